This design comes from an exercise in tuning for small area on the open sky130 flow, not from production work. In this exercise RTL edits were held to simulation tests only and were not proved equivalent to the original. Order is by start time. A run may have started before the one above it ended, and the first run may already hold edits. Not every run is shown, and edits may drop behaviour that the tests do not exercise. Power is estimated from default activity; no workload was simulated.

==> design/flow/run.sh <==
#!/bin/bash
# synth_recipe.tcl (not shown) runs the flow's synth.tcl, then flattens the netlist and writes it again
# the make line also repeats each setting of config.mk as NAME=value (left out here)
make -C /OpenROAD-flow-scripts/flow DESIGN_CONFIG=/design/flow/config.mk WORK_HOME=/design/flow/orfs CLKGATE_MAP_FILE= SYNTH_SCRIPT=/design/flow/synth_recipe.tcl finish
==> design/flow/config.mk <==
export PLATFORM = sky130hd
export DESIGN_NAME = ticket_booking_system
export DESIGN_NICKNAME = ticket_booking_system
export VERILOG_FILES = /design/flow/design.v
export SDC_FILE = /design/flow/constraint.sdc
export NUM_CORES = 4
export LEC_CHECK = 0
export CAP_MARGIN = 20
export CORE_MARGIN = 2
export CORE_UTILIZATION = 40
export PLACE_DENSITY = 0.6
export SLEW_MARGIN = 20
==> design/flow/constraint.sdc <==
create_clock -name core_clock -period 8.0 [get_ports {clk}]
set_input_delay 1.6000 -clock core_clock [delete_from_list [all_inputs] [get_ports {clk}]]
set_output_delay 1.6000 -clock core_clock [all_outputs]
set_load 0.01 [all_outputs]
==> design/flow/design.v <==
`timescale 1ns/1ps
module ticket_booking_system (
    input clk,
    input rst,
    input book,
    input cancel,
    input check,
    input [3:0] seat_type,
    input [4:0] travel_date,
    output reg [7:0] price,
    output reg [7:0] seats_left,
    output reg booking_success,
    output reg cancel_success,
    output reg availability_status
);
    parameter IDLE = 2'b00,
              BOOKING = 2'b01,
              CANCELLING = 2'b10,
              CHECKING = 2'b11;
    reg [1:0] state, next_state;
    reg [7:0] seat_matrix [0:2][0:31];   
    reg [1:0] pulse_count;
    integer i, j;
    wire type_ok = (seat_type < 4'd3);
    wire [7:0] seats_cur = type_ok ? seat_matrix[seat_type[1:0]][travel_date] : 8'd0;
    always @(*) begin
        case (state)
            IDLE: begin
                if (book)
                    next_state = BOOKING;
                else if (cancel)
                    next_state = CANCELLING;
                else if (check)
                    next_state = CHECKING;
                else
                    next_state = IDLE;
            end
            default: next_state = IDLE;
        endcase
    end
    always @(posedge clk or posedge rst) begin
        if (rst) begin
            state <= IDLE;
            price <= 8'd0;
            booking_success <= 0;
            cancel_success <= 0;
            availability_status <= 0;
            seats_left <= 0;
            pulse_count <= 0;
            for (i = 0; i < 3; i = i + 1)
                for (j = 0; j < 32; j = j + 1)
                    seat_matrix[i][j] <= 8'd10;
        end else begin
            state <= next_state;
            if (pulse_count > 0)
                pulse_count <= pulse_count - 1;
            else begin
                booking_success <= 0;
                cancel_success <= 0;
                availability_status <= 0;
            end
            case (next_state)
                BOOKING: begin
                    if (seats_cur > 0) begin
                        seat_matrix[seat_type[1:0]][travel_date] <= seats_cur - 1;
                        booking_success <= 1;
                        pulse_count <= 2;
                        case (seat_type)
                            0: price <= 8'd100;
                            1: price <= 8'd150;
                            2: price <= 8'd200;
                            default: price <= 8'd0;
                        endcase
                    end
                end
                CANCELLING: begin
                    if (type_ok && seats_cur < 8'd10) begin
                        seat_matrix[seat_type[1:0]][travel_date] <= seats_cur + 1;
                        cancel_success <= 1;
                        price <= 8'd0;
                        pulse_count <= 2;
                    end
                end
                CHECKING: begin
                    seats_left <= seats_cur;
                    availability_status <= 1;
                    pulse_count <= 2;
                end
            endcase
        end
    end
endmodule
==> flow_summary.yaml, run 1 <==
drt:
  drtPass1Iterations: 16
  drc: 0
  drt-vias-per-instance: 6.87
  vias: 31425
  drt_iter0_drc: 4950
  ant_nets: 0
  wire_per_inst_um: 41.7
  wirelength_mm: 191
worst_setup_path:
  critPathMaxStageDelay_ns: 0.81
  timing.critical_path.mode_cell: "buf_4"
  r2r_end: "seat_matrix[29][7]$_DFFE_PP0P_"
  path_cells: "buf_4 > buf_4 > nor2b_1 > buf_4 > a22oi_1 > nor3_1 > a2111oi_0 > buf_4 > o2111ai_1 > o41ai_2 > o2111a_2 > nand3_2 > and2_4 > buf_12 > buf_4 > nor3_4 > mux2_2"
  startpoint_type: "input pin"
  path_class: "input pin to flop"
  crit_arrival_ns: 7.81
  crit_slowest_cell: "a2111oi_0"
  worstPathRequired_ns: 8.57
  endpoint: "seat_matrix[29][7]$_DFFE_PP0P_"
  timing.rr.start: "seat_matrix[5][6]$_DFFE_PP0P_"
  cp_max_fo: 45
  cp-startpoint: "travel_date[3]"
  rrSetupSlack_ns: 2.77
  end_kind: "flop"
  reg2reg_depth: 14
die:
  die_width_um: 317
  initial_core_util_pct: 40.5
  pin_count: 33
  dieHeight_um: 317
  dieArea_um2: 101000
  num_rows: 114
  coreArea_um2: 96900
logic_synthesis:
  yosys-top-cells-area: "dfrtp_1, mux2_2, dfstp_2"
  async_flop_share_pct: 100
  syn_area_um2: 39200
  ys_seq_elements: 789
  ys_seq_area_share_pct: 51.0
  yosysTopAreaCell: "dfrtp_1"
  netlist_instances: 3010
  synthTopCellsByCount: "mux2_2, dfrtp_1, dfstp_2"
  synth_cell_type_count: 93
  synth_edf_count: 0
  synth_area_per_cell_um2: 13.0
  yosys_warnings: 2
  synth_top_area_share_pct: 38.1
  synth_most_common_cell: "mux2_2"
  synth_ff_type: "dfrtp_1"
power_and_ir_drop:
  pwr-share-seq_pct: 44.5
  swShare_pct: 27.5
  p_int_mw: 6.92
  ir_drop_v: 0.000162
  combPwrFrac_pct: 11.3
  netSwitchingPower_mw: 2.62
  clock_power_share_pct: 44.2
  p_leak_nw: 21.8
  p_per_area_nw_per_um2: 203
sta:
  worst_pin_slew_ns: 1.26
  fmax_ghz: 0.138
  rsz0062_at_grt: "no"
  relSlewSlack_pct: 15.8
  slew_violations: 0
  period_needed_ns: 7.24
  hold_violations: 0
  setup_viol: 0
  finalClockSkew_ns: 0.0253
  fin_crit_sh_pct: 90.5
  finalHoldWorstSlack_ns: 0.479
final_layout:
  layout-drive-gt1-share_pct: 50.1
  fin_area_um2: 47000
  fin_nets: 3239
  syn2layout_area_growth_pct: 19.8
cts:
  cts_resized: 0
  htree_levels: 3
  postCtsHoldBufs: 0
  cts_tree: "yes"
  cts-buffers-inserted: 90
  root_buffer: "clkbuf_16"
  clkSinkCount: 789
  cts_setup_buffers: 0
  cts_buffer_depth: 3
  insertion_delay_ns: 0.69
  clk_pin_slew_ns: 0.06
placed_design:
  dpl_cell_area_um2: 44000
  io_buffers: 31
  dp_hpwl_mm: 134
  globalplace.congestion: 1.09
run:
  max_cap_viol_count: 0
grt:
  overflow: 0
  grt_max_degree: 180
  grt_pass1_wl_mm: 262
  grt_usage_pct: 37.9
  grt_pass1_vias: 30513
  antenna_found_initial: 16
outcome:
  status: "finished clean"
min_path:
  hp-class: "flop to flop"
==> critical path, delay by kind of cell <==
kind / cells / cell delay [ns]
buf+inv: 6 / 1.87
simple gates: 5 / 1.27
compound gates: 5 / 2.53
mux: 1 / 0.42
==> layer usage <==
metal | vias to the layer above | track usage, % | routed length (um)
li1 | 11776 | - | -
met1 | 16393 | 49.0 | 72100
met2 | 2516 | 53.0 | 77800
met3 | 724 | 13.1 | 24000
met4 | 16 | 26.8 | 16600
met5 | - | 0 | 110
==> cell type report <==
cell class,instances,area [um2]
Inverter,15,60.1
Clock buffer,141,2690
Fill cell,8377,49900
Timing Repair Buffer,395,4300
Multi-Input combinational cell,1927,18000
Clock inverter,27,265
Sequential cell,789,20000
Antenna cell,5,12.5
Tap cell,1276,1600
==> cell families after synthesis <==
kind of cell	synth area share, %
other	0.00957
AND/OR/NAND/NOR	11.5
AO/OA/AOI/OAI	8.61
XOR/XNOR	0.156
flip-flops	51.0
multiplexers	24.9
buffers and inverters	3.59
adder cells (fa/ha/maj)	0.243
==> through the flow <==
step,util [%],worst slack (ns),instances,setup TNS [ns],total power [mW]
floorplan,-,-4.27,3010,-2786.13,4.79
global placement,45.4,0.219,4402,0,5.33
detailed placement,45.4,0.510,4402,0,5.34
CTS,48.5,1.19,4570,0,9.53
global route,48.5,0.914,4570,0,9.74
finish,48.5,0.756,4575,0,9.54
==> flip-flops by register name, summed over array words and instances, names as in the netlist <==
signal / count
availability_status: 1
booking_success: 1
cancel_success: 1
price: 6
pulse_count: 2
seat_matrix: 768
seats_left: 8
state: 2
==> cell usage in the layout (no fill, tap or decap), drive strengths merged, types with 20 or more instances in the layout <==
cell type,synthesis,final
a21oi,36,36
a22o,22,22
a22oi,119,119
a32oi,31,31
and3b,20,20
buf,132,371
clkbuf,147,141
clkdlybuf4s50,0,24
dfrtp,597,597
dfstp,192,192
mux2,813,813
mux2i,35,35
nand2,78,78
nand3,145,145
nand3b,26,26
nand4,38,38
nor2,42,42
nor3,103,103
o21ai,49,49
o22ai,20,20
==> worst min-delay path by stage <==
stage,from,endpoint,slack (ns),cells past startpoint
floorplan,seat_matrix[46][7]$_DFFE_PP0P_,seat_matrix[46][7]$_DFFE_PP0P_,0.45,1
global placement,price[5]$_DFFE_PP0P_,price[5]$_DFFE_PP0P_,0.46,2
detailed placement,seat_matrix[55][7]$_DFFE_PP0P_,seat_matrix[55][7]$_DFFE_PP0P_,0.47,1
CTS,seat_matrix[69][7]$_DFFE_PP0P_,seat_matrix[69][7]$_DFFE_PP0P_,0.49,1
global route,seat_matrix[55][7]$_DFFE_PP0P_,seat_matrix[55][7]$_DFFE_PP0P_,0.50,1
finish,seats_left[6]$_DFFE_PP0P_,seats_left[6]$_DFFE_PP0P_,0.48,2
==> power by group through the flow <==
stage,clock network (mW),registers [mW],logic (mW)
floorplan,0,4.27,0.512
global placement,0,4.30,1.03
detailed placement,0,4.30,1.04
CTS,4.25,4.24,1.05
global route,4.40,4.25,1.09
finish,4.22,4.24,1.08
==> run 2, diff against run 1 <==
==> design/flow/design.v (replaced) <==
`timescale 1ns/1ps
module ticket_booking_system (
    input clk,
    input rst,
    input book,
    input cancel,
    input check,
    input [3:0] seat_type,
    input [4:0] travel_date,
    output reg [7:0] price,
    output reg [7:0] seats_left,
    output reg booking_success,
    output reg cancel_success,
    output reg availability_status
);
    localparam [6:0] FULL = 7'd120;   
    reg        busy;
    reg [1:0]  pulse_count;
    reg [6:0]  mem [0:47];
    reg [47:0] valid;
    wire       type_ok = ~seat_type[3] & ~seat_type[2] & ~(seat_type[1] & seat_type[0]);
    wire [5:0] waddr   = {seat_type[1:0], travel_date[4:1]};
    wire       hi_sel  = travel_date[0];
    wire [6:0] raw = mem[waddr];
    wire [6:0] v   = valid[waddr] ? raw : FULL;
    reg [6:0] r;
    reg [3:0] q;
    always @(*) begin
        r = v;
        q[3] = (r >= 7'd88); if (q[3]) r = r - 7'd88;
        q[2] = (r >= 7'd44); if (q[2]) r = r - 7'd44;
        q[1] = (r >= 7'd22); if (q[1]) r = r - 7'd22;
        q[0] = (r >= 7'd11); if (q[0]) r = r - 7'd11;
    end
    wire [3:0] cur = hi_sel ? q : r[3:0];
    wire accept = ~busy & (book | cancel | check);
    wire do_book   = accept & book;
    wire do_cancel = accept & ~book & cancel;
    wire do_check  = accept & ~book & ~cancel & check;
    wire book_ok   = do_book & type_ok & (cur != 4'd0);
    wire cancel_ok = do_cancel & type_ok & (cur != 4'd10);
    wire wr = book_ok | cancel_ok;
    wire [6:0] step = hi_sel ? 7'd11 : 7'd1;
    wire [6:0] nv   = book ? v - step : v + step;
    integer i;
    always @(posedge clk) begin
        for (i = 0; i < 48; i = i + 1)
            if (wr && waddr == i) mem[i] <= nv;
    end
    always @(posedge clk or posedge rst) begin
        if (rst) begin
            busy <= 1'b0;
            valid <= 48'd0;
            price <= 8'd0;
            seats_left <= 8'd0;
            booking_success <= 1'b0;
            cancel_success <= 1'b0;
            availability_status <= 1'b0;
            pulse_count <= 2'd0;
        end else begin
            busy <= accept;
            if (wr) valid[waddr] <= 1'b1;
            if (pulse_count != 2'd0)
                pulse_count <= pulse_count - 2'd1;
            else begin
                booking_success <= 1'b0;
                cancel_success <= 1'b0;
                availability_status <= 1'b0;
            end
            if (book_ok) begin
                booking_success <= 1'b1;
                pulse_count <= 2'd2;
                case (seat_type[1:0])
                    2'd0: price <= 8'd100;
                    2'd1: price <= 8'd150;
                    default: price <= 8'd200;
                endcase
            end
            if (cancel_ok) begin
                cancel_success <= 1'b1;
                price <= 8'd0;
                pulse_count <= 2'd2;
            end
            if (do_check) begin
                seats_left <= type_ok ? {4'd0, cur} : 8'd0;
                availability_status <= 1'b1;
                pulse_count <= 2'd2;
            end
        end
    end
endmodule
==> run 2 against run 1 <==
  * Non-clock buffer count down 1
  * Still clean on timing, DRC and antenna
  * Critical path type unchanged
  * Sequential cell count down 389
  * Power down 48%
  * Critical path depth up 11
  * Sequential power down 45%
  * Via count down 55%
  * Final area down 49%
==> flow_summary.yaml, run 2 <==
logic_synthesis:
  synth_top_area_share_pct: 56.2
  yosys_warnings: 2
  synth_area_per_cell_um2: 13.6
  synthTopCellsByCount: "edfxtp_1, nand3_1, dfrtp_1"
  synth_edf_count: 336
  synth_compound_area_share_pct: 13.2
  synth-adder-area-share_pct: 1.16
  yosysTopAreaCell: "edfxtp_1"
  synth_most_common_cell: "edfxtp_1"
  ys_seq_area_share_pct: 65.1
  synthXorXnorAreaFrac_pct: 0.732
  synth_cell_type_count: 100
  ys_seq_elements: 400
  async_flop_share_pct: 16.0
  synth_ff_type: "edfxtp_1"
  netlist_instances: 1318
  synth_mux_area_share_pct: 2.91
  synthSimpleGateAreaFrac_pct: 13.4
  syn_area_um2: 18000
  synth_top_family_by_area: "simple AND/OR/NAND/NOR gates"
  yosys-top-cells-area: "edfxtp_1, dfrtp_1, nand3_1"
power_and_ir_drop:
  p_per_area_nw_per_um2: 205
  ir_drop_v: 0.000173
  p_total_mw: 4.93
  p_leak_nw: 9.34
drt:
  drtPass1Iterations: 5
  vias: 14171
  wire_per_inst_um: 29.5
  drt-vias-per-instance: 6.22
  ant_nets: 0
  wirelength_mm: 67.2
  drt_iter0_drc: 2290
  drc: 0
final_layout:
  fin_cells: 2279
  largest_register_ffs: 336
  layout-drive-gt1-share_pct: 36.0
  reg_top3: "mem (336), valid (48), price (6)"
  fin_area_um2: 24000
  mostFrequentLayoutCell: "edfxtp_1"
  antenna_cells: 0
  final_cell_mix: "edfxtp_1, buf_4, nand3_1"
  syn2layout_area_growth_pct: 33.9
  fin_nets: 1688
  top_register: "mem"
cts:
  clkSinkCount: 400
  cts_tree: "yes"
  postCtsHoldBufs: 0
  htree_levels: 2
  root_buffer: "clkbuf_16"
  cts-buffers-inserted: 42
  insertion_delay_ns: 0.58
  cts_buffer_depth: 3
  clk_pin_slew_ns: 0.06
grt:
  grt_pass1_wl_mm: 96.6
  antenna_found_initial: 2
  grt_usage_pct: 28.8
  grt_pass1_vias: 13732
  grt_max_degree: 65
  overflow: 0
die:
  initial_core_util_pct: 40.6
  die_width_um: 216
  num_rows: 77
  dieHeight_um: 216
  pin_count: 33
  dieArea_um2: 46600
  coreArea_um2: 44200
min_path:
  hold_path_startpoint: "valid[46]$_DFFE_PP0N_"
  hp-class: "flop to flop"
worst_setup_path:
  timing.rr.start: "mem[23][5]$_DFFE_PP_"
  startpoint_type: "input pin"
  end_kind: "flop"
  path_class: "input pin to flop"
  rrSetupSlack_ns: 1.42
  crit_arrival_ns: 8.01
  cp-startpoint: "travel_date[3]"
  worstPathRequired_ns: 8.30
  cp_max_fo: 13
placed_design:
  io_buffers: 27
  dp_hpwl_mm: 48.4
  globalplace.congestion: 0.998
  dpl_cell_area_um2: 21800
  dp_cells: 2169
sta:
  period_needed_ns: 7.71
  worst_pin_slew_ns: 1.12
  finalClockSkew_ns: 0.0257
  setup_viol: 0
  relSlewSlack_pct: 24.5
  slew_violations: 0
  fmax_ghz: 0.130
  hold_violations: 0
  rsz0062_at_grt: "yes"
  fin_crit_sh_pct: 96.4
outcome:
  status: "finished clean"
run:
  max_cap_viol_count: 0
==> run 2: area by class of cell <==
type	count	area, um2
clock inverter	14	87.6
multi-input combinational	793	6640
inverter	27	111
tap	592	741
fill	3619	20200
sequential	400	11700
clock buffer	59	1140
timing repair buffer	394	3620
==> run 2: final timing paths <==
check	to	cells after the start
max reg2reg	mem[32][4]$_DFFE_PP_	24
min reg2reg	valid[46]$_DFFE_PP0N_	1
max in group asynchronous	valid[24]$_DFFE_PP0N_	3
max	mem[32][4]$_DFFE_PP_	28
min in group asynchronous	valid[44]$_DFFE_PP0N_	3
min	valid[46]$_DFFE_PP0N_	1
==> run 2: timing repair <==
| action | CTS | global route |
|---|---|---|
| pin swaps | 32 | 35 |
| setup endpoints to repair | 392 | 391 |
| buffers inserted | 22 | 15 |
| gates cloned | 2 | 0 |
| resized for setup | 61 | 63 |
==> run 2: per-stage QoR <==
stage	setup slack (ns)	util [%]	hold WS (ns)	setup TNS [ns]
detailed placement	-1.24	49.4	0.450	-413.50
floorplan	-0.0417	-	0.431	-0.655
CTS	0.0414	53.6	0.463	0
global placement	-1.23	49.4	0.442	-413.28
global route	-0.0211	54.3	0.474	-0.505
finish	0.286	54.3	0.461	0
==> run 2: logic make-up after synthesis <==
group                    count (synthesis)
AO/OA/AOI/OAI                          291
AND/OR/NAND/NOR                        431
flip-flops                             400
XOR/XNOR                                15
buffers and inverters                  129
other                                    1
adder cells (fa/ha/maj)                 16
multiplexers                            35
==> run 2: metal layers <==
layer | share of wire, % | routed length [um] | GRT usage (%)
met2 | 44 | 29800 | 43.6
met3 | 12 | 7890 | 7.91
met1 | 40 | 26700 | 39.4
met4 | 4.3 | 2880 | 11.4
met5 | 0.021 | 14 | 0
==> run 2: worst max-delay path, stage by stage <==
cell and delay [ns]:
clkbuf_4 0.29, buf_4 0.27, mux2_2 0.40, and3_1 0.19
a31oi_1 0.17, nand4_1 0.12, or4_4 0.59, and4bb_2 0.36
inv_4 0.05, ha_4 0.24, buf_4 0.13, and2_1 0.14
a221o_1 0.39, or2_4 0.30, o31ai_1 0.40, nor2_1 0.16
buf_4 0.16, o32a_4 0.32, o211ai_1 0.14, a21oi_2 0.11
buf_4 0.16, buf_4 0.15, a211oi_4 0.28, o21ai_4 0.15
buf_12 0.22, buf_12 0.14, nor3_4 0.20, buf_12 0.15
==> run 2: power breakdown <==
group / total, mW / switching [mW] / internal, mW / leakage, nW
combinational: 0.767 / 0.444 / 0.322 / 4.76
clock: 1.81 / 0.817 / 0.993 / 0.591
sequential: 2.35 / 0.0241 / 2.33 / 4.00
--- run 3: outline of the changes from run 2 ---
design/flow/design.v: 91 -> 2139 lines; modules unchanged: 0
  ticket_booking_system: edited, 90 -> 702 lines, shown in part
  tbk_glue: new, 1364 lines
  tbk_a211o_1: new, 3 lines
  tbk_a222oi_1: new, 3 lines
  tbk_a22o_1: new, 3 lines
  tbk_a31oi_1: new, 3 lines
  tbk_a32o_1: new, 3 lines
  tbk_a32oi_1: new, 3 lines
  tbk_and2_0: new, 3 lines
  tbk_and3_1: new, 3 lines
  tbk_clkinv_1: new, 3 lines
  tbk_nand2_1: new, 3 lines
  tbk_nand2b_1: new, 3 lines
  tbk_nand3_1: new, 3 lines
  tbk_nand4_1: new, 3 lines
  tbk_nor2_1: new, 3 lines
  tbk_o21ai_0: new, 3 lines
  tbk_o21ba_1: new, 3 lines
  tbk_o21bai_1: new, 3 lines
  tbk_o22a_1: new, 3 lines
  tbk_o22ai_1: new, 3 lines
  tbk_o31a_1: new, 3 lines
  tbk_or2_0: new, 3 lines
  tbk_or4_1: new, 3 lines
  tbk_xnor2_1: new, 3 lines
  tbk_xor2_1: new, 3 lines
==> module ticket_booking_system, changes in run 3, first 49 of 751 lines <==
@@ -13,42 +13,674 @@
     output reg availability_status
 );
-    localparam [6:0] FULL = 7'd120;   
-    reg        busy;
-    reg [1:0]  pulse_count;
-    reg [6:0]  mem [0:47];
-    reg [47:0] valid;
-    wire       type_ok = ~seat_type[3] & ~seat_type[2] & ~(seat_type[1] & seat_type[0]);
-    wire [5:0] waddr   = {seat_type[1:0], travel_date[4:1]};
-    wire       hi_sel  = travel_date[0];
-    wire [6:0] raw = mem[waddr];
-    wire [6:0] v   = valid[waddr] ? raw : FULL;
-    reg [6:0] r;
-    reg [3:0] q;
-    always @(*) begin
-        r = v;
-        q[3] = (r >= 7'd88); if (q[3]) r = r - 7'd88;
-        q[2] = (r >= 7'd44); if (q[2]) r = r - 7'd44;
-        q[1] = (r >= 7'd22); if (q[1]) r = r - 7'd22;
-        q[0] = (r >= 7'd11); if (q[0]) r = r - 7'd11;
-    end
-    wire [3:0] cur = hi_sel ? q : r[3:0];
-    wire accept = ~busy & (book | cancel | check);
-    wire do_book   = accept & book;
-    wire do_cancel = accept & ~book & cancel;
-    wire do_check  = accept & ~book & ~cancel & check;
-    wire book_ok   = do_book & type_ok & (cur != 4'd0);
-    wire cancel_ok = do_cancel & type_ok & (cur != 4'd10);
-    wire wr = book_ok | cancel_ok;
-    wire [6:0] step = hi_sel ? 7'd11 : 7'd1;
-    wire [6:0] nv   = book ? v - step : v + step;
-    integer i;
-    always @(posedge clk) begin
-        for (i = 0; i < 48; i = i + 1)
-            if (wr && waddr == i) mem[i] <= nv;
-    end
+    reg         busy;
+    reg [1:0]   pulse_count;
+    reg [7:0]   valid;
+    reg [335:0] mem;                
+    wire busy_d, bs_d, cs_d, av_d;
+    wire [1:0] pc_d;
+    wire [7:1] price_d;
+    wire [3:0] sl_d;
+    wire [7:0] valid_d, blkv_n, inv, wrb, wrb_n;
+    wire [5:0] pos_oh, pos_n;
+    wire [6:0] nv, raw;
+    tbk_glue g (
==> module tbk_glue as of run 3 <==
module tbk_glue(book, cancel, check, seat_type, travel_date, busy, pc, bs, cs, av, price, sl, valid, raw, busy_d, pc_d, bs_d, cs_d, av_d, price_d, sl_d
, valid_d, blkv_n, pos_oh, pos_n, inv, wrb, wrb_n, nv);
  input book;
  wire book;
  input cancel;
  wire cancel;
  input check;
  wire check;
  input [3:0] seat_type;
  wire [3:0] seat_type;
  input [4:0] travel_date;
  wire [4:0] travel_date;
  input busy;
  wire busy;
  input [1:0] pc;
  wire [1:0] pc;
  input bs;
  wire bs;
  input cs;
  wire cs;
  input av;
  wire av;
  input [7:1] price;
  wire [7:1] price;
  input [3:0] sl;
  wire [3:0] sl;
  input [7:0] valid;
  wire [7:0] valid;
  input [6:0] raw;
  wire [6:0] raw;
  output busy_d;
  wire busy_d;
  output [1:0] pc_d;
  wire [1:0] pc_d;
  output bs_d;
  wire bs_d;
  output cs_d;
  wire cs_d;
  output av_d;
  wire av_d;
  output [7:1] price_d;
  wire [7:1] price_d;
  output [3:0] sl_d;
  wire [3:0] sl_d;
  output [7:0] valid_d;
  wire [7:0] valid_d;
  output [7:0] blkv_n;
  wire [7:0] blkv_n;
  output [5:0] pos_oh;
  wire [5:0] pos_oh;
  output [5:0] pos_n;
  wire [5:0] pos_n;
  output [7:0] inv;
  wire [7:0] inv;
  output [7:0] wrb;
  wire [7:0] wrb;
  output [7:0] wrb_n;
  wire [7:0] wrb_n;
  output [6:0] nv;
  wire [6:0] nv;
  wire _000_;
  wire _001_;
  wire _002_;
  wire _003_;
  wire _004_;
  wire _005_;
  wire _006_;
  wire _007_;
  wire _008_;
  wire _009_;
  wire _010_;
  wire _011_;
  wire _012_;
  wire _013_;
  wire _014_;
  wire _015_;
  wire _016_;
  wire _017_;
  wire _018_;
  wire _019_;
  wire _020_;
  wire _021_;
  wire _022_;
  wire _023_;
  wire _024_;
  wire _025_;
  wire _026_;
  wire _027_;
  wire _028_;
  wire _029_;
  wire _030_;
  wire _031_;
  wire _032_;
  wire _033_;
  wire _034_;
  wire _035_;
  wire _036_;
  wire _037_;
  wire _038_;
  wire _039_;
  wire _040_;
  wire _041_;
  wire _042_;
  wire _043_;
  wire _044_;
  wire _045_;
  wire _046_;
  wire _047_;
  wire _048_;
  wire _049_;
  wire _050_;
  wire _051_;
  wire _052_;
  wire _053_;
  wire _054_;
  wire _055_;
  wire _056_;
  wire _057_;
  wire _058_;
  wire _059_;
  wire _060_;
  wire _061_;
  wire _062_;
  wire _063_;
  wire _064_;
  wire _065_;
  wire _066_;
  wire _067_;
  wire _068_;
  wire _069_;
  wire _070_;
  wire _071_;
  wire _072_;
  wire _073_;
  wire _074_;
  wire _075_;
  wire _076_;
  wire _077_;
  wire _078_;
  wire _079_;
  wire _080_;
  wire _081_;
  wire _082_;
  wire _083_;
  wire _084_;
  wire _085_;
  wire _086_;
  wire _087_;
  wire _088_;
  wire _089_;
  wire _090_;
  wire _091_;
  wire _092_;
  wire _093_;
  wire _094_;
  wire _095_;
  wire _096_;
  wire _097_;
  wire _098_;
  wire _099_;
  wire _100_;
  wire _101_;
  wire _102_;
  wire _103_;
  wire _104_;
  wire _105_;
  wire _106_;
  wire _107_;
  wire _108_;
  wire _109_;
  wire _110_;
  wire _111_;
  wire _112_;
  wire _113_;
  wire _114_;
  wire _115_;
  wire _116_;
  wire _117_;
  wire _118_;
  wire _119_;
  wire _120_;
  wire _121_;
  wire _122_;
  wire _123_;
  wire _124_;
  wire _125_;
  wire _126_;
  wire _127_;
  wire _128_;
  wire _129_;
  wire _130_;
  wire _131_;
  wire _132_;
  wire _133_;
  wire _134_;
  wire _135_;
  wire _136_;
  wire _137_;
  wire _138_;
  wire _139_;
  wire _140_;
  wire _141_;
  wire _142_;
  wire _143_;
  wire _144_;
  wire _145_;
  wire _146_;
  wire _147_;
  wire accept;
  wire [2:0] blk;
  wire hi_sel;
  wire [7:0] pb;
  wire [2:0] pos;
  wire [3:0] step;
  tbk_xnor2_1 _148_ (
    .A(book),
    .B(raw[4]),
    .Y(_000_)
  );
  tbk_clkinv_1 _149_ (
    .A(book),
    .Y(_001_)
  );
  tbk_clkinv_1 _150_ (
    .A(travel_date[0]),
    .Y(_002_)
  );
  tbk_nand2_1 _151_ (
    .A(_001_),
    .B(_002_),
    .Y(_003_)
  );
  tbk_nand2_1 _152_ (
    .A(book),
    .B(travel_date[0]),
    .Y(_004_)
  );
  tbk_nand2_1 _153_ (
    .A(_003_),
    .B(_004_),
    .Y(_005_)
  );
  tbk_nand2_1 _154_ (
    .A(_005_),
    .B(raw[3]),
    .Y(_006_)
  );
  tbk_clkinv_1 _155_ (
    .A(raw[3]),
    .Y(_007_)
  );
  tbk_nand3_1 _156_ (
    .A(_003_),
    .B(_007_),
    .C(_004_),
    .Y(_008_)
  );
  tbk_nand2_1 _157_ (
    .A(_006_),
    .B(_008_),
    .Y(_009_)
  );
  tbk_nor2_1 _158_ (
    .A(raw[2]),
    .B(_001_),
    .Y(_010_)
  );
  tbk_clkinv_1 _159_ (
    .A(raw[1]),
    .Y(_011_)
  );
  tbk_clkinv_1 _160_ (
    .A(raw[0]),
    .Y(nv[0])
  );
  tbk_nand2_1 _161_ (
    .A(_011_),
    .B(nv[0]),
    .Y(_012_)
  );
  tbk_nand2_1 _162_ (
    .A(raw[1]),
    .B(raw[0]),
    .Y(_013_)
  );
  tbk_nand2_1 _163_ (
    .A(_012_),
    .B(_013_),
    .Y(_014_)
  );
  tbk_o21ai_0 _164_ (
    .A1(_005_),
    .A2(_014_),
    .B1(_012_),
    .Y(_015_)
  );
  tbk_clkinv_1 _165_ (
    .A(raw[2]),
    .Y(_016_)
  );
  tbk_nor2_1 _166_ (
    .A(book),
    .B(_016_),
    .Y(_017_)
  );
  tbk_o21ba_1 _167_ (
    .A1(_010_),
    .A2(_015_),
    .B1_N(_017_),
    .X(_018_)
  );
  tbk_o21ai_0 _168_ (
    .A1(_009_),
    .A2(_018_),
    .B1(_006_),
    .Y(_019_)
  );
  tbk_xor2_1 _169_ (
    .A(_000_),
    .B(_019_),
    .X(nv[4])
  );
  tbk_clkinv_1 _170_ (
    .A(busy),
    .Y(_020_)
  );
  tbk_o31a_1 _171_ (
    .A1(book),
    .A2(check),
    .A3(cancel),
    .B1(_020_),
    .X(busy_d)
  );
  tbk_clkinv_1 _172_ (
    .A(raw[6]),
    .Y(_021_)
  );
  tbk_clkinv_1 _173_ (
    .A(raw[4]),
    .Y(_022_)
  );
  tbk_nor2_1 _174_ (
    .A(_007_),
    .B(_022_),
    .Y(_023_)
  );
  tbk_nor2_1 _175_ (
    .A(_021_),
    .B(_023_),
    .Y(_024_)
  );
  tbk_clkinv_1 _176_ (
    .A(_024_),
    .Y(_025_)
  );
  tbk_nor2_1 _177_ (
    .A(raw[5]),
    .B(_025_),
    .Y(_026_)
  );
  tbk_nor2_1 _178_ (
    .A(_021_),
    .B(_026_),
    .Y(_027_)
  );
  tbk_clkinv_1 _179_ (
    .A(_027_),
    .Y(_028_)
  );
  tbk_nor2_1 _180_ (
    .A(_007_),
    .B(_028_),
    .Y(_029_)
  );
  tbk_nor2_1 _181_ (
    .A(raw[4]),
    .B(_029_),
    .Y(_030_)
  );
  tbk_a31oi_1 _182_ (
    .A1(raw[3]),
    .A2(raw[4]),
    .A3(raw[6]),
    .B1(_030_),
    .Y(_031_)
  );
  tbk_nor2_1 _183_ (
    .A(raw[3]),
    .B(_027_),
    .Y(_032_)
  );
  tbk_nor2_1 _184_ (
    .A(_032_),
    .B(_029_),
    .Y(_033_)
  );
  tbk_clkinv_1 _185_ (
    .A(_033_),
    .Y(_034_)
  );
  tbk_nor2_1 _186_ (
    .A(_016_),
    .B(_034_),
    .Y(_035_)
  );
  tbk_nor2_1 _187_ (
    .A(_031_),
    .B(_035_),
    .Y(_036_)
  );
  tbk_clkinv_1 _188_ (
    .A(raw[5]),
    .Y(_037_)
  );
  tbk_nor2_1 _189_ (
    .A(_037_),
    .B(_024_),
    .Y(_038_)
  );
  tbk_clkinv_1 _190_ (
    .A(_038_),
    .Y(_039_)
  );
  tbk_nand2_1 _191_ (
    .A(_036_),
    .B(_039_),
    .Y(_040_)
  );
  tbk_o21ai_0 _192_ (
    .A1(_026_),
    .A2(_036_),
    .B1(_040_),
    .Y(_041_)
  );
  tbk_o21bai_1 _193_ (
    .A1(_039_),
    .A2(_036_),
    .B1_N(_026_),
    .Y(_042_)
  );
  tbk_nand2_1 _194_ (
    .A(_042_),
    .B(raw[2]),
    .Y(_043_)
  );
  tbk_xor2_1 _195_ (
    .A(_033_),
    .B(_043_),
    .X(_044_)
  );
  tbk_xor2_1 _196_ (
    .A(raw[2]),
    .B(_042_),
    .X(_045_)
  );
  tbk_nand2_1 _197_ (
    .A(_045_),
    .B(raw[1]),
    .Y(_046_)
  );
  tbk_nand2_1 _198_ (
    .A(_044_),
    .B(_046_),
    .Y(_047_)
  );
  tbk_nand2b_1 _199_ (
    .A_N(_041_),
    .B(_047_),
    .Y(_048_)
  );
  tbk_o21ai_0 _200_ (
    .A1(_016_),
    .A2(_034_),
    .B1(_042_),
    .Y(_049_)
  );
  tbk_a32oi_1 _201_ (
    .A1(_037_),
    .A2(_024_),
    .A3(_036_),
    .B1(_049_),
    .B2(_031_),
    .Y(_050_)
  );
  tbk_nand2_1 _202_ (
    .A(_048_),
    .B(_050_),
    .Y(_051_)
  );
  tbk_nand2b_1 _203_ (
    .A_N(_050_),
    .B(_047_),
    .Y(_052_)
  );
  tbk_and2_0 _204_ (
    .A(_051_),
    .B(_052_),
    .X(_053_)
  );
  tbk_nand2_1 _205_ (
    .A(_052_),
    .B(_041_),
    .Y(_054_)
  );
  tbk_nand2_1 _206_ (
    .A(_054_),
    .B(raw[1]),
    .Y(_055_)
  );
  tbk_nand3_1 _207_ (
    .A(_052_),
    .B(_011_),
    .C(_041_),
    .Y(_056_)
  );
  tbk_and2_0 _208_ (
    .A(_055_),
    .B(_056_),
    .X(_057_)
  );
  tbk_clkinv_1 _209_ (
    .A(_057_),
    .Y(_058_)
  );
  tbk_xor2_1 _210_ (
    .A(_045_),
    .B(_055_),
    .X(_059_)
  );
  tbk_o21ai_0 _211_ (
    .A1(nv[0]),
    .A2(_058_),
    .B1(_059_),
    .Y(_060_)
  );
  tbk_and2_0 _212_ (
    .A(_054_),
    .B(_046_),
    .X(_061_)
  );
  tbk_o22ai_1 _213_ (
    .A1(_047_),
    .A2(_041_),
    .B1(_044_),
    .B2(_061_),
    .Y(_062_)
  );
  tbk_nand2_1 _214_ (
    .A(_060_),
    .B(_062_),
    .Y(_063_)
  );
  tbk_nand2b_1 _215_ (
    .A_N(_053_),
    .B(_063_),
    .Y(_064_)
  );
  tbk_clkinv_1 _216_ (
    .A(_064_),
    .Y(_065_)
  );
  tbk_o21ai_0 _217_ (
    .A1(travel_date[0]),
    .A2(nv[0]),
    .B1(_065_),
    .Y(_066_)
  );
  tbk_nand3_1 _218_ (
    .A(_064_),
    .B(_002_),
    .C(raw[0]),
    .Y(_067_)
  );
  tbk_and2_0 _219_ (
    .A(_066_),
    .B(_067_),
    .X(_068_)
  );
  tbk_clkinv_1 _220_ (
    .A(_068_),
    .Y(_069_)
  );
  tbk_o21ai_0 _221_ (
    .A1(_002_),
    .A2(_011_),
    .B1(_067_),
    .Y(_070_)
  );
  tbk_nand2b_1 _222_ (
    .A_N(_070_),
    .B(_058_),
    .Y(_071_)
  );
  tbk_nand2_1 _223_ (
    .A(_070_),
    .B(_057_),
    .Y(_072_)
  );
  tbk_nand2_1 _224_ (
    .A(_071_),
    .B(_072_),
    .Y(_073_)
  );
  tbk_nor2_1 _225_ (
    .A(_069_),
    .B(_073_),
    .Y(_074_)
  );
  tbk_a31oi_1 _226_ (
    .A1(raw[0]),
    .A2(_055_),
    .A3(_056_),
    .B1(_065_),
    .Y(_075_)
  );
  tbk_nor2_1 _227_ (
    .A(_059_),
    .B(_075_),
    .Y(_076_)
  );
  tbk_nand2_1 _228_ (
    .A(_075_),
    .B(_059_),
    .Y(_077_)
  );
  tbk_nand2_1 _229_ (
    .A(_077_),
    .B(_002_),
    .Y(_078_)
  );
  tbk_o22a_1 _230_ (
    .A1(_002_),
    .A2(_042_),
    .B1(_076_),
    .B2(_078_),
    .X(_079_)
  );
  tbk_or2_0 _231_ (
    .A(_074_),
    .B(_079_),
    .X(_080_)
  );
  tbk_nand2_1 _232_ (
    .A(_079_),
    .B(_074_),
    .Y(_081_)
  );
  tbk_nand2_1 _233_ (
    .A(seat_type[1]),
    .B(seat_type[0]),
    .Y(_082_)
  );
  tbk_clkinv_1 _234_ (
    .A(seat_type[3]),
    .Y(_083_)
  );
  tbk_clkinv_1 _235_ (
    .A(seat_type[2]),
    .Y(_084_)
  );
  tbk_nand3_1 _236_ (
    .A(_082_),
    .B(_083_),
    .C(_084_),
    .Y(_085_)
  );
  tbk_nor2_1 _237_ (
    .A(book),
    .B(cancel),
    .Y(_086_)
  );
  tbk_nand2_1 _238_ (
    .A(busy_d),
    .B(_086_),
    .Y(_087_)
  );
  tbk_nor2_1 _239_ (
    .A(_085_),
    .B(_087_),
    .Y(_088_)
  );
  tbk_a32o_1 _240_ (
    .A1(_080_),
    .A2(_081_),
    .A3(_088_),
    .B1(sl[2]),
    .B2(_087_),
    .X(sl_d[2])
  );
  tbk_clkinv_1 _241_ (
    .A(_073_),
    .Y(_089_)
  );
  tbk_nor2_1 _242_ (
    .A(_068_),
    .B(_089_),
    .Y(_090_)
  );
  tbk_o21ai_0 _243_ (
    .A1(_074_),
    .A2(_090_),
    .B1(_088_),
    .Y(_091_)
  );
  tbk_nand2_1 _244_ (
    .A(_087_),
    .B(sl[1]),
    .Y(_092_)
  );
  tbk_nand2_1 _245_ (
    .A(_091_),
    .B(_092_),
    .Y(sl_d[1])
  );
  tbk_clkinv_1 _246_ (
    .A(_088_),
    .Y(_093_)
  );
  tbk_nand2_1 _247_ (
    .A(_087_),
    .B(sl[0]),
    .Y(_094_)
  );
  tbk_o21ai_0 _248_ (
    .A1(_093_),
    .A2(_069_),
    .B1(_094_),
    .Y(sl_d[0])
  );
  tbk_a31oi_1 _249_ (
    .A1(_060_),
    .A2(_052_),
    .A3(_051_),
    .B1(_062_),
    .Y(_095_)
  );
  tbk_nand2_1 _250_ (
    .A(_063_),
    .B(_002_),
    .Y(_096_)
  );
  tbk_o22ai_1 _251_ (
    .A1(_002_),
    .A2(_028_),
    .B1(_095_),
    .B2(_096_),
    .Y(_097_)
  );
  tbk_nand3_1 _252_ (
    .A(_089_),
    .B(_069_),
    .C(_097_),
    .Y(_098_)
  );
  tbk_clkinv_1 _253_ (
    .A(_085_),
    .Y(_099_)
  );
  tbk_and3_1 _254_ (
    .A(_099_),
    .B(book),
    .C(_020_),
    .X(_100_)
  );
  tbk_nand2_1 _255_ (
    .A(_098_),
    .B(_100_),
    .Y(_101_)
  );
  tbk_clkinv_1 _256_ (
    .A(seat_type[0]),
    .Y(_102_)
  );
  tbk_nor2_1 _257_ (
    .A(seat_type[1]),
    .B(_102_),
    .Y(_103_)
  );
  tbk_nor2_1 _258_ (
    .A(_097_),
    .B(_080_),
    .Y(_104_)
  );
  tbk_nand3_1 _259_ (
    .A(_099_),
    .B(busy_d),
    .C(cancel),
    .Y(_105_)
  );
  tbk_a211o_1 _260_ (
    .A1(_104_),
    .A2(_090_),
    .B1(book),
    .C1(_105_),
    .X(_106_)
  );
  tbk_nand2_1 _261_ (
    .A(_106_),
    .B(_101_),
    .Y(_107_)
  );
  tbk_clkinv_1 _262_ (
    .A(_107_),
    .Y(_108_)
  );
  tbk_nand2_1 _263_ (
    .A(_108_),
    .B(price[6]),
    .Y(_109_)
  );
  tbk_o21ai_0 _264_ (
    .A1(_101_),
    .A2(_103_),
    .B1(_109_),
    .Y(price_d[6])
  );
  tbk_nor2_1 _265_ (
    .A(seat_type[1]),
    .B(_101_),
    .Y(_110_)
  );
  tbk_clkinv_1 _266_ (
    .A(_110_),
    .Y(_111_)
  );
  tbk_nand2_1 _267_ (
    .A(_108_),
    .B(price[5]),
    .Y(_112_)
  );
  tbk_o21ai_0 _268_ (
    .A1(seat_type[0]),
    .A2(_111_),
    .B1(_112_),
    .Y(price_d[5])
  );
  tbk_nand2_1 _269_ (
    .A(_108_),
    .B(price[4]),
    .Y(_113_)
  );
  tbk_nand2_1 _270_ (
    .A(_110_),
    .B(seat_type[0]),
    .Y(_114_)
  );
  tbk_nand2_1 _271_ (
    .A(_113_),
    .B(_114_),
    .Y(price_d[4])
  );
  tbk_a32o_1 _272_ (
    .A1(seat_type[1]),
    .A2(_098_),
    .A3(_100_),
    .B1(_108_),
    .B2(price[3]),
    .X(price_d[3])
  );
  tbk_nand2_1 _273_ (
    .A(_108_),
    .B(price[2]),
    .Y(_115_)
  );
  tbk_nand2_1 _274_ (
    .A(_115_),
    .B(_111_),
    .Y(price_d[2])
  );
  tbk_nand2_1 _275_ (
    .A(_108_),
    .B(price[1]),
    .Y(_116_)
  );
  tbk_nand2_1 _276_ (
    .A(_116_),
    .B(_114_),
    .Y(price_d[1])
  );
  tbk_clkinv_1 _277_ (
    .A(pc[1]),
    .Y(_117_)
  );
  tbk_nand2_1 _278_ (
    .A(pc[1]),
    .B(pc[0]),
    .Y(_118_)
  );
  tbk_nand3_1 _279_ (
    .A(_108_),
    .B(_087_),
    .C(_118_),
    .Y(pc_d[1])
  );
  tbk_nor2_1 _280_ (
    .A(_117_),
    .B(pc_d[1]),
    .Y(pc_d[0])
  );
  tbk_clkinv_1 _281_ (
    .A(travel_date[2]),
    .Y(_119_)
  );
  tbk_nand3_1 _282_ (
    .A(_119_),
    .B(travel_date[4]),
    .C(travel_date[3]),
    .Y(_120_)
  );
  tbk_nor2_1 _283_ (
    .A(_120_),
    .B(_108_),
    .Y(wrb[6])
  );
  tbk_clkinv_1 _284_ (
    .A(wrb[6]),
    .Y(wrb_n[6])
  );
  tbk_clkinv_1 _285_ (
    .A(valid[6]),
    .Y(inv[6])
  );
  tbk_nand2_1 _286_ (
    .A(wrb_n[6]),
    .B(inv[6]),
    .Y(valid_d[6])
  );
  tbk_clkinv_1 _287_ (
    .A(travel_date[3]),
    .Y(_121_)
  );
  tbk_nand3_1 _288_ (
    .A(_121_),
    .B(travel_date[4]),
    .C(travel_date[2]),
    .Y(_122_)
  );
  tbk_nor2_1 _289_ (
    .A(_122_),
    .B(_108_),
    .Y(wrb[5])
  );
  tbk_clkinv_1 _290_ (
    .A(wrb[5]),
    .Y(wrb_n[5])
  );
  tbk_clkinv_1 _291_ (
    .A(valid[5]),
    .Y(inv[5])
  );
  tbk_nand2_1 _292_ (
    .A(wrb_n[5]),
    .B(inv[5]),
    .Y(valid_d[5])
  );
  tbk_nand3_1 _293_ (
    .A(_119_),
    .B(_121_),
    .C(travel_date[4]),
    .Y(_123_)
  );
  tbk_nor2_1 _294_ (
    .A(_123_),
    .B(_108_),
    .Y(wrb[4])
  );
  tbk_clkinv_1 _295_ (
    .A(wrb[4]),
    .Y(wrb_n[4])
  );
  tbk_clkinv_1 _296_ (
    .A(valid[4]),
    .Y(inv[4])
  );
  tbk_nand2_1 _297_ (
    .A(wrb_n[4]),
    .B(inv[4]),
    .Y(valid_d[4])
  );
  tbk_clkinv_1 _298_ (
    .A(travel_date[4]),
    .Y(_124_)
  );
  tbk_nand3_1 _299_ (
    .A(_124_),
    .B(travel_date[2]),
    .C(travel_date[3]),
    .Y(_125_)
  );
  tbk_nor2_1 _300_ (
    .A(_125_),
    .B(_108_),
    .Y(wrb[3])
  );
  tbk_clkinv_1 _301_ (
    .A(wrb[3]),
    .Y(wrb_n[3])
  );
  tbk_clkinv_1 _302_ (
    .A(valid[3]),
    .Y(inv[3])
  );
  tbk_nand2_1 _303_ (
    .A(wrb_n[3]),
    .B(inv[3]),
    .Y(valid_d[3])
  );
  tbk_nand3_1 _304_ (
    .A(_124_),
    .B(_119_),
    .C(travel_date[3]),
    .Y(_126_)
  );
  tbk_nor2_1 _305_ (
    .A(_126_),
    .B(_108_),
    .Y(wrb[2])
  );
  tbk_clkinv_1 _306_ (
    .A(wrb[2]),
    .Y(wrb_n[2])
  );
  tbk_clkinv_1 _307_ (
    .A(valid[2]),
    .Y(inv[2])
  );
  tbk_nand2_1 _308_ (
    .A(wrb_n[2]),
    .B(inv[2]),
    .Y(valid_d[2])
  );
  tbk_nand3_1 _309_ (
    .A(_124_),
    .B(_121_),
    .C(travel_date[2]),
    .Y(_127_)
  );
  tbk_nor2_1 _310_ (
    .A(_127_),
    .B(_108_),
    .Y(wrb[1])
  );
  tbk_clkinv_1 _311_ (
    .A(wrb[1]),
    .Y(wrb_n[1])
  );
  tbk_clkinv_1 _312_ (
    .A(valid[1]),
    .Y(inv[1])
  );
  tbk_nand2_1 _313_ (
    .A(wrb_n[1]),
    .B(inv[1]),
    .Y(valid_d[1])
  );
  tbk_nand3_1 _314_ (
    .A(_124_),
    .B(_119_),
    .C(_121_),
    .Y(_128_)
  );
  tbk_nor2_1 _315_ (
    .A(_128_),
    .B(_108_),
    .Y(wrb[0])
  );
  tbk_clkinv_1 _316_ (
    .A(wrb[0]),
    .Y(wrb_n[0])
  );
  tbk_clkinv_1 _317_ (
    .A(valid[0]),
    .Y(inv[0])
  );
  tbk_nand2_1 _318_ (
    .A(wrb_n[0]),
    .B(inv[0]),
    .Y(valid_d[0])
  );
  tbk_nand4_1 _319_ (
    .A(_119_),
    .B(travel_date[4]),
    .C(travel_date[3]),
    .D(valid[6]),
    .Y(blkv_n[6])
  );
  tbk_nand4_1 _320_ (
    .A(_121_),
    .B(travel_date[4]),
    .C(travel_date[2]),
    .D(valid[5]),
    .Y(blkv_n[5])
  );
  tbk_nand4_1 _321_ (
    .A(_119_),
    .B(_121_),
    .C(travel_date[4]),
    .D(valid[4]),
    .Y(blkv_n[4])
  );
  tbk_nand4_1 _322_ (
    .A(_124_),
    .B(travel_date[2]),
    .C(travel_date[3]),
    .D(valid[3]),
    .Y(blkv_n[3])
  );
  tbk_nand4_1 _323_ (
    .A(_124_),
    .B(_119_),
    .C(travel_date[3]),
    .D(valid[2]),
    .Y(blkv_n[2])
  );
  tbk_nand4_1 _324_ (
    .A(_124_),
    .B(_121_),
    .C(travel_date[2]),
    .D(valid[1]),
    .Y(blkv_n[1])
  );
  tbk_nand4_1 _325_ (
    .A(_124_),
    .B(_119_),
    .C(valid[0]),
    .D(_121_),
    .Y(blkv_n[0])
  );
  tbk_nand2_1 _326_ (
    .A(_102_),
    .B(seat_type[1]),
    .Y(_129_)
  );
  tbk_nor2_1 _327_ (
    .A(travel_date[1]),
    .B(_129_),
    .Y(pos_oh[4])
  );
  tbk_clkinv_1 _328_ (
    .A(pos_oh[4]),
    .Y(pos_n[4])
  );
  tbk_clkinv_1 _329_ (
    .A(travel_date[1]),
    .Y(_130_)
  );
  tbk_clkinv_1 _330_ (
    .A(_103_),
    .Y(_131_)
  );
  tbk_nor2_1 _331_ (
    .A(_130_),
    .B(_131_),
    .Y(pos_oh[3])
  );
  tbk_clkinv_1 _332_ (
    .A(pos_oh[3]),
    .Y(pos_n[3])
  );
  tbk_nor2_1 _333_ (
    .A(travel_date[1]),
    .B(_131_),
    .Y(pos_oh[2])
  );
  tbk_clkinv_1 _334_ (
    .A(pos_oh[2]),
    .Y(pos_n[2])
  );
  tbk_nor2_1 _335_ (
    .A(seat_type[1]),
    .B(seat_type[0]),
    .Y(_132_)
  );
  tbk_clkinv_1 _336_ (
    .A(_132_),
    .Y(_133_)
  );
  tbk_nor2_1 _337_ (
    .A(_130_),
    .B(_133_),
    .Y(pos_oh[1])
  );
  tbk_clkinv_1 _338_ (
    .A(pos_oh[1]),
    .Y(pos_n[1])
  );
  tbk_nor2_1 _339_ (
    .A(travel_date[1]),
    .B(_133_),
    .Y(pos_oh[0])
  );
  tbk_clkinv_1 _340_ (
    .A(pos_oh[0]),
    .Y(pos_n[0])
  );
  tbk_nor2_1 _341_ (
    .A(_130_),
    .B(_129_),
    .Y(pos_oh[5])
  );
  tbk_nor2_1 _342_ (
    .A(_017_),
    .B(_010_),
    .Y(_134_)
  );
  tbk_xnor2_1 _343_ (
    .A(_134_),
    .B(_015_),
    .Y(nv[2])
  );
  tbk_xnor2_1 _344_ (
    .A(book),
    .B(raw[6]),
    .Y(_135_)
  );
  tbk_nand2_1 _345_ (
    .A(_019_),
    .B(_000_),
    .Y(_136_)
  );
  tbk_o21ai_0 _346_ (
    .A1(book),
    .A2(_022_),
    .B1(_136_),
    .Y(_137_)
  );
  tbk_xnor2_1 _347_ (
    .A(book),
    .B(raw[5]),
    .Y(_138_)
  );
  tbk_nand2_1 _348_ (
    .A(_137_),
    .B(_138_),
    .Y(_139_)
  );
  tbk_o21ai_0 _349_ (
    .A1(book),
    .A2(_037_),
    .B1(_139_),
    .Y(_140_)
  );
  tbk_xor2_1 _350_ (
    .A(_135_),
    .B(_140_),
    .X(nv[6])
  );
  tbk_xnor2_1 _351_ (
    .A(_005_),
    .B(_014_),
    .Y(nv[1])
  );
  tbk_xor2_1 _352_ (
    .A(_138_),
    .B(_137_),
    .X(nv[5])
  );
  tbk_xor2_1 _353_ (
    .A(_009_),
    .B(_018_),
    .X(nv[3])
  );
  tbk_xor2_1 _354_ (
    .A(_097_),
    .B(_080_),
    .X(_141_)
  );
  tbk_nand2_1 _355_ (
    .A(_087_),
    .B(sl[3]),
    .Y(_142_)
  );
  tbk_o21ai_0 _356_ (
    .A1(_093_),
    .A2(_141_),
    .B1(_142_),
    .Y(sl_d[3])
  );
  tbk_nand2_1 _357_ (
    .A(_108_),
    .B(price[7]),
    .Y(_143_)
  );
  tbk_o21ai_0 _358_ (
    .A1(_101_),
    .A2(_132_),
    .B1(_143_),
    .Y(price_d[7])
  );
  tbk_o21ai_0 _359_ (
    .A1(pc[1]),
    .A2(pc[0]),
    .B1(av),
    .Y(_144_)
  );
  tbk_nand2_1 _360_ (
    .A(_087_),
    .B(_144_),
    .Y(av_d)
  );
  tbk_o21ai_0 _361_ (
    .A1(pc[1]),
    .A2(pc[0]),
    .B1(cs),
    .Y(_145_)
  );
  tbk_nand2_1 _362_ (
    .A(_106_),
    .B(_145_),
    .Y(cs_d)
  );
  tbk_o21ai_0 _363_ (
    .A1(pc[1]),
    .A2(pc[0]),
    .B1(bs),
    .Y(_146_)
  );
  tbk_nand2_1 _364_ (
    .A(_101_),
    .B(_146_),
    .Y(bs_d)
  );
  tbk_nand3_1 _365_ (
    .A(travel_date[4]),
    .B(travel_date[2]),
    .C(travel_date[3]),
    .Y(_147_)
  );
  tbk_nor2_1 _366_ (
    .A(_147_),
    .B(_108_),
    .Y(wrb[7])
  );
  tbk_clkinv_1 _367_ (
    .A(wrb[7]),
    .Y(wrb_n[7])
  );
  tbk_clkinv_1 _368_ (
    .A(valid[7]),
    .Y(inv[7])
  );
  tbk_nand2_1 _369_ (
    .A(wrb_n[7]),
    .B(inv[7]),
    .Y(valid_d[7])
  );
  tbk_nand4_1 _370_ (
    .A(travel_date[4]),
    .B(travel_date[2]),
    .C(travel_date[3]),
    .D(valid[7]),
    .Y(blkv_n[7])
  );
  tbk_clkinv_1 _371_ (
    .A(pos_oh[5]),
    .Y(pos_n[5])
  );
  assign { pb[4], pb[0] } = { pb[1], 1'h0 };
  assign accept = busy_d;
  assign step = { travel_date[0], 1'h0, travel_date[0], 1'h1 };
  assign hi_sel = travel_date[0];
  assign pos = { seat_type[1:0], travel_date[1] };
  assign blk = travel_date[4:2];
endmodule
==> module tbk_a211o_1 as of run 3 <==
module tbk_a211o_1 (input A1, A2, B1, C1, output X);
    assign X = (A1&A2) | (B1) | (C1);
endmodule
==> module tbk_a222oi_1 as of run 3 <==
module tbk_a222oi_1 (input A1, A2, B1, B2, C1, C2, output Y);
    assign Y = (~A1&~B1&~C1) | (~A1&~B1&~C2) | (~A1&~B2&~C1) | (~A2&~B1&~C1) | (~A1&~B2&~C2) | (~A2&~B1&~C2) | (~A2&~B2&~C1) | (~A2&~B2&~C2);
endmodule
==> module tbk_a22o_1 as of run 3 <==
module tbk_a22o_1 (input A1, A2, B1, B2, output X);
    assign X = (B1&B2) | (A1&A2);
endmodule
==> module tbk_a31oi_1 as of run 3 <==
module tbk_a31oi_1 (input A1, A2, A3, B1, output Y);
    assign Y = (~A1&~B1) | (~A2&~B1) | (~A3&~B1);
endmodule
==> module tbk_a32o_1 as of run 3 <==
module tbk_a32o_1 (input A1, A2, A3, B1, B2, output X);
    assign X = (A1&A2&A3) | (B1&B2);
endmodule
==> module tbk_a32oi_1 as of run 3 <==
module tbk_a32oi_1 (input A1, A2, A3, B1, B2, output Y);
    assign Y = (~A1&~B1) | (~A1&~B2) | (~A2&~B1) | (~A3&~B1) | (~A2&~B2) | (~A3&~B2);
endmodule
==> module tbk_and2_0 as of run 3 <==
module tbk_and2_0 (input A, B, output X);
    assign X = (A&B);
endmodule
==> module tbk_and3_1 as of run 3 <==
module tbk_and3_1 (input A, B, C, output X);
    assign X = (A&B&C);
endmodule
==> module tbk_clkinv_1 as of run 3 <==
module tbk_clkinv_1 (input A, output Y);
    assign Y = (~A);
endmodule
==> module tbk_nand2_1 as of run 3 <==
module tbk_nand2_1 (input A, B, output Y);
    assign Y = (~A) | (~B);
endmodule
==> module tbk_nand2b_1 as of run 3 <==
module tbk_nand2b_1 (input A_N, B, output Y);
    assign Y = (A_N) | (~B);
endmodule
==> module tbk_nand3_1 as of run 3 <==
module tbk_nand3_1 (input A, B, C, output Y);
    assign Y = (~A) | (~B) | (~C);
endmodule
==> module tbk_nand4_1 as of run 3 <==
module tbk_nand4_1 (input A, B, C, D, output Y);
    assign Y = (~A) | (~B) | (~C) | (~D);
endmodule
==> module tbk_nor2_1 as of run 3 <==
module tbk_nor2_1 (input A, B, output Y);
    assign Y = (~A&~B);
endmodule
==> module tbk_o21ai_0 as of run 3 <==
module tbk_o21ai_0 (input A1, A2, B1, output Y);
    assign Y = (~A1&~A2) | (~B1);
endmodule
==> module tbk_o21ba_1 as of run 3 <==
module tbk_o21ba_1 (input A1, A2, B1_N, output X);
    assign X = (A1&~B1_N) | (A2&~B1_N);
endmodule
==> module tbk_o21bai_1 as of run 3 <==
module tbk_o21bai_1 (input A1, A2, B1_N, output Y);
    assign Y = (~A1&~A2) | (B1_N);
endmodule
==> module tbk_o22a_1 as of run 3 <==
module tbk_o22a_1 (input A1, A2, B1, B2, output X);
    assign X = (A1&B1) | (A2&B1) | (A1&B2) | (A2&B2);
endmodule
==> module tbk_o22ai_1 as of run 3 <==
module tbk_o22ai_1 (input A1, A2, B1, B2, output Y);
    assign Y = (~B1&~B2) | (~A1&~A2);
endmodule
==> module tbk_o31a_1 as of run 3 <==
module tbk_o31a_1 (input A1, A2, A3, B1, output X);
    assign X = (A1&B1) | (A2&B1) | (A3&B1);
endmodule
==> module tbk_or2_0 as of run 3 <==
module tbk_or2_0 (input A, B, output X);
    assign X = (A) | (B);
endmodule
==> module tbk_or4_1 as of run 3 <==
module tbk_or4_1 (input A, B, C, D, output X);
    assign X = (A) | (B) | (C) | (D);
endmodule
==> module tbk_xnor2_1 as of run 3 <==
module tbk_xnor2_1 (input A, B, output Y);
    assign Y = (~A&~B) | (A&B);
endmodule
==> module tbk_xor2_1 as of run 3 <==
module tbk_xor2_1 (input A, B, output X);
    assign X = (A&~B) | (~A&B);
endmodule
--- a/design/flow/config.mk
+++ b/design/flow/config.mk
@@ -11,2 +11,4 @@
 export PLACE_DENSITY = 0.6
 export SLEW_MARGIN = 20
+export SYNTH_HIERARCHICAL = 1
+export SYNTH_MINIMUM_KEEP_SIZE = 0
==> run 3 against run 2 <==
  * Still clean on timing, DRC and antenna
  * Non-clock buffer count fell by 126
  * First-iteration DRC count fell by 30%
  * Die area fell by 25%
  * Clock power barely moved
  * Critical path depth rose by 21
  * Power fell by 16%
  * Count of clock-buffer cells in the layout fell by 5
  * Synthesized area fell by 26%
==> flow_summary.yaml, run 3 <==
sta:
  worst_pin_slew_ns: 0.683
  setup_viol: 0
  finalClockSkew_ns: 0.0171
  period_needed_ns: 7.80
  fin_crit_sh_pct: 97.5
  relSlewSlack_pct: 54.5
  slew_violations: 0
  fmax_ghz: 0.128
  hold_violations: 0
placed_design:
  globalplace.congestion: 0.917
  dp_cells: 1891
  dp_hpwl_mm: 29.8
  io_buffers: 27
min_path:
  hp-class: "flop to flop"
  hold_path_startpoint: "seats_left[1]$_DFF_PP0_"
  hold_end: "seats_left[1]$_DFF_PP0_"
  whs_path_depth: 2
die:
  dieArea_um2: 34800
  pin_count: 33
  dieHeight_um: 187
  num_rows: 66
  initial_core_util_pct: 40.8
  coreArea_um2: 32700
  die_width_um: 187
logic_synthesis:
  async_flop_share_pct: 6.93
  synth_edf_count: 0
  yosysTopAreaCell: "dfxtp_1"
  synth_top_area_share_pct: 50.4
  ys_seq_elements: 361
  synth_area_per_cell_um2: 10.9
  syn_area_um2: 13300
  yosys-top-cells-area: "dfxtp_1, a22o_1, a222oi_1"
  yosys_warnings: 7
  ys_seq_area_share_pct: 55.1
  synth_cell_type_count: 28
  synth_ff_type: "dfxtp_1"
  netlist_instances: 1219
  synthTopCellsByCount: "a22o_1, dfxtp_1, nor2_1"
worst_setup_path:
  crit_arrival_ns: 8.25
  worst-path-buf-inv: 15
  end_kind: "flop"
  path_class: "input pin to flop"
  rrSetupSlack_ns: 1.22
  path_delay_family: "simple AND/OR/NAND/NOR gates"
  cp_max_fo: 7
  startpoint_type: "input pin"
  timing.rr.start: "valid[3]$_DFF_PP0_"
  r2r_end: "mem[177]$_DFF_P_"
  worstPathRequired_ns: 8.45
  reg2reg_depth: 43
  critPathMaxStageDelay_ns: 0.58
  timing.critical_path.mode_cell: "nor2_4"
  crit_slowest_cell: "or4_4"
cts:
  root_buffer: "clkbuf_16"
  cts_buffer_depth: 3
  clk_pin_slew_ns: 0.06
  htree_levels: 2
  clkSinkCount: 361
  cts_tree: "yes"
  insertion_delay_ns: 0.52
  cts-buffers-inserted: 40
grt:
  grt_max_degree: 46
  antenna_found_initial: 1
  grt_usage_pct: 24.5
  overflow: 0
  grt_pass1_vias: 11648
  grt_pass1_wl_mm: 68.0
drt:
  drtPass1Iterations: 9
  drt-vias-per-instance: 6.16
  drt_iter0_drc: 1602
  ant_nets: 0
  drc: 0
  vias: 12321
  wirelength_mm: 44.9
  wire_per_inst_um: 22.4
final_layout:
  antenna_cells: 0
  final_cell_mix: "a22o_1, dfxtp_1, buf_4"
  top_register: "mem"
  fin_nets: 1543
  fin_cells: 1999
  layout-drive-gt1-share_pct: 29.0
  largest_register_ffs: 336
  syn2layout_area_growth_pct: 36.1
  utilization_pct: 55.5
  reg_top3: "mem (336), valid (8), price (7)"
power_and_ir_drop:
  pwr-share-seq_pct: 46.7
  ir_drop_v: 0.000122
  netSwitchingPower_mw: 0.980
  p_leak_nw: 7.15
  p_total_mw: 4.12
  swShare_pct: 23.8
  clock_power_share_pct: 44.6
  combPwrFrac_pct: 8.7
  p_int_mw: 3.14
  p_per_area_nw_per_um2: 227
run:
  max_cap_viol_count: 0
outcome:
  status: "finished clean"
[run 3: cell types whose count changed after synthesis, moves of 39 or more]
cell      previous run  this run
dfxtp_1              0       336
edfxtp_1           336         0
a22o_1              13       336
a222oi_1             2       112
nor2_1              58       134
o21ai_1              4        66
nand3_1             75        15
nor3_1              54         0
clkbuf_1            48         0
and3_1              47         1
dfrtp_1             64        25
[run 3: final cells by class]
cell class | instances | area (um2)
Fill cell | 2843 | 14600
Inverter | 55 | 235
Multi-Input combinational cell | 802 | 6440
Timing Repair Buffer | 268 | 2240
Sequential cell | 361 | 7350
Tap cell | 442 | 553
Clock buffer | 54 | 1120
Timing Repair inverter | 1 | 7.51
Clock inverter | 16 | 190
[run 3: what timing repair did]
item | in CTS | in global routing
hold buffers | 0 | 0
gates resized for setup | 111 | 125
pin swaps | 17 | 55
endpoints found under the setup margin | 346 | 354
cloned | 1 | 1
setup buffers | 12 | 29
[run 3: worst reg2reg max path, delay by kind of cell, from the launching register on]
family          cells  cell delay, ns
compound gates     10            2.18
buf+inv            10            1.06
flops               1            0.40
simple gates       23            3.09
[run 3: power groups by stage]
stage / Clock [mW] / Sequential, mW / Combinational, mW
floorplan: 0 / 1.95 / 0.151
global placement: 0 / 1.96 / 0.314
detailed placement: 0 / 1.96 / 0.319
CTS: 1.86 / 1.92 / 0.331
global route: 1.95 / 1.93 / 0.378
finish: 1.84 / 1.92 / 0.357
[run 3: worst max-delay path by stage]
stage / end / cells after the start / start
finish: mem[177]$_DFF_P_ / 49 / seat_type[0]
global route: mem[20]$_DFF_P_ / 49 / seat_type[0]
CTS: mem[253]$_DFF_P_ / 49 / seat_type[0]
detailed placement: mem[66]$_DFF_P_ / 45 / travel_date[3]
global placement: mem[68]$_DFF_P_ / 49 / seat_type[1]
floorplan: mem[106]$_DFF_P_ / 47 / seat_type[0]
[run 3: cell families (layout without fill, tap and decap cells)]
family / Yosys count / count (layout) / synth area share [%]
flip-flops: 361 / 361 / 55.1
XOR/XNOR: 13 / 13 / 0.854
AO/OA/AOI/OAI: 527 / 527 / 33.7
other: 1 / 5 / 0.0281
buffers and inverters: 60 / 394 / 1.83
AND/OR/NAND/NOR: 257 / 257 / 8.43
[run 3: metal layers]
metal | global-route usage [%] | up-vias | part of all wire [%]
met5 | 0 | - | 0.036
met4 | 9.89 | 2 | 3.7
met3 | 4.48 | 111 | 8.4
met2 | 36.7 | 611 | 44
met1 | 34.7 | 5975 | 44
li1 | - | 5622 | -
[run 3: Yosys stat by module (local to each module, per instance), excerpt]
module / area (um2) / cells inside / flops+latches / times used
tbk_o21ba_1: 10.0 / 1 / 0 / 1
tbk_o21ai_0: 5.00 / 1 / 0 / 66
tbk_and2_0: 6.26 / 1 / 0 / 4
tbk_o21bai_1: 7.51 / 1 / 0 / 1
tbk_nand2_1: 3.75 / 1 / 0 / 55
tbk_o31a_1: 8.76 / 1 / 0 / 1
tbk_or4_1: 7.51 / 1 / 0 / 7
tbk_o22a_1: 8.76 / 1 / 0 / 1
tbk_a31oi_1: 6.26 / 1 / 0 / 3
tbk_xnor2_1: 8.76 / 1 / 0 / 5
tbk_a222oi_1: 10.0 / 1 / 0 / 112
tbk_xor2_1: 8.76 / 1 / 0 / 8
tbk_nand2b_1: 6.26 / 1 / 0 / 4
tbk_nand4_1: 6.26 / 1 / 0 / 36
tbk_and3_1: 6.26 / 1 / 0 / 1
tbk_nor2_1: 3.75 / 1 / 0 / 134
[run 3: per-stage QoR]
stage                     setup TNS [ns]  hold slack, ns  area [um2]  worst slack (ns)
after global routing              -41.49           0.482       18100            -0.186
after global placement           -290.72           0.453       15800            -0.928
after detailed placement         -359.87           0.454       15800             -1.12
after CTS                              0           0.468       17600           0.00207
final                                  0           0.464       18100             0.200
after floorplan                        0           0.441       13400           0.00133
==> run 4, diff against run 3 <==
--- a/design/flow/config.mk
+++ b/design/flow/config.mk
@@ -8,6 +8,8 @@
 export CAP_MARGIN = 20
 export CORE_MARGIN = 2
-export CORE_UTILIZATION = 40
-export PLACE_DENSITY = 0.6
+export CORE_UTILIZATION = 60
+export CTS_BUF_LIST = sky130_fd_sc_hd__clkbuf_8
+export GPL_TIMING_DRIVEN = 0
+export PLACE_DENSITY = 0.75
 export SLEW_MARGIN = 20
 export SYNTH_HIERARCHICAL = 1
==> run 4 against run 3 <==
  * Now fails the layout checks on negative setup slack
  * Combinational power grew 17%
  * Non-clock buffer count shrank 93
  * Fmax shrank 11%
  * Die area shrank 33%
  * Cell count shrank 11%
  * Clock skew grew 0.018 ns
  * Final area shrank 1.9%
  * Critical path type unchanged
  * Highest routed layer unchanged
==> flow_summary.yaml, run 4 <==
placed_design:
  dp_hpwl_mm: 26.2
  io_buffers: 27
  pre_cts_slack_ns: -2.88
  dpl_cell_area_um2: 14300
  globalplace.congestion: 0.987
final_layout:
  fin_area_um2: 17800
  top_register: "mem"
  final_cell_mix: "a22o_1, dfxtp_1, a222oi_1"
  layout-drive-gt1-share_pct: 28.4
  reg_top3: "mem (336), valid (8), price (7)"
  fillers: 1169
  syn2layout_area_growth_pct: 33.4
  fin_nets: 1464
  largest_register_ffs: 336
worst_setup_path:
  path_delay_family: "simple AND/OR/NAND/NOR gates"
  worstPathRequired_ns: 8.52
  path_class: "input pin to flop"
  timing.rr.start: "valid[4]$_DFF_PP0_"
  cp_max_fo: 9
  end_kind: "flop"
  startpoint_type: "input pin"
  crit_slowest_cell: "or4_4"
  worst-path-buf-inv: 14
  r2r_end: "mem[68]$_DFF_P_"
  cp-startpoint: "travel_date[2]"
  reg2reg_depth: 46
  timing.critical_path.mode_cell: "nor2_4"
  critPathMaxStageDelay_ns: 0.62
  crit_arrival_ns: 9.32
  rrSetupSlack_ns: 0.17
die:
  num_rows: 54
  dieArea_um2: 23400
  dieHeight_um: 153
  die_width_um: 153
  coreArea_um2: 21800
  initial_core_util_pct: 61.1
  pin_count: 33
cts:
  root_buffer: "clkbuf_8"
  htree_levels: 2
  cts_tree: "yes"
  clk_pin_slew_ns: 0.07
  postCtsHoldBufs: 0
  cts-buffers-inserted: 55
  cts_buffer_depth: 3
  clkSinkCount: 361
  insertion_delay_ns: 0.62
min_path:
  hp-class: "flop to flop"
  hold_path_startpoint: "mem[178]$_DFF_P_"
  hold_end: "mem[178]$_DFF_P_"
  whs_path_depth: 1
power_and_ir_drop:
  p_int_mw: 2.96
  swShare_pct: 26.1
  combPwrFrac_pct: 10.4
  clock_power_share_pct: 41.5
  p_leak_nw: 6.86
  p_total_mw: 4.01
  ir_drop_v: 0.000172
  pwr-share-seq_pct: 48.1
  p_per_area_nw_per_um2: 225
  netSwitchingPower_mw: 1.05
logic_synthesis:
  syn_area_um2: 13300
  synth_edf_count: 0
  synthTopCellsByCount: "a22o_1, dfxtp_1, nor2_1"
  synth_cell_type_count: 28
  async_flop_share_pct: 6.93
  yosysTopAreaCell: "dfxtp_1"
  yosys_warnings: 7
  synth_area_per_cell_um2: 10.9
  netlist_instances: 1219
  synth_top_area_share_pct: 50.4
  synth_ff_type: "dfxtp_1"
  yosys-top-cells-area: "dfxtp_1, a22o_1, a222oi_1"
  ys_seq_elements: 361
  ys_seq_area_share_pct: 55.1
sta:
  finalClockSkew_ns: 0.0349
  finalHoldWorstSlack_ns: 0.475
  setup_viol: 352
  period_needed_ns: 8.80
  setup_ws_ns: -0.799
  relSlewSlack_pct: 31.2
  worst_pin_slew_ns: 1.03
  rsz0062_at_grt: "yes"
  fmax_ghz: 0.114
  fin_crit_sh_pct: 110
  hold_violations: 0
  slew_violations: 0
outcome:
  violatedChecks: "negative setup slack"
  status: "failed layout checks"
drt:
  wirelength_mm: 49.8
  drc: 0
  drt_iter0_drc: 2450
  vias: 13069
  drt-vias-per-instance: 7.35
  drtPass1Iterations: 10
  wire_per_inst_um: 28.0
  ant_nets: 0
grt:
  grt_pass1_vias: 11566
  grt_pass1_wl_mm: 66.0
  overflow: 0
  grt_usage_pct: 35.2
  antenna_found_initial: 2
  grt_max_degree: 28
run:
  max_cap_viol_count: 0
## run 4: cell counts after synthesis
Identical to the previous run, type by type.
## run 4: worst reg2reg max path: cells and delay by family (launching register included)
family | cells | cell delay, ns
buffers and inverters | 11 | 1.36
AOI/OAI and AO/OA | 7 | 1.84
DFF | 1 | 0.38
xor gates and xnor gates | 2 | 0.48
and+or+nand+nor | 26 | 3.69
## run 4: area by class of cell
cell class	instances	area (um2)	area share (%)
plain buffers	5	37.5	0.211
clock buffers	83	1140	6.42
repair buffers	170	1800	10.1
inverters	55	297	1.67
clock inverters	19	91.3	0.513
multi-input cells	802	6720	37.7
flip-flops and latches	361	7350	41.3
diodes	2	5.00	0.0281
well taps	280	350	1.97
## run 4: worst max-delay path by stage
stage                  endpoint  slack, ns  cells past startpoint
6_report        mem[68]$_DFF_P_      -0.80                     49
3_3_place_gp    mem[19]$_DFF_P_      -3.61                     19
5_1_grt         mem[91]$_DFF_P_      -0.96                     46
4_1_cts        mem[214]$_DFF_P_      0.006                     49
2_1_floorplan  mem[106]$_DFF_P_      0.001                     47
3_5_place_dp   mem[122]$_DFF_P_      -2.88                     47
## run 4: repair_timing
action | in CTS | in global routing
buffers inserted | 61 | 66
endpoints found under the setup margin | 359 | 353
cloned | 0 | 1
pin swaps | 50 | 210
endpoints found under the hold margin | 0 | 0
gates resized for setup | 209 | 144
## run 4: cells by family (layout without fill, tap and decap cells)
family | Yosys count | count (layout) | share of synthesized area [%]
xor gates and xnor gates | 13 | 13 | 0.854
AOI/OAI and AO/OA | 527 | 527 | 33.7
other | 1 | 7 | 0.0281
buffers and inverters | 60 | 332 | 1.83
DFF | 361 | 361 | 55.1
and+or+nand+nor | 257 | 257 | 8.43
## run 4: metal layers
metal | global-route usage, % | share of wire [%]
met1 | 48.2 | 37
met4 | 18.0 | 7.0
met5 | 0 | 0.034
met2 | 50.7 | 43
met3 | 10.5 | 14
## run 4: power by group through the flow
| stage | Sequential (mW) | Combinational (mW) | Clock [mW] |
|---|---|---|---|
| after floorplan | 1.95 | 0.151 | 0 |
| after global placement | 1.96 | 0.258 | 0 |
| after detailed placement | 1.96 | 0.305 | 0 |
| after CTS | 1.92 | 0.340 | 1.65 |
| after global routing | 1.93 | 0.429 | 1.74 |
| final | 1.93 | 0.418 | 1.66 |
## run 4: Yosys stat by module, one instance, submodules excluded, a selection
| module | cells | flip-flops and latches | times used | cell area [um2] |
|---|---|---|---|---|
| tbk_a211o_1 | 1 | 0 | 1 | 8.76 |
| tbk_o21ba_1 | 1 | 0 | 1 | 10.0 |
| tbk_nand2b_1 | 1 | 0 | 4 | 6.26 |
| tbk_and2_0 | 1 | 0 | 4 | 6.26 |
| tbk_o31a_1 | 1 | 0 | 1 | 8.76 |
| tbk_nand2_1 | 1 | 0 | 55 | 3.75 |
| tbk_a222oi_1 | 1 | 0 | 112 | 10.0 |
| tbk_nor2_1 | 1 | 0 | 134 | 3.75 |
| tbk_or4_1 | 1 | 0 | 7 | 7.51 |
| tbk_o22ai_1 | 1 | 0 | 2 | 6.26 |
| tbk_nand3_1 | 1 | 0 | 15 | 5.00 |
| tbk_xnor2_1 | 1 | 0 | 5 | 8.76 |
| tbk_a32oi_1 | 1 | 0 | 1 | 8.76 |
| tbk_xor2_1 | 1 | 0 | 8 | 8.76 |
| ticket_booking_system | 368 | 361 | 1 | 7400 |
## run 4: through the flow
step                      instances  utilization [%]  TNS (ns)
after global routing           1775             81.5   -288.66
after floorplan                1223                -         0
after detailed placement       1545             65.7   -985.46
final                          1777             81.6   -226.43
after global placement         1530             64.0  -1155.31
after CTS                      1708             76.7         0
## Run 5: large edit since run 4, in outline
design/flow/design.v: 2139 -> 1863 lines; modules unchanged: 15
  ticket_booking_system: edited, 702 -> 729 lines, shown in part
  tbk_glue: edited, 1364 -> 1070 lines
  tbk_a2111o_1: new, 3 lines
  tbk_a21o_1: new, 3 lines
  tbk_a311oi_1: new, 3 lines
  tbk_o21a_1: new, 3 lines
  tbk_o221a_1: new, 3 lines
  tbk_or3_1: new, 3 lines
  removed: tbk_a211o_1, tbk_a31oi_1, tbk_and3_1, tbk_nand2b_1, tbk_o21ba_1, tbk_o31a_1, tbk_or4_1, tbk_xnor2_1, tbk_xor2_1
==> module ticket_booking_system, changes in run 5, first 43 of 1005 lines <==
@@ -15,5 +15,5 @@
     reg         busy;
     reg [1:0]   pulse_count;
-    reg [7:0]   valid;
+    reg         valid;              
     reg [335:0] mem;                
     wire busy_d, bs_d, cs_d, av_d;
@@ -21,7 +21,12 @@
     wire [7:1] price_d;
     wire [3:0] sl_d;
-    wire [7:0] valid_d, blkv_n, inv, wrb, wrb_n;
-    wire [5:0] pos_oh, pos_n;
+    wire valid_d, wpinv;
+    wire [7:0] blkv_n, wrb_n;
+    wire [5:0] pos_n, wpos_n;
     wire [6:0] nv, raw;
+    wire wr;
+    reg        wp;                  
+    reg [2:0]  wblk, wpos;
+    reg [6:0]  nvr;
     tbk_glue g (
         .book(book), .cancel(cancel), .check(check),
@@ -32,6 +37,7 @@
         .busy_d(busy_d), .pc_d(pc_d), .bs_d(bs_d), .cs_d(cs_d), .av_d(av_d),
         .price_d(price_d), .sl_d(sl_d), .valid_d(valid_d),
-        .blkv_n(blkv_n), .pos_oh(pos_oh), .pos_n(pos_n), .inv(inv),
-        .wrb(wrb), .wrb_n(wrb_n), .nv(nv));
+        .blkv_n(blkv_n), .pos_n(pos_n), .wr(wr), .nv(nv),
+        .wp(wp), .wblk(wblk), .wpos(wpos), .wpos_n(wpos_n),
+        .wpinv(wpinv), .wrb_n(wrb_n));
     wire [47:0] sel;
     tbk_nor2_1 s0 (.A(blkv_n[0]), .B(pos_n[0]), .Y(sel[0]));
@@ -84,5 +90,5 @@
     tbk_nor2_1 s47 (.A(blkv_n[7]), .B(pos_n[5]), .Y(sel[47]));
     wire [15:0] g0;
-    wire [3:0] h0;
+    wire [5:0] h0;
     tbk_a222oi_1 r0_0 (.A1(mem[0]), .A2(sel[0]), .B1(mem[7]), .B2(sel[1]), .C1(mem[14]), .C2(sel[2]), .Y(g0[0]));
     tbk_a222oi_1 r0_1 (.A1(mem[21]), .A2(sel[3]), .B1(mem[28]), .B2(sel[4]), .C1(mem[35]), .C2(sel[5]), .Y(g0[1]));
@@ -105,7 +111,9 @@
     tbk_nand4_1 n0_2 (.A(g0[8]), .B(g0[9]), .C(g0[10]), .D(g0[11]), .Y(h0[2]));
     tbk_nand4_1 n0_3 (.A(g0[12]), .B(g0[13]), .C(g0[14]), .D(g0[15]), .Y(h0[3]));
-    tbk_or4_1 o0 (.A(h0[0]), .B(h0[1]), .C(h0[2]), .D(h0[3]), .X(raw[0]));
==> module tbk_glue as of run 5 <==
module tbk_glue(book, cancel, check, seat_type, travel_date, busy, pc, bs, cs, av, price, sl, valid, raw, busy_d, pc_d, bs_d, cs_d, av_d, price_d, sl_d
, valid_d, blkv_n, pos_n, wr, nv, wp, wblk, wpos, wpos_n, wpinv, wrb_n);
  input book;
  wire book;
  input cancel;
  wire cancel;
  input check;
  wire check;
  input [3:0] seat_type;
  wire [3:0] seat_type;
  input [4:0] travel_date;
  wire [4:0] travel_date;
  input busy;
  wire busy;
  input [1:0] pc;
  wire [1:0] pc;
  input bs;
  wire bs;
  input cs;
  wire cs;
  input av;
  wire av;
  input [7:1] price;
  wire [7:1] price;
  input [3:0] sl;
  wire [3:0] sl;
  input valid;
  wire valid;
  input [6:0] raw;
  wire [6:0] raw;
  output busy_d;
  wire busy_d;
  output [1:0] pc_d;
  wire [1:0] pc_d;
  output bs_d;
  wire bs_d;
  output cs_d;
  wire cs_d;
  output av_d;
  wire av_d;
  output [7:1] price_d;
  wire [7:1] price_d;
  output [3:0] sl_d;
  wire [3:0] sl_d;
  output valid_d;
  wire valid_d;
  output [7:0] blkv_n;
  wire [7:0] blkv_n;
  output [5:0] pos_n;
  wire [5:0] pos_n;
  output wr;
  wire wr;
  output [6:0] nv;
  wire [6:0] nv;
  input wp;
  wire wp;
  input [2:0] wblk;
  wire [2:0] wblk;
  input [2:0] wpos;
  wire [2:0] wpos;
  output [5:0] wpos_n;
  wire [5:0] wpos_n;
  output wpinv;
  wire wpinv;
  output [7:0] wrb_n;
  wire [7:0] wrb_n;
  wire _000_;
  wire _001_;
  wire _002_;
  wire _003_;
  wire _004_;
  wire _005_;
  wire _006_;
  wire _007_;
  wire _008_;
  wire _009_;
  wire _010_;
  wire _011_;
  wire _012_;
  wire _013_;
  wire _014_;
  wire _015_;
  wire _016_;
  wire _017_;
  wire _018_;
  wire _019_;
  wire _020_;
  wire _021_;
  wire _022_;
  wire _023_;
  wire _024_;
  wire _025_;
  wire _026_;
  wire _027_;
  wire _028_;
  wire _029_;
  wire _030_;
  wire _031_;
  wire _032_;
  wire _033_;
  wire _034_;
  wire _035_;
  wire _036_;
  wire _037_;
  wire _038_;
  wire _039_;
  wire _040_;
  wire _041_;
  wire _042_;
  wire _043_;
  wire _044_;
  wire _045_;
  wire _046_;
  wire _047_;
  wire _048_;
  wire _049_;
  wire _050_;
  wire _051_;
  wire _052_;
  wire _053_;
  wire _054_;
  wire _055_;
  wire _056_;
  wire _057_;
  wire _058_;
  wire _059_;
  wire _060_;
  wire _061_;
  wire _062_;
  wire _063_;
  wire _064_;
  wire _065_;
  wire _066_;
  wire _067_;
  wire _068_;
  wire _069_;
  wire _070_;
  wire _071_;
  wire _072_;
  wire _073_;
  wire _074_;
  wire _075_;
  wire _076_;
  wire _077_;
  wire _078_;
  wire _079_;
  wire _080_;
  wire _081_;
  wire _082_;
  wire _083_;
  wire _084_;
  wire _085_;
  wire _086_;
  wire _087_;
  wire _088_;
  wire _089_;
  wire _090_;
  wire _091_;
  wire _092_;
  wire _093_;
  wire _094_;
  wire _095_;
  wire _096_;
  wire _097_;
  wire _098_;
  wire _099_;
  wire _100_;
  wire _101_;
  wire _102_;
  wire _103_;
  wire _104_;
  wire _105_;
  wire _106_;
  wire _107_;
  wire [3:0] A;
  wire [2:0] B;
  wire accept;
  wire [2:0] blk;
  wire [6:0] enc;
  wire hi_sel;
  wire [7:0] pb;
  wire [2:0] pos;
  tbk_or2_0 _108_ (
    .A(cancel),
    .B(book),
    .X(_000_)
  );
  tbk_nor2_1 _109_ (
    .A(check),
    .B(_000_),
    .Y(_001_)
  );
  tbk_nor2_1 _110_ (
    .A(busy),
    .B(_001_),
    .Y(busy_d)
  );
  tbk_nand3_1 _111_ (
    .A(raw[3]),
    .B(raw[4]),
    .C(raw[6]),
    .Y(_002_)
  );
  tbk_clkinv_1 _112_ (
    .A(_002_),
    .Y(_003_)
  );
  tbk_nand2_1 _113_ (
    .A(raw[5]),
    .B(raw[6]),
    .Y(_004_)
  );
  tbk_clkinv_1 _114_ (
    .A(_004_),
    .Y(_005_)
  );
  tbk_nor2_1 _115_ (
    .A(_003_),
    .B(_005_),
    .Y(_006_)
  );
  tbk_o22ai_1 _116_ (
    .A1(raw[0]),
    .A2(_006_),
    .B1(raw[3]),
    .B2(_005_),
    .Y(_007_)
  );
  tbk_clkinv_1 _117_ (
    .A(_007_),
    .Y(_008_)
  );
  tbk_clkinv_1 _118_ (
    .A(raw[6]),
    .Y(_009_)
  );
  tbk_o21ai_0 _119_ (
    .A1(raw[2]),
    .A2(_009_),
    .B1(raw[5]),
    .Y(_010_)
  );
  tbk_or2_0 _120_ (
    .A(raw[3]),
    .B(_004_),
    .X(_011_)
  );
  tbk_o21ai_0 _121_ (
    .A1(raw[0]),
    .A2(_005_),
    .B1(_011_),
    .Y(_012_)
  );
  tbk_a21o_1 _122_ (
    .A1(_003_),
    .A2(_010_),
    .B1(_012_),
    .X(_013_)
  );
  tbk_nand2_1 _123_ (
    .A(travel_date[0]),
    .B(_013_),
    .Y(_014_)
  );
  tbk_o21ai_0 _124_ (
    .A1(travel_date[0]),
    .A2(_008_),
    .B1(_014_),
    .Y(_015_)
  );
  tbk_clkinv_1 _125_ (
    .A(travel_date[0]),
    .Y(_016_)
  );
  tbk_clkinv_1 _126_ (
    .A(raw[4]),
    .Y(_017_)
  );
  tbk_o21ai_0 _127_ (
    .A1(raw[1]),
    .A2(_003_),
    .B1(_004_),
    .Y(_018_)
  );
  tbk_o21ai_0 _128_ (
    .A1(_017_),
    .A2(_011_),
    .B1(_018_),
    .Y(_019_)
  );
  tbk_o22a_1 _129_ (
    .A1(raw[1]),
    .A2(_006_),
    .B1(raw[4]),
    .B2(_005_),
    .X(_020_)
  );
  tbk_o22ai_1 _130_ (
    .A1(_016_),
    .A2(_019_),
    .B1(travel_date[0]),
    .B2(_020_),
    .Y(_021_)
  );
  tbk_nor2_1 _131_ (
    .A(_015_),
    .B(_021_),
    .Y(_022_)
  );
  tbk_clkinv_1 _132_ (
    .A(_022_),
    .Y(_023_)
  );
  tbk_nand2_1 _133_ (
    .A(raw[2]),
    .B(_004_),
    .Y(_024_)
  );
  tbk_clkinv_1 _134_ (
    .A(_024_),
    .Y(_025_)
  );
  tbk_nor2_1 _135_ (
    .A(_003_),
    .B(_010_),
    .Y(_026_)
  );
  tbk_a32oi_1 _136_ (
    .A1(travel_date[0]),
    .A2(_002_),
    .A3(_025_),
    .B1(_016_),
    .B2(_026_),
    .Y(_027_)
  );
  tbk_nand2_1 _137_ (
    .A(_023_),
    .B(_027_),
    .Y(_028_)
  );
  tbk_o21a_1 _138_ (
    .A1(_023_),
    .A2(_027_),
    .B1(_028_),
    .X(_029_)
  );
  tbk_clkinv_1 _139_ (
    .A(busy_d),
    .Y(_030_)
  );
  tbk_a2111o_1 _140_ (
    .A1(seat_type[0]),
    .A2(seat_type[1]),
    .B1(seat_type[3]),
    .C1(seat_type[2]),
    .D1(_030_),
    .X(_031_)
  );
  tbk_nor2_1 _141_ (
    .A(_000_),
    .B(_031_),
    .Y(_032_)
  );
  tbk_or3_1 _142_ (
    .A(cancel),
    .B(book),
    .C(_030_),
    .X(_033_)
  );
  tbk_a22o_1 _143_ (
    .A1(_029_),
    .A2(_032_),
    .B1(sl[2]),
    .B2(_033_),
    .X(sl_d[2])
  );
  tbk_clkinv_1 _144_ (
    .A(_032_),
    .Y(_034_)
  );
  tbk_and2_0 _145_ (
    .A(_015_),
    .B(_021_),
    .X(_035_)
  );
  tbk_nor2_1 _146_ (
    .A(_022_),
    .B(_035_),
    .Y(_036_)
  );
  tbk_nand2_1 _147_ (
    .A(sl[1]),
    .B(_033_),
    .Y(_037_)
  );
  tbk_o21ai_0 _148_ (
    .A1(_034_),
    .A2(_036_),
    .B1(_037_),
    .Y(sl_d[1])
  );
  tbk_nand2_1 _149_ (
    .A(sl[0]),
    .B(_033_),
    .Y(_038_)
  );
  tbk_o21ai_0 _150_ (
    .A1(_015_),
    .A2(_034_),
    .B1(_038_),
    .Y(sl_d[0])
  );
  tbk_nor2_1 _151_ (
    .A(_016_),
    .B(_003_),
    .Y(_039_)
  );
  tbk_nor2_1 _152_ (
    .A(raw[5]),
    .B(_009_),
    .Y(_040_)
  );
  tbk_nor2_1 _153_ (
    .A(_003_),
    .B(_040_),
    .Y(_041_)
  );
  tbk_o22ai_1 _154_ (
    .A1(_016_),
    .A2(_004_),
    .B1(_039_),
    .B2(_041_),
    .Y(_042_)
  );
  tbk_nand2_1 _155_ (
    .A(_023_),
    .B(_042_),
    .Y(_043_)
  );
  tbk_o21ai_0 _156_ (
    .A1(_021_),
    .A2(_043_),
    .B1(book),
    .Y(_044_)
  );
  tbk_nor2_1 _157_ (
    .A(_031_),
    .B(_044_),
    .Y(_045_)
  );
  tbk_clkinv_1 _158_ (
    .A(_045_),
    .Y(_046_)
  );
  tbk_clkinv_1 _159_ (
    .A(_042_),
    .Y(_047_)
  );
  tbk_clkinv_1 _160_ (
    .A(book),
    .Y(_048_)
  );
  tbk_nand2_1 _161_ (
    .A(cancel),
    .B(_048_),
    .Y(_049_)
  );
  tbk_a311oi_1 _162_ (
    .A1(_027_),
    .A2(_047_),
    .A3(_035_),
    .B1(_031_),
    .C1(_049_),
    .Y(_050_)
  );
  tbk_nor2_1 _163_ (
    .A(_045_),
    .B(_050_),
    .Y(_051_)
  );
  tbk_nand2_1 _164_ (
    .A(price[6]),
    .B(_051_),
    .Y(_052_)
  );
  tbk_o21ai_0 _165_ (
    .A1(seat_type[0]),
    .A2(_046_),
    .B1(_052_),
    .Y(price_d[6])
  );
  tbk_nor2_1 _166_ (
    .A(seat_type[0]),
    .B(seat_type[1]),
    .Y(_053_)
  );
  tbk_a22o_1 _167_ (
    .A1(price[5]),
    .A2(_051_),
    .B1(_045_),
    .B2(_053_),
    .X(price_d[5])
  );
  tbk_clkinv_1 _168_ (
    .A(price[4]),
    .Y(_054_)
  );
  tbk_clkinv_1 _169_ (
    .A(_051_),
    .Y(wr)
  );
  tbk_nand2_1 _170_ (
    .A(seat_type[0]),
    .B(_045_),
    .Y(_055_)
  );
  tbk_o21ai_0 _171_ (
    .A1(_054_),
    .A2(wr),
    .B1(_055_),
    .Y(price_d[4])
  );
  tbk_clkinv_1 _172_ (
    .A(seat_type[1]),
    .Y(_056_)
  );
  tbk_nand2_1 _173_ (
    .A(price[3]),
    .B(_051_),
    .Y(_057_)
  );
  tbk_o21ai_0 _174_ (
    .A1(_056_),
    .A2(_046_),
    .B1(_057_),
    .Y(price_d[3])
  );
  tbk_nand2_1 _175_ (
    .A(price[2]),
    .B(_051_),
    .Y(_058_)
  );
  tbk_o21ai_0 _176_ (
    .A1(seat_type[1]),
    .A2(_046_),
    .B1(_058_),
    .Y(price_d[2])
  );
  tbk_clkinv_1 _177_ (
    .A(price[1]),
    .Y(_059_)
  );
  tbk_o21ai_0 _178_ (
    .A1(_059_),
    .A2(wr),
    .B1(_055_),
    .Y(price_d[1])
  );
  tbk_clkinv_1 _179_ (
    .A(pc[1]),
    .Y(_060_)
  );
  tbk_nand2_1 _180_ (
    .A(pc[1]),
    .B(pc[0]),
    .Y(_061_)
  );
  tbk_nand3_1 _181_ (
    .A(_051_),
    .B(_061_),
    .C(_033_),
    .Y(pc_d[1])
  );
  tbk_nor2_1 _182_ (
    .A(_060_),
    .B(pc_d[1]),
    .Y(pc_d[0])
  );
  tbk_clkinv_1 _183_ (
    .A(wblk[0]),
    .Y(_062_)
  );
  tbk_and2_0 _184_ (
    .A(wp),
    .B(wblk[2]),
    .X(_063_)
  );
  tbk_nand3_1 _185_ (
    .A(_062_),
    .B(wblk[1]),
    .C(_063_),
    .Y(wrb_n[6])
  );
  tbk_clkinv_1 _186_ (
    .A(wblk[1]),
    .Y(_064_)
  );
  tbk_nand3_1 _187_ (
    .A(wblk[0]),
    .B(_064_),
    .C(_063_),
    .Y(wrb_n[5])
  );
  tbk_nand3_1 _188_ (
    .A(_062_),
    .B(_064_),
    .C(_063_),
    .Y(wrb_n[4])
  );
  tbk_clkinv_1 _189_ (
    .A(wp),
    .Y(_065_)
  );
  tbk_nor2_1 _190_ (
    .A(_065_),
    .B(wblk[2]),
    .Y(_066_)
  );
  tbk_nand3_1 _191_ (
    .A(wblk[0]),
    .B(wblk[1]),
    .C(_066_),
    .Y(wrb_n[3])
  );
  tbk_nand3_1 _192_ (
    .A(_062_),
    .B(wblk[1]),
    .C(_066_),
    .Y(wrb_n[2])
  );
  tbk_nand3_1 _193_ (
    .A(wblk[0]),
    .B(_064_),
    .C(_066_),
    .Y(wrb_n[1])
  );
  tbk_nand3_1 _194_ (
    .A(_062_),
    .B(_064_),
    .C(_066_),
    .Y(wrb_n[0])
  );
  tbk_clkinv_1 _195_ (
    .A(valid),
    .Y(_067_)
  );
  tbk_nor2_1 _196_ (
    .A(_067_),
    .B(travel_date[2]),
    .Y(_068_)
  );
  tbk_nand3_1 _197_ (
    .A(travel_date[4]),
    .B(travel_date[3]),
    .C(_068_),
    .Y(blkv_n[6])
  );
  tbk_clkinv_1 _198_ (
    .A(travel_date[3]),
    .Y(_069_)
  );
  tbk_and2_0 _199_ (
    .A(valid),
    .B(travel_date[2]),
    .X(_070_)
  );
  tbk_nand3_1 _200_ (
    .A(travel_date[4]),
    .B(_069_),
    .C(_070_),
    .Y(blkv_n[5])
  );
  tbk_nand3_1 _201_ (
    .A(travel_date[4]),
    .B(_069_),
    .C(_068_),
    .Y(blkv_n[4])
  );
  tbk_clkinv_1 _202_ (
    .A(travel_date[4]),
    .Y(_071_)
  );
  tbk_nand3_1 _203_ (
    .A(_071_),
    .B(travel_date[3]),
    .C(_070_),
    .Y(blkv_n[3])
  );
  tbk_nand3_1 _204_ (
    .A(_071_),
    .B(travel_date[3]),
    .C(_068_),
    .Y(blkv_n[2])
  );
  tbk_nand3_1 _205_ (
    .A(_071_),
    .B(_069_),
    .C(_070_),
    .Y(blkv_n[1])
  );
  tbk_nand3_1 _206_ (
    .A(_071_),
    .B(_069_),
    .C(_068_),
    .Y(blkv_n[0])
  );
  tbk_clkinv_1 _207_ (
    .A(wpos[1]),
    .Y(_072_)
  );
  tbk_clkinv_1 _208_ (
    .A(wpos[0]),
    .Y(_073_)
  );
  tbk_nand3_1 _209_ (
    .A(wpos[2]),
    .B(_072_),
    .C(_073_),
    .Y(wpos_n[4])
  );
  tbk_clkinv_1 _210_ (
    .A(wpos[2]),
    .Y(_074_)
  );
  tbk_nand3_1 _211_ (
    .A(_074_),
    .B(wpos[0]),
    .C(wpos[1]),
    .Y(wpos_n[3])
  );
  tbk_nand3_1 _212_ (
    .A(_074_),
    .B(_073_),
    .C(wpos[1]),
    .Y(wpos_n[2])
  );
  tbk_nand3_1 _213_ (
    .A(_074_),
    .B(wpos[0]),
    .C(_072_),
    .Y(wpos_n[1])
  );
  tbk_nand3_1 _214_ (
    .A(_074_),
    .B(_073_),
    .C(_072_),
    .Y(wpos_n[0])
  );
  tbk_clkinv_1 _215_ (
    .A(seat_type[0]),
    .Y(_075_)
  );
  tbk_clkinv_1 _216_ (
    .A(travel_date[1]),
    .Y(_076_)
  );
  tbk_nand3_1 _217_ (
    .A(_075_),
    .B(seat_type[1]),
    .C(_076_),
    .Y(pos_n[4])
  );
  tbk_nand3_1 _218_ (
    .A(seat_type[0]),
    .B(_056_),
    .C(travel_date[1]),
    .Y(pos_n[3])
  );
  tbk_nand3_1 _219_ (
    .A(seat_type[0]),
    .B(_056_),
    .C(_076_),
    .Y(pos_n[2])
  );
  tbk_nand2_1 _220_ (
    .A(travel_date[1]),
    .B(_053_),
    .Y(pos_n[1])
  );
  tbk_nand2_1 _221_ (
    .A(_076_),
    .B(_053_),
    .Y(pos_n[0])
  );
  tbk_o22ai_1 _222_ (
    .A1(travel_date[0]),
    .A2(_008_),
    .B1(_016_),
    .B2(_007_),
    .Y(_077_)
  );
  tbk_o22ai_1 _223_ (
    .A1(book),
    .A2(_035_),
    .B1(_048_),
    .B2(_022_),
    .Y(_078_)
  );
  tbk_nor2_1 _224_ (
    .A(_016_),
    .B(_078_),
    .Y(_079_)
  );
  tbk_clkinv_1 _225_ (
    .A(_079_),
    .Y(_080_)
  );
  tbk_nor2_1 _226_ (
    .A(_029_),
    .B(_080_),
    .Y(_081_)
  );
  tbk_nand2_1 _227_ (
    .A(_006_),
    .B(_081_),
    .Y(_082_)
  );
  tbk_o21ai_0 _228_ (
    .A1(_006_),
    .A2(_081_),
    .B1(_082_),
    .Y(_083_)
  );
  tbk_o21ai_0 _229_ (
    .A1(travel_date[0]),
    .A2(_013_),
    .B1(_014_),
    .Y(_084_)
  );
  tbk_clkinv_1 _230_ (
    .A(_083_),
    .Y(_085_)
  );
  tbk_or2_0 _231_ (
    .A(travel_date[0]),
    .B(_078_),
    .X(_086_)
  );
  tbk_nor2_1 _232_ (
    .A(_029_),
    .B(_086_),
    .Y(_087_)
  );
  tbk_nand2_1 _233_ (
    .A(_041_),
    .B(_087_),
    .Y(_088_)
  );
  tbk_o21ai_0 _234_ (
    .A1(_041_),
    .A2(_087_),
    .B1(_088_),
    .Y(_089_)
  );
  tbk_or2_0 _235_ (
    .A(_085_),
    .B(_089_),
    .X(_090_)
  );
  tbk_o22a_1 _236_ (
    .A1(_077_),
    .A2(_083_),
    .B1(_084_),
    .B2(_090_),
    .X(nv[3])
  );
  tbk_nand2_1 _237_ (
    .A(_026_),
    .B(_086_),
    .Y(_091_)
  );
  tbk_o21ai_0 _238_ (
    .A1(_026_),
    .A2(_086_),
    .B1(_091_),
    .Y(_092_)
  );
  tbk_o22ai_1 _239_ (
    .A1(_024_),
    .A2(_079_),
    .B1(_025_),
    .B2(_080_),
    .Y(_093_)
  );
  tbk_nor2_1 _240_ (
    .A(_085_),
    .B(_084_),
    .Y(_094_)
  );
  tbk_nand2_1 _241_ (
    .A(_089_),
    .B(_094_),
    .Y(_095_)
  );
  tbk_o221a_1 _242_ (
    .A1(_090_),
    .A2(_092_),
    .B1(_083_),
    .B2(_093_),
    .C1(_095_),
    .X(nv[2])
  );
  tbk_nand2_1 _243_ (
    .A(book),
    .B(_036_),
    .Y(_096_)
  );
  tbk_o21ai_0 _244_ (
    .A1(book),
    .A2(_036_),
    .B1(_096_),
    .Y(_097_)
  );
  tbk_o22ai_1 _245_ (
    .A1(_016_),
    .A2(_097_),
    .B1(travel_date[0]),
    .B2(_019_),
    .Y(_098_)
  );
  tbk_o22a_1 _246_ (
    .A1(_016_),
    .A2(_020_),
    .B1(travel_date[0]),
    .B2(_097_),
    .X(_099_)
  );
  tbk_nand2_1 _247_ (
    .A(_083_),
    .B(_099_),
    .Y(_100_)
  );
  tbk_o21ai_0 _248_ (
    .A1(_083_),
    .A2(_098_),
    .B1(_100_),
    .Y(nv[1])
  );
  tbk_a22o_1 _249_ (
    .A1(_077_),
    .A2(_083_),
    .B1(_085_),
    .B2(_084_),
    .X(nv[0])
  );
  tbk_clkinv_1 _250_ (
    .A(_098_),
    .Y(_101_)
  );
  tbk_o22a_1 _251_ (
    .A1(_083_),
    .A2(_099_),
    .B1(_090_),
    .B2(_101_),
    .X(nv[4])
  );
  tbk_o22a_1 _252_ (
    .A1(_083_),
    .A2(_092_),
    .B1(_095_),
    .B2(_098_),
    .X(nv[5])
  );
  tbk_or2_0 _253_ (
    .A(_083_),
    .B(_089_),
    .X(nv[6])
  );
  tbk_nand2_1 _254_ (
    .A(_028_),
    .B(_047_),
    .Y(_102_)
  );
  tbk_a32o_1 _255_ (
    .A1(_032_),
    .A2(_102_),
    .A3(_043_),
    .B1(sl[3]),
    .B2(_033_),
    .X(sl_d[3])
  );
  tbk_clkinv_1 _256_ (
    .A(price[7]),
    .Y(_103_)
  );
  tbk_o22ai_1 _257_ (
    .A1(_103_),
    .A2(wr),
    .B1(_046_),
    .B2(_053_),
    .Y(price_d[7])
  );
  tbk_clkinv_1 _258_ (
    .A(av),
    .Y(_104_)
  );
  tbk_nor2_1 _259_ (
    .A(pc[1]),
    .B(pc[0]),
    .Y(_105_)
  );
  tbk_o21ai_0 _260_ (
    .A1(_104_),
    .A2(_105_),
    .B1(_033_),
    .Y(av_d)
  );
  tbk_clkinv_1 _261_ (
    .A(cs),
    .Y(_106_)
  );
  tbk_o21bai_1 _262_ (
    .A1(_106_),
    .A2(_105_),
    .B1_N(_050_),
    .Y(cs_d)
  );
  tbk_clkinv_1 _263_ (
    .A(bs),
    .Y(_107_)
  );
  tbk_o21ai_0 _264_ (
    .A1(_107_),
    .A2(_105_),
    .B1(_046_),
    .Y(bs_d)
  );
  tbk_nand2_1 _265_ (
    .A(_065_),
    .B(_067_),
    .Y(valid_d)
  );
  tbk_nand3_1 _266_ (
    .A(wblk[0]),
    .B(wblk[1]),
    .C(_063_),
    .Y(wrb_n[7])
  );
  tbk_nor2_1 _267_ (
    .A(_065_),
    .B(valid),
    .Y(wpinv)
  );
  tbk_nand3_1 _268_ (
    .A(travel_date[4]),
    .B(travel_date[3]),
    .C(_070_),
    .Y(blkv_n[7])
  );
  tbk_nand3_1 _269_ (
    .A(wpos[2]),
    .B(_072_),
    .C(wpos[0]),
    .Y(wpos_n[5])
  );
  tbk_nand3_1 _270_ (
    .A(_075_),
    .B(seat_type[1]),
    .C(travel_date[1]),
    .Y(pos_n[5])
  );
  assign { pb[4], pb[0] } = { pb[1], 1'h0 };
  assign accept = busy_d;
  assign enc = nv;
  assign B = raw[2:0];
  assign A = raw[6:3];
  assign hi_sel = travel_date[0];
  assign pos = { seat_type[1:0], travel_date[1] };
  assign blk = travel_date[4:2];
endmodule
==> module tbk_a2111o_1 as of run 5 <==
module tbk_a2111o_1 (input A1, A2, B1, C1, D1, output X);
    assign X = (A1&A2) | (B1) | (C1) | (D1);
endmodule
==> module tbk_a21o_1 as of run 5 <==
module tbk_a21o_1 (input A1, A2, B1, output X);
    assign X = (A1&A2) | (B1);
endmodule
==> module tbk_a311oi_1 as of run 5 <==
module tbk_a311oi_1 (input A1, A2, A3, B1, C1, output Y);
    assign Y = (~A1&~B1&~C1) | (~A2&~B1&~C1) | (~A3&~B1&~C1);
endmodule
==> module tbk_o21a_1 as of run 5 <==
module tbk_o21a_1 (input A1, A2, B1, output X);
    assign X = (A1&B1) | (A2&B1);
endmodule
==> module tbk_o221a_1 as of run 5 <==
module tbk_o221a_1 (input A1, A2, B1, B2, C1, output X);
    assign X = (A1&B1&C1) | (A2&B1&C1) | (A1&B2&C1) | (A2&B2&C1);
endmodule
==> module tbk_or3_1 as of run 5 <==
module tbk_or3_1 (input A, B, C, output X);
    assign X = (A) | (B) | (C);
endmodule
--- a/design/flow/config.mk
+++ b/design/flow/config.mk
@@ -8,8 +8,6 @@
 export CAP_MARGIN = 20
 export CORE_MARGIN = 2
-export CORE_UTILIZATION = 60
-export CTS_BUF_LIST = sky130_fd_sc_hd__clkbuf_8
-export GPL_TIMING_DRIVEN = 0
-export PLACE_DENSITY = 0.75
+export CORE_UTILIZATION = 40
+export PLACE_DENSITY = 0.6
 export SLEW_MARGIN = 20
 export SYNTH_HIERARCHICAL = 1
==> run 5 against run 4 <==
  * Critical path type unchanged
  * Critical endpoint is now nvr[2]$_DFF_P_
  * Via count shrank 15%
  * The run now finishes clean
  * Utilization down 34 points
  * Die area is 47% higher
==> flow_summary.yaml, run 5 <==
drt:
  vias: 11081
  drt-vias-per-instance: 6.42
  drt_iter0_drc: 2147
  ant_nets: 0
  wirelength_mm: 42.2
  wire_per_inst_um: 24.5
  drtPass1Iterations: 12
  drc: 0
sta:
  rsz0062_at_grt: "no"
  setup_viol: 0
  finalSetupTns_ns: 0
  slew_violations: 0
  relSlewSlack_pct: 38.4
  finalClockSkew_ns: 0.0169
  finalHoldWorstSlack_ns: 0.404
  worst_pin_slew_ns: 0.922
  period_needed_ns: 6.58
  fmax_ghz: 0.152
  fin_crit_sh_pct: 82.3
  hold_violations: 0
final_layout:
  mostFrequentLayoutCell: "dfxtp_1"
  layout-drive-gt1-share_pct: 6.00
  reg_top3: "mem (336), nvr (7), price (7)"
  antenna_cells: 0
  fin_nets: 1269
  largest_register_ffs: 336
  final_cell_mix: "dfxtp_1, a22o_1, nor2_1"
  top_register: "mem"
  syn2layout_area_growth_pct: 16.3
cts:
  htree_levels: 2
  cts_tree: "yes"
  cts-buffers-inserted: 39
  cts_setup_buffers: 0
  clk_pin_slew_ns: 0.06
  clkSinkCount: 368
  cts_resized: 0
  insertion_delay_ns: 0.53
  root_buffer: "clkbuf_16"
  postCtsHoldBufs: 0
  cts_buffer_depth: 3
die:
  coreArea_um2: 32500
  dieArea_um2: 34400
  die_width_um: 185
  initial_core_util_pct: 40.6
  pin_count: 33
  num_rows: 66
  dieHeight_um: 185
logic_synthesis:
  synth_top_area_share_pct: 53.1
  synth_mux_area_share_pct: 0
  netlist_instances: 1179
  synth-adder-area-share_pct: 0
  synth_area_per_cell_um2: 11.2
  yosys-top-cells-area: "dfxtp_1, a22o_1, a222oi_1"
  synth_ff_type: "dfxtp_1"
  ys_seq_elements: 368
  synth_most_common_cell: "dfxtp_1"
  yosysTopAreaCell: "dfxtp_1"
  synth_edf_count: 0
  synth_compound_area_share_pct: 33.1
  synthTopCellsByCount: "dfxtp_1, a22o_1, nor2_1"
  synth_top_family_by_area: "compound AO/OA/AOI/OAI gates"
  syn_area_um2: 13200
  async_flop_share_pct: 5.16
  synthXorXnorAreaFrac_pct: 0
  synthSimpleGateAreaFrac_pct: 8.81
  ys_seq_area_share_pct: 56.7
  yosys_warnings: 7
  synth_cell_type_count: 25
power_and_ir_drop:
  p_leak_nw: 5.73
  p_per_area_nw_per_um2: 260
  ir_drop_v: 0.000186
min_path:
  hold_path_startpoint: "busy$_DFF_PP0_"
  hp-class: "flop to flop"
placed_design:
  dp_hpwl_mm: 27.0
  globalplace.congestion: 0.883
  io_buffers: 27
worst_setup_path:
  path_cells: "clkdlybuf4s50_1 > inv_1 > nand3_1 > nor2_1 > a222oi_1 > nand4_1 > nor2_1 > nand2_1 > nand2_1 > inv_1 > nor2_1 > o22ai_1 > inv_1 > o21ai_1 > nor2_1 > inv_1 > nand2_1 > o21a_1 > nor2_1 > o21ai_1 > inv_1 > or2_1 > o221a_1"
  cp_max_fo: 9
  startpoint_type: "input pin"
  cp-startpoint: "seat_type[0]"
  critPathMaxStageDelay_ns: 0.64
  timing.rr.start: "valid$_DFF_PP0_"
  end_kind: "flop"
  path_class: "input pin to flop"
  crit_slowest_cell: "clkdlybuf4s50_1"
  crit_arrival_ns: 6.99
  worstPathRequired_ns: 8.40
grt:
  grt_usage_pct: 24.3
  antenna_found_initial: 0
  grt_pass1_vias: 10335
  grt_max_degree: 48
  grt_pass1_wl_mm: 64.0
  overflow: 0
run:
  max_cap_viol_count: 0
outcome:
  status: "finished clean"
-- run 5: cell count changes after synthesis, sizes merged, moves of 8 or more --
cell	delta
xor2	-8
inv	-18
nand4	-8
nand3	+13
dfxtp	+13
o21ai	-45
nor2	+46
nand2	-25
-- run 5: final timing paths --
check | endpoint | slack, ns | cells after the start
setup reg to reg | nvr[2]$_DFF_P_ | 3.07 | 22
hold reg to reg | busy$_DFF_PP0_ | 0.40 | 1
hold / removal | busy$_DFF_PP0_ | 0.40 | 1
max in group asynchronous | price[6]$_DFF_PP0_ | 5.91 | 2
min in group asynchronous | price[1]$_DFF_PP0_ | 1.56 | 2
setup / recovery | nvr[2]$_DFF_P_ | 1.42 | 23
-- run 5: cells by family (layout without fill, tap and decap cells) --
logic type             count (synthesis)  in the layout
AO/OA/AOI/OAI                        493            493
flip-flops                           368            368
AND/OR/NAND/NOR                      275            275
buffers and inverters                 42            142
other                                  1              5
-- run 5: layout make-up --
type                       count  area (um2)
clock buffer                  55        1110
sequential                   368        7470
tap                          442         553
fill                        2935       17200
clock inverter                14         149
inverter                      37         139
timing repair buffer          36         338
multi-input combinational    773        5550
-- run 5: Yosys stat by module (local to each module, per instance), excerpt --
module / cell area [um2] / flip-flops and latches
tbk_nand2_1: 3.75 / 0
tbk_or2_0: 6.26 / 0
tbk_a222oi_1: 10.0 / 0
tbk_a2111o_1: 11.3 / 0
tbk_o22ai_1: 6.26 / 0
tbk_a21o_1: 7.51 / 0
tbk_o221a_1: 11.3 / 0
tbk_a32o_1: 10.0 / 0
tbk_a311oi_1: 8.76 / 0
tbk_o21ai_0: 5.00 / 0
tbk_and2_0: 6.26 / 0
tbk_o21a_1: 7.51 / 0
tbk_a32oi_1: 8.76 / 0
tbk_clkinv_1: 3.75 / 0
-- run 5: worst max-delay path: cells and delay by family --
kind / cells / cell delay, ns
compound gates: 6 / 1.64
buf+inv: 6 / 1.16
simple gates: 11 / 2.56
-- run 5: metal layers --
metal / global-route usage, % / vias up / wire length, um
met4: 8.00 / 0 / 1410
met3: 3.79 / 106 / 3660
met5: 0 / - / 0
met2: 38.0 / 641 / 18400
met1: 34.3 / 5306 / 18800
li1: - / 5028 / -
-- run 5: where the power goes --
part	internal, mW	leakage, nW	switching, mW
clock network	1.06	0.628	0.724
logic	0.0829	2.03	0.151
registers	1.90	3.07	0.0628
total	3.05	5.73	0.937
-- run 5: metrics by stage --
stage / power [mW] / setup WS, ns / std cells / util, % / cell area, um2
final: 3.98 / 1.42 / 1725 / 47.2 / 15300
after global routing: 4.10 / 1.06 / 1725 / 47.2 / 15300
after CTS: 4.00 / 1.59 / 1725 / 47.2 / 15300
after detailed placement: 2.23 / 1.07 / 1656 / 43.3 / 14000
after global placement: 2.23 / 1.17 / 1656 / 43.3 / 14000
after floorplan: 2.10 / 3.05 / 1183 / - / 13200
==> run 6, diff against run 5 <==
--- a/design/flow/config.mk
+++ b/design/flow/config.mk
@@ -8,6 +8,6 @@
 export CAP_MARGIN = 20
 export CORE_MARGIN = 2
-export CORE_UTILIZATION = 40
-export PLACE_DENSITY = 0.6
+export CORE_UTILIZATION = 55
+export PLACE_DENSITY = 0.7
 export SLEW_MARGIN = 20
 export SYNTH_HIERARCHICAL = 1
==> run 6 against run 5 <==
  * Still clean on timing, DRC and antenna
  * Via count is essentially flat
  * Utilization grew 17 points
  * Clock power shrank 3%
  * Global-route usage grew 6.2 points
  * Synthesized area is the same
  * Fmax shrank 0.12%
  * Setup slack lost 0.0080 ns
  * Power shrank 1.7%
  * Largest cell class unchanged
==> flow_summary.yaml, run 6 <==
cts:
  cts_tree: "yes"
  cts_resized: 0
  root_buffer: "clkbuf_16"
  insertion_delay_ns: 0.53
  cts_setup_buffers: 0
  cts_buffer_depth: 3
  postCtsHoldBufs: 0
  clk_pin_slew_ns: 0.06
  htree_levels: 2
  cts-buffers-inserted: 38
  clkSinkCount: 368
worst_setup_path:
  end_kind: "flop"
  path_class: "input pin to flop"
  path_delay_family: "simple AND/OR/NAND/NOR gates"
  crit_slowest_cell: "clkdlybuf4s50_1"
  worst-path-buf-inv: 5
  crit_arrival_ns: 7.00
  startpoint_type: "input pin"
  critPathMaxStageDelay_ns: 0.62
  path_cells: "clkdlybuf4s50_1 > inv_1 > nand3_1 > nor2_1 > a222oi_1 > nand4_1 > nor2_1 > nand2_1 > nand2_1 > inv_1 > nor2_1 > o22a_1 > o22ai_1 > nor2_1 > inv_1 > nand2_1 > o21a_1 > nor2_1 > o21ai_1 > inv_1 > or2_1 > o221a_1"
  worstPathRequired_ns: 8.40
  rrSetupSlack_ns: 2.96
  timing.critical_path.mode_cell: "nor2_1"
  cp_max_fo: 9
logic_synthesis:
  synth_cell_type_count: 25
  synth_edf_count: 0
  synth_ff_type: "dfxtp_1"
  yosys_warnings: 7
  synth_area_per_cell_um2: 11.2
  yosys-top-cells-area: "dfxtp_1, a22o_1, a222oi_1"
  synth_most_common_cell: "dfxtp_1"
  synth_compound_area_share_pct: 33.1
  synth_top_area_share_pct: 53.1
  ys_seq_area_share_pct: 56.7
  netlist_instances: 1179
  async_flop_share_pct: 5.16
  yosysTopAreaCell: "dfxtp_1"
  synth_top_family_by_area: "compound AO/OA/AOI/OAI gates"
  synthTopCellsByCount: "dfxtp_1, a22o_1, nor2_1"
  synthSimpleGateAreaFrac_pct: 8.81
  ys_seq_elements: 368
  synth_mux_area_share_pct: 0
  synthXorXnorAreaFrac_pct: 0
  synth-adder-area-share_pct: 0
  syn_area_um2: 13200
die:
  pin_count: 33
  dieHeight_um: 159
  die_width_um: 159
  coreArea_um2: 23500
  initial_core_util_pct: 56.1
  num_rows: 56
  dieArea_um2: 25200
drt:
  drtPass1Iterations: 9
  drc: 0
  drt-vias-per-instance: 6.94
  drt_iter0_drc: 2011
  ant_nets: 0
  wire_per_inst_um: 25.1
  vias: 11091
  wirelength_mm: 40.1
placed_design:
  dp_hpwl_mm: 25.3
  io_buffers: 27
  globalplace.congestion: 0.926
  dpl_cell_area_um2: 13900
  dp_cells: 1532
  pre_cts_slack_ns: 1.15
sta:
  hold_violations: 0
  finalSetupTns_ns: 0
  worst_pin_slew_ns: 0.892
  rsz0062_at_grt: "no"
  finalHoldWorstSlack_ns: 0.425
  period_needed_ns: 6.59
  fmax_ghz: 0.152
  slew_violations: 0
  finalClockSkew_ns: 0.0164
  setup_viol: 0
  fin_crit_sh_pct: 82.4
  relSlewSlack_pct: 40.4
  setup_ws_ns: 1.41
grt:
  grt_pass1_wl_mm: 60.6
  grt_pass1_vias: 10363
  antenna_found_initial: 0
  grt_max_degree: 49
  grt_usage_pct: 30.5
  overflow: 0
final_layout:
  utilization_pct: 64.3
  fillers: 1864
  reg_top3: "mem (336), nvr (7), price (7)"
  final_cell_mix: "dfxtp_1, a22o_1, nor2_1"
  mostFrequentLayoutCell: "dfxtp_1"
  layout-drive-gt1-share_pct: 5.86
  antenna_cells: 0
  top_register: "mem"
  largest_register_ffs: 336
  fin_nets: 1267
  fin_cells: 1599
  fin_area_um2: 15100
  syn2layout_area_growth_pct: 14.7
power_and_ir_drop:
  p_leak_nw: 5.70
  p_per_area_nw_per_um2: 259
  p_total_mw: 3.91
  ir_drop_v: 0.000235
min_path:
  hp-class: "flop to flop"
run:
  max_cap_viol_count: 0
outcome:
  status: "finished clean"
-- run 6: cell counts after synthesis --
Identical to the previous run, type by type.
-- run 6: final timing paths --
kind                                  from                        to  cells after the start
max                           seat_type[0]            nvr[2]$_DFF_P_                     22
min                         busy$_DFF_PP0_            busy$_DFF_PP0_                      1
max reg2reg                valid$_DFF_PP0_            nvr[2]$_DFF_P_                     21
min reg2reg                 busy$_DFF_PP0_            busy$_DFF_PP0_                      1
max in group asynchronous              rst  pulse_count[0]$_DFF_PP0_                      2
min in group asynchronous              rst   seats_left[0]$_DFF_PP0_                      2
-- run 6: worst reg2reg max path, stage by stage (launching register included) --
cell and delay, ns:
dfrtp_1 0.42, and2_1 0.23, nand3_1 0.24, nor2_1 0.19, a222oi_1 0.52, nand4_1 0.26
nor2_1 0.31, nand2_1 0.16, nand2_1 0.16, inv_1 0.10, nor2_1 0.25, o22a_1 0.22
o22ai_1 0.13, nor2_1 0.20, inv_1 0.10, nand2_1 0.09, o21a_1 0.17, nor2_1 0.06
o21ai_1 0.44, inv_1 0.14, or2_1 0.27, o221a_1 0.27
-- run 6: cell type report --
type	instances	area [um2]	share of cell area, %
clock buffer	52	1070	7.12
clock inverter	15	136	0.903
inverter	37	139	0.920
multi-input combinational	773	5550	36.7
sequential	368	7470	49.5
tap	319	399	2.64
timing repair buffer	35	330	2.19
-- run 6: modules after synthesis (local to each module, per instance), a selection --
module                 cells  copies in the design  flip-flops and latches
tbk_nand4_1                1                    28                       0
tbk_o21a_1                 1                     1                       0
tbk_o21ai_0                1                    21                       0
tbk_nand3_1                1                    28                       0
tbk_o22a_1                 1                     5                       0
tbk_clkinv_1               1                    36                       0
tbk_or2_0                  1                     5                       0
tbk_and2_0                 1                     3                       0
tbk_a32oi_1                1                     1                       0
tbk_a22o_1                 1                   339                       0
tbk_o221a_1                1                     1                       0
ticket_booking_system    375                     1                     368
tbk_a32o_1                 1                     1                       0
tbk_a311oi_1               1                     1                       0
tbk_o21bai_1               1                     1                       0
-- run 6: logic make-up after synthesis --
| kind of cell | Yosys count |
|---|---|
| other | 1 |
| flip-flops | 368 |
| buffers and inverters | 42 |
| AO/OA/AOI/OAI | 493 |
| AND/OR/NAND/NOR | 275 |
-- run 6: per-layer routing --
layer  wire length [um]  vias to the layer above  global-route usage (%)  part of all wire, %
met1              17300                     5297                    42.8                   43
li1                   -                     5007                       -                    -
met3               3910                       97                    5.09                  9.8
met2              17600                      690                    47.6                   44
met5                  0                        -                       0                    0
met4               1290                        0                    11.3                  3.2
-- run 6: power breakdown --
group          leakage (nW)  internal (mW)  switching (mW)
logic                  2.03         0.0828           0.161
registers              3.07           1.90          0.0470
clock network         0.607           1.01           0.713
==> run 7, diff against run 6 <==
--- a/design/flow/config.mk
+++ b/design/flow/config.mk
@@ -9,4 +9,5 @@
 export CORE_MARGIN = 2
 export CORE_UTILIZATION = 55
+export CTS_BUF_LIST = sky130_fd_sc_hd__clkbuf_4
 export PLACE_DENSITY = 0.7
 export SLEW_MARGIN = 20
==> run 7 against run 6 <==
  * Global-route usage grew 0.45 points
  * Critical path depth is the same
  * Largest cell class unchanged
  * Sequential cell count is the same
  * Still clean on timing, DRC and antenna
  * Non-clock buffer count is the same
  * First-iteration DRC count grew 1.6%
  * Critical path type unchanged
  * Cell count grew 6.1%
==> flow_summary.yaml, run 7 <==
outcome:
  status: "finished clean"
sta:
  fin_crit_sh_pct: 80.7
  setup_ws_ns: 1.55
  worst_pin_slew_ns: 0.901
  finalSetupTns_ns: 0
  fmax_ghz: 0.155
  finalClockSkew_ns: 0.0492
  relSlewSlack_pct: 39.8
  hold_violations: 0
  period_needed_ns: 6.45
  slew_violations: 0
  setup_viol: 0
  rsz0062_at_grt: "no"
cts:
  clk_pin_slew_ns: 0.07
  clkSinkCount: 368
  htree_levels: 3
  cts_buffer_depth: 3
  cts_tree: "yes"
  postCtsHoldBufs: 0
  cts_setup_buffers: 0
  insertion_delay_ns: 0.74
  cts-buffers-inserted: 91
  cts_resized: 0
  root_buffer: "clkbuf_4"
drt:
  drt-vias-per-instance: 6.72
  wire_per_inst_um: 24.0
  drt_iter0_drc: 2043
  drc: 0
  vias: 11409
  wirelength_mm: 40.7
  drtPass1Iterations: 7
  ant_nets: 0
logic_synthesis:
  ys_seq_area_share_pct: 56.7
  synth_area_per_cell_um2: 11.2
  syn_area_um2: 13200
  yosysTopAreaCell: "dfxtp_1"
  yosys_warnings: 7
  synth_most_common_cell: "dfxtp_1"
  yosys-top-cells-area: "dfxtp_1, a22o_1, a222oi_1"
  synth_cell_type_count: 25
  synthTopCellsByCount: "dfxtp_1, a22o_1, nor2_1"
  async_flop_share_pct: 5.16
  synth_edf_count: 0
  ys_seq_elements: 368
  netlist_instances: 1179
  synth_top_area_share_pct: 53.1
  synth_ff_type: "dfxtp_1"
final_layout:
  largest_register_ffs: 336
  layout-drive-gt1-share_pct: 11.5
  mostFrequentLayoutCell: "dfxtp_1"
  utilization_pct: 64.0
  fin_area_um2: 15000
  reg_top3: "mem (336), nvr (7), price (7)"
  syn2layout_area_growth_pct: 14.2
  top_register: "mem"
  fin_nets: 1320
  final_cell_mix: "dfxtp_1, a22o_1, nor2_1"
worst_setup_path:
  r2r_end: "nvr[2]$_DFF_P_"
  reg2reg_depth: 21
  cp_max_fo: 9
  timing.rr.start: "valid$_DFF_PP0_"
  worstPathRequired_ns: 8.60
  cp-startpoint: "seat_type[0]"
  end_kind: "flop"
  crit_arrival_ns: 7.06
  endpoint: "nvr[2]$_DFF_P_"
  rrSetupSlack_ns: 2.96
  path_class: "input pin to flop"
  startpoint_type: "input pin"
grt:
  grt_pass1_wl_mm: 61.3
  grt_usage_pct: 31.0
  grt_max_degree: 49
  antenna_found_initial: 1
  overflow: 0
  grt_pass1_vias: 10800
placed_design:
  dpl_cell_area_um2: 13900
  dp_hpwl_mm: 25.3
  globalplace.congestion: 0.926
  io_buffers: 27
  pre_cts_slack_ns: 1.15
die:
  dieHeight_um: 159
  die_width_um: 159
  pin_count: 33
  coreArea_um2: 23500
  num_rows: 56
  initial_core_util_pct: 56.1
  dieArea_um2: 25200
min_path:
  hp-class: "flop to flop"
power_and_ir_drop:
  p_per_area_nw_per_um2: 248
  p_leak_nw: 5.77
  ir_drop_v: 0.000175
  p_total_mw: 3.72
run:
  max_cap_viol_count: 0
## run 7: area by class of cell
| type | instances | area, um2 |
|---|---|---|
| Multi-Input combinational cell | 773 | 5550 |
| Antenna cell | 1 | 2.50 |
| Clock inverter | 28 | 121 |
| Clock buffer | 136 | 1020 |
| Fill cell | 1936 | 8440 |
| Sequential cell | 368 | 7470 |
| Timing Repair Buffer | 35 | 330 |
| Inverter | 37 | 139 |
| Tap cell | 319 | 399 |
## run 7: worst min path at each step
| stage | start | end | slack (ns) | cells after the start |
|---|---|---|---|---|
| 6_report | busy$_DFF_PP0_ | busy$_DFF_PP0_ | 0.42 | 1 |
| 5_1_grt | busy$_DFF_PP0_ | busy$_DFF_PP0_ | 0.43 | 1 |
| 4_1_cts | busy$_DFF_PP0_ | busy$_DFF_PP0_ | 0.42 | 1 |
| 3_5_place_dp | busy$_DFF_PP0_ | busy$_DFF_PP0_ | 0.40 | 1 |
| 3_3_place_gp | busy$_DFF_PP0_ | busy$_DFF_PP0_ | 0.40 | 1 |
| 2_1_floorplan | busy$_DFF_PP0_ | busy$_DFF_PP0_ | 0.38 | 1 |
## run 7: through the flow
stage | hold slack, ns | cells
after floorplan | 0.384 | 1183
after global placement | 0.402 | 1532
after detailed placement | 0.403 | 1532
after CTS | 0.418 | 1696
after global routing | 0.430 | 1697
final | 0.416 | 1697
## run 7: power breakdown
group	switching, mW	internal [mW]	leakage (nW)
Clock	0.751	0.779	0.673
Combinational	0.161	0.0828	2.03
Sequential	0.0469	1.90	3.07
## run 7: per-layer routing
| layer | part of all wire, % | GRT usage (%) | vias up | routed length [um] |
|---|---|---|---|---|
| met4 | 4.0 | 14.5 | 0 | 1620 |
| met1 | 43 | 42.1 | 5400 | 17500 |
| met5 | 0 | 0 | - | 0 |
| met2 | 43 | 47.1 | 723 | 17700 |
| li1 | - | - | 5157 | - |
| met3 | 9.6 | 6.95 | 129 | 3920 |
## run 7: kinds of logic after synthesis
family                 share of synthesized area, %
buffers and inverters                          1.34
flip-flops                                     56.7
AO/OA/AOI/OAI                                  33.1
AND/OR/NAND/NOR                                8.81
other                                        0.0285
## run 7: critical path: stages
cell and delay, ns:
clkdlybuf4s50_1 0.63, inv_1 0.09, nand3_1 0.56, nor2_1 0.29, a222oi_1 0.55, nand4_1 0.26, nor2_1 0.29, nand2_1 0.15
nand2_1 0.16, inv_1 0.10, nor2_1 0.25, o22a_1 0.22, o22ai_1 0.13, nor2_1 0.20, inv_1 0.10, nand2_1 0.09
o21a_1 0.17, nor2_1 0.06, o21ai_1 0.45, inv_1 0.14, or2_1 0.27, o221a_1 0.27
## run 7: per-module statistics from Yosys (local to each module, per instance), a selection
module        cells  flip-flops and latches
tbk_or3_1         1                       0
tbk_a311oi_1      1                       0
tbk_a32oi_1       1                       0
tbk_or2_0         1                       0
tbk_o221a_1       1                       0
tbk_a32o_1        1                       0
tbk_nand2_1       1                       0
tbk_a21o_1        1                       0
tbk_nand4_1       1                       0
tbk_o21ai_0       1                       0
tbk_nand3_1       1                       0
tbk_nor2_1        1                       0
tbk_a22o_1        1                       0
tbk_o21bai_1      1                       0
tbk_and2_0        1                       0
==> run 8, diff against run 7 <==
--- a/design/flow/config.mk
+++ b/design/flow/config.mk
@@ -9,5 +9,7 @@
 export CORE_MARGIN = 2
 export CORE_UTILIZATION = 55
-export CTS_BUF_LIST = sky130_fd_sc_hd__clkbuf_4
+export CTS_BUF_LIST = sky130_fd_sc_hd__clkbuf_16
+export CTS_CLUSTER_DIAMETER = 80
+export CTS_CLUSTER_SIZE = 24
 export PLACE_DENSITY = 0.7
 export SLEW_MARGIN = 20
==> run 8 against run 7 <==
  * Hold slack improved by 0.0080 ns
  * Critical path depth increased by 1
  * Clock power decreased by 33%
  * Cell count decreased by 8.2%
  * Final area decreased by 4.2%
  * Utilization decreased by 2.7 points
  * Critical path type unchanged
==> flow_summary.yaml, run 8 <==
die:
  num_rows: 56
  initial_core_util_pct: 56.1
  pin_count: 33
  die_width_um: 159
  coreArea_um2: 23500
  dieHeight_um: 159
  dieArea_um2: 25200
cts:
  clk_pin_slew_ns: 0.09
  cts_resized: 0
  insertion_delay_ns: 0.53
  postCtsHoldBufs: 0
  cts_buffer_depth: 3
  cts-buffers-inserted: 19
  clkSinkCount: 368
  htree_levels: 1
  cts_setup_buffers: 0
  cts_tree: "yes"
  root_buffer: "clkbuf_16"
worst_setup_path:
  cp_max_fo: 9
  end_kind: "flop"
  worstPathRequired_ns: 8.43
  startpoint_type: "input pin"
  path_delay_family: "simple AND/OR/NAND/NOR gates"
  rrSetupSlack_ns: 2.96
  r2r_end: "nvr[2]$_DFF_P_"
  path_class: "input pin to flop"
  crit_arrival_ns: 7.00
  path_cells: "clkdlybuf4s50_1 > inv_1 > nand3_1 > nor2_1 > a222oi_1 > nand4_1 > nor2_1 > nand2_1 > nand2_1 > inv_1 > nor2_1 > o22ai_1 > inv_1 > o21ai_1 > and2_1 > o22ai_1 > nor2_1 > inv_1 > nor2_1 > o21ai_1 > inv_1 > or2_1 > o221a_1"
  critPathMaxStageDelay_ns: 0.62
  worst-path-buf-inv: 6
  crit_slowest_cell: "clkdlybuf4s50_1"
  reg2reg_depth: 22
  timing.rr.start: "valid$_DFF_PP0_"
power_and_ir_drop:
  netSwitchingPower_mw: 0.790
  combPwrFrac_pct: 7.6
  p_total_mw: 3.21
  pwr-share-seq_pct: 60.6
  p_per_area_nw_per_um2: 223
  clock_power_share_pct: 31.8
  p_leak_nw: 5.36
  p_int_mw: 2.42
  ir_drop_v: 0.000188
  swShare_pct: 24.6
min_path:
  hp-class: "flop to flop"
  hold_end: "busy$_DFF_PP0_"
  hold_path_startpoint: "busy$_DFF_PP0_"
  whs_path_depth: 1
sta:
  setup_viol: 0
  slew_violations: 0
  hold_violations: 0
  fin_crit_sh_pct: 82.2
  finalSetupTns_ns: 0
  worst_pin_slew_ns: 0.896
  finalHoldWorstSlack_ns: 0.424
  fmax_ghz: 0.152
  relSlewSlack_pct: 40.1
  rsz0062_at_grt: "no"
  setup_ws_ns: 1.42
  period_needed_ns: 6.58
  finalClockSkew_ns: 0.0237
final_layout:
  fillers: 1934
  syn2layout_area_growth_pct: 9.41
  reg_top3: "mem (336), nvr (7), price (7)"
  largest_register_ffs: 336
  regArea_um2: 7470
  fin_nets: 1248
  multi_input_area_um2: 5550
  antenna_cells: 0
  fin_area_um2: 14400
  layout-drive-gt1-share_pct: 2.99
  top_register: "mem"
  mostFrequentLayoutCell: "dfxtp_1"
  final_cell_mix: "dfxtp_1, a22o_1, nor2_1"
drt:
  vias: 10841
  ant_nets: 0
  wire_per_inst_um: 25.3
  drt_iter0_drc: 1943
  drc: 0
  wirelength_mm: 39.5
  drtPass1Iterations: 10
  drt-vias-per-instance: 6.96
grt:
  grt_pass1_vias: 10140
  grt_usage_pct: 29.8
  grt_pass1_wl_mm: 59.5
  overflow: 0
  antenna_found_initial: 0
  grt_max_degree: 49
logic_synthesis:
  synth_most_common_cell: "dfxtp_1"
  syn_area_um2: 13200
  synth_area_per_cell_um2: 11.2
  yosysTopAreaCell: "dfxtp_1"
  ys_seq_area_share_pct: 56.7
  ys_seq_elements: 368
  netlist_instances: 1179
  synth_ff_type: "dfxtp_1"
  async_flop_share_pct: 5.16
  synth_edf_count: 0
  yosys-top-cells-area: "dfxtp_1, a22o_1, a222oi_1"
  synth_top_area_share_pct: 53.1
  yosys_warnings: 7
  synthTopCellsByCount: "dfxtp_1, a22o_1, nor2_1"
  synth_cell_type_count: 25
placed_design:
  dpl_cell_area_um2: 13900
  pre_cts_slack_ns: 1.15
  io_buffers: 27
  dp_hpwl_mm: 25.3
  globalplace.congestion: 0.926
run:
  max_cap_viol_count: 0
outcome:
  status: "finished clean"
-- run 8: cell types whose count changed in the layout (fill, tap and decap cells not counted), moves of 2 or more --
cell,previous run,this run
clkbuf_16,0,19
clkbuf_4,136,0
clkinv_1,22,1
clkinvlp_4,3,0
inv_1,37,40
inv_2,2,0
-- run 8: layout make-up --
type	count	area share, %
clock buffers	19	3.30
clock inverters	6	0.278
inverters	37	0.964
multi-input cells	773	38.5
flip-flops and latches	368	51.9
well taps	319	2.77
repair buffers	35	2.29
-- run 8: Yosys stat by module (local to each module, per instance), excerpt --
module	cells inside	copies in the design	flip-flops and latches	area [um2]
tbk_o21bai_1	1	1	0	7.51
tbk_a2111o_1	1	1	0	11.3
tbk_a32o_1	1	1	0	10.0
tbk_o221a_1	1	1	0	11.3
tbk_clkinv_1	1	36	0	3.75
tbk_or2_0	1	5	0	6.26
ticket_booking_system	375	1	368	7510
tbk_a311oi_1	1	1	0	8.76
tbk_a222oi_1	1	112	0	10.0
tbk_a21o_1	1	1	0	7.51
tbk_o21a_1	1	1	0	7.51
tbk_nand3_1	1	28	0	5.00
tbk_o22a_1	1	5	0	8.76
tbk_o22ai_1	1	8	0	6.26
tbk_nor2_1	1	180	0	3.75
tbk_nand4_1	1	28	0	6.26
-- run 8: worst max-delay path by stage --
| stage | start | to | slack, ns | cells after the start |
|---|---|---|---|---|
| 3_5_place_dp | seat_type[0] | nvr[2]$_DFF_P_ | 1.15 | 22 |
| 4_1_cts | seat_type[0] | nvr[2]$_DFF_P_ | 1.69 | 22 |
| 2_1_floorplan | travel_date[2] | nvr[2]$_DFF_P_ | 3.05 | 21 |
| 5_1_grt | seat_type[0] | nvr[2]$_DFF_P_ | 1.09 | 24 |
| 3_3_place_gp | seat_type[0] | nvr[2]$_DFF_P_ | 1.23 | 23 |
| 6_report | seat_type[0] | nvr[2]$_DFF_P_ | 1.42 | 23 |
-- run 8: kinds of logic (layout without fill, tap and decap cells) --
logic type	after synthesis	in the layout	synth area share, %
AO/OA/AOI/OAI	493	493	33.1
buffers and inverters	42	97	1.34
flip-flops	368	368	56.7
other	1	5	0.0285
AND/OR/NAND/NOR	275	275	8.81
-- run 8: metrics by stage --
stage,utilization (%),instances
2_1_floorplan,-,1183
3_3_place_gp,59.2,1532
3_5_place_dp,59.2,1532
4_1_cts,61.4,1557
5_1_grt,61.4,1557
6_report,61.4,1557
-- run 8: metal layers --
layer	global-route usage [%]	part of all wire (%)
met5	0	0
met4	10.1	3.5
met3	4.55	8.1
met2	46.7	44
met1	42.1	45
-- run 8: power by group through the flow --
stage / logic, mW / registers [mW] / clock network, mW
after floorplan: 0.0924 / 2.01 / 0
after global placement: 0.236 / 1.99 / 0
after detailed placement: 0.238 / 1.99 / 0
after CTS: 0.239 / 1.94 / 1.03
after global routing: 0.258 / 1.95 / 1.09
final: 0.244 / 1.95 / 1.02
==> run 9, diff against run 8 <==
--- a/design/flow/config.mk
+++ b/design/flow/config.mk
@@ -9,7 +9,7 @@
 export CORE_MARGIN = 2
 export CORE_UTILIZATION = 55
-export CTS_BUF_LIST = sky130_fd_sc_hd__clkbuf_16
-export CTS_CLUSTER_DIAMETER = 80
-export CTS_CLUSTER_SIZE = 24
+export CTS_BUF_LIST = sky130_fd_sc_hd__clkbuf_8
+export CTS_CLUSTER_DIAMETER = 60
+export CTS_CLUSTER_SIZE = 16
 export PLACE_DENSITY = 0.7
 export SLEW_MARGIN = 20
==> run 9 against run 8 <==
  * Hold slack lost 0.0041 ns
  * Clock skew grew 0.0091 ns
  * Register-to-register slack gained 0.02 ns
  * Routed wire length grew 0.33%
  * Via count grew 0.55%
  * Synthesized cell count is the same
  * Die area is the same
  * Global-route usage grew 0.16 points
  * Highest routed layer unchanged
==> flow_summary.yaml, run 9 <==
grt:
  antenna_found_initial: 0
  grt_pass1_wl_mm: 59.7
  grt_usage_pct: 29.9
  grt_max_degree: 49
  overflow: 0
  grt_pass1_vias: 10215
final_layout:
  layout-drive-gt1-share_pct: 4.30
  fin_area_um2: 14400
  antenna_cells: 0
  syn2layout_area_growth_pct: 9.45
  regArea_um2: 7470
  top_register: "mem"
  fillers: 1939
  reg_top3: "mem (336), nvr (7), price (7)"
  largest_register_ffs: 336
  fin_nets: 1258
  utilization_pct: 61.4
  final_cell_mix: "dfxtp_1, a22o_1, nor2_1"
  multi_input_area_um2: 5550
  mostFrequentLayoutCell: "dfxtp_1"
drt:
  wirelength_mm: 39.6
  ant_nets: 0
  drtPass1Iterations: 9
  drt_iter0_drc: 1881
  drc: 0
  vias: 10901
  wire_per_inst_um: 25.1
  drt-vias-per-instance: 6.92
worst_setup_path:
  crit_arrival_ns: 6.99
  path_class: "input pin to flop"
  worstPathRequired_ns: 8.49
  startpoint_type: "input pin"
  end_kind: "flop"
  cp_max_fo: 9
run:
  max_cap_viol_count: 0
placed_design:
  globalplace.congestion: 0.926
  dp_hpwl_mm: 25.3
  io_buffers: 27
  dpl_cell_area_um2: 13900
die:
  die_width_um: 159
  dieHeight_um: 159
  initial_core_util_pct: 56.1
  dieArea_um2: 25200
  num_rows: 56
  pin_count: 33
  coreArea_um2: 23500
logic_synthesis:
  syn_area_um2: 13200
  synth_top_area_share_pct: 53.1
  netlist_instances: 1179
  synthTopCellsByCount: "dfxtp_1, a22o_1, nor2_1"
  synth_edf_count: 0
  ys_seq_area_share_pct: 56.7
  yosysTopAreaCell: "dfxtp_1"
  yosys_warnings: 7
  ys_seq_elements: 368
  synth_most_common_cell: "dfxtp_1"
  synth_ff_type: "dfxtp_1"
  synth_area_per_cell_um2: 11.2
  synth_cell_type_count: 25
  async_flop_share_pct: 5.16
  yosys-top-cells-area: "dfxtp_1, a22o_1, a222oi_1"
cts:
  postCtsHoldBufs: 0
  cts_resized: 0
  clkSinkCount: 368
  cts_buffer_depth: 3
  clk_pin_slew_ns: 0.10
  cts_tree: "yes"
  cts-buffers-inserted: 29
  root_buffer: "clkbuf_8"
  cts_setup_buffers: 0
  htree_levels: 1
  insertion_delay_ns: 0.62
sta:
  rsz0062_at_grt: "no"
  fin_crit_sh_pct: 81.2
  hold_violations: 0
  slew_violations: 0
  fmax_ghz: 0.154
  period_needed_ns: 6.50
  finalClockSkew_ns: 0.0328
  finalSetupTns_ns: 0
  setup_viol: 0
  relSlewSlack_pct: 41.1
  worst_pin_slew_ns: 0.881
power_and_ir_drop:
  p_per_area_nw_per_um2: 221
  ir_drop_v: 0.000143
  p_leak_nw: 5.37
min_path:
  hp-class: "flop to flop"
outcome:
  status: "finished clean"
## run 9: cell count changes in the layout (fill, tap and decap cells not counted), sizes merged
| cell | previous run | this run |
|---|---|---|
| clkbuf | 19 | 30 |
| inv | 42 | 45 |
| clkinvlp | 0 | 2 |
| bufinv | 0 | 1 |
| clkinv | 1 | 2 |
## run 9: worst max-delay path, stage by stage
cell,delay (ns)
clkdlybuf4s50_1,0.62
inv_1,0.09
nand3_1,0.55
nor2_1,0.30
a222oi_1,0.51
nand4_1,0.24
nor2_1,0.29
nand2_1,0.16
nand2_1,0.16
inv_1,0.10
nor2_1,0.25
o22a_1,0.22
o22ai_1,0.13
nor2_1,0.20
inv_1,0.10
nand2_1,0.09
o21a_1,0.17
nor2_1,0.06
o21ai_1,0.44
inv_1,0.14
or2_1,0.27
o221a_1,0.27
## run 9: per-layer routing
metal / global-route usage, % / up-vias / wire length [um]
met5: 0 / - / 0
met2: 47.0 / 640 / 17400
met4: 9.84 / 0 / 1270
met3: 5.25 / 97 / 3710
li1: - / 4966 / -
met1: 41.9 / 5198 / 17200
## run 9: through the flow
stage          hold WS, ns  worst slack, ns  total power, mW  instances
3_5_place_dp         0.403             1.15             2.22       1532
3_3_place_gp         0.402             1.23             2.22       1532
2_1_floorplan        0.384             3.05             2.10       1183
6_report             0.420             1.50             3.18       1575
4_1_cts              0.420             1.76             3.19       1575
5_1_grt              0.433             1.16             3.29       1575
## run 9: modules after synthesis (local to each module, per instance), a selection
module / area (um2) / times used / flip-flops and latches
tbk_nor2_1: 3.75 / 180 / 0
tbk_o22a_1: 8.76 / 5 / 0
ticket_booking_system: 7510 / 1 / 368
tbk_o221a_1: 11.3 / 1 / 0
tbk_clkinv_1: 3.75 / 36 / 0
tbk_a22o_1: 8.76 / 339 / 0
tbk_or3_1: 6.26 / 1 / 0
tbk_nand3_1: 5.00 / 28 / 0
## run 9: worst paths after layout
check,from,end,slack [ns],cells after the start
max reg2reg,valid$_DFF_PP0_,nvr[2]$_DFF_P_,2.98,21
min,busy$_DFF_PP0_,busy$_DFF_PP0_,0.42,1
min reg2reg,busy$_DFF_PP0_,busy$_DFF_PP0_,0.42,1
max in group asynchronous,rst,seats_left[1]$_DFF_PP0_,6.09,2
min in group asynchronous,rst,price[1]$_DFF_PP0_,1.42,2
max,seat_type[0],nvr[2]$_DFF_P_,1.50,22
## run 9: cell families after synthesis
group	share of synthesized area [%]
compound gates	33.1
flops	56.7
simple gates	8.81
buf+inv	1.34
other cells	0.0285
## run 9: area by class of cell
type                    instances  share of cell area, %
clock buffers                  30                   2.87
clock inverters                13                  0.747
inverters                      37                  0.964
multi-input cells             773                   38.5
flip-flops and latches        368                   51.9
well taps                     319                   2.77
repair buffers                 35                   2.29
## run 9: report_power, final
group | internal [mW] | leakage [nW] | switching [mW] | total (mW)
clock network | 0.385 | 0.279 | 0.605 | 0.990
registers | 1.90 | 3.07 | 0.0471 | 1.95
logic | 0.0828 | 2.03 | 0.161 | 0.243
total | 2.37 | 5.37 | 0.812 | 3.18
==> run 10, diff against run 9 <==
--- a/design/flow/design.v
+++ b/design/flow/design.v
@@ -91,5 +91,5 @@
     tbk_nor2_1 s47 (.A(blkv_n[7]), .B(pos_n[5]), .Y(sel[47]));
     wire [15:0] g0;
-    wire [5:0] h0;
+    wire [3:0] h0;
     tbk_a222oi_1 r0_0 (.A1(mem[0]), .A2(sel[0]), .B1(mem[7]), .B2(sel[1]), .C1(mem[14]), .C2(sel[2]), .Y(g0[0]));
     tbk_a222oi_1 r0_1 (.A1(mem[21]), .A2(sel[3]), .B1(mem[28]), .B2(sel[4]), .C1(mem[35]), .C2(sel[5]), .Y(g0[1]));
@@ -112,9 +112,7 @@
     tbk_nand4_1 n0_2 (.A(g0[8]), .B(g0[9]), .C(g0[10]), .D(g0[11]), .Y(h0[2]));
     tbk_nand4_1 n0_3 (.A(g0[12]), .B(g0[13]), .C(g0[14]), .D(g0[15]), .Y(h0[3]));
-    tbk_nor2_1 o0a (.A(h0[0]), .B(h0[1]), .Y(h0[4]));
-    tbk_nor2_1 o0b (.A(h0[2]), .B(h0[3]), .Y(h0[5]));
-    tbk_nand2_1 o0 (.A(h0[4]), .B(h0[5]), .Y(raw[0]));
+    tbk_or4_1 o0 (.A(h0[0]), .B(h0[1]), .C(h0[2]), .D(h0[3]), .X(raw[0]));
     wire [15:0] g1;
-    wire [5:0] h1;
+    wire [3:0] h1;
     tbk_a222oi_1 r1_0 (.A1(mem[1]), .A2(sel[0]), .B1(mem[8]), .B2(sel[1]), .C1(mem[15]), .C2(sel[2]), .Y(g1[0]));
     tbk_a222oi_1 r1_1 (.A1(mem[22]), .A2(sel[3]), .B1(mem[29]), .B2(sel[4]), .C1(mem[36]), .C2(sel[5]), .Y(g1[1]));
@@ -137,9 +135,7 @@
     tbk_nand4_1 n1_2 (.A(g1[8]), .B(g1[9]), .C(g1[10]), .D(g1[11]), .Y(h1[2]));
     tbk_nand4_1 n1_3 (.A(g1[12]), .B(g1[13]), .C(g1[14]), .D(g1[15]), .Y(h1[3]));
-    tbk_nor2_1 o1a (.A(h1[0]), .B(h1[1]), .Y(h1[4]));
-    tbk_nor2_1 o1b (.A(h1[2]), .B(h1[3]), .Y(h1[5]));
-    tbk_nand2_1 o1 (.A(h1[4]), .B(h1[5]), .Y(raw[1]));
+    tbk_or4_1 o1 (.A(h1[0]), .B(h1[1]), .C(h1[2]), .D(h1[3]), .X(raw[1]));
     wire [15:0] g2;
-    wire [5:0] h2;
+    wire [3:0] h2;
     tbk_a222oi_1 r2_0 (.A1(mem[2]), .A2(sel[0]), .B1(mem[9]), .B2(sel[1]), .C1(mem[16]), .C2(sel[2]), .Y(g2[0]));
     tbk_a222oi_1 r2_1 (.A1(mem[23]), .A2(sel[3]), .B1(mem[30]), .B2(sel[4]), .C1(mem[37]), .C2(sel[5]), .Y(g2[1]));
@@ -162,9 +158,7 @@
     tbk_nand4_1 n2_2 (.A(g2[8]), .B(g2[9]), .C(g2[10]), .D(g2[11]), .Y(h2[2]));
     tbk_nand4_1 n2_3 (.A(g2[12]), .B(g2[13]), .C(g2[14]), .D(g2[15]), .Y(h2[3]));
-    tbk_nor2_1 o2a (.A(h2[0]), .B(h2[1]), .Y(h2[4]));
-    tbk_nor2_1 o2b (.A(h2[2]), .B(h2[3]), .Y(h2[5]));
-    tbk_nand2_1 o2 (.A(h2[4]), .B(h2[5]), .Y(raw[2]));
+    tbk_or4_1 o2 (.A(h2[0]), .B(h2[1]), .C(h2[2]), .D(h2[3]), .X(raw[2]));
     wire [15:0] g3;
-    wire [5:0] h3;
+    wire [3:0] h3;
     tbk_a222oi_1 r3_0 (.A1(mem[3]), .A2(sel[0]), .B1(mem[10]), .B2(sel[1]), .C1(mem[17]), .C2(sel[2]), .Y(g3[0]));
     tbk_a222oi_1 r3_1 (.A1(mem[24]), .A2(sel[3]), .B1(mem[31]), .B2(sel[4]), .C1(mem[38]), .C2(sel[5]), .Y(g3[1]));
@@ -187,9 +181,7 @@
     tbk_nand4_1 n3_2 (.A(g3[8]), .B(g3[9]), .C(g3[10]), .D(g3[11]), .Y(h3[2]));
     tbk_nand4_1 n3_3 (.A(g3[12]), .B(g3[13]), .C(g3[14]), .D(g3[15]), .Y(h3[3]));
-    tbk_nor2_1 o3a (.A(h3[0]), .B(h3[1]), .Y(h3[4]));
-    tbk_nor2_1 o3b (.A(h3[2]), .B(h3[3]), .Y(h3[5]));
-    tbk_nand2_1 o3 (.A(h3[4]), .B(h3[5]), .Y(raw[3]));
+    tbk_or4_1 o3 (.A(h3[0]), .B(h3[1]), .C(h3[2]), .D(h3[3]), .X(raw[3]));
     wire [15:0] g4;
-    wire [5:0] h4;
+    wire [3:0] h4;
     tbk_a222oi_1 r4_0 (.A1(mem[4]), .A2(sel[0]), .B1(mem[11]), .B2(sel[1]), .C1(mem[18]), .C2(sel[2]), .Y(g4[0]));
     tbk_a222oi_1 r4_1 (.A1(mem[25]), .A2(sel[3]), .B1(mem[32]), .B2(sel[4]), .C1(mem[39]), .C2(sel[5]), .Y(g4[1]));
@@ -212,9 +204,7 @@
     tbk_nand4_1 n4_2 (.A(g4[8]), .B(g4[9]), .C(g4[10]), .D(g4[11]), .Y(h4[2]));
     tbk_nand4_1 n4_3 (.A(g4[12]), .B(g4[13]), .C(g4[14]), .D(g4[15]), .Y(h4[3]));
-    tbk_nor2_1 o4a (.A(h4[0]), .B(h4[1]), .Y(h4[4]));
-    tbk_nor2_1 o4b (.A(h4[2]), .B(h4[3]), .Y(h4[5]));
-    tbk_nand2_1 o4 (.A(h4[4]), .B(h4[5]), .Y(raw[4]));
+    tbk_or4_1 o4 (.A(h4[0]), .B(h4[1]), .C(h4[2]), .D(h4[3]), .X(raw[4]));
     wire [15:0] g5;
-    wire [5:0] h5;
+    wire [3:0] h5;
     tbk_a222oi_1 r5_0 (.A1(mem[5]), .A2(sel[0]), .B1(mem[12]), .B2(sel[1]), .C1(mem[19]), .C2(sel[2]), .Y(g5[0]));
     tbk_a222oi_1 r5_1 (.A1(mem[26]), .A2(sel[3]), .B1(mem[33]), .B2(sel[4]), .C1(mem[40]), .C2(sel[5]), .Y(g5[1]));
@@ -237,9 +227,7 @@
     tbk_nand4_1 n5_2 (.A(g5[8]), .B(g5[9]), .C(g5[10]), .D(g5[11]), .Y(h5[2]));
     tbk_nand4_1 n5_3 (.A(g5[12]), .B(g5[13]), .C(g5[14]), .D(g5[15]), .Y(h5[3]));
-    tbk_nor2_1 o5a (.A(h5[0]), .B(h5[1]), .Y(h5[4]));
-    tbk_nor2_1 o5b (.A(h5[2]), .B(h5[3]), .Y(h5[5]));
-    tbk_nand2_1 o5 (.A(h5[4]), .B(h5[5]), .Y(raw[5]));
+    tbk_or4_1 o5 (.A(h5[0]), .B(h5[1]), .C(h5[2]), .D(h5[3]), .X(raw[5]));
     wire [15:0] g6;
-    wire [5:0] h6;
+    wire [3:0] h6;
     tbk_a222oi_1 r6_0 (.A1(mem[6]), .A2(sel[0]), .B1(mem[13]), .B2(sel[1]), .C1(mem[20]), .C2(sel[2]), .Y(g6[0]));
     tbk_a222oi_1 r6_1 (.A1(mem[27]), .A2(sel[3]), .B1(mem[34]), .B2(sel[4]), .C1(mem[41]), .C2(sel[5]), .Y(g6[1]));
@@ -262,7 +250,5 @@
     tbk_nand4_1 n6_2 (.A(g6[8]), .B(g6[9]), .C(g6[10]), .D(g6[11]), .Y(h6[2]));
     tbk_nand4_1 n6_3 (.A(g6[12]), .B(g6[13]), .C(g6[14]), .D(g6[15]), .Y(h6[3]));
-    tbk_nor2_1 o6a (.A(h6[0]), .B(h6[1]), .Y(h6[4]));
-    tbk_nor2_1 o6b (.A(h6[2]), .B(h6[3]), .Y(h6[5]));
-    tbk_nand2_1 o6 (.A(h6[4]), .B(h6[5]), .Y(raw[6]));
+    tbk_or4_1 o6 (.A(h6[0]), .B(h6[1]), .C(h6[2]), .D(h6[3]), .X(raw[6]));
     wire [47:0] hold, ensel;
     wire [335:0] mem_d;
@@ -895,896 +881,852 @@
   wire _098_;
   wire _099_;
-  wire _100_;
-  wire _101_;
-  wire _102_;
-  wire _103_;
-  wire _104_;
-  wire _105_;
-  wire _106_;
-  wire _107_;
   wire [3:0] A;
   wire [2:0] B;
   wire accept;
   wire [2:0] blk;
+  wire [6:0] cx;
   wire [6:0] enc;
   wire hi_sel;
   wire [7:0] pb;
   wire [2:0] pos;
-  tbk_or2_0 _108_ (
+  tbk_or2_0 _100_ (
     .A(cancel),
     .B(book),
     .X(_000_)
   );
-  tbk_nor2_1 _109_ (
+  tbk_nor2_1 _101_ (
     .A(check),
     .B(_000_),
     .Y(_001_)
   );
-  tbk_nor2_1 _110_ (
+  tbk_nor2_1 _102_ (
     .A(busy),
     .B(_001_),
     .Y(busy_d)
   );
-  tbk_nand3_1 _111_ (
-    .A(raw[3]),
-    .B(raw[4]),
-    .C(raw[6]),
+  tbk_clkinv_1 _103_ (
+    .A(busy_d),
     .Y(_002_)
   );
-  tbk_clkinv_1 _112_ (
-    .A(_002_),
-    .Y(_003_)
+  tbk_a2111o_1 _104_ (
+    .A1(seat_type[1]),
+    .A2(seat_type[0]),
+    .B1(seat_type[3]),
+    .C1(seat_type[2]),
+    .D1(_002_),
+    .X(_003_)
   );
-  tbk_nand2_1 _113_ (
-    .A(raw[5]),
-    .B(raw[6]),
-    .Y(_004_)
+  tbk_or3_1 _105_ (
+    .A(cancel),
+    .B(book),
+    .C(_003_),
+    .X(_004_)
   );
-  tbk_clkinv_1 _114_ (
-    .A(_004_),
+  tbk_clkinv_1 _106_ (
+    .A(travel_date[0]),
     .Y(_005_)
   );
-  tbk_nor2_1 _115_ (
-    .A(_003_),
-    .B(_005_),
+  tbk_clkinv_1 _107_ (
+    .A(raw[5]),
     .Y(_006_)
   );
-  tbk_o22ai_1 _116_ (
-    .A1(raw[0]),
-    .A2(_006_),
-    .B1(raw[3]),
-    .B2(_005_),
+  tbk_nor2_1 _108_ (
+    .A(raw[3]),
+    .B(_006_),
     .Y(_007_)
   );
-  tbk_clkinv_1 _117_ (
-    .A(_007_),
+  tbk_nor2_1 _109_ (
+    .A(_006_),
+    .B(raw[6]),
     .Y(_008_)
   );
-  tbk_clkinv_1 _118_ (
-    .A(raw[6]),
+  tbk_clkinv_1 _110_ (
+    .A(raw[3]),
     .Y(_009_)
   );
-  tbk_o21ai_0 _119_ (
-    .A1(raw[2]),
-    .A2(_009_),
-    .B1(raw[5]),
+  tbk_clkinv_1 _111_ (
+    .A(raw[4]),
     .Y(_010_)
   );
-  tbk_or2_0 _120_ (
-    .A(raw[3]),
-    .B(_004_),
+  tbk_and3b_1 _112_ (
+    .A_N(raw[6]),
+    .B(_009_),
+    .C(_010_),
     .X(_011_)
   );
-  tbk_o21ai_0 _121_ (
-    .A1(raw[0]),
-    .A2(_005_),
-    .B1(_011_),
+  tbk_nor2_1 _113_ (
+    .A(_008_),
+    .B(_011_),
     .Y(_012_)
   );
-  tbk_a21o_1 _122_ (
-    .A1(_003_),
-    .A2(_010_),
-    .B1(_012_),
+  tbk_o32a_1 _114_ (
+    .A1(raw[4]),
+    .A2(_007_),
+    .A3(_012_),
+    .B1(raw[1]),
+    .B2(_008_),
     .X(_013_)
   );
-  tbk_nand2_1 _123_ (
-    .A(travel_date[0]),
-    .B(_013_),
+  tbk_clkinv_1 _115_ (
+    .A(raw[1]),
     .Y(_014_)
   );
-  tbk_o21ai_0 _124_ (
-    .A1(travel_date[0]),
-    .A2(_008_),
-    .B1(_014_),
+  tbk_o22ai_1 _116_ (
+    .A1(_014_),
+    .A2(_012_),
+    .B1(_010_),
+    .B2(_008_),
     .Y(_015_)
   );
-  tbk_clkinv_1 _125_ (
-    .A(travel_date[0]),
+  tbk_o22ai_1 _117_ (
+    .A1(_005_),
+    .A2(_013_),
+    .B1(travel_date[0]),
+    .B2(_015_),
     .Y(_016_)
   );
-  tbk_clkinv_1 _126_ (
-    .A(raw[4]),
+  tbk_clkinv_1 _118_ (
+    .A(_016_),
     .Y(_017_)
   );
-  tbk_o21ai_0 _127_ (
-    .A1(raw[1]),
-    .A2(_003_),
-    .B1(_004_),
+  tbk_clkinv_1 _119_ (
+    .A(sl[1]),
     .Y(_018_)
   );
-  tbk_o21ai_0 _128_ (
-    .A1(_017_),
-    .A2(_011_),
-    .B1(_018_),
+  tbk_nor2_1 _120_ (
+    .A(_000_),
+    .B(_002_),
     .Y(_019_)
   );
-  tbk_o22a_1 _129_ (
-    .A1(raw[1]),
-    .A2(_006_),
-    .B1(raw[4]),
-    .B2(_005_),
-    .X(_020_)
-  );
-  tbk_o22ai_1 _130_ (
-    .A1(_016_),
-    .A2(_019_),
-    .B1(travel_date[0]),
-    .B2(_020_),
-    .Y(_021_)
+  tbk_o22ai_1 _121_ (
+    .A1(_004_),
+    .A2(_017_),
+    .B1(_018_),
+    .B2(_019_),
+    .Y(sl_d[1])
   );
-  tbk_nor2_1 _131_ (
-    .A(_015_),
-    .B(_021_),
+  tbk_o22ai_1 _122_ (
+    .A1(raw[0]),
+    .A2(_012_),
+    .B1(_009_),
+    .B2(_008_),
+    .Y(_020_)
+  );
+  tbk_o21a_1 _123_ (
+    .A1(raw[4]),
+    .A2(raw[2]),
+    .B1(_007_),
+    .X(_021_)
+  );
+  tbk_clkinv_1 _124_ (
+    .A(_012_),
     .Y(_022_)
   );
-  tbk_clkinv_1 _132_ (
-    .A(_022_),
+  tbk_o22ai_1 _125_ (
+    .A1(_012_),
+    .A2(_021_),
+    .B1(raw[0]),
+    .B2(_022_),
     .Y(_023_)
   );
-  tbk_nand2_1 _133_ (
-    .A(raw[2]),
-    .B(_004_),
+  tbk_o22ai_1 _126_ (
+    .A1(travel_date[0]),
+    .A2(_020_),
+    .B1(_005_),
+    .B2(_023_),
     .Y(_024_)
   );
-  tbk_clkinv_1 _134_ (
+  tbk_clkinv_1 _127_ (
     .A(_024_),
     .Y(_025_)
   );
-  tbk_nor2_1 _135_ (
-    .A(_003_),
-    .B(_010_),
+  tbk_clkinv_1 _128_ (
+    .A(sl[0]),
     .Y(_026_)
   );
-  tbk_a32oi_1 _136_ (
-    .A1(travel_date[0]),
-    .A2(_002_),
-    .A3(_025_),
-    .B1(_016_),
-    .B2(_026_),
+  tbk_o22ai_1 _129_ (
+    .A1(_004_),
+    .A2(_025_),
+    .B1(_026_),
+    .B2(_019_),
+    .Y(sl_d[0])
+  );
+  tbk_nor2_1 _130_ (
+    .A(_006_),
+    .B(_011_),
     .Y(_027_)
   );
-  tbk_nand2_1 _137_ (
-    .A(_023_),
+  tbk_nor2_1 _131_ (
+    .A(raw[6]),
     .B(_027_),
     .Y(_028_)
   );
-  tbk_o21a_1 _138_ (
-    .A1(_023_),
-    .A2(_027_),
-    .B1(_028_),
-    .X(_029_)
+  tbk_o22ai_1 _132_ (
+    .A1(_005_),
+    .A2(_022_),
+    .B1(travel_date[0]),
+    .B2(_028_),
+    .Y(_029_)
   );
-  tbk_clkinv_1 _139_ (
-    .A(busy_d),
+  tbk_o21ai_0 _133_ (
+    .A1(raw[6]),
+    .A2(raw[2]),
+    .B1(_027_),
     .Y(_030_)
   );
-  tbk_a2111o_1 _140_ (
-    .A1(seat_type[0]),
-    .A2(seat_type[1]),
-    .B1(seat_type[3]),
-    .C1(seat_type[2]),
-    .D1(_030_),
-    .X(_031_)
+  tbk_nand3_1 _134_ (
+    .A(travel_date[0]),
+    .B(_012_),
+    .C(raw[2]),
+    .Y(_031_)
   );
-  tbk_nor2_1 _141_ (
-    .A(_000_),
-    .B(_031_),
+  tbk_o21ai_0 _135_ (
+    .A1(travel_date[0]),
+    .A2(_030_),
+    .B1(_031_),
     .Y(_032_)
   );
-  tbk_or3_1 _142_ (
-    .A(cancel),
-    .B(book),
-    .C(_030_),
-    .X(_033_)
-  );
-  tbk_a22o_1 _143_ (
-    .A1(_029_),
-    .A2(_032_),
-    .B1(sl[2]),
-    .B2(_033_),
-    .X(sl_d[2])
-  );
-  tbk_clkinv_1 _144_ (
+  tbk_clkinv_1 _136_ (
     .A(_032_),
+    .Y(_033_)
+  );
+  tbk_clkinv_1 _137_ (
+    .A(book),
     .Y(_034_)
   );
-  tbk_and2_0 _145_ (
-    .A(_015_),
-    .B(_021_),
-    .X(_035_)
-  );
-  tbk_nor2_1 _146_ (
-    .A(_022_),
-    .B(_035_),
+  tbk_nand3_1 _138_ (
+    .A(_034_),
+    .B(_016_),
+    .C(_024_),
+    .Y(_035_)
+  );
+  tbk_nand3_1 _139_ (
+    .A(book),
+    .B(_017_),
+    .C(_025_),
     .Y(_036_)
   );
-  tbk_nand2_1 _147_ (
-    .A(sl[1]),
-    .B(_033_),
+  tbk_o22ai_1 _140_ (
+    .A1(_033_),
+    .A2(_035_),
+    .B1(_032_),
+    .B2(_036_),
     .Y(_037_)
   );
-  tbk_o21ai_0 _148_ (
-    .A1(_034_),
-    .A2(_036_),
-    .B1(_037_),
-    .Y(sl_d[1])
-  );
-  tbk_nand2_1 _149_ (
-    .A(sl[0]),
-    .B(_033_),
+  tbk_nand2_1 _141_ (
+    .A(_029_),
+    .B(_037_),
     .Y(_038_)
   );
-  tbk_o21ai_0 _150_ (
-    .A1(_015_),
-    .A2(_034_),
-    .B1(_038_),
-    .Y(sl_d[0])
-  );
-  tbk_nor2_1 _151_ (
-    .A(_016_),
-    .B(_003_),
+  tbk_clkinv_1 _142_ (
+    .A(_003_),
     .Y(_039_)
   );
-  tbk_nor2_1 _152_ (
-    .A(raw[5]),
-    .B(_009_),
+  tbk_nand3_1 _143_ (
+    .A(book),
+    .B(_038_),
+    .C(_039_),
     .Y(_040_)
   );
-  tbk_nor2_1 _153_ (
-    .A(_003_),
-    .B(_040_),
+  tbk_clkinv_1 _144_ (
+    .A(_040_),
     .Y(_041_)
   );
-  tbk_o22ai_1 _154_ (
-    .A1(_016_),
-    .A2(_004_),
-    .B1(_039_),
-    .B2(_041_),
+  tbk_o22ai_1 _145_ (
+    .A1(book),
+    .A2(_017_),
+    .B1(_034_),
+    .B2(_016_),
     .Y(_042_)
   );
-  tbk_nand2_1 _155_ (
-    .A(_023_),
+  tbk_nand2_1 _146_ (
+    .A(_025_),
     .B(_042_),
     .Y(_043_)
   );
-  tbk_o21ai_0 _156_ (
-    .A1(_021_),
+  tbk_o2111a_1 _147_ (
+    .A1(_029_),
     .A2(_043_),
-    .B1(book),
-    .Y(_044_)
+    .B1(cancel),
+    .C1(_034_),
+    .D1(_039_),
+    .X(_044_)
   );
-  tbk_nor2_1 _157_ (
-    .A(_031_),
+  tbk_nor2_1 _148_ (
+    .A(_041_),
     .B(_044_),
     .Y(_045_)
   );
-  tbk_clkinv_1 _158_ (
-    .A(_045_),
-    .Y(_046_)
-  );
-  tbk_clkinv_1 _159_ (
-    .A(_042_),
-    .Y(_047_)
-  );
-  tbk_clkinv_1 _160_ (
-    .A(book),
-    .Y(_048_)
-  );
-  tbk_nand2_1 _161_ (
-    .A(cancel),
-    .B(_048_),
-    .Y(_049_)
-  );
-  tbk_a311oi_1 _162_ (
-    .A1(_027_),
-    .A2(_047_),
-    .A3(_035_),
-    .B1(_031_),
-    .C1(_049_),
-    .Y(_050_)
-  );
-  tbk_nor2_1 _163_ (
-    .A(_045_),
-    .B(_050_),
-    .Y(_051_)
-  );
-  tbk_nand2_1 _164_ (
+  tbk_nand2_1 _149_ (
     .A(price[6]),
-    .B(_051_),
-    .Y(_052_)
+    .B(_045_),
+    .Y(_046_)
   );
-  tbk_o21ai_0 _165_ (
+  tbk_o21ai_0 _150_ (
     .A1(seat_type[0]),
-    .A2(_046_),
-    .B1(_052_),
+    .A2(_040_),
+    .B1(_046_),
     .Y(price_d[6])
   );
-  tbk_nor2_1 _166_ (
-    .A(seat_type[0]),
-    .B(seat_type[1]),
-    .Y(_053_)
+  tbk_nor2_1 _151_ (
+    .A(seat_type[1]),
+    .B(seat_type[0]),
+    .Y(_047_)
   );
-  tbk_a22o_1 _167_ (
+  tbk_a22o_1 _152_ (
     .A1(price[5]),
-    .A2(_051_),
-    .B1(_045_),
-    .B2(_053_),
+    .A2(_045_),
+    .B1(_041_),
+    .B2(_047_),
     .X(price_d[5])
   );
-  tbk_clkinv_1 _168_ (
+  tbk_clkinv_1 _153_ (
     .A(price[4]),
-    .Y(_054_)
+    .Y(_048_)
   );
-  tbk_clkinv_1 _169_ (
-    .A(_051_),
+  tbk_clkinv_1 _154_ (
+    .A(_045_),
     .Y(wr)
   );
-  tbk_nand2_1 _170_ (
+  tbk_nand2_1 _155_ (
     .A(seat_type[0]),
-    .B(_045_),
-    .Y(_055_)
+    .B(_041_),
+    .Y(_049_)
   );
-  tbk_o21ai_0 _171_ (
-    .A1(_054_),
+  tbk_o21ai_0 _156_ (
+    .A1(_048_),
     .A2(wr),
-    .B1(_055_),
+    .B1(_049_),
     .Y(price_d[4])
   );
-  tbk_clkinv_1 _172_ (
+  tbk_clkinv_1 _157_ (
     .A(seat_type[1]),
-    .Y(_056_)
+    .Y(_050_)
   );
-  tbk_nand2_1 _173_ (
+  tbk_nand2_1 _158_ (
     .A(price[3]),
-    .B(_051_),
-    .Y(_057_)
+    .B(_045_),
+    .Y(_051_)
   );
-  tbk_o21ai_0 _174_ (
-    .A1(_056_),
-    .A2(_046_),
-    .B1(_057_),
+  tbk_o21ai_0 _159_ (
+    .A1(_050_),
+    .A2(_040_),
+    .B1(_051_),
     .Y(price_d[3])
   );
-  tbk_nand2_1 _175_ (
+  tbk_nand2_1 _160_ (
     .A(price[2]),
-    .B(_051_),
-    .Y(_058_)
+    .B(_045_),
+    .Y(_052_)
   );
-  tbk_o21ai_0 _176_ (
+  tbk_o21ai_0 _161_ (
     .A1(seat_type[1]),
-    .A2(_046_),
-    .B1(_058_),
+    .A2(_040_),
+    .B1(_052_),
     .Y(price_d[2])
   );
-  tbk_clkinv_1 _177_ (
+  tbk_clkinv_1 _162_ (
     .A(price[1]),
-    .Y(_059_)
+    .Y(_053_)
   );
-  tbk_o21ai_0 _178_ (
-    .A1(_059_),
+  tbk_o21ai_0 _163_ (
+    .A1(_053_),
     .A2(wr),
-    .B1(_055_),
+    .B1(_049_),
     .Y(price_d[1])
   );
-  tbk_clkinv_1 _179_ (
+  tbk_clkinv_1 _164_ (
     .A(pc[1]),
-    .Y(_060_)
+    .Y(_054_)
   );
-  tbk_nand2_1 _180_ (
+  tbk_nand2_1 _165_ (
     .A(pc[1]),
     .B(pc[0]),
-    .Y(_061_)
+    .Y(_055_)
+  );
+  tbk_clkinv_1 _166_ (
+    .A(_019_),
+    .Y(_056_)
   );
-  tbk_nand3_1 _181_ (
-    .A(_051_),
-    .B(_061_),
-    .C(_033_),
+  tbk_nand3_1 _167_ (
+    .A(_045_),
+    .B(_055_),
+    .C(_056_),
     .Y(pc_d[1])
   );
-  tbk_nor2_1 _182_ (
-    .A(_060_),
+  tbk_nor2_1 _168_ (
+    .A(_054_),
     .B(pc_d[1]),
     .Y(pc_d[0])
   );
-  tbk_clkinv_1 _183_ (
+  tbk_clkinv_1 _169_ (
     .A(wblk[0]),
-    .Y(_062_)
+    .Y(_057_)
   );
-  tbk_and2_0 _184_ (
+  tbk_and2_0 _170_ (
     .A(wp),
     .B(wblk[2]),
-    .X(_063_)
+    .X(_058_)
   );
-  tbk_nand3_1 _185_ (
-    .A(_062_),
+  tbk_nand3_1 _171_ (
+    .A(_057_),
     .B(wblk[1]),
-    .C(_063_),
+    .C(_058_),
     .Y(wrb_n[6])
   );
-  tbk_clkinv_1 _186_ (
+  tbk_clkinv_1 _172_ (
     .A(wblk[1]),
-    .Y(_064_)
+    .Y(_059_)
   );
-  tbk_nand3_1 _187_ (
+  tbk_nand3_1 _173_ (
     .A(wblk[0]),
-    .B(_064_),
-    .C(_063_),
+    .B(_059_),
+    .C(_058_),
     .Y(wrb_n[5])
   );
-  tbk_nand3_1 _188_ (
-    .A(_062_),
-    .B(_064_),
-    .C(_063_),
+  tbk_nand3_1 _174_ (
+    .A(_057_),
+    .B(_059_),
+    .C(_058_),
     .Y(wrb_n[4])
   );
-  tbk_clkinv_1 _189_ (
+  tbk_clkinv_1 _175_ (
     .A(wp),
-    .Y(_065_)
+    .Y(_060_)
   );
-  tbk_nor2_1 _190_ (
-    .A(_065_),
+  tbk_nor2_1 _176_ (
+    .A(_060_),
     .B(wblk[2]),
-    .Y(_066_)
+    .Y(_061_)
   );
-  tbk_nand3_1 _191_ (
+  tbk_nand3_1 _177_ (
     .A(wblk[0]),
     .B(wblk[1]),
-    .C(_066_),
+    .C(_061_),
     .Y(wrb_n[3])
   );
-  tbk_nand3_1 _192_ (
-    .A(_062_),
+  tbk_nand3_1 _178_ (
+    .A(_057_),
     .B(wblk[1]),
-    .C(_066_),
+    .C(_061_),
     .Y(wrb_n[2])
   );
-  tbk_nand3_1 _193_ (
+  tbk_nand3_1 _179_ (
     .A(wblk[0]),
-    .B(_064_),
-    .C(_066_),
+    .B(_059_),
+    .C(_061_),
     .Y(wrb_n[1])
   );
-  tbk_nand3_1 _194_ (
-    .A(_062_),
-    .B(_064_),
-    .C(_066_),
+  tbk_nand3_1 _180_ (
+    .A(_057_),
+    .B(_059_),
+    .C(_061_),
     .Y(wrb_n[0])
   );
-  tbk_clkinv_1 _195_ (
+  tbk_o21a_1 _181_ (
+    .A1(_029_),
+    .A2(_037_),
+    .B1(_038_),
+    .X(_062_)
+  );
+  tbk_o22ai_1 _182_ (
+    .A1(_005_),
+    .A2(_062_),
+    .B1(travel_date[0]),
+    .B2(_012_),
+    .Y(_063_)
+  );
+  tbk_nand2_1 _183_ (
+    .A(travel_date[0]),
+    .B(_028_),
+    .Y(_064_)
+  );
+  tbk_o21ai_0 _184_ (
+    .A1(travel_date[0]),
+    .A2(_062_),
+    .B1(_064_),
+    .Y(_065_)
+  );
+  tbk_clkinv_1 _185_ (
+    .A(_065_),
+    .Y(_066_)
+  );
+  tbk_xor2_1 _186_ (
+    .A(_005_),
+    .B(_023_),
+    .X(_067_)
+  );
+  tbk_or2_0 _187_ (
+    .A(_066_),
+    .B(_067_),
+    .X(_068_)
+  );
+  tbk_nand2_1 _188_ (
+    .A(_035_),
+    .B(_036_),
+    .Y(_069_)
+  );
+  tbk_nand2_1 _189_ (
+    .A(_032_),
+    .B(_069_),
+    .Y(_070_)
+  );
+  tbk_o21ai_0 _190_ (
+    .A1(_032_),
+    .A2(_069_),
+    .B1(_070_),
+    .Y(_071_)
+  );
+  tbk_o22ai_1 _191_ (
+    .A1(travel_date[0]),
+    .A2(_071_),
+    .B1(_005_),
+    .B2(_030_),
+    .Y(_072_)
+  );
+  tbk_or2_0 _192_ (
+    .A(_065_),
+    .B(_072_),
+    .X(_073_)
+  );
+  tbk_clkinv_1 _193_ (
+    .A(_063_),
+    .Y(_074_)
+  );
+  tbk_clkinv_1 _194_ (
+    .A(_071_),
+    .Y(_075_)
+  );
+  tbk_o22a_1 _195_ (
+    .A1(_005_),
+    .A2(_075_),
+    .B1(travel_date[0]),
+    .B2(raw[2]),
+    .X(_076_)
+  );
+  tbk_a32o_1 _196_ (
+    .A1(_063_),
+    .A2(_068_),
+    .A3(_073_),
+    .B1(_074_),
+    .B2(_076_),
+    .X(nv[2])
+  );
+  tbk_clkinv_1 _197_ (
     .A(valid),
-    .Y(_067_)
+    .Y(_077_)
   );
-  tbk_nor2_1 _196_ (
-    .A(_067_),
+  tbk_nor2_1 _198_ (
+    .A(_077_),
     .B(travel_date[2]),
-    .Y(_068_)
+    .Y(_078_)
   );
-  tbk_nand3_1 _197_ (
+  tbk_nand3_1 _199_ (
     .A(travel_date[4]),
     .B(travel_date[3]),
-    .C(_068_),
+    .C(_078_),
     .Y(blkv_n[6])
   );
-  tbk_clkinv_1 _198_ (
+  tbk_clkinv_1 _200_ (
     .A(travel_date[3]),
-    .Y(_069_)
+    .Y(_079_)
   );
-  tbk_and2_0 _199_ (
+  tbk_and2_0 _201_ (
     .A(valid),
     .B(travel_date[2]),
-    .X(_070_)
+    .X(_080_)
   );
-  tbk_nand3_1 _200_ (
+  tbk_nand3_1 _202_ (
     .A(travel_date[4]),
-    .B(_069_),
-    .C(_070_),
+    .B(_079_),
+    .C(_080_),
     .Y(blkv_n[5])
   );
-  tbk_nand3_1 _201_ (
+  tbk_nand3_1 _203_ (
     .A(travel_date[4]),
-    .B(_069_),
-    .C(_068_),
+    .B(_079_),
+    .C(_078_),
     .Y(blkv_n[4])
   );
-  tbk_clkinv_1 _202_ (
+  tbk_clkinv_1 _204_ (
     .A(travel_date[4]),
-    .Y(_071_)
+    .Y(_081_)
   );
-  tbk_nand3_1 _203_ (
-    .A(_071_),
+  tbk_nand3_1 _205_ (
+    .A(_081_),
     .B(travel_date[3]),
-    .C(_070_),
+    .C(_080_),
     .Y(blkv_n[3])
   );
-  tbk_nand3_1 _204_ (
-    .A(_071_),
+  tbk_nand3_1 _206_ (
+    .A(_081_),
     .B(travel_date[3]),
-    .C(_068_),
+    .C(_078_),
     .Y(blkv_n[2])
   );
-  tbk_nand3_1 _205_ (
-    .A(_071_),
-    .B(_069_),
-    .C(_070_),
+  tbk_nand3_1 _207_ (
+    .A(_081_),
+    .B(_079_),
+    .C(_080_),
     .Y(blkv_n[1])
   );
-  tbk_nand3_1 _206_ (
-    .A(_071_),
-    .B(_069_),
-    .C(_068_),
+  tbk_nand3_1 _208_ (
+    .A(_081_),
+    .B(_079_),
+    .C(_078_),
     .Y(blkv_n[0])
   );
-  tbk_clkinv_1 _207_ (
+  tbk_clkinv_1 _209_ (
     .A(wpos[1]),
-    .Y(_072_)
+    .Y(_082_)
   );
-  tbk_clkinv_1 _208_ (
+  tbk_clkinv_1 _210_ (
     .A(wpos[0]),
-    .Y(_073_)
+    .Y(_083_)
   );
-  tbk_nand3_1 _209_ (
+  tbk_nand3_1 _211_ (
     .A(wpos[2]),
-    .B(_072_),
-    .C(_073_),
+    .B(_082_),
+    .C(_083_),
     .Y(wpos_n[4])
   );
-  tbk_clkinv_1 _210_ (
+  tbk_clkinv_1 _212_ (
     .A(wpos[2]),
-    .Y(_074_)
+    .Y(_084_)
   );
-  tbk_nand3_1 _211_ (
-    .A(_074_),
+  tbk_nand3_1 _213_ (
+    .A(_084_),
     .B(wpos[0]),
     .C(wpos[1]),
     .Y(wpos_n[3])
   );
-  tbk_nand3_1 _212_ (
-    .A(_074_),
-    .B(_073_),
+  tbk_nand3_1 _214_ (
+    .A(_084_),
+    .B(_083_),
     .C(wpos[1]),
     .Y(wpos_n[2])
   );
-  tbk_nand3_1 _213_ (
-    .A(_074_),
+  tbk_nand3_1 _215_ (
+    .A(_084_),
     .B(wpos[0]),
-    .C(_072_),
+    .C(_082_),
     .Y(wpos_n[1])
   );
-  tbk_nand3_1 _214_ (
-    .A(_074_),
-    .B(_073_),
-    .C(_072_),
+  tbk_nand3_1 _216_ (
+    .A(_084_),
+    .B(_083_),
+    .C(_082_),
     .Y(wpos_n[0])
   );
-  tbk_clkinv_1 _215_ (
+  tbk_clkinv_1 _217_ (
     .A(seat_type[0]),
-    .Y(_075_)
+    .Y(_085_)
   );
-  tbk_clkinv_1 _216_ (
+  tbk_clkinv_1 _218_ (
     .A(travel_date[1]),
-    .Y(_076_)
+    .Y(_086_)
   );
-  tbk_nand3_1 _217_ (
-    .A(_075_),
-    .B(seat_type[1]),
-    .C(_076_),
+  tbk_nand3_1 _219_ (
+    .A(seat_type[1]),
+    .B(_085_),
+    .C(_086_),
     .Y(pos_n[4])
   );
-  tbk_nand3_1 _218_ (
-    .A(seat_type[0]),
-    .B(_056_),
+  tbk_nand3_1 _220_ (
+    .A(_050_),
+    .B(seat_type[0]),
     .C(travel_date[1]),
     .Y(pos_n[3])
   );
-  tbk_nand3_1 _219_ (
-    .A(seat_type[0]),
-    .B(_056_),
-    .C(_076_),
+  tbk_nand3_1 _221_ (
+    .A(_050_),
+    .B(seat_type[0]),
+    .C(_086_),
     .Y(pos_n[2])
   );
-  tbk_nand2_1 _220_ (
+  tbk_nand2_1 _222_ (
     .A(travel_date[1]),
-    .B(_053_),
+    .B(_047_),
     .Y(pos_n[1])
   );
-  tbk_nand2_1 _221_ (
-    .A(_076_),
-    .B(_053_),
+  tbk_nand2_1 _223_ (
+    .A(_086_),
+    .B(_047_),
     .Y(pos_n[0])
   );
-  tbk_o22ai_1 _222_ (
-    .A1(travel_date[0]),
-    .A2(_008_),
-    .B1(_016_),
-    .B2(_007_),
-    .Y(_077_)
-  );
-  tbk_o22ai_1 _223_ (
-    .A1(book),
-    .A2(_035_),
-    .B1(_048_),
-    .B2(_022_),
-    .Y(_078_)
-  );
-  tbk_nor2_1 _224_ (
-    .A(_016_),
-    .B(_078_),
-    .Y(_079_)
-  );
-  tbk_clkinv_1 _225_ (
-    .A(_079_),
-    .Y(_080_)
-  );
-  tbk_nor2_1 _226_ (
-    .A(_029_),
-    .B(_080_),
-    .Y(_081_)
-  );
-  tbk_nand2_1 _227_ (
-    .A(_006_),
-    .B(_081_),
-    .Y(_082_)
-  );
-  tbk_o21ai_0 _228_ (
-    .A1(_006_),
-    .A2(_081_),
-    .B1(_082_),
-    .Y(_083_)
-  );
-  tbk_o21ai_0 _229_ (
-    .A1(travel_date[0]),
-    .A2(_013_),
-    .B1(_014_),
-    .Y(_084_)
-  );
-  tbk_clkinv_1 _230_ (
-    .A(_083_),
-    .Y(_085_)
-  );
-  tbk_or2_0 _231_ (
-    .A(travel_date[0]),
-    .B(_078_),
-    .X(_086_)
-  );
-  tbk_nor2_1 _232_ (
-    .A(_029_),
-    .B(_086_),
-    .Y(_087_)
-  );
-  tbk_nand2_1 _233_ (
-    .A(_041_),
-    .B(_087_),
+  tbk_o21a_1 _224_ (
+    .A1(_025_),
+    .A2(_042_),
+    .B1(_043_),
+    .X(_087_)
+  );
+  tbk_o22ai_1 _225_ (
+    .A1(_005_),
+    .A2(_015_),
+    .B1(travel_date[0]),
+    .B2(_087_),
     .Y(_088_)
   );
-  tbk_o21ai_0 _234_ (
-    .A1(_041_),
+  tbk_o22ai_1 _226_ (
+    .A1(_005_),
     .A2(_087_),
-    .B1(_088_),
+    .B1(travel_date[0]),
+    .B2(_013_),
     .Y(_089_)
   );
-  tbk_or2_0 _235_ (
-    .A(_085_),
-    .B(_089_),
-    .X(_090_)
-  );
-  tbk_o22a_1 _236_ (
-    .A1(_077_),
-    .A2(_083_),
-    .B1(_084_),
+  tbk_nand2_1 _227_ (
+    .A(_063_),
+    .B(_066_),
+    .Y(_090_)
+  );
+  tbk_o22ai_1 _228_ (
+    .A1(_063_),
+    .A2(_088_),
+    .B1(_089_),
     .B2(_090_),
-    .X(nv[3])
-  );
-  tbk_nand2_1 _237_ (
-    .A(_026_),
-    .B(_086_),
-    .Y(_091_)
-  );
-  tbk_o21ai_0 _238_ (
-    .A1(_026_),
-    .A2(_086_),
-    .B1(_091_),
-    .Y(_092_)
-  );
-  tbk_o22ai_1 _239_ (
-    .A1(_024_),
-    .A2(_079_),
-    .B1(_025_),
-    .B2(_080_),
-    .Y(_093_)
-  );
-  tbk_nor2_1 _240_ (
-    .A(_085_),
-    .B(_084_),
-    .Y(_094_)
-  );
-  tbk_nand2_1 _241_ (
-    .A(_089_),
-    .B(_094_),
-    .Y(_095_)
-  );
-  tbk_o221a_1 _242_ (
-    .A1(_090_),
-    .A2(_092_),
-    .B1(_083_),
-    .B2(_093_),
-    .C1(_095_),
-    .X(nv[2])
-  );
-  tbk_nand2_1 _243_ (
-    .A(book),
-    .B(_036_),
-    .Y(_096_)
-  );
-  tbk_o21ai_0 _244_ (
-    .A1(book),
-    .A2(_036_),
-    .B1(_096_),
-    .Y(_097_)
-  );
-  tbk_o22ai_1 _245_ (
-    .A1(_016_),
-    .A2(_097_),
-    .B1(travel_date[0]),
-    .B2(_019_),
-    .Y(_098_)
+    .Y(nv[4])
   );
-  tbk_o22a_1 _246_ (
-    .A1(_016_),
-    .A2(_020_),
-    .B1(travel_date[0]),
-    .B2(_097_),
-    .X(_099_)
+  tbk_xor2_1 _229_ (
+    .A(travel_date[0]),
+    .B(_020_),
+    .X(_091_)
   );
-  tbk_nand2_1 _247_ (
-    .A(_083_),
-    .B(_099_),
-    .Y(_100_)
-  );
-  tbk_o21ai_0 _248_ (
-    .A1(_083_),
-    .A2(_098_),
-    .B1(_100_),
+  tbk_o22ai_1 _230_ (
+    .A1(_067_),
+    .A2(_090_),
+    .B1(_063_),
+    .B2(_091_),
+    .Y(nv[3])
+  );
+  tbk_o22ai_1 _231_ (
+    .A1(_063_),
+    .A2(_089_),
+    .B1(_074_),
+    .B2(_088_),
     .Y(nv[1])
   );
-  tbk_a22o_1 _249_ (
-    .A1(_077_),
-    .A2(_083_),
-    .B1(_085_),
-    .B2(_084_),
+  tbk_o22a_1 _232_ (
+    .A1(_074_),
+    .A2(_091_),
+    .B1(_063_),
+    .B2(_067_),
     .X(nv[0])
   );
-  tbk_clkinv_1 _250_ (
-    .A(_098_),
-    .Y(_101_)
-  );
-  tbk_o22a_1 _251_ (
-    .A1(_083_),
-    .A2(_099_),
-    .B1(_090_),
-    .B2(_101_),
-    .X(nv[4])
-  );
-  tbk_o22a_1 _252_ (
-    .A1(_083_),
-    .A2(_092_),
-    .B1(_095_),
-    .B2(_098_),
-    .X(nv[5])
-  );
-  tbk_or2_0 _253_ (
-    .A(_083_),
+  tbk_nand2_1 _233_ (
+    .A(_063_),
     .B(_089_),
-    .X(nv[6])
+    .Y(_092_)
   );
-  tbk_nand2_1 _254_ (
-    .A(_028_),
-    .B(_047_),
-    .Y(_102_)
+  tbk_o22a_1 _234_ (
+    .A1(_063_),
+    .A2(_072_),
+    .B1(_068_),
+    .B2(_092_),
+    .X(nv[5])
   );
-  tbk_a32o_1 _255_ (
-    .A1(_032_),
-    .A2(_102_),
-    .A3(_043_),
-    .B1(sl[3]),
-    .B2(_033_),
-    .X(sl_d[3])
+  tbk_clkinv_1 _235_ (
+    .A(sl[3]),
+    .Y(_093_)
   );
-  tbk_clkinv_1 _256_ (
+  tbk_o22ai_1 _236_ (
+    .A1(_004_),
+    .A2(_029_),
+    .B1(_093_),
+    .B2(_019_),
+    .Y(sl_d[3])
+  );
+  tbk_clkinv_1 _237_ (
     .A(price[7]),
-    .Y(_103_)
+    .Y(_094_)
   );
-  tbk_o22ai_1 _257_ (
-    .A1(_103_),
-    .A2(wr),
-    .B1(_046_),
-    .B2(_053_),
+  tbk_o22ai_1 _238_ (
+    .A1(_040_),
+    .A2(_047_),
+    .B1(_094_),
+    .B2(wr),
     .Y(price_d[7])
   );
-  tbk_clkinv_1 _258_ (
+  tbk_clkinv_1 _239_ (
     .A(av),
-    .Y(_104_)
+    .Y(_095_)
   );
-  tbk_nor2_1 _259_ (
+  tbk_nor2_1 _240_ (
     .A(pc[1]),
     .B(pc[0]),
-    .Y(_105_)
+    .Y(_096_)
   );
-  tbk_o21ai_0 _260_ (
-    .A1(_104_),
-    .A2(_105_),
-    .B1(_033_),
+  tbk_o21ai_0 _241_ (
+    .A1(_095_),
+    .A2(_096_),
+    .B1(_056_),
     .Y(av_d)
   );
-  tbk_clkinv_1 _261_ (
+  tbk_clkinv_1 _242_ (
     .A(cs),
-    .Y(_106_)
+    .Y(_097_)
   );
-  tbk_o21bai_1 _262_ (
-    .A1(_106_),
-    .A2(_105_),
-    .B1_N(_050_),
+  tbk_o21bai_1 _243_ (
+    .A1(_097_),
+    .A2(_096_),
+    .B1_N(_044_),
     .Y(cs_d)
   );
-  tbk_clkinv_1 _263_ (
+  tbk_clkinv_1 _244_ (
     .A(bs),
-    .Y(_107_)
+    .Y(_098_)
   );
-  tbk_o21ai_0 _264_ (
-    .A1(_107_),
-    .A2(_105_),
-    .B1(_046_),
+  tbk_o21ai_0 _245_ (
+    .A1(_098_),
+    .A2(_096_),
+    .B1(_040_),
     .Y(bs_d)
   );
-  tbk_nand2_1 _265_ (
-    .A(_065_),
-    .B(_067_),
+  tbk_nand2_1 _246_ (
+    .A(_060_),
+    .B(_077_),
     .Y(valid_d)
   );
-  tbk_nand3_1 _266_ (
+  tbk_nand3_1 _247_ (
     .A(wblk[0]),
     .B(wblk[1]),
-    .C(_063_),
+    .C(_058_),
     .Y(wrb_n[7])
   );
-  tbk_nor2_1 _267_ (
-    .A(_065_),
+  tbk_nor2_1 _248_ (
+    .A(_063_),
+    .B(_065_),
+    .Y(nv[6])
+  );
+  tbk_clkinv_1 _249_ (
+    .A(sl[2]),
+    .Y(_099_)
+  );
+  tbk_o22ai_1 _250_ (
+    .A1(_004_),
+    .A2(_033_),
+    .B1(_099_),
+    .B2(_019_),
+    .Y(sl_d[2])
+  );
+  tbk_nor2_1 _251_ (
+    .A(_060_),
     .B(valid),
     .Y(wpinv)
   );
-  tbk_nand3_1 _268_ (
+  tbk_nand3_1 _252_ (
     .A(travel_date[4]),
     .B(travel_date[3]),
-    .C(_070_),
+    .C(_080_),
     .Y(blkv_n[7])
   );
-  tbk_nand3_1 _269_ (
+  tbk_nand3_1 _253_ (
     .A(wpos[2]),
-    .B(_072_),
+    .B(_082_),
     .C(wpos[0]),
     .Y(wpos_n[5])
   );
-  tbk_nand3_1 _270_ (
-    .A(_075_),
-    .B(seat_type[1]),
+  tbk_nand3_1 _254_ (
+    .A(seat_type[1]),
+    .B(_085_),
     .C(travel_date[1]),
     .Y(pos_n[5])
@@ -1792,7 +1734,8 @@
   assign { pb[4], pb[0] } = { pb[1], 1'h0 };
   assign accept = busy_d;
-  assign enc = nv;
-  assign B = raw[2:0];
-  assign A = raw[6:3];
+  assign { enc[5], enc[2], enc[0] } = { nv[5], nv[2], nv[0] };
+  assign { B[2], B[0] } = { raw[2], raw[0] };
+  assign A[2] = raw[5];
+  assign cx = { A[3], raw[5], A[1:0], raw[2], B[1], raw[0] };
   assign hi_sel = travel_date[0];
   assign pos = { seat_type[1:0], travel_date[1] };
@@ -1802,7 +1745,4 @@
     assign X = (A1&A2) | (B1) | (C1) | (D1);
 endmodule
-module tbk_a21o_1 (input A1, A2, B1, output X);
-    assign X = (A1&A2) | (B1);
-endmodule
 module tbk_a222oi_1 (input A1, A2, B1, B2, C1, C2, output Y);
     assign Y = (~A1&~B1&~C1) | (~A1&~B1&~C2) | (~A1&~B2&~C1) | (~A2&~B1&~C1) | (~A1&~B2&~C2) | (~A2&~B1&~C2) | (~A2&~B2&~C1) | (~A2&~B2&~C2);
@@ -1811,16 +1751,13 @@
     assign X = (B1&B2) | (A1&A2);
 endmodule
-module tbk_a311oi_1 (input A1, A2, A3, B1, C1, output Y);
-    assign Y = (~A1&~B1&~C1) | (~A2&~B1&~C1) | (~A3&~B1&~C1);
-endmodule
 module tbk_a32o_1 (input A1, A2, A3, B1, B2, output X);
     assign X = (A1&A2&A3) | (B1&B2);
 endmodule
-module tbk_a32oi_1 (input A1, A2, A3, B1, B2, output Y);
-    assign Y = (~A1&~B1) | (~A1&~B2) | (~A2&~B1) | (~A3&~B1) | (~A2&~B2) | (~A3&~B2);
-endmodule
 module tbk_and2_0 (input A, B, output X);
     assign X = (A&B);
 endmodule
+module tbk_and3b_1 (input A_N, B, C, output X);
+    assign X = (~A_N&B&C);
+endmodule
 module tbk_clkinv_1 (input A, output Y);
     assign Y = (~A);
@@ -1838,4 +1775,7 @@
     assign Y = (~A&~B);
 endmodule
+module tbk_o2111a_1 (input A1, A2, B1, C1, D1, output X);
+    assign X = (A1&B1&C1&D1) | (A2&B1&C1&D1);
+endmodule
 module tbk_o21a_1 (input A1, A2, B1, output X);
     assign X = (A1&B1) | (A2&B1);
@@ -1847,7 +1787,4 @@
     assign Y = (~A1&~A2) | (B1_N);
 endmodule
-module tbk_o221a_1 (input A1, A2, B1, B2, C1, output X);
-    assign X = (A1&B1&C1) | (A2&B1&C1) | (A1&B2&C1) | (A2&B2&C1);
-endmodule
 module tbk_o22a_1 (input A1, A2, B1, B2, output X);
     assign X = (A1&B1) | (A2&B1) | (A1&B2) | (A2&B2);
@@ -1856,4 +1793,7 @@
     assign Y = (~B1&~B2) | (~A1&~A2);
 endmodule
+module tbk_o32a_1 (input A1, A2, A3, B1, B2, output X);
+    assign X = (A1&B1) | (A1&B2) | (A2&B1) | (A3&B1) | (A2&B2) | (A3&B2);
+endmodule
 module tbk_or2_0 (input A, B, output X);
     assign X = (A) | (B);
@@ -1862,2 +1802,8 @@
     assign X = (A) | (B) | (C);
 endmodule
+module tbk_or4_1 (input A, B, C, D, output X);
+    assign X = (A) | (B) | (C) | (D);
+endmodule
+module tbk_xor2_1 (input A, B, output X);
+    assign X = (A&~B) | (~A&B);
+endmodule
--- a/design/flow/config.mk
+++ b/design/flow/config.mk
@@ -9,7 +9,7 @@
 export CORE_MARGIN = 2
 export CORE_UTILIZATION = 55
-export CTS_BUF_LIST = sky130_fd_sc_hd__clkbuf_8
-export CTS_CLUSTER_DIAMETER = 60
-export CTS_CLUSTER_SIZE = 16
+export CTS_BUF_LIST = sky130_fd_sc_hd__clkbuf_16
+export CTS_CLUSTER_DIAMETER = 80
+export CTS_CLUSTER_SIZE = 24
 export PLACE_DENSITY = 0.7
 export SLEW_MARGIN = 20
==> run 10 against run 9 <==
  * Final area down 0.35%
  * Power about the same
  * Register-to-register slack worse by 0.28 ns
  * Synthesized area down 0.36%
  * Global-route usage up 1.5 points
  * Sequential cell count unchanged
  * Sequential power about the same
==> flow_summary.yaml, run 10 <==
grt:
  overflow: 0
  grt_max_degree: 49
  grt_usage_pct: 31.4
  grt_pass1_vias: 10065
  antenna_found_initial: 5
  grt_pass1_wl_mm: 60.3
worst_setup_path:
  startpoint_type: "input pin"
  crit_arrival_ns: 7.33
  worstPathRequired_ns: 8.43
  path_class: "input pin to flop"
  end_kind: "flop"
  cp_max_fo: 10
drt:
  drt_iter0_drc: 2046
  wire_per_inst_um: 25.8
  ant_nets: 0
  vias: 10799
  drt-vias-per-instance: 7.02
  drtPass1Iterations: 8
  wirelength_mm: 39.7
  drc: 0
cts:
  root_buffer: "clkbuf_16"
  cts_tree: "yes"
  cts_setup_buffers: 0
  cts-buffers-inserted: 19
  cts_resized: 0
  clk_pin_slew_ns: 0.09
  cts_buffer_depth: 3
  htree_levels: 1
  postCtsHoldBufs: 0
  clkSinkCount: 368
  insertion_delay_ns: 0.53
power_and_ir_drop:
  p_per_area_nw_per_um2: 221
  combPwrFrac_pct: 7.0
  netSwitchingPower_mw: 0.771
  swShare_pct: 24.3
  p_int_mw: 2.41
  pwr-share-seq_pct: 61.0
  ir_drop_v: 0.000197
  p_leak_nw: 5.33
  clock_power_share_pct: 32.0
sta:
  worst_pin_slew_ns: 0.843
  fin_crit_sh_pct: 86.4
  rsz0062_at_grt: "no"
  fmax_ghz: 0.145
  setup_viol: 0
  finalSetupTns_ns: 0
  period_needed_ns: 6.91
  relSlewSlack_pct: 43.6
  hold_violations: 0
  finalClockSkew_ns: 0.0159
  slew_violations: 0
  setup_ws_ns: 1.09
logic_synthesis:
  synth_area_per_cell_um2: 11.3
  synth_top_area_share_pct: 53.3
  yosysTopAreaCell: "dfxtp_1"
  ys_seq_area_share_pct: 56.9
  synth_cell_type_count: 26
  synth_edf_count: 0
  synth_ff_type: "dfxtp_1"
  netlist_instances: 1157
  ys_seq_elements: 368
  yosys_warnings: 7
  async_flop_share_pct: 5.16
  synth_most_common_cell: "dfxtp_1"
  synthTopCellsByCount: "dfxtp_1, a22o_1, nor2_1"
  syn_area_um2: 13100
  yosys-top-cells-area: "dfxtp_1, a22o_1, a222oi_1"
final_layout:
  layout-drive-gt1-share_pct: 3.04
  fin_cells: 1538
  top_register: "mem"
  reg_top3: "mem (336), nvr (7), price (7)"
  final_cell_mix: "dfxtp_1, a22o_1, nor2_1"
  mostFrequentLayoutCell: "dfxtp_1"
  fillers: 1909
  largest_register_ffs: 336
  syn2layout_area_growth_pct: 9.46
  utilization_pct: 61.2
  fin_nets: 1226
  fin_area_um2: 14400
die:
  coreArea_um2: 23500
  die_width_um: 158
  num_rows: 56
  dieArea_um2: 25100
  pin_count: 33
  dieHeight_um: 158
  initial_core_util_pct: 55.9
placed_design:
  dpl_cell_area_um2: 13800
  dp_hpwl_mm: 25.5
  dp_cells: 1510
  pre_cts_slack_ns: 0.787
  io_buffers: 27
  globalplace.congestion: 0.952
min_path:
  hp-class: "flop to flop"
run:
  max_cap_viol_count: 0
outcome:
  status: "finished clean"
## run 10: cell count changes after synthesis, sizes merged, moves of 3 or more
| cell | delta |
|---|---|
| inv | +5 |
| nor2 | -20 |
| o21ai | -10 |
| or4 | +7 |
| nand2 | -15 |
| nand3 | +3 |
| o22ai | +12 |
## run 10: critical path, stage by stage
cell             delay (ns)
clkdlybuf4s50_1        0.62
inv_1                  0.12
nand3_1                0.56
nor2_1                 0.30
a222oi_1               0.54
nand4_1                0.28
or4_1                  0.55
inv_1                  0.11
nor2_1                 0.08
nor2_1                 0.36
inv_1                  0.11
o22ai_1                0.26
o22ai_1                0.16
inv_1                  0.15
nand3_1                0.12
o22ai_1                0.23
nand2_1                0.10
o21a_1                 0.15
o22ai_1                0.54
inv_1                  0.17
a32o_1                 0.24
## run 10: metrics by stage
| step | hold slack (ns) | power [mW] |
|---|---|---|
| 3_5_place_dp | 0.428 | 2.20 |
| 6_report | 0.438 | 3.18 |
| 5_1_grt | 0.447 | 3.28 |
| 3_3_place_gp | 0.395 | 2.19 |
| 4_1_cts | 0.441 | 3.19 |
| 2_1_floorplan | 0.384 | 2.08 |
## run 10: modules after synthesis, one instance, submodules excluded, a selection
module                 cells inside  area [um2]  flops+latches  times used
tbk_a2111o_1                      1        11.3              0           1
tbk_nand2_1                       1        3.75              0          15
tbk_and3b_1                       1        8.76              0           1
tbk_o21a_1                        1        7.51              0           3
tbk_nand4_1                       1        6.26              0          28
tbk_or3_1                         1        6.26              0           1
tbk_o21bai_1                      1        7.51              0           1
tbk_nor2_1                        1        3.75              0         160
ticket_booking_system           375        7510            368           1
tbk_a222oi_1                      1        10.0              0         112
tbk_o22ai_1                       1        6.26              0          20
tbk_xor2_1                        1        8.76              0           2
## run 10: kinds of logic (layout without fill, tap and decap cells)
family / Yosys count / in the layout / synth area share [%]
xor+xnor: 2 / 2 / 0.134
flops: 368 / 368 / 56.9
other cells: 1 / 8 / 0.0286
simple gates: 248 / 248 / 8.28
buf+inv: 47 / 102 / 1.49
compound gates: 491 / 491 / 33.2
## run 10: area by class of cell
cell class,count,area [um2],share of cell area [%]
clock buffer,19,475,3.31
inverter,42,158,1.10
timing repair buffer,35,330,2.30
multi-input combinational,746,5480,38.2
tap,319,399,2.78
antenna,3,7.51,0.0523
sequential,368,7470,52.0
clock inverter,6,35.0,0.244
## run 10: path summary, 6_finish.rpt
check                                start                       end  slack (ns)  depth (start not counted)
min in group asynchronous              rst   seats_left[0]$_DFF_PP0_        1.51                          2
max in group asynchronous              rst  pulse_count[0]$_DFF_PP0_        6.01                          2
max reg2reg                valid$_DFF_PP0_            nvr[2]$_DFF_P_        2.70                         21
min                         busy$_DFF_PP0_            busy$_DFF_PP0_        0.44                          1
min reg2reg                 busy$_DFF_PP0_            busy$_DFF_PP0_        0.44                          1
max                           seat_type[1]            nvr[2]$_DFF_P_        1.09                         21
## run 10: per-layer routing
layer  part of all wire, %  up-vias  wire (um)  track usage, %
li1                      -     4892          -               -
met3                    11      107       4340            6.51
met4                   3.9        4       1560            11.3
met5                 0.081        -         32               0
met1                    42     5135      16500            44.4
met2                    43      661      17200            47.8
## run 10: power groups by stage
stage,Clock (mW),Sequential (mW),Combinational [mW]
3_3_place_gp,0,1.98,0.215
3_5_place_dp,0,1.98,0.219
2_1_floorplan,0,1.99,0.0878
6_report,1.02,1.94,0.224
4_1_cts,1.03,1.94,0.220
5_1_grt,1.09,1.95,0.237
==> run 11, diff against run 10 <==
--- a/design/flow/config.mk
+++ b/design/flow/config.mk
@@ -10,6 +10,6 @@
 export CORE_UTILIZATION = 55
 export CTS_BUF_LIST = sky130_fd_sc_hd__clkbuf_16
-export CTS_CLUSTER_DIAMETER = 80
-export CTS_CLUSTER_SIZE = 24
+export CTS_CLUSTER_DIAMETER = 70
+export CTS_CLUSTER_SIZE = 30
 export PLACE_DENSITY = 0.7
 export SLEW_MARGIN = 20
==> run 11 against run 10 <==
  * Still clean on timing, DRC and antenna
  * Sequential cell count is the same
  * Global-route usage grew 0.067 points
  * Clock skew increased by 0.0022 ns
  * Final area is 1.2% higher
  * Cell count grew 0.39%
  * Via count grew 0.69%
  * Hold slack better by 0.00060 ns
  * Largest cell class unchanged
  * Highest routed layer unchanged
==> flow_summary.yaml, run 11 <==
drt:
  wl_met2_mm: 17.5
  drc: 0
  wire_per_inst_um: 25.8
  routedLengthMet1_mm: 16.6
  top_layer_used: "met5"
  wirelength_mm: 39.9
  wl_met3_mm: 4.32
  drtPass1Iterations: 10
  ant_nets: 0
  drt_iter0_drc: 2050
  vias: 10873
  drt-vias-per-instance: 7.04
cts:
  clkSinkCount: 368
  cts_tree: "yes"
  cts-buffers-inserted: 18
  insertion_delay_ns: 0.53
  clk_pin_slew_ns: 0.10
  postCtsHoldBufs: 0
  cts_setup_buffers: 0
  root_buffer: "clkbuf_16"
  cts_buffer_depth: 3
  htree_levels: 1
  cts_resized: 0
sta:
  period_needed_ns: 6.96
  worst_pin_slew_ns: 0.864
  finalClockSkew_ns: 0.0182
  rsz0062_at_grt: "no"
  relSlewSlack_pct: 42.2
  fmax_ghz: 0.144
  slew_violations: 0
  setup_viol: 0
  hold_violations: 0
  setup_ws_ns: 1.04
  finalHoldWorstSlack_ns: 0.439
  fin_crit_sh_pct: 87.0
  finalSetupTns_ns: 0
placed_design:
  globalplace.congestion: 0.952
  dp_hpwl_mm: 25.5
  dp_cells: 1510
  pre_cts_slack_ns: 0.787
  io_buffers: 27
final_layout:
  largest_register_ffs: 336
  final_cell_mix: "dfxtp_1, a22o_1, nor2_1"
  syn2layout_area_growth_pct: 10.7
  fin_cells: 1544
  fin_nets: 1225
  mostFrequentLayoutCell: "dfxtp_1"
  layout-drive-gt1-share_pct: 3.69
  top_register: "mem"
  reg_top3: "mem (336), nvr (7), price (7)"
worst_setup_path:
  crit_arrival_ns: 7.39
  cp_max_fo: 10
  startpoint_type: "input pin"
  worstPathRequired_ns: 8.43
  end_kind: "flop"
  path_class: "input pin to flop"
die:
  dieArea_um2: 25100
  die_width_um: 158
  pin_count: 33
  dieHeight_um: 158
  initial_core_util_pct: 55.9
  coreArea_um2: 23500
  num_rows: 56
logic_synthesis:
  syn_area_um2: 13100
  synthTopCellsByCount: "dfxtp_1, a22o_1, nor2_1"
  yosys_warnings: 7
  async_flop_share_pct: 5.16
  synth_edf_count: 0
  synth_cell_type_count: 26
  ys_seq_area_share_pct: 56.9
  synth_ff_type: "dfxtp_1"
  synth_most_common_cell: "dfxtp_1"
  synth_top_area_share_pct: 53.3
  yosys-top-cells-area: "dfxtp_1, a22o_1, a222oi_1"
  yosysTopAreaCell: "dfxtp_1"
  ys_seq_elements: 368
  netlist_instances: 1157
  synth_area_per_cell_um2: 11.3
power_and_ir_drop:
  ir_drop_v: 0.000191
  p_per_area_nw_per_um2: 231
  p_total_mw: 3.36
  p_leak_nw: 5.39
grt:
  antenna_found_initial: 3
  grt_max_degree: 49
  grt_pass1_vias: 10100
  overflow: 0
  grt_pass1_wl_mm: 60.4
  grt_usage_pct: 31.5
outcome:
  status: "finished clean"
min_path:
  hp-class: "flop to flop"
run:
  max_cap_viol_count: 0
[run 11: cell counts after synthesis]
Identical to the previous run, type by type.
[run 11: cell type report]
class / count / area (um2)
fill: 1902 / 8950
sequential: 368 / 7470
multi-input combinational: 746 / 5480
clock buffer: 20 / 500
tap: 319 / 399
timing repair buffer: 35 / 330
clock inverter: 10 / 173
inverter: 42 / 158
antenna: 4 / 10.0
[run 11: per-layer routing]
layer	vias up	global-route usage [%]
met3	119	6.80
met4	2	11.2
met5	-	1.45
met1	5171	44.1
li1	4901	-
met2	680	48.0
[run 11: stage by stage]
stage | util [%] | instance area [um2]
global placement | 59.0 | 13800
finish | 61.9 | 14500
global route | 61.8 | 14500
detailed placement | 59.0 | 13800
CTS | 61.8 | 14500
floorplan | - | 13100
[run 11: logic make-up (layout without fill, tap and decap cells)]
family	Yosys count	in the layout	share of synthesized area [%]
compound gates	491	491	33.2
xor+xnor	2	2	0.134
buf+inv	47	107	1.49
flops	368	368	56.9
other cells	1	9	0.0286
simple gates	248	248	8.28
[run 11: report_power, final]
group	switching [mW]	total [mW]	internal [mW]
Clock	0.620	1.19	0.571
Combinational	0.146	0.225	0.0784
Sequential	0.0452	1.94	1.89
Total	0.812	3.36	2.54
[run 11: path summary, 6_finish.rpt]
check                                      from                 end  slack [ns]  cells past startpoint
worst max-delay path               seat_type[1]      nvr[2]$_DFF_P_        1.04                     21
worst min-delay path             busy$_DFF_PP0_      busy$_DFF_PP0_        0.44                      1
worst max register to register  valid$_DFF_PP0_      nvr[2]$_DFF_P_        2.65                     21
worst min register to register   busy$_DFF_PP0_      busy$_DFF_PP0_        0.44                      1
max in group asynchronous                   rst  price[3]$_DFF_PP0_        6.01                      2
min in group asynchronous                   rst  price[6]$_DFF_PP0_        1.50                      2
[run 11: Yosys stat by module (local to each module, per instance), a selection]
| module | flops+latches | cells inside |
|---|---|---|
| tbk_o32a_1 | 0 | 1 |
| tbk_or2_0 | 0 | 1 |
| tbk_and2_0 | 0 | 1 |
| tbk_or4_1 | 0 | 1 |
| tbk_o21a_1 | 0 | 1 |
| tbk_nand2_1 | 0 | 1 |
[run 11: critical path, cell delays in order]
cell             delay, ns
clkdlybuf4s50_1       0.62
inv_1                 0.12
nand3_1               0.57
nor2_1                0.30
a222oi_1              0.56
nand4_1               0.28
or4_1                 0.55
inv_1                 0.11
nor2_1                0.08
nor2_1                0.36
inv_1                 0.13
o22ai_1               0.26
o22ai_1               0.16
inv_1                 0.15
nand3_1               0.12
o22ai_1               0.23
nand2_1               0.10
o21a_1                0.15
o22ai_1               0.54
inv_1                 0.17
a32o_1                0.24
==> run 12: too many edits to list; what changed since run 11 <==
design/flow/design.v: 1809 -> 1770 lines; modules unchanged: 20
  ticket_booking_system: edited, 715 -> 717 lines, shown in part
  tbk_glue: edited, 1027 -> 980 lines
  tbk_a21o_1: new, 3 lines
  tbk_a31oi_1: new, 3 lines
  tbk_a32oi_1: new, 3 lines
  tbk_nand2b_1: new, 3 lines
  removed: tbk_o2111a_1, tbk_or4_1
==> module ticket_booking_system, changes in run 12, first 38 of 943 lines <==
@@ -23,10 +23,6 @@
     wire valid_d, wpinv;
     wire [7:0] blkv_n, wrb_n;
-    wire [5:0] pos_n, wpos_n;
+    wire [5:0] pos_n;
     wire [6:0] nv, raw;
-    wire wr;
-    reg        wp;                  
-    reg [2:0]  wblk, wpos;
-    reg [6:0]  nvr;
     tbk_glue g (
         .book(book), .cancel(cancel), .check(check),
@@ -37,6 +33,5 @@
         .busy_d(busy_d), .pc_d(pc_d), .bs_d(bs_d), .cs_d(cs_d), .av_d(av_d),
         .price_d(price_d), .sl_d(sl_d), .valid_d(valid_d),
-        .blkv_n(blkv_n), .pos_n(pos_n), .wr(wr), .nv(nv),
-        .wp(wp), .wblk(wblk), .wpos(wpos), .wpos_n(wpos_n),
+        .blkv_n(blkv_n), .pos_n(pos_n), .nv(nv),
         .wpinv(wpinv), .wrb_n(wrb_n));
     wire [47:0] sel;
@@ -90,5 +85,5 @@
     tbk_nor2_1 s47 (.A(blkv_n[7]), .B(pos_n[5]), .Y(sel[47]));
     wire [15:0] g0;
-    wire [3:0] h0;
+    wire [5:0] h0;
     tbk_a222oi_1 r0_0 (.A1(mem[0]), .A2(sel[0]), .B1(mem[7]), .B2(sel[1]), .C1(mem[14]), .C2(sel[2]), .Y(g0[0]));
     tbk_a222oi_1 r0_1 (.A1(mem[21]), .A2(sel[3]), .B1(mem[28]), .B2(sel[4]), .C1(mem[35]), .C2(sel[5]), .Y(g0[1]));
@@ -111,7 +106,9 @@
     tbk_nand4_1 n0_2 (.A(g0[8]), .B(g0[9]), .C(g0[10]), .D(g0[11]), .Y(h0[2]));
     tbk_nand4_1 n0_3 (.A(g0[12]), .B(g0[13]), .C(g0[14]), .D(g0[15]), .Y(h0[3]));
-    tbk_or4_1 o0 (.A(h0[0]), .B(h0[1]), .C(h0[2]), .D(h0[3]), .X(raw[0]));
+    tbk_nor2_1 o0a (.A(h0[0]), .B(h0[1]), .Y(h0[4]));
+    tbk_nor2_1 o0b (.A(h0[2]), .B(h0[3]), .Y(h0[5]));
+    tbk_nand2_1 o0 (.A(h0[4]), .B(h0[5]), .Y(raw[0]));
     wire [15:0] g1;
-    wire [3:0] h1;
+    wire [5:0] h1;
     tbk_a222oi_1 r1_0 (.A1(mem[1]), .A2(sel[0]), .B1(mem[8]), .B2(sel[1]), .C1(mem[15]), .C2(sel[2]), .Y(g1[0]));
==> module tbk_glue as of run 12 <==
module tbk_glue(book, cancel, check, seat_type, travel_date, busy, pc, bs, cs, av, price, sl, valid, raw, busy_d, pc_d, bs_d, cs_d, av_d, price_d, sl_d
, valid_d, blkv_n, pos_n, nv, wpinv, wrb_n);
  input book;
  wire book;
  input cancel;
  wire cancel;
  input check;
  wire check;
  input [3:0] seat_type;
  wire [3:0] seat_type;
  input [4:0] travel_date;
  wire [4:0] travel_date;
  input busy;
  wire busy;
  input [1:0] pc;
  wire [1:0] pc;
  input bs;
  wire bs;
  input cs;
  wire cs;
  input av;
  wire av;
  input [7:1] price;
  wire [7:1] price;
  input [3:0] sl;
  wire [3:0] sl;
  input valid;
  wire valid;
  input [6:0] raw;
  wire [6:0] raw;
  output busy_d;
  wire busy_d;
  output [1:0] pc_d;
  wire [1:0] pc_d;
  output bs_d;
  wire bs_d;
  output cs_d;
  wire cs_d;
  output av_d;
  wire av_d;
  output [7:1] price_d;
  wire [7:1] price_d;
  output [3:0] sl_d;
  wire [3:0] sl_d;
  output valid_d;
  wire valid_d;
  output [7:0] blkv_n;
  wire [7:0] blkv_n;
  output [5:0] pos_n;
  wire [5:0] pos_n;
  output [6:0] nv;
  wire [6:0] nv;
  output wpinv;
  wire wpinv;
  output [7:0] wrb_n;
  wire [7:0] wrb_n;
  wire _000_;
  wire _001_;
  wire _002_;
  wire _003_;
  wire _004_;
  wire _005_;
  wire _006_;
  wire _007_;
  wire _008_;
  wire _009_;
  wire _010_;
  wire _011_;
  wire _012_;
  wire _013_;
  wire _014_;
  wire _015_;
  wire _016_;
  wire _017_;
  wire _018_;
  wire _019_;
  wire _020_;
  wire _021_;
  wire _022_;
  wire _023_;
  wire _024_;
  wire _025_;
  wire _026_;
  wire _027_;
  wire _028_;
  wire _029_;
  wire _030_;
  wire _031_;
  wire _032_;
  wire _033_;
  wire _034_;
  wire _035_;
  wire _036_;
  wire _037_;
  wire _038_;
  wire _039_;
  wire _040_;
  wire _041_;
  wire _042_;
  wire _043_;
  wire _044_;
  wire _045_;
  wire _046_;
  wire _047_;
  wire _048_;
  wire _049_;
  wire _050_;
  wire _051_;
  wire _052_;
  wire _053_;
  wire _054_;
  wire _055_;
  wire _056_;
  wire _057_;
  wire _058_;
  wire _059_;
  wire _060_;
  wire _061_;
  wire _062_;
  wire _063_;
  wire _064_;
  wire _065_;
  wire _066_;
  wire _067_;
  wire _068_;
  wire _069_;
  wire _070_;
  wire _071_;
  wire _072_;
  wire _073_;
  wire _074_;
  wire _075_;
  wire _076_;
  wire _077_;
  wire _078_;
  wire _079_;
  wire _080_;
  wire _081_;
  wire _082_;
  wire _083_;
  wire _084_;
  wire _085_;
  wire _086_;
  wire _087_;
  wire _088_;
  wire _089_;
  wire _090_;
  wire _091_;
  wire _092_;
  wire _093_;
  wire _094_;
  wire _095_;
  wire _096_;
  wire _097_;
  wire _098_;
  wire _099_;
  wire [3:0] A;
  wire [2:0] B;
  wire accept;
  wire [2:0] blk;
  wire [6:0] cx;
  wire [6:0] enc;
  wire hi_sel;
  wire [7:0] pb;
  wire [2:0] pos;
  tbk_or2_0 _100_ (
    .A(cancel),
    .B(book),
    .X(_087_)
  );
  tbk_nor2_1 _101_ (
    .A(check),
    .B(_087_),
    .Y(_088_)
  );
  tbk_nor2_1 _102_ (
    .A(busy),
    .B(_088_),
    .Y(busy_d)
  );
  tbk_clkinv_1 _103_ (
    .A(travel_date[0]),
    .Y(_089_)
  );
  tbk_clkinv_1 _104_ (
    .A(raw[5]),
    .Y(_090_)
  );
  tbk_nor2_1 _105_ (
    .A(_090_),
    .B(raw[6]),
    .Y(_091_)
  );
  tbk_nor2_1 _106_ (
    .A(raw[3]),
    .B(raw[6]),
    .Y(_092_)
  );
  tbk_nor2_1 _107_ (
    .A(_091_),
    .B(_092_),
    .Y(_093_)
  );
  tbk_clkinv_1 _108_ (
    .A(_091_),
    .Y(_094_)
  );
  tbk_nor2_1 _109_ (
    .A(raw[3]),
    .B(_094_),
    .Y(_095_)
  );
  tbk_o32a_1 _110_ (
    .A1(raw[4]),
    .A2(_093_),
    .A3(_095_),
    .B1(raw[1]),
    .B2(_091_),
    .X(_096_)
  );
  tbk_clkinv_1 _111_ (
    .A(raw[1]),
    .Y(_097_)
  );
  tbk_nand2_1 _112_ (
    .A(raw[4]),
    .B(_094_),
    .Y(_098_)
  );
  tbk_o21ai_0 _113_ (
    .A1(_097_),
    .A2(_093_),
    .B1(_098_),
    .Y(_099_)
  );
  tbk_o22ai_1 _114_ (
    .A1(_089_),
    .A2(_096_),
    .B1(travel_date[0]),
    .B2(_099_),
    .Y(_000_)
  );
  tbk_clkinv_1 _115_ (
    .A(busy_d),
    .Y(_001_)
  );
  tbk_a2111o_1 _116_ (
    .A1(seat_type[1]),
    .A2(seat_type[0]),
    .B1(seat_type[3]),
    .C1(seat_type[2]),
    .D1(_001_),
    .X(_002_)
  );
  tbk_nor2_1 _117_ (
    .A(_087_),
    .B(_002_),
    .Y(_003_)
  );
  tbk_or3_1 _118_ (
    .A(cancel),
    .B(book),
    .C(_001_),
    .X(_004_)
  );
  tbk_a22o_1 _119_ (
    .A1(_000_),
    .A2(_003_),
    .B1(sl[1]),
    .B2(_004_),
    .X(sl_d[1])
  );
  tbk_clkinv_1 _120_ (
    .A(_003_),
    .Y(_005_)
  );
  tbk_clkinv_1 _121_ (
    .A(raw[0]),
    .Y(_006_)
  );
  tbk_or3_1 _122_ (
    .A(raw[3]),
    .B(raw[6]),
    .C(raw[4]),
    .X(_007_)
  );
  tbk_nand2_1 _123_ (
    .A(_094_),
    .B(_007_),
    .Y(_008_)
  );
  tbk_o21ai_0 _124_ (
    .A1(raw[4]),
    .A2(raw[2]),
    .B1(_095_),
    .Y(_009_)
  );
  tbk_o21ai_0 _125_ (
    .A1(_006_),
    .A2(_008_),
    .B1(_009_),
    .Y(_010_)
  );
  tbk_nor2_1 _126_ (
    .A(_089_),
    .B(_010_),
    .Y(_011_)
  );
  tbk_clkinv_1 _127_ (
    .A(raw[6]),
    .Y(_012_)
  );
  tbk_a32oi_1 _128_ (
    .A1(_012_),
    .A2(_006_),
    .A3(_098_),
    .B1(raw[3]),
    .B2(_094_),
    .Y(_013_)
  );
  tbk_nor2_1 _129_ (
    .A(travel_date[0]),
    .B(_013_),
    .Y(_014_)
  );
  tbk_nor2_1 _130_ (
    .A(_011_),
    .B(_014_),
    .Y(_015_)
  );
  tbk_clkinv_1 _131_ (
    .A(_015_),
    .Y(_016_)
  );
  tbk_nand2_1 _132_ (
    .A(sl[0]),
    .B(_004_),
    .Y(_017_)
  );
  tbk_o21ai_0 _133_ (
    .A1(_005_),
    .A2(_016_),
    .B1(_017_),
    .Y(sl_d[0])
  );
  tbk_and3b_1 _134_ (
    .A_N(_000_),
    .B(_016_),
    .C(book),
    .X(_018_)
  );
  tbk_nand2_1 _135_ (
    .A(_090_),
    .B(_089_),
    .Y(_019_)
  );
  tbk_nand2_1 _136_ (
    .A(raw[5]),
    .B(travel_date[0]),
    .Y(_020_)
  );
  tbk_and2_0 _137_ (
    .A(_019_),
    .B(_020_),
    .X(_021_)
  );
  tbk_o21ai_0 _138_ (
    .A1(raw[6]),
    .A2(_021_),
    .B1(_007_),
    .Y(_022_)
  );
  tbk_clkinv_1 _139_ (
    .A(book),
    .Y(_023_)
  );
  tbk_a31oi_1 _140_ (
    .A1(_023_),
    .A2(_015_),
    .A3(_000_),
    .B1(_018_),
    .Y(_024_)
  );
  tbk_nor2_1 _141_ (
    .A(raw[6]),
    .B(raw[2]),
    .Y(_025_)
  );
  tbk_o21ai_0 _142_ (
    .A1(_089_),
    .A2(raw[2]),
    .B1(_019_),
    .Y(_026_)
  );
  tbk_or3_1 _143_ (
    .A(_022_),
    .B(_025_),
    .C(_026_),
    .X(_027_)
  );
  tbk_nor2_1 _144_ (
    .A(_024_),
    .B(_027_),
    .Y(_028_)
  );
  tbk_nor2_1 _145_ (
    .A(_022_),
    .B(_028_),
    .Y(_029_)
  );
  tbk_nand2_1 _146_ (
    .A(_018_),
    .B(_029_),
    .Y(_030_)
  );
  tbk_clkinv_1 _147_ (
    .A(_002_),
    .Y(_031_)
  );
  tbk_nand3_1 _148_ (
    .A(book),
    .B(_030_),
    .C(_031_),
    .Y(_032_)
  );
  tbk_clkinv_1 _149_ (
    .A(_032_),
    .Y(_033_)
  );
  tbk_nand3_1 _150_ (
    .A(_023_),
    .B(_031_),
    .C(cancel),
    .Y(_034_)
  );
  tbk_a31oi_1 _151_ (
    .A1(_000_),
    .A2(_022_),
    .A3(_016_),
    .B1(_034_),
    .Y(_035_)
  );
  tbk_nor2_1 _152_ (
    .A(_033_),
    .B(_035_),
    .Y(_036_)
  );
  tbk_nand2_1 _153_ (
    .A(price[6]),
    .B(_036_),
    .Y(_037_)
  );
  tbk_o21ai_0 _154_ (
    .A1(seat_type[0]),
    .A2(_032_),
    .B1(_037_),
    .Y(price_d[6])
  );
  tbk_nor2_1 _155_ (
    .A(seat_type[1]),
    .B(seat_type[0]),
    .Y(_038_)
  );
  tbk_a22o_1 _156_ (
    .A1(price[5]),
    .A2(_036_),
    .B1(_033_),
    .B2(_038_),
    .X(price_d[5])
  );
  tbk_clkinv_1 _157_ (
    .A(price[4]),
    .Y(_039_)
  );
  tbk_clkinv_1 _158_ (
    .A(_036_),
    .Y(_040_)
  );
  tbk_nand2_1 _159_ (
    .A(seat_type[0]),
    .B(_033_),
    .Y(_041_)
  );
  tbk_o21ai_0 _160_ (
    .A1(_039_),
    .A2(_040_),
    .B1(_041_),
    .Y(price_d[4])
  );
  tbk_clkinv_1 _161_ (
    .A(seat_type[1]),
    .Y(_042_)
  );
  tbk_nand2_1 _162_ (
    .A(price[3]),
    .B(_036_),
    .Y(_043_)
  );
  tbk_o21ai_0 _163_ (
    .A1(_042_),
    .A2(_032_),
    .B1(_043_),
    .Y(price_d[3])
  );
  tbk_nand2_1 _164_ (
    .A(price[2]),
    .B(_036_),
    .Y(_044_)
  );
  tbk_o21ai_0 _165_ (
    .A1(seat_type[1]),
    .A2(_032_),
    .B1(_044_),
    .Y(price_d[2])
  );
  tbk_clkinv_1 _166_ (
    .A(price[1]),
    .Y(_045_)
  );
  tbk_o21ai_0 _167_ (
    .A1(_045_),
    .A2(_040_),
    .B1(_041_),
    .Y(price_d[1])
  );
  tbk_clkinv_1 _168_ (
    .A(pc[1]),
    .Y(_046_)
  );
  tbk_nand2_1 _169_ (
    .A(pc[1]),
    .B(pc[0]),
    .Y(_047_)
  );
  tbk_nand3_1 _170_ (
    .A(_036_),
    .B(_047_),
    .C(_004_),
    .Y(pc_d[1])
  );
  tbk_nor2_1 _171_ (
    .A(_046_),
    .B(pc_d[1]),
    .Y(pc_d[0])
  );
  tbk_clkinv_1 _172_ (
    .A(travel_date[4]),
    .Y(_048_)
  );
  tbk_clkinv_1 _173_ (
    .A(travel_date[2]),
    .Y(_049_)
  );
  tbk_nand2_1 _174_ (
    .A(_049_),
    .B(travel_date[3]),
    .Y(_050_)
  );
  tbk_or3_1 _175_ (
    .A(_048_),
    .B(_036_),
    .C(_050_),
    .X(wrb_n[6])
  );
  tbk_clkinv_1 _176_ (
    .A(travel_date[3]),
    .Y(_051_)
  );
  tbk_nand2_1 _177_ (
    .A(travel_date[2]),
    .B(_051_),
    .Y(_052_)
  );
  tbk_or3_1 _178_ (
    .A(_048_),
    .B(_036_),
    .C(_052_),
    .X(wrb_n[5])
  );
  tbk_nand2_1 _179_ (
    .A(_049_),
    .B(_051_),
    .Y(_053_)
  );
  tbk_or3_1 _180_ (
    .A(_048_),
    .B(_036_),
    .C(_053_),
    .X(wrb_n[4])
  );
  tbk_nand2_1 _181_ (
    .A(travel_date[2]),
    .B(travel_date[3]),
    .Y(_054_)
  );
  tbk_or3_1 _182_ (
    .A(travel_date[4]),
    .B(_036_),
    .C(_054_),
    .X(wrb_n[3])
  );
  tbk_or3_1 _183_ (
    .A(travel_date[4]),
    .B(_036_),
    .C(_050_),
    .X(wrb_n[2])
  );
  tbk_or3_1 _184_ (
    .A(travel_date[4]),
    .B(_036_),
    .C(_052_),
    .X(wrb_n[1])
  );
  tbk_or3_1 _185_ (
    .A(travel_date[4]),
    .B(_036_),
    .C(_053_),
    .X(wrb_n[0])
  );
  tbk_o21a_1 _186_ (
    .A1(_018_),
    .A2(_029_),
    .B1(_030_),
    .X(_055_)
  );
  tbk_nand2_1 _187_ (
    .A(_089_),
    .B(_008_),
    .Y(_056_)
  );
  tbk_o21ai_0 _188_ (
    .A1(_089_),
    .A2(_055_),
    .B1(_056_),
    .Y(_057_)
  );
  tbk_nand2_1 _189_ (
    .A(_090_),
    .B(_012_),
    .Y(_058_)
  );
  tbk_a32oi_1 _190_ (
    .A1(travel_date[0]),
    .A2(_058_),
    .A3(_007_),
    .B1(_089_),
    .B2(_055_),
    .Y(_059_)
  );
  tbk_a21o_1 _191_ (
    .A1(_024_),
    .A2(_027_),
    .B1(_028_),
    .X(_060_)
  );
  tbk_o22ai_1 _192_ (
    .A1(travel_date[0]),
    .A2(_060_),
    .B1(_020_),
    .B2(_025_),
    .Y(_061_)
  );
  tbk_or2_0 _193_ (
    .A(_059_),
    .B(_061_),
    .X(_062_)
  );
  tbk_a21o_1 _194_ (
    .A1(_089_),
    .A2(_010_),
    .B1(_011_),
    .X(_063_)
  );
  tbk_nand2b_1 _195_ (
    .A_N(_063_),
    .B(_059_),
    .Y(_064_)
  );
  tbk_clkinv_1 _196_ (
    .A(_057_),
    .Y(_065_)
  );
  tbk_clkinv_1 _197_ (
    .A(_060_),
    .Y(_066_)
  );
  tbk_o22a_1 _198_ (
    .A1(_089_),
    .A2(_066_),
    .B1(travel_date[0]),
    .B2(raw[2]),
    .X(_067_)
  );
  tbk_a32o_1 _199_ (
    .A1(_057_),
    .A2(_062_),
    .A3(_064_),
    .B1(_065_),
    .B2(_067_),
    .X(nv[2])
  );
  tbk_clkinv_1 _200_ (
    .A(valid),
    .Y(_068_)
  );
  tbk_or3_1 _201_ (
    .A(_048_),
    .B(_068_),
    .C(_050_),
    .X(blkv_n[6])
  );
  tbk_or3_1 _202_ (
    .A(_048_),
    .B(_068_),
    .C(_052_),
    .X(blkv_n[5])
  );
  tbk_or3_1 _203_ (
    .A(_048_),
    .B(_068_),
    .C(_053_),
    .X(blkv_n[4])
  );
  tbk_or3_1 _204_ (
    .A(travel_date[4]),
    .B(_068_),
    .C(_054_),
    .X(blkv_n[3])
  );
  tbk_or3_1 _205_ (
    .A(travel_date[4]),
    .B(_068_),
    .C(_050_),
    .X(blkv_n[2])
  );
  tbk_or3_1 _206_ (
    .A(travel_date[4]),
    .B(_068_),
    .C(_052_),
    .X(blkv_n[1])
  );
  tbk_or3_1 _207_ (
    .A(travel_date[4]),
    .B(_068_),
    .C(_053_),
    .X(blkv_n[0])
  );
  tbk_clkinv_1 _208_ (
    .A(seat_type[0]),
    .Y(_069_)
  );
  tbk_clkinv_1 _209_ (
    .A(travel_date[1]),
    .Y(_070_)
  );
  tbk_nand3_1 _210_ (
    .A(seat_type[1]),
    .B(_069_),
    .C(_070_),
    .Y(pos_n[4])
  );
  tbk_nand3_1 _211_ (
    .A(_042_),
    .B(seat_type[0]),
    .C(travel_date[1]),
    .Y(pos_n[3])
  );
  tbk_nand3_1 _212_ (
    .A(_042_),
    .B(seat_type[0]),
    .C(_070_),
    .Y(pos_n[2])
  );
  tbk_nand2_1 _213_ (
    .A(travel_date[1]),
    .B(_038_),
    .Y(pos_n[1])
  );
  tbk_nand2_1 _214_ (
    .A(_070_),
    .B(_038_),
    .Y(pos_n[0])
  );
  tbk_nor2_1 _215_ (
    .A(_065_),
    .B(_059_),
    .Y(_071_)
  );
  tbk_o22a_1 _216_ (
    .A1(_023_),
    .A2(_015_),
    .B1(book),
    .B2(_016_),
    .X(_072_)
  );
  tbk_or2_0 _217_ (
    .A(_089_),
    .B(_072_),
    .X(_073_)
  );
  tbk_nand2_1 _218_ (
    .A(_096_),
    .B(_073_),
    .Y(_074_)
  );
  tbk_o21ai_0 _219_ (
    .A1(_096_),
    .A2(_073_),
    .B1(_074_),
    .Y(_075_)
  );
  tbk_nor2_1 _220_ (
    .A(travel_date[0]),
    .B(_072_),
    .Y(_076_)
  );
  tbk_xor2_1 _221_ (
    .A(_099_),
    .B(_076_),
    .X(_077_)
  );
  tbk_a22o_1 _222_ (
    .A1(_071_),
    .A2(_075_),
    .B1(_065_),
    .B2(_077_),
    .X(nv[4])
  );
  tbk_clkinv_1 _223_ (
    .A(_071_),
    .Y(_078_)
  );
  tbk_a21o_1 _224_ (
    .A1(travel_date[0]),
    .A2(_013_),
    .B1(_014_),
    .X(_079_)
  );
  tbk_o22ai_1 _225_ (
    .A1(_063_),
    .A2(_078_),
    .B1(_057_),
    .B2(_079_),
    .Y(nv[3])
  );
  tbk_o22a_1 _226_ (
    .A1(_057_),
    .A2(_075_),
    .B1(_065_),
    .B2(_077_),
    .X(nv[1])
  );
  tbk_o22a_1 _227_ (
    .A1(_065_),
    .A2(_079_),
    .B1(_057_),
    .B2(_063_),
    .X(nv[0])
  );
  tbk_o21ai_0 _228_ (
    .A1(_089_),
    .A2(_096_),
    .B1(_074_),
    .Y(_080_)
  );
  tbk_o32a_1 _229_ (
    .A1(_065_),
    .A2(_080_),
    .A3(_064_),
    .B1(_057_),
    .B2(_061_),
    .X(nv[5])
  );
  tbk_a22o_1 _230_ (
    .A1(_003_),
    .A2(_022_),
    .B1(sl[3]),
    .B2(_004_),
    .X(sl_d[3])
  );
  tbk_clkinv_1 _231_ (
    .A(price[7]),
    .Y(_081_)
  );
  tbk_o22ai_1 _232_ (
    .A1(_032_),
    .A2(_038_),
    .B1(_081_),
    .B2(_040_),
    .Y(price_d[7])
  );
  tbk_clkinv_1 _233_ (
    .A(av),
    .Y(_082_)
  );
  tbk_nor2_1 _234_ (
    .A(pc[1]),
    .B(pc[0]),
    .Y(_083_)
  );
  tbk_o21ai_0 _235_ (
    .A1(_082_),
    .A2(_083_),
    .B1(_004_),
    .Y(av_d)
  );
  tbk_clkinv_1 _236_ (
    .A(cs),
    .Y(_084_)
  );
  tbk_o21bai_1 _237_ (
    .A1(_084_),
    .A2(_083_),
    .B1_N(_035_),
    .Y(cs_d)
  );
  tbk_clkinv_1 _238_ (
    .A(bs),
    .Y(_085_)
  );
  tbk_o21ai_0 _239_ (
    .A1(_085_),
    .A2(_083_),
    .B1(_032_),
    .Y(bs_d)
  );
  tbk_nand2_1 _240_ (
    .A(_068_),
    .B(_036_),
    .Y(valid_d)
  );
  tbk_or3_1 _241_ (
    .A(_048_),
    .B(_036_),
    .C(_054_),
    .X(wrb_n[7])
  );
  tbk_nor2_1 _242_ (
    .A(_057_),
    .B(_059_),
    .Y(nv[6])
  );
  tbk_nor2_1 _243_ (
    .A(valid),
    .B(_036_),
    .Y(wpinv)
  );
  tbk_nand2_1 _244_ (
    .A(sl[2]),
    .B(_004_),
    .Y(_086_)
  );
  tbk_o21ai_0 _245_ (
    .A1(_005_),
    .A2(_027_),
    .B1(_086_),
    .Y(sl_d[2])
  );
  tbk_or3_1 _246_ (
    .A(_048_),
    .B(_068_),
    .C(_054_),
    .X(blkv_n[7])
  );
  tbk_nand3_1 _247_ (
    .A(seat_type[1]),
    .B(_069_),
    .C(travel_date[1]),
    .Y(pos_n[5])
  );
  assign { pb[4], pb[0] } = { pb[1], 1'h0 };
  assign accept = busy_d;
  assign { enc[5], enc[2], enc[0] } = { nv[5], nv[2], nv[0] };
  assign { B[2], B[0] } = { raw[2], raw[0] };
  assign A[2] = raw[5];
  assign cx = { A[3], raw[5], A[1:0], raw[2], B[1], raw[0] };
  assign hi_sel = travel_date[0];
  assign pos = { seat_type[1:0], travel_date[1] };
  assign blk = travel_date[4:2];
endmodule
==> module tbk_a21o_1 as of run 12 <==
module tbk_a21o_1 (input A1, A2, B1, output X);
    assign X = (A1&A2) | (B1);
endmodule
==> module tbk_a31oi_1 as of run 12 <==
module tbk_a31oi_1 (input A1, A2, A3, B1, output Y);
    assign Y = (~A1&~B1) | (~A2&~B1) | (~A3&~B1);
endmodule
==> module tbk_a32oi_1 as of run 12 <==
module tbk_a32oi_1 (input A1, A2, A3, B1, B2, output Y);
    assign Y = (~A1&~B1) | (~A1&~B2) | (~A2&~B1) | (~A3&~B1) | (~A2&~B2) | (~A3&~B2);
endmodule
==> module tbk_nand2b_1 as of run 12 <==
module tbk_nand2b_1 (input A_N, B, output Y);
    assign Y = (A_N) | (~B);
endmodule
--- a/design/flow/config.mk
+++ b/design/flow/config.mk
@@ -10,6 +10,6 @@
 export CORE_UTILIZATION = 55
 export CTS_BUF_LIST = sky130_fd_sc_hd__clkbuf_16
-export CTS_CLUSTER_DIAMETER = 70
-export CTS_CLUSTER_SIZE = 30
+export CTS_CLUSTER_DIAMETER = 80
+export CTS_CLUSTER_SIZE = 24
 export PLACE_DENSITY = 0.7
 export SLEW_MARGIN = 20
==> run 12 against run 11 <==
  * Sequential cell count down 14
  * Largest cell class unchanged
  * Still clean
  * Sequential power decreased by 5%
  * Combinational power decreased by 8%
  * First-iteration DRC count shrank 7.1%
  * Synthesized cell count shrank 0.61%
  * Setup slack got worse by 0.32 ns
  * Final area shrank 1.6%
  * Sequential share of layout area shrank 1.2 points
  * Clock skew grew 0.0033 ns
==> flow_summary.yaml, run 12 <==
cts:
  clk_pin_slew_ns: 0.09
  root_buffer: "clkbuf_16"
  cts_tree: "yes"
  htree_levels: 1
  cts_setup_buffers: 0
  cts_buffer_depth: 3
  postCtsHoldBufs: 0
  cts_resized: 0
  insertion_delay_ns: 0.53
  cts-buffers-inserted: 18
  clkSinkCount: 354
die:
  die_width_um: 157
  coreArea_um2: 22800
  pin_count: 33
  num_rows: 55
  dieHeight_um: 157
  dieArea_um2: 24600
  initial_core_util_pct: 56.4
logic_synthesis:
  syn_area_um2: 12800
  synth_top_area_share_pct: 52.4
  ys_seq_area_share_pct: 55.9
  netlist_instances: 1150
  yosysTopAreaCell: "dfxtp_1"
  synth_most_common_cell: "a22o_1"
  async_flop_share_pct: 5.08
  yosys_warnings: 7
  yosys-top-cells-area: "dfxtp_1, a22o_1, a222oi_1"
  synthTopCellsByCount: "a22o_1, dfxtp_1, nor2_1"
  ys_seq_elements: 354
  synth_area_per_cell_um2: 11.2
  synth_edf_count: 0
  synth_ff_type: "dfxtp_1"
  synth_cell_type_count: 28
worst_setup_path:
  startpoint_type: "input pin"
  path_class: "input pin to flop"
  worstPathRequired_ns: 8.42
  cp_max_fo: 16
  crit_arrival_ns: 7.71
  end_kind: "flop"
sta:
  setup_ws_ns: 0.717
  finalSetupTns_ns: 0
  fmax_ghz: 0.137
  relSlewSlack_pct: 31.5
  slew_violations: 0
  setup_viol: 0
  fin_crit_sh_pct: 91.0
  worst_pin_slew_ns: 1.03
  rsz0062_at_grt: "no"
  period_needed_ns: 7.28
  finalClockSkew_ns: 0.0215
  hold_violations: 0
grt:
  grt_pass1_wl_mm: 57.2
  grt_max_degree: 36
  grt_usage_pct: 29.6
  antenna_found_initial: 1
  grt_pass1_vias: 9919
  overflow: 0
drt:
  ant_nets: 0
  routedLengthMet1_mm: 16.5
  drc: 0
  wire_per_inst_um: 24.1
  wl_met3_mm: 3.67
  top_layer_used: "met4"
  drt_iter0_drc: 1905
  wl_met2_mm: 15.8
  drt-vias-per-instance: 7.00
  drtPass1Iterations: 6
  wirelength_mm: 37.0
  vias: 10757
placed_design:
  io_buffers: 27
  dp_hpwl_mm: 24.6
  globalplace.congestion: 0.957
  pre_cts_slack_ns: 0.444
power_and_ir_drop:
  p_total_mw: 3.04
  swShare_pct: 23.4
  p_leak_nw: 5.33
  pwr-share-seq_pct: 60.7
  p_per_area_nw_per_um2: 212
  ir_drop_v: 0.000159
  p_int_mw: 2.33
  combPwrFrac_pct: 6.8
  netSwitchingPower_mw: 0.711
  clock_power_share_pct: 32.4
final_layout:
  reg_top3: "mem (336), price (7), seats_left (4)"
  largest_register_ffs: 336
  syn2layout_area_growth_pct: 11.3
  layout-drive-gt1-share_pct: 4.33
  mostFrequentLayoutCell: "a22o_1"
  final_cell_mix: "a22o_1, dfxtp_1, nor2_1"
  top_register: "mem"
  fin_nets: 1235
outcome:
  status: "finished clean"
min_path:
  hp-class: "flop to flop"
run:
  max_cap_viol_count: 0
## run 12: changes by cell type in the layout (fill, tap and decap cells not counted), sizes merged, moves of 11 or more
cell   previous run  this run
inv              44        33
o22ai            20         4
or3               1        19
dfxtp           349       336
nand3            31         7
nand2            15        29
buf               8        25
nor2            160       179
## run 12: power by group through the flow
stage / Sequential (mW) / Combinational (mW) / Clock (mW)
finish: 1.84 / 0.208 / 0.985
global route: 1.85 / 0.223 / 1.06
CTS: 1.84 / 0.205 / 1.00
detailed placement: 1.88 / 0.204 / 0
global placement: 1.88 / 0.202 / 0
floorplan: 1.88 / 0.0987 / 0
## run 12: through the flow
stage | hold slack [ns] | instance area (um2) | utilization (%) | std cells
after floorplan | 0.384 | 12900 | - | 1154
after global placement | 0.398 | 13800 | 60.5 | 1513
after detailed placement | 0.413 | 13800 | 60.6 | 1514
after CTS | 0.426 | 14300 | 62.8 | 1536
after global routing | 0.453 | 14300 | 62.8 | 1537
final | 0.424 | 14300 | 62.8 | 1537
## run 12: logic make-up (layout without fill, tap and decap cells)
| kind of cell | Yosys count | in the layout | share of synthesized area, % |
|---|---|---|---|
| XOR/XNOR | 1 | 1 | 0.0682 |
| AND/OR/NAND/NOR | 268 | 268 | 8.95 |
| AO/OA/AOI/OAI | 490 | 490 | 33.9 |
| flip-flops | 354 | 354 | 55.9 |
| buffers and inverters | 36 | 105 | 1.20 |
| other | 1 | 6 | 0.0292 |
## run 12: critical path, stage by stage
cell and delay [ns]:
clkdlybuf4s50_1 0.58, inv_1 0.10, nand3_1 0.09, buf_4 0.30, nor2_1 0.19, a222oi_1 0.50
nand4_1 0.26, nor2_1 0.23, nand2_1 0.17, or3_1 0.45, nand2_1 0.10, o21ai_1 0.10
nor2_1 0.15, nor2_1 0.09, inv_1 0.11, and3b_1 0.21, a31oi_1 0.07, nor2_1 0.15
nor2_1 0.08, nand2_1 0.10, nand3_1 0.09, inv_1 0.11, nor2_1 0.08, buf_4 0.20
or3_1 0.54, nor2_1 0.51, nor2_1 0.28, a22o_1 0.25
## run 12: routing by layer
metal  up-vias  track usage [%]
met5         -                0
met2       612             43.8
met4         0             9.04
met1      5177             43.7
li1       4886                -
met3        82             5.43
## run 12: cell type report
class	count	area, um2
diodes	1	2.50
clock inverters	3	16.3
multi-input cells	764	5570
inverters	31	116
flip-flops and latches	354	7180
well taps	313	392
clock buffers	19	475
fillers	1842	8480
repair buffers	52	553
## run 12: worst paths after layout
path	start	end	slack (ns)	depth (start not counted)
hold / removal	busy$_DFF_PP0_	busy$_DFF_PP0_	0.42	1
min in group asynchronous	rst	valid$_DFF_PP0_	1.48	2
hold reg to reg	busy$_DFF_PP0_	busy$_DFF_PP0_	0.42	1
setup / recovery	seat_type[1]	mem[64]$_DFF_P_	0.72	28
setup reg to reg	valid$_DFF_PP0_	mem[64]$_DFF_P_	1.91	26
max in group asynchronous	rst	cancel_success$_DFF_PP0_	6.07	2
## run 12: per-module statistics from Yosys (local to each module, per instance), a selection
module	area, um2	flip-flops and latches	cells inside	times used
tbk_a32oi_1	8.76	0	1	2
tbk_or3_1	6.26	0	1	19
tbk_nor2_1	3.75	0	1	179
tbk_a31oi_1	6.26	0	1	2
tbk_o21a_1	7.51	0	1	1
tbk_o21bai_1	7.51	0	1	1
tbk_and3b_1	8.76	0	1	1
tbk_clkinv_1	3.75	0	1	30
tbk_a2111o_1	11.3	0	1	1
ticket_booking_system	7220	354	361	1
tbk_o22ai_1	6.26	0	1	4
==> run 13, diff against run 12 <==
==> design/flow/design.v: back to that of run 10 <==
==> design/flow/flow/run.sh (new file) <==
#!/bin/bash
# The standard layout (standard.sh: ORFS synthesis to final layout),
# with one change: the port buffers that global placement inserts are the
# platform's smallest buffer instead of the one buffer_ports picks by itself.
set -euo pipefail
export BUFFER_PORTS_ARGS="-buffer_cell sky130_fd_sc_hd__buf_1"
bash standard.sh > standard.log 2>&1
==> design/flow/standard.sh (new file) <==
#!/bin/bash
# synth_recipe.tcl (not shown) runs the flow's synth.tcl, then flattens the netlist and writes it again
# the make line also repeats each setting of config.mk as NAME=value (left out here)
make -C /OpenROAD-flow-scripts/flow DESIGN_CONFIG=/design/flow/config.mk WORK_HOME=/design/flow/orfs CLKGATE_MAP_FILE= SYNTH_SCRIPT=/design/flow/synth_recipe.tcl "${@:-finish}"
removed: design/flow/run.sh
==> run 13 against run 12 <==
  * Die area is 2.0% higher
  * Final area is 0.73% lower
  * Synthesized cell count is 0.61% higher
  * Sequential power is 5% higher
  * Sequential share of layout area is 2.4 points higher
  * Hold slack worse by 0.0063 ns
==> flow_summary.yaml, run 13 <==
final_layout:
  fin_nets: 1226
  fin_cells: 1537
  largest_register_ffs: 336
  multi_input_area_um2: 5480
  fillers: 1957
  mostFrequentLayoutCell: "dfxtp_1"
  layout-drive-gt1-share_pct: 3.12
  reg_top3: "mem (336), nvr (7), price (7)"
  top_register: "mem"
  syn2layout_area_growth_pct: 8.21
  final_cell_mix: "dfxtp_1, a22o_1, nor2_1"
  regArea_um2: 7470
logic_synthesis:
  synth_cell_type_count: 26
  yosysTopAreaCell: "dfxtp_1"
  netlist_instances: 1157
  ys_seq_elements: 368
  synth_mux_area_share_pct: 0
  synth_most_common_cell: "dfxtp_1"
  syn_area_um2: 13100
  synth_edf_count: 0
  synthTopCellsByCount: "dfxtp_1, a22o_1, nor2_1"
  synth_top_area_share_pct: 53.3
  synth-adder-area-share_pct: 0
  ys_seq_area_share_pct: 56.9
  async_flop_share_pct: 5.16
  synthXorXnorAreaFrac_pct: 0.134
  yosys-top-cells-area: "dfxtp_1, a22o_1, a222oi_1"
  synthSimpleGateAreaFrac_pct: 8.28
  synth_area_per_cell_um2: 11.3
  synth_ff_type: "dfxtp_1"
  yosys_warnings: 7
  synth_compound_area_share_pct: 33.2
  synth_top_family_by_area: "compound AO/OA/AOI/OAI gates"
cts:
  clkSinkCount: 368
  postCtsHoldBufs: 0
  cts_setup_buffers: 0
  clk_pin_slew_ns: 0.10
  cts_buffer_depth: 3
  cts_resized: 0
  cts-buffers-inserted: 19
  root_buffer: "clkbuf_16"
  cts_tree: "yes"
  htree_levels: 1
  insertion_delay_ns: 0.53
grt:
  overflow: 0
  antenna_found_initial: 2
  grt_max_degree: 49
  grt_pass1_wl_mm: 59.5
  grt_pass1_vias: 10044
  grt_usage_pct: 31.0
drt:
  wirelength_mm: 39.5
  drc: 0
  wire_per_inst_um: 25.7
  drt-vias-per-instance: 7.07
  drtPass1Iterations: 10
  ant_nets: 0
  drt_iter0_drc: 2228
  vias: 10859
min_path:
  hp-class: "flop to flop"
sta:
  fin_crit_sh_pct: 81.1
  rsz0062_at_grt: "no"
  worst_pin_slew_ns: 0.909
  period_needed_ns: 6.49
  slew_violations: 0
  setup_viol: 0
  fmax_ghz: 0.154
  finalSetupTns_ns: 0
  hold_violations: 0
  finalClockSkew_ns: 0.0248
  relSlewSlack_pct: 39.3
worst_setup_path:
  path_class: "input pin to flop"
  crit_arrival_ns: 6.90
  worstPathRequired_ns: 8.41
  cp_max_fo: 10
  startpoint_type: "input pin"
  end_kind: "flop"
placed_design:
  globalplace.congestion: 0.939
  dp_hpwl_mm: 25.3
  dp_cells: 1510
  io_buffers: 27
die:
  dieArea_um2: 25100
  die_width_um: 158
  num_rows: 56
  pin_count: 33
  initial_core_util_pct: 55.9
  dieHeight_um: 158
  coreArea_um2: 23500
power_and_ir_drop:
  ir_drop_v: 0.000172
  p_per_area_nw_per_um2: 222
  p_leak_nw: 5.27
run:
  max_cap_viol_count: 0
outcome:
  status: "finished clean"
==> run 13: worst paths after layout <==
path | cells after the start | to | slack, ns | from
hold reg to reg | 1 | busy$_DFF_PP0_ | 0.42 | busy$_DFF_PP0_
setup reg to reg | 21 | nvr[2]$_DFF_P_ | 2.71 | valid$_DFF_PP0_
hold / removal | 1 | busy$_DFF_PP0_ | 0.42 | busy$_DFF_PP0_
max in group asynchronous | 2 | price[6]$_DFF_PP0_ | 6.37 | rst
setup / recovery | 21 | nvr[2]$_DFF_P_ | 1.51 | seat_type[1]
min in group asynchronous | 2 | price[3]$_DFF_PP0_ | 1.16 | rst
==> run 13: logic make-up (layout without fill, tap and decap cells) <==
kind of cell	after synthesis	count (layout)
other cells	1	6
simple gates	248	248
compound gates	491	491
flops	368	368
buf+inv	47	103
xor+xnor	2	2
==> run 13: through the flow <==
| stage | hold slack [ns] | util, % | setup slack (ns) | area, um2 | total power, mW |
|---|---|---|---|---|---|
| finish | 0.418 | 60.5 | 1.51 | 14200 | 3.16 |
| global route | 0.438 | 60.5 | 1.17 | 14200 | 3.25 |
| CTS | 0.419 | 60.5 | 1.69 | 14200 | 3.17 |
| detailed placement | 0.406 | 58.2 | 1.15 | 13700 | 2.18 |
| global placement | 0.395 | 58.2 | 1.25 | 13700 | 2.17 |
| floorplan | 0.384 | - | 2.66 | 13100 | 2.08 |
==> run 13: Yosys stat by module, one instance, submodules excluded, excerpt <==
module	cell area, um2	flops+latches	cells
tbk_nand3_1	5.00	0	1
tbk_o22a_1	8.76	0	1
tbk_or4_1	7.51	0	1
tbk_a32o_1	10.0	0	1
tbk_a2111o_1	11.3	0	1
tbk_and3b_1	8.76	0	1
==> run 13: report_power, final <==
group          total, mW  leakage (nW)  switching, mW  internal [mW]
clock               1.02         0.271          0.579          0.437
combinational      0.196          1.93          0.139         0.0571
sequential          1.94          3.07         0.0497           1.89
total               3.16          5.27          0.767           2.39
==> run 13: critical path: stages <==
cell	delay [ns]
buf_1	0.24
inv_1	0.12
nand3_1	0.56
nor2_1	0.30
a222oi_1	0.58
nand4_1	0.21
or4_1	0.58
inv_1	0.11
nor2_1	0.08
nor2_1	0.34
inv_1	0.10
o22ai_1	0.26
o22ai_1	0.15
inv_1	0.15
nand3_1	0.11
o22ai_1	0.22
nand2_1	0.10
o21a_1	0.14
o22ai_1	0.53
inv_1	0.16
a32o_1	0.24
==> run 13: cell type report <==
class,instances,area share (%)
inverters,42,1.11
well taps,319,2.81
clock buffers,19,3.35
flip-flops and latches,368,52.6
multi-input cells,746,38.6
clock inverters,7,0.317
repair buffers,35,1.14
diodes,1,0.0176
==> run 13: layer usage <==
| layer | routed length, um | global-route usage, % | up-vias |
|---|---|---|---|
| met5 | 13 | 0 | - |
| met3 | 4130 | 6.21 | 116 |
| met2 | 17000 | 47.7 | 690 |
| met1 | 16800 | 43.4 | 5153 |
| li1 | - | - | 4898 |
| met4 | 1500 | 11.0 | 2 |
==> run 14, diff against run 13 <==
==> design/flow/design.v: back to that of run 12 <==
==> design/flow/run.sh (new file) <==
#!/bin/bash
# synth_recipe.tcl (not shown) runs the flow's synth.tcl, then flattens the netlist and writes it again
# the make line also repeats each setting of config.mk as NAME=value (left out here)
make -C /OpenROAD-flow-scripts/flow DESIGN_CONFIG=/design/flow/config.mk WORK_HOME=/design/flow/orfs CLKGATE_MAP_FILE= SYNTH_SCRIPT=/design/flow/synth_recipe.tcl finish
--- a/design/flow/config.mk
+++ b/design/flow/config.mk
@@ -12,4 +12,5 @@
 export CTS_CLUSTER_DIAMETER = 80
 export CTS_CLUSTER_SIZE = 24
+export GPL_TIMING_DRIVEN = 0
 export PLACE_DENSITY = 0.7
 export SLEW_MARGIN = 20
removed: design/flow/flow/run.sh
removed: design/flow/standard.sh
==> run 14 against run 13 <==
  * Hold slack worse by 0.011 ns
  * Routed wire length down 13%
  * Fmax down 14%
  * First-iteration DRC count down 28%
  * Synthesized area down 2.1%
  * Highest routed layer is now met4
  * Global-route usage down 3.7 points
  * Setup slack worse by 1.0 ns
  * Final area up 1.4%
  * Utilization up 2.7 points
  * Sequential cell count down 14
  * Still clean
  * Non-clock buffer count up 5
==> flow_summary.yaml, run 14 <==
drt:
  wirelength_mm: 34.3
  wire_per_inst_um: 22.4
  drt-vias-per-instance: 6.71
  drc: 0
  drt_iter0_drc: 1598
  drtPass1Iterations: 11
  ant_nets: 0
  vias: 10244
logic_synthesis:
  synth_mux_area_share_pct: 0
  synth_most_common_cell: "a22o_1"
  synthXorXnorAreaFrac_pct: 0.0682
  ys_seq_area_share_pct: 55.9
  async_flop_share_pct: 5.08
  synth_top_area_share_pct: 52.4
  synth-adder-area-share_pct: 0
  yosys-top-cells-area: "dfxtp_1, a22o_1, a222oi_1"
  synthSimpleGateAreaFrac_pct: 8.95
  synthTopCellsByCount: "a22o_1, dfxtp_1, nor2_1"
  synth_edf_count: 0
  synth_top_family_by_area: "compound AO/OA/AOI/OAI gates"
  syn_area_um2: 12800
  netlist_instances: 1150
  synth_ff_type: "dfxtp_1"
  synth_compound_area_share_pct: 33.9
  synth_cell_type_count: 28
  yosys_warnings: 7
  ys_seq_elements: 354
  yosysTopAreaCell: "dfxtp_1"
  synth_area_per_cell_um2: 11.2
worst_setup_path:
  path_class: "input pin to flop"
  crit_slowest_cell: "clkdlybuf4s50_1"
  timing.critical_path.mode_cell: "nor2_1"
  crit_arrival_ns: 7.99
  reg2reg_depth: 28
  cp.depth: 29
  critPathMaxStageDelay_ns: 0.67
  end_kind: "flop"
  worstPathRequired_ns: 8.46
  worst-path-buf-inv: 7
  timing.rr.start: "valid$_DFF_PP0_"
  path_delay_family: "simple AND/OR/NAND/NOR gates"
  startpoint_type: "input pin"
  r2r_end: "mem[277]$_DFF_P_"
  cp_max_fo: 19
  rrSetupSlack_ns: 1.81
sta:
  period_needed_ns: 7.53
  fin_crit_sh_pct: 94.2
  hold_violations: 0
  setup_ws_ns: 0.467
  relSlewSlack_pct: 48.1
  slew_violations: 0
  setup_viol: 0
  finalClockSkew_ns: 0.0134
  worst_pin_slew_ns: 0.778
  finalSetupTns_ns: 0
  fmax_ghz: 0.133
placed_design:
  io_buffers: 27
  dpl_cell_area_um2: 13800
  globalplace.congestion: 0.870
  pre_cts_slack_ns: -0.794
  dp_hpwl_mm: 23.0
run:
  max_cap_viol_count: 0
cts:
  clk_pin_slew_ns: 0.09
  cts_tree: "yes"
  insertion_delay_ns: 0.52
  clkSinkCount: 354
  postCtsHoldBufs: 0
  root_buffer: "clkbuf_16"
  cts-buffers-inserted: 18
  cts_buffer_depth: 3
  htree_levels: 1
outcome:
  status: "finished clean"
die:
  num_rows: 55
  dieArea_um2: 24600
  initial_core_util_pct: 56.4
  coreArea_um2: 22800
  dieHeight_um: 157
  die_width_um: 157
  pin_count: 33
final_layout:
  syn2layout_area_growth_pct: 12.1
  final_cell_mix: "a22o_1, dfxtp_1, nor2_1"
  fin_area_um2: 14400
  layout-drive-gt1-share_pct: 4.28
  mostFrequentLayoutCell: "a22o_1"
  largest_register_ffs: 336
  utilization_pct: 63.2
  fin_nets: 1223
  reg_top3: "mem (336), price (7), seats_left (4)"
  top_register: "mem"
  antenna_cells: 0
min_path:
  hp-class: "flop to flop"
  hold_end: "busy$_DFF_PP0_"
  hold_path_startpoint: "busy$_DFF_PP0_"
  whs_path_depth: 1
grt:
  grt_max_degree: 49
  grt_pass1_vias: 9290
  antenna_found_initial: 0
  overflow: 0
  grt_usage_pct: 27.3
  grt_pass1_wl_mm: 52.9
power_and_ir_drop:
  p_leak_nw: 5.35
  p_per_area_nw_per_um2: 211
  ir_drop_v: 0.000122
-- run 14: cell count changes in the layout (fill, tap and decap cells not counted), moves of 7 or more --
cell             previous run  this run
o22ai_1                    20         3
or3_1                       1        19
buf_1                      27         0
nor2_1                    159       173
nand3_1                    31         3
dfxtp_2                     7         0
inv_1                      46        36
clkdlybuf4s50_1             0        27
nand2_1                    15        27
or4_1                       7         0
-- run 14: what timing repair did --
action | in CTS | in global routing
setup buffers | 0 | 1
endpoints found under the setup margin | 209 | 336
pin swaps | 0 | 1
resized for setup | 6 | 13
-- run 14: cell type report --
type	count	area (um2)
fillers	1846	8380
flip-flops and latches	354	7180
multi-input cells	764	5690
clock buffers	20	500
repair buffers	35	463
well taps	313	392
inverters	31	116
plain buffers	5	37.5
clock inverters	5	18.8
-- run 14: per-layer routing --
| metal | global-route usage [%] | part of all wire, % | vias up | routed length (um) |
|---|---|---|---|---|
| li1 | - | - | 4868 | - |
| met1 | 41.0 | 47 | 4870 | 16200 |
| met2 | 40.6 | 42 | 435 | 14300 |
| met3 | 4.21 | 7.8 | 71 | 2670 |
| met4 | 7.47 | 2.9 | 0 | 1000 |
| met5 | 0 | 0 | - | 0 |
-- run 14: cells by family after synthesis --
kind of cell              after synthesis
and+or+nand+nor                       268
AOI/OAI and AO/OA                     490
other                                   1
DFF                                   354
buffers and inverters                  36
xor gates and xnor gates                1
-- run 14: stage by stage --
step	cells	hold WS, ns	power (mW)
after floorplan	1154	0.384	1.98
after global placement	1494	0.397	2.06
after detailed placement	1501	0.394	2.08
after CTS	1526	0.406	3.05
after global routing	1527	0.440	3.14
final	1527	0.406	3.04
-- run 14: report_power, final --
part / internal, mW / leakage, nW / total, mW / switching, mW
clock network: 0.449 / 0.273 / 0.988 / 0.539
logic: 0.0840 / 2.14 / 0.207 / 0.123
registers: 1.81 / 2.94 / 1.84 / 0.0286
-- run 14: worst max-delay path by stage --
stage                         from  slack [ns]               end
detailed placement    seat_type[1]       -0.79  mem[110]$_DFF_P_
global placement      seat_type[1]       -3.23  mem[199]$_DFF_P_
finish              travel_date[1]        0.47  mem[277]$_DFF_P_
floorplan             seat_type[1]        0.72  mem[101]$_DFF_P_
global route          seat_type[1]       -0.02  mem[333]$_DFF_P_
CTS                   seat_type[0]        0.09  mem[110]$_DFF_P_
-- run 14: per-module statistics from Yosys, one instance, submodules excluded, excerpt --
module	flip-flops and latches	times used	cells inside
tbk_nand4_1	0	28	1
tbk_and2_0	0	1	1
tbk_xor2_1	0	1	1
tbk_nor2_1	0	179	1
tbk_o22ai_1	0	4	1
tbk_o22a_1	0	4	1
tbk_nand2_1	0	29	1
tbk_a31oi_1	0	2	1
tbk_o21ai_0	0	17	1
tbk_o32a_1	0	2	1
tbk_o21bai_1	0	1	1
tbk_a32oi_1	0	2	1
tbk_o21a_1	0	1	1
tbk_a222oi_1	0	112	1
tbk_a2111o_1	0	1	1
==> run 15, diff against run 14 <==
==> design/flow/design.v: back to that of run 10 <==
==> design/flow/flow/run.sh (new file) <==
#!/bin/bash
# The standard layout (standard.sh: ORFS synthesis to final layout),
# with one change: the port buffers that global placement inserts are the
# platform's smallest buffer instead of the one buffer_ports picks by itself.
set -euo pipefail
export BUFFER_PORTS_ARGS="-buffer_cell sky130_fd_sc_hd__buf_1"
bash standard.sh > standard.log 2>&1
==> design/flow/standard.sh (new file) <==
#!/bin/bash
# synth_recipe.tcl (not shown) runs the flow's synth.tcl, then flattens the netlist and writes it again
# the make line also repeats each setting of config.mk as NAME=value (left out here)
make -C /OpenROAD-flow-scripts/flow DESIGN_CONFIG=/design/flow/config.mk WORK_HOME=/design/flow/orfs CLKGATE_MAP_FILE= SYNTH_SCRIPT=/design/flow/synth_recipe.tcl "${@:-finish}"
--- a/design/flow/config.mk
+++ b/design/flow/config.mk
@@ -6,5 +6,5 @@
 export NUM_CORES = 4
 export LEC_CHECK = 0
-export CAP_MARGIN = 20
+export CAP_MARGIN = 5
 export CORE_MARGIN = 2
 export CORE_UTILIZATION = 55
@@ -12,7 +12,6 @@
 export CTS_CLUSTER_DIAMETER = 80
 export CTS_CLUSTER_SIZE = 24
-export GPL_TIMING_DRIVEN = 0
 export PLACE_DENSITY = 0.7
-export SLEW_MARGIN = 20
+export SLEW_MARGIN = 5
 export SYNTH_HIERARCHICAL = 1
 export SYNTH_MINIMUM_KEEP_SIZE = 0
removed: design/flow/run.sh
==> run 15 against run 14 <==
  * Routed wire length up 15%
  * Final area shrank 1.4%
  * Hold slack gained 0.011 ns
  * First-iteration DRC count up 39%
  * Register-to-register slack better by 0.90 ns
  * Utilization fell by 2.7 points
  * Clock power about the same
  * Critical path type unchanged
==> flow_summary.yaml, run 15 <==
logic_synthesis:
  yosys-top-cells-area: "dfxtp_1, a22o_1, a222oi_1"
  async_flop_share_pct: 5.16
  netlist_instances: 1157
  ys_seq_elements: 368
  syn_area_um2: 13100
  synth_most_common_cell: "dfxtp_1"
  synth_top_area_share_pct: 53.3
  yosys_warnings: 7
  ys_seq_area_share_pct: 56.9
  synth_cell_type_count: 26
  synth_ff_type: "dfxtp_1"
  yosysTopAreaCell: "dfxtp_1"
  synthTopCellsByCount: "dfxtp_1, a22o_1, nor2_1"
  synth_edf_count: 0
  synth_area_per_cell_um2: 11.3
placed_design:
  globalplace.congestion: 0.939
  dpl_cell_area_um2: 13700
  dp_cells: 1510
  dp_hpwl_mm: 25.3
  io_buffers: 27
  pre_cts_slack_ns: 1.15
die:
  coreArea_um2: 23500
  die_width_um: 158
  initial_core_util_pct: 55.9
  dieArea_um2: 25100
  dieHeight_um: 158
  num_rows: 56
  pin_count: 33
cts:
  htree_levels: 1
  cts-buffers-inserted: 19
  cts_resized: 0
  cts_setup_buffers: 0
  insertion_delay_ns: 0.53
  postCtsHoldBufs: 0
  clkSinkCount: 368
  cts_buffer_depth: 3
  cts_tree: "yes"
  clk_pin_slew_ns: 0.10
  root_buffer: "clkbuf_16"
power_and_ir_drop:
  swShare_pct: 24.3
  p_total_mw: 3.16
  p_int_mw: 2.39
  ir_drop_v: 0.000172
  netSwitchingPower_mw: 0.767
  pwr-share-seq_pct: 61.6
  p_leak_nw: 5.27
  p_per_area_nw_per_um2: 222
  combPwrFrac_pct: 6.2
  clock_power_share_pct: 32.2
worst_setup_path:
  rrSetupSlack_ns: 2.71
  startpoint_type: "input pin"
  crit_arrival_ns: 6.90
  path_class: "input pin to flop"
  end_kind: "flop"
  worstPathRequired_ns: 8.41
  cp_max_fo: 10
drt:
  drtPass1Iterations: 10
  drc: 0
  wirelength_mm: 39.5
  drt-vias-per-instance: 7.07
  wire_per_inst_um: 25.7
  vias: 10859
  drt_iter0_drc: 2228
  ant_nets: 0
final_layout:
  mostFrequentLayoutCell: "dfxtp_1"
  largest_register_ffs: 336
  fillers: 1957
  layout-drive-gt1-share_pct: 3.12
  fin_cells: 1537
  regArea_um2: 7470
  top_register: "mem"
  fin_area_um2: 14200
  reg_top3: "mem (336), nvr (7), price (7)"
  multi_input_area_um2: 5480
  final_cell_mix: "dfxtp_1, a22o_1, nor2_1"
  syn2layout_area_growth_pct: 8.21
  fin_nets: 1226
outcome:
  status: "finished clean"
grt:
  grt_usage_pct: 31.0
  grt_pass1_vias: 10044
  overflow: 0
  antenna_found_initial: 2
  grt_max_degree: 49
  grt_pass1_wl_mm: 59.5
sta:
  rsz0062_at_grt: "no"
  relSlewSlack_pct: 39.3
  period_needed_ns: 6.49
  fin_crit_sh_pct: 81.1
  hold_violations: 0
  setup_viol: 0
  worst_pin_slew_ns: 0.909
  finalSetupTns_ns: 0
  slew_violations: 0
  setup_ws_ns: 1.51
  finalClockSkew_ns: 0.0248
  fmax_ghz: 0.154
run:
  max_cap_viol_count: 0
min_path:
  hp-class: "flop to flop"
[run 15: layout make-up]
cell class	instances	area share, %
Clock buffer	19	3.35
Tap cell	319	2.81
Multi-Input combinational cell	746	38.6
Inverter	42	1.11
Antenna cell	1	0.0176
Sequential cell	368	52.6
Timing Repair Buffer	35	1.14
Clock inverter	7	0.317
[run 15: metrics by stage]
| stage | hold slack [ns] | utilization, % |
|---|---|---|
| CTS | 0.419 | 60.5 |
| detailed placement | 0.406 | 58.2 |
| global route | 0.438 | 60.5 |
| finish | 0.418 | 60.5 |
| global placement | 0.395 | 58.2 |
| floorplan | 0.384 | - |
[run 15: kinds of logic after synthesis]
group,share of synthesized area [%]
AO/OA/AOI/OAI,33.2
XOR/XNOR,0.134
buffers and inverters,1.49
flip-flops,56.9
other,0.0286
AND/OR/NAND/NOR,8.28
[run 15: power groups by stage]
stage,clock (mW),sequential (mW),combinational [mW]
floorplan,0,1.99,0.0878
global placement,0,1.98,0.189
detailed placement,0,1.98,0.192
CTS,1.03,1.94,0.192
global route,1.09,1.95,0.210
finish,1.02,1.94,0.196
[run 15: layer usage]
metal	global-route usage [%]	up-vias	share of wire, %
met1	43.4	5153	43
li1	-	4898	-
met4	11.0	2	3.8
met5	0	-	0.033
met2	47.7	690	43
met3	6.21	116	10
[run 15: modules after synthesis, one instance, submodules excluded, a selection]
module,copies in the design,flops+latches,cell area [um2]
tbk_nand3_1,31,0,5.00
tbk_and3b_1,1,0,8.76
tbk_o32a_1,1,0,10.0
tbk_a222oi_1,112,0,10.0
tbk_or3_1,1,0,6.26
tbk_o2111a_1,1,0,11.3
tbk_o22a_1,3,0,8.76
tbk_xor2_1,2,0,8.76
tbk_a32o_1,1,0,10.0
[run 15: worst paths after layout]
kind                            depth (start not counted)            endpoint             from
max in group asynchronous                               2  price[6]$_DFF_PP0_              rst
worst max register to register                         21      nvr[2]$_DFF_P_  valid$_DFF_PP0_
min in group asynchronous                               2  price[3]$_DFF_PP0_              rst
worst min register to register                          1      busy$_DFF_PP0_   busy$_DFF_PP0_
worst min-delay path                                    1      busy$_DFF_PP0_   busy$_DFF_PP0_
worst max-delay path                                   21      nvr[2]$_DFF_P_     seat_type[1]
[run 15: worst max-delay path: stages]
cell and delay, ns:
buf_1 0.24, inv_1 0.12, nand3_1 0.56, nor2_1 0.30
a222oi_1 0.58, nand4_1 0.21, or4_1 0.58, inv_1 0.11
nor2_1 0.08, nor2_1 0.34, inv_1 0.10, o22ai_1 0.26
o22ai_1 0.15, inv_1 0.15, nand3_1 0.11, o22ai_1 0.22
nand2_1 0.10, o21a_1 0.14, o22ai_1 0.53, inv_1 0.16
a32o_1 0.24
==> run 16, diff against run 15 <==
==> design/flow/config.mk (replaced) <==
export PLATFORM = sky130hd
export DESIGN_NAME = ticket_booking_system
export DESIGN_NICKNAME = ticket_booking_system
export VERILOG_FILES = /design/flow/design.v
export SDC_FILE = /design/flow/constraint.sdc
export NUM_CORES = 4
export LEC_CHECK = 0
export CAP_MARGIN = 20
export CORE_MARGIN = 2
export CORE_UTILIZATION = 55
export CTS_BUF_LIST = sky130_fd_sc_hd__clkbuf_4
export CTS_CLUSTER_DIAMETER = 40
export CTS_CLUSTER_SIZE = 8
export PLACE_DENSITY = 0.7
export SLEW_MARGIN = 20
export SYNTH_HIERARCHICAL = 1
export SYNTH_MINIMUM_KEEP_SIZE = 0
==> run 16 against run 15 <==
  * Utilization up 0.36 points
  * Global-route usage up 0.61 points
  * Hold slack lost 0.0016 ns
  * Power is 1.9% higher
  * Fmax increased by 2.6%
==> flow_summary.yaml, run 16 <==
final_layout:
  layout-drive-gt1-share_pct: 7.09
  top_register: "mem"
  reg_top3: "mem (336), nvr (7), price (7)"
  syn2layout_area_growth_pct: 8.85
  final_cell_mix: "dfxtp_1, a22o_1, nor2_1"
  mostFrequentLayoutCell: "dfxtp_1"
  fin_area_um2: 14300
  largest_register_ffs: 336
  fin_nets: 1263
grt:
  use_met3_pct: 7.51
  grt.busiest_layer: "met2"
  use_met2_pct: 47.9
  overflow: 0
  grt_util_met1_pct: 43.4
  grt_usage_pct: 31.6
  antenna_found_initial: 2
  grt_pass1_wl_mm: 60.4
  grt_pass1_vias: 10362
  grt_max_degree: 49
worst_setup_path:
  cp_max_fo: 10
  worstPathRequired_ns: 8.58
  rrSetupSlack_ns: 2.68
  reg2reg_depth: 21
  crit_arrival_ns: 6.91
  startpoint_type: "input pin"
  end_kind: "flop"
  r2r_end: "nvr[2]$_DFF_P_"
  path_class: "input pin to flop"
  timing.rr.start: "valid$_DFF_PP0_"
logic_synthesis:
  synthTopCellsByCount: "dfxtp_1, a22o_1, nor2_1"
  synth_ff_type: "dfxtp_1"
  synth_top_area_share_pct: 53.3
  yosys-top-cells-area: "dfxtp_1, a22o_1, a222oi_1"
  synth_edf_count: 0
  synth_cell_type_count: 26
  netlist_instances: 1157
  syn_area_um2: 13100
  ys_seq_area_share_pct: 56.9
  yosysTopAreaCell: "dfxtp_1"
  ys_seq_elements: 368
  async_flop_share_pct: 5.16
  synth_area_per_cell_um2: 11.3
  yosys_warnings: 7
  synth_most_common_cell: "dfxtp_1"
power_and_ir_drop:
  p_leak_nw: 5.34
  swShare_pct: 25.6
  ir_drop_v: 0.000223
  pwr-share-seq_pct: 60.5
  p_per_area_nw_per_um2: 225
  combPwrFrac_pct: 6.1
  netSwitchingPower_mw: 0.823
  p_int_mw: 2.39
  clock_power_share_pct: 33.4
cts:
  cts_setup_buffers: 0
  postCtsHoldBufs: 0
  insertion_delay_ns: 0.73
  cts_resized: 0
  htree_levels: 2
  cts-buffers-inserted: 56
  root_buffer: "clkbuf_4"
  clk_pin_slew_ns: 0.09
  clkSinkCount: 368
  cts_buffer_depth: 3
  cts_tree: "yes"
drt:
  wirelength_mm: 40.0
  drt_iter0_drc: 2229
  vias: 11031
  wire_per_inst_um: 25.2
  drtPass1Iterations: 9
  drc: 0
  ant_nets: 0
  drt-vias-per-instance: 6.94
sta:
  setup_viol: 0
  period_needed_ns: 6.33
  worst_pin_slew_ns: 0.884
  fin_crit_sh_pct: 79.1
  finalSetupTns_ns: 0
  relSlewSlack_pct: 40.9
  fmax_ghz: 0.158
  slew_violations: 0
  rsz0062_at_grt: "no"
  finalClockSkew_ns: 0.0626
  hold_violations: 0
run:
  max_cap_viol_count: 0
placed_design:
  dpl_cell_area_um2: 13700
  dp_hpwl_mm: 25.3
  io_buffers: 27
  globalplace.congestion: 0.939
min_path:
  whs_path_depth: 1
  hold_path_startpoint: "busy$_DFF_PP0_"
  hold_end: "busy$_DFF_PP0_"
  hp-class: "flop to flop"
die:
  pin_count: 33
  initial_core_util_pct: 55.9
  num_rows: 56
  dieHeight_um: 158
  dieArea_um2: 25100
  die_width_um: 158
  coreArea_um2: 23500
outcome:
  status: "finished clean"
## run 16: cell types whose count changed in the layout (fill, tap and decap cells not counted), sizes merged
cell / before / now
inv: 47 / 43
clkinvlp: 0 / 4
bufinv: 0 / 2
clkbuf: 19 / 64
clkinv: 2 / 7
## run 16: per-module statistics from Yosys (local to each module, per instance), a selection
module / times used / cell area, um2
tbk_nand2_1: 15 / 3.75
tbk_nand3_1: 31 / 5.00
tbk_clkinv_1: 41 / 3.75
tbk_o21ai_0: 11 / 5.00
tbk_a22o_1: 337 / 8.76
tbk_or3_1: 1 / 6.26
## run 16: cell families (layout without fill, tap and decap cells)
group,after synthesis,in the layout,share of synthesized area [%]
AOI/OAI and AO/OA,491,491,33.2
xor gates and xnor gates,2,2,0.134
buffers and inverters,47,155,1.49
DFF,368,368,56.9
other,1,6,0.0286
and+or+nand+nor,248,248,8.28
## run 16: power groups by stage
stage	logic [mW]	clock network, mW	registers [mW]
floorplan	0.0878	0	1.99
global placement	0.189	0	1.98
detailed placement	0.192	0	1.98
CTS	0.192	1.10	1.94
global route	0.210	1.18	1.95
finish	0.196	1.07	1.94
## run 16: metrics by stage
stage	total power [mW]	setup slack [ns]	utilization, %	cells	hold WS [ns]
2_1_floorplan	2.08	2.66	-	1161	0.384
3_3_place_gp	2.17	1.25	58.2	1510	0.395
3_5_place_dp	2.18	1.15	58.2	1510	0.406
4_1_cts	3.23	1.90	60.8	1588	0.418
5_1_grt	3.34	1.36	60.8	1589	0.437
6_report	3.21	1.67	60.8	1589	0.416
## run 16: per-layer routing
layer  vias up  routed length (um)
met5         -                  11
met4         2                1450
met3       108                4200
met2       685               17300
met1      5244               17000
li1       4992                   -
## run 16: critical path: stages
cell and delay (ns):
buf_1 0.25, inv_1 0.12, nand3_1 0.56, nor2_1 0.30, a222oi_1 0.55, nand4_1 0.22, or4_1 0.58, inv_1 0.11
nor2_1 0.08, nor2_1 0.34, inv_1 0.10, o22ai_1 0.26, o22ai_1 0.15, inv_1 0.15, nand3_1 0.11, o22ai_1 0.22
nand2_1 0.10, o21a_1 0.14, o22ai_1 0.54, inv_1 0.17, a32o_1 0.24
## run 16: worst max path at each step
stage / start / to / slack (ns) / cells past startpoint
2_1_floorplan: travel_date[2] / nvr[2]$_DFF_P_ / 2.66 / 20
3_3_place_gp: seat_type[1] / nvr[2]$_DFF_P_ / 1.25 / 21
3_5_place_dp: seat_type[1] / nvr[2]$_DFF_P_ / 1.15 / 21
4_1_cts: seat_type[1] / nvr[2]$_DFF_P_ / 1.90 / 21
5_1_grt: seat_type[1] / nvr[2]$_DFF_P_ / 1.36 / 21
6_report: seat_type[1] / nvr[2]$_DFF_P_ / 1.67 / 21
## run 16: final cells by class
class	count	area [um2]
fill	1967	9200
sequential	368	7470
multi-input combinational	746	5480
clock buffer	64	480
tap	319	399
timing repair buffer	35	161
inverter	42	158
clock inverter	14	124
antenna	1	2.50
==> run 17, diff against run 16 <==
--- a/design/flow/config.mk
+++ b/design/flow/config.mk
@@ -9,7 +9,7 @@
 export CORE_MARGIN = 2
 export CORE_UTILIZATION = 55
-export CTS_BUF_LIST = sky130_fd_sc_hd__clkbuf_4
-export CTS_CLUSTER_DIAMETER = 40
-export CTS_CLUSTER_SIZE = 8
+export CTS_BUF_LIST = sky130_fd_sc_hd__clkbuf_8
+export CTS_CLUSTER_DIAMETER = 50
+export CTS_CLUSTER_SIZE = 18
 export PLACE_DENSITY = 0.7
 export SLEW_MARGIN = 20
==> run 17 against run 16 <==
  * First-iteration DRC count grew 2.6%
  * Hold slack barely moved
  * Sequential cell count unchanged
  * Synthesized cell count unchanged
  * Synthesized area did not move
  * Final area rose by 0.81%
  * Critical path type unchanged
==> flow_summary.yaml, run 17 <==
logic_synthesis:
  netlist_instances: 1157
  ys_seq_area_share_pct: 56.9
  synth_area_per_cell_um2: 11.3
  synth_edf_count: 0
  synth_top_area_share_pct: 53.3
  ys_seq_elements: 368
  yosys_warnings: 7
  yosys-top-cells-area: "dfxtp_1, a22o_1, a222oi_1"
  synth_most_common_cell: "dfxtp_1"
  yosysTopAreaCell: "dfxtp_1"
  synth_cell_type_count: 26
  async_flop_share_pct: 5.16
  syn_area_um2: 13100
  synth_ff_type: "dfxtp_1"
  synthTopCellsByCount: "dfxtp_1, a22o_1, nor2_1"
worst_setup_path:
  cp_max_fo: 10
  r2r_end: "nvr[2]$_DFF_P_"
  path_cells: "buf_1 > inv_1 > nand3_1 > nor2_1 > a222oi_1 > nand4_1 > or4_1 > inv_1 > nor2_1 > nor2_1 > inv_1 > o22ai_1 > o22ai_1 > inv_1 > nand3_1 > o22ai_1 > nand2_1 > o21a_1 > o22ai_1 > inv_1 > a32o_1"
  cp-startpoint: "seat_type[1]"
  path_delay_family: "simple AND/OR/NAND/NOR gates"
  crit_arrival_ns: 6.94
  path_class: "input pin to flop"
  reg2reg_depth: 21
  cp.depth: 21
  end_kind: "flop"
  endpoint: "nvr[2]$_DFF_P_"
  worstPathRequired_ns: 8.43
  timing.rr.start: "valid$_DFF_PP0_"
  critPathMaxStageDelay_ns: 0.58
  startpoint_type: "input pin"
  worst-path-buf-inv: 6
  crit_slowest_cell: "or4_1"
  timing.critical_path.mode_cell: "inv_1"
  rrSetupSlack_ns: 2.67
die:
  dieHeight_um: 158
  pin_count: 33
  dieArea_um2: 25100
  initial_core_util_pct: 55.9
  num_rows: 56
  coreArea_um2: 23500
  die_width_um: 158
drt:
  wl_met2_mm: 17.2
  top_layer_used: "met4"
  wirelength_mm: 39.9
  drc: 0
  drtPass1Iterations: 10
  routedLengthMet1_mm: 17.2
  wire_per_inst_um: 25.4
  vias: 10975
  drt_iter0_drc: 2288
  ant_nets: 0
  drt-vias-per-instance: 6.98
  wl_met3_mm: 3.99
cts:
  cts_setup_buffers: 0
  cts_buffer_depth: 3
  postCtsHoldBufs: 0
  cts_tree: "yes"
  root_buffer: "clkbuf_8"
  clkSinkCount: 368
  clk_pin_slew_ns: 0.08
  cts_resized: 0
  htree_levels: 2
  insertion_delay_ns: 0.56
  cts-buffers-inserted: 34
final_layout:
  syn2layout_area_growth_pct: 9.73
  final_cell_mix: "dfxtp_1, a22o_1, nor2_1"
  layout-drive-gt1-share_pct: 5.84
  fin_cells: 1573
  fin_nets: 1241
  reg_top3: "mem (336), nvr (7), price (7)"
  fin_area_um2: 14400
  top_register: "mem"
  mostFrequentLayoutCell: "dfxtp_1"
  fillers: 1940
  largest_register_ffs: 336
run:
  max_cap_viol_count: 0
power_and_ir_drop:
  netSwitchingPower_mw: 0.855
  p_per_area_nw_per_um2: 230
  clock_power_share_pct: 35.4
  ir_drop_v: 0.000217
  combPwrFrac_pct: 5.9
  p_int_mw: 2.46
  swShare_pct: 25.8
  p_leak_nw: 5.36
  pwr-share-seq_pct: 58.6
placed_design:
  dpl_cell_area_um2: 13700
  io_buffers: 27
  globalplace.congestion: 0.939
  dp_hpwl_mm: 25.3
  dp_cells: 1510
sta:
  rsz0062_at_grt: "no"
  slew_violations: 0
  hold_violations: 0
  finalHoldWorstSlack_ns: 0.416
  fmax_ghz: 0.153
  finalClockSkew_ns: 0.0253
  relSlewSlack_pct: 39.1
  finalSetupTns_ns: 0
  worst_pin_slew_ns: 0.912
  period_needed_ns: 6.52
  setup_viol: 0
  fin_crit_sh_pct: 81.4
grt:
  grt_pass1_vias: 10201
  overflow: 0
  grt_max_degree: 49
  grt_usage_pct: 31.4
  grt_pass1_wl_mm: 60.0
  antenna_found_initial: 2
min_path:
  hp-class: "flop to flop"
outcome:
  status: "finished clean"
[run 17: power groups by stage]
stage	sequential, mW	combinational, mW	clock, mW
after global routing	1.95	0.210	1.27
after global placement	1.98	0.189	0
after detailed placement	1.98	0.192	0
after CTS	1.94	0.192	1.20
final	1.94	0.197	1.18
after floorplan	1.99	0.0878	0
[run 17: logic make-up after synthesis]
group / after synthesis / share of synthesized area, %
AOI/OAI and AO/OA: 491 / 33.2
xor gates and xnor gates: 2 / 0.134
buffers and inverters: 47 / 1.49
DFF: 368 / 56.9
other: 1 / 0.0286
and+or+nand+nor: 248 / 8.28
[run 17: worst min path at each step]
stage	start	depth (start not counted)	end
floorplan	busy$_DFF_PP0_	1	busy$_DFF_PP0_
global placement	busy$_DFF_PP0_	1	busy$_DFF_PP0_
detailed placement	busy$_DFF_PP0_	1	busy$_DFF_PP0_
CTS	busy$_DFF_PP0_	1	busy$_DFF_PP0_
global route	busy$_DFF_PP0_	1	busy$_DFF_PP0_
finish	busy$_DFF_PP0_	1	busy$_DFF_PP0_
[run 17: routing by layer]
layer,GRT usage [%],vias to the layer above
li1,-,4950
met1,43.4,5230
met2,47.7,681
met3,7.08,114
met4,12.9,0
met5,0,-
[run 17: modules after synthesis, one instance, submodules excluded, a selection]
module                 flops+latches  times used  cell area (um2)
tbk_o21bai_1                       0           1             7.51
tbk_and2_0                         0           2             6.26
tbk_o21a_1                         0           3             7.51
tbk_clkinv_1                       0          41             3.75
tbk_and3b_1                        0           1             8.76
tbk_or4_1                          0           7             7.51
tbk_xor2_1                         0           2             8.76
tbk_nand3_1                        0          31             5.00
tbk_a2111o_1                       0           1             11.3
tbk_or2_0                          0           3             6.26
tbk_o2111a_1                       0           1             11.3
tbk_o22a_1                         0           3             8.76
tbk_nor2_1                         0         160             3.75
tbk_o22ai_1                        0          20             6.26
ticket_booking_system            368           1             7510
tbk_o21ai_0                        0          11             5.00
[run 17: stage by stage]
stage	total power [mW]	util [%]	setup WS, ns
final	3.32	61.3	1.48
after global routing	3.43	61.3	1.18
after CTS	3.33	61.3	1.76
after detailed placement	2.18	58.2	1.15
after global placement	2.17	58.2	1.25
after floorplan	2.08	-	2.66
[run 17: final cells by class]
class | count | area [um2] | area share, %
antenna | 3 | 7.51 | 0.0522
clock buffer | 36 | 495 | 3.44
clock inverter | 24 | 219 | 1.52
inverter | 42 | 158 | 1.10
multi-input combinational | 746 | 5480 | 38.1
sequential | 368 | 7470 | 51.9
tap | 319 | 399 | 2.77
timing repair buffer | 35 | 161 | 1.12
==> run 18, diff against run 17 <==
==> design/flow/design.v: back to that of run 12 <==
--- a/design/flow/config.mk
+++ b/design/flow/config.mk
@@ -9,7 +9,7 @@
 export CORE_MARGIN = 2
 export CORE_UTILIZATION = 55
-export CTS_BUF_LIST = sky130_fd_sc_hd__clkbuf_8
+export CTS_BUF_LIST = sky130_fd_sc_hd__clkbuf_4
 export CTS_CLUSTER_DIAMETER = 50
-export CTS_CLUSTER_SIZE = 18
+export CTS_CLUSTER_SIZE = 10
 export PLACE_DENSITY = 0.7
 export SLEW_MARGIN = 20
==> run 18 against run 17 <==
  * Still clean on timing, DRC and antenna
  * Non-clock buffer count increased by 61
  * Synthesized area fell by 2.1%
  * Highest routed layer unchanged
  * Sequential share of layout area fell by 1.8 points
  * Critical path depth increased by 9
  * Clock skew fell by 0.0031 ns
  * Largest power group unchanged
  * Routed wire length shrank 5.8%
  * Count of clock-buffer cells in the layout is 13 higher
==> flow_summary.yaml, run 18 <==
worst_setup_path:
  timing.rr.start: "valid$_DFF_PP0_"
  critPathMaxStageDelay_ns: 0.54
  end_kind: "flop"
  crit_arrival_ns: 7.70
  crit_slowest_cell: "a222oi_1"
  rrSetupSlack_ns: 1.73
  path_class: "input pin to flop"
  timing.critical_path.mode_cell: "nor2_1"
  startpoint_type: "input pin"
  reg2reg_depth: 29
  cp_max_fo: 10
  r2r_end: "mem[64]$_DFF_P_"
  worstPathRequired_ns: 8.63
logic_synthesis:
  yosys_warnings: 7
  synth_cell_type_count: 28
  netlist_instances: 1150
  yosys-top-cells-area: "dfxtp_1, a22o_1, a222oi_1"
  syn_area_um2: 12800
  synth_ff_type: "dfxtp_1"
  synthTopCellsByCount: "a22o_1, dfxtp_1, nor2_1"
  async_flop_share_pct: 5.08
  ys_seq_area_share_pct: 55.9
  synth_top_area_share_pct: 52.4
  yosysTopAreaCell: "dfxtp_1"
  synth_edf_count: 0
  synth_most_common_cell: "a22o_1"
  synth_area_per_cell_um2: 11.2
  ys_seq_elements: 354
final_layout:
  fin_area_um2: 14300
  regArea_um2: 7180
  fin_nets: 1303
  top_register: "mem"
  syn2layout_area_growth_pct: 11.5
  reg_top3: "mem (336), price (7), seats_left (4)"
  mostFrequentLayoutCell: "a22o_1"
  layout-drive-gt1-share_pct: 9.94
  utilization_pct: 62.9
  fillers: 1894
  fin_cells: 1613
  largest_register_ffs: 336
  multi_input_area_um2: 5570
  final_cell_mix: "a22o_1, dfxtp_1, nor2_1"
sta:
  fmax_ghz: 0.142
  worst_pin_slew_ns: 0.971
  fin_crit_sh_pct: 88.3
  hold_violations: 0
  rsz0062_at_grt: "no"
  finalClockSkew_ns: 0.0222
  setup_viol: 0
  finalSetupTns_ns: 0
  setup_ws_ns: 0.934
  period_needed_ns: 7.07
  relSlewSlack_pct: 35.1
  slew_violations: 0
placed_design:
  io_buffers: 27
  dp_cells: 1558
  dpl_cell_area_um2: 13900
  globalplace.congestion: 0.981
  pre_cts_slack_ns: 0.467
  dp_hpwl_mm: 24.6
die:
  coreArea_um2: 22800
  initial_core_util_pct: 56.4
  die_width_um: 157
  num_rows: 55
  pin_count: 33
  dieArea_um2: 24600
  dieHeight_um: 157
drt:
  ant_nets: 0
  wirelength_mm: 37.6
  vias: 11041
  drt_iter0_drc: 1867
  drc: 0
  drtPass1Iterations: 10
  drt-vias-per-instance: 6.85
  wire_per_inst_um: 23.3
grt:
  grt_usage_pct: 29.9
  grt_pass1_vias: 10169
  grt_pass1_wl_mm: 57.7
  grt_max_degree: 49
  antenna_found_initial: 2
  overflow: 0
power_and_ir_drop:
  clock_power_share_pct: 29.7
  combPwrFrac_pct: 6.4
  ir_drop_v: 0.000115
  swShare_pct: 25.1
  pwr-share-seq_pct: 63.9
  p_per_area_nw_per_um2: 201
  p_leak_nw: 5.48
  p_int_mw: 2.16
  netSwitchingPower_mw: 0.725
cts:
  htree_levels: 2
  cts-buffers-inserted: 42
  cts_setup_buffers: 0
  insertion_delay_ns: 0.69
  cts_tree: "yes"
  cts_buffer_depth: 3
  clk_pin_slew_ns: 0.11
  root_buffer: "clkbuf_4"
  clkSinkCount: 354
  cts_resized: 0
  postCtsHoldBufs: 0
run:
  max_cap_viol_count: 0
outcome:
  status: "finished clean"
min_path:
  hold_path_startpoint: "busy$_DFF_PP0_"
  hold_end: "busy$_DFF_PP0_"
  hp-class: "flop to flop"
  whs_path_depth: 1
==> run 18: changes by cell type after synthesis, sizes merged, moves of 3 or more <==
| cell | before | now |
|---|---|---|
| inv | 42 | 31 |
| nor2 | 160 | 179 |
| or3 | 1 | 19 |
| nand2 | 15 | 29 |
| or4 | 7 | 0 |
| o21ai | 11 | 17 |
| nand3 | 31 | 7 |
| a21o | 0 | 3 |
| o22ai | 20 | 4 |
| dfxtp | 349 | 336 |
| a22o | 337 | 340 |
==> run 18: cell families after synthesis <==
group,count (synthesis),share of synthesized area (%)
compound gates,490,33.9
flops,354,55.9
simple gates,268,8.95
buf+inv,36,1.20
xor+xnor,1,0.0682
other cells,1,0.0292
==> run 18: per-module statistics from Yosys (local to each module, per instance), excerpt <==
| module | cells inside | copies in the design |
|---|---|---|
| tbk_a22o_1 | 1 | 340 |
| tbk_a2111o_1 | 1 | 1 |
| tbk_or2_0 | 1 | 3 |
| tbk_clkinv_1 | 1 | 30 |
| tbk_a32o_1 | 1 | 1 |
| ticket_booking_system | 361 | 1 |
| tbk_o21a_1 | 1 | 1 |
| tbk_o21bai_1 | 1 | 1 |
| tbk_nor2_1 | 1 | 179 |
| tbk_a222oi_1 | 1 | 112 |
| tbk_o21ai_0 | 1 | 17 |
==> run 18: stage by stage <==
stage	hold slack (ns)	power [mW]
2_1_floorplan	0.384	1.98
4_1_cts	0.417	2.90
5_1_grt	0.438	3.00
6_report	0.414	2.89
3_5_place_dp	0.401	2.06
3_3_place_gp	0.397	2.06
==> run 18: worst max path at each step <==
stage / endpoint / slack [ns] / from / depth (start not counted)
5_1_grt: mem[168]$_DFF_P_ / 0.50 / seat_type[0] / 30
6_report: mem[64]$_DFF_P_ / 0.93 / seat_type[1] / 30
3_3_place_gp: mem[63]$_DFF_P_ / 0.57 / seat_type[1] / 29
3_5_place_dp: mem[77]$_DFF_P_ / 0.47 / seat_type[1] / 29
2_1_floorplan: mem[101]$_DFF_P_ / 0.72 / seat_type[1] / 23
4_1_cts: mem[77]$_DFF_P_ / 1.17 / seat_type[1] / 29
==> run 18: power by group through the flow <==
stage | logic [mW] | clock network [mW] | registers [mW]
2_1_floorplan | 0.0987 | 0 | 1.88
3_3_place_gp | 0.179 | 0 | 1.88
3_5_place_dp | 0.181 | 0 | 1.88
5_1_grt | 0.200 | 0.947 | 1.85
6_report | 0.185 | 0.857 | 1.84
4_1_cts | 0.182 | 0.877 | 1.84
==> run 18: routing by layer <==
metal	share of wire, %	GRT usage (%)
met3	10	6.06
met2	43	44.7
met1	44	42.8
met5	0	0
met4	2.9	11.2
==> run 18: critical path, delay by kind of cell <==
family | cells | cell delay [ns]
AO/OA/AOI/OAI | 5 | 1.14
buffers and inverters | 7 | 1.09
AND/OR/NAND/NOR | 18 | 3.82
==> run 18: area by class of cell <==
class,count,share of cell area [%]
Tap cell,313,2.73
Clock inverter,4,0.166
Timing Repair Buffer,96,4.76
Sequential cell,354,50.1
Inverter,31,0.812
Antenna cell,2,0.0349
Multi-Input combinational cell,764,38.8
Clock buffer,49,2.57
==> run 19, diff against run 18 <==
==> design/flow/design.v: back to that of run 10 <==
==> run 19 against run 18 <==
  * Utilization is 2.8 points lower
  * Synthesized area grew 2.1%
  * Via count fell by 0.96%
  * Final area shrank 1.6%
  * Clock skew up 0.032 ns
  * Synthesized cell count up 0.61%
  * Routed wire length up 6.0%
  * Count of clock-buffer cells in the layout increased by 2
  * Sequential cell count increased by 14
  * Sequential power increased by 5%
  * Cell count shrank 2.9%
==> flow_summary.yaml, run 19 <==
outcome:
  status: "finished clean"
die:
  die_width_um: 158
  initial_core_util_pct: 55.9
  dieArea_um2: 25100
  num_rows: 56
  dieHeight_um: 158
  pin_count: 33
  coreArea_um2: 23500
final_layout:
  mostFrequentLayoutCell: "dfxtp_1"
  multi_input_area_um2: 5480
  layout-drive-gt1-share_pct: 5.62
  final_cell_mix: "dfxtp_1, a22o_1, nor2_1"
  fillers: 1939
  syn2layout_area_growth_pct: 7.49
  largest_register_ffs: 336
  utilization_pct: 60.1
  regArea_um2: 7470
  reg_top3: "mem (336), nvr (7), price (7)"
  top_register: "mem"
  fin_nets: 1250
worst_setup_path:
  reg2reg_depth: 21
  end_kind: "flop"
  rrSetupSlack_ns: 2.69
  worstPathRequired_ns: 8.59
  path_class: "input pin to flop"
  critPathMaxStageDelay_ns: 0.60
  crit_arrival_ns: 6.92
  worst-path-buf-inv: 6
  path_delay_family: "simple AND/OR/NAND/NOR gates"
  timing.critical_path.mode_cell: "inv_1"
  startpoint_type: "input pin"
  timing.rr.start: "valid$_DFF_PP0_"
  cp_max_fo: 10
  path_cells: "buf_1 > inv_1 > nand3_1 > nor2_1 > a222oi_1 > nand4_1 > or4_1 > inv_1 > nor2_1 > nor2_1 > inv_1 > o22ai_1 > o22ai_1 > inv_1 > nand3_1 > o22ai_1 > nand2_1 > o21a_1 > o22ai_1 > inv_1 > a32o_1"
  r2r_end: "nvr[2]$_DFF_P_"
  crit_slowest_cell: "a222oi_1"
sta:
  finalHoldWorstSlack_ns: 0.417
  period_needed_ns: 6.33
  finalSetupTns_ns: 0
  relSlewSlack_pct: 36.3
  worst_pin_slew_ns: 0.953
  setup_viol: 0
  slew_violations: 0
  hold_violations: 0
  rsz0062_at_grt: "no"
  fmax_ghz: 0.158
  fin_crit_sh_pct: 79.1
  finalClockSkew_ns: 0.0544
logic_synthesis:
  synthTopCellsByCount: "dfxtp_1, a22o_1, nor2_1"
  synth_cell_type_count: 26
  synth_most_common_cell: "dfxtp_1"
  synth_area_per_cell_um2: 11.3
  async_flop_share_pct: 5.16
  netlist_instances: 1157
  yosysTopAreaCell: "dfxtp_1"
  synth_ff_type: "dfxtp_1"
  synth_edf_count: 0
  syn_area_um2: 13100
  synth_top_area_share_pct: 53.3
  yosys-top-cells-area: "dfxtp_1, a22o_1, a222oi_1"
  yosys_warnings: 7
  ys_seq_area_share_pct: 56.9
  ys_seq_elements: 368
cts:
  postCtsHoldBufs: 0
  cts_setup_buffers: 0
  root_buffer: "clkbuf_4"
  cts_resized: 0
  clk_pin_slew_ns: 0.11
  htree_levels: 2
  clkSinkCount: 368
  cts_tree: "yes"
  insertion_delay_ns: 0.70
  cts_buffer_depth: 3
  cts-buffers-inserted: 43
power_and_ir_drop:
  p_per_area_nw_per_um2: 217
  ir_drop_v: 0.000121
  p_leak_nw: 5.25
drt:
  drtPass1Iterations: 9
  drt-vias-per-instance: 6.98
  wirelength_mm: 39.8
  drc: 0
  ant_nets: 0
  drt_iter0_drc: 2318
  vias: 10935
  wire_per_inst_um: 25.4
grt:
  grt_max_degree: 49
  overflow: 0
  grt_usage_pct: 31.4
  grt_util_met1_pct: 43.7
  grt_pass1_vias: 10243
  antenna_found_initial: 1
  grt.busiest_layer: "met2"
  use_met2_pct: 48.1
  use_met3_pct: 6.37
  grt_pass1_wl_mm: 60.1
min_path:
  whs_path_depth: 1
  hold_end: "busy$_DFF_PP0_"
  hold_path_startpoint: "busy$_DFF_PP0_"
  hp-class: "flop to flop"
placed_design:
  io_buffers: 27
  dp_hpwl_mm: 25.3
  globalplace.congestion: 0.939
run:
  max_cap_viol_count: 0
run 19: changes by cell type in the layout (fill, tap and decap cells not counted), sizes merged, moves of 10 or more:
| cell | before | now |
|---|---|---|
| buf | 96 | 35 |
| dfxtp | 336 | 349 |
| inv | 32 | 42 |
| nand2 | 29 | 15 |
| nand3 | 7 | 31 |
| nor2 | 179 | 160 |
| o22ai | 4 | 20 |
| or3 | 19 | 1 |
run 19: power breakdown:
part	total, mW	leakage [nW]	internal [mW]	switching (mW)
combinational	0.197	1.93	0.0571	0.139
sequential	1.94	3.07	1.89	0.0495
clock	0.912	0.257	0.325	0.587
total	3.05	5.25	2.28	0.776
run 19: Yosys stat by module, one instance, submodules excluded, excerpt:
module,copies in the design,flip-flops and latches,cell area (um2)
tbk_xor2_1,2,0,8.76
tbk_o32a_1,1,0,10.0
tbk_o22ai_1,20,0,6.26
tbk_nand2_1,15,0,3.75
tbk_or4_1,7,0,7.51
tbk_a222oi_1,112,0,10.0
tbk_o21bai_1,1,0,7.51
tbk_o21a_1,3,0,7.51
tbk_or3_1,1,0,6.26
ticket_booking_system,1,368,7510
run 19: through the flow:
| stage | instances | cell area [um2] | power [mW] | setup WS (ns) |
|---|---|---|---|---|
| after global placement | 1510 | 13700 | 2.17 | 1.25 |
| after detailed placement | 1510 | 13700 | 2.18 | 1.15 |
| after global routing | 1565 | 14100 | 3.16 | 1.36 |
| final | 1566 | 14100 | 3.05 | 1.67 |
| after floorplan | 1161 | 13100 | 2.08 | 2.66 |
| after CTS | 1564 | 14100 | 3.07 | 1.91 |
run 19: how the worst max path moves through the flow:
| stage | start | end | slack, ns | cells past startpoint |
|---|---|---|---|---|
| 3_5_place_dp | seat_type[1] | nvr[2]$_DFF_P_ | 1.15 | 21 |
| 6_report | seat_type[1] | nvr[2]$_DFF_P_ | 1.67 | 21 |
| 4_1_cts | seat_type[1] | nvr[2]$_DFF_P_ | 1.91 | 21 |
| 5_1_grt | seat_type[1] | nvr[2]$_DFF_P_ | 1.36 | 21 |
| 3_3_place_gp | seat_type[1] | nvr[2]$_DFF_P_ | 1.25 | 21 |
| 2_1_floorplan | travel_date[2] | nvr[2]$_DFF_P_ | 2.66 | 20 |
run 19: cell families (layout without fill, tap and decap cells):
logic type      after synthesis  after routing  synth area share, %
compound gates              491            491                 33.2
xor+xnor                      2              2                0.134
buf+inv                      47            131                 1.49
flops                       368            368                 56.9
other cells                   1              7               0.0286
simple gates                248            248                 8.28
run 19: metal layers:
metal | part of all wire (%) | routed length, um | up-vias
li1 | - | - | 4957
met1 | 43 | 17100 | 5191
met5 | 0 | 0 | -
met4 | 3.6 | 1430 | 0
met2 | 43 | 17200 | 678
met3 | 10 | 4080 | 109
run 19: layout make-up:
type,count,area share (%)
Inverter,42,1.12
Timing Repair Buffer,35,1.14
Clock inverter,3,0.284
Multi-Input combinational cell,746,38.9
Clock buffer,51,2.72
Antenna cell,2,0.0355
Tap cell,319,2.83
Sequential cell,368,53.0
==> run 20, diff against run 19 <==
--- a/design/flow/config.mk
+++ b/design/flow/config.mk
@@ -9,7 +9,7 @@
 export CORE_MARGIN = 2
 export CORE_UTILIZATION = 55
-export CTS_BUF_LIST = sky130_fd_sc_hd__clkbuf_4
+export CTS_BUF_LIST = sky130_fd_sc_hd__clkbuf_4 sky130_fd_sc_hd__clkbuf_8
 export CTS_CLUSTER_DIAMETER = 50
-export CTS_CLUSTER_SIZE = 10
+export CTS_CLUSTER_SIZE = 12
 export PLACE_DENSITY = 0.7
 export SLEW_MARGIN = 20
==> run 20 against run 19 <==
  * Still clean on timing, DRC and antenna
  * Critical path depth stayed put
  * Synthesized area stayed put
  * First-iteration DRC count fell by 9.2%
  * Critical endpoint unchanged
  * Highest routed layer is now met5
==> flow_summary.yaml, run 20 <==
outcome:
  status: "finished clean"
logic_synthesis:
  synth_top_area_share_pct: 53.3
  yosys_warnings: 7
  netlist_instances: 1157
  synthSimpleGateAreaFrac_pct: 8.28
  synth_edf_count: 0
  synth_most_common_cell: "dfxtp_1"
  ys_seq_elements: 368
  yosys-top-cells-area: "dfxtp_1, a22o_1, a222oi_1"
  synth_ff_type: "dfxtp_1"
  synth_cell_type_count: 26
  ys_seq_area_share_pct: 56.9
  async_flop_share_pct: 5.16
  synth-adder-area-share_pct: 0
  synthXorXnorAreaFrac_pct: 0.134
  synth_top_family_by_area: "compound AO/OA/AOI/OAI gates"
  synth_mux_area_share_pct: 0
  synth_area_per_cell_um2: 11.3
  synthTopCellsByCount: "dfxtp_1, a22o_1, nor2_1"
  syn_area_um2: 13100
  yosysTopAreaCell: "dfxtp_1"
  synth_compound_area_share_pct: 33.2
placed_design:
  pre_cts_slack_ns: 1.15
  dpl_cell_area_um2: 13700
  dp_hpwl_mm: 25.3
  io_buffers: 27
  globalplace.congestion: 0.939
sta:
  rsz0062_at_grt: "no"
  setup_viol: 0
  finalSetupTns_ns: 0
  period_needed_ns: 6.52
  hold_violations: 0
  finalClockSkew_ns: 0.0219
  setup_ws_ns: 1.48
  worst_pin_slew_ns: 0.911
  slew_violations: 0
  relSlewSlack_pct: 39.1
  fin_crit_sh_pct: 81.5
  fmax_ghz: 0.153
worst_setup_path:
  path_class: "input pin to flop"
  crit_slowest_cell: "or4_1"
  worst-path-buf-inv: 6
  path_cells: "buf_1 > inv_1 > nand3_1 > nor2_1 > a222oi_1 > nand4_1 > or4_1 > inv_1 > nor2_1 > nor2_1 > inv_1 > o22ai_1 > o22ai_1 > inv_1 > nand3_1 > o22ai_1 > nand2_1 > o21a_1 > o22ai_1 > inv_1 > a32o_1"
  r2r_end: "nvr[2]$_DFF_P_"
  cp-startpoint: "seat_type[1]"
  startpoint_type: "input pin"
  timing.rr.start: "valid$_DFF_PP0_"
  cp_max_fo: 10
  rrSetupSlack_ns: 2.67
  timing.critical_path.mode_cell: "inv_1"
  critPathMaxStageDelay_ns: 0.58
  worstPathRequired_ns: 8.45
  path_delay_family: "simple AND/OR/NAND/NOR gates"
  reg2reg_depth: 21
  crit_arrival_ns: 6.97
  end_kind: "flop"
min_path:
  hold_path_startpoint: "busy$_DFF_PP0_"
  hp-class: "flop to flop"
  hold_end: "busy$_DFF_PP0_"
  whs_path_depth: 1
drt:
  drtPass1Iterations: 8
  ant_nets: 0
  wirelength_mm: 40.1
  vias: 10987
  drc: 0
  drt_iter0_drc: 2104
  drt-vias-per-instance: 7.01
  wire_per_inst_um: 25.6
final_layout:
  layout-drive-gt1-share_pct: 5.62
  fin_area_um2: 14400
  fillers: 1924
  utilization_pct: 61.4
  largest_register_ffs: 336
  reg_top3: "mem (336), nvr (7), price (7)"
  mostFrequentLayoutCell: "dfxtp_1"
  final_cell_mix: "dfxtp_1, a22o_1, nor2_1"
  fin_nets: 1245
  top_register: "mem"
  syn2layout_area_growth_pct: 9.96
die:
  coreArea_um2: 23500
  dieHeight_um: 158
  die_width_um: 158
  initial_core_util_pct: 55.9
  num_rows: 56
  pin_count: 33
  dieArea_um2: 25100
power_and_ir_drop:
  p_leak_nw: 5.39
  p_per_area_nw_per_um2: 234
  ir_drop_v: 0.000186
cts:
  cts_tree: "yes"
  insertion_delay_ns: 0.56
  htree_levels: 2
  root_buffer: "clkbuf_8"
  cts_resized: 0
  cts_buffer_depth: 3
  cts-buffers-inserted: 38
  cts_setup_buffers: 0
  postCtsHoldBufs: 0
  clk_pin_slew_ns: 0.07
  clkSinkCount: 368
grt:
  grt_pass1_vias: 10269
  antenna_found_initial: 3
  grt_max_degree: 49
  grt_usage_pct: 31.6
  overflow: 0
  grt_pass1_wl_mm: 60.4
run:
  max_cap_viol_count: 0
==> run 20: cell count changes in the layout (fill, tap and decap cells not counted) <==
cell / previous run / this run
diode_2: 2 / 3
clkbuf_8: 0 / 44
clkinv_2: 2 / 1
bufinv_16: 1 / 3
clkbuf_4: 51 / 5
inv_4: 0 / 1
==> run 20: cells by family after synthesis <==
kind of cell | after synthesis
flops | 368
buf+inv | 47
xor+xnor | 2
simple gates | 248
compound gates | 491
other cells | 1
==> run 20: cell type report <==
type | instances | area, um2 | area share, %
antenna | 3 | 7.51 | 0.0521
clock buffer | 49 | 643 | 4.46
clock inverter | 5 | 101 | 0.703
inverter | 42 | 158 | 1.09
multi-input combinational | 746 | 5480 | 38.0
sequential | 368 | 7470 | 51.8
tap | 319 | 399 | 2.77
timing repair buffer | 35 | 161 | 1.12
==> run 20: metrics by stage <==
step                cells  hold WS [ns]  power [mW]
floorplan            1161         0.384        2.08
global placement     1510         0.395        2.17
detailed placement   1510         0.406        2.18
CTS                  1564         0.416        3.40
global route         1565         0.434        3.49
finish               1567         0.414        3.38
==> run 20: report_power, final <==
group          switching, mW  leakage, nW  internal [mW]
logic                  0.140         1.93         0.0571
registers             0.0499         3.07           1.89
clock network          0.624        0.390          0.615
==> run 20: worst max-delay path by stage <==
| stage | endpoint | slack, ns | cells after the start |
|---|---|---|---|
| global route | nvr[2]$_DFF_P_ | 1.15 | 21 |
| floorplan | nvr[2]$_DFF_P_ | 2.66 | 20 |
| detailed placement | nvr[2]$_DFF_P_ | 1.15 | 21 |
| global placement | nvr[2]$_DFF_P_ | 1.25 | 21 |
| finish | nvr[2]$_DFF_P_ | 1.48 | 21 |
| CTS | nvr[2]$_DFF_P_ | 1.73 | 21 |
==> run 20: per-layer routing <==
metal	track usage, %	vias to the layer above	part of all wire [%]
li1	-	4930	-
met1	43.4	5186	42
met2	48.0	747	43
met3	7.46	122	11
met4	13.3	2	4.1
met5	1.24	-	0.087
==> run 20: worst register-to-register path, stage by stage, from the launching register on <==
cell and delay [ns]:
dfrtp_1 0.43, inv_1 0.10, nor2_1 0.08, nand3_1 0.28
nor2_1 0.22, a222oi_1 0.56, nand4_1 0.22, or4_1 0.58
inv_1 0.11, nor2_1 0.08, nor2_1 0.37, inv_1 0.11
o22ai_1 0.27, o22ai_1 0.15, inv_1 0.15, nand3_1 0.11
o22ai_1 0.22, nand2_1 0.10, o21a_1 0.14, o22ai_1 0.54
inv_1 0.17, a32o_1 0.25
==> run 20: per-module statistics from Yosys, one instance, submodules excluded, excerpt <==
module / cell area (um2) / times used / flops+latches / cells
tbk_a222oi_1: 10.0 / 112 / 0 / 1
tbk_and3b_1: 8.76 / 1 / 0 / 1
tbk_or4_1: 7.51 / 7 / 0 / 1
tbk_nand3_1: 5.00 / 31 / 0 / 1
tbk_a22o_1: 8.76 / 337 / 0 / 1
tbk_nor2_1: 3.75 / 160 / 0 / 1
tbk_xor2_1: 8.76 / 2 / 0 / 1
ticket_booking_system: 7510 / 1 / 368 / 375
tbk_o22ai_1: 6.26 / 20 / 0 / 1
tbk_o21a_1: 7.51 / 3 / 0 / 1
tbk_o32a_1: 10.0 / 1 / 0 / 1
tbk_o2111a_1: 11.3 / 1 / 0 / 1
==> run 21, diff against run 20 <==
--- a/design/flow/config.mk
+++ b/design/flow/config.mk
@@ -9,7 +9,7 @@
 export CORE_MARGIN = 2
 export CORE_UTILIZATION = 55
-export CTS_BUF_LIST = sky130_fd_sc_hd__clkbuf_4 sky130_fd_sc_hd__clkbuf_8
-export CTS_CLUSTER_DIAMETER = 50
-export CTS_CLUSTER_SIZE = 12
+export CTS_BUF_LIST = sky130_fd_sc_hd__clkbuf_4
+export CTS_CLUSTER_DIAMETER = 40
+export CTS_CLUSTER_SIZE = 10
 export PLACE_DENSITY = 0.7
 export SLEW_MARGIN = 20
==> run 21 against run 20 <==
  * Utilization is 0.76 points lower
  * Global-route usage decreased by 0.13 points
  * First-iteration DRC count up 7.8%
  * Register-to-register slack better by 0.04 ns
  * Critical path type unchanged
  * Highest routed layer unchanged
==> flow_summary.yaml, run 21 <==
power_and_ir_drop:
  p_int_mw: 2.37
  p_leak_nw: 5.31
  p_per_area_nw_per_um2: 224
  ir_drop_v: 0.000164
  pwr-share-seq_pct: 60.8
  netSwitchingPower_mw: 0.822
  swShare_pct: 25.7
  clock_power_share_pct: 33.0
  combPwrFrac_pct: 6.1
die:
  pin_count: 33
  coreArea_um2: 23500
  die_width_um: 158
  dieHeight_um: 158
  initial_core_util_pct: 55.9
  num_rows: 56
  dieArea_um2: 25100
worst_setup_path:
  worst-path-buf-inv: 6
  reg2reg_depth: 21
  worstPathRequired_ns: 8.60
  critPathMaxStageDelay_ns: 0.59
  end_kind: "flop"
  path_delay_family: "simple AND/OR/NAND/NOR gates"
  cp.depth: 21
  path_class: "input pin to flop"
  cp_max_fo: 10
  crit_slowest_cell: "or4_1"
  crit_arrival_ns: 6.90
  path_cells: "buf_1 > inv_1 > nand3_1 > nor2_1 > a222oi_1 > nand4_1 > or4_1 > inv_1 > nor2_1 > nor2_1 > inv_1 > o22ai_1 > o22ai_1 > inv_1 > nand3_1 > o22ai_1 > nand2_1 > o21a_1 > o22ai_1 > inv_1 > a32o_1"
  timing.critical_path.mode_cell: "inv_1"
  startpoint_type: "input pin"
  timing.rr.start: "valid$_DFF_PP0_"
  cp-startpoint: "seat_type[1]"
grt:
  grt_util_met1_pct: 43.7
  grt_max_degree: 49
  overflow: 0
  grt_pass1_wl_mm: 60.4
  antenna_found_initial: 2
  grt_usage_pct: 31.5
  grt_pass1_vias: 10346
  grt.busiest_layer: "met2"
  use_met3_pct: 7.00
  use_met2_pct: 47.8
cts:
  cts-buffers-inserted: 47
  clkSinkCount: 368
  cts_resized: 0
  cts_buffer_depth: 3
  clk_pin_slew_ns: 0.10
  insertion_delay_ns: 0.71
  cts_tree: "yes"
  htree_levels: 2
  root_buffer: "clkbuf_4"
  postCtsHoldBufs: 0
  cts_setup_buffers: 0
final_layout:
  largest_register_ffs: 336
  top_register: "mem"
  reg_top3: "mem (336), nvr (7), price (7)"
  utilization_pct: 60.7
  fin_nets: 1254
  fin_cells: 1581
  syn2layout_area_growth_pct: 8.60
  mostFrequentLayoutCell: "dfxtp_1"
  layout-drive-gt1-share_pct: 6.42
  final_cell_mix: "dfxtp_1, a22o_1, nor2_1"
placed_design:
  globalplace.congestion: 0.939
  pre_cts_slack_ns: 1.15
  dp_hpwl_mm: 25.3
  dp_cells: 1510
  io_buffers: 27
drt:
  ant_nets: 0
  drtPass1Iterations: 8
  vias: 11011
  drt_iter0_drc: 2269
  wire_per_inst_um: 25.3
  drt-vias-per-instance: 6.96
  drc: 0
  wirelength_mm: 40.0
logic_synthesis:
  synth_top_area_share_pct: 53.3
  synth_edf_count: 0
  yosysTopAreaCell: "dfxtp_1"
  synth_cell_type_count: 26
  synthTopCellsByCount: "dfxtp_1, a22o_1, nor2_1"
  synth_ff_type: "dfxtp_1"
  netlist_instances: 1157
  synth_area_per_cell_um2: 11.3
  ys_seq_area_share_pct: 56.9
  yosys-top-cells-area: "dfxtp_1, a22o_1, a222oi_1"
  yosys_warnings: 7
  async_flop_share_pct: 5.16
  syn_area_um2: 13100
  synth_most_common_cell: "dfxtp_1"
  ys_seq_elements: 368
sta:
  finalSetupTns_ns: 0
  finalHoldWorstSlack_ns: 0.416
  relSlewSlack_pct: 40.7
  rsz0062_at_grt: "no"
  slew_violations: 0
  hold_violations: 0
  fmax_ghz: 0.159
  worst_pin_slew_ns: 0.887
  period_needed_ns: 6.30
  setup_ws_ns: 1.70
  setup_viol: 0
  finalClockSkew_ns: 0.0459
  fin_crit_sh_pct: 78.7
min_path:
  hold_path_startpoint: "busy$_DFF_PP0_"
  whs_path_depth: 1
  hp-class: "flop to flop"
outcome:
  status: "finished clean"
run:
  max_cap_viol_count: 0
[run 21: cell types whose count changed in the layout (fill, tap and decap cells not counted), moves of 2 or more]
cell	before	now
clkinvlp_4	0	5
clkbuf_4	5	54
diode_2	3	1
clkinv_1	0	5
clkbuf_8	44	0
[run 21: per-layer routing]
layer	up-vias	part of all wire, %
met1	5236	42
met3	117	11
met5	-	0.033
met2	684	43
met4	2	3.7
li1	4972	-
[run 21: power by group through the flow]
stage | sequential (mW) | combinational [mW] | clock (mW)
2_1_floorplan | 1.99 | 0.0878 | 0
3_3_place_gp | 1.98 | 0.189 | 0
3_5_place_dp | 1.98 | 0.192 | 0
4_1_cts | 1.94 | 0.192 | 1.07
5_1_grt | 1.95 | 0.210 | 1.14
6_report | 1.94 | 0.196 | 1.05
[run 21: worst paths after layout]
check,to,slack (ns)
worst max register to register,nvr[2]$_DFF_P_,2.71
max in group asynchronous,price[3]$_DFF_PP0_,6.55
worst min register to register,busy$_DFF_PP0_,0.42
min in group asynchronous,valid$_DFF_PP0_,0.97
worst max-delay path,nvr[2]$_DFF_P_,1.70
worst min-delay path,busy$_DFF_PP0_,0.42
[run 21: final cells by class]
class / count / area, um2
Timing Repair Buffer: 35 / 161
Sequential cell: 368 / 7470
Inverter: 42 / 158
Antenna cell: 1 / 2.50
Clock buffer: 54 / 405
Tap cell: 319 / 399
Multi-Input combinational cell: 746 / 5480
Fill cell: 1933 / 9230
Clock inverter: 16 / 165
[run 21: worst register-to-register path: stages, from the launching register on]
cell	delay (ns)
dfrtp_1	0.44
inv_1	0.10
nor2_1	0.08
nand3_1	0.27
nor2_1	0.21
a222oi_1	0.58
nand4_1	0.21
or4_1	0.59
inv_1	0.11
nor2_1	0.08
nor2_1	0.34
inv_1	0.11
o22ai_1	0.26
o22ai_1	0.15
inv_1	0.15
nand3_1	0.11
o22ai_1	0.22
nand2_1	0.10
o21a_1	0.14
o22ai_1	0.53
inv_1	0.16
a32o_1	0.24
[run 21: modules after synthesis (local to each module, per instance), a selection]
module	area, um2	cells
tbk_o2111a_1	11.3	1
tbk_a32o_1	10.0	1
tbk_o32a_1	10.0	1
tbk_and3b_1	8.76	1
tbk_o22a_1	8.76	1
tbk_a22o_1	8.76	1
tbk_nand4_1	6.26	1
tbk_or3_1	6.26	1
tbk_or2_0	6.26	1
[run 21: logic make-up (layout without fill, tap and decap cells)]
family / count (synthesis) / in the layout / synth area share [%]
AO/OA/AOI/OAI: 491 / 491 / 33.2
XOR/XNOR: 2 / 2 / 0.134
buffers and inverters: 47 / 147 / 1.49
flip-flops: 368 / 368 / 56.9
other: 1 / 6 / 0.0286
AND/OR/NAND/NOR: 248 / 248 / 8.28
[run 21: metrics by stage]
stage               area, um2  total power [mW]
detailed placement      13700              2.18
global route            14200              3.30
global placement        13700              2.17
floorplan               13100              2.08
finish                  14200              3.20
CTS                     14200              3.21
==> run 22, diff against run 21 <==
--- a/design/flow/config.mk
+++ b/design/flow/config.mk
@@ -8,9 +8,9 @@
 export CAP_MARGIN = 20
 export CORE_MARGIN = 2
-export CORE_UTILIZATION = 55
+export CORE_UTILIZATION = 65
 export CTS_BUF_LIST = sky130_fd_sc_hd__clkbuf_4
-export CTS_CLUSTER_DIAMETER = 40
+export CTS_CLUSTER_DIAMETER = 50
 export CTS_CLUSTER_SIZE = 10
-export PLACE_DENSITY = 0.7
+export PLACE_DENSITY = 0.75
 export SLEW_MARGIN = 20
 export SYNTH_HIERARCHICAL = 1
==> run 22 against run 21 <==
  * Still clean on timing, DRC and antenna
  * Combinational power is essentially flat
  * Clock skew decreased by 0.015 ns
  * Setup slack got worse by 0.076 ns
  * Sequential cell count unchanged
  * Sequential power barely moved
  * Routed wire length is 1.6% lower
==> flow_summary.yaml, run 22 <==
outcome:
  status: "finished clean"
logic_synthesis:
  synth-adder-area-share_pct: 0
  async_flop_share_pct: 5.16
  synth_edf_count: 0
  synth_mux_area_share_pct: 0
  synthSimpleGateAreaFrac_pct: 8.28
  synth_area_per_cell_um2: 11.3
  netlist_instances: 1157
  synthTopCellsByCount: "dfxtp_1, a22o_1, nor2_1"
  synth_top_area_share_pct: 53.3
  synthXorXnorAreaFrac_pct: 0.134
  yosys_warnings: 7
  synth_compound_area_share_pct: 33.2
  ys_seq_area_share_pct: 56.9
  synth_ff_type: "dfxtp_1"
  synth_top_family_by_area: "compound AO/OA/AOI/OAI gates"
  ys_seq_elements: 368
  yosysTopAreaCell: "dfxtp_1"
  syn_area_um2: 13100
  yosys-top-cells-area: "dfxtp_1, a22o_1, a222oi_1"
  synth_cell_type_count: 26
  synth_most_common_cell: "dfxtp_1"
final_layout:
  syn2layout_area_growth_pct: 7.00
  utilization_pct: 71.4
  final_cell_mix: "dfxtp_1, a22o_1, nor2_1"
  layout-drive-gt1-share_pct: 5.54
  fin_cells: 1515
  fillers: 1512
  largest_register_ffs: 336
  fin_nets: 1250
  reg_top3: "mem (336), nvr (7), price (7)"
  mostFrequentLayoutCell: "dfxtp_1"
  top_register: "mem"
cts:
  cts-buffers-inserted: 43
  postCtsHoldBufs: 0
  cts_resized: 0
  cts_setup_buffers: 0
  htree_levels: 2
  clk_pin_slew_ns: 0.10
  cts_buffer_depth: 3
  root_buffer: "clkbuf_4"
  clkSinkCount: 368
  insertion_delay_ns: 0.69
  cts_tree: "yes"
drt:
  drt-vias-per-instance: 7.35
  vias: 11130
  wire_per_inst_um: 26.0
  wirelength_mm: 39.3
  drtPass1Iterations: 10
  ant_nets: 0
  drt_iter0_drc: 1979
  drc: 0
die:
  coreArea_um2: 19700
  dieArea_um2: 21300
  die_width_um: 146
  num_rows: 51
  pin_count: 33
  dieHeight_um: 146
  initial_core_util_pct: 66.7
placed_design:
  dp_hpwl_mm: 25.2
  globalplace.congestion: 0.942
  io_buffers: 27
  dp_cells: 1456
worst_setup_path:
  cp_max_fo: 10
  startpoint_type: "input pin"
  worstPathRequired_ns: 8.57
  path_class: "input pin to flop"
  end_kind: "flop"
  crit_arrival_ns: 6.95
power_and_ir_drop:
  ir_drop_v: 0.000136
  p_leak_nw: 5.25
  p_per_area_nw_per_um2: 217
sta:
  worst_pin_slew_ns: 0.910
  relSlewSlack_pct: 39.2
  hold_violations: 0
  period_needed_ns: 6.38
  finalClockSkew_ns: 0.0313
  slew_violations: 0
  setup_viol: 0
  fmax_ghz: 0.157
  fin_crit_sh_pct: 79.7
  rsz0062_at_grt: "no"
  finalSetupTns_ns: 0
grt:
  grt_pass1_vias: 10267
  antenna_found_initial: 3
  grt_usage_pct: 35.7
  grt_max_degree: 49
  overflow: 0
  grt_pass1_wl_mm: 60.1
run:
  max_cap_viol_count: 0
min_path:
  hp-class: "flop to flop"
run 22: kinds of logic after synthesis:
group / Yosys count
XOR/XNOR: 2
other: 1
AO/OA/AOI/OAI: 491
flip-flops: 368
AND/OR/NAND/NOR: 248
buffers and inverters: 47
run 22: layout make-up:
class | count | area, um2 | share of cell area, %
Antenna cell | 4 | 10.0 | 0.0713
Clock buffer | 50 | 375 | 2.67
Clock inverter | 5 | 46.3 | 0.330
Inverter | 42 | 158 | 1.12
Multi-Input combinational cell | 746 | 5480 | 39.1
Sequential cell | 368 | 7470 | 53.2
Tap cell | 265 | 332 | 2.36
Timing Repair Buffer | 35 | 161 | 1.15
run 22: final timing paths:
kind / startpoint / to / slack [ns] / cells after the start
max: seat_type[1] / nvr[2]$_DFF_P_ / 1.62 / 18
min: busy$_DFF_PP0_ / busy$_DFF_PP0_ / 0.41 / 1
max reg2reg: valid$_DFF_PP0_ / nvr[2]$_DFF_P_ / 2.68 / 18
min reg2reg: busy$_DFF_PP0_ / busy$_DFF_PP0_ / 0.41 / 1
max in group asynchronous: rst / price[2]$_DFF_PP0_ / 6.52 / 2
min in group asynchronous: rst / wp$_DFF_PP0_ / 0.99 / 2
run 22: modules after synthesis, one instance, submodules excluded, a selection:
module / cell area (um2) / cells / flops+latches / times used
tbk_a2111o_1: 11.3 / 1 / 0 / 1
tbk_a22o_1: 8.76 / 1 / 0 / 337
tbk_a32o_1: 10.0 / 1 / 0 / 1
tbk_and2_0: 6.26 / 1 / 0 / 2
tbk_and3b_1: 8.76 / 1 / 0 / 1
tbk_nand4_1: 6.26 / 1 / 0 / 28
tbk_nor2_1: 3.75 / 1 / 0 / 160
tbk_o2111a_1: 11.3 / 1 / 0 / 1
tbk_o21ai_0: 5.00 / 1 / 0 / 11
tbk_o22ai_1: 6.26 / 1 / 0 / 20
tbk_o32a_1: 10.0 / 1 / 0 / 1
run 22: routing by layer:
metal  part of all wire [%]  up-vias  routed length, um  global-route usage [%]
li1                       -     4954                  -                       -
met1                     41     5272              16200                    50.9
met2                     43      768              17100                    53.8
met3                     12      134               4550                    7.22
met4                    3.9        2               1520                    14.4
met5                  0.031        -                 12                       0
run 22: worst max-delay path: stages:
cell and delay (ns):
buf_1 0.25, inv_1 0.13, nand3_1 0.55, nor2_1 0.28, a222oi_1 0.55, nand4_1 0.28
or4_1 0.65, nor2_1 0.26, nor2_1 0.16, o32a_1 0.34, o22ai_1 0.26, nand3_1 0.15
o22ai_1 0.24, nand2_1 0.11, o21a_1 0.14, o22ai_1 0.58, inv_1 0.17, a32o_1 0.24
run 22: power by group:
group,total (mW),leakage [nW],switching (mW),internal (mW)
Combinational,0.199,1.93,0.142,0.0571
Clock,0.903,0.255,0.582,0.321
Sequential,1.94,3.07,0.0477,1.89
run 22: through the flow:
step	total power, mW	hold slack [ns]	area (um2)	setup WS [ns]
2_1_floorplan	2.08	0.384	13100	2.66
3_3_place_gp	2.17	0.394	13600	1.36
3_5_place_dp	2.17	0.398	13600	1.19
4_1_cts	3.05	0.413	14000	1.88
5_1_grt	3.15	0.451	14000	1.41
6_report	3.04	0.411	14000	1.62
==> run 23, diff against run 22 <==
--- a/design/flow/config.mk
+++ b/design/flow/config.mk
@@ -8,9 +8,9 @@
 export CAP_MARGIN = 20
 export CORE_MARGIN = 2
-export CORE_UTILIZATION = 65
+export CORE_UTILIZATION = 70
 export CTS_BUF_LIST = sky130_fd_sc_hd__clkbuf_4
 export CTS_CLUSTER_DIAMETER = 50
 export CTS_CLUSTER_SIZE = 10
-export PLACE_DENSITY = 0.75
+export PLACE_DENSITY = 0.8
 export SLEW_MARGIN = 20
 export SYNTH_HIERARCHICAL = 1
==> run 23 against run 22 <==
  * Highest routed layer unchanged
  * Sequential cell count is the same
  * Global-route usage increased by 2.5 points
  * Routed wire length shrank 1.1%
  * Synthesized cell count is the same
  * Largest cell class unchanged
  * Count of clock-buffer cells in the layout stayed put
  * Combinational power about the same
  * Critical path depth increased by 2
  * Critical path type unchanged
  * Final area decreased by 0.60%
  * Largest power group unchanged
  * Setup slack worse by 0.11 ns
  * Clock power down 5.3%
  * Sequential power barely moved
  * Utilization grew 3.9 points
==> flow_summary.yaml, run 23 <==
outcome:
  status: "finished clean"
final_layout:
  largest_register_ffs: 336
  mostFrequentLayoutCell: "dfxtp_1"
  final_cell_mix: "dfxtp_1, a22o_1, nor2_1"
  top_register: "mem"
  layout-drive-gt1-share_pct: 5.39
  reg_top3: "mem (336), nvr (7), price (7)"
  fin_nets: 1249
  syn2layout_area_growth_pct: 6.36
worst_setup_path:
  worst-path-buf-inv: 5
  end_kind: "flop"
  crit_arrival_ns: 7.06
  cp.depth: 20
  path_delay_family: "simple AND/OR/NAND/NOR gates"
  r2r_end: "nvr[2]$_DFF_P_"
  worstPathRequired_ns: 8.57
  path_class: "input pin to flop"
  critPathMaxStageDelay_ns: 0.69
  cp-startpoint: "seat_type[1]"
  rrSetupSlack_ns: 2.59
  endpoint: "nvr[2]$_DFF_P_"
  reg2reg_depth: 20
  crit_slowest_cell: "or4_1"
  startpoint_type: "input pin"
  timing.rr.start: "valid$_DFF_PP0_"
  path_cells: "buf_1 > inv_1 > nand3_1 > nor2_1 > a222oi_1 > nand4_1 > or4_1 > inv_1 > and3b_1 > nor2_1 > o22ai_1 > o22ai_1 > inv_1 > nand3_1 > o22ai_1 > nand2_1 > o21a_1 > o22ai_1 > inv_1 > a32o_1"
  cp_max_fo: 10
die:
  die_width_um: 141
  coreArea_um2: 18500
  pin_count: 33
  dieArea_um2: 19800
  initial_core_util_pct: 70.8
  num_rows: 50
  dieHeight_um: 141
sta:
  setup_viol: 0
  rsz0062_at_grt: "no"
  slew_violations: 0
  relSlewSlack_pct: 41.9
  finalSetupTns_ns: 0
  finalClockSkew_ns: 0.0282
  fmax_ghz: 0.154
  period_needed_ns: 6.48
  hold_violations: 0
  setup_ws_ns: 1.52
  fin_crit_sh_pct: 81.0
  worst_pin_slew_ns: 0.869
placed_design:
  io_buffers: 27
  dp_hpwl_mm: 25.0
  pre_cts_slack_ns: 1.10
  globalplace.congestion: 0.980
min_path:
  hp-class: "flop to flop"
cts:
  clk_pin_slew_ns: 0.12
  cts_resized: 0
  cts_tree: "yes"
  htree_levels: 2
  clkSinkCount: 368
  cts_setup_buffers: 0
  postCtsHoldBufs: 0
  cts_buffer_depth: 3
  insertion_delay_ns: 0.69
  root_buffer: "clkbuf_4"
  cts-buffers-inserted: 42
grt:
  grt_max_degree: 46
  antenna_found_initial: 4
  grt_pass1_vias: 10220
  overflow: 0
  grt_usage_pct: 38.2
  grt_pass1_wl_mm: 59.2
logic_synthesis:
  netlist_instances: 1157
  synth_top_area_share_pct: 53.3
  synth_area_per_cell_um2: 11.3
  synth_edf_count: 0
  synth_most_common_cell: "dfxtp_1"
  yosysTopAreaCell: "dfxtp_1"
  synthTopCellsByCount: "dfxtp_1, a22o_1, nor2_1"
  synth_ff_type: "dfxtp_1"
  ys_seq_elements: 368
  synth_cell_type_count: 26
  ys_seq_area_share_pct: 56.9
  async_flop_share_pct: 5.16
  syn_area_um2: 13100
  yosys_warnings: 7
  yosys-top-cells-area: "dfxtp_1, a22o_1, a222oi_1"
drt:
  drt-vias-per-instance: 7.51
  drt_iter0_drc: 1950
  drtPass1Iterations: 13
  wire_per_inst_um: 26.3
  vias: 11104
  top_layer_used: "met5"
  ant_nets: 0
  routedLengthMet1_mm: 15.7
  wl_met2_mm: 16.7
  wl_met3_mm: 4.65
  wirelength_mm: 38.9
  drc: 0
power_and_ir_drop:
  ir_drop_v: 0.000158
  p_total_mw: 3.00
  p_leak_nw: 5.23
  p_per_area_nw_per_um2: 215
run:
  max_cap_viol_count: 0
[run 23: cell counts after synthesis]
No cell type changed its count.
[run 23: per-layer routing]
metal  vias up  GRT usage, %
met3       156          8.80
li1       4964             -
met2       810          55.7
met4         2          20.4
met5         -             0
met1      5172          53.3
[run 23: worst min-delay path by stage]
stage,start,endpoint,slack [ns],cells past startpoint
floorplan,busy$_DFF_PP0_,busy$_DFF_PP0_,0.38,1
global placement,busy$_DFF_PP0_,busy$_DFF_PP0_,0.39,1
detailed placement,busy$_DFF_PP0_,busy$_DFF_PP0_,0.41,1
CTS,busy$_DFF_PP0_,busy$_DFF_PP0_,0.42,1
global route,busy$_DFF_PP0_,busy$_DFF_PP0_,0.45,1
finish,busy$_DFF_PP0_,busy$_DFF_PP0_,0.43,1
[run 23: layout make-up]
type                            count  area [um2]
Antenna cell                        3        7.51
Clock buffer                       50         375
Clock inverter                      1        3.75
Fill cell                        1281        4570
Inverter                           42         158
Multi-Input combinational cell    746        5480
Sequential cell                   368        7470
Tap cell                          234         293
Timing Repair Buffer               35         161
[run 23: metrics by stage]
step           utilization [%]  hold WS (ns)  instance area, um2  instances
6_report                  75.3         0.426               14000       1479
5_1_grt                   75.3         0.446               13900       1478
4_1_cts                   75.3         0.423               13900       1476
3_5_place_dp              73.3         0.406               13600       1425
3_3_place_gp              73.3         0.394               13600       1425
2_1_floorplan                -         0.384               13100       1161
[run 23: logic make-up after synthesis]
family                 after synthesis  share of synthesized area [%]
buffers and inverters               47                           1.49
XOR/XNOR                             2                          0.134
AO/OA/AOI/OAI                      491                           33.2
flip-flops                         368                           56.9
AND/OR/NAND/NOR                    248                           8.28
other                                1                         0.0286
[run 23: worst reg2reg max path, stage by stage, from the launching register on]
cell and delay, ns:
dfrtp_1 0.43, inv_1 0.09, nor2_1 0.08, nand3_1 0.26
nor2_1 0.19, a222oi_1 0.60, nand4_1 0.32, or4_1 0.69
inv_1 0.12, and3b_1 0.19, nor2_1 0.12, o22ai_1 0.29
o22ai_1 0.18, inv_1 0.16, nand3_1 0.11, o22ai_1 0.21
nand2_1 0.10, o21a_1 0.15, o22ai_1 0.56, inv_1 0.18
a32o_1 0.24
[run 23: report_power, final]
group / switching (mW) / internal, mW
clock: 0.570 / 0.285
sequential: 0.0469 / 1.89
combinational: 0.142 / 0.0571
total: 0.759 / 2.24
[run 23: Yosys stat by module (local to each module, per instance), a selection]
module        cell area (um2)  flip-flops and latches  cells
tbk_a2111o_1             11.3                       0      1
tbk_o21bai_1             7.51                       0      1
tbk_nand2_1              3.75                       0      1
tbk_or4_1                7.51                       0      1
tbk_o22a_1               8.76                       0      1
tbk_a222oi_1             10.0                       0      1
tbk_and3b_1              8.76                       0      1
tbk_o32a_1               10.0                       0      1

==> port drivers added, routing unchanged <==
Ports are ideal in the flow. The routed layouts listed here were re-timed in OpenROAD.
Step 1 sets driving cells, clkbuf_16 on the clock port and buf_2 on the other inputs (assumed; they add their load-dependent delay and slew).
Step 2 times the ports against the registers' clock, not the clock port: input delays grow and output delays shrink by t, the midpoint of the rising clock arrivals with the driver on.
Three values: no drivers, after step 1, after step 2; two values: the first two.
run	t (ns)	setup WS [ns]	clock arrival spread, ns	slew at the worst register clock pin (ns)	worst slew at a driven data input, ns
run 1	0.752	0.756 / 0.805 / 0.053	0.025 / 0.026	0.07 / 0.07	0.05
run 2	0.623	0.286 / 0.312 / -0.311	0.026 / 0.026	0.06 / 0.06	0.04
run 3	0.563	0.200 / 0.213 / -0.350	0.017 / 0.018	0.06 / 0.06	0.05
run 4	0.643	-0.799 / -0.838 / -1.482	0.035 / 0.035	0.08 / 0.08	0.09
run 5	0.566	1.416 / 1.434 / 0.868	0.018 / 0.018	0.06 / 0.06	0.03
run 6	0.569	1.408 / 1.429 / 0.861	0.017 / 0.017	0.06 / 0.06	0.04
run 7	0.762	1.546 / 1.563 / 0.800	0.049 / 0.049	0.08 / 0.08	0.04
run 8	0.572	1.423 / 1.444 / 0.872	0.025 / 0.025	0.10 / 0.10	0.04
run 9	0.644	1.501 / 1.517 / 0.873	0.033 / 0.034	0.10 / 0.10	0.04
run 10	0.564	1.091 / 1.110 / 0.546	0.018 / 0.018	0.10 / 0.10	0.08
run 11	0.568	1.037 / 1.057 / 0.489	0.021 / 0.021	0.11 / 0.11	0.07
run 12	0.567	0.717 / 0.725 / 0.159	0.022 / 0.021	0.10 / 0.10	0.07
run 13	0.566	1.512 / 1.536 / 0.970	0.025 / 0.025	0.10 / 0.10	0.08
run 14	0.561	0.467 / 0.468 / -0.093	0.014 / 0.014	0.10 / 0.10	0.05
run 15	0.566	1.512 / 1.536 / 0.970	0.025 / 0.025	0.10 / 0.10	0.08
run 16	0.742	1.675 / 1.693 / 0.951	0.063 / 0.062	0.11 / 0.11	0.08
run 17	0.591	1.484 / 1.505 / 0.914	0.025 / 0.026	0.10 / 0.10	0.07
run 18	0.719	0.934 / 0.952 / 0.233	0.022 / 0.022	0.12 / 0.12	0.08
run 19	0.716	1.672 / 1.690 / 0.973	0.055 / 0.055	0.12 / 0.12	0.07
run 20	0.592	1.482 / 1.503 / 0.911	0.024 / 0.024	0.08 / 0.08	0.08
run 21	0.732	1.701 / 1.718 / 0.986	0.046 / 0.046	0.12 / 0.12	0.08
run 22	0.718	1.624 / 1.646 / 0.928	0.032 / 0.032	0.12 / 0.12	0.08
run 23	0.718	1.517 / 1.536 / 0.818	0.032 / 0.031	0.12 / 0.12	0.07
With both steps, setup timing fails in run 2, run 3 and run 14, where it was met with ideal ports. For run 7, which loses most, drivers alone change the setup slack by +0.017 ns; drivers and shift together by -0.746 ns.
